Background: an optimization exercise with open tools, aiming at a short achievable clock period and few clock cycles. Do not read the settings as production practice.
At most, simulation tests tie the RTL to the original design; equivalence was not proved.
Order is by start time. A run may have started before the one above it ended, and the first run may already hold edits.
Some runs may be left out. An edit can pass the tests and still lose a function that they never use.
Function not checked in runs 7 to 19, 21 to 25, 28 to 30, 34 and 37 to 51: the RTL went through the layout flow alone.
Power and IR drop assume default switching activity.

`flow/run.sh`:
```
#!/bin/bash
# synth_recipe.tcl (not shown) runs the flow's synth.tcl, then flattens the netlist and writes it again
# the make line also repeats each setting of config.mk as NAME=value (left out here)
make -C /OpenROAD-flow-scripts/flow DESIGN_CONFIG=/design/flow/config.mk WORK_HOME=/design/flow/orfs CLKGATE_MAP_FILE= SYNTH_SCRIPT=/design/flow/synth_recipe.tcl finish
```
`flow/config.mk`:
```
export PLATFORM = sky130hd
export DESIGN_NAME = mips8_cpu
export DESIGN_NICKNAME = mips8_cpu
export VERILOG_FILES = /design/flow/design.v
export SDC_FILE = /design/flow/constraint.sdc
export NUM_CORES = 4
export LEC_CHECK = 0
export CAP_MARGIN = 20
export CORE_MARGIN = 2
export CORE_UTILIZATION = 40
export PLACE_DENSITY = 0.6
export SLEW_MARGIN = 20
```
`flow/constraint.sdc`:
```
create_clock -name core_clock -period 5.0 [get_ports {clk}]
set_input_delay 1.0000 -clock core_clock [delete_from_list [all_inputs] [get_ports {clk}]]
set_output_delay 1.0000 -clock core_clock [all_outputs]
set_load 0.01 [all_outputs]
```
`flow/design.v`:
```
module state_control(clk, rst, prog_len, program_counter, state);
   input clk;
   input rst;
   input [7:0] prog_len;
   input [7:0] program_counter;
   output reg [2:0] state;
   always @ (posedge clk) begin
      if (rst) begin
         state <= 0;
      end
      else if ((state == 5) && (program_counter < prog_len)) begin
         state <= 0;
      end
      else if (state != 6) begin
         state <= state + 1;
      end
   end
endmodule
module decode(clk, state, instruction, opcode, rs, rt, rd, imm, func, jump_target);
   input clk;
   input [2:0] state;
   input [31:0] instruction;
   output reg [5:0] opcode;
   output reg [4:0] rs;
   output reg [4:0] rt;
   output reg [4:0] rd;
   output reg [15:0] imm;
   output reg [5:0] func;
   output reg [25:0] jump_target;
   always @ (posedge clk) begin
      if (state == 1) begin
         opcode <= instruction[31:26];
         rs <= instruction[25:21];
         imm <= instruction[15:0];
         func <= instruction[5:0];
         jump_target <= instruction[25:0];
         rd <= instruction[15:11];
         if (instruction[31:26] == 6'b000011) begin
            rt <= 31;
         end
         else begin
            rt <= instruction[20:16];
         end
      end
   end
endmodule
module execute(clk, rst, state, opcode, rsv, rtv, imm, func, jump_target, program_counter, data_addr, result, instruction_invalid);
   input clk;
   input rst;
   input [2:0] state;
   input [5:0] opcode;
   input [7:0] rsv;
   input [7:0] rtv;
   input [15:0] imm;
   input [5:0] func;
   input [25:0] jump_target;
   output reg [7:0] program_counter;
   output reg [7:0] data_addr;
   output reg [7:0] result;
   output reg instruction_invalid;
   always @ (posedge clk) begin
      if (rst) begin
         program_counter <= 0;
      end
      else if (state == 0) begin
         program_counter <= program_counter + 1;
      end
      else if (state == 3) begin
         if ((opcode == 6'b000000) && (func == 6'b001000)) begin
            program_counter <= rsv;
         end
         else if (opcode == 6'b000100) begin
            if (rsv == rtv) begin
               program_counter <= program_counter + imm[7:0] - 1;
            end
         end
         else if (opcode == 6'b000101) begin
            if (rsv != rtv) begin
               program_counter <= program_counter + imm[7:0] - 1;
            end
         end
         else if (opcode == 6'b000011) begin
            program_counter <= imm[7:0];
         end
      end
   end
   always @ (posedge clk) begin
      if (rst) begin
         instruction_invalid <= 1;
         data_addr <= 0;
      end
      else if (state == 3) begin
         if ((opcode == 6'b000000) && (func == 6'b100001)) begin
            result <= rsv + rtv;
            instruction_invalid <= 0;
         end
         else if ((opcode == 6'b000000) && (func == 6'b101010)) begin
            result <= {7'b0, $signed(rsv) < $signed(rtv)};
            instruction_invalid <= 0;
         end
         else if ((opcode == 6'b000000) && (func == 6'b001000)) begin
            instruction_invalid <= 1;
         end
         else if ((opcode == 6'b000100) || (opcode == 6'b000101)) begin
            instruction_invalid <= 0;
         end
         else if (opcode == 6'b000011) begin
            result <= program_counter;
            instruction_invalid <= 0;
         end
         else if (opcode == 6'b010111) begin
            data_addr <= rsv + imm[7:0];
            instruction_invalid <= 0;
         end
         else if (opcode == 6'b001001) begin
            result <= rsv + imm[7:0];
            instruction_invalid <= 0;
         end
         else begin
            instruction_invalid <= 1;
         end
      end
   end
endmodule
module register_file(clk, rst, state, rs, rt, rd, result, instruction_invalid, rsv, rtv, done, wb_en);
   input clk;
   input rst;
   input [2:0] state;
   input [4:0] rs;
   input [4:0] rt;
   input [4:0] rd;
   input [7:0] result;
   input instruction_invalid;
   output reg [7:0] rsv;
   output reg [7:0] rtv;
   output reg done;
   output wb_en;
   reg [7:0] regfile [0:31];
   integer i;
   assign wb_en = (state == 5) && (rd != 0) && (instruction_invalid == 0);
   always @ (posedge clk) begin
      if (rst) begin
         for (i = 0; i < 32; i = i + 1) begin
            regfile[i] <= 0;
         end
      end
      else if (wb_en) begin
         regfile[rd] <= result;
      end
   end
   always @ (posedge clk) begin
      if (rst) begin
         done <= 0;
      end
      else if (state == 2) begin
         rsv <= regfile[rs];
         rtv <= regfile[rt];
      end
      else if (state == 6) begin
         rsv <= regfile[2];
         done <= 1;
      end
   end
endmodule
module mips8_cpu(clk, rst, prog_len, imem_addr, imem_rdata, dmem_addr, dmem_rdata,
                 wb_en, wb_addr, wb_data, done, result);
   input clk;
   input rst;
   input [7:0] prog_len;
   output [7:0] imem_addr;
   input [31:0] imem_rdata;
   output [7:0] dmem_addr;
   input [7:0] dmem_rdata;
   output wb_en;
   output [4:0] wb_addr;
   output [7:0] wb_data;
   output done;
   output [7:0] result;
   wire [7:0] PC;
   wire [2:0] state;
   wire [5:0] opcode;
   wire [4:0] rs;
   wire [4:0] rt;
   wire [4:0] rd;
   wire [15:0] imm;
   wire [5:0] func;
   wire [25:0] jump_target;
   wire [7:0] alu_result;
   wire instruction_invalid;
   wire [7:0] rsv;
   wire [7:0] rtv;
   wire [7:0] data_addr;
   assign wb_addr = (opcode == 6'b000000) ? rd : (((opcode == 6'b000100) || (opcode == 6'b000101)) ? 5'b0 : rt);
   assign wb_data = (opcode == 6'b010111) ? dmem_rdata : alu_result;
   assign imem_addr = PC;
   assign dmem_addr = data_addr;
   assign result = rsv;
   state_control SC(clk, rst, prog_len, PC, state);
   decode ID(clk, state, imem_rdata, opcode, rs, rt, rd, imm, func, jump_target);
   register_file RF(clk, rst, state, rs, rt, wb_addr, wb_data, instruction_invalid, rsv, rtv, done, wb_en);
   execute EX(clk, rst, state, opcode, rsv, rtv, imm, func, jump_target, PC, data_addr, alu_result, instruction_invalid);
endmodule
```
==> results of run 1 <==
-- sequential cells by signal, indices dropped and copies added (netlist names), named ones only --
name / count
EX.data_addr: 8
EX.instruction_invalid: 1
EX.program_counter: 8
EX.result: 8
ID.func: 5
ID.imm: 3
ID.opcode: 6
ID.rd: 5
ID.rs: 5
ID.rt: 5
RF.done: 1
RF.regfile: 256
RF.rsv: 8
RF.rtv: 8
SC.state: 3
-- area by class of cell --
class,count,share of cell area (%)
clock inverters,24,1.20
flip-flops and latches,335,46.6
repair buffers,118,5.26
inverters,65,1.16
well taps,600,3.57
multi-input cells,907,37.4
clock buffers,44,4.73
-- worst max path at each step --
| stage | start | to | slack, ns |
|---|---|---|---|
| after floorplan | ID.opcode[3]$_DFFE_PP_ | RF.regfile[8][0]$_SDFFCE_PN0P_ | 2.03 |
| after global placement | ID.opcode[3]$_DFFE_PP_ | RF.regfile[24][1]$_SDFFCE_PN0P_ | 0.95 |
| after detailed placement | ID.opcode[3]$_DFFE_PP_ | RF.regfile[24][4]$_SDFFCE_PN0P_ | 0.83 |
| after CTS | ID.opcode[3]$_DFFE_PP_ | wb_en | 0.36 |
| after global routing | ID.opcode[3]$_DFFE_PP_ | wb_en | 0.15 |
| final | ID.opcode[3]$_DFFE_PP_ | wb_en | 0.39 |
-- cell usage after synthesis (3+ instances only) --
library cell / number
or3_1: 3
fa_1: 3
a211oi_1: 9
dfxtp_1: 26
ha_1: 48
nand3_1: 12
a221o_1: 4
nand2_1: 80
nand2b_1: 20
buf_1: 13
nor2_1: 279
o21ai_0: 27
clkbuf_1: 59
nor4_1: 6
mux4_2: 144
edfxtp_1: 309
mux2i_1: 16
nand3b_1: 4
o31ai_1: 5
nor3_1: 13
mux2_2: 13
and3_1: 5
nand4_1: 5
inv_1: 64
a21oi_1: 39
o22a_1: 4
or2_2: 8
xnor2_1: 18
buf_2: 6
buf_6: 4
nand2_4: 3
o22ai_1: 6
xor2_1: 5
a22oi_1: 35
and2_1: 3
a21o_1: 14
a31oi_1: 3
o21bai_1: 13
nand3_2: 6
nor2b_1: 7
o211ai_1: 3
-- layer usage --
layer | vias to the layer above | wire length (microns) | part of all wire, % | track usage (%)
met4 | 0 | 2250 | 4.0 | 9.38
li1 | 5405 | - | - | -
met3 | 108 | 5650 | 10 | 4.75
met2 | 671 | 27300 | 48 | 40.0
met5 | - | 0 | 0 | 0
met1 | 6330 | 21400 | 38 | 31.8
-- cells by family after synthesis --
group                      after synthesis
other                                    1
AOI/OAI and AO/OA                      184
DFF                                    335
buffers and inverters                  148
adders and majority gates               51
muxes                                  173
and+or+nand+nor                        468
xor gates and xnor gates                23
-- cell usage in the layout (no fill, tap or decap), types with 6 or more instances in the layout --
master / instances
a211oi_1: 9
a21o_1: 14
a21oi_1: 39
a22oi_1: 35
buf_4: 32
clkbuf_16: 39
clkdlybuf4s50_1: 84
clkinv_2: 10
conb_1: 8
dfxtp_1: 24
edfxtp_1: 309
ha_1: 48
inv_1: 64
mux2_2: 13
mux2i_1: 8
mux2i_2: 8
mux4_2: 144
nand2_1: 80
nand2b_1: 20
nand3_1: 12
nand3_2: 6
nor2_1: 279
nor3_1: 12
nor4_1: 6
o21ai_0: 27
o21bai_1: 13
o22ai_1: 6
or2_2: 8
xnor2_1: 18
-- stage by stage --
step / hold slack, ns / util (%) / setup slack, ns / instances / total power, mW
2_1_floorplan: 0.450 / - / 2.03 / 1390 / 4.43
3_3_place_gp: 0.444 / 43.8 / 0.948 / 2025 / 4.99
3_5_place_dp: 0.449 / 43.8 / 0.831 / 2025 / 5.02
4_1_cts: 0.458 / 46.5 / 0.356 / 2093 / 7.83
5_1_grt: 0.476 / 46.5 / 0.146 / 2093 / 8.07
6_report: 0.456 / 46.5 / 0.391 / 2093 / 7.81
-- critical path, delay by kind of cell, from the launching register on --
family,cells,cell delay [ns]
AO/OA/AOI/OAI,2,0.64
buffers and inverters,2,0.81
flip-flops,1,0.51
AND/OR/NAND/NOR,2,1.11
-- power groups by stage --
stage | Sequential, mW | Clock [mW] | Combinational (mW)
2_1_floorplan | 3.34 | 0 | 1.09
3_3_place_gp | 3.45 | 0 | 1.54
3_5_place_dp | 3.46 | 0 | 1.56
4_1_cts | 3.40 | 2.86 | 1.56
5_1_grt | 3.42 | 2.98 | 1.67
6_report | 3.40 | 2.83 | 1.58
==> results by group, run 1 <==
STA
  – Setup_tns: 0 ns
  – Max-slew headroom: 29.5%
  – Period utilization: between 90% and 100%
  – Final Hold Vio Count: 0
  – Worst-margin pin slew: 1.06 ns
  – Final Max Tran Viols: 0
  – Max frequency: approximately 220 MHz
  – Unrepaired setup endpoints after global routing: no
  – Fin crit period: roughly 4.6 ns
  – Clk_skew: approximately 0.024 ns
  – # setup viols final: 0

Finish
  – Area growth syn-to-layout: 15.5%
  – Fill cells: 4,023
  – N_diodes: 0
  – Final net count: around 1,600
  – Multi-input combinational cell area: just under 0.008 sq mm
  – Final instance area: roughly 0.021 sq mm
  – Storage element area: around 0.0098 sq mm
  – Share of layout cells above drive strength 1: between 15 and 20%

Min path
  – WHS Path Cells: 2
  – Hold Path Class: reg2reg
  – Worst Hold End: EX.data_addr[0]$_SDFFE_PP0P_
  – Min-delay src: EX.data_addr[0]$_SDFFE_PP0P_

Clock tree
  – Clock transition at the registers of the reported paths: around 0.06 ns
  – Clock Root Buffer: clkbuf_16
  – Clock Latency Late Sink: between 0.5 and 0.6 ns
  – CTS max path bufs: 3
  – Cts repair resizes: 0
  – CTS tree: built
  – CTS Buf Count: 37
  – CTS Sinks: between 300 and 400
  – Max H-tree Level: 2
  – # hold bufs at CTS: 0
  – Post-CTS setup repair buffer count: 0

Placement
  – Buffers on Ports: 85
  – Post-placement cell area: 0.0198 sq mm
  – Final HPWL DP: between 40,000 and 50,000 microns
  – Final GP Congestion: 0.969

Routing
  – DRT Pass-1 Iters: 7
  – Vias after detailed routing: 12,500
  – Total Routed Length: roughly 57,000 microns
  – Antenna viol nets, final: 0
  – Initial DRC count: ~1,700
  – Drt via density: 5.98
  – Drc violations: 0
  – WL per Instance: ~27 microns

Global routing
  – Largest net degree at the start of global routing: between 60 and 70
  – Global-route wire length before repair: 82,800 microns
  – Vias in the first global route: around 12,000
  – Total congestion overflow: 0
  – Gr usage total: between 20% and 30%
  – Initial antenna violation count: 0

Setup path
  – Flop2flop setup slack: a little over 0.8 ns
  – Critical-path cell list: nor4_4, buf_4, and2_0, a22oi_4, a211oi_1, clkdlybuf4s50_1
  – Worst r2r src: ID.opcode[3]$_DFFE_PP_
  – Worst EP required: roughly 4 ns
  – Worst Path Class, Setup: reg2out
  – Crit path largest cell delay: approximately 0.8 ns
  – Slowest CP cell: and2_0
  – Startpoint types: register
  – R2R depth: 7
  – RR Endpoint: RF.regfile[26][3]$_SDFFCE_PN0P_
  – Critical Path AT: 3.61 ns
  – Worst Path Max Fanout: 15
  – Crit end category: output port

Run status
  – Status: no timing/DRC/antenna violations

Synthesis
  – Most used DFF post-synth: edfxtp_1
  – Simple-Gate Fraction of Synth Area: a little under an eighth
  – Asr flop ratio synth: 0%
  – Ys Warns: 4
  – Adder-Cell Fraction of Synth Area: around 3.6%
  – Avg Inst Size Synth: between 10 and 15 sq um
  – Post-synth EDFFs: just over 300
  – Post-synthesis cell area: approximately 0.018 sq mm
  – Seq/Total Area, Yosys: ~54%
  – Complex-gate fraction of the synthesized area: slightly above 7%
  – Post-synthesis cell type count: between 70 and 80
  – Xor and xnor fraction of the mapped netlist area: between 1 and 1.5%
  – Mux contribution to synthesized area: about a fifth
  – Synth Instances: around 1,400
  – Synth area leader: edfxtp_1
  – Synth area leaders: edfxtp_1 51%, mux4_2 18%, nor2_1 5.8%, ha_1 3.3%, dfxtp_1 2.9%
  – Combinational family with the most area after synthesis: multiplexers
  – Post-synth top area share: between 50% and 60%
  – Flops & latches, synth: ~340

Power and ir drop
  – Clock share of power: 36.2%
  – Sw Pwr: ~2.2 mW
  – Logic gate share of total power: 20.2%
  – Sw Share: between 20% and 30%
  – Leak: ~7.5 nW
  – Internal power: 5.60 mW
  – Maximum vdd drop: approximately 0.00022 V
  – Sequential power share: between 40% and 50%
  – Cell area power density: between 300 and 400 mW/mm^2

Die
  – Die width: between 200 and 250 microns
  – Core Area: 0.0452 sq mm
  – Placement Rows: 78
  – Die ar.: around 0.047 sq mm
  – Initial core utilization: about two fifths
  – # IOs: 89
  – Die H: 217 microns

Job
  – Max-cap viol count: 0
Testbench counts, summed over its fixed seeds: cycles 146,610.
--- run 2: outline of the changes from run 1 ---
flow/design.v: 202 -> 210 lines; modules unchanged: 0
  mips8_cpu: edited, 38 -> 210 lines, shown in part
  removed: state_control, decode, execute, register_file
==> module mips8_cpu, changes in run 2, first 30 of 223 lines <==
@@ -12,27 +12,199 @@
    output [7:0] wb_data;
    output done;
    output [7:0] result;
-   wire [7:0] PC;
-   wire [2:0] state;
-   wire [5:0] opcode;
-   wire [4:0] rs;
-   wire [4:0] rt;
-   wire [4:0] rd;
-   wire [15:0] imm;
-   wire [5:0] func;
-   wire [25:0] jump_target;
-   wire [7:0] alu_result;
-   wire instruction_invalid;
-   wire [7:0] rsv;
-   wire [7:0] rtv;
-   wire [7:0] data_addr;
-   assign wb_addr = (opcode == 6'b000000) ? rd : (((opcode == 6'b000100) || (opcode == 6'b000101)) ? 5'b0 : rt);
-   assign wb_data = (opcode == 6'b010111) ? dmem_rdata : alu_result;
-   assign imem_addr = PC;
-   assign dmem_addr = data_addr;
-   assign result = rsv;
-   state_control SC(clk, rst, prog_len, PC, state);
-   decode ID(clk, state, imem_rdata, opcode, rs, rt, rd, imm, func, jump_target);
-   register_file RF(clk, rst, state, rs, rt, wb_addr, wb_data, instruction_invalid, rsv, rtv, done, wb_en);
-   execute EX(clk, rst, state, opcode, rsv, rtv, imm, func, jump_target, PC, data_addr, alu_result, instruction_invalid);
+   localparam NB = 8;
+   integer i;
+   reg [7:0] len_r;
==> run 2 against run 1 <==
  * Still clean
  * Non-clock buffer count is 40 higher
  * Largest cell class unchanged
  * Register-to-register slack better by 0.31 ns
  * Maximum frequency is 19% higher
  * Combinational power is 15% lower
  * Sequential power is 75% higher
  * Wire length is 39% higher
  * Final cell count is 48% higher
  * Clock skew hardly changed
  * Total power is 56% higher
  * Critical path depth is 4 higher
  * Worst setup slack better by 0.75 ns
  * Largest power group unchanged
  * Highest routed layer unchanged
==> results by group, run 2 <==
Synthesis
  – Asr flop ratio synth: 0%
  – Post-synthesis cell type count: between 70 and 80
  – Synth area leader: edfxtp_1
  – Top-count cell post-synth: edfxtp_1
  – Post-synth EDFFs: about 550
  – Most used DFF post-synth: edfxtp_1
  – Avg Inst Size Synth: roughly 15 sq um
  – Synth Instances: a little under 2,000
  – Seq/Total Area, Yosys: approximately 60%
  – Post-synthesis cell area: ~0.029 sq mm
  – Flops & latches, synth: 590
  – Ys Warns: 1
  – Commonest cells post-synth: 552 x edfxtp_1, 258 x and2_1, 157 x mux4_2
  – Post-synth top area share: a little under three fifths
  – Synth area leaders: edfxtp_1 57%, mux4_2 12%, and2_1 5.6%, dfxtp_1 2.6%, ha_1 2.2%

Die
  – Placement Rows: approximately 100
  – Core Area: between 0.07 and 0.08 sq mm
  – Initial core utilization: 40.4%
  – # IOs: slightly below 90
  – Die ar.: 0.0744 sq mm
  – Die width: around 270 microns
  – Die H: approximately 270 microns

Clock tree
  – Cts repair resizes: 0
  – Clock Root Buffer: clkbuf_16
  – CTS Buf Count: 66
  – Max H-tree Level: 3
  – CTS Sinks: 590
  – Clock transition at the registers of the reported paths: about 0.06 ns
  – CTS tree: built
  – CTS max path bufs: 3
  – Post-CTS setup repair buffer count: 0
  – # hold bufs at CTS: 0
  – Clock Latency Late Sink: 0.61 ns

Run status
  – Status: no timing/DRC/antenna violations

Finish
  – Largest registers: rf: 256 flops, btag: 64 flops, btgt: 64 flops
  – Reg with most FFs: rf
  – Max reg flops: around 260
  – Most frequent cells in the layout: 552 x edfxtp_1, 257 x and2_1, 157 x mux4_2, 109 x nor2_1, 85 x clkdlybuf4s50_1
  – Multi-input combinational cell area: approximately 0.011 sq mm
  – Most common cell after layout, fill and taps aside: edfxtp_1
  – Final net count: roughly 2,200
  – Final instance area: between 0.03 and 0.04 sq mm
  – Layout Utilization: 46.4%
  – Area growth syn-to-layout: 14.6%
  – Storage element area: 0.0173 sq mm
  – N_diodes: 0
  – Fill cells: just over 6,000
  – Share of layout cells above drive strength 1: 17.1%

Setup path
  – Crit end category: register
  – Worst Path Class, Setup: reg2reg
  – Critical Path Sink: A[5]$_SDFF_PP0_
  – Startpoint types: register
  – Worst Path Max Fanout: 8
  – RR Endpoint: A[5]$_SDFF_PP0_
  – Worst EP required: ~5.6 ns
  – R2R depth: 10
  – Worst r2r src: opA[6]$_DFFE_PN_
  – Flop2flop setup slack: between 1 and 1.5 ns
  – Crit path from: opA[6]$_DFFE_PN_
  – Critical Path AT: about 4.4 ns

Routing
  – WL per Instance: about 25 microns
  – Initial DRC count: ~1,700
  – Vias after detailed routing: about 18,000
  – Total Routed Length: 78,500 microns
  – Antenna viol nets, final: 0
  – Drc violations: 0
  – Drt via density: about 5.7
  – DRT Pass-1 Iters: 5

Global routing
  – Initial antenna violation count: 1
  – Global-route wire length before repair: roughly 120,000 microns
  – Largest net degree at the start of global routing: 65
  – Total congestion overflow: 0
  – Gr usage total: between 20% and 30%
  – Vias in the first global route: ~18,000

Power and ir drop
  – Logic gate share of total power: 11.1%
  – Leak: about 12 nW
  – Internal power: 9.10 mW
  – Sw Pwr: ~3.0 mW
  – Clock share of power: between 30% and 40%
  – Design Power: ~12 mW
  – Maximum vdd drop: 0.000260 V
  – Sequential power share: 49.0%
  – Sw Share: roughly 25%
  – Cell area power density: between 300 and 400 mW/mm^2

STA
  – Period utilization: around 77%
  – Final Max Tran Viols: 0
  – Fin crit period: 3.86 ns
  – Unrepaired setup endpoints after global routing: no
  – Final Hold Vio Count: 0
  – # setup viols final: 0
  – Setup_tns: 0 ns
  – Worst-margin pin slew: roughly 1.1 ns
  – Max frequency: 259 MHz
  – Clk_skew: 0.0239 ns
  – Max-slew headroom: between 20% and 30%

Placement
  – Buffers on Ports: 85
  – Final HPWL DP: 54,800 microns
  – Final GP Congestion: between 0.9 and 1
  – Post-placement cell area: roughly 0.031 sq mm

Job
  – Max-cap viol count: 0

Min path
  – Hold Path Class: reg2reg
==> run 2: how the worst min path moves through the flow <==
| stage | startpoint | end | slack, ns | cells past startpoint |
|---|---|---|---|---|
| final | idxI[2]$_SDFFCE_PP1N_ | idxD[2]$_DFFE_PP_ | 0.41 | 0 |
| after global routing | idxI[2]$_SDFFCE_PP1N_ | idxD[2]$_DFFE_PP_ | 0.42 | 0 |
| after CTS | idxI[2]$_SDFFCE_PP1N_ | idxD[2]$_DFFE_PP_ | 0.41 | 0 |
| after detailed placement | idxD[1]$_DFFE_PP_ | idxE[1]$_DFFE_PN_ | 0.41 | 0 |
| after global placement | predD$_DFFE_PP_ | predE$_DFFE_PN_ | 0.41 | 0 |
| after floorplan | idxI[0]$_SDFFCE_PP1N_ | idxD[0]$_DFFE_PP_ | 0.40 | 0 |
==> run 2: layout make-up <==
type / instances / area share [%]
inverter: 43 / 0.502
tap: 950 / 3.59
clock inverter: 34 / 1.10
multi-input combinational: 1232 / 32.8
clock buffer: 82 / 5.35
timing repair buffer: 158 / 4.33
sequential: 590 / 52.4
==> run 2: kinds of logic after synthesis <==
| logic type | after synthesis | synth area share [%] |
|---|---|---|
| compound gates | 236 | 5.60 |
| flops | 590 | 60.0 |
| xor+xnor | 131 | 3.99 |
| buf+inv | 165 | 2.47 |
| fa+ha+maj | 53 | 2.35 |
| simple gates | 607 | 11.6 |
| mux | 205 | 14.0 |
==> run 2: metrics by stage <==
step                cells  hold slack, ns  worst slack [ns]
finish               3089           0.412              1.14
global route         3089           0.416             0.948
CTS                  3089           0.412              1.21
detailed placement   2973           0.408              1.19
global placement     2973           0.407              1.28
floorplan            1987           0.400             0.692
==> run 2: worst max-delay path, stage by stage, from the launching register on <==
cell and delay [ns]:
edfxtp_1 0.54, ha_1 0.51, and3_1 0.35, nand3_1 0.14, o31a_1 0.31, ha_1 0.30, nand2b_1 0.09, o311ai_1 0.49
and2_1 0.35, nor3b_1 0.49, a221o_1 0.24
==> run 2: power by group through the flow <==
stage	Combinational (mW)	Clock, mW	Sequential, mW
2_1_floorplan	0.904	0	5.89
3_3_place_gp	1.32	0	6.05
3_5_place_dp	1.34	0	6.06
4_1_cts	1.35	4.92	5.96
5_1_grt	1.45	5.13	5.99
6_report	1.35	4.84	5.96
==> run 2: layer usage <==
| metal | share of wire (%) | GRT usage, % |
|---|---|---|
| met4 | 3.1 | 7.20 |
| met2 | 47 | 33.8 |
| met1 | 42 | 28.4 |
| met3 | 8.0 | 4.75 |
| met5 | 0 | 0 |
Testbench counts for the RTL of run 2, summed over its fixed seeds: cycles 29,368.
==> run 3, diff against run 2 <==
--- a/flow/config.mk
+++ b/flow/config.mk
@@ -5,8 +5,10 @@
 export SDC_FILE = /design/flow/constraint.sdc
 export NUM_CORES = 4
 export LEC_CHECK = 0
+export ABC_CLOCK_PERIOD_IN_PS = 2000
 export CAP_MARGIN = 20
 export CORE_MARGIN = 2
 export CORE_UTILIZATION = 40
 export PLACE_DENSITY = 0.6
+export SETUP_SLACK_MARGIN = 2
 export SLEW_MARGIN = 20
==> run 3 against run 2 <==
  * Still clean on timing, DRC and antenna
  * Clock skew grew 0.0085 ns
  * Register-to-register slack improved by 0.77 ns
  * Total power is 1.8% higher
  * Sequential share of layout area fell by 2.1 points
  * Critical path type unchanged
  * Highest routed layer is now met5
==> results by group, run 3 <==
Placement
  – Setup Slack @ Placement: between 1 and 1.5 ns
  – Final GP Congestion: roughly 0.91
  – Final HPWL DP: about 55,000 microns
  – Buffers on Ports: 85
  – Post-placement cell area: between 0.03 and 0.04 sq mm
  – Post-placement cell count: approximately 3,000

Finish
  – Layout Utilization: between 40% and 50%
  – Share of layout cells above drive strength 1: between 20% and 30%
  – Max reg flops: between 200 and 300
  – Fin cells: 3,169
  – Final instance area: 0.0346 sq mm
  – Reg with most FFs: rf
  – Most frequent cells in the layout: 552 x edfxtp_1, 255 x and2_1, 157 x mux4_2, 102 x buf_4, 92 x nor2_1
  – Most common cell after layout, fill and taps aside: edfxtp_1
  – Final net count: approximately 2,300
  – Largest registers: rf: 256 flops, btag: 64 flops, btgt: 64 flops
  – Fill cells: 6,065
  – Area growth syn-to-layout: 19.5%

Synthesis
  – Avg Inst Size Synth: 14.5 sq um
  – Commonest cells post-synth: 552 x edfxtp_1, 258 x and2_1, 157 x mux4_2
  – Post-synthesis cell area: about 0.029 sq mm
  – Synth Instances: about 2,000
  – Synth area leader: edfxtp_1
  – Synth area leaders: edfxtp_1 57%, mux4_2 12%, and2_1 5.6%, dfxtp_1 2.6%, ha_1 2.2%
  – Seq/Total Area, Yosys: 60.0%
  – Flops & latches, synth: just under 600
  – Ys Warns: 1
  – Post-synth EDFFs: approximately 550
  – Most used DFF post-synth: edfxtp_1
  – Top-count cell post-synth: edfxtp_1
  – Post-synthesis cell type count: 76
  – Post-synth top area share: 57.3%
  – Asr flop ratio synth: 0%

Die
  – Placement Rows: 98
  – Die ar.: between 0.07 and 0.08 sq mm
  – Core Area: between 0.07 and 0.08 sq mm
  – Die H: between 200 and 300 microns
  – Die width: between 200 and 300 microns
  – # IOs: between 80 and 90
  – Initial core utilization: 40.4%

Power and ir drop
  – Internal power: between 9 and 10 mW
  – Clock share of power: 39.5%
  – Sequential power share: between 40% and 50%
  – Leak: around 12 nW
  – Sw Share: 25.8%
  – Design Power: approximately 12 mW
  – Sw Pwr: ~3.2 mW
  – Logic gate share of total power: 12.6%
  – Cell area power density: roughly 360 mW/mm^2
  – Maximum vdd drop: 0.000310 V

STA
  – Period utilization: between 60 and 70%
  – Setup_tns: 0 ns
  – Max-slew headroom: about 28%
  – Worst-margin pin slew: 1.08 ns
  – Final Max Tran Viols: 0
  – Max frequency: 324 MHz
  – Clk_skew: approximately 0.032 ns
  – Unrepaired setup endpoints after global routing: yes
  – Setup ws final: between 1.5 and 2 ns
  – Hold slack: a little under 0.4 ns
  – Fin crit period: 3.09 ns
  – Final Hold Vio Count: 0
  – # setup viols final: 0

Setup path
  – Crit-path leading delay family: simple AND/OR/NAND/NOR gates
  – Worst Path Max Fanout: 8
  – Slowest CP cell: or4_4
  – Most frequent CP cell: ha_4
  – Buffering stage count on the worst path with inverters included: 2
  – Critical Path AT: around 3.4 ns
  – Crit path largest cell delay: between 0.4 and 0.5 ns
  – Worst EP required: roughly 5.3 ns
  – Worst Path Class, Setup: reg2reg
  – Critical-path cell list: ha_4, and4_4, a311o_1, o31a_1, ha_4, nand4bb_4, or4_4, buf_6, nor2_4, buf_16
  – Startpoint types: register
  – Crit end category: register

Routing
  – Total Routed Length: 81,700 microns
  – DRT Pass-1 Iters: 5
  – Drt via density: 5.70
  – Antenna viol nets, final: 0
  – WL per Instance: approximately 26 microns
  – Initial DRC count: 1,809
  – Drc violations: 0
  – Vias after detailed routing: 18,100

Clock tree
  – Max H-tree Level: 3
  – CTS max path bufs: 3
  – Clock Root Buffer: clkbuf_16
  – CTS Buf Count: slightly below 70
  – CTS tree: built
  – Clock Latency Late Sink: 0.62 ns
  – # hold bufs at CTS: 0
  – CTS Sinks: around 600
  – Clock transition at the registers of the reported paths: about 0.06 ns

Global routing
  – Vias in the first global route: ~18,000
  – Global-route wire length before repair: about 120,000 microns
  – Initial antenna violation count: 2
  – Gr usage total: 22.0%
  – Total congestion overflow: 0
  – Largest net degree at the start of global routing: 66

Min path
  – Hold Path Class: reg2reg

Run status
  – Status: no timing/DRC/antenna violations

Job
  – Max-cap viol count: 0
[run 3: timing repair]
action / 4_1_cts / 5_1_grt
setup buffers: 67 / 9
resized for setup: 68 / 51
pin swaps: 26 / 11
setup endpoints to repair: 331 / 395
cloned: 3 / 0
[run 3: cells by family (layout without fill, tap and decap cells)]
| kind of cell | Yosys count | in the layout | share of synthesized area [%] |
|---|---|---|---|
| adders and majority gates | 53 | 53 | 2.35 |
| and+or+nand+nor | 607 | 608 | 11.6 |
| xor gates and xnor gates | 131 | 131 | 3.99 |
| muxes | 205 | 205 | 14.0 |
| AOI/OAI and AO/OA | 236 | 236 | 5.60 |
| DFF | 590 | 590 | 60.0 |
| buffers and inverters | 165 | 395 | 2.47 |
| other | 0 | 1 | 0 |
[run 3: power by group through the flow]
| stage | clock, mW | combinational, mW | sequential, mW |
|---|---|---|---|
| 3_3_place_gp | 0 | 1.34 | 6.05 |
| 6_report | 4.89 | 1.55 | 5.92 |
| 3_5_place_dp | 0 | 1.35 | 6.06 |
| 5_1_grt | 5.15 | 1.65 | 5.95 |
| 2_1_floorplan | 0 | 0.917 | 5.89 |
| 4_1_cts | 4.96 | 1.51 | 5.92 |
[run 3: per-layer routing]
metal	part of all wire, %	vias to the layer above	wire length (microns)	GRT usage [%]
met5	0.026	-	21	0
met2	48	722	39600	36.7
li1	-	7967	-	-
met3	6.8	121	5530	3.81
met1	42	9238	34500	29.6
met4	2.5	4	2060	6.26
[run 3: path summary, 6_finish.rpt]
| path | start | to | slack (ns) | depth (start not counted) |
|---|---|---|---|---|
| max | opA[2]$_DFFE_PN_ | btgt[0][1]$_DFFE_PP_ | 1.91 | 10 |
| min | idxD[0]$_DFFE_PP_ | idxE[0]$_DFFE_PN_ | 0.39 | 0 |
| max reg2reg | opA[2]$_DFFE_PN_ | btgt[0][1]$_DFFE_PP_ | 1.91 | 10 |
| min reg2reg | idxD[0]$_DFFE_PP_ | idxE[0]$_DFFE_PN_ | 0.39 | 0 |
[run 3: cell type report]
class | count | area, sq um | area share (%)
diodes | 1 | 2.50 | 0.00724
multi-input cells | 1233 | 11300 | 32.8
inverters | 43 | 174 | 0.503
clock inverters | 40 | 413 | 1.19
well taps | 950 | 1190 | 3.44
repair buffers | 228 | 2310 | 6.70
flip-flops and latches | 590 | 17400 | 50.2
clock buffers | 84 | 1770 | 5.13
==> run 4, diff against run 3 <==
--- a/flow/config.mk
+++ b/flow/config.mk
@@ -10,5 +10,5 @@
 export CORE_MARGIN = 2
 export CORE_UTILIZATION = 40
 export PLACE_DENSITY = 0.6
-export SETUP_SLACK_MARGIN = 2
+export SETUP_SLACK_MARGIN = 3
 export SLEW_MARGIN = 20
==> run 4 against run 3 <==
  * Count of clock-buffer cells in the layout is 2 higher
  * Total power is 6.4% higher
  * Register-to-register slack better by 0.05 ns
  * Critical path depth is 3 higher
  * Hold slack better by 0.026 ns
  * Clock skew is 0.012 ns higher
  * Die area stayed put
  * Critical endpoint is now A[5]$_SDFF_PP0_
  * Largest cell class unchanged
  * Largest power group unchanged
==> results by group, run 4 <==
Run status
  – Status: no timing/DRC/antenna violations

Synthesis
  – Post-synthesis cell area: 0.0289 sq mm
  – Post-synthesis cell type count: 76
  – Synth area leader: edfxtp_1
  – Ys Warns: 1
  – Synth area leaders: edfxtp_1 57%, mux4_2 12%, and2_1 5.6%, dfxtp_1 2.6%, ha_1 2.2%
  – Top-count cell post-synth: edfxtp_1
  – Seq/Total Area, Yosys: approximately 60%
  – Post-synth top area share: a little under three fifths
  – Post-synth EDFFs: ~550
  – Avg Inst Size Synth: 14.5 sq um
  – Synth Instances: a little under 2,000
  – Commonest cells post-synth: 552 x edfxtp_1, 258 x and2_1, 157 x mux4_2
  – Most used DFF post-synth: edfxtp_1
  – Asr flop ratio synth: 0%
  – Flops & latches, synth: 590

STA
  – Setup ws final: 1.96 ns
  – Clk_skew: roughly 0.044 ns
  – Max frequency: 329 MHz
  – Fin crit period: about 3 ns
  – Final Max Tran Viols: 0
  – Unrepaired setup endpoints after global routing: yes
  – Max-slew headroom: between 20% and 30%
  – Hold slack: 0.420 ns
  – Setup_tns: 0 ns
  – Period utilization: between 60% and 70%
  – # setup viols final: 0
  – Final Hold Vio Count: 0
  – Worst-margin pin slew: about 1.2 ns

Setup path
  – WP depth: 13
  – Crit path from: opA[5]$_DFFE_PN_
  – Critical Path AT: between 3 and 4 ns
  – Crit-path leading delay family: compound AO/OA/AOI/OAI gates
  – R2R depth: 13
  – RR Endpoint: A[5]$_SDFF_PP0_
  – Worst Path Class, Setup: reg2reg
  – Worst EP required: 5.56 ns
  – Critical Path Sink: A[5]$_SDFF_PP0_
  – Buffering stage count on the worst path with inverters included: 1
  – Startpoint types: register
  – Critical-path cell list: ha_4, and3_4, a311o_1, o31a_1, buf_8, ha_4, nand2b_4, nor2_4, o311ai_4, o311ai_4, and2_4, nor3b_4, a221o_1
  – Slowest CP cell: edfxtp_1
  – Worst r2r src: opA[5]$_DFFE_PN_
  – Crit path largest cell delay: ~0.47 ns
  – Crit end category: register
  – Flop2flop setup slack: approximately 2.0 ns
  – Worst Path Max Fanout: 4

Finish
  – Max reg flops: around 260
  – Area growth syn-to-layout: 31.7%
  – Most common cell after layout, fill and taps aside: edfxtp_1
  – Final net count: 2,442
  – Largest registers: rf: 256 flops, btag: 64 flops, btgt: 64 flops
  – Fin cells: ~3,300
  – Share of layout cells above drive strength 1: a little under two fifths
  – Reg with most FFs: rf
  – Final instance area: approximately 0.038 sq mm
  – N_diodes: 0
  – Most frequent cells in the layout: 552 x edfxtp_1, 253 x and2_1, 193 x buf_4, 157 x mux4_2, 75 x buf_6
  – Layout Utilization: 53.3%

Die
  – Die H: 273 microns
  – Core Area: roughly 0.071 sq mm
  – Die ar.: 0.0744 sq mm
  – # IOs: 89
  – Die width: between 200 and 300 microns
  – Initial core utilization: 40.4%
  – Placement Rows: 98

Clock tree
  – CTS Sinks: 590
  – CTS Buf Count: 66
  – Clock Latency Late Sink: 0.63 ns
  – Clock Root Buffer: clkbuf_16
  – # hold bufs at CTS: 0
  – CTS max path bufs: 3
  – Max H-tree Level: 3
  – Clock transition at the registers of the reported paths: ~0.06 ns
  – CTS tree: built

Global routing
  – Total congestion overflow: 0
  – Initial antenna violation count: 3
  – Gr usage total: between 20% and 30%
  – Largest net degree at the start of global routing: 109
  – Global-route wire length before repair: 132,000 microns
  – Vias in the first global route: about 19,000

Routing
  – Drc violations: 0
  – DRT Pass-1 Iters: 7
  – Initial DRC count: around 2,300
  – Antenna viol nets, final: 0
  – WL per Instance: around 28 microns
  – Vias after detailed routing: between 15,000 and 20,000
  – Total Routed Length: a little over 90,000 microns
  – Drt via density: a little under 6

Power and ir drop
  – Sequential power share: 45.0%
  – Logic gate share of total power: between 10% and 20%
  – Sw Pwr: 3.40 mW
  – Clock share of power: 39.6%
  – Sw Share: between 20% and 30%
  – Maximum vdd drop: slightly above 0.0003 V
  – Design Power: ~13 mW
  – Internal power: 9.75 mW
  – Leak: 13.9 nW
  – Cell area power density: ~350 mW/mm^2

Min path
  – Hold Path Class: reg2reg
  – WHS Path Cells: 0

Placement
  – Final HPWL DP: 55,000 microns
  – Final GP Congestion: approximately 0.85
  – Post-placement cell area: roughly 0.031 sq mm
  – Setup Slack @ Placement: between 0.9 and 1 ns
  – Post-placement cell count: slightly below 3,000
  – Buffers on Ports: 85

Job
  – Max-cap viol count: 0
run 4: changes by cell type in the layout (fill, tap and decap cells not counted), sizes merged:
cell | before | now
clkbuf | 84 | 91
diode | 1 | 0
dlymetal6s2s | 1 | 0
clkinvlp | 4 | 0
and2 | 262 | 263
clkinv | 29 | 24
nand3 | 28 | 29
bufinv | 4 | 7
dlygate4sd2 | 0 | 1
clkdlybuf4s50 | 84 | 49
bufbuf | 0 | 8
buf | 143 | 338
run 4: area by class of cell:
class / count / area [sq um]
Multi-Input combinational cell: 1235 / 12600
Sequential cell: 590 / 17400
Timing Repair Buffer: 401 / 4410
Clock inverter: 32 / 457
Tap cell: 950 / 1190
Timing Repair inverter: 2 / 17.5
Inverter: 43 / 178
Fill cell: 5676 / 33400
Clock buffer: 86 / 1890
run 4: logic make-up (layout without fill, tap and decap cells):
group                    after synthesis  in the layout  share of synthesized area [%]
AND/OR/NAND/NOR                      607            610                           11.6
XOR/XNOR                             131            131                           3.99
adder cells (fa/ha/maj)               53             53                           2.35
AO/OA/AOI/OAI                        236            236                           5.60
multiplexers                         205            205                           14.0
flip-flops                           590            590                           60.0
buffers and inverters                165            564                           2.47
run 4: worst min path at each step:
stage / start / slack [ns] / to
after detailed placement: predD$_DFFE_PP_ / 0.40 / predE$_DFFE_PN_
final: predD$_DFFE_PP_ / 0.42 / predE$_DFFE_PN_
after CTS: predD$_DFFE_PP_ / 0.42 / predE$_DFFE_PN_
after global placement: predD$_DFFE_PP_ / 0.41 / predE$_DFFE_PN_
after floorplan: idxI[0]$_SDFFCE_PP1N_ / 0.40 / idxD[0]$_DFFE_PP_
after global routing: idxI[0]$_SDFFCE_PP1N_ / 0.44 / idxD[0]$_DFFE_PP_
run 4: routing by layer:
metal  wire length [microns]  track usage, %  vias to the layer above  part of all wire, %
met5                      26               0                        -                0.028
met4                    3120            7.82                        4                  3.4
met3                    9450            6.18                      194                   10
met2                   43400            39.1                     1077                   47
met1                   36600            32.8                    10000                   40
li1                        -               -                     8354                    -
run 4: repair_timing:
item                                    4_1_cts  5_1_grt
endpoints found under the setup margin      874      551
setup buffers                               197       65
gates cloned                                 20        4
pin swaps                                    98       64
gates resized for setup                     447      100
run 4: power by group through the flow:
| stage | clock network (mW) | registers [mW] | logic, mW |
|---|---|---|---|
| after detailed placement | 0 | 6.06 | 1.38 |
| after global placement | 0 | 6.05 | 1.36 |
| final | 5.20 | 5.92 | 2.03 |
| after global routing | 5.44 | 5.94 | 2.12 |
| after CTS | 5.25 | 5.91 | 1.88 |
| after floorplan | 0 | 5.89 | 0.961 |
--- run 5: outline of the changes from run 4 ---
flow/design.v: 210 -> 262 lines; modules unchanged: 0
  mips8_cpu: edited, 210 -> 262 lines, shown in part
==> module mips8_cpu, changes in run 5, first 25 of 329 lines <==
@@ -18,21 +18,24 @@
    always @(posedge clk) len_r <= prog_len;
    reg [7:0] rf [1:31];
    reg [7:0] A;
-   reg       fv;
    reg       halted;
+   reg       jrchk;
    reg [7:0] pcI;
    reg       vI;
    reg       predI;
    reg [2:0] idxI;
-   reg [31:0] IR;
-   reg [7:0] pcD;
    reg       vD;
+   reg [4:0] rsD, rtD, destD;
+   reg [31:1] rsohD, rtohD;
+   reg [7:0] immD, pcD, pc1D, tgtD;
+   reg       adduD, sltD, jrD, beqD, bneD, jalD, lwD, addiuD, wenD, useRsD, useRtD;
+   reg       pc1_geD;
    reg       predD;
    reg [2:0] idxD;
    reg       vE;
-   reg [7:0] opA, opB, pcE, pc1E, tgtE;
-   reg       tgt_geE, pc1_geE;
-   reg       sltE, jrE, beqE, bneE, jalE, lwE, wenE;
==> flow/config.mk (replaced) <==
export PLATFORM = sky130hd
export DESIGN_NAME = mips8_cpu
export DESIGN_NICKNAME = mips8_cpu
export VERILOG_FILES = /design/flow/design.v
export SDC_FILE = /design/flow/constraint.sdc
export NUM_CORES = 4
export LEC_CHECK = 0
export ABC_CLOCK_PERIOD_IN_PS = 1500
export CAP_MARGIN = 20
export CORE_MARGIN = 2
export CORE_UTILIZATION = 30
export PLACE_DENSITY = 0.5
export SETUP_SLACK_MARGIN = 3.5
export SLEW_MARGIN = 20
==> run 5 against run 4 <==
  * Die area increased by 37%
  * Clock skew decreased by 0.016 ns
  * Global-route usage rose by 2.1 points
  * Final cell count is 26% higher
  * Register-to-register slack better by 0.46 ns
  * Maximum frequency increased by 18%
  * First-iteration DRC count up 31%
  * Design area increased by 12%
  * Synthesized area grew 3.6%
  * Non-clock buffer count rose by 162
  * Critical endpoint is now opA[5]$_DFF_P_
  * Largest cell class unchanged
  * Highest routed layer unchanged
==> results by group, run 5 <==
Run status
  – Status: no timing/DRC/antenna violations

Clock tree
  – Max H-tree Level: 3
  – Clock Latency Late Sink: 0.68 ns
  – CTS Sinks: between 600 and 700
  – CTS tree: built
  – Clock transition at the registers of the reported paths: approximately 0.06 ns
  – CTS max path bufs: 3
  – CTS Buf Count: roughly 80
  – Clock Root Buffer: clkbuf_16

STA
  – Final Max Tran Viols: 0
  – Max-slew headroom: between 30 and 40%
  – # setup viols final: 0
  – Period utilization: around half
  – Setup ws final: approximately 2.4 ns
  – Max frequency: approximately 390 MHz
  – Fin crit period: 2.58 ns
  – Worst-margin pin slew: about 0.93 ns
  – Clk_skew: ~0.028 ns
  – Unrepaired setup endpoints after global routing: yes
  – Setup_tns: 0 ns
  – Final Hold Vio Count: 0

Synthesis
  – Most used DFF post-synth: edfxtp_1
  – Commonest cells post-synth: 508 x edfxtp_1, 251 x and2_1, 178 x dfxtp_1
  – Synth Instances: 2,357
  – Post-synth EDFFs: 508
  – Synth area leaders: edfxtp_1 51%, dfxtp_1 12%, and2_1 5.2%, a22oi_1 3.0%, xnor2_1 2.6%
  – Post-synth top area share: between 50% and 60%
  – Post-synthesis cell type count: 77
  – Flops & latches, synth: 686
  – Ys Warns: 1
  – Asr flop ratio synth: 0%
  – Post-synthesis cell area: between 0.02 and 0.03 sq mm
  – Seq/Total Area, Yosys: a little over three fifths
  – Top-count cell post-synth: edfxtp_1
  – Avg Inst Size Synth: 12.7 sq um
  – Synth area leader: edfxtp_1

Power and ir drop
  – Combinational Power: around 2.4 mW
  – Clock share of power: about two fifths
  – Sw Pwr: about 4.4 mW
  – Sw Share: 28.8%
  – Biggest consumer: registers
  – Maximum vdd drop: approximately 0.00025 V
  – Sequential power share: 46.0%
  – Logic gate share of total power: 15.4%
  – Cell area power density: 360 mW/mm^2
  – Leak: roughly 16 nW
  – Seq. pwr: between 7 and 8 mW
  – P_clk: ~6.0 mW
  – Internal power: about 11 mW

Placement
  – Post-placement cell area: approximately 0.033 sq mm
  – Final GP Congestion: between 1 and 1.5
  – Buffers on Ports: between 80 and 90
  – Setup Slack @ Placement: approximately 1.6 ns
  – Final HPWL DP: 91,200 microns

Finish
  – Final net count: about 3,000
  – Max reg flops: ~250
  – Most frequent cells in the layout: 508 x edfxtp_1, 271 x buf_4, 180 x buf_6, 144 x and2_1, 123 x dfxtp_1
  – Largest registers: rf: 248 flops, btag: 64 flops, btgt: 64 flops
  – Most common cell after layout, fill and taps aside: edfxtp_1
  – Share of layout cells above drive strength 1: 44.7%
  – N_diodes: 0
  – Area growth syn-to-layout: 42.9%
  – Reg with most FFs: rf
  – Final instance area: about 0.043 sq mm

Routing
  – Drt via density: around 5.6
  – Wire length on met1: approximately 59,000 microns
  – WL per Instance: 33.1 microns
  – Antenna viol nets, final: 0
  – Vias after detailed routing: approximately 23,000
  – DRT Pass-1 Iters: 8
  – DR WL met2: between 60,000 and 70,000 microns
  – Metal3 WL: 10,600 microns
  – Drc violations: 0
  – DR top layer: met5
  – Total Routed Length: between 100,000 and 150,000 microns
  – Initial DRC count: ~3,000

Global routing
  – Largest net degree at the start of global routing: 34
  – Vias in the first global route: 22,600
  – Initial antenna violation count: 6
  – Global-route wire length before repair: 188,000 microns
  – M2 GR Usage: between 30% and 40%
  – Total congestion overflow: 0
  – GRT busiest layer: met2
  – Grt met1 use: a little over a third
  – Met3 Usage GRT: ~5.3%
  – Gr usage total: a little over a quarter

Die
  – Core Area: ~0.099 sq mm
  – Die width: 320 microns
  – # IOs: 89
  – Die H: roughly 320 microns
  – Die ar.: 0.102 sq mm
  – Initial core utilization: a little under a third
  – Placement Rows: about 120

Min path
  – Hold Path Class: reg2reg

Setup path
  – Worst Path Max Fanout: 3
  – Critical Path Sink: opA[5]$_DFF_P_
  – R2R depth: 6
  – Worst EP required: 5.56 ns
  – Crit end category: register
  – Flop2flop setup slack: around 2.4 ns
  – Crit path from: rsohD[8]$_DFFE_PN_
  – Worst Path Class, Setup: reg2reg
  – RR Endpoint: opA[5]$_DFF_P_
  – Critical Path AT: 3.14 ns
  – Startpoint types: register
  – Worst r2r src: rsohD[8]$_DFFE_PN_

Job
  – Max-cap viol count: 0
run 5: changes by cell type after synthesis, sizes merged, moves of 40 or more:
cell	delta
mux4	-157
dfxtp	+140
a22oi	+101
a22o	+73
nor2	+69
a221oi	+65
clkbuf	+48
edfxtp	-44
o21ai	-40
run 5: kinds of logic (layout without fill, tap and decap cells):
| family | after synthesis | after routing | share of synthesized area [%] |
|---|---|---|---|
| xor gates and xnor gates | 131 | 131 | 4.02 |
| and+or+nand+nor | 790 | 804 | 14.4 |
| muxes | 45 | 45 | 1.63 |
| AOI/OAI and AO/OA | 463 | 464 | 12.1 |
| DFF | 686 | 686 | 62.8 |
| adders and majority gates | 51 | 51 | 2.18 |
| buffers and inverters | 191 | 747 | 2.81 |
run 5: repair_timing:
item,CTS,global route
pin swaps,227,130
setup endpoints to repair,963,826
resized for setup,755,265
hold buffers,0,0
buffers inserted,375,66
gates cloned,10,8
run 5: final cells by class:
type                       count  area (sq um)
timing repair buffer         563          5760
clock buffer                 104          2230
inverter                      39           158
fill                        8889         55900
tap                         1287          1610
multi-input combinational   1495         13600
clock inverter                41           458
sequential                   686         19000
run 5: through the flow:
step / hold slack (ns) / utilization (%) / instances / total power, mW
6_report: 0.325 / 43.4 / 4215 / 15.4
5_1_grt: 0.334 / 43.4 / 4215 / 15.8
4_1_cts: 0.326 / 41.7 / 4141 / 15.3
3_5_place_dp: 0.312 / 33.4 / 3611 / 8.85
3_3_place_gp: 0.312 / 33.4 / 3611 / 8.83
2_1_floorplan: 0.310 / - / 2357 / 7.76
run 5: worst min path at each step:
| stage | startpoint | end | slack (ns) | cells past startpoint |
|---|---|---|---|---|
| after CTS | pcE[3]$_DFF_P_ | uPc[3]$_DFF_P_ | 0.33 | 0 |
| after detailed placement | pcE[3]$_DFF_P_ | uPc[3]$_DFF_P_ | 0.31 | 0 |
| final | idxE[0]$_DFF_P_ | uIdx[0]$_DFF_P_ | 0.32 | 0 |
| after global routing | pcE[4]$_DFF_P_ | uPc[4]$_DFF_P_ | 0.33 | 0 |
| after floorplan | idxE[0]$_DFF_P_ | uIdx[0]$_DFF_P_ | 0.31 | 0 |
| after global placement | pcE[2]$_DFF_P_ | uPc[2]$_DFF_P_ | 0.31 | 0 |
run 5: worst max-delay path: stages (launching register included):
cell and delay [ns]:
edfxtp_1 0.54, a222oi_1 0.72, nand4_1 0.26, nor3_4 0.23, o22ai_1 0.13, a221o_1 0.30
mux2_2 0.27
Testbench counts for the RTL of run 5, summed over its fixed seeds: cycles 29,391.
==> run 6, diff against run 5 <==
==> flow/config.mk (replaced) <==
export PLATFORM = sky130hd
export DESIGN_NAME = mips8_cpu
export DESIGN_NICKNAME = mips8_cpu
export VERILOG_FILES = /design/flow/design.v
export SDC_FILE = /design/flow/constraint.sdc
export NUM_CORES = 4
export LEC_CHECK = 0
export ABC_CLOCK_PERIOD_IN_PS = 2000
export CAP_MARGIN = 20
export CORE_MARGIN = 2
export CORE_UTILIZATION = 40
export PLACE_DENSITY = 0.6
export SETUP_SLACK_MARGIN = 3
export SLEW_MARGIN = 20
==> run 6 against run 5 <==
  * Sequential power fell by 0.7%
  * Clock power decreased by 3%
  * Clock skew increased by 0.0051 ns
  * Wire length decreased by 6.2%
  * Combinational power is 11% lower
  * Design area decreased by 5.5%
  * Still clean
  * Critical path type unchanged
  * Largest power group unchanged
  * Sequential cell count unchanged
  * Utilization rose by 11 points
  * Critical path depth grew 3
==> results by group, run 6 <==
Global routing
  – Gr usage total: about a third
  – Total congestion overflow: 0
  – Vias in the first global route: ~22,000
  – Largest net degree at the start of global routing: 40
  – Global-route wire length before repair: ~180,000 microns
  – Initial antenna violation count: 4

Die
  – Core Area: 0.0743 sq mm
  – Initial core utilization: 40.3%
  – Die H: approximately 280 microns
  – Die ar.: approximately 0.077 sq mm
  – # IOs: 89
  – Die width: 278 microns
  – Placement Rows: 100

Placement
  – Final GP Congestion: 1.03
  – Post-placement cell area: ~0.032 sq mm
  – Final HPWL DP: between 80,000 and 90,000 microns
  – Buffers on Ports: 85

Power and ir drop
  – P_clk: approximately 5.8 mW
  – Seq. pwr: between 7 and 8 mW
  – Sequential power share: between 40% and 50%
  – Internal power: around 11 mW
  – Cell area power density: approximately 370 mW/mm^2
  – Leak: ~15 nW
  – Sw Share: 28.0%
  – Biggest consumer: registers
  – Logic gate share of total power: approximately 14%
  – Sw Pwr: roughly 4.2 mW
  – Maximum vdd drop: approximately 0.00025 V
  – Combinational Power: approximately 2.1 mW
  – Clock share of power: slightly below 40%

STA
  – Unrepaired setup endpoints after global routing: yes
  – Fin crit period: between 2 and 3 ns
  – Setup_tns: 0 ns
  – Period utilization: approximately half
  – Final Hold Vio Count: 0
  – # setup viols final: 0
  – Worst-margin pin slew: 1.01 ns
  – Max frequency: between 300 and 400 MHz
  – Max-slew headroom: 32.4%
  – Clk_skew: 0.0335 ns
  – Final Max Tran Viols: 0

Routing
  – Total Routed Length: between 100,000 and 150,000 microns
  – Vias after detailed routing: about 24,000
  – Antenna viol nets, final: 0
  – Drt via density: a little over 6
  – DRT Pass-1 Iters: 6
  – WL per Instance: between 30 and 40 microns
  – Drc violations: 0
  – Initial DRC count: 3,182

Clock tree
  – Clock Root Buffer: clkbuf_16
  – CTS max path bufs: 3
  – # hold bufs at CTS: 0
  – CTS Sinks: ~690
  – Max H-tree Level: 3
  – Clock transition at the registers of the reported paths: roughly 0.06 ns
  – CTS tree: built
  – CTS Buf Count: 74
  – Clock Latency Late Sink: 0.64 ns

Setup path
  – Worst EP required: roughly 5.5 ns
  – Crit end category: register
  – Startpoint types: register
  – Critical Path AT: 3.04 ns
  – Worst Path Max Fanout: 2
  – Worst Path Class, Setup: reg2reg
  – Flop2flop setup slack: 2.49 ns

Synthesis
  – Ys Warns: 1
  – Post-synthesis cell type count: 77
  – Post-synth top area share: about half
  – Commonest cells post-synth: 508 x edfxtp_1, 251 x and2_1, 178 x dfxtp_1
  – Synth area leaders: edfxtp_1 51%, dfxtp_1 12%, and2_1 5.2%, a22oi_1 3.0%, xnor2_1 2.6%
  – Seq/Total Area, Yosys: between 60% and 70%
  – Most used DFF post-synth: edfxtp_1
  – Synth Instances: 2,357
  – Top-count cell post-synth: edfxtp_1
  – Avg Inst Size Synth: ~13 sq um
  – Synth area leader: edfxtp_1
  – Post-synth EDFFs: 508
  – Post-synthesis cell area: 0.0299 sq mm
  – Asr flop ratio synth: 0%
  – Flops & latches, synth: between 600 and 700

Finish
  – Area growth syn-to-layout: 35.0%
  – Layout Utilization: 54.4%
  – Most common cell after layout, fill and taps aside: edfxtp_1
  – Share of layout cells above drive strength 1: ~36%
  – Final net count: roughly 2,900
  – Most frequent cells in the layout: 508 x edfxtp_1, 299 x buf_4, 251 x and2_1, 133 x dfxtp_1, 129 x nor2_1
  – Largest registers: rf: 248 flops, btag: 64 flops, btgt: 64 flops
  – Max reg flops: 248
  – Final instance area: approximately 0.04 sq mm
  – Reg with most FFs: rf

Job
  – Max-cap viol count: 0

Run status
  – Status: no timing/DRC/antenna violations

Min path
  – Hold Path Class: reg2reg
run 6: cell counts after synthesis:
No cell type changed its count.
run 6: layout make-up:
cell class / instances / area, sq um
Multi-Input combinational cell: 1502 / 12800
Clock inverter: 48 / 644
Sequential cell: 686 / 18900
Clock buffer: 87 / 1920
Tap cell: 969 / 1210
Inverter: 39 / 148
Timing Repair Buffer: 497 / 4730
Fill cell: 6038 / 33900
Antenna cell: 1 / 2.50
run 6: layer usage:
| layer | track usage [%] | part of all wire, % |
|---|---|---|
| met5 | 0 | 0.0069 |
| met4 | 21.0 | 7.6 |
| met3 | 6.97 | 10 |
| met2 | 49.3 | 43 |
| met1 | 43.8 | 39 |
run 6: final timing paths:
| path | startpoint | end | cells after the start |
|---|---|---|---|
| max | rtohD[14]$_DFFE_PN_ | opB[6]$_DFF_P_ | 9 |
| max reg2reg | rtohD[14]$_DFFE_PN_ | opB[6]$_DFF_P_ | 9 |
| min reg2reg | tgtE[6]$_DFF_P_ | uTgt[6]$_DFF_P_ | 0 |
| min | tgtE[6]$_DFF_P_ | uTgt[6]$_DFF_P_ | 0 |
run 6: critical path, stage by stage, from the launching register on:
cell      delay, ns
edfxtp_1       0.39
buf_4          0.17
a22o_1         0.22
a221oi_1       0.25
nand4_1        0.20
nor3_4         0.42
a211oi_2       0.14
a211oi_2       0.26
nor3_1         0.07
a221o_1        0.25
run 6: cell families (layout without fill, tap and decap cells):
group / Yosys count / count (layout) / share of synthesized area (%)
adder cells (fa/ha/maj): 51 / 51 / 2.18
multiplexers: 45 / 45 / 1.63
other: 0 / 1 / 0
buffers and inverters: 191 / 671 / 2.81
AND/OR/NAND/NOR: 790 / 808 / 14.4
flip-flops: 686 / 686 / 62.8
XOR/XNOR: 131 / 131 / 4.02
AO/OA/AOI/OAI: 463 / 467 / 12.1
run 6: what timing repair did:
item,in CTS,in global routing
setup buffers,301,78
pin swaps,160,111
cloned,16,6
endpoints found under the setup margin,685,345
resized for setup,544,149
run 6: through the flow:
| step | instances | total power, mW | hold slack, ns | setup slack [ns] |
|---|---|---|---|---|
| after floorplan | 2357 | 7.71 | 0.310 | 2.39 |
| after global placement | 3292 | 8.69 | 0.310 | 1.54 |
| after detailed placement | 3292 | 8.71 | 0.312 | 1.52 |
| after CTS | 3744 | 14.7 | 0.314 | 2.55 |
| after global routing | 3828 | 15.3 | 0.328 | 2.38 |
| final | 3829 | 14.9 | 0.322 | 2.49 |
==> run 7, diff against run 6 <==
--- a/flow/design.v
+++ b/flow/design.v
@@ -30,6 +30,8 @@
    reg [7:0] immD, pcD, pc1D, tgtD;
    reg       adduD, sltD, jrD, beqD, bneD, jalD, lwD, addiuD, wenD, useRsD, useRtD;
    reg       pc1_geD;
+   reg       sEs, sMs, sWs, sOs, sRs, sEt, sMt, sWt, sOt, sRt;
+   reg       hzE, hzM;
    reg       predD;
    reg [2:0] idxD;
    reg       vE;
@@ -74,27 +76,11 @@
             rdrf = rdrf | (oh[k] ? rf[k] : 8'd0);
       end
    endfunction
-   function [7:0] fwd;
-      input [4:0] r;
-      input [7:0] rfv;
-      reg mE, mM, mW, mO;
-      begin
-         mE = vE & wenE & (destE == r);
-         mM = mV & (mDest == r);
-         mW = wV & (wDest == r);
-         mO = oV & (oDest == r);
-         fwd = (mE ? resE : 8'd0)
-             | ((~mE & mM) ? mRes : 8'd0)
-             | ((~mE & ~mM & mW) ? wdata : 8'd0)
-             | ((~mE & ~mM & ~mW & mO) ? oData : 8'd0)
-             | ((~mE & ~mM & ~mW & ~mO) ? rfv : 8'd0);
-      end
-   endfunction
-   wire [7:0] rsv = fwd(rsD, rdrf(rsohD));
-   wire [7:0] rtv = fwd(rtD, rdrf(rtohD));
-   wire hazE = vE & wenE & lwE & ((useRsD & (destE == rsD)) | (useRtD & (destE == rtD)));
-   wire hazM = mV & mLoad & ((useRsD & (mDest == rsD)) | (useRtD & (mDest == rtD)));
-   wire stallD = vD & (hazE | hazM);
+   wire [7:0] rsv = ({8{sEs}} & resE) | ({8{sMs}} & mRes) | ({8{sWs}} & wdata)
+                  | ({8{sOs}} & oData) | ({8{sRs}} & rdrf(rsohD));
+   wire [7:0] rtv = ({8{sEt}} & resE) | ({8{sMt}} & mRes) | ({8{sWt}} & wdata)
+                  | ({8{sOt}} & oData) | ({8{sRt}} & rdrf(rtohD));
+   wire stallD = vD & (hzE | hzM);
    wire replayD = stallD & vI;
    wire tgt_geD = (tgtD >= len_r);
    wire tk_eqD = jalD | beqD;
@@ -121,6 +107,18 @@
    wire wenI = (adduI | sltI | jalI | lwI | addiuI) & (destI != 5'd0);
    wire [7:0] pc1I = pcI + 8'd1;
    wire [7:0] tgtI = jalI ? ins[7:0] : (pcI + ins[7:0]);
+   wire useRsI = adduI | sltI | jrI | beqI | bneI | lwI | addiuI;
+   wire useRtI = adduI | sltI | beqI | bneI;
+   wire fEs = vD & wenD & (destD == rsI);
+   wire fMs = vE & wenE & (destE == rsI);
+   wire fWs = mV & (mDest == rsI);
+   wire fOs = wV & (wDest == rsI);
+   wire fEt = vD & wenD & (destD == rtI);
+   wire fMt = vE & wenE & (destE == rtI);
+   wire fWt = mV & (mDest == rtI);
+   wire fOt = wV & (wDest == rtI);
+   wire hzEI = vD & wenD & lwD & ((useRsI & (destD == rsI)) | (useRtI & (destD == rtI)));
+   wire hzMI = vE & wenE & lwE & ((useRsI & (destE == rsI)) | (useRtI & (destE == rtI)));
    reg [31:1] rsohI, rtohI;
    always @(*) begin
       for (i = 1; i < 32; i = i + 1) begin
@@ -173,10 +171,27 @@
          lwD <= lwI;
          addiuD <= addiuI;
          wenD <= wenI;
-         useRsD <= adduI | sltI | jrI | beqI | bneI | lwI | addiuI;
-         useRtD <= adduI | sltI | beqI | bneI;
          predD <= predI;
          idxD <= idxI;
+         useRsD <= useRsI;
+         useRtD <= useRtI;
+         sEs <= fEs;
+         sMs <= ~fEs & fMs;
+         sWs <= ~fEs & ~fMs & fWs;
+         sOs <= ~fEs & ~fMs & ~fWs & fOs;
+         sRs <= ~fEs & ~fMs & ~fWs & ~fOs;
+         sEt <= fEt;
+         sMt <= ~fEt & fMt;
+         sWt <= ~fEt & ~fMt & fWt;
+         sOt <= ~fEt & ~fMt & ~fWt & fOt;
+         sRt <= ~fEt & ~fMt & ~fWt & ~fOt;
+         hzE <= hzEI;
+         hzM <= hzMI;
+      end else begin
+         sEs <= 1'b0; sMs <= sEs; sWs <= sMs; sOs <= sWs; sRs <= sRs | sOs;
+         sEt <= 1'b0; sMt <= sEt; sWt <= sMt; sOt <= sWt; sRt <= sRt | sOt;
+         hzE <= 1'b0;
+         hzM <= hzE;
       end
       opA <= jalD ? pc1D : rsv;
       opB <= (addiuD | lwD) ? immD : (jalD ? 8'd0 : rtv);
==> run 7 against run 6 <==
  * Synthesized cell count is 1.1% higher
  * First-iteration DRC count is 2.0% higher
  * Wire length is 5.3% higher
  * Clock skew is 0.00077 ns higher
  * Critical path depth is 4 higher
  * Hold slack better by 0.0016 ns
  * Via count is 0.30% lower
  * Highest routed layer unchanged
  * Worst setup slack better by 0.15 ns
  * Non-clock buffer count is 56 lower
  * Global-route usage is 2.2 points higher
==> results by group, run 7 <==
Run status
  – Status: no timing/DRC/antenna violations

Synthesis
  – Simple-Gate Fraction of Synth Area: between 10% and 20%
  – Avg Inst Size Synth: about 12 sq um
  – Mux contribution to synthesized area: 0.809%
  – Post-synth EDFFs: 496
  – Post-synthesis cell area: 0.0297 sq mm
  – Synth area leaders: edfxtp_1 50%, dfxtp_1 13%, and2_1 5.5%, a221oi_1 3.7%, a22o_1 3.6%
  – Post-synth top area share: between 50 and 60%
  – Synth Instances: ~2,400
  – Flops & latches, synth: approximately 690
  – Combinational family with the most area after synthesis: simple AND/OR/NAND/NOR gates
  – Xor and xnor fraction of the mapped netlist area: 3.86%
  – Synth area leader: edfxtp_1
  – Ys Warns: 1
  – Adder-Cell Fraction of Synth Area: roughly 2.2%
  – Top-count cell post-synth: edfxtp_1
  – Complex-gate fraction of the synthesized area: roughly 13%
  – Commonest cells post-synth: 496 x edfxtp_1, 259 x and2_1, 190 x dfxtp_1
  – Post-synthesis cell type count: between 60 and 70
  – Most used DFF post-synth: edfxtp_1
  – Asr flop ratio synth: 0%
  – Seq/Total Area, Yosys: a little over three fifths

Global routing
  – Global-route wire length before repair: around 180,000 microns
  – Initial antenna violation count: 12
  – Total congestion overflow: 0
  – Largest net degree at the start of global routing: 48
  – Gr usage total: between 30% and 40%
  – Vias in the first global route: between 20,000 and 25,000

Die
  – Initial core utilization: 40.6%
  – Placement Rows: 99
  – # IOs: 89
  – Die H: around 280 microns
  – Die ar.: roughly 0.076 sq mm
  – Core Area: between 0.07 and 0.08 sq mm
  – Die width: ~280 microns

Min path
  – Worst Hold End: uTgt[6]$_DFF_P_
  – WHS Path Cells: 0
  – Hold Path Class: reg2reg
  – Min-delay src: tgtE[6]$_DFF_P_

STA
  – # setup viols final: 0
  – Clk_skew: 0.0342 ns
  – Worst-margin pin slew: ~1.5 ns
  – Period utilization: 47.3%
  – Max-slew headroom: under 10%
  – Final Max Tran Viols: 0
  – Unrepaired setup endpoints after global routing: yes
  – Setup_tns: 0 ns
  – Fin crit period: approximately 2.4 ns
  – Max frequency: approximately 420 MHz
  – Final Hold Vio Count: 0

Setup path
  – Crit end category: register
  – Flop2flop setup slack: between 2 and 3 ns
  – Buffering stage count on the worst path with inverters included: 5
  – Worst EP required: 5.53 ns
  – R2R depth: 13
  – Most frequent CP cell: buf_6
  – Worst Path Max Fanout: 6
  – Worst r2r src: A[1]$_SDFF_PP0_
  – Critical Path AT: approximately 2.9 ns
  – Worst Path Class, Setup: reg2reg
  – RR Endpoint: A[2]$_SDFF_PP0_
  – Crit path largest cell delay: 0.40 ns
  – Critical-path cell list: buf_8, buf_4, xnor2_2, nand2_2, nor3_4, buf_6, nor4_4, and2_4, inv_6, buf_6, nand4b_1, o211ai_1, o21ai_1
  – Crit-path leading delay family: simple AND/OR/NAND/NOR gates
  – Slowest CP cell: dfxtp_4
  – Startpoint types: register

Finish
  – Area growth syn-to-layout: 32.7%
  – Fin cells: approximately 3,800
  – Final instance area: slightly below 0.04 sq mm
  – Layout Utilization: 53.8%
  – Final net count: ~2,800
  – Largest registers: rf: 248 flops, btag: 64 flops, btgt: 64 flops
  – Max reg flops: 248
  – Fill cells: 6,032
  – Most frequent cells in the layout: 496 x edfxtp_1, 255 x and2_1, 239 x buf_4, 143 x dfxtp_1, 130 x nor2_1
  – Share of layout cells above drive strength 1: a little under a third
  – Most common cell after layout, fill and taps aside: edfxtp_1
  – Reg with most FFs: rf

Routing
  – Total Routed Length: between 100,000 and 150,000 microns
  – WL per Instance: between 30 and 40 microns
  – Drt via density: 6.25
  – Initial DRC count: approximately 3,200
  – Vias after detailed routing: around 24,000
  – Antenna viol nets, final: 0
  – DRT Pass-1 Iters: 8
  – Drc violations: 0

Placement
  – Post-placement cell area: roughly 0.032 sq mm
  – Post-placement cell count: between 3,000 and 4,000
  – Final HPWL DP: ~85,000 microns
  – Final GP Congestion: roughly 1
  – Buffers on Ports: between 80 and 90

Clock tree
  – Clock transition at the registers of the reported paths: 0.06 ns
  – # hold bufs at CTS: 0
  – CTS Sinks: 686
  – Clock Root Buffer: clkbuf_16
  – Max H-tree Level: 3
  – CTS tree: built
  – Clock Latency Late Sink: 0.65 ns
  – CTS Buf Count: 76
  – CTS max path bufs: 3

Job
  – Max-cap viol count: 0

Power and ir drop
  – Cell area power density: between 300 and 400 mW/mm^2
  – Design Power: 15.3 mW
  – Maximum vdd drop: approximately 0.00030 V
  – Leak: 14.9 nW
[run 7: cell types whose count changed in the layout (fill, tap and decap cells not counted), sizes merged, moves of 10 or more]
cell	before	now
nand2	78	89
mux2	31	16
edfxtp	508	496
clkbuf	89	99
a221oi	76	127
nor3	58	45
and3	17	7
buf	459	395
a22o	84	121
dfxtp	178	190
a22oi	121	24
o21ai	17	54
[run 7: cell type report]
cell class	count	area, sq um	share of cell area, %
Clock inverter	45	609	1.55
Antenna cell	6	15.0	0.0381
Inverter	49	193	0.489
Sequential cell	686	18800	47.8
Tap cell	959	1200	3.05
Multi-Input combinational cell	1490	12100	30.8
Timing Repair inverter	1	7.51	0.0191
Timing Repair Buffer	441	4410	11.2
Clock buffer	95	2010	5.11
[run 7: logic make-up after synthesis]
logic type / Yosys count
xor+xnor: 131
mux: 22
flops: 686
buf+inv: 207
fa+ha+maj: 51
compound gates: 483
simple gates: 802
[run 7: layer usage]
metal	GRT usage, %	vias to the layer above	routed length, microns	share of wire [%]
li1	-	9714	-	-
met1	47.8	11900	55200	40
met2	50.8	1550	57600	42
met3	10.0	427	15600	11
met4	19.2	6	9220	6.7
met5	0	-	94	0.068
[run 7: worst max-delay path by stage]
stage / end / depth (start not counted) / startpoint / slack [ns]
2_1_floorplan: hzM$_DFF_P_ / 5 / hzE$_SDFF_PP0_ / 2.19
3_3_place_gp: tgtD[7]$_DFFE_PN_ / 10 / imem_rdata[1] / 1.53
3_5_place_dp: tgtD[7]$_DFFE_PN_ / 10 / imem_rdata[1] / 1.55
4_1_cts: A[1]$_SDFF_PP0_ / 11 / A[6]$_SDFF_PP0_ / 2.65
5_1_grt: A[2]$_SDFF_PP0_ / 13 / A[1]$_SDFF_PP0_ / 2.55
6_report: A[2]$_SDFF_PP0_ / 13 / A[1]$_SDFF_PP0_ / 2.64
[run 7: power breakdown]
part,internal (mW),leakage (nW),switching [mW]
registers,6.51,6.73,0.391
clock network,3.38,1.27,2.49
logic,1.14,6.93,1.42
[run 7: repair_timing]
item,CTS,global route
pin swaps,139,133
gates resized for setup,504,183
setup buffers,203,64
gates cloned,8,0
endpoints found under the setup margin,687,216
endpoints found under the hold margin,0,0
[run 7: per-stage QoR]
step	hold WS (ns)	setup slack (ns)
2_1_floorplan	0.310	2.19
3_3_place_gp	0.310	1.53
3_5_place_dp	0.312	1.55
4_1_cts	0.323	2.65
5_1_grt	0.329	2.55
6_report	0.324	2.64
==> run 8, diff against run 7 <==
--- a/flow/design.v
+++ b/flow/design.v
@@ -22,7 +22,7 @@
    reg       jrchk;
    reg [7:0] pcI;
    reg       vI;
-   reg       predI;
+   reg       predI;    
    reg [2:0] idxI;
    reg       vD;
    reg [4:0] rsD, rtD, destD;
@@ -32,7 +32,8 @@
    reg       pc1_geD;
    reg       sEs, sMs, sWs, sOs, sRs, sEt, sMt, sWt, sOt, sRt;
    reg       hzE, hzM;
-   reg       predD;
+   reg       predD;    
+   reg       btbD;     
    reg [2:0] idxD;
    reg       vE;
    reg [7:0] opA, opB, pcE, tgtE, next_eqE, next_neE;
@@ -40,6 +41,7 @@
    reg       sltE, jrE, brE, lwE, wenE;
    reg [4:0] destE;
    reg       predE;
+   reg       btbE;
    reg [2:0] idxE;
    reg       mV, mLoad;
    reg [4:0] mDest;
@@ -142,7 +144,8 @@
       end
    end
    wire haltF = jrchk & (A >= len_r);
-   wire [7:0] Apred = replayD ? pcI : (hitF ? btF : A + 8'd1);
+   wire spI = vI & ~predI & ~stallD & (jalI | ((beqI | bneI) & ins[7]));
+   wire [7:0] Apred = replayD ? pcI : (spI ? tgtI : (hitF ? btF : A + 8'd1));
    wire [7:0] Xeq = (vE & redir_eqE) ? (jrE ? opA : next_eqE) : Apred;
    wire [7:0] Xne = (vE & redir_neE) ? (jrE ? opA : next_neE) : Apred;
    wire [7:0] Anext = eq ? Xeq : Xne;
@@ -171,7 +174,8 @@
          lwD <= lwI;
          addiuD <= addiuI;
          wenD <= wenI;
-         predD <= predI;
+         predD <= predI | spI;
+         btbD <= predI;
          idxD <= idxI;
          useRsD <= useRsI;
          useRtD <= useRtI;
@@ -212,6 +216,7 @@
       wenE <= wenD;
       destE <= destD;
       predE <= predD;
+      btbE <= btbD;
       idxE <= idxD;
       mLoad <= lwE;
       mDest <= destE;
@@ -248,7 +253,7 @@
       end else begin
          halted <= halted | haltE | haltF;
          jrchk <= vE & jrE;
-         vI <= ~halted & ~haltE & ~haltF & ~redirE & ~replayD;
+         vI <= ~halted & ~haltE & ~haltF & ~redirE & ~replayD & ~spI;
          if (redirE) vD <= 1'b0;
          else if (~stallD) vD <= vI;
          vE <= vD & ~stallD & ~redirE;
@@ -257,8 +262,8 @@
          oV <= wV;
          if (oV) rf[oDest] <= oData;
          done_r <= (halted | haltE | haltF) & ~(vE & wenE) & ~mV & ~wV;
-         uAlloc <= vE & brE & takenE & ~predE;
-         uInval <= vE & brE & ~takenE & predE;
+         uAlloc <= vE & brE & takenE & ~btbE;
+         uInval <= vE & brE & ~takenE & btbE;
          if (uAlloc) begin
             bv[brr] <= 1'b1;
             brr <= brr + 3'd1;
==> run 8 against run 7 <==
  * Combinational power decreased by 11%
  * Largest cell class unchanged
  * Wire length decreased by 8.3%
  * Sequential power increased by 2%
  * Critical path type unchanged
  * Utilization decreased by 1.1 points
  * Final cell count decreased by 0.40%
==> results by group, run 8 <==
Power and ir drop
  – Design Power: 15.0 mW
  – Maximum vdd drop: ~0.00026 V
  – Leak: between 10 and 15 nW
  – Cell area power density: between 300 and 400 mW/mm^2

STA
  – Setup_tns: 0 ns
  – # setup viols final: 0
  – Final Hold Vio Count: 0
  – Unrepaired setup endpoints after global routing: yes
  – Max-slew headroom: about 15%
  – Max frequency: approximately 410 MHz
  – Fin crit period: 2.41 ns
  – Clk_skew: 0.0313 ns
  – Worst-margin pin slew: 1.28 ns
  – Period utilization: approximately half
  – Final Max Tran Viols: 0

Setup path
  – Worst Path Max Fanout: 4
  – Critical-path cell list: ha_4, inv_2, fa_2, nor2b_1, o21ai_1, nor3b_2, o31ai_2, buf_4, o22a_1, o21ai_2, a221oi_2, or2_1
  – Critical Path AT: ~3 ns
  – Worst EP required: ~5.6 ns
  – Crit path largest cell delay: 0.42 ns
  – Startpoint types: register
  – Slowest CP cell: dfxtp_4
  – Crit path from: pcI[0]$_DFF_P_
  – Crit end category: register
  – Worst r2r src: pcI[0]$_DFF_P_
  – Worst Path Class, Setup: reg2reg

Clock tree
  – Max H-tree Level: 3
  – CTS Buf Count: 74
  – CTS tree: built
  – CTS Sinks: between 600 and 700
  – CTS max path bufs: 3
  – Clock Latency Late Sink: 0.65 ns
  – Clock Root Buffer: clkbuf_16
  – # hold bufs at CTS: 0
  – Clock transition at the registers of the reported paths: 0.06 ns

Synthesis
  – Synth Instances: roughly 2,400
  – Commonest cells post-synth: 497 x edfxtp_1, 258 x and2_1, 190 x dfxtp_1
  – Most used DFF post-synth: edfxtp_1
  – Post-synthesis cell area: about 0.03 sq mm
  – Flops & latches, synth: between 600 and 700
  – Synth area leaders: edfxtp_1 50%, dfxtp_1 13%, and2_1 5.4%, a221oi_1 3.8%, a22o_1 3.7%
  – Post-synth top area share: ~50%
  – Ys Warns: 1
  – Synth area leader: edfxtp_1
  – Seq/Total Area, Yosys: between 60% and 70%
  – Top-count cell post-synth: edfxtp_1
  – Post-synthesis cell type count: just under 70
  – Post-synth EDFFs: roughly 500
  – Asr flop ratio synth: 0%
  – Avg Inst Size Synth: about 12 sq um

Placement
  – Final GP Congestion: between 1 and 1.5
  – Final HPWL DP: between 80,000 and 90,000 microns
  – Post-placement cell area: roughly 0.032 sq mm
  – Buffers on Ports: 85
  – Post-placement cell count: between 3,000 and 4,000

Die
  – Initial core utilization: around two fifths
  – Die H: around 280 microns
  – Core Area: 0.0732 sq mm
  – Die width: 276 microns
  – Placement Rows: 99
  – # IOs: a little under 90
  – Die ar.: 0.0764 sq mm

Routing
  – Initial DRC count: 3,096
  – DR WL met2: around 54,000 microns
  – Drt via density: between 6 and 7
  – Drc violations: 0
  – Metal3 WL: roughly 13,000 microns
  – WL per Instance: 33.7 microns
  – Antenna viol nets, final: 0
  – Vias after detailed routing: around 23,000
  – Wire length on met1: 52,600 microns
  – DRT Pass-1 Iters: 8
  – DR top layer: met4
  – Total Routed Length: ~130,000 microns

Global routing
  – Gr usage total: around 33%
  – Total congestion overflow: 0
  – Largest net degree at the start of global routing: approximately 70
  – Initial antenna violation count: 5
  – Global-route wire length before repair: about 170,000 microns
  – Vias in the first global route: about 22,000

Min path
  – Min-delay src: idxE[1]$_DFF_P_
  – Hold Path Class: reg2reg

Finish
  – Storage element area: between 0.015 and 0.02 sq mm
  – Reg with most FFs: rf
  – Final net count: between 2,000 and 3,000
  – Area growth syn-to-layout: 30.0%
  – Largest registers: rf: 248 flops, btag: 64 flops, btgt: 64 flops
  – Share of layout cells above drive strength 1: between 30% and 40%
  – Most frequent cells in the layout: 497 x edfxtp_1, 257 x and2_1, 249 x buf_4, 143 x dfxtp_1, 122 x a22o_1
  – Most common cell after layout, fill and taps aside: edfxtp_1
  – Multi-input combinational cell area: 0.0120 sq mm
  – Final instance area: between 0.03 and 0.04 sq mm
  – Max reg flops: between 200 and 250
  – Fill cells: a little over 6,000
  – Fin cells: about 3,800

Job
  – Max-cap viol count: 0

Run status
  – Status: no timing/DRC/antenna violations
[run 8: per-stage QoR]
step	hold slack (ns)	setup WS (ns)	util (%)
after CTS	0.323	2.63	51.6
after global routing	0.322	2.47	52.7
after global placement	0.310	1.13	43.7
final	0.322	2.59	52.7
after floorplan	0.310	2.26	-
after detailed placement	0.312	1.14	43.7
[run 8: critical path: cells and delay by family (launching register included)]
kind                     cells  cell delay, ns
buffers and inverters        2            0.20
AND/OR/NAND/NOR              3            0.40
adder cells (fa/ha/maj)      2            0.49
flip-flops                   1            0.42
AO/OA/AOI/OAI                5            0.83
[run 8: repair_timing]
item	CTS	global route
hold endpoints to repair	0	0
pin swaps	111	82
resized for setup	563	125
buffers inserted	243	43
cloned	3	0
setup endpoints to repair	540	185
[run 8: area by class of cell]
type	instances	share of cell area, %
multi-input cells	1503	31.0
repair inverters	1	0.0227
diodes	2	0.0130
clock buffers	95	5.16
flip-flops and latches	687	48.8
well taps	959	3.11
inverters	56	0.632
repair buffers	414	9.91
clock inverters	40	1.33
[run 8: logic make-up (layout without fill, tap and decap cells)]
logic type / count (synthesis) / count (layout) / synth area share (%)
compound gates: 503 / 504 / 13.1
xor+xnor: 128 / 128 / 3.77
fa+ha+maj: 51 / 51 / 2.20
buf+inv: 206 / 606 / 2.76
flops: 687 / 687 / 63.1
mux: 23 / 23 / 0.826
other cells: 0 / 2 / 0
simple gates: 797 / 797 / 14.3
[run 8: path summary, 6_finish.rpt]
kind                     endpoint  slack [ns]  cells past startpoint
setup reg to reg  A[4]$_SDFF_PP0_        2.59                     12
hold reg to reg   uIdx[1]$_DFF_P_        0.32                      0
hold / removal    uIdx[1]$_DFF_P_        0.32                      0
setup / recovery  A[4]$_SDFF_PP0_        2.59                     12
[run 8: power breakdown]
part           switching [mW]  total (mW)  internal (mW)  leakage, nW
clock network            2.42        5.65           3.23         1.21
logic                    1.34        2.28          0.941         6.61
registers               0.506        7.08           6.57         6.74
total                    4.26        15.0           10.7         14.6
[run 8: metal layers]
layer | vias to the layer above | GRT usage, %
li1 | 9669 | -
met3 | 292 | 6.90
met4 | 0 | 15.5
met2 | 1381 | 48.0
met5 | - | 0
met1 | 11700 | 45.7
==> run 9, diff against run 8 <==
--- a/flow/design.v
+++ b/flow/design.v
@@ -128,24 +128,29 @@
          rtohI[i] = (rtI == i);
       end
    end
-   reg       hitF;
+   wire [7:0] Aseq = A + 8'd1;
+   reg       hitN;
+   reg [2:0] idxN;
+   reg [7:0] btN;
+   always @(*) begin
+      hitN = 1'b0;
+      idxN = 3'd0;
+      btN  = 8'd0;
+      for (i = 0; i < NB; i = i + 1) begin
+         if (bv[i] && (btag[i] == Aseq)) begin
+            hitN = 1'b1;
+            idxN = i;
+            btN  = btN | btgt[i];
+         end
+      end
+   end
+   reg       hitS, seqS;
    reg [2:0] idxF;
    reg [7:0] btF;
-   always @(*) begin
-      hitF = 1'b0;
-      idxF = 3'd0;
-      btF  = 8'd0;
-      for (i = 0; i < NB; i = i + 1) begin
-         if (bv[i] && (btag[i] == A)) begin
-            hitF = 1'b1;
-            idxF = i;
-            btF  = btF | btgt[i];
-         end
-      end
-   end
+   wire      hitF = hitS & seqS;
    wire haltF = jrchk & (A >= len_r);
    wire spI = vI & ~predI & ~stallD & (jalI | ((beqI | bneI) & ins[7]));
-   wire [7:0] Apred = replayD ? pcI : (spI ? tgtI : (hitF ? btF : A + 8'd1));
+   wire [7:0] Apred = replayD ? pcI : (spI ? tgtI : (hitF ? btF : Aseq));
    wire [7:0] Xeq = (vE & redir_eqE) ? (jrE ? opA : next_eqE) : Apred;
    wire [7:0] Xne = (vE & redir_neE) ? (jrE ? opA : next_neE) : Apred;
    wire [7:0] Anext = eq ? Xeq : Xne;
@@ -154,6 +159,9 @@
       pcI <= A;
       predI <= hitF;
       idxI <= idxF;
+      hitS <= hitN;
+      idxF <= idxN;
+      btF <= btN;
       if (~stallD) begin
          rsD <= rsI;
          rtD <= rtI;
@@ -248,10 +256,12 @@
          uAlloc <= 1'b0;
          uInval <= 1'b0;
          A <= 8'd0;
+         seqS <= 1'b0;
          for (i = 0; i < NB; i = i + 1) bv[i] <= 1'b0;
          for (i = 1; i < 32; i = i + 1) rf[i] <= 8'd0;
       end else begin
          halted <= halted | haltE | haltF;
+         seqS <= ~redirE & ~replayD & ~spI & ~hitF;
          jrchk <= vE & jrE;
          vI <= ~halted & ~haltE & ~haltF & ~redirE & ~replayD & ~spI;
          if (redirE) vD <= 1'b0;
--- a/flow/config.mk
+++ b/flow/config.mk
@@ -9,6 +9,8 @@
 export CAP_MARGIN = 20
 export CORE_MARGIN = 2
 export CORE_UTILIZATION = 40
+export CTS_CLUSTER_DIAMETER = 80
+export CTS_CLUSTER_SIZE = 20
 export PLACE_DENSITY = 0.6
 export SETUP_SLACK_MARGIN = 3
 export SLEW_MARGIN = 20
==> run 9 against run 8 <==
  * Critical path depth did not move
  * Sequential power barely moved
  * Still clean on timing, DRC and antenna
  * Combinational power rose by 14%
  * Clock power shrank about 30%
  * Worst setup slack got worse by 0.15 ns
  * Hold slack better by 0.0068 ns
  * Sequential cell count increased by 13
  * Synthesized area up 2.3%
  * Final cell count increased by 1.0%
  * Global-route usage is 1.3 points higher
  * Design area up 0.85%
==> results by group, run 9 <==
Placement
  – Final HPWL DP: 89,200 microns
  – Buffers on Ports: between 80 and 90
  – Post-placement cell count: ~3,400
  – Final GP Congestion: slightly above 1

Clock tree
  – Clock Latency Late Sink: approximately 0.64 ns
  – CTS tree: built
  – Max H-tree Level: 2
  – Clock transition at the registers of the reported paths: ~0.080 ns
  – CTS max path bufs: 3
  – Clock Root Buffer: clkbuf_16
  – CTS Sinks: 700
  – # hold bufs at CTS: 0
  – CTS Buf Count: 46

Setup path
  – Most frequent CP cell: buf_6
  – Slowest CP cell: or4_4
  – Startpoint types: register
  – Crit-path leading delay family: simple AND/OR/NAND/NOR gates
  – Worst Path Class, Setup: reg2reg
  – Crit end category: register
  – Critical Path AT: roughly 3 ns
  – Crit path largest cell delay: 0.55 ns
  – Critical-path cell list: ha_4, nand3_4, xnor2_4, buf_6, buf_6, xnor2_1, or4_4, nor4_4, buf_6, buf_4, a21oi_2, o31ai_1
  – Worst EP required: ~5.5 ns
  – Worst Path Max Fanout: 8
  – Flop2flop setup slack: between 2 and 2.5 ns
  – Buffering stage count on the worst path with inverters included: 4

Synthesis
  – Synth area leaders: edfxtp_1 49%, dfxtp_1 13%, and2_1 5.2%, a221oi_1 3.7%, a22o_1 3.4%
  – Commonest cells post-synth: 497 x edfxtp_1, 254 x and2_1, 203 x dfxtp_1
  – Post-synthesis cell type count: 83
  – Post-synth top area share: 49.1%
  – Most used DFF post-synth: edfxtp_1
  – Post-synthesis cell area: 0.0304 sq mm
  – Seq/Total Area, Yosys: between 60% and 70%
  – Top-count cell post-synth: edfxtp_1
  – Synth Instances: between 2,000 and 2,500
  – Asr flop ratio synth: 0%
  – Post-synth EDFFs: slightly below 500
  – Synth area leader: edfxtp_1
  – Flops & latches, synth: 700
  – Avg Inst Size Synth: between 10 and 15 sq um
  – Ys Warns: 1

Routing
  – Drc violations: 0
  – DRT Pass-1 Iters: 7
  – Antenna viol nets, final: 0
  – Vias after detailed routing: ~23,000
  – WL per Instance: between 30 and 40 microns
  – Initial DRC count: ~2,700
  – Drt via density: approximately 6.1
  – Total Routed Length: ~130,000 microns

STA
  – Final Hold Vio Count: 0
  – Max frequency: approximately 390 MHz
  – Period utilization: 51.2%
  – Worst-margin pin slew: 1.18 ns
  – Final Max Tran Viols: 0
  – Setup_tns: 0 ns
  – Hold slack: about 0.33 ns
  – Fin crit period: about 2.6 ns
  – Clk_skew: between 0.03 and 0.04 ns
  – Unrepaired setup endpoints after global routing: yes
  – Max-slew headroom: 21.3%
  – # setup viols final: 0

Power and ir drop
  – Clock share of power: 29.1%
  – Sequential power share: 51.9%
  – Maximum vdd drop: 0.000264 V
  – Cell area power density: roughly 350 mW/mm^2
  – Internal power: 9.59 mW
  – Leak: between 10 and 15 nW
  – Design Power: between 10 and 15 mW
  – Sw Pwr: slightly above 4 mW
  – Logic gate share of total power: 19.0%
  – Sw Share: approximately 30%

Global routing
  – Largest net degree at the start of global routing: 64
  – Total congestion overflow: 0
  – Initial antenna violation count: 9
  – M2 GR Usage: approximately half
  – Global-route wire length before repair: roughly 180,000 microns
  – Gr usage total: ~34%
  – GRT busiest layer: met2
  – Met3 Usage GRT: 8.32%
  – Grt met1 use: between 40% and 50%
  – Vias in the first global route: 22,200

Job
  – Max-cap viol count: 0

Die
  – Die width: 280 microns
  – Die H: roughly 280 microns
  – # IOs: between 80 and 90
  – Core Area: about 0.076 sq mm
  – Die ar.: 0.0782 sq mm
  – Placement Rows: 101
  – Initial core utilization: 40.2%

Finish
  – Most frequent cells in the layout: 497 x edfxtp_1, 254 x and2_1, 253 x buf_4, 152 x dfxtp_1, 120 x nor2_1
  – Multi-input combinational cell area: around 0.013 sq mm
  – Max reg flops: between 200 and 250
  – Share of layout cells above drive strength 1: between 30% and 40%
  – Fill cells: roughly 6,500
  – Layout Utilization: approximately half
  – Reg with most FFs: rf
  – Fin cells: ~3,800
  – Largest registers: rf: 248 flops, btag: 64 flops, btgt: 64 flops
  – Storage element area: ~0.019 sq mm
  – Most common cell after layout, fill and taps aside: edfxtp_1
  – Area growth syn-to-layout: 28.1%
  – Final net count: 2,880

Run status
  – Status: no timing/DRC/antenna violations

Min path
  – Hold Path Class: reg2reg
==> run 9: cell families after synthesis <==
kind of cell	count (synthesis)	share of synthesized area, %
fa+ha+maj	53	2.22
buf+inv	201	2.60
xor+xnor	124	3.85
mux	30	1.05
simple gates	798	14.4
flops	700	62.5
compound gates	528	13.4
==> run 9: per-layer routing <==
metal	vias to the layer above	part of all wire (%)
met5	-	0.0097
met4	2	6.2
met3	318	9.8
met2	1307	44
met1	11800	40
li1	9859	-
==> run 9: cell type report <==
cell class,count,share of cell area [%]
Tap cell,978,3.14
Timing Repair Buffer,444,11.0
Clock buffer,67,3.16
Multi-Input combinational cell,1534,32.4
Inverter,52,0.601
Clock inverter,18,0.517
Antenna cell,1,0.00643
Timing Repair inverter,1,0.0418
Sequential cell,700,49.1
==> run 9: power groups by stage <==
stage	registers (mW)	logic (mW)	clock network (mW)
2_1_floorplan	6.95	0.845	0
3_3_place_gp	7.20	1.58	0
3_5_place_dp	7.20	1.60	0
4_1_cts	7.05	2.41	4.01
5_1_grt	7.10	2.69	4.20
6_report	7.08	2.60	3.97
==> run 9: worst register-to-register path: stages (launching register included) <==
cell     delay (ns)
dfxtp_4        0.41
ha_4           0.23
nand3_4        0.14
xnor2_4        0.19
buf_6          0.13
buf_6          0.10
xnor2_1        0.12
or4_4          0.55
nor4_4         0.21
buf_6          0.18
buf_4          0.12
a21oi_2        0.03
o31ai_1        0.06
==> run 9: repair_timing <==
| action | 4_1_cts | 5_1_grt |
|---|---|---|
| gates resized for setup | 620 | 150 |
| pin swaps | 132 | 94 |
| setup buffers | 256 | 46 |
| gates cloned | 9 | 0 |
| setup endpoints to repair | 753 | 243 |
==> run 9: metrics by stage <==
stage,cell area [sq um],setup slack [ns]
after global placement,32800,1.16
final,38900,2.44
after floorplan,31100,2.09
after detailed placement,32800,1.15
after CTS,38000,2.49
after global routing,38900,2.40
==> run 9: final timing paths <==
check	startpoint	end	cells after the start
worst min register to register	tgtE[1]$_DFF_P_	uTgt[1]$_DFF_P_	0
worst max-delay path	A[0]$_SDFF_PP0_	idxF[0]$_SDFF_PP1_	12
worst min-delay path	tgtE[1]$_DFF_P_	uTgt[1]$_DFF_P_	0
worst max register to register	A[0]$_SDFF_PP0_	idxF[0]$_SDFF_PP1_	12
==> run 10, diff against run 9 <==
--- a/flow/config.mk
+++ b/flow/config.mk
@@ -9,8 +9,6 @@
 export CAP_MARGIN = 20
 export CORE_MARGIN = 2
 export CORE_UTILIZATION = 40
-export CTS_CLUSTER_DIAMETER = 80
-export CTS_CLUSTER_SIZE = 20
 export PLACE_DENSITY = 0.6
 export SETUP_SLACK_MARGIN = 3
 export SLEW_MARGIN = 20
==> run 10 against run 9 <==
  * Still clean
  * Final cell count increased by 1.2%
  * Total power increased by 13%
  * Design area rose by 2.3%
  * Register-to-register slack better by 0.04 ns
  * Hold slack worse by 0.0080 ns
  * Sequential cell count unchanged
  * Critical path depth fell by 1
  * Via count rose by 1.7%
  * Clock power increased by 46%
  * Global-route usage grew 0.28 points
  * Sequential share of layout area shrank 1.1 points
  * Critical endpoint unchanged
  * Highest routed layer is now met4
==> results by group, run 10 <==
Run status
  – Status: no timing/DRC/antenna violations

STA
  – Max frequency: roughly 400 MHz
  – Final Hold Vio Count: 0
  – Worst-margin pin slew: approximately 1.2 ns
  – Clk_skew: ~0.023 ns
  – Setup ws final: between 2 and 2.5 ns
  – Max-slew headroom: a little over a fifth
  – Final Max Tran Viols: 0
  – Setup_tns: 0 ns
  – Fin crit period: 2.52 ns
  – # setup viols final: 0
  – Unrepaired setup endpoints after global routing: yes
  – Period utilization: between 50% and 60%

Setup path
  – Critical Path AT: slightly above 3 ns
  – Startpoint types: register
  – Worst Path Class, Setup: reg2reg
  – Worst EP required: ~5.5 ns
  – Crit path largest cell delay: about 0.55 ns
  – Slowest CP cell: or4_4
  – Buffering stage count on the worst path with inverters included: 3
  – Crit-path leading delay family: simple AND/OR/NAND/NOR gates
  – Critical-path cell list: ha_4, nand3_4, xnor2_4, buf_6, xnor2_2, or4_4, nor4_4, buf_6, buf_4, a21oi_2, o31ai_1
  – Crit end category: register
  – Most frequent CP cell: buf_6
  – Worst Path Max Fanout: 9

Finish
  – Reg with most FFs: rf
  – Fill cells: around 6,400
  – Final net count: 2,902
  – Largest registers: rf: 248 flops, btag: 64 flops, btgt: 64 flops
  – Share of layout cells above drive strength 1: roughly 32%
  – Max reg flops: ~250
  – Most frequent cells in the layout: 497 x edfxtp_1, 256 x buf_4, 253 x and2_1, 154 x dfxtp_1, 120 x nor2_1
  – Fin cells: 3,841
  – Area growth syn-to-layout: 31.1%
  – Layout Utilization: ~53%
  – Most common cell after layout, fill and taps aside: edfxtp_1

Routing
  – Vias after detailed routing: 23,700
  – WL per Instance: between 30 and 40 microns
  – Antenna viol nets, final: 0
  – Total Routed Length: roughly 140,000 microns
  – DRT Pass-1 Iters: 6
  – Drt via density: about 6
  – Initial DRC count: about 3,000
  – Drc violations: 0

Global routing
  – Global-route wire length before repair: between 150,000 and 200,000 microns
  – Total congestion overflow: 0
  – Largest net degree at the start of global routing: 64
  – Vias in the first global route: about 23,000
  – Initial antenna violation count: 8
  – Gr usage total: around 34%

Clock tree
  – CTS Buf Count: between 70 and 80
  – CTS tree: built
  – Clock Root Buffer: clkbuf_16
  – CTS max path bufs: 3
  – Max H-tree Level: 3
  – Clock transition at the registers of the reported paths: approximately 0.060 ns
  – Clock Latency Late Sink: 0.64 ns
  – CTS Sinks: 700

Synthesis
  – Commonest cells post-synth: 497 x edfxtp_1, 254 x and2_1, 203 x dfxtp_1
  – Flops & latches, synth: 700
  – Asr flop ratio synth: 0%
  – Post-synthesis cell type count: 83
  – Ys Warns: 1
  – Synth area leader: edfxtp_1
  – Seq/Total Area, Yosys: 62.5%
  – Avg Inst Size Synth: approximately 12 sq um
  – Synth area leaders: edfxtp_1 49%, dfxtp_1 13%, and2_1 5.2%, a221oi_1 3.7%, a22o_1 3.4%
  – Synth Instances: 2,434
  – Post-synthesis cell area: a little over 0.03 sq mm
  – Most used DFF post-synth: edfxtp_1
  – Post-synth EDFFs: 497
  – Post-synth top area share: roughly half
  – Top-count cell post-synth: edfxtp_1

Die
  – Die width: around 280 microns
  – Die ar.: between 0.07 and 0.08 sq mm
  – Placement Rows: 101
  – Initial core utilization: between 40% and 50%
  – Core Area: roughly 0.076 sq mm
  – # IOs: 89
  – Die H: 280 microns

Job
  – Max-cap viol count: 0

Min path
  – Hold Path Class: reg2reg

Power and ir drop
  – Design Power: between 15 and 20 mW
  – Cell area power density: ~390 mW/mm^2
  – Maximum vdd drop: 0.000269 V
  – Leak: between 15 and 20 nW

Placement
  – Post-placement cell count: roughly 3,400
  – Final HPWL DP: ~89,000 microns
  – Final GP Congestion: 1.01
  – Buffers on Ports: 85
  – Setup Slack @ Placement: between 1 and 1.5 ns
run 10: worst paths after layout:
path	start	end	slack [ns]	cells after the start
worst max-delay path	A[0]$_SDFF_PP0_	idxF[0]$_SDFF_PP1_	2.48	11
worst min-delay path	pcE[2]$_DFF_P_	uPc[2]$_DFF_P_	0.32	0
worst max register to register	A[0]$_SDFF_PP0_	idxF[0]$_SDFF_PP1_	2.48	11
worst min register to register	pcE[2]$_DFF_P_	uPc[2]$_DFF_P_	0.32	0
run 10: cells by family after synthesis:
logic type	after synthesis	synth area share, %
AOI/OAI and AO/OA	528	13.4
buffers and inverters	201	2.60
xor gates and xnor gates	124	3.85
muxes	30	1.05
and+or+nand+nor	798	14.4
DFF	700	62.5
adders and majority gates	53	2.22
run 10: report_power, final:
group / switching [mW] / total [mW] / internal [mW]
clock network: 2.40 / 5.80 / 3.39
logic: 1.47 / 2.57 / 1.10
registers: 0.446 / 7.09 / 6.64
run 10: metrics by stage:
step | cell area (sq um) | hold WS, ns
final | 39800 | 0.320
after global routing | 39800 | 0.326
after CTS | 39000 | 0.323
after detailed placement | 32800 | 0.312
after global placement | 32800 | 0.310
after floorplan | 31100 | 0.310
run 10: timing repair:
| action | in CTS | in global routing |
|---|---|---|
| pin swaps | 129 | 86 |
| cloned | 9 | 0 |
| setup buffers | 246 | 48 |
| hold buffers | 0 | 0 |
| gates resized for setup | 608 | 130 |
| endpoints found under the setup margin | 752 | 216 |
run 10: cell type report:
type	instances	area (sq um)	share of cell area [%]
Clock inverter	41	440	1.11
Timing Repair Buffer	436	4160	10.5
Multi-Input combinational cell	1534	12500	31.4
Inverter	52	235	0.590
Tap cell	978	1220	3.07
Timing Repair inverter	1	16.3	0.0408
Clock buffer	98	2100	5.27
Sequential cell	700	19100	48.0
Antenna cell	1	2.50	0.00628
run 10: per-layer routing:
layer | up-vias | routed length, microns | GRT usage (%)
met1 | 12000 | 54500 | 45.4
met2 | 1441 | 59600 | 51.6
met3 | 338 | 13500 | 9.11
li1 | 9924 | - | -
met4 | 0 | 7740 | 16.6
met5 | - | 0 | 0.188
==> run 11, diff against run 10 <==
--- a/flow/design.v
+++ b/flow/design.v
@@ -13,7 +13,7 @@
    output done;
    output [7:0] result;
    localparam NB = 8;
-   integer i;
+   integer i, ia, ib;
    reg [7:0] len_r;
    always @(posedge clk) len_r <= prog_len;
    reg [7:0] rf [1:31];
@@ -23,7 +23,7 @@
    reg [7:0] pcI;
    reg       vI;
    reg       predI;    
-   reg [2:0] idxI;
+   reg [NB-1:0] idxI;
    reg       vD;
    reg [4:0] rsD, rtD, destD;
    reg [31:1] rsohD, rtohD;
@@ -34,7 +34,7 @@
    reg       hzE, hzM;
    reg       predD;    
    reg       btbD;     
-   reg [2:0] idxD;
+   reg [NB-1:0] idxD;
    reg       vE;
    reg [7:0] opA, opB, pcE, tgtE, next_eqE, next_neE;
    reg       redir_eqE, redir_neE, halt_eqE, halt_neE, tk_eqE, tk_neE;
@@ -42,7 +42,7 @@
    reg [4:0] destE;
    reg       predE;
    reg       btbE;
-   reg [2:0] idxE;
+   reg [NB-1:0] idxE;
    reg       mV, mLoad;
    reg [4:0] mDest;
    reg [7:0] mRes;
@@ -60,7 +60,7 @@
    reg [2:0] brr;
    reg       uAlloc, uInval;
    reg [7:0] uPc, uTgt;
-   reg [2:0] uIdx;
+   reg [NB-1:0] uIdx;
    wire [7:0] sum = opA + opB;
    wire       lt  = $signed(opA) < $signed(opB);
    wire [7:0] resE = sltE ? {7'b0, lt} : sum;
@@ -123,33 +123,28 @@
    wire hzMI = vE & wenE & lwE & ((useRsI & (destE == rsI)) | (useRtI & (destE == rtI)));
    reg [31:1] rsohI, rtohI;
    always @(*) begin
-      for (i = 1; i < 32; i = i + 1) begin
-         rsohI[i] = (rsI == i);
-         rtohI[i] = (rtI == i);
+      for (ia = 1; ia < 32; ia = ia + 1) begin
+         rsohI[ia] = (rsI == ia);
+         rtohI[ia] = (rtI == ia);
       end
    end
    wire [7:0] Aseq = A + 8'd1;
-   reg       hitN;
-   reg [2:0] idxN;
+   reg [NB-1:0] ohN;
    reg [7:0] btN;
    always @(*) begin
-      hitN = 1'b0;
-      idxN = 3'd0;
       btN  = 8'd0;
-      for (i = 0; i < NB; i = i + 1) begin
-         if (bv[i] && (btag[i] == Aseq)) begin
-            hitN = 1'b1;
-            idxN = i;
-            btN  = btN | btgt[i];
-         end
+      for (ib = 0; ib < NB; ib = ib + 1) begin
+         ohN[ib] = bv[ib] && (btag[ib] == A);
+         btN  = btN | (ohN[ib] ? btgt[ib] : 8'd0);
       end
    end
    reg       hitS, seqS;
-   reg [2:0] idxF;
+   reg [NB-1:0] idxF;
    reg [7:0] btF;
    wire      hitF = hitS & seqS;
-   wire haltF = jrchk & (A >= len_r);
-   wire spI = vI & ~predI & ~stallD & (jalI | ((beqI | bneI) & ins[7]));
+   wire haltF = jrchk;    
+   localparam SP = 0;
+   wire spI = (SP != 0) & vI & ~predI & ~stallD & (jalI | ((beqI | bneI) & ins[7]));
    wire [7:0] Apred = replayD ? pcI : (spI ? tgtI : (hitF ? btF : Aseq));
    wire [7:0] Xeq = (vE & redir_eqE) ? (jrE ? opA : next_eqE) : Apred;
    wire [7:0] Xne = (vE & redir_neE) ? (jrE ? opA : next_neE) : Apred;
@@ -159,8 +154,8 @@
       pcI <= A;
       predI <= hitF;
       idxI <= idxF;
-      hitS <= hitN;
-      idxF <= idxN;
+      hitS <= |ohN;
+      idxF <= ohN;
       btF <= btN;
       if (~stallD) begin
          rsD <= rsI;
@@ -239,7 +234,7 @@
       uTgt <= tgtE;
       uIdx <= idxE;
       if (uAlloc) begin
-         btag[brr] <= uPc;
+         btag[brr] <= uPc - 8'd1;
          btgt[brr] <= uTgt;
       end
       if (rst) begin
@@ -262,7 +257,7 @@
       end else begin
          halted <= halted | haltE | haltF;
          seqS <= ~redirE & ~replayD & ~spI & ~hitF;
-         jrchk <= vE & jrE;
+         jrchk <= vE & jrE & (opA >= len_r);
          vI <= ~halted & ~haltE & ~haltF & ~redirE & ~replayD & ~spI;
          if (redirE) vD <= 1'b0;
          else if (~stallD) vD <= vI;
@@ -278,7 +273,8 @@
             bv[brr] <= 1'b1;
             brr <= brr + 3'd1;
          end else if (uInval) begin
-            bv[uIdx] <= 1'b0;
+            for (i = 0; i < NB; i = i + 1)
+               if (uIdx[i]) bv[i] <= 1'b0;
          end
       end
    end
==> run 11 against run 10 <==
  * Critical endpoint is now result[1]
  * Maximum frequency grew 6.5%
  * Utilization fell by 0.31 points
  * Design area shrank 1.7%
  * Critical path type is now reg2out
  * Still clean on timing, DRC and antenna
  * Final cell count down 2.0%
  * Sequential power rose by 0.8%
==> results by group, run 11 <==
Setup path
  – Critical Path AT: 1.37 ns
  – Crit-path leading delay family: flip-flops
  – Flop2flop setup slack: around 2.8 ns
  – Crit end category: output port
  – Worst EP required: about 4.0 ns
  – Crit path largest cell delay: around 0.42 ns
  – Buffering stage count on the worst path with inverters included: 2
  – Worst Path Max Fanout: 2
  – Slowest CP cell: edfxtp_1
  – Startpoint types: register
  – Worst Path Class, Setup: reg2out
  – Critical-path cell list: buf_12, buf_6

Run status
  – Status: no timing/DRC/antenna violations

Power and ir drop
  – Sequential power share: a little under half
  – Logic gate share of total power: between 10% and 20%
  – Internal power: 11.5 mW
  – Cell area power density: about 400 mW/mm^2
  – Maximum vdd drop: approximately 0.00027 V
  – Clock share of power: approximately 40%
  – Leak: 14.7 nW
  – Sw Share: around 27%
  – Sw Pwr: between 4 and 5 mW

STA
  – Fin crit period: about 2.4 ns
  – Final Max Tran Viols: 0
  – Worst-margin pin slew: 1.17 ns
  – # setup viols final: 0
  – Unrepaired setup endpoints after global routing: yes
  – Clk_skew: roughly 0.040 ns
  – Period utilization: a little under half
  – Final Hold Vio Count: 0
  – Setup_tns: 0 ns
  – Max-slew headroom: between 20% and 30%
  – Max frequency: between 400 and 500 MHz

Synthesis
  – Synth area leader: edfxtp_1
  – Seq/Total Area, Yosys: 64.1%
  – Xor and xnor fraction of the mapped netlist area: under 10%
  – Ys Warns: 1
  – Synth Instances: 2,415
  – Mux contribution to synthesized area: approximately 1.2%
  – Post-synth top area share: between 40% and 50%
  – Commonest cells post-synth: 493 x edfxtp_1, 259 x and2_1, 231 x dfxtp_1
  – Asr flop ratio synth: 0%
  – Top-count cell post-synth: edfxtp_1
  – Flops & latches, synth: around 720
  – Post-synth EDFFs: around 490
  – Post-synthesis cell area: 0.0303 sq mm
  – Complex-gate fraction of the synthesized area: between 10% and 20%
  – Synth area leaders: edfxtp_1 49%, dfxtp_1 15%, and2_1 5.3%, a22oi_1 3.4%, xnor2_1 2.2%
  – Most used DFF post-synth: edfxtp_1
  – Combinational family with the most area after synthesis: simple AND/OR/NAND/NOR gates
  – Avg Inst Size Synth: 12.5 sq um
  – Adder-Cell Fraction of Synth Area: around 2.2%
  – Post-synthesis cell type count: 64
  – Simple-Gate Fraction of Synth Area: 14.1%

Clock tree
  – Clock Latency Late Sink: around 0.65 ns
  – CTS max path bufs: 3
  – Clock transition at the registers of the reported paths: roughly 0.070 ns
  – CTS Sinks: ~720
  – CTS tree: built
  – CTS Buf Count: 78
  – # hold bufs at CTS: 0
  – Max H-tree Level: 3
  – Clock Root Buffer: clkbuf_16

Global routing
  – Vias in the first global route: roughly 22,000
  – Largest net degree at the start of global routing: 89
  – Total congestion overflow: 0
  – Global-route wire length before repair: around 170,000 microns
  – Initial antenna violation count: 2
  – Gr usage total: about 31%

Placement
  – Final HPWL DP: between 80,000 and 90,000 microns
  – Final GP Congestion: around 1
  – Buffers on Ports: between 80 and 90

Routing
  – Total Routed Length: roughly 120,000 microns
  – WL per Instance: approximately 32 microns
  – Initial DRC count: between 3,000 and 4,000
  – Drc violations: 0
  – Antenna viol nets, final: 0
  – DRT Pass-1 Iters: 6
  – Drt via density: between 6 and 7
  – Vias after detailed routing: 23,000

Die
  – Die ar.: between 0.07 and 0.08 sq mm
  – Initial core utilization: roughly 40%
  – Core Area: 0.0747 sq mm
  – Die H: about 280 microns
  – Die width: about 280 microns
  – Placement Rows: 100
  – # IOs: 89

Finish
  – Layout Utilization: about 52%
  – Fill cells: roughly 6,200
  – Most frequent cells in the layout: 493 x edfxtp_1, 258 x and2_1, 237 x buf_4, 178 x dfxtp_1, 123 x nor2_1
  – Largest registers: rf: 248 flops, btag: 64 flops, btgt: 64 flops
  – Reg with most FFs: rf
  – Final net count: approximately 2,800
  – Share of layout cells above drive strength 1: 29.2%
  – Max reg flops: 248
  – Area growth syn-to-layout: 29.2%
  – Most common cell after layout, fill and taps aside: edfxtp_1

Min path
  – Hold Path Class: reg2reg

Job
  – Max-cap viol count: 0
[run 11: final cells by class]
cell class,count,area (sq um),share of cell area [%]
antenna,2,5.00,0.0128
clock buffer,114,2290,5.85
clock inverter,32,539,1.38
inverter,46,179,0.457
multi-input combinational,1497,11800,30.1
sequential,724,19600,50.0
tap,969,1210,3.10
timing repair buffer,380,3550,9.08
[run 11: power by group through the flow]
stage | clock [mW] | combinational, mW | sequential, mW
floorplan | 0 | 0.767 | 7.10
global placement | 0 | 1.48 | 7.27
detailed placement | 0 | 1.49 | 7.28
CTS | 6.38 | 2.04 | 7.14
global route | 6.62 | 2.31 | 7.17
finish | 6.30 | 2.21 | 7.15
[run 11: worst paths after layout]
path / start / endpoint / cells past startpoint
hold reg to reg: idxE[6]$_DFF_P_ / uIdx[6]$_DFF_P_ / 0
setup reg to reg: rtohD[21]$_DFFE_PN_ / opB[1]$_DFF_P_ / 6
hold / removal: idxE[6]$_DFF_P_ / uIdx[6]$_DFF_P_ / 0
setup / recovery: rf[2][1]$_SDFFCE_PN0P_ / result[1] / 2
[run 11: cell families (layout without fill, tap and decap cells)]
family,after synthesis,after routing
and+or+nand+nor,793,796
DFF,724,724
AOI/OAI and AO/OA,483,483
buffers and inverters,197,572
xor gates and xnor gates,133,133
adders and majority gates,52,52
muxes,33,33
other,0,2
[run 11: routing by layer]
| layer | GRT usage [%] | routed length [microns] |
|---|---|---|
| met4 | 14.2 | 6770 |
| met3 | 6.66 | 11400 |
| met1 | 43.2 | 51400 |
| met5 | 0 | 0 |
| met2 | 45.5 | 52700 |
[run 11: timing repair]
action / in CTS / in global routing
pin swaps: 92 / 99
setup endpoints to repair: 608 / 295
setup buffers: 203 / 45
cloned: 6 / 2
resized for setup: 510 / 137
[run 11: through the flow]
stage	setup slack, ns	area [sq um]	std cells	hold WS, ns	total power, mW
finish	2.63	39100	3764	0.315	15.7
global route	2.60	39100	3762	0.318	16.1
CTS	2.62	38200	3715	0.310	15.6
detailed placement	1.64	32600	3360	0.312	8.77
global placement	1.67	32600	3360	0.311	8.75
floorplan	2.28	30900	2415	0.310	7.86
--- run 12: outline of the changes from run 11 ---
flow/design.v: 288 -> 219 lines; modules unchanged: 0
  mips8_cpu: edited, 288 -> 219 lines, shown in part
==> module mips8_cpu, changes in run 12, first 39 of 301 lines <==
@@ -13,6 +13,7 @@
    output done;
    output [7:0] result;
    localparam NB = 8;
+   localparam SP = 1;    
    integer i, ia, ib;
    reg [7:0] len_r;
    always @(posedge clk) len_r <= prog_len;
@@ -20,28 +21,21 @@
    reg [7:0] A;
    reg       halted;
    reg       jrchk;
-   reg [7:0] pcI;
-   reg       vI;
-   reg       predI;    
-   reg [NB-1:0] idxI;
+   reg       hitS, seqS;
+   reg [NB-1:0] idxF;
+   reg [7:0] btF;
+   reg [7:0] pcD;
    reg       vD;
-   reg [4:0] rsD, rtD, destD;
-   reg [31:1] rsohD, rtohD;
-   reg [7:0] immD, pcD, pc1D, tgtD;
-   reg       adduD, sltD, jrD, beqD, bneD, jalD, lwD, addiuD, wenD, useRsD, useRtD;
-   reg       pc1_geD;
-   reg       sEs, sMs, sWs, sOs, sRs, sEt, sMt, sWt, sOt, sRt;
-   reg       hzE, hzM;
    reg       predD;    
-   reg       btbD;     
    reg [NB-1:0] idxD;
    reg       vE;
-   reg [7:0] opA, opB, pcE, tgtE, next_eqE, next_neE;
-   reg       redir_eqE, redir_neE, halt_eqE, halt_neE, tk_eqE, tk_neE;
+   reg [7:0] opA, opB, pcE, pc1E, tgtE;
+   reg       pc1_geE;
+   reg       tk_eqE, tk_neE;
    reg       sltE, jrE, brE, lwE, wenE;
    reg [4:0] destE;
==> run 12 against run 11 <==
  * Still clean
  * Non-clock buffer count increased by 93
  * Critical path depth increased by 7
  * Maximum frequency decreased by 11%
  * Combinational power grew 8%
  * Wire length is 9.1% higher
  * First-iteration DRC count down 21%
  * Critical path type is now in2reg
  * Largest cell class unchanged
  * Largest power group unchanged
==> results by group, run 12 <==
Run status
  – Status: no timing/DRC/antenna violations

Clock tree
  – Clock Root Buffer: clkbuf_16
  – CTS Buf Count: 60
  – Clock Latency Late Sink: approximately 0.67 ns
  – CTS tree: built
  – Clock transition at the registers of the reported paths: approximately 0.060 ns
  – Max H-tree Level: 2
  – # hold bufs at CTS: 0
  – CTS max path bufs: 3
  – CTS Sinks: roughly 600

STA
  – Clk_skew: 0.0613 ns
  – Unrepaired setup endpoints after global routing: yes
  – Fin crit period: 2.67 ns
  – Max-slew headroom: 33.9%
  – Setup ws final: 2.33 ns
  – Final Hold Vio Count: 0
  – # setup viols final: 0
  – Setup_tns: 0 ns
  – Period utilization: between 50% and 60%
  – Worst-margin pin slew: approximately 0.99 ns
  – Final Max Tran Viols: 0
  – Max frequency: 374 MHz

Placement
  – Setup Slack @ Placement: just over 0.5 ns
  – Final GP Congestion: slightly above 1
  – Buffers on Ports: between 80 and 90
  – Final HPWL DP: between 90,000 and 100,000 microns

Synthesis
  – Post-synth top area share: 43.3%
  – Flops & latches, synth: about 580
  – Synth Instances: between 2,000 and 2,500
  – Xor and xnor fraction of the mapped netlist area: 4.46%
  – Complex-gate fraction of the synthesized area: roughly an eighth
  – Combinational family with the most area after synthesis: simple AND/OR/NAND/NOR gates
  – Ys Warns: 1
  – Top-count cell post-synth: edfxtp_1
  – Avg Inst Size Synth: about 12 sq um
  – Synth area leaders: edfxtp_1 43%, dfxtp_1 16%, a22oi_1 6.7%, and2_1 6.1%, nor2_1 3.0%
  – Adder-Cell Fraction of Synth Area: 2.55%
  – Mux contribution to synthesized area: under 10%
  – Most used DFF post-synth: edfxtp_1
  – Seq/Total Area, Yosys: about three fifths
  – Synth area leader: edfxtp_1
  – Asr flop ratio synth: 0%
  – Post-synthesis cell type count: 79
  – Post-synthesis cell area: between 0.02 and 0.03 sq mm
  – Simple-Gate Fraction of Synth Area: approximately 18%
  – Post-synth EDFFs: 376
  – Commonest cells post-synth: 376 x edfxtp_1, 255 x and2_1, 232 x a22oi_1

Setup path
  – Startpoint types: primary input
  – Crit path from: imem_rdata[7]
  – Crit path largest cell delay: about 0.43 ns
  – Worst Path Class, Setup: in2reg
  – Slowest CP cell: dlygate4sd2_1
  – R2R depth: 11
  – Worst r2r src: tgtE[0]$_DFF_P_
  – Critical Path Sink: A[5]$_SDFF_PP0_
  – Crit end category: register
  – Worst Path Max Fanout: 6
  – Critical Path AT: roughly 3.2 ns
  – Worst EP required: about 5.5 ns
  – RR Endpoint: A[4]$_SDFF_PP0_
  – Critical-path cell list: dlygate4sd2_1, nand3_1, a211o_4, a221o_1, o22ai_4, buf_12, mux2_4, mux2i_1, o22ai_1
  – Flop2flop setup slack: around 2.5 ns

Routing
  – Drc violations: 0
  – Wire length on met1: between 40,000 and 50,000 microns
  – Antenna viol nets, final: 0
  – DR WL met2: 62,600 microns
  – DR top layer: met5
  – DRT Pass-1 Iters: 8
  – Initial DRC count: about 2,400
  – Drt via density: ~6.1
  – Metal3 WL: roughly 9500 microns
  – Vias after detailed routing: 21,900
  – WL per Instance: around 37 microns
  – Total Routed Length: approximately 130,000 microns

Power and ir drop
  – Leak: 13.7 nW
  – Cell area power density: about 350 mW/mm^2
  – Sw Pwr: roughly 3.9 mW
  – Internal power: around 8.9 mW
  – Design Power: between 10 and 15 mW
  – Clock share of power: 35.1%
  – Logic gate share of total power: between 10% and 20%
  – Sequential power share: around 46%
  – Sw Share: about 30%
  – Maximum vdd drop: 0.000361 V

Die
  – Die width: between 200 and 300 microns
  – Core Area: 0.0645 sq mm
  – Placement Rows: 93
  – # IOs: 89
  – Die ar.: slightly below 0.07 sq mm
  – Die H: 259 microns
  – Initial core utilization: between 40% and 50%

Global routing
  – Largest net degree at the start of global routing: 34
  – Initial antenna violation count: 8
  – Vias in the first global route: 21,300
  – Global-route wire length before repair: 178,000 microns
  – Total congestion overflow: 0
  – Gr usage total: approximately two fifths

Min path
  – Hold Path Class: reg2reg

Finish
  – Final net count: 2,806
  – Largest registers: rf: 248 flops, btag: 64 flops, btgt: 64 flops
  – Layout Utilization: 56.5%
  – Most frequent cells in the layout: 376 x edfxtp_1, 262 x buf_4, 252 x and2_1, 190 x a22oi_1, 156 x dfxtp_1
  – Reg with most FFs: rf
  – Share of layout cells above drive strength 1: 37.2%
  – Most common cell after layout, fill and taps aside: edfxtp_1
  – Area growth syn-to-layout: 39.6%
  – Fill cells: 5,270
  – Max reg flops: between 200 and 250

Job
  – Max-cap viol count: 0
## run 12: power groups by stage
stage	Clock, mW	Combinational, mW	Sequential, mW
final	4.48	2.38	5.90
after global routing	4.71	2.48	5.90
after detailed placement	0	1.78	5.95
after global placement	0	1.77	5.94
after CTS	4.51	2.24	5.88
after floorplan	0	0.824	5.75
## run 12: critical path, delay by kind of cell
kind / cells / cell delay (ns)
AOI/OAI and AO/OA: 4 / 0.93
buffers and inverters: 2 / 0.58
muxes: 2 / 0.47
and+or+nand+nor: 1 / 0.22
## run 12: metrics by stage
stage / instance area [sq um] / instances / hold WS [ns]
after floorplan: 27200 / 2255 / 0.310
after global routing: 36400 / 3609 / 0.326
after global placement: 29400 / 3219 / 0.310
after CTS: 35300 / 3541 / 0.325
final: 36400 / 3611 / 0.323
after detailed placement: 29400 / 3219 / 0.312
## run 12: worst min path at each step
stage,start,endpoint,slack [ns],cells after the start
final,idxF[3]$_DFF_P_,idxD[3]$_DFF_P_,0.32,0
after global routing,idxF[0]$_DFF_P_,idxD[0]$_DFF_P_,0.33,0
after CTS,idxF[3]$_DFF_P_,idxD[3]$_DFF_P_,0.33,0
after detailed placement,pcE[2]$_DFF_P_,uPc[2]$_DFF_P_,0.31,0
after global placement,idxD[6]$_DFF_P_,idxE[6]$_DFF_P_,0.31,0
after floorplan,idxF[0]$_DFF_P_,idxD[0]$_DFF_P_,0.31,0
## run 12: cell type report
type                       instances  area [sq um]  area share, %
antenna                            2          5.00         0.0137
tap                              855          1070           2.94
clock buffer                      86          1700           4.66
clock inverter                    26           267          0.732
inverter                          48           186          0.512
multi-input combinational       1537         12700           34.9
sequential                       584         15600           42.8
timing repair buffer             473          4890           13.4
## run 12: repair_timing
| item | in CTS | in global routing |
|---|---|---|
| gates resized for setup | 772 | 132 |
| pin swaps | 179 | 114 |
| endpoints found under the setup margin | 619 | 183 |
| setup buffers | 202 | 65 |
| cloned | 8 | 3 |
## run 12: per-layer routing
layer,vias to the layer above,track usage [%]
met5,-,0
met4,6,27.8
met3,396,7.21
met2,1186,64.6
met1,11100,46.1
li1,9264,-
## run 12: logic make-up (layout without fill, tap and decap cells)
group | count (synthesis) | after routing
muxes | 28 | 28
other | 0 | 2
xor gates and xnor gates | 133 | 133
and+or+nand+nor | 856 | 858
AOI/OAI and AO/OA | 465 | 466
DFF | 584 | 584
adders and majority gates | 52 | 52
buffers and inverters | 137 | 633
==> run 13, diff against run 12 <==
--- a/flow/design.v
+++ b/flow/design.v
@@ -48,6 +48,7 @@
    reg [4:0] oDest;
    reg [7:0] oData;
    reg       done_r;
+   reg [7:0] res_r;    
    reg       bv [0:NB-1];
    reg [7:0] btag [0:NB-1];    
    reg [7:0] btgt [0:NB-1];
@@ -86,6 +87,8 @@
    wire [7:0] pc1D = pcD + 8'd1;
    wire [7:0] tgtD = jalD ? immD : (pcD + immD);
    wire [7:0] wdata = wLoad ? dmem_rdata : wRes;
+   wire skipM = mV & ~mLoad & ~wV;
+   wire skipE = vE & wenE & ~lwE & ~mV & ~wV;
    function [7:0] rdrf;
       input [4:0] r;
       integer k;
@@ -162,8 +165,8 @@
       wLoad <= mLoad;
       wDest <= mDest;
       wRes <= mRes;
-      oDest <= wDest;
-      oData <= wdata;
+      oDest <= wV ? wDest : (mV ? mDest : destE);
+      oData <= wV ? wdata : (mV ? mRes : resE);
       uPc <= pcE;
       uTgt <= tgtE;
       uIdx <= idxE;
@@ -187,16 +190,18 @@
          A <= 8'd0;
          for (i = 0; i < NB; i = i + 1) bv[i] <= 1'b0;
          for (i = 1; i < 32; i = i + 1) rf[i] <= 8'd0;
+         res_r <= 8'd0;
       end else begin
          halted <= halted | haltE | haltF;
          jrchk <= vE & jrE & (opA >= len_r);
          seqS <= ~redirE & ~stallD & ~spD & ~hitF;
          vD <= ~halted & ~haltE & ~haltF & ~redirE & ~stallD & ~spD;
          vE <= vD & ~stallD & ~redirE;
-         mV <= vE & wenE;
-         wV <= mV;
-         oV <= wV;
+         mV <= vE & wenE & ~skipE;
+         wV <= mV & ~skipM;
+         oV <= wV | skipM | skipE;
          if (oV) rf[oDest] <= oData;
+         res_r <= (oV & (oDest == 5'd2)) ? oData : rf[2];
          done_r <= (halted | haltE | haltF) & ~(vE & wenE) & ~mV & ~wV;
          uAlloc <= vE & brE & takenE & ~btbE;
          uInval <= vE & brE & ~takenE & btbE;
@@ -215,5 +220,5 @@
    assign wb_addr = oDest;
    assign wb_data = oData;
    assign done = done_r;
-   assign result = rf[2];
+   assign result = res_r;
 endmodule
==> run 13 against run 12 <==
  * Still clean
  * Sequential share of layout area decreased by 0.96 points
  * First-iteration DRC count decreased by 1.4%
  * Wire length decreased by 0.65%
  * Via count increased by 2.6%
  * Design area increased by 3.3%
  * Utilization increased by 0.80 points
  * Die area increased by 1.4%
  * Clock power increased by 15%
  * Synthesized area increased by 1.4%
  * Register-to-register slack got worse by 0.25 ns
  * Largest cell class unchanged
  * Largest power group unchanged
  * Highest routed layer unchanged
==> results by group, run 13 <==
Run status
  – Status: no timing/DRC/antenna violations

Setup path
  – RR Endpoint: A[5]$_SDFF_PP0_
  – Critical-path cell list: inv_2, ha_4, nand4_1, nor3_4, mux2i_1, buf_6, a311o_1, mux2_4, o21a_4, or3_4, o32ai_2
  – Buffering stage count on the worst path with inverters included: 2
  – Startpoint types: register
  – R2R depth: 11
  – Worst Path Max Fanout: 5
  – Worst EP required: ~5.5 ns
  – Crit end category: register
  – Critical Path AT: between 3 and 4 ns
  – Crit-path leading delay family: compound AO/OA/AOI/OAI gates
  – Worst r2r src: opA[0]$_DFF_P_
  – Flop2flop setup slack: roughly 2.2 ns
  – Worst Path Class, Setup: reg2reg
  – Slowest CP cell: dfxtp_2
  – Crit path largest cell delay: about 0.36 ns

Power and ir drop
  – Internal power: 9.74 mW
  – Design Power: about 14 mW
  – Sequential power share: between 40% and 50%
  – Cell area power density: 369 mW/mm^2
  – Sw Share: ~30%
  – Clock share of power: a little under two fifths
  – Logic gate share of total power: 20.7%
  – Sw Pwr: 4.14 mW
  – Leak: around 14 nW
  – Maximum vdd drop: ~0.00026 V

Clock tree
  – Max H-tree Level: 3
  – Clock transition at the registers of the reported paths: around 0.060 ns
  – CTS tree: built
  – Clock Latency Late Sink: 0.64 ns
  – Clock Root Buffer: clkbuf_16
  – # hold bufs at CTS: 0
  – CTS max path bufs: 3
  – CTS Buf Count: 67
  – CTS Sinks: ~590

Finish
  – Most common cell after layout, fill and taps aside: edfxtp_1
  – Share of layout cells above drive strength 1: 37.1%
  – Final net count: 2,868
  – Largest registers: rf: 248 flops, btag: 64 flops, btgt: 64 flops
  – Reg with most FFs: rf
  – Most frequent cells in the layout: 376 x edfxtp_1, 250 x and2_1, 230 x buf_4, 188 x a22oi_1, 166 x dfxtp_1
  – Fill cells: about 5,300
  – Max reg flops: roughly 250
  – Area growth syn-to-layout: 42.1%

Routing
  – WL per Instance: ~36 microns
  – DRT Pass-1 Iters: 8
  – Total Routed Length: between 100,000 and 150,000 microns
  – Vias after detailed routing: between 20,000 and 25,000
  – Drc violations: 0
  – Drt via density: about 6.1
  – Antenna viol nets, final: 0
  – Initial DRC count: 2,404

Min path
  – Hold Path Class: reg2reg
  – Min-delay src: idxE[3]$_DFF_P_
  – WHS Path Cells: 0
  – Worst Hold End: uIdx[3]$_DFF_P_

STA
  – Setup_tns: 0 ns
  – Worst-margin pin slew: slightly below 1 ns
  – Period utilization: between 50% and 60%
  – Max frequency: 359 MHz
  – Final Max Tran Viols: 0
  – Final Hold Vio Count: 0
  – Max-slew headroom: 34.7%
  – Clk_skew: about 0.022 ns
  – Unrepaired setup endpoints after global routing: yes
  – # setup viols final: 0
  – Fin crit period: 2.79 ns
  – Hold slack: approximately 0.32 ns

Synthesis
  – Post-synth EDFFs: between 300 and 400
  – Seq/Total Area, Yosys: 59.0%
  – Synth area leader: edfxtp_1
  – Asr flop ratio synth: 0%
  – Post-synthesis cell area: 0.0265 sq mm
  – Synth Instances: ~2,300
  – Avg Inst Size Synth: 11.5 sq um
  – Ys Warns: 1
  – Post-synthesis cell type count: between 60 and 70
  – Commonest cells post-synth: 376 x edfxtp_1, 254 x and2_1, 235 x a22oi_1
  – Most used DFF post-synth: edfxtp_1
  – Top-count cell post-synth: edfxtp_1
  – Post-synth top area share: between 40% and 50%
  – Flops & latches, synth: ~590
  – Synth area leaders: edfxtp_1 43%, dfxtp_1 16%, a22oi_1 6.7%, and2_1 6.0%, nor2_1 2.7%

Die
  – Initial core utilization: about two fifths
  – Core Area: 0.0656 sq mm
  – Die H: about 260 microns
  – Die ar.: 0.0683 sq mm
  – Placement Rows: 94
  – # IOs: between 80 and 90
  – Die width: about 260 microns

Placement
  – Final GP Congestion: 1.04
  – Final HPWL DP: 89,000 microns
  – Buffers on Ports: 85

Global routing
  – Vias in the first global route: roughly 22,000
  – Gr usage total: a little under two fifths
  – Largest net degree at the start of global routing: 33
  – Global-route wire length before repair: between 150,000 and 200,000 microns
  – Total congestion overflow: 0
  – Initial antenna violation count: 10

Job
  – Max-cap viol count: 0
==> run 13: cell types whose count changed in the layout (fill, tap and decap cells not counted), moves of 9 or more <==
cell / delta
dfxtp_1: +10
buf_4: -32
buf_6: +26
nand4_1: -13
buf_12: +9
xnor2_1: +12
xor2_1: -14
nor3_2: +18
nand2_1: +27
o21ai_0: +12
clkbuf_16: +10
==> run 13: stage by stage <==
stage,setup slack (ns),utilization [%],instances,cell area (sq um)
finish,2.21,57.3,3690,37600
detailed placement,0.621,45.2,3263,29700
CTS,2.22,54.8,3598,35900
global route,2.13,57.3,3686,37600
global placement,0.660,45.2,3262,29600
floorplan,2.08,-,2311,27600
==> run 13: kinds of logic after synthesis <==
group,share of synthesized area (%)
flip-flops,59.0
adder cells (fa/ha/maj),2.51
multiplexers,1.52
AO/OA/AOI/OAI,13.3
XOR/XNOR,4.40
AND/OR/NAND/NOR,17.3
buffers and inverters,2.05
==> run 13: layout make-up <==
cell class	count	area, sq um	area share [%]
diodes	5	12.5	0.0333
flip-flops and latches	592	15700	41.8
multi-input cells	1584	13100	34.8
clock buffers	96	2000	5.32
inverters	44	165	0.439
well taps	864	1080	2.87
repair buffers	477	5180	13.8
clock inverters	28	327	0.868
==> run 13: power by group through the flow <==
stage | sequential [mW] | combinational, mW | clock [mW]
floorplan | 5.81 | 0.844 | 0
detailed placement | 5.90 | 1.74 | 0
global placement | 5.89 | 1.73 | 0
CTS | 5.84 | 2.61 | 5.17
finish | 5.87 | 2.88 | 5.14
global route | 5.88 | 2.97 | 5.36
==> run 13: timing repair <==
action	CTS	global route
setup endpoints to repair	538	245
setup buffers	198	83
pin swaps	171	161
gates cloned	13	4
gates resized for setup	742	208
==> run 13: layer usage <==
metal,up-vias,track usage (%),part of all wire [%]
met5,-,0,0.026
met4,6,24.9,8.1
met3,382,7.19,7.3
met2,1190,63.2,47
met1,11400,45.5,37
li1,9533,-,-
==> run 13: worst max-delay path by stage <==
| stage | from | end | slack (ns) | cells past startpoint |
|---|---|---|---|---|
| global placement | imem_rdata[18] | opB[2]$_DFF_P_ | 0.66 | 10 |
| detailed placement | imem_rdata[16] | opB[6]$_DFF_P_ | 0.62 | 12 |
| floorplan | imem_rdata[27] | A[5]$_SDFF_PP0_ | 2.08 | 8 |
| CTS | opA[0]$_DFF_P_ | A[5]$_SDFF_PP0_ | 2.22 | 11 |
| global route | opA[0]$_DFF_P_ | A[5]$_SDFF_PP0_ | 2.13 | 11 |
| finish | opA[0]$_DFF_P_ | A[5]$_SDFF_PP0_ | 2.21 | 11 |
--- run 14: outline of the changes from run 13 ---
flow/design.v: 224 -> 303 lines; modules unchanged: 0
  mips8_cpu: edited, 224 -> 303 lines, shown in part
==> module mips8_cpu, changes in run 14, first 39 of 314 lines <==
@@ -13,7 +13,6 @@
    output done;
    output [7:0] result;
    localparam NB = 8;
-   localparam SP = 1;    
    integer i, ia, ib;
    reg [7:0] len_r;
    always @(posedge clk) len_r <= prog_len;
@@ -21,21 +20,28 @@
    reg [7:0] A;
    reg       halted;
    reg       jrchk;
-   reg       hitS, seqS;
-   reg [NB-1:0] idxF;
-   reg [7:0] btF;
-   reg [7:0] pcD;
+   reg [7:0] pcI;
+   reg       vI;
+   reg       predI;    
+   reg [NB-1:0] idxI;
    reg       vD;
+   reg [4:0] rsD, rtD, destD;
+   reg [31:1] rsohD, rtohD;
+   reg [7:0] immD, pcD, pc1D, tgtD;
+   reg       adduD, sltD, jrD, beqD, bneD, jalD, lwD, addiuD, wenD, useRsD, useRtD;
+   reg       pc1_geD;
+   reg       sEs, sMs, sWs, sOs, sRs, sEt, sMt, sWt, sOt, sRt;
+   reg       hzE, hzM;
    reg       predD;    
+   reg       btbD;     
    reg [NB-1:0] idxD;
    reg       vE;
-   reg [7:0] opA, opB, pcE, pc1E, tgtE;
-   reg       pc1_geE;
-   reg       tk_eqE, tk_neE;
+   reg [7:0] opA, opB, pcE, tgtE, next_eqE, next_neE;
+   reg       redir_eqE, redir_neE, halt_eqE, halt_neE, tk_eqE, tk_neE;
    reg       sltE, jrE, brE, lwE, wenE;
    reg [4:0] destE;
==> run 14 against run 13 <==
  * Total power increased by 15%
  * Largest power group unchanged
  * Critical path depth decreased by 3
  * Synthesized cell count increased by 8.2%
  * Clock skew increased by 0.037 ns
  * Via count increased by 6.6%
  * Combinational power decreased by 14%
  * Die area increased by 17%
  * Sequential share of layout area increased by 6.7 points
==> results by group, run 14 <==
Run status
  – Status: no timing/DRC/antenna violations

Die
  – Placement Rows: approximately 100
  – Die width: around 280 microns
  – Initial core utilization: approximately two fifths
  – Core Area: a little under 0.08 sq mm
  – Die H: 282 microns
  – # IOs: 89
  – Die ar.: around 0.08 sq mm
  – Tap Count: 1,040

Finish
  – Most frequent cells in the layout: 494 x edfxtp_1, 253 x and2_1, 240 x buf_4, 184 x dfxtp_1, 131 x nor2_1
  – FF+latch count: approximately 730
  – Non-CTS inverters: 53
  – Most common cell after layout, fill and taps aside: edfxtp_1
  – Fraction of area in registers: approximately 49%
  – Clock buffers: 101
  – Fill cells: ~6,600
  – Area growth syn-to-layout: 31.3%
  – Dominant class by area: sequential cells
  – Max reg flops: 248
  – Final instance area: between 0.04 and 0.05 sq mm
  – Count of multi-input gates: between 1,500 and 2,000
  – Multi-input gate share of the layout cell area: a little under a third
  – Clock tree cell share of total cell area: 6.77%
  – Largest registers: rf: 248 flops, btag: 64 flops, btgt: 64 flops
  – Reg with most FFs: rf
  – Storage element area: 0.0198 sq mm
  – Non-clock buffers: 413
  – Share of layout cells above drive strength 1: 31.9%
  – Final net count: just under 3,000
  – Multi-input combinational cell area: ~0.013 sq mm
  – N_diodes: 1
  – Layout non-clock buf frac: between 9 and 10%

STA
  – Setup_tns: 0 ns
  – Unrepaired setup endpoints after global routing: yes
  – # setup viols final: 0
  – Final Max Tran Viols: 0
  – Clk_skew: 0.0591 ns
  – Fin crit period: approximately 2.6 ns
  – Final Hold Vio Count: 0
  – Worst-margin pin slew: about 1.1 ns
  – Max-slew headroom: 27.5%
  – Max frequency: 379 MHz
  – Period utilization: 52.7%

Setup path
  – Crit end category: register
  – Critical Path AT: ~3.2 ns
  – Worst EP required: 5.53 ns
  – Worst Path Max Fanout: 6
  – Startpoint types: primary input
  – Worst Path Class, Setup: in2reg

Global routing
  – Initial antenna violation count: 5
  – Total congestion overflow: 0
  – Gr usage total: between 30% and 40%
  – Largest net degree at the start of global routing: 72
  – Vias in the first global route: roughly 23,000
  – Global-route wire length before repair: around 180,000 microns

Routing
  – Antenna viol nets, final: 0
  – Initial DRC count: 3,004
  – DRT Pass-1 Iters: 7
  – Drc violations: 0
  – Total Routed Length: 130,000 microns
  – Drt via density: ~6.1
  – DR WL met2: around 57,000 microns
  – WL per Instance: around 33 microns
  – Wire length on met1: around 53,000 microns
  – DR top layer: met5
  – Vias after detailed routing: approximately 24,000
  – Metal3 WL: ~13,000 microns

Synthesis
  – Top-count cell post-synth: edfxtp_1
  – Synth Instances: 2,500
  – Avg Inst Size Synth: about 12 sq um
  – Synth area leader: edfxtp_1
  – Ys Warns: 1
  – Synth area leaders: edfxtp_1 48%, dfxtp_1 15%, and2_1 5.1%, a221oi_1 3.7%, a22o_1 3.5%
  – Post-synth EDFFs: around 490
  – Asr flop ratio synth: 0%
  – Post-synthesis cell type count: 70
  – Post-synth top area share: between 40% and 50%
  – Post-synthesis cell area: ~0.031 sq mm
  – Commonest cells post-synth: 494 x edfxtp_1, 254 x and2_1, 239 x dfxtp_1
  – Most used DFF post-synth: edfxtp_1
  – Seq/Total Area, Yosys: a little over three fifths
  – Flops & latches, synth: between 700 and 800

Clock tree
  – Clock Latency Late Sink: 0.66 ns
  – CTS Sinks: 733
  – CTS max path bufs: 3
  – CTS Buf Count: between 70 and 80
  – # hold bufs at CTS: 0
  – CTS tree: built
  – Max H-tree Level: 3
  – Clock transition at the registers of the reported paths: ~0.060 ns
  – Clock Root Buffer: clkbuf_16

Placement
  – Post-placement cell area: 0.0333 sq mm
  – Final HPWL DP: approximately 85,000 microns
  – Final GP Congestion: roughly 1.0
  – Buffers on Ports: 85

Power and ir drop
  – Maximum vdd drop: approximately 0.00026 V
  – Cell area power density: 391 mW/mm^2
  – Leak: approximately 15 nW

Min path
  – Hold Path Class: reg2reg

Job
  – Max-cap viol count: 0
[run 14: cell count changes after synthesis, moves of 23 or more]
cell      delta
a22oi_1    -217
edfxtp_1   +118
o21ai_0     +24
nand2_1     -32
clkbuf_1    +66
a22o_1     +110
dfxtp_1     +23
a221oi_1   +110
[run 14: what timing repair did]
item / in CTS / in global routing
setup endpoints to repair: 789 / 197
pin swaps: 108 / 122
resized for setup: 628 / 179
setup buffers: 225 / 55
cloned: 4 / 2
[run 14: cells by family (layout without fill, tap and decap cells)]
family          count (synthesis)  count (layout)  share of synthesized area, %
buf+inv                       210             613                          2.58
other cells                     0               1                             0
fa+ha+maj                      52              52                          2.15
compound gates                512             512                          12.6
simple gates                  815             816                          14.1
xor+xnor                      134             134                          3.79
mux                            44              44                          1.49
flops                         733             733                          63.3
[run 14: critical path: stages]
cell	delay, ns
buf_6	0.10
or4_4	0.53
or2_4	0.31
a211o_4	0.39
mux2_4	0.32
mux2i_2	0.18
nand2_1	0.08
a32o_1	0.26
[run 14: layer usage]
metal  vias up  global-route usage (%)
met5         -                       0
met4         2                    16.9
met3       388                    8.46
met2      1470                    48.2
met1     12100                    42.6
li1      10100                       -
[run 14: final timing paths]
check / startpoint / end / slack, ns / cells past startpoint
setup / recovery: imem_rdata[31] / A[0]$_SDFF_PP0_ / 2.36 / 8
hold / removal: idxD[0]$_DFFE_PN_ / idxE[0]$_DFF_P_ / 0.31 / 0
setup reg to reg: rf[6][5]$_SDFFCE_PN0P_ / opA[5]$_DFF_P_ / 2.72 / 7
hold reg to reg: idxD[0]$_DFFE_PN_ / idxE[0]$_DFF_P_ / 0.31 / 0
[run 14: report_power, final]
group | switching (mW) | total, mW | internal [mW] | leakage [nW]
Clock | 2.59 | 6.16 | 3.57 | 1.34
Sequential | 0.370 | 7.28 | 6.91 | 7.10
Combinational | 1.49 | 2.48 | 0.990 | 7.05
Total | 4.44 | 15.9 | 11.5 | 15.5
[run 14: stage by stage]
step	power (mW)	std cells	utilization [%]	hold WS, ns	setup WS (ns)
3_5_place_dp	9.10	3511	43.2	0.312	1.02
3_3_place_gp	9.07	3511	43.2	0.311	1.04
6_report	15.9	3945	52.8	0.313	2.36
4_1_cts	15.7	3887	51.2	0.308	2.40
2_1_floorplan	8.11	2500	-	0.310	1.93
5_1_grt	16.3	3944	52.8	0.327	2.36
==> run 15, diff against run 14 <==
--- a/flow/design.v
+++ b/flow/design.v
@@ -26,7 +26,7 @@
    reg [NB-1:0] idxI;
    reg       vD;
    reg [4:0] rsD, rtD, destD;
-   reg [31:1] rsohD, rtohD;
+   reg [7:0] prsD, prtD;
    reg [7:0] immD, pcD, pc1D, tgtD;
    reg       adduD, sltD, jrD, beqD, bneD, jalD, lwD, addiuD, wenD, useRsD, useRtD;
    reg       pc1_geD;
@@ -66,8 +66,12 @@
    wire       lt  = $signed(opA) < $signed(opB);
    wire [7:0] resE = sltE ? {7'b0, lt} : sum;
    wire       eq  = (opA == opB);
-   wire       redirE = vE & (eq ? redir_eqE : redir_neE);
-   wire       haltE  = vE & (eq ? halt_eqE : halt_neE);
+   wire       rEq = vE & redir_eqE;
+   wire       rNe = vE & redir_neE;
+   wire       hEq = vE & halt_eqE;
+   wire       hNe = vE & halt_neE;
+   wire       redirE = eq ? rEq : rNe;
+   wire       haltE  = eq ? hEq : hNe;
    wire       takenE = eq ? tk_eqE : tk_neE;
    wire [7:0] wdata = wLoad ? dmem_rdata : wRes;
    wire skipM = mV & ~mLoad & ~wV;
@@ -82,9 +86,9 @@
       end
    endfunction
    wire [7:0] rsv = ({8{sEs}} & resE) | ({8{sMs}} & mRes) | ({8{sWs}} & wdata)
-                  | ({8{sOs}} & oData) | ({8{sRs}} & rdrf(rsohD));
+                  | ({8{sOs}} & oData) | ({8{sRs}} & prsD);
    wire [7:0] rtv = ({8{sEt}} & resE) | ({8{sMt}} & mRes) | ({8{sWt}} & wdata)
-                  | ({8{sOt}} & oData) | ({8{sRt}} & rdrf(rtohD));
+                  | ({8{sOt}} & oData) | ({8{sRt}} & prtD);
    wire stallD = vD & (hzE | hzM);
    wire replayD = stallD & vI;
    wire tgt_geD = (tgtD >= len_r);
@@ -172,8 +176,8 @@
          rsD <= rsI;
          rtD <= rtI;
          destD <= destI;
-         rsohD <= rsohI;
-         rtohD <= rtohI;
+         prsD <= (oV & (oDest == rsI)) ? oData : rdrf(rsohI);
+         prtD <= (oV & (oDest == rtI)) ? oData : rdrf(rtohI);
          immD <= ins[7:0];
          pcD <= pcI;
          pc1D <= pc1I;
@@ -212,6 +216,8 @@
          sOt <= (sEt & skipE) | (sMt & skipM) | sWt; sRt <= sRt | sOt;
          hzE <= 1'b0;
          hzM <= hzE;
+         if (oV & (oDest == rsD)) prsD <= oData;
+         if (oV & (oDest == rtD)) prtD <= oData;
       end
       opA <= jalD ? pc1D : rsv;
       opB <= (addiuD | lwD) ? immD : (jalD ? 8'd0 : rtv);
@@ -269,21 +275,22 @@
          for (i = 1; i < 32; i = i + 1) rf[i] <= 8'd0;
          res_r <= 8'd0;
       end else begin
-         halted <= halted | haltE | haltF;
-         seqS <= ~redirE & ~replayD & ~spI & ~hitF;
+         halted <= eq ? (halted | hEq | haltF) : (halted | hNe | haltF);
+         seqS <= eq ? (~rEq & ~replayD & ~spI & ~hitF) : (~rNe & ~replayD & ~spI & ~hitF);
          jrchk <= vE & jrE & (opA >= len_r);
-         vI <= ~halted & ~haltE & ~haltF & ~redirE & ~replayD & ~spI;
-         if (redirE) vD <= 1'b0;
-         else if (~stallD) vD <= vI;
-         vE <= vD & ~stallD & ~redirE;
+         vI <= eq ? (~halted & ~haltF & ~rEq & ~replayD & ~spI)
+                  : (~halted & ~haltF & ~rNe & ~replayD & ~spI);
+         vD <= eq ? (~rEq & (stallD ? vD : vI)) : (~rNe & (stallD ? vD : vI));
+         vE <= eq ? (vD & ~stallD & ~rEq) : (vD & ~stallD & ~rNe);
          mV <= vE & wenE & ~skipE;
          wV <= mV & ~skipM;
          oV <= wV | skipM | skipE;
          if (oV) rf[oDest] <= oData;
          res_r <= (oV & (oDest == 5'd2)) ? oData : rf[2];
-         done_r <= (halted | haltE | haltF) & ~(vE & wenE) & ~mV & ~wV;
-         uAlloc <= vE & brE & takenE & ~btbE;
-         uInval <= vE & brE & ~takenE & btbE;
+         done_r <= eq ? ((halted | hEq | haltF) & ~(vE & wenE) & ~mV & ~wV)
+                      : ((halted | hNe | haltF) & ~(vE & wenE) & ~mV & ~wV);
+         uAlloc <= vE & brE & ~btbE & (eq ? tk_eqE : tk_neE);
+         uInval <= vE & brE & btbE & ~(eq ? tk_eqE : tk_neE);
          if (uAlloc) begin
             bv[brr] <= 1'b1;
             brr <= brr + 3'd1;
==> run 15 against run 14 <==
  * Still clean
  * Wire length up 17%
  * Die area is 0.54% lower
  * Final cell count grew 7.2%
  * Global-route usage rose by 6.0 points
  * Count of clock-buffer cells in the layout increased by 4
  * Clock skew is 0.036 ns lower
  * Critical path depth increased by 1
  * Highest routed layer unchanged
==> results by group, run 15 <==
Run status
  – Status: no timing/DRC/antenna violations

Finish
  – Max reg flops: between 200 and 250
  – Fin cells: around 4,200
  – Fill cells: 6,343
  – Most common cell after layout, fill and taps aside: edfxtp_1
  – Area growth syn-to-layout: 39.4%
  – Share of layout cells above drive strength 1: between 30 and 40%
  – Reg with most FFs: rf
  – Most frequent cells in the layout: 458 x edfxtp_1, 285 x buf_4, 251 x and2_1, 190 x dfxtp_1, 162 x a22oi_1
  – Largest registers: rf: 248 flops, btag: 64 flops, btgt: 64 flops
  – Final net count: 3,237

Placement
  – Final GP Congestion: between 1 and 1.5
  – Buffers on Ports: 85
  – Post-placement cell count: approximately 3,800
  – Final HPWL DP: 103,000 microns

Die
  – # IOs: just under 90
  – Placement Rows: 101
  – Die ar.: about 0.079 sq mm
  – Die H: 282 microns
  – Core Area: 0.0761 sq mm
  – Initial core utilization: 40.5%
  – Die width: between 200 and 300 microns

Global routing
  – Largest net degree at the start of global routing: 33
  – Gr usage total: between 30% and 40%
  – Global-route wire length before repair: between 200,000 and 250,000 microns
  – Initial antenna violation count: 11
  – Total congestion overflow: 0
  – Vias in the first global route: ~25,000

Job
  – Max-cap viol count: 0

Setup path
  – Worst Path Max Fanout: 7
  – Crit path from: imem_rdata[20]
  – Worst Path Class, Setup: in2reg
  – Critical Path AT: 3.02 ns
  – Crit end category: register
  – R2R depth: 6
  – Critical Path Sink: prtD[7]$_DFFE_PP_
  – Startpoint types: primary input
  – Flop2flop setup slack: around 2.5 ns
  – Worst EP required: 5.35 ns
  – Worst r2r src: rf[2][3]$_SDFFCE_PN0P_
  – RR Endpoint: prsD[3]$_DFFE_PP_

Routing
  – Antenna viol nets, final: 0
  – Drc violations: 0
  – WL per Instance: 36.1 microns
  – Initial DRC count: roughly 3,000
  – DRT Pass-1 Iters: 8
  – Total Routed Length: ~150,000 microns
  – Drt via density: a little over 6
  – Vias after detailed routing: 25,700

Synthesis
  – Post-synthesis cell area: about 0.03 sq mm
  – Post-synth top area share: roughly 45%
  – Most used DFF post-synth: edfxtp_1
  – Asr flop ratio synth: 0%
  – Avg Inst Size Synth: around 12 sq um
  – Ys Warns: 1
  – Post-synth EDFFs: ~460
  – Synth Instances: 2,653
  – Top-count cell post-synth: edfxtp_1
  – Seq/Total Area, Yosys: about three fifths
  – Post-synthesis cell type count: a little under 80
  – Synth area leader: edfxtp_1
  – Flops & latches, synth: 697
  – Synth area leaders: edfxtp_1 45%, dfxtp_1 16%, and2_1 5.2%, a22oi_1 4.9%, nor2_1 2.4%
  – Commonest cells post-synth: 458 x edfxtp_1, 255 x and2_1, 239 x dfxtp_1

Power and ir drop
  – Clock share of power: between 30 and 40%
  – Maximum vdd drop: 0.000281 V
  – Sw Share: 30.4%
  – Sw Pwr: 4.88 mW
  – Leak: 16.1 nW
  – Logic gate share of total power: roughly 22%
  – Cell area power density: ~370 mW/mm^2
  – Sequential power share: between 40 and 50%
  – Internal power: between 10 and 15 mW

STA
  – Setup_tns: 0 ns
  – Final Hold Vio Count: 0
  – Hold slack: 0.318 ns
  – Max-slew headroom: between 30% and 40%
  – Max frequency: ~370 MHz
  – Fin crit period: 2.67 ns
  – Worst-margin pin slew: approximately 0.9 ns
  – # setup viols final: 0
  – Period utilization: between 50% and 60%
  – Final Max Tran Viols: 0
  – Unrepaired setup endpoints after global routing: yes
  – Clk_skew: between 0.02 and 0.025 ns

Clock tree
  – Clock Latency Late Sink: between 0.6 and 0.7 ns
  – # hold bufs at CTS: 0
  – CTS max path bufs: 3
  – CTS Sinks: approximately 700
  – Max H-tree Level: 3
  – CTS tree: built
  – Clock transition at the registers of the reported paths: ~0.070 ns
  – Clock Root Buffer: clkbuf_16
  – CTS Buf Count: between 70 and 80

Min path
  – Worst Hold End: uIdx[5]$_DFF_P_
  – WHS Path Cells: 0
  – Hold Path Class: reg2reg
  – Min-delay src: idxE[5]$_DFF_P_
[run 15: repair_timing]
action / CTS / global route
setup buffers: 252 / 64
endpoints found under the setup margin: 735 / 294
pin swaps: 221 / 174
gates resized for setup: 844 / 217
gates cloned: 19 / 2
[run 15: layout make-up]
type                            count  area [sq um]  share of cell area [%]
Antenna cell                        5          12.5                  0.0291
Clock buffer                      105          2190                    5.09
Clock inverter                     34           288                   0.670
Inverter                           62           272                   0.632
Multi-Input combinational cell   1764         14600                    34.0
Sequential cell                   697         18700                    43.4
Tap cell                         1030          1290                    3.00
Timing Repair Buffer              531          5620                    13.1
Timing Repair inverter              3          18.8                  0.0437
[run 15: routing by layer]
| metal | vias to the layer above | GRT usage (%) | routed length, microns |
|---|---|---|---|
| li1 | 10800 | - | - |
| met2 | 1449 | 62.8 | 71800 |
| met1 | 13000 | 46.3 | 58200 |
| met4 | 4 | 24.6 | 12200 |
| met3 | 428 | 6.50 | 10600 |
| met5 | - | 0 | 27 |
[run 15: per-stage QoR]
stage,worst slack [ns],cell area [sq um],utilization (%),power (mW)
global route,2.34,43000,56.5,16.5
floorplan,2.22,32000,-,7.95
CTS,2.44,41500,54.5,15.8
global placement,0.568,34200,44.9,9.19
detailed placement,0.626,34200,44.9,9.22
finish,2.33,43000,56.5,16.1
[run 15: logic make-up after synthesis]
logic type | after synthesis | synth area share [%]
adder cells (fa/ha/maj) | 52 | 2.16
flip-flops | 697 | 60.1
multiplexers | 62 | 2.10
XOR/XNOR | 157 | 4.46
AO/OA/AOI/OAI | 569 | 12.6
buffers and inverters | 195 | 2.69
AND/OR/NAND/NOR | 921 | 15.8
[run 15: power by group through the flow]
stage               combinational, mW  clock, mW  sequential, mW
global placement                 2.01          0            7.18
floorplan                        1.02          0            6.92
CTS                              3.19       5.63            7.01
finish                           3.47       5.55            7.04
detailed placement               2.03          0            7.19
global route                     3.56       5.84            7.05
[run 15: worst max-delay path, cell delays in order]
cell      delay (ns)
buf_12          0.11
buf_12          0.13
nand3b_1        0.12
buf_6           0.14
nor2_4          0.04
a222oi_1        0.68
and3_4          0.33
nand4_1         0.11
o31a_1          0.35
--- run 16: outline of the changes from run 15 ---
flow/design.v: 310 -> 353 lines; modules unchanged: 0
  mips8_cpu: edited, 310 -> 353 lines, shown in part
==> module mips8_cpu, changes in run 16, first 37 of 193 lines <==
@@ -26,7 +26,7 @@
    reg [NB-1:0] idxI;
    reg       vD;
    reg [4:0] rsD, rtD, destD;
-   reg [7:0] prsD, prtD;
+   reg [31:1] rsohD, rtohD;
    reg [7:0] immD, pcD, pc1D, tgtD;
    reg       adduD, sltD, jrD, beqD, bneD, jalD, lwD, addiuD, wenD, useRsD, useRtD;
    reg       pc1_geD;
@@ -62,16 +62,53 @@
    reg       uAlloc, uInval;
    reg [7:0] uPc, uTgt;
    reg [NB-1:0] uIdx;
-   wire [7:0] sum = opA + opB;
-   wire       lt  = $signed(opA) < $signed(opB);
-   wire [7:0] resE = sltE ? {7'b0, lt} : sum;
+   function [8:0] add8;    
+      input [7:0] a;
+      input [7:0] b;
+      input       cin;
+      reg [7:0] g, p, g1, p1, g2, p2, g3;
+      reg [8:0] c;
+      integer n;
+      begin
+         g = a & b;
+         p = a ^ b;
+         g[0] = g[0] | (p[0] & cin);
+         g1 = g; p1 = p;
+         for (n = 1; n < 8; n = n + 1) begin
+            g1[n] = g[n] | (p[n] & g[n-1]);
+            p1[n] = p[n] & p[n-1];
+         end
+         g2 = g1; p2 = p1;
+         for (n = 2; n < 8; n = n + 1) begin
+            g2[n] = g1[n] | (p1[n] & g1[n-2]);
+            p2[n] = p1[n] & p1[n-2];
+         end
==> run 16 against run 15 <==
  * Hold slack gained 0.0019 ns
  * Critical path depth grew 4
  * Clock skew grew 0.017 ns
  * Largest power group unchanged
  * Clock power grew 15%
  * Synthesized area grew 0.65%
  * Still clean
  * Largest cell class unchanged
  * Count of clock-buffer cells in the layout grew 9
==> results by group, run 16 <==
Global routing
  – Gr usage total: about a third
  – Largest net degree at the start of global routing: 80
  – Initial antenna violation count: 12
  – Met3 Usage GRT: a little over a tenth
  – Total congestion overflow: 0
  – Global-route wire length before repair: 182,000 microns
  – Grt met1 use: approximately 44%
  – Vias in the first global route: between 20,000 and 25,000
  – M2 GR Usage: 47.7%
  – GRT busiest layer: met2

Finish
  – Most frequent cells in the layout: 494 x edfxtp_1, 252 x and2_1, 249 x buf_4, 187 x dfxtp_1, 146 x a22oi_1
  – Final net count: 2,941
  – Storage element area: between 0.015 and 0.02 sq mm
  – Largest registers: rf: 248 flops, btag: 64 flops, btgt: 64 flops
  – Area growth syn-to-layout: 30.0%
  – Layout Utilization: between 50% and 60%
  – Fill cells: between 6,000 and 7,000
  – Final instance area: a little over 0.04 sq mm
  – Reg with most FFs: rf
  – Most common cell after layout, fill and taps aside: edfxtp_1
  – Fin cells: between 3,000 and 4,000
  – Share of layout cells above drive strength 1: ~30%
  – Max reg flops: approximately 250
  – Multi-input combinational cell area: 0.0123 sq mm

Setup path
  – Worst Path Class, Setup: reg2reg
  – Crit path from: opA[0]$_DFF_P_
  – Most frequent CP cell: o21a_1
  – Worst r2r src: opA[0]$_DFF_P_
  – Worst Path Max Fanout: 3
  – Buffering stage count on the worst path with inverters included: 1
  – Startpoint types: register
  – Crit-path leading delay family: compound AO/OA/AOI/OAI gates
  – Critical Path AT: between 3 and 4 ns
  – Crit end category: register
  – Slowest CP cell: dfxtp_4
  – Critical-path cell list: inv_1, ha_2, nor2b_4, o21a_1, o21a_1, o21ai_2, a21oi_2, a211oi_2, fa_2, mux2_4, a222oi_1, nand3_1, a22o_1
  – Crit path largest cell delay: ~0.37 ns
  – Worst EP required: 5.55 ns

Synthesis
  – Post-synthesis cell type count: 81
  – Commonest cells post-synth: 494 x edfxtp_1, 252 x and2_1, 239 x dfxtp_1
  – Asr flop ratio synth: 0%
  – Seq/Total Area, Yosys: between 60% and 70%
  – Avg Inst Size Synth: between 10 and 15 sq um
  – Post-synth EDFFs: around 490
  – Flops & latches, synth: between 700 and 800
  – Synth Instances: 2,510
  – Synth area leaders: edfxtp_1 48%, dfxtp_1 15%, and2_1 5.1%, a22oi_1 3.8%, xnor2_1 2.3%
  – Ys Warns: 1
  – Most used DFF post-synth: edfxtp_1
  – Synth area leader: edfxtp_1
  – Post-synthesis cell area: a little over 0.03 sq mm
  – Top-count cell post-synth: edfxtp_1
  – Post-synth top area share: roughly 48%

STA
  – Unrepaired setup endpoints after global routing: yes
  – Max-slew headroom: 17.6%
  – Final Hold Vio Count: 0
  – Max frequency: 345 MHz
  – Period utilization: roughly 58%
  – Fin crit period: approximately 2.9 ns
  – Setup_tns: 0 ns
  – Final Max Tran Viols: 0
  – # setup viols final: 0
  – Hold slack: between 0.3 and 0.4 ns
  – Setup ws final: approximately 2.1 ns
  – Clk_skew: between 0.03 and 0.04 ns
  – Worst-margin pin slew: around 1.2 ns

Routing
  – Drc violations: 0
  – Total Routed Length: roughly 140,000 microns
  – DRT Pass-1 Iters: 7
  – Wire length on met1: between 50,000 and 60,000 microns
  – Metal3 WL: about 15,000 microns
  – Drt via density: a little over 6
  – DR WL met2: about 57,000 microns
  – Antenna viol nets, final: 0
  – Vias after detailed routing: ~24,000
  – DR top layer: met5
  – Initial DRC count: between 3,000 and 4,000
  – WL per Instance: ~34 microns

Die
  – # IOs: between 80 and 90
  – Placement Rows: 102
  – Die ar.: 0.0798 sq mm
  – Core Area: roughly 0.077 sq mm
  – Initial core utilization: about two fifths
  – Die H: ~280 microns
  – Die width: between 200 and 300 microns

Clock tree
  – Clock Root Buffer: clkbuf_16
  – CTS Sinks: 733
  – Clock transition at the registers of the reported paths: about 0.06 ns
  – CTS Buf Count: between 80 and 90
  – CTS max path bufs: 3
  – Max H-tree Level: 3
  – CTS tree: built
  – Clock Latency Late Sink: about 0.66 ns

Placement
  – Buffers on Ports: 85
  – Post-placement cell area: 0.0336 sq mm
  – Post-placement cell count: roughly 3,500
  – Final GP Congestion: between 1 and 1.5
  – Final HPWL DP: around 88,000 microns
  – Setup Slack @ Placement: 1.56 ns

Min path
  – Hold Path Class: reg2reg
  – Min-delay src: idxF[5]$_DFF_P_

Power and ir drop
  – Leak: between 15 and 20 nW
  – Maximum vdd drop: approximately 0.00029 V
  – Design Power: about 16 mW
  – Cell area power density: 397 mW/mm^2

Run status
  – Status: no timing/DRC/antenna violations

Job
  – Max-cap viol count: 0
-- run 16: cell count changes after synthesis, moves of 17 or more --
cell	delta
a21oi_1	-44
a221oi_1	+36
a22o_1	+39
a22oi_1	-47
clkbuf_1	+39
edfxtp_1	+36
inv_1	-17
mux2i_1	-19
nand2_1	-49
nor2_1	-21
nor4_1	-21
o21ai_0	-66
or2_2	+35
xor2_1	-26
-- run 16: where the power goes --
part           internal (mW)  leakage, nW  switching, mW
logic                  0.988         6.63           1.49
clock network           3.74         1.41           2.63
registers               6.83         7.11          0.349
total                   11.6         15.1           4.46
-- run 16: worst paths after layout --
kind	slack, ns	cells past startpoint	to
worst max-delay path	2.10	13	opB[0]$_DFF_P_
worst min-delay path	0.32	0	idxI[5]$_DFF_P_
worst max register to register	2.10	13	opB[0]$_DFF_P_
worst min register to register	0.32	0	idxI[5]$_DFF_P_
-- run 16: cell families (layout without fill, tap and decap cells) --
group | count (synthesis) | after routing | share of synthesized area [%]
XOR/XNOR | 130 | 130 | 3.67
buffers and inverters | 205 | 602 | 2.63
AND/OR/NAND/NOR | 850 | 850 | 14.8
flip-flops | 733 | 733 | 63.2
adder cells (fa/ha/maj) | 50 | 50 | 2.09
multiplexers | 40 | 40 | 1.38
AO/OA/AOI/OAI | 502 | 502 | 12.2
other | 0 | 5 | 0
-- run 16: layout make-up --
| class | instances | share of cell area, % |
|---|---|---|
| antenna | 5 | 0.0310 |
| clock buffer | 114 | 6.00 |
| clock inverter | 35 | 1.11 |
| inverter | 47 | 0.515 |
| multi-input combinational | 1572 | 30.6 |
| sequential | 733 | 49.0 |
| tap | 1040 | 3.23 |
| timing repair buffer | 405 | 9.49 |
| timing repair inverter | 1 | 0.0217 |
-- run 16: what timing repair did --
action | CTS | global route
endpoints found under the hold margin | 0 | 0
endpoints found under the setup margin | 746 | 198
cloned | 4 | 2
resized for setup | 548 | 178
pin swaps | 98 | 114
hold buffers | 0 | 0
setup buffers | 178 | 65
-- run 16: worst register-to-register path, cell delays in order (launching register included) --
cell and delay, ns:
dfxtp_4 0.37, inv_1 0.08, ha_2 0.22, nor2b_4 0.11, o21a_1 0.13, o21a_1 0.15
o21ai_2 0.08, a21oi_2 0.15, a211oi_2 0.06, fa_2 0.33, mux2_4 0.30, a222oi_1 0.36
nand3_1 0.20, a22o_1 0.27
==> run 17, diff against run 16 <==
--- a/flow/config.mk
+++ b/flow/config.mk
@@ -8,7 +8,7 @@
 export ABC_CLOCK_PERIOD_IN_PS = 2000
 export CAP_MARGIN = 20
 export CORE_MARGIN = 2
-export CORE_UTILIZATION = 40
-export PLACE_DENSITY = 0.6
+export CORE_UTILIZATION = 50
+export PLACE_DENSITY = 0.7
 export SETUP_SLACK_MARGIN = 3
 export SLEW_MARGIN = 20
==> run 17 against run 16 <==
  * Non-clock buffer count is 22 lower
  * Total power shrank 3.9%
  * Synthesized area unchanged
  * Critical path type unchanged
==> results by group, run 17 <==
Synthesis
  – Post-synthesis cell type count: 81
  – Flops & latches, synth: ~730
  – Asr flop ratio synth: 0%
  – Post-synth top area share: between 40 and 50%
  – Ys Warns: 1
  – Synth Instances: around 2,500
  – Most used DFF post-synth: edfxtp_1
  – Top-count cell post-synth: edfxtp_1
  – Synth area leaders: edfxtp_1 48%, dfxtp_1 15%, and2_1 5.1%, a22oi_1 3.8%, xnor2_1 2.3%
  – Synth area leader: edfxtp_1
  – Seq/Total Area, Yosys: between 60% and 70%
  – Post-synthesis cell area: ~0.031 sq mm
  – Post-synth EDFFs: 494
  – Commonest cells post-synth: 494 x edfxtp_1, 252 x and2_1, 239 x dfxtp_1
  – Avg Inst Size Synth: between 10 and 15 sq um

Min path
  – Min-delay src: tgtE[2]$_DFF_P_
  – WHS Path Cells: 0
  – Worst Hold End: uTgt[2]$_DFF_P_
  – Hold Path Class: reg2reg

Power and ir drop
  – Design Power: between 15 and 20 mW
  – Cell area power density: between 300 and 400 mW/mm^2
  – Maximum vdd drop: 0.000254 V
  – Leak: between 10 and 15 nW

Finish
  – Area growth syn-to-layout: 27.6%
  – Most common cell after layout, fill and taps aside: edfxtp_1
  – Final net count: 2,915
  – Multi-input combinational cell area: 0.0126 sq mm
  – Reg with most FFs: rf
  – Storage element area: 0.0197 sq mm
  – Largest registers: rf: 248 flops, btag: 64 flops, btgt: 64 flops
  – Max reg flops: about 250
  – Most frequent cells in the layout: 494 x edfxtp_1, 252 x and2_1, 233 x buf_4, 190 x dfxtp_1, 136 x a22oi_1
  – Share of layout cells above drive strength 1: between 30% and 40%
  – Fill cells: ~4,500

Clock tree
  – CTS tree: built
  – Max H-tree Level: 3
  – # hold bufs at CTS: 0
  – Clock Latency Late Sink: approximately 0.65 ns
  – CTS Sinks: roughly 730
  – Clock Root Buffer: clkbuf_16
  – Clock transition at the registers of the reported paths: 0.06 ns
  – CTS Buf Count: 77
  – CTS max path bufs: 3

Die
  – Initial core utilization: around half
  – Core Area: 0.0615 sq mm
  – # IOs: 89
  – Die width: roughly 250 microns
  – Placement Rows: 91
  – Die H: roughly 250 microns
  – Die ar.: roughly 0.064 sq mm

Setup path
  – Crit path largest cell delay: 0.39 ns
  – Most frequent CP cell: o21a_1
  – R2R depth: 13
  – Worst Path Class, Setup: reg2reg
  – RR Endpoint: opB[0]$_DFF_P_
  – Critical Path AT: between 3 and 4 ns
  – Worst r2r src: opA[0]$_DFF_P_
  – Startpoint types: register
  – Worst EP required: ~5.5 ns
  – Slowest CP cell: dfxtp_4
  – Worst Path Max Fanout: 2
  – Flop2flop setup slack: approximately 2.1 ns
  – Crit end category: register
  – Critical-path cell list: inv_2, ha_2, nor2b_4, o21a_1, o21a_1, o21ai_2, a21oi_2, a211oi_2, fa_2, mux2_4, a222oi_1, nand3_1, a22o_1

Run status
  – Status: no timing/DRC/antenna violations

Placement
  – Final HPWL DP: between 80,000 and 90,000 microns
  – Final GP Congestion: ~1.1
  – Buffers on Ports: 85

Global routing
  – Global-route wire length before repair: about 180,000 microns
  – Total congestion overflow: 0
  – Gr usage total: between 40% and 50%
  – Vias in the first global route: between 20,000 and 25,000
  – Initial antenna violation count: 6
  – Largest net degree at the start of global routing: 61

STA
  – # setup viols final: 0
  – Period utilization: a little under three fifths
  – Final Hold Vio Count: 0
  – Fin crit period: 2.88 ns
  – Final Max Tran Viols: 0
  – Max-slew headroom: a little over an eighth
  – Worst-margin pin slew: approximately 1.3 ns
  – Clk_skew: between 0.03 and 0.04 ns
  – Max frequency: 348 MHz
  – Unrepaired setup endpoints after global routing: yes
  – Setup_tns: 0 ns

Routing
  – Drt via density: between 6 and 7
  – Drc violations: 0
  – Antenna viol nets, final: 0
  – Total Routed Length: ~130,000 microns
  – Initial DRC count: about 4,000
  – DRT Pass-1 Iters: 9
  – WL per Instance: ~36 microns
  – Vias after detailed routing: approximately 25,000

Job
  – Max-cap viol count: 0
run 17: cell counts after synthesis:
No cell type changed its count.
run 17: timing repair:
action	4_1_cts	5_1_grt
setup buffers	211	41
gates cloned	2	1
pin swaps	115	88
resized for setup	608	137
setup endpoints to repair	730	218
run 17: stage by stage:
step                      setup WS (ns)  std cells  area [sq um]  util, %  hold WS (ns)
after CTS                          2.21       3627         38700     62.9         0.324
after global routing               1.99       3669         39600     64.4         0.329
after global placement             1.52       3271         33000     53.8         0.311
final                              2.12       3672         39600     64.4         0.322
after floorplan                    2.48       2510         31600        -         0.310
after detailed placement           1.48       3271         33100     53.8         0.312
run 17: logic make-up after synthesis:
family | share of synthesized area [%]
muxes | 1.38
adders and majority gates | 2.09
xor gates and xnor gates | 3.67
and+or+nand+nor | 14.8
AOI/OAI and AO/OA | 12.2
buffers and inverters | 2.63
DFF | 63.2
run 17: layout make-up:
cell class	instances	area share, %
diodes	3	0.0190
clock buffers	110	5.52
clock inverters	33	0.825
inverters	47	0.493
multi-input cells	1573	31.9
flip-flops and latches	733	49.9
well taps	790	2.50
repair buffers	383	8.91
run 17: worst max-delay path, delay by kind of cell, from the launching register on:
kind	cells	cell delay (ns)
and+or+nand+nor	2	0.31
muxes	1	0.31
buffers and inverters	1	0.08
adders and majority gates	2	0.56
DFF	1	0.39
AOI/OAI and AO/OA	7	1.13
run 17: layer usage:
layer  routed length, microns  share of wire, %  track usage (%)
met3                    19900                15             18.0
met5                       65             0.049            0.309
met2                    53300                40             55.9
met1                    51200                39             55.0
met4                     7760               5.9             19.3
run 17: worst max-delay path by stage:
stage | startpoint | endpoint | slack [ns]
CTS | A[0]$_SDFF_PP0_ | imem_addr[0] | 2.21
detailed placement | imem_rdata[30] | A[6]$_SDFF_PP0_ | 1.48
global route | opA[0]$_DFF_P_ | opB[0]$_DFF_P_ | 1.99
floorplan | opB[1]$_DFF_P_ | opB[0]$_DFF_P_ | 2.48
global placement | imem_rdata[30] | A[6]$_SDFF_PP0_ | 1.52
finish | opA[0]$_DFF_P_ | opB[0]$_DFF_P_ | 2.12
run 17: power breakdown:
part / internal [mW] / switching [mW]
registers: 6.83 / 0.346
clock network: 3.28 / 2.47
logic: 0.953 / 1.51
==> run 18, diff against run 17 <==
--- a/flow/design.v
+++ b/flow/design.v
@@ -103,8 +103,7 @@
    endfunction
    wire [8:0] sumc = add8(opA, opB, 1'b0);
    wire [7:0] sum = sumc[7:0];
-   wire [8:0] difc = add8(opA, ~opB, 1'b1);
-   wire       lt  = (opA[7] & ~opB[7]) | (~(opA[7] ^ opB[7]) & difc[7]);
+   wire       lt  = ~ge8({~opA[7], opA[6:0]}, {~opB[7], opB[6:0]});
    wire [7:0] resE = {sum[7:1] & {7{~sltE}}, sltE ? lt : sum[0]};
    wire       eq  = (opA == opB);
    wire       redirE = vE & (eq ? redir_eqE : redir_neE);
--- a/flow/config.mk
+++ b/flow/config.mk
@@ -8,7 +8,7 @@
 export ABC_CLOCK_PERIOD_IN_PS = 2000
 export CAP_MARGIN = 20
 export CORE_MARGIN = 2
-export CORE_UTILIZATION = 50
-export PLACE_DENSITY = 0.7
+export CORE_UTILIZATION = 40
+export PLACE_DENSITY = 0.6
 export SETUP_SLACK_MARGIN = 3
 export SLEW_MARGIN = 20
==> run 18 against run 17 <==
  * Count of clock-buffer cells in the layout decreased by 11
  * Critical path depth down 4
  * Die area is 24% higher
  * Utilization down 11 points
  * Synthesized cell count down 0.84%
  * Clock power grew 9.2%
  * Global-route usage fell by 7.2 points
  * Maximum frequency rose by 15%
  * Combinational power shrank 6%
  * Wire length up 2.4%
  * Sequential cell count did not move
  * Critical path type unchanged
==> results by group, run 18 <==
Finish
  – Largest registers: rf: 248 flops, btag: 64 flops, btgt: 64 flops
  – Layout Utilization: a little over half
  – Storage element area: 0.0197 sq mm
  – Fill cells: approximately 6,400
  – Area growth syn-to-layout: 30.8%
  – Share of layout cells above drive strength 1: roughly 30%
  – Final instance area: roughly 0.040 sq mm
  – Multi-input combinational cell area: 0.0123 sq mm
  – Final net count: just under 3,000
  – Most common cell after layout, fill and taps aside: edfxtp_1
  – Fin cells: ~4,000
  – Max reg flops: 248
  – Most frequent cells in the layout: 494 x edfxtp_1, 257 x buf_4, 254 x and2_1, 185 x dfxtp_1, 135 x nor2_1
  – Reg with most FFs: rf

Power and ir drop
  – Maximum vdd drop: about 0.00030 V
  – Design Power: 15.8 mW
  – Cell area power density: 390 mW/mm^2
  – Leak: 15.2 nW

Setup path
  – Worst EP required: about 5.6 ns
  – Startpoint types: register
  – Slowest CP cell: or3b_4
  – Buffering stage count on the worst path with inverters included: 0
  – Crit end category: register
  – Crit-path leading delay family: simple AND/OR/NAND/NOR gates
  – Critical Path AT: 3.06 ns
  – Worst Path Class, Setup: reg2reg
  – Critical-path cell list: ha_4, fa_2, nor2b_4, or3_4, a21oi_4, o21bai_4, xor2_4, or3b_4, a32oi_2
  – Worst Path Max Fanout: 4
  – Crit path largest cell delay: around 0.4 ns

Synthesis
  – Ys Warns: 1
  – Post-synthesis cell area: between 0.03 and 0.04 sq mm
  – Post-synthesis cell type count: 72
  – Synth area leader: edfxtp_1
  – Seq/Total Area, Yosys: between 60% and 70%
  – Commonest cells post-synth: 494 x edfxtp_1, 254 x and2_1, 239 x dfxtp_1
  – Synth Instances: about 2,500
  – Post-synth top area share: approximately 48%
  – Synth area leaders: edfxtp_1 48%, dfxtp_1 15%, and2_1 5.1%, a22oi_1 3.3%, nor2_1 2.1%
  – Asr flop ratio synth: 0%
  – Post-synth EDFFs: approximately 490
  – Avg Inst Size Synth: 12.4 sq um
  – Most used DFF post-synth: edfxtp_1
  – Flops & latches, synth: about 730
  – Top-count cell post-synth: edfxtp_1

Clock tree
  – CTS Buf Count: 80
  – Clock Root Buffer: clkbuf_16
  – CTS tree: built
  – Max H-tree Level: 3
  – CTS max path bufs: 3
  – Clock transition at the registers of the reported paths: roughly 0.06 ns
  – CTS Sinks: 733
  – Clock Latency Late Sink: approximately 0.66 ns

Die
  – Core Area: between 0.07 and 0.08 sq mm
  – # IOs: 89
  – Die ar.: roughly 0.080 sq mm
  – Die H: between 200 and 300 microns
  – Placement Rows: 101
  – Initial core utilization: roughly 41%
  – Die width: roughly 280 microns

STA
  – Setup ws final: about 2.5 ns
  – Final Hold Vio Count: 0
  – Final Max Tran Viols: 0
  – Setup_tns: 0 ns
  – Period utilization: 50.2%
  – Clk_skew: approximately 0.027 ns
  – Fin crit period: around 2.5 ns
  – Unrepaired setup endpoints after global routing: yes
  – Max frequency: between 300 and 400 MHz
  – Worst-margin pin slew: ~1.2 ns
  – Max-slew headroom: between 20 and 25%
  – Hold slack: about 0.32 ns
  – # setup viols final: 0

Global routing
  – Largest net degree at the start of global routing: 80
  – Total congestion overflow: 0
  – Gr usage total: between 30% and 40%
  – Vias in the first global route: 23,200
  – Global-route wire length before repair: roughly 180,000 microns
  – Initial antenna violation count: 8

Routing
  – WL per Instance: 34.5 microns
  – Initial DRC count: 3,366
  – Vias after detailed routing: ~24,000
  – Drc violations: 0
  – Total Routed Length: between 100,000 and 150,000 microns
  – Drt via density: roughly 6
  – Antenna viol nets, final: 0
  – DRT Pass-1 Iters: 7

Job
  – Max-cap viol count: 0

Placement
  – Post-placement cell count: approximately 3,500
  – Setup Slack @ Placement: 1.41 ns
  – Post-placement cell area: approximately 0.033 sq mm
  – Final HPWL DP: about 86,000 microns
  – Buffers on Ports: 85
  – Final GP Congestion: roughly 1

Run status
  – Status: no timing/DRC/antenna violations

Min path
  – Hold Path Class: reg2reg
run 18: layer usage:
layer | global-route usage (%) | up-vias | routed length, microns
met4 | 18.6 | 4 | 9040
met1 | 44.2 | 12200 | 53400
met3 | 10.5 | 403 | 15800
met2 | 48.9 | 1555 | 57100
li1 | - | 9990 | -
met5 | 0 | - | 20
run 18: final cells by class:
cell class	instances	share of cell area, %
antenna	4	0.0248
clock buffer	99	5.41
clock inverter	49	1.56
inverter	43	0.483
multi-input combinational	1553	30.4
sequential	733	48.9
tap	1030	3.19
timing repair buffer	415	10.1
run 18: worst register-to-register path, stage by stage (launching register included):
cell      delay (ns)
dfxtp_4         0.36
ha_4            0.17
fa_2            0.35
nor2b_4         0.14
or3_4           0.34
a21oi_4         0.19
o21bai_4        0.09
xor2_4          0.18
or3b_4          0.40
a32oi_2         0.21
run 18: timing repair:
item | CTS | global route
endpoints found under the setup margin | 676 | 218
pin swaps | 100 | 98
setup buffers | 207 | 61
gates cloned | 4 | 4
gates resized for setup | 563 | 136
hold buffers | 0 | 0
run 18: power by group:
group / switching [mW] / leakage, nW / internal [mW] / total [mW]
logic: 1.40 / 6.77 / 0.905 / 2.31
registers: 0.326 / 7.10 / 6.83 / 7.15
clock network: 2.65 / 1.36 / 3.64 / 6.29
run 18: worst paths after layout:
kind | from | end | slack (ns) | cells past startpoint
max | opA[0]$_DFF_P_ | opA[6]$_DFF_P_ | 2.49 | 9
max reg2reg | opA[0]$_DFF_P_ | opA[6]$_DFF_P_ | 2.49 | 9
min | idxE[0]$_DFF_P_ | uIdx[0]$_DFF_P_ | 0.32 | 0
min reg2reg | idxE[0]$_DFF_P_ | uIdx[0]$_DFF_P_ | 0.32 | 0
run 18: cells by family after synthesis:
group	Yosys count	synth area share [%]
buf+inv	205	2.87
fa+ha+maj	49	2.03
xor+xnor	134	3.80
simple gates	821	14.3
mux	38	1.29
flops	733	63.5
compound gates	509	12.2
==> run 19, diff against run 18 <==
--- a/flow/config.mk
+++ b/flow/config.mk
@@ -5,7 +5,7 @@
 export SDC_FILE = /design/flow/constraint.sdc
 export NUM_CORES = 4
 export LEC_CHECK = 0
-export ABC_CLOCK_PERIOD_IN_PS = 2000
+export ABC_CLOCK_PERIOD_IN_PS = 1200
 export CAP_MARGIN = 20
 export CORE_MARGIN = 2
 export CORE_UTILIZATION = 40
==> run 19 against run 18 <==
  * Worst setup slack did not move
  * Utilization did not move
  * Combinational power barely moved
  * Critical endpoint unchanged
  * Largest cell class unchanged
==> results by group, run 19 <==
Routing
  – Drc violations: 0
  – DRT Pass-1 Iters: 7
  – Total Routed Length: ~140,000 microns
  – DR WL met2: around 57,000 microns
  – Drt via density: between 6 and 7
  – Wire length on met1: 53,400 microns
  – Metal3 WL: between 15,000 and 20,000 microns
  – Antenna viol nets, final: 0
  – Vias after detailed routing: ~24,000
  – Initial DRC count: between 3,000 and 4,000
  – WL per Instance: 34.5 microns
  – DR top layer: met5

Finish
  – Reg with most FFs: rf
  – Layout Utilization: around 53%
  – Most frequent cells in the layout: 494 x edfxtp_1, 257 x buf_4, 254 x and2_1, 185 x dfxtp_1, 135 x nor2_1
  – Largest registers: rf: 248 flops, btag: 64 flops, btgt: 64 flops
  – Area growth syn-to-layout: 30.8%
  – Fin cells: between 3,000 and 4,000
  – Final net count: 2,925
  – Max reg flops: ~250
  – Share of layout cells above drive strength 1: ~30%
  – Most common cell after layout, fill and taps aside: edfxtp_1

STA
  – Worst-margin pin slew: between 1 and 1.5 ns
  – Unrepaired setup endpoints after global routing: yes
  – Final Max Tran Viols: 0
  – Fin crit period: about 2.5 ns
  – Setup ws final: between 2 and 2.5 ns
  – Clk_skew: 0.0271 ns
  – Setup_tns: 0 ns
  – Max-slew headroom: between 20% and 30%
  – Period utilization: between 50% and 60%
  – # setup viols final: 0
  – Max frequency: approximately 400 MHz
  – Final Hold Vio Count: 0

Min path
  – Worst Hold End: uIdx[0]$_DFF_P_
  – Hold Path Class: reg2reg
  – Min-delay src: idxE[0]$_DFF_P_
  – WHS Path Cells: 0

Global routing
  – Grt met1 use: about 44%
  – Gr usage total: around 34%
  – GRT busiest layer: met2
  – Global-route wire length before repair: roughly 180,000 microns
  – M2 GR Usage: between 40% and 50%
  – Largest net degree at the start of global routing: 80
  – Initial antenna violation count: 8
  – Vias in the first global route: roughly 23,000
  – Met3 Usage GRT: between 10% and 20%
  – Total congestion overflow: 0

Clock tree
  – # hold bufs at CTS: 0
  – CTS tree: built
  – Clock Root Buffer: clkbuf_16
  – CTS Sinks: approximately 730
  – Max H-tree Level: 3
  – CTS max path bufs: 3
  – Clock Latency Late Sink: 0.66 ns
  – CTS Buf Count: 80
  – Clock transition at the registers of the reported paths: ~0.06 ns

Synthesis
  – Seq/Total Area, Yosys: 63.5%
  – Flops & latches, synth: approximately 730
  – Most used DFF post-synth: edfxtp_1
  – Commonest cells post-synth: 494 x edfxtp_1, 254 x and2_1, 239 x dfxtp_1
  – Avg Inst Size Synth: 12.4 sq um
  – Post-synth EDFFs: about 490
  – Top-count cell post-synth: edfxtp_1
  – Post-synthesis cell type count: 72
  – Post-synthesis cell area: 0.0309 sq mm
  – Asr flop ratio synth: 0%
  – Ys Warns: 1
  – Synth Instances: 2,489
  – Synth area leader: edfxtp_1
  – Synth area leaders: edfxtp_1 48%, dfxtp_1 15%, and2_1 5.1%, a22oi_1 3.3%, nor2_1 2.1%
  – Post-synth top area share: a little under half

Setup path
  – RR Endpoint: opA[6]$_DFF_P_
  – Crit end category: register
  – Worst r2r src: opA[0]$_DFF_P_
  – Startpoint types: register
  – Worst Path Max Fanout: 4
  – Flop2flop setup slack: between 2 and 2.5 ns
  – Worst Path Class, Setup: reg2reg
  – R2R depth: 9
  – Critical Path AT: 3.06 ns
  – Worst EP required: about 5.6 ns

Die
  – Die H: between 200 and 300 microns
  – Die width: between 200 and 300 microns
  – Core Area: ~0.076 sq mm
  – Placement Rows: between 100 and 150
  – Initial core utilization: 40.6%
  – # IOs: between 80 and 90
  – Die ar.: just under 0.08 sq mm

Placement
  – Post-placement cell count: between 3,000 and 4,000
  – Final GP Congestion: a little over 1
  – Buffers on Ports: 85
  – Final HPWL DP: between 80,000 and 90,000 microns
  – Setup Slack @ Placement: 1.41 ns

Power and ir drop
  – Leak: between 15 and 20 nW
  – Maximum vdd drop: ~0.00030 V
  – Cell area power density: roughly 390 mW/mm^2

Job
  – Max-cap viol count: 0

Run status
  – Status: no timing/DRC/antenna violations
==> run 19: cell counts in the layout (fill, tap and decap cells not counted) <==
Identical to the previous run, type by type.
==> run 19: worst max-delay path by stage <==
stage / from / endpoint / slack (ns) / cells after the start
2_1_floorplan: imem_rdata[1] / A[7]$_SDFF_PP0_ / 2.38 / 8
3_3_place_gp: imem_rdata[1] / A[7]$_SDFF_PP0_ / 1.44 / 9
3_5_place_dp: imem_rdata[1] / A[7]$_SDFF_PP0_ / 1.41 / 9
4_1_cts: opA[0]$_DFF_P_ / opA[6]$_DFF_P_ / 2.52 / 9
5_1_grt: opA[0]$_DFF_P_ / opA[6]$_DFF_P_ / 2.43 / 9
6_report: opA[0]$_DFF_P_ / opA[6]$_DFF_P_ / 2.49 / 9
==> run 19: layout make-up <==
cell class                 count  area (sq um)
fill                        6448         35800
sequential                   733         19700
multi-input combinational   1553         12300
timing repair buffer         415          4080
clock buffer                  99          2190
tap                         1030          1290
clock inverter                49           629
inverter                      43           195
antenna                        4          10.0
==> run 19: logic make-up (layout without fill, tap and decap cells) <==
logic type | after synthesis | after routing | share of synthesized area (%)
fa+ha+maj | 49 | 49 | 2.03
flops | 733 | 733 | 63.5
buf+inv | 205 | 606 | 2.87
compound gates | 509 | 509 | 12.2
mux | 38 | 38 | 1.29
simple gates | 821 | 823 | 14.3
other cells | 0 | 4 | 0
xor+xnor | 134 | 134 | 3.80
==> run 19: power by group <==
group / leakage [nW] / switching [mW] / internal (mW)
Clock: 1.36 / 2.65 / 3.64
Sequential: 7.10 / 0.326 / 6.83
Combinational: 6.77 / 1.40 / 0.905
==> run 19: repair_timing <==
| action | CTS | global route |
|---|---|---|
| resized for setup | 563 | 136 |
| setup endpoints to repair | 676 | 218 |
| pin swaps | 100 | 98 |
| setup buffers | 207 | 61 |
| cloned | 4 | 4 |
==> run 19: stage by stage <==
stage	total power [mW]	instance area, sq um	hold slack [ns]
2_1_floorplan	7.89	31500	0.310
5_1_grt	16.1	40400	0.323
6_report	15.8	40400	0.316
3_5_place_dp	8.82	33300	0.312
3_3_place_gp	8.79	33300	0.311
4_1_cts	15.6	39200	0.309
==> run 19: critical path, stage by stage, from the launching register on <==
cell and delay, ns:
dfxtp_4 0.36, ha_4 0.17, fa_2 0.35, nor2b_4 0.14, or3_4 0.34, a21oi_4 0.19, o21bai_4 0.09, xor2_4 0.18
or3b_4 0.40, a32oi_2 0.21
--- run 20: outline of the changes from run 19 ---
flow/design.v: 352 -> 288 lines; modules unchanged: 0
  mips8_cpu: edited, 352 -> 288 lines, shown in part
==> module mips8_cpu as of run 20, first 30 of 288 lines <==
module mips8_cpu(clk, rst, prog_len, imem_addr, imem_rdata, dmem_addr, dmem_rdata,
                 wb_en, wb_addr, wb_data, done, result);
   input clk;
   input rst;
   input [7:0] prog_len;
   output [7:0] imem_addr;
   input [31:0] imem_rdata;
   output [7:0] dmem_addr;
   input [7:0] dmem_rdata;
   output wb_en;
   output [4:0] wb_addr;
   output [7:0] wb_data;
   output done;
   output [7:0] result;
   localparam NB = 8;
   integer i, ia, ib;
   reg [7:0] len_r;
   always @(posedge clk) len_r <= prog_len;
   reg [7:0] rf [1:31];
   reg [7:0] A;
   reg       halted;
   reg       jrchk;
   reg [7:0] pcI;
   reg       vI;
   reg       predI;    
   reg [NB-1:0] idxI;
   reg       vD;
   reg [4:0] rsD, rtD, destD;
   reg [31:1] rsohD, rtohD;
   reg [7:0] immD, pcD, pc1D, tgtD;
--- a/flow/config.mk
+++ b/flow/config.mk
@@ -5,7 +5,7 @@
 export SDC_FILE = /design/flow/constraint.sdc
 export NUM_CORES = 4
 export LEC_CHECK = 0
-export ABC_CLOCK_PERIOD_IN_PS = 1200
+export ABC_CLOCK_PERIOD_IN_PS = 2000
 export CAP_MARGIN = 20
 export CORE_MARGIN = 2
 export CORE_UTILIZATION = 40
==> run 20 against run 19 <==
  * Still clean on timing, DRC and antenna
  * Synthesized cell count down 1.0%
  * Design area down 0.81%
  * Final cell count down 1.4%
  * Maximum frequency up 5.7%
  * Hold slack better by 0.0097 ns
  * Global-route usage down 1.9 points
  * Die area down 0.41%
  * Non-clock buffer count down 41
  * Sequential share of layout area about the same
  * First-iteration DRC count down 8.6%
  * Critical path type is now reg2out
  * Largest cell class unchanged
  * Largest power group unchanged
==> results by group, run 20 <==
Run status
  – Status: no timing/DRC/antenna violations

Finish
  – Storage element area: 0.0196 sq mm
  – Largest registers: rf: 248 flops, btag: 64 flops, btgt: 64 flops
  – Most common cell after layout, fill and taps aside: edfxtp_1
  – Area growth syn-to-layout: 30.3%
  – Final net count: around 2,900
  – Fill cells: 6,501
  – Most frequent cells in the layout: 494 x edfxtp_1, 258 x and2_1, 209 x buf_4, 179 x dfxtp_1, 157 x a22oi_1
  – Layout Utilization: between 50% and 60%
  – Multi-input combinational cell area: between 0.01 and 0.015 sq mm
  – Max reg flops: around 250
  – Reg with most FFs: rf
  – Share of layout cells above drive strength 1: a little under a third

STA
  – Clk_skew: around 0.018 ns
  – Setup_tns: 0 ns
  – # setup viols final: 0
  – Worst-margin pin slew: ~1.3 ns
  – Final Max Tran Viols: 0
  – Max-slew headroom: 11.9%
  – Final Hold Vio Count: 0
  – Fin crit period: around 2.4 ns
  – Unrepaired setup endpoints after global routing: yes
  – Hold slack: about 0.33 ns
  – Period utilization: approximately 47%
  – Max frequency: about 420 MHz

Min path
  – Hold Path Class: reg2reg
  – WHS Path Cells: 0

Synthesis
  – Asr flop ratio synth: 0%
  – Post-synthesis cell type count: 85
  – Commonest cells post-synth: 494 x edfxtp_1, 260 x and2_1, 231 x dfxtp_1
  – Xor and xnor fraction of the mapped netlist area: approximately 3.8%
  – Post-synth top area share: ~48%
  – Complex-gate fraction of the synthesized area: 12.1%
  – Post-synth EDFFs: ~490
  – Ys Warns: 1
  – Adder-Cell Fraction of Synth Area: around 2.2%
  – Combinational family with the most area after synthesis: simple AND/OR/NAND/NOR gates
  – Seq/Total Area, Yosys: 63.2%
  – Simple-Gate Fraction of Synth Area: 14.8%
  – Most used DFF post-synth: edfxtp_1
  – Avg Inst Size Synth: around 12 sq um
  – Post-synthesis cell area: 0.0308 sq mm
  – Synth area leaders: edfxtp_1 48%, dfxtp_1 15%, and2_1 5.3%, a22oi_1 4.3%, xnor2_1 2.6%
  – Mux contribution to synthesized area: under 10%
  – Synth Instances: about 2,500
  – Flops & latches, synth: about 730
  – Synth area leader: edfxtp_1
  – Top-count cell post-synth: edfxtp_1

Setup path
  – Startpoint types: register
  – Crit path largest cell delay: between 0.5 and 0.6 ns
  – Worst EP required: ~4 ns
  – Slowest CP cell: edfxtp_1
  – Worst Path Class, Setup: reg2out
  – Critical-path cell list: buf_6
  – Crit end category: output port
  – Critical Path AT: between 1 and 1.5 ns
  – Buffering stage count on the worst path with inverters included: 1
  – R2R depth: 7
  – Worst Path Max Fanout: 3
  – Crit-path leading delay family: flip-flops
  – WP depth: 1

Die
  – Die width: 281 microns
  – Die H: 281 microns
  – Core Area: around 0.076 sq mm
  – Die ar.: about 0.079 sq mm
  – Placement Rows: roughly 100
  – Initial core utilization: 40.5%
  – # IOs: 89

Clock tree
  – CTS Buf Count: 81
  – Clock Root Buffer: clkbuf_16
  – Clock transition at the registers of the reported paths: approximately 0.06 ns
  – CTS Sinks: roughly 730
  – Clock Latency Late Sink: 0.65 ns
  – CTS max path bufs: 3
  – # hold bufs at CTS: 0
  – Max H-tree Level: 3
  – CTS tree: built

Global routing
  – Gr usage total: 31.6%
  – Initial antenna violation count: 5
  – Vias in the first global route: around 23,000
  – Global-route wire length before repair: between 150,000 and 200,000 microns
  – Largest net degree at the start of global routing: 67
  – Total congestion overflow: 0

Power and ir drop
  – Design Power: about 16 mW
  – Cell area power density: ~400 mW/mm^2
  – Leak: between 15 and 20 nW
  – Maximum vdd drop: approximately 0.00026 V

Routing
  – Initial DRC count: roughly 3,100
  – DRT Pass-1 Iters: 6
  – Total Routed Length: 126,000 microns
  – Drt via density: slightly above 6
  – WL per Instance: 32.6 microns
  – Drc violations: 0
  – Antenna viol nets, final: 0
  – Vias after detailed routing: about 23,000

Placement
  – Final GP Congestion: roughly 1.0
  – Final HPWL DP: approximately 85,000 microns
  – Buffers on Ports: between 80 and 90

Job
  – Max-cap viol count: 0
==> run 20: logic make-up after synthesis <==
group           after synthesis
simple gates                828
flops                       725
compound gates              488
buf+inv                     199
xor+xnor                    132
fa+ha+maj                    52
mux                          40
==> run 20: area by class of cell <==
type                            count  share of cell area (%)
Antenna cell                        2                  0.0125
Clock buffer                      113                    5.87
Clock inverter                     38                    1.18
Inverter                           48                   0.502
Multi-Input combinational cell   1542                    31.3
Sequential cell                   725                    48.9
Tap cell                         1030                    3.21
Timing Repair Buffer              374                    9.04
==> run 20: worst paths after layout <==
check                    startpoint              end  slack (ns)
min reg2reg         idxF[0]$_DFF_P_  idxI[0]$_DFF_P_        0.33
min                 idxF[0]$_DFF_P_  idxI[0]$_DFF_P_        0.33
max          rf[2][7]$_SDFFCE_PN0P_        result[7]        2.63
max reg2reg     rsohD[11]$_DFFE_PN_   opA[7]$_DFF_P_        2.70
==> run 20: stage by stage <==
step	setup slack [ns]	instance area, sq um	instances
4_1_cts	2.59	39100	3838
5_1_grt	2.59	40100	3870
2_1_floorplan	2.25	31400	2464
3_5_place_dp	1.44	33200	3482
3_3_place_gp	1.44	33200	3482
6_report	2.63	40100	3872
==> run 20: report_power, final <==
group          leakage, nW  switching, mW  internal, mW
Clock                 1.38           2.59          3.61
Combinational         6.59           1.45          1.12
Sequential            7.04          0.342          6.86
==> run 20: metal layers <==
| metal | part of all wire, % | wire length [microns] | global-route usage [%] |
|---|---|---|---|
| met3 | 8.9 | 11200 | 6.61 |
| met5 | 0.010 | 13 | 0 |
| met2 | 44 | 55000 | 46.9 |
| met1 | 42 | 53600 | 44.6 |
| met4 | 5.1 | 6440 | 13.9 |
==> run 20: what timing repair did <==
action	CTS	global route
endpoints found under the setup margin	530	242
pin swaps	148	127
buffers inserted	199	31
gates resized for setup	591	151
cloned	6	1
Testbench counts for the RTL of run 20, summed over its fixed seeds: cycles 29,120.
==> run 21, diff against run 20 <==
--- a/flow/design.v
+++ b/flow/design.v
@@ -54,6 +54,7 @@
    reg [4:0] oDest;
    reg [7:0] oData;
    reg       done_r;
+   reg [7:0] res_r;    
    reg       bv [0:NB-1];
    reg [7:0] btag [0:NB-1];
    reg [7:0] btgt [0:NB-1];
@@ -69,6 +70,8 @@
    wire       haltE  = vE & (eq ? halt_eqE : halt_neE);
    wire       takenE = eq ? tk_eqE : tk_neE;
    wire [7:0] wdata = wLoad ? dmem_rdata : wRes;
+   wire skipM = mV & ~mLoad & ~wV;
+   wire skipE = vE & wenE & ~lwE & ~mV & ~wV;
    function [7:0] rdrf;
       input [31:1] oh;
       integer k;
@@ -106,19 +109,27 @@
    wire [4:0] rsI = ins[25:21];
    wire [4:0] rtI = ins[20:16];
    wire [4:0] destI = (adduI | sltI) ? ins[15:11] : (jalI ? 5'd31 : rtI);
-   wire wenI = (adduI | sltI | jalI | lwI | addiuI) & (destI != 5'd0);
+   wire wenI = ((adduI | sltI) & (ins[15:11] != 5'd0)) | jalI | ((lwI | addiuI) & (rtI != 5'd0));
    wire [7:0] pc1I = pcI + 8'd1;
    wire [7:0] tgtI = jalI ? ins[7:0] : (pcI + ins[7:0]);
    wire useRsI = adduI | sltI | jrI | beqI | bneI | lwI | addiuI;
    wire useRtI = adduI | sltI | beqI | bneI;
-   wire fEs = vD & wenD & (destD == rsI);
-   wire fMs = vE & wenE & (destE == rsI);
-   wire fWs = mV & (mDest == rsI);
-   wire fOs = wV & (wDest == rsI);
-   wire fEt = vD & wenD & (destD == rtI);
-   wire fMt = vE & wenE & (destE == rtI);
-   wire fWt = mV & (mDest == rtI);
-   wire fOt = wV & (wDest == rtI);
+   wire mDs = vD & wenD & (destD == rsI);
+   wire mEs = vE & wenE & (destE == rsI);
+   wire mMs = mV & (mDest == rsI);
+   wire mWs = wV & (wDest == rsI);
+   wire mDt = vD & wenD & (destD == rtI);
+   wire mEt = vE & wenE & (destE == rtI);
+   wire mMt = mV & (mDest == rtI);
+   wire mWt = wV & (wDest == rtI);
+   wire fEs = mDs;
+   wire fMs = ~mDs & mEs & ~skipE;
+   wire fWs = ~mDs & ~mEs & mMs & ~skipM;
+   wire fOs = ~mDs & ((mEs & skipE) | (~mEs & mMs & skipM) | (~mEs & ~mMs & mWs));
+   wire fEt = mDt;
+   wire fMt = ~mDt & mEt & ~skipE;
+   wire fWt = ~mDt & ~mEt & mMt & ~skipM;
+   wire fOt = ~mDt & ((mEt & skipE) | (~mEt & mMt & skipM) | (~mEt & ~mMt & mWt));
    wire hzEI = vD & wenD & lwD & ((useRsI & (destD == rsI)) | (useRtI & (destD == rtI)));
    wire hzMI = vE & wenE & lwE & ((useRsI & (destE == rsI)) | (useRtI & (destE == rtI)));
    reg [31:1] rsohI, rtohI;
@@ -143,7 +154,7 @@
    reg [7:0] btF;
    wire      hitF = hitS & seqS;
    wire haltF = jrchk;    
-   localparam SP = 1;
+   localparam SP = 0;
    wire spI = (SP != 0) & vI & ~predI & ~stallD & (jalI | ((beqI | bneI) & ins[7]));
    wire [7:0] Apred = replayD ? pcI : (spI ? tgtI : (hitF ? btF : Aseq));
    wire [7:0] Xeq = (vE & redir_eqE) ? (jrE ? opA : next_eqE) : Apred;
@@ -183,20 +194,22 @@
          useRsD <= useRsI;
          useRtD <= useRtI;
          sEs <= fEs;
-         sMs <= ~fEs & fMs;
-         sWs <= ~fEs & ~fMs & fWs;
-         sOs <= ~fEs & ~fMs & ~fWs & fOs;
+         sMs <= fMs;
+         sWs <= fWs;
+         sOs <= fOs;
          sRs <= ~fEs & ~fMs & ~fWs & ~fOs;
          sEt <= fEt;
-         sMt <= ~fEt & fMt;
-         sWt <= ~fEt & ~fMt & fWt;
-         sOt <= ~fEt & ~fMt & ~fWt & fOt;
+         sMt <= fMt;
+         sWt <= fWt;
+         sOt <= fOt;
          sRt <= ~fEt & ~fMt & ~fWt & ~fOt;
          hzE <= hzEI;
          hzM <= hzMI;
       end else begin
-         sEs <= 1'b0; sMs <= sEs; sWs <= sMs; sOs <= sWs; sRs <= sRs | sOs;
-         sEt <= 1'b0; sMt <= sEt; sWt <= sMt; sOt <= sWt; sRt <= sRt | sOt;
+         sEs <= 1'b0; sMs <= sEs & ~skipE; sWs <= sMs & ~skipM;
+         sOs <= (sEs & skipE) | (sMs & skipM) | sWs; sRs <= sRs | sOs;
+         sEt <= 1'b0; sMt <= sEt & ~skipE; sWt <= sMt & ~skipM;
+         sOt <= (sEt & skipE) | (sMt & skipM) | sWt; sRt <= sRt | sOt;
          hzE <= 1'b0;
          hzM <= hzE;
       end
@@ -228,8 +241,8 @@
       wLoad <= mLoad;
       wDest <= mDest;
       wRes <= mRes;
-      oDest <= wDest;
-      oData <= wdata;
+      oDest <= wV ? wDest : (mV ? mDest : destE);
+      oData <= wV ? wdata : (mV ? mRes : resE);
       uPc <= pcE;
       uTgt <= tgtE;
       uIdx <= idxE;
@@ -254,6 +267,7 @@
          seqS <= 1'b0;
          for (i = 0; i < NB; i = i + 1) bv[i] <= 1'b0;
          for (i = 1; i < 32; i = i + 1) rf[i] <= 8'd0;
+         res_r <= 8'd0;
       end else begin
          halted <= halted | haltE | haltF;
          seqS <= ~redirE & ~replayD & ~spI & ~hitF;
@@ -262,10 +276,11 @@
          if (redirE) vD <= 1'b0;
          else if (~stallD) vD <= vI;
          vE <= vD & ~stallD & ~redirE;
-         mV <= vE & wenE;
-         wV <= mV;
-         oV <= wV;
+         mV <= vE & wenE & ~skipE;
+         wV <= mV & ~skipM;
+         oV <= wV | skipM | skipE;
          if (oV) rf[oDest] <= oData;
+         res_r <= (oV & (oDest == 5'd2)) ? oData : rf[2];
          done_r <= (halted | haltE | haltF) & ~(vE & wenE) & ~mV & ~wV;
          uAlloc <= vE & brE & takenE & ~btbE;
          uInval <= vE & brE & ~takenE & btbE;
@@ -284,5 +299,5 @@
    assign wb_addr = oDest;
    assign wb_data = oData;
    assign done = done_r;
-   assign result = rf[2];
+   assign result = res_r;
 endmodule
--- a/flow/config.mk
+++ b/flow/config.mk
@@ -5,7 +5,6 @@
 export SDC_FILE = /design/flow/constraint.sdc
 export NUM_CORES = 4
 export LEC_CHECK = 0
-export ABC_CLOCK_PERIOD_IN_PS = 2000
 export CAP_MARGIN = 20
 export CORE_MARGIN = 2
 export CORE_UTILIZATION = 40
==> run 21 against run 20 <==
  * Critical path depth increased by 5
  * Non-clock buffer count up 59
  * Maximum frequency down 9.7%
  * Still clean on timing, DRC and antenna
  * First-iteration DRC count is 5.6% higher
  * Sequential share of layout area fell by 0.77 points
  * Clock power grew 4.3%
  * Sequential power about the same
  * Register-to-register slack worse by 0.33 ns
  * Hold slack got worse by 0.0021 ns
==> results by group, run 21 <==
STA
  – Period utilization: 52.5%
  – Final Hold Vio Count: 0
  – # setup viols final: 0
  – Clk_skew: between 0.03 and 0.04 ns
  – Max frequency: approximately 380 MHz
  – Final Max Tran Viols: 0
  – Fin crit period: about 2.6 ns
  – Max-slew headroom: 14.8%
  – Setup_tns: 0 ns
  – Worst-margin pin slew: approximately 1.3 ns
  – Unrepaired setup endpoints after global routing: yes

Synthesis
  – Seq/Total Area, Yosys: a little over three fifths
  – Post-synth EDFFs: just under 500
  – Post-synth top area share: roughly 48%
  – Commonest cells post-synth: 493 x edfxtp_1, 260 x and2_1, 239 x dfxtp_1
  – Most used DFF post-synth: edfxtp_1
  – Asr flop ratio synth: 0%
  – Avg Inst Size Synth: about 12 sq um
  – Synth Instances: between 2,000 and 3,000
  – Synth area leader: edfxtp_1
  – Flops & latches, synth: ~730
  – Post-synthesis cell area: roughly 0.031 sq mm
  – Synth area leaders: edfxtp_1 48%, dfxtp_1 15%, and2_1 5.3%, a22oi_1 4.3%, xnor2_1 2.5%
  – Top-count cell post-synth: edfxtp_1
  – Post-synthesis cell type count: 69
  – Ys Warns: 1

Clock tree
  – Clock Latency Late Sink: 0.66 ns
  – CTS Sinks: roughly 730
  – Max H-tree Level: 3
  – # hold bufs at CTS: 0
  – Cts repair resizes: ~540
  – Clock transition at the registers of the reported paths: approximately 0.06 ns
  – Clock Root Buffer: clkbuf_16
  – CTS Buf Count: 81
  – Post-CTS setup repair buffer count: approximately 230
  – CTS max path bufs: 3
  – CTS tree: built

Setup path
  – Startpoint types: register
  – Crit path largest cell delay: 0.91 ns
  – Buffering stage count on the worst path with inverters included: 1
  – Crit-path leading delay family: compound AO/OA/AOI/OAI gates
  – Worst Path Class, Setup: reg2reg
  – Critical Path AT: between 3 and 4 ns
  – Slowest CP cell: a222oi_1
  – Critical-path cell list: buf_6, a222oi_1, nand3_1, o41ai_2, nand3_1, a22o_1
  – Worst Path Max Fanout: 3
  – R2R depth: 6
  – Most frequent CP cell: nand3_1
  – Worst EP required: roughly 5.5 ns
  – Flop2flop setup slack: 2.37 ns
  – RR Endpoint: opB[1]$_DFF_P_
  – Crit end category: register
  – Worst r2r src: rtohD[14]$_DFFE_PN_

Power and ir drop
  – Cell area power density: between 300 and 400 mW/mm^2
  – Maximum vdd drop: 0.000251 V
  – Logic gate share of total power: 16.0%
  – Design Power: around 16 mW
  – Leak: approximately 16 nW
  – Sequential power share: 44.2%
  – Sw Share: ~28%
  – Clock share of power: between 30% and 40%
  – Sw Pwr: around 4.5 mW
  – Internal power: roughly 12 mW

Run status
  – Status: no timing/DRC/antenna violations

Finish
  – Final instance area: just over 0.04 sq mm
  – Layout Utilization: roughly 53%
  – Reg with most FFs: rf
  – Share of layout cells above drive strength 1: between 30% and 40%
  – Most frequent cells in the layout: 493 x edfxtp_1, 260 x and2_1, 255 x buf_4, 184 x dfxtp_1, 152 x a22oi_1
  – Largest registers: rf: 248 flops, btag: 64 flops, btgt: 64 flops
  – Max reg flops: between 200 and 250
  – Most common cell after layout, fill and taps aside: edfxtp_1
  – Fin cells: between 4,000 and 5,000
  – Final net count: 2,991
  – Area growth syn-to-layout: 32.4%

Routing
  – Antenna viol nets, final: 0
  – Initial DRC count: around 3,300
  – DRT Pass-1 Iters: 7
  – Drc violations: 0
  – Total Routed Length: about 140,000 microns
  – WL per Instance: about 34 microns
  – Vias after detailed routing: 24,400
  – Drt via density: 6.09

Min path
  – Min-delay src: pcE[3]$_DFF_P_
  – Hold Path Class: reg2reg
  – WHS Path Cells: 0
  – Worst Hold End: uPc[3]$_DFF_P_

Placement
  – Buffers on Ports: 85
  – Final GP Congestion: around 1
  – Post-placement cell count: between 3,000 and 4,000
  – Post-placement cell area: 0.0333 sq mm
  – Final HPWL DP: roughly 89,000 microns

Die
  – Initial core utilization: between 40% and 50%
  – Die width: about 280 microns
  – Die H: 282 microns
  – # IOs: 89
  – Placement Rows: ~100
  – Core Area: a little under 0.08 sq mm
  – Die ar.: 0.0797 sq mm

Global routing
  – Vias in the first global route: 23,200
  – Largest net degree at the start of global routing: roughly 120
  – Initial antenna violation count: 12
  – Global-route wire length before repair: 185,000 microns
  – Total congestion overflow: 0
  – Gr usage total: 34.2%

Job
  – Max-cap viol count: 0
-- run 21: changes by cell type in the layout (fill, tap and decap cells not counted), moves of 9 or more --
cell | before | now
nand2_1 | 86 | 105
xnor2_2 | 12 | 21
buf_12 | 25 | 36
nand3_1 | 58 | 67
a21oi_1 | 39 | 61
a31oi_1 | 5 | 16
clkbuf_1 | 17 | 6
nor2_1 | 120 | 137
clkinvlp_4 | 3 | 12
o21ai_0 | 18 | 40
buf_4 | 209 | 255
-- run 21: logic make-up (layout without fill, tap and decap cells) --
logic type	after synthesis	in the layout	share of synthesized area [%]
AO/OA/AOI/OAI	526	526	12.5
XOR/XNOR	132	132	3.73
AND/OR/NAND/NOR	840	841	14.5
multiplexers	35	35	1.21
adder cells (fa/ha/maj)	52	52	2.15
buffers and inverters	212	639	2.73
flip-flops	732	732	63.2
other	0	7	0
-- run 21: routing by layer --
layer	track usage, %	vias to the layer above	routed length, microns
met3	10.5	350	17000
met5	0	-	22
met4	15.8	4	7540
met2	49.7	1650	57800
li1	-	10200	-
met1	46.6	12200	55400
-- run 21: per-stage QoR --
step	setup WS (ns)	hold slack [ns]
detailed placement	1.45	0.312
CTS	2.53	0.326
global placement	1.51	0.310
global route	2.24	0.329
finish	2.37	0.323
floorplan	2.14	0.310
-- run 21: how the worst max path moves through the flow --
stage          cells past startpoint                 endpoint           startpoint  slack (ns)
2_1_floorplan                      5              sOs$_DFF_P_       hzE$_SDFF_PP0_        2.14
3_3_place_gp                       5  rf[16][7]$_SDFFCE_PN0P_                  rst        1.51
3_5_place_dp                       5  rf[16][7]$_SDFFCE_PN0P_                  rst        1.45
4_1_cts                            6           opB[1]$_DFF_P_  rtohD[14]$_DFFE_PN_        2.53
5_1_grt                            6           opB[1]$_DFF_P_  rtohD[25]$_DFFE_PN_        2.24
6_report                           6           opB[1]$_DFF_P_  rtohD[14]$_DFFE_PN_        2.37
-- run 21: power by group through the flow --
stage	registers (mW)	logic [mW]	clock network [mW]
3_5_place_dp	7.38	1.59	0
6_report	7.20	2.61	6.48
4_1_cts	7.18	2.37	6.55
2_1_floorplan	7.17	0.830	0
5_1_grt	7.22	2.70	6.79
3_3_place_gp	7.38	1.57	0
-- run 21: area by class of cell --
cell class / count / area (sq um)
Tap cell: 1040 / 1300
Timing Repair Buffer: 433 / 4330
Clock inverter: 50 / 618
Clock buffer: 101 / 2310
Multi-Input combinational cell: 1586 / 12500
Antenna cell: 7 / 17.5
Inverter: 55 / 228
Fill cell: 6531 / 36100
Sequential cell: 732 / 19700
==> run 22, diff against run 21 <==
--- a/flow/design.v
+++ b/flow/design.v
@@ -109,7 +109,7 @@
    wire [4:0] rsI = ins[25:21];
    wire [4:0] rtI = ins[20:16];
    wire [4:0] destI = (adduI | sltI) ? ins[15:11] : (jalI ? 5'd31 : rtI);
-   wire wenI = ((adduI | sltI) & (ins[15:11] != 5'd0)) | jalI | ((lwI | addiuI) & (rtI != 5'd0));
+   wire wenI = (adduI | sltI | jalI | lwI | addiuI) & (destI != 5'd0);
    wire [7:0] pc1I = pcI + 8'd1;
    wire [7:0] tgtI = jalI ? ins[7:0] : (pcI + ins[7:0]);
    wire useRsI = adduI | sltI | jrI | beqI | bneI | lwI | addiuI;
@@ -154,7 +154,7 @@
    reg [7:0] btF;
    wire      hitF = hitS & seqS;
    wire haltF = jrchk;    
-   localparam SP = 0;
+   localparam SP = 1;
    wire spI = (SP != 0) & vI & ~predI & ~stallD & (jalI | ((beqI | bneI) & ins[7]));
    wire [7:0] Apred = replayD ? pcI : (spI ? tgtI : (hitF ? btF : Aseq));
    wire [7:0] Xeq = (vE & redir_eqE) ? (jrE ? opA : next_eqE) : Apred;
--- a/flow/config.mk
+++ b/flow/config.mk
@@ -7,7 +7,7 @@
 export LEC_CHECK = 0
 export CAP_MARGIN = 20
 export CORE_MARGIN = 2
-export CORE_UTILIZATION = 40
-export PLACE_DENSITY = 0.6
+export CORE_UTILIZATION = 50
+export PLACE_DENSITY = 0.7
 export SETUP_SLACK_MARGIN = 3
 export SLEW_MARGIN = 20
==> run 22 against run 21 <==
  * Combinational power is 8.8% lower
  * Total power is 4.8% lower
  * Final cell count is 7.1% lower
  * Via count is 0.98% higher
  * Critical endpoint is now A[0]$_SDFF_PP0_
  * Count of clock-buffer cells in the layout is 5 higher
==> results by group, run 22 <==
Power and ir drop
  – Maximum vdd drop: roughly 0.00033 V
  – Cell area power density: between 300 and 400 mW/mm^2
  – Sequential power share: roughly 47%
  – Internal power: 11.2 mW
  – Sw Pwr: 4.34 mW
  – Logic gate share of total power: about 15%
  – Sw Share: between 20% and 30%
  – Leak: 15.4 nW
  – Design Power: approximately 16 mW
  – Clock share of power: about 38%

Synthesis
  – Synth Instances: 2,500
  – Most used DFF post-synth: edfxtp_1
  – Ys Warns: 1
  – Post-synthesis cell area: 0.0310 sq mm
  – Top-count cell post-synth: edfxtp_1
  – Avg Inst Size Synth: between 10 and 15 sq um
  – Synth area leader: edfxtp_1
  – Post-synthesis cell type count: 70
  – Asr flop ratio synth: 0%
  – Flops & latches, synth: ~730
  – Post-synth EDFFs: 494
  – Seq/Total Area, Yosys: a little over three fifths
  – Post-synth top area share: a little under half
  – Commonest cells post-synth: 494 x edfxtp_1, 254 x and2_1, 239 x dfxtp_1
  – Synth area leaders: edfxtp_1 48%, dfxtp_1 15%, and2_1 5.1%, a221oi_1 3.7%, a22o_1 3.5%

Global routing
  – Largest net degree at the start of global routing: 57
  – Vias in the first global route: 23,000
  – Initial antenna violation count: 10
  – Total congestion overflow: 0
  – Global-route wire length before repair: between 150,000 and 200,000 microns
  – Gr usage total: between 30% and 40%

Min path
  – Min-delay src: pcE[0]$_DFF_P_
  – Hold Path Class: reg2reg
  – WHS Path Cells: 0
  – Worst Hold End: uPc[0]$_DFF_P_

Clock tree
  – Clock transition at the registers of the reported paths: ~0.06 ns
  – CTS Sinks: between 700 and 800
  – Max H-tree Level: 3
  – # hold bufs at CTS: 0
  – Clock Latency Late Sink: 0.64 ns
  – Clock Root Buffer: clkbuf_16
  – CTS tree: built
  – CTS max path bufs: 3
  – CTS Buf Count: 77

Finish
  – Reg with most FFs: rf
  – Storage element area: between 0.015 and 0.02 sq mm
  – Max reg flops: approximately 250
  – Largest registers: rf: 248 flops, btag: 64 flops, btgt: 64 flops
  – Final net count: between 2,000 and 3,000
  – Multi-input combinational cell area: between 0.01 and 0.015 sq mm
  – Fill cells: approximately 4,400
  – Area growth syn-to-layout: 29.2%
  – Share of layout cells above drive strength 1: between 30 and 40%
  – Layout Utilization: about two thirds
  – Most common cell after layout, fill and taps aside: edfxtp_1
  – Final instance area: approximately 0.040 sq mm
  – Fin cells: 3,719
  – Most frequent cells in the layout: 494 x edfxtp_1, 264 x buf_4, 253 x and2_1, 190 x dfxtp_1, 132 x nor2_1

STA
  – Hold slack: about 0.32 ns
  – Final Hold Vio Count: 0
  – Max-slew headroom: 10.5%
  – Clk_skew: ~0.020 ns
  – Final Max Tran Viols: 0
  – Period utilization: between 50% and 60%
  – Setup ws final: 2.35 ns
  – Max frequency: ~380 MHz
  – # setup viols final: 0
  – Worst-margin pin slew: 1.34 ns
  – Setup_tns: 0 ns
  – Unrepaired setup endpoints after global routing: yes
  – Fin crit period: roughly 2.7 ns

Placement
  – Final GP Congestion: roughly 1.0
  – Buffers on Ports: 85
  – Post-placement cell count: around 3,300
  – Post-placement cell area: about 0.033 sq mm
  – Final HPWL DP: 83,900 microns
  – Setup Slack @ Placement: between 1 and 1.5 ns

Die
  – Placement Rows: 91
  – Core Area: around 0.061 sq mm
  – Die H: roughly 250 microns
  – # IOs: 89
  – Initial core utilization: approximately 50%
  – Die width: between 200 and 300 microns
  – Die ar.: around 0.064 sq mm

Setup path
  – Critical Path AT: approximately 3.2 ns
  – Buffering stage count on the worst path with inverters included: 1
  – Worst EP required: ~5.5 ns
  – Critical-path cell list: buf_8, or4_4, or2_4, a211o_4, mux2_4, mux2i_2, nand2_1, a32o_1
  – Crit-path leading delay family: simple AND/OR/NAND/NOR gates
  – Worst Path Class, Setup: in2reg
  – WP depth: 8
  – Crit path largest cell delay: between 0.5 and 0.6 ns
  – Slowest CP cell: or4_4
  – Crit end category: register
  – R2R depth: 7
  – Startpoint types: primary input
  – Flop2flop setup slack: between 2 and 2.5 ns
  – RR Endpoint: opA[3]$_DFF_P_
  – Worst Path Max Fanout: 5
  – Worst r2r src: rsohD[19]$_DFFE_PN_

Routing
  – Drc violations: 0
  – Drt via density: approximately 6.6
  – Total Routed Length: around 130,000 microns
  – DRT Pass-1 Iters: 8
  – WL per Instance: roughly 35 microns
  – Vias after detailed routing: approximately 25,000
  – Antenna viol nets, final: 0
  – Initial DRC count: about 3,700

Run status
  – Status: no timing/DRC/antenna violations

Job
  – Max-cap viol count: 0
[run 22: changes by cell type in the layout (fill, tap and decap cells not counted), sizes merged, moves of 10 or more]
cell,delta
a22oi,-160
a22o,+83
a221oi,+82
xor2,+36
nand3,-34
xnor2,-34
o41ai,-12
a21o,-11
buf,+11
o21ai,+11
clkinvlp,-10
[run 22: how the worst max path moves through the flow]
stage | from | to
floorplan | imem_rdata[29] | A[0]$_SDFF_PP0_
global placement | imem_rdata[29] | A[0]$_SDFF_PP0_
detailed placement | imem_rdata[28] | A[0]$_SDFF_PP0_
CTS | imem_rdata[31] | A[0]$_SDFF_PP0_
global route | imem_rdata[28] | A[0]$_SDFF_PP0_
finish | imem_rdata[28] | A[0]$_SDFF_PP0_
[run 22: layout make-up]
cell class                      instances  area share, %
Tap cell                              790           2.47
Clock inverter                         36          0.960
Multi-Input combinational cell       1558           31.2
Clock buffer                          106           5.45
Inverter                               53          0.560
Timing Repair Buffer                  434           9.93
Timing Repair inverter                  1         0.0219
Antenna cell                            8         0.0500
Sequential cell                       733           49.3
[run 22: layer usage]
layer  vias up  routed length (microns)  global-route usage, %
met5         -                      412                   3.32
met4         8                     7330                   17.8
met3       425                    17600                   14.2
met2      1805                    54500                   57.4
met1     12300                    49800                   54.0
li1      10100                        -                      -
[run 22: what timing repair did]
item                                    4_1_cts  5_1_grt
cloned                                        3        1
pin swaps                                   121      108
gates resized for setup                     606      154
buffers inserted                            241       65
endpoints found under the setup margin      752      259
[run 22: power by group through the flow]
| stage | Sequential, mW | Clock [mW] | Combinational [mW] |
|---|---|---|---|
| 2_1_floorplan | 7.24 | 0 | 0.870 |
| 3_3_place_gp | 7.39 | 0 | 1.70 |
| 3_5_place_dp | 7.40 | 0 | 1.73 |
| 4_1_cts | 7.27 | 5.84 | 2.14 |
| 5_1_grt | 7.31 | 6.07 | 2.45 |
| 6_report | 7.30 | 5.84 | 2.38 |
[run 22: kinds of logic (layout without fill, tap and decap cells)]
group	Yosys count	in the layout	share of synthesized area, %
compound gates	512	512	12.6
fa+ha+maj	52	52	2.15
mux	44	44	1.49
other cells	0	8	0
simple gates	815	816	14.1
xor+xnor	134	134	3.79
flops	733	733	63.3
buf+inv	210	630	2.58
==> run 23, diff against run 22 <==
--- a/flow/config.mk
+++ b/flow/config.mk
@@ -7,7 +7,7 @@
 export LEC_CHECK = 0
 export CAP_MARGIN = 20
 export CORE_MARGIN = 2
-export CORE_UTILIZATION = 50
-export PLACE_DENSITY = 0.7
-export SETUP_SLACK_MARGIN = 3
+export CORE_UTILIZATION = 40
+export PLACE_DENSITY = 0.6
+export SETUP_SLACK_MARGIN = 2.8
 export SLEW_MARGIN = 20
==> run 23 against run 22 <==
  * Critical path depth did not move
  * Sequential power barely moved
  * Maximum frequency up 1.4%
  * Total power is 0.11% higher
  * Critical endpoint unchanged
  * Largest power group unchanged
==> results by group, run 23 <==
Run status
  – Status: no timing/DRC/antenna violations

Die
  – Die H: between 200 and 300 microns
  – Placement Rows: 102
  – Die ar.: ~0.08 sq mm
  – Core Area: roughly 0.077 sq mm
  – Die width: ~280 microns
  – # IOs: approximately 90
  – Initial core utilization: between 40% and 50%

STA
  – Hold slack: a little over 0.3 ns
  – Final Hold Vio Count: 0
  – Final Max Tran Viols: 0
  – Max-slew headroom: ~27%
  – Max frequency: ~380 MHz
  – Clk_skew: 0.0319 ns
  – Setup ws final: roughly 2.4 ns
  – Period utilization: between 50% and 60%
  – Setup_tns: 0 ns
  – Unrepaired setup endpoints after global routing: yes
  – Fin crit period: 2.62 ns
  – Worst-margin pin slew: between 1 and 1.5 ns
  – # setup viols final: 0

Synthesis
  – Post-synthesis cell type count: 70
  – Synth area leaders: edfxtp_1 48%, dfxtp_1 15%, and2_1 5.1%, a221oi_1 3.7%, a22o_1 3.5%
  – Commonest cells post-synth: 494 x edfxtp_1, 254 x and2_1, 239 x dfxtp_1
  – Flops & latches, synth: ~730
  – Top-count cell post-synth: edfxtp_1
  – Most used DFF post-synth: edfxtp_1
  – Synth area leader: edfxtp_1
  – Avg Inst Size Synth: 12.4 sq um
  – Synth Instances: approximately 2,500
  – Asr flop ratio synth: 0%
  – Post-synth top area share: 47.9%
  – Ys Warns: 1
  – Post-synthesis cell area: between 0.03 and 0.04 sq mm
  – Seq/Total Area, Yosys: roughly 63%
  – Post-synth EDFFs: between 400 and 500

Global routing
  – Vias in the first global route: 22,200
  – Total congestion overflow: 0
  – Gr usage total: 30.8%
  – Global-route wire length before repair: ~170,000 microns
  – Largest net degree at the start of global routing: a little over 70
  – Initial antenna violation count: 11

Setup path
  – RR Endpoint: opA[3]$_DFF_P_
  – Startpoint types: primary input
  – Worst EP required: about 5.5 ns
  – Worst Path Max Fanout: 6
  – Worst r2r src: rsohD[24]$_DFFE_PN_
  – Crit path from: imem_rdata[31]
  – Worst Path Class, Setup: in2reg
  – Flop2flop setup slack: about 2.7 ns
  – Critical Path AT: 3.15 ns
  – R2R depth: 7
  – Crit end category: register

Finish
  – Layout Utilization: between 50% and 60%
  – Max reg flops: between 200 and 250
  – Area growth syn-to-layout: 24.7%
  – Most common cell after layout, fill and taps aside: edfxtp_1
  – Final net count: between 2,000 and 3,000
  – Share of layout cells above drive strength 1: between 20% and 30%
  – Reg with most FFs: rf
  – Largest registers: rf: 248 flops, btag: 64 flops, btgt: 64 flops
  – Most frequent cells in the layout: 494 x edfxtp_1, 253 x and2_1, 204 x dfxtp_1, 196 x buf_4, 143 x nor2_1

Clock tree
  – Clock Latency Late Sink: ~0.66 ns
  – Clock transition at the registers of the reported paths: about 0.060 ns
  – CTS Sinks: roughly 730
  – # hold bufs at CTS: 0
  – CTS tree: built
  – Clock Root Buffer: clkbuf_16
  – Max H-tree Level: 3
  – CTS max path bufs: 3
  – CTS Buf Count: 79

Min path
  – Hold Path Class: reg2reg
  – Min-delay src: tgtE[0]$_DFF_P_
  – WHS Path Cells: 0
  – Worst Hold End: uTgt[0]$_DFF_P_

Routing
  – Antenna viol nets, final: 0
  – Drc violations: 0
  – Vias after detailed routing: about 23,000
  – Initial DRC count: between 3,000 and 4,000
  – Total Routed Length: between 100,000 and 150,000 microns
  – DRT Pass-1 Iters: 10
  – Drt via density: between 6 and 7
  – WL per Instance: around 32 microns

Power and ir drop
  – Leak: around 15 nW
  – Design Power: about 16 mW
  – Cell area power density: roughly 400 mW/mm^2
  – Maximum vdd drop: around 0.00028 V

Job
  – Max-cap viol count: 0

Placement
  – Buffers on Ports: 85
  – Setup Slack @ Placement: 1.03 ns
  – Final GP Congestion: roughly 1.1
  – Final HPWL DP: ~86,000 microns
-- run 23: layout make-up --
| cell class | instances | area (sq um) |
|---|---|---|
| fillers | 6732 | 38400 |
| flip-flops and latches | 733 | 19700 |
| multi-input cells | 1557 | 11800 |
| repair buffers | 324 | 2820 |
| clock buffers | 106 | 2240 |
| well taps | 1040 | 1300 |
| clock inverters | 41 | 527 |
| inverters | 53 | 214 |
| diodes | 2 | 5.00 |
-- run 23: cells by family after synthesis --
kind of cell             Yosys count  synth area share, %
flip-flops                       733                 63.3
AND/OR/NAND/NOR                  815                 14.1
multiplexers                      44                 1.49
XOR/XNOR                         134                 3.79
buffers and inverters            210                 2.58
AO/OA/AOI/OAI                    512                 12.6
adder cells (fa/ha/maj)           52                 2.15
-- run 23: how the worst max path moves through the flow --
stage | cells after the start | end | slack [ns]
finish | 8 | A[0]$_SDFF_PP0_ | 2.38
global route | 8 | A[0]$_SDFF_PP0_ | 2.34
CTS | 8 | A[0]$_SDFF_PP0_ | 2.39
detailed placement | 8 | A[0]$_SDFF_PP0_ | 1.03
global placement | 8 | A[0]$_SDFF_PP0_ | 1.05
floorplan | 9 | A[0]$_SDFF_PP0_ | 1.93
-- run 23: power by group --
group / total, mW / leakage [nW] / internal, mW / switching (mW)
logic: 2.09 / 6.17 / 0.700 / 1.39
registers: 7.31 / 7.10 / 6.91 / 0.396
clock network: 6.13 / 1.33 / 3.57 / 2.56
-- run 23: critical path: stages --
cell,delay (ns)
buf_6,0.09
or4_4,0.52
or2_4,0.30
a211o_4,0.39
mux2_4,0.32
mux2i_2,0.17
nand2_1,0.08
a32o_1,0.26
-- run 23: stage by stage --
stage | cells | area [sq um]
after CTS | 3814 | 37900
after detailed placement | 3516 | 33200
final | 3856 | 38600
after global routing | 3854 | 38600
after global placement | 3516 | 33200
after floorplan | 2500 | 31400
-- run 23: layer usage --
layer | wire, microns | vias up | global-route usage, %
li1 | - | 9867 | -
met1 | 50400 | 11800 | 41.6
met4 | 7570 | 6 | 15.7
met3 | 12900 | 345 | 8.07
met5 | 85 | - | 0
met2 | 53100 | 1429 | 45.5
-- run 23: repair_timing --
| item | 4_1_cts | 5_1_grt |
|---|---|---|
| pin swaps | 39 | 59 |
| setup endpoints to repair | 600 | 207 |
| buffers inserted | 151 | 40 |
| hold endpoints to repair | 0 | 0 |
| resized for setup | 427 | 146 |
==> run 24, diff against run 23 <==
--- a/flow/config.mk
+++ b/flow/config.mk
@@ -5,9 +5,10 @@
 export SDC_FILE = /design/flow/constraint.sdc
 export NUM_CORES = 4
 export LEC_CHECK = 0
+export ABC_CLOCK_PERIOD_IN_PS = 10
 export CAP_MARGIN = 20
 export CORE_MARGIN = 2
 export CORE_UTILIZATION = 40
 export PLACE_DENSITY = 0.6
-export SETUP_SLACK_MARGIN = 2.8
+export SETUP_SLACK_MARGIN = 3
 export SLEW_MARGIN = 20
==> run 24 against run 23 <==
  * Still clean on timing, DRC and antenna
  * Wire length increased by 5.1%
  * Critical path depth did not move
  * Final cell count is 2.3% higher
  * Sequential power hardly changed
  * Die area unchanged
  * Utilization is 2.7 points higher
  * Total power grew 2.5%
  * Sequential cell count unchanged
  * Design area grew 5.3%
  * Synthesized area stayed put
  * Critical endpoint unchanged
  * Largest power group unchanged
==> results by group, run 24 <==
Run status
  – Status: no timing/DRC/antenna violations

STA
  – # setup viols final: 0
  – Setup_tns: 0 ns
  – Max frequency: between 300 and 400 MHz
  – Setup ws final: 2.36 ns
  – Final Hold Vio Count: 0
  – Unrepaired setup endpoints after global routing: yes
  – Final Max Tran Viols: 0
  – Worst-margin pin slew: 1.09 ns
  – Fin crit period: between 2 and 3 ns
  – Period utilization: 52.7%
  – Clk_skew: 0.0591 ns
  – Max-slew headroom: 27.5%

Finish
  – Most frequent cells in the layout: 494 x edfxtp_1, 253 x and2_1, 240 x buf_4, 184 x dfxtp_1, 131 x nor2_1
  – Area growth syn-to-layout: 31.3%
  – Most common cell after layout, fill and taps aside: edfxtp_1
  – Share of layout cells above drive strength 1: approximately a third
  – Final instance area: slightly above 0.04 sq mm
  – Largest registers: rf: 248 flops, btag: 64 flops, btgt: 64 flops
  – Reg with most FFs: rf
  – Final net count: between 2,000 and 3,000
  – Max reg flops: about 250

Die
  – # IOs: a little under 90
  – Die width: ~280 microns
  – Die H: roughly 280 microns
  – Core Area: ~0.077 sq mm
  – Placement Rows: 102
  – Initial core utilization: 40.2%
  – Die ar.: about 0.080 sq mm

Synthesis
  – Seq/Total Area, Yosys: between 60 and 70%
  – Synth Instances: 2,500
  – Avg Inst Size Synth: ~12 sq um
  – Asr flop ratio synth: 0%
  – Post-synthesis cell type count: 70
  – Flops & latches, synth: ~730
  – Synth area leaders: edfxtp_1 48%, dfxtp_1 15%, and2_1 5.1%, a221oi_1 3.7%, a22o_1 3.5%
  – Post-synthesis cell area: between 0.03 and 0.04 sq mm
  – Most used DFF post-synth: edfxtp_1
  – Post-synth top area share: between 40% and 50%
  – Post-synth EDFFs: between 400 and 500
  – Top-count cell post-synth: edfxtp_1
  – Ys Warns: 1
  – Synth area leader: edfxtp_1
  – Commonest cells post-synth: 494 x edfxtp_1, 254 x and2_1, 239 x dfxtp_1

Clock tree
  – Max H-tree Level: 3
  – Clock Root Buffer: clkbuf_16
  – # hold bufs at CTS: 0
  – Post-CTS setup repair buffer count: 225
  – Clock transition at the registers of the reported paths: 0.06 ns
  – CTS Buf Count: 79
  – Clock Latency Late Sink: 0.66 ns
  – Cts repair resizes: about 630
  – CTS tree: built
  – CTS Sinks: 733
  – CTS max path bufs: 3

Power and ir drop
  – Sw Share: 27.9%
  – Sw Pwr: between 4 and 5 mW
  – Maximum vdd drop: approximately 0.00026 V
  – Leak: around 15 nW
  – Logic gate share of total power: about 16%
  – Clock share of power: around two fifths
  – Internal power: ~11 mW
  – Sequential power share: about 46%
  – Combinational Power: 2.48 mW
  – Cell area power density: 391 mW/mm^2
  – Biggest consumer: registers
  – Design Power: 15.9 mW
  – P_clk: slightly above 6 mW
  – Seq. pwr: around 7.3 mW

Global routing
  – Largest net degree at the start of global routing: between 70 and 80
  – Vias in the first global route: 23,300
  – Initial antenna violation count: 5
  – Total congestion overflow: 0
  – Global-route wire length before repair: 177,000 microns
  – Gr usage total: about a third

Placement
  – Final GP Congestion: between 1 and 1.5
  – Setup Slack @ Placement: roughly 1 ns
  – Post-placement cell area: approximately 0.033 sq mm
  – Final HPWL DP: between 80,000 and 90,000 microns
  – Buffers on Ports: between 80 and 90

Setup path
  – R2R depth: 7
  – Worst Path Class, Setup: in2reg
  – Worst Path Max Fanout: 6
  – RR Endpoint: opA[5]$_DFF_P_
  – Worst EP required: ~5.5 ns
  – Crit end category: register
  – Critical Path Sink: A[0]$_SDFF_PP0_
  – Crit path from: imem_rdata[31]
  – Flop2flop setup slack: ~2.7 ns
  – Critical Path AT: roughly 3.2 ns
  – Startpoint types: primary input
  – Worst r2r src: rf[6][5]$_SDFFCE_PN0P_

Min path
  – Hold Path Class: reg2reg

Routing
  – Drt via density: 6.08
  – Vias after detailed routing: roughly 24,000
  – Initial DRC count: around 3,000
  – DRT Pass-1 Iters: 7
  – Drc violations: 0
  – WL per Instance: 33.0 microns
  – Antenna viol nets, final: 0
  – Total Routed Length: about 130,000 microns

Job
  – Max-cap viol count: 0
## run 24: cell count changes in the layout (fill, tap and decap cells not counted), moves of 10 or more
cell | before | now
buf_12 | 17 | 33
buf_2 | 32 | 19
buf_4 | 196 | 240
buf_6 | 40 | 84
or2_2 | 15 | 4
a221oi_1 | 90 | 64
or2_4 | 22 | 33
dfxtp_1 | 204 | 184
nor2_1 | 143 | 131
dfxtp_4 | 13 | 26
xnor2_1 | 53 | 43
nor2_4 | 22 | 34
a221oi_2 | 34 | 61
xnor2_2 | 3 | 13
## run 24: layout make-up
type	count	area, sq um
tap	1040	1300
antenna	1	2.50
multi-input combinational	1558	12600
inverter	53	216
timing repair buffer	413	4010
clock buffer	101	2230
clock inverter	46	522
sequential	733	19800
fill	6553	36400
## run 24: stage by stage
step / util (%) / std cells / hold slack [ns]
global placement: 43.2 / 3511 / 0.311
floorplan: - / 2500 / 0.310
CTS: 51.2 / 3887 / 0.308
detailed placement: 43.2 / 3511 / 0.312
finish: 52.8 / 3945 / 0.313
global route: 52.8 / 3944 / 0.327
## run 24: how the worst min path moves through the flow
stage	startpoint	end	slack [ns]	cells past startpoint
after floorplan	idxF[0]$_DFF_P_	idxI[0]$_DFF_P_	0.31	0
after global routing	idxF[6]$_DFF_P_	idxI[6]$_DFF_P_	0.33	0
final	idxD[0]$_DFFE_PN_	idxE[0]$_DFF_P_	0.31	0
after CTS	idxD[0]$_DFFE_PN_	idxE[0]$_DFF_P_	0.31	0
after global placement	idxF[2]$_DFF_P_	idxI[2]$_DFF_P_	0.31	0
after detailed placement	idxE[3]$_DFF_P_	uIdx[3]$_DFF_P_	0.31	0
## run 24: cell families after synthesis
group                      count (synthesis)  synth area share [%]
AOI/OAI and AO/OA                        512                  12.6
xor gates and xnor gates                 134                  3.79
adders and majority gates                 52                  2.15
buffers and inverters                    210                  2.58
DFF                                      733                  63.3
muxes                                     44                  1.49
and+or+nand+nor                          815                  14.1
## run 24: metal layers
| metal | up-vias | global-route usage (%) | share of wire (%) |
|---|---|---|---|
| met5 | - | 0 | 0.011 |
| met4 | 2 | 16.9 | 5.8 |
| met3 | 388 | 8.46 | 10 |
| met2 | 1470 | 48.2 | 44 |
| met1 | 12100 | 42.6 | 40 |
| li1 | 10100 | - | - |
## run 24: critical path: stages
cell and delay, ns:
buf_6 0.10, or4_4 0.53, or2_4 0.31, a211o_4 0.39
mux2_4 0.32, mux2i_2 0.18, nand2_1 0.08, a32o_1 0.26
==> run 25, diff against run 24 <==
--- a/flow/config.mk
+++ b/flow/config.mk
@@ -5,7 +5,7 @@
 export SDC_FILE = /design/flow/constraint.sdc
 export NUM_CORES = 4
 export LEC_CHECK = 0
-export ABC_CLOCK_PERIOD_IN_PS = 10
+export ABC_CLOCK_PERIOD_IN_PS = 600
 export CAP_MARGIN = 20
 export CORE_MARGIN = 2
 export CORE_UTILIZATION = 40
==> run 25 against run 24 <==
  * Count of clock-buffer cells in the layout did not move
  * Total power did not move
  * Design area did not move
  * Sequential power barely moved
  * Clock skew did not move
  * Non-clock buffer count did not move
  * Register-to-register slack barely moved
  * Sequential cell count did not move
  * Synthesized area did not move
  * Combinational power barely moved
  * Still clean on timing, DRC and antenna
  * Critical endpoint unchanged
==> results by group, run 25 <==
STA
  – Final Max Tran Viols: 0
  – Max-slew headroom: between 20% and 30%
  – Setup_tns: 0 ns
  – # setup viols final: 0
  – Setup ws final: about 2.4 ns
  – Worst-margin pin slew: between 1 and 1.5 ns
  – Clk_skew: 0.0591 ns
  – Final Hold Vio Count: 0
  – Unrepaired setup endpoints after global routing: yes
  – Max frequency: 379 MHz
  – Fin crit period: 2.64 ns
  – Period utilization: a little over half

Synthesis
  – Commonest cells post-synth: 494 x edfxtp_1, 254 x and2_1, 239 x dfxtp_1
  – Post-synthesis cell type count: 70
  – Synth Instances: approximately 2,500
  – Top-count cell post-synth: edfxtp_1
  – Post-synthesis cell area: roughly 0.031 sq mm
  – Asr flop ratio synth: 0%
  – Synth area leaders: edfxtp_1 48%, dfxtp_1 15%, and2_1 5.1%, a221oi_1 3.7%, a22o_1 3.5%
  – Seq/Total Area, Yosys: 63.3%
  – Flops & latches, synth: 733
  – Synth area leader: edfxtp_1
  – Post-synth EDFFs: approximately 500
  – Post-synth top area share: a little under half
  – Most used DFF post-synth: edfxtp_1
  – Avg Inst Size Synth: roughly 12 sq um
  – Ys Warns: 1

Run status
  – Status: no timing/DRC/antenna violations

Finish
  – Largest registers: rf: 248 flops, btag: 64 flops, btgt: 64 flops
  – Final net count: between 2,000 and 3,000
  – Area growth syn-to-layout: 31.3%
  – Most frequent cells in the layout: 494 x edfxtp_1, 253 x and2_1, 240 x buf_4, 184 x dfxtp_1, 131 x nor2_1
  – Most common cell after layout, fill and taps aside: edfxtp_1
  – Max reg flops: ~250
  – Share of layout cells above drive strength 1: 31.9%
  – Fill cells: approximately 6,600
  – Reg with most FFs: rf

Global routing
  – Gr usage total: ~32%
  – Total congestion overflow: 0
  – Vias in the first global route: roughly 23,000
  – Largest net degree at the start of global routing: just over 70
  – Global-route wire length before repair: between 150,000 and 200,000 microns
  – Initial antenna violation count: 5

Die
  – Placement Rows: between 100 and 150
  – Core Area: 0.0771 sq mm
  – Die ar.: 0.0797 sq mm
  – Die H: between 200 and 300 microns
  – # IOs: 89
  – Die width: 282 microns
  – Initial core utilization: between 40% and 50%

Routing
  – Initial DRC count: between 3,000 and 4,000
  – DRT Pass-1 Iters: 7
  – Drt via density: a little over 6
  – WL per Instance: around 33 microns
  – Vias after detailed routing: ~24,000
  – Antenna viol nets, final: 0
  – Total Routed Length: ~130,000 microns
  – Drc violations: 0

Clock tree
  – CTS tree: built
  – Clock Root Buffer: clkbuf_16
  – CTS Sinks: approximately 730
  – CTS max path bufs: 3
  – Max H-tree Level: 3
  – Clock Latency Late Sink: 0.66 ns
  – CTS Buf Count: 79
  – Clock transition at the registers of the reported paths: about 0.06 ns

Power and ir drop
  – Maximum vdd drop: 0.000259 V
  – Design Power: roughly 16 mW
  – Cell area power density: roughly 400 mW/mm^2
  – Leak: 15.5 nW

Placement
  – Final HPWL DP: roughly 85,000 microns
  – Final GP Congestion: between 1 and 1.5
  – Setup Slack @ Placement: roughly 1.0 ns
  – Buffers on Ports: 85

Setup path
  – Critical-path cell list: buf_6, or4_4, or2_4, a211o_4, mux2_4, mux2i_2, nand2_1, a32o_1
  – Crit end category: register
  – Worst EP required: 5.53 ns
  – Buffering stage count on the worst path with inverters included: 1
  – Worst Path Class, Setup: in2reg
  – Worst Path Max Fanout: 6
  – Startpoint types: primary input
  – Crit-path leading delay family: simple AND/OR/NAND/NOR gates
  – Critical Path AT: around 3.2 ns
  – Crit path largest cell delay: between 0.5 and 0.6 ns
  – Slowest CP cell: or4_4

Job
  – Max-cap viol count: 0

Min path
  – Hold Path Class: reg2reg
-- run 25: cell counts in the layout (fill, tap and decap cells not counted) --
Identical to the previous run, type by type.
-- run 25: area by class of cell --
type / count / area, sq um / area share (%)
antenna: 1 / 2.50 / 0.00615
inverter: 53 / 216 / 0.532
clock inverter: 46 / 522 / 1.28
multi-input combinational: 1558 / 12600 / 31.1
tap: 1040 / 1300 / 3.20
sequential: 733 / 19800 / 48.5
timing repair buffer: 413 / 4010 / 9.86
clock buffer: 101 / 2230 / 5.49
-- run 25: power breakdown --
group,switching (mW),internal [mW],leakage (nW)
Sequential,0.370,6.91,7.10
Combinational,1.49,0.990,7.05
Clock,2.59,3.57,1.34
-- run 25: cells by family after synthesis --
logic type | synth area share [%]
simple gates | 14.1
flops | 63.3
compound gates | 12.6
buf+inv | 2.58
xor+xnor | 3.79
fa+ha+maj | 2.15
mux | 1.49
-- run 25: metrics by stage --
| stage | cell area, sq um | utilization [%] | std cells | hold slack, ns |
|---|---|---|---|---|
| after global placement | 33300 | 43.2 | 3511 | 0.311 |
| after detailed placement | 33300 | 43.2 | 3511 | 0.312 |
| after global routing | 40700 | 52.8 | 3944 | 0.327 |
| final | 40700 | 52.8 | 3945 | 0.313 |
| after CTS | 39500 | 51.2 | 3887 | 0.308 |
| after floorplan | 31600 | - | 2500 | 0.310 |
-- run 25: worst paths after layout --
path | cells after the start | slack (ns) | start | endpoint
max reg2reg | 7 | 2.72 | rf[6][5]$_SDFFCE_PN0P_ | opA[5]$_DFF_P_
min | 0 | 0.31 | idxD[0]$_DFFE_PN_ | idxE[0]$_DFF_P_
min reg2reg | 0 | 0.31 | idxD[0]$_DFFE_PN_ | idxE[0]$_DFF_P_
max | 8 | 2.36 | imem_rdata[31] | A[0]$_SDFF_PP0_
-- run 25: worst reg2reg max path: cells and delay by family, from the launching register on --
kind | cells | cell delay, ns
DFF | 1 | 0.50
and+or+nand+nor | 2 | 0.52
AOI/OAI and AO/OA | 5 | 1.16
-- run 25: layer usage --
layer  up-vias  part of all wire [%]  track usage, %
met5         -                 0.011               0
met4         2                   5.8            16.9
met3       388                    10            8.46
met2      1470                    44            48.2
met1     12100                    40            42.6
li1      10100                     -               -
-- run 25: repair_timing --
item,4_1_cts,5_1_grt
hold buffers,0,0
pin swaps,108,122
gates cloned,4,2
gates resized for setup,628,179
setup buffers,225,55
setup endpoints to repair,789,197
==> run 26, diff against run 25 <==
--- a/flow/design.v
+++ b/flow/design.v
@@ -109,11 +109,11 @@
    wire [4:0] rsI = ins[25:21];
    wire [4:0] rtI = ins[20:16];
    wire [4:0] destI = (adduI | sltI) ? ins[15:11] : (jalI ? 5'd31 : rtI);
-   wire wenI = (adduI | sltI | jalI | lwI | addiuI) & (destI != 5'd0);
+   wire wenI = ((adduI | sltI) & (ins[15:11] != 5'd0)) | jalI | ((lwI | addiuI) & (rtI != 5'd0));
    wire [7:0] pc1I = pcI + 8'd1;
    wire [7:0] tgtI = jalI ? ins[7:0] : (pcI + ins[7:0]);
-   wire useRsI = adduI | sltI | jrI | beqI | bneI | lwI | addiuI;
-   wire useRtI = adduI | sltI | beqI | bneI;
+   wire useRsI = 1'b1;
+   wire useRtI = ~opI[5] & ~opI[4] & ~opI[3] & ~opI[1];
    wire mDs = vD & wenD & (destD == rsI);
    wire mEs = vE & wenE & (destE == rsI);
    wire mMs = mV & (mDest == rsI);
@@ -155,11 +155,18 @@
    wire      hitF = hitS & seqS;
    wire haltF = jrchk;    
    localparam SP = 1;
-   wire spI = (SP != 0) & vI & ~predI & ~stallD & (jalI | ((beqI | bneI) & ins[7]));
-   wire [7:0] Apred = replayD ? pcI : (spI ? tgtI : (hitF ? btF : Aseq));
-   wire [7:0] Xeq = (vE & redir_eqE) ? (jrE ? opA : next_eqE) : Apred;
-   wire [7:0] Xne = (vE & redir_neE) ? (jrE ? opA : next_neE) : Apred;
-   wire [7:0] Anext = eq ? Xeq : Xne;
+   wire spOp = (opI == 6'b000011) | ((opI[5:1] == 5'b00010) & ins[7]);
+   wire spI = (SP != 0) & vI & ~predI & ~stallD & spOp;
+   wire [7:0] Abase = replayD ? pcI : (hitF ? btF : Aseq);
+   wire       spSel = spI & ~replayD;
+   wire [7:0] Apred = spSel ? tgtI : Abase;
+   wire [7:0] Ceq = jrE ? opA : next_eqE;
+   wire [7:0] Cne = jrE ? opA : next_neE;
+   wire       rEqA = vE & redir_eqE;
+   wire       rNeA = vE & redir_neE;
+   wire       rA = eq ? rEqA : rNeA;
+   wire [7:0] Cr = eq ? Ceq : Cne;
+   wire [7:0] Anext = rA ? Cr : Apred;
    always @(posedge clk) begin
       A <= Anext;
       pcI <= A;
--- a/flow/config.mk
+++ b/flow/config.mk
@@ -5,10 +5,9 @@
 export SDC_FILE = /design/flow/constraint.sdc
 export NUM_CORES = 4
 export LEC_CHECK = 0
-export ABC_CLOCK_PERIOD_IN_PS = 600
 export CAP_MARGIN = 20
 export CORE_MARGIN = 2
 export CORE_UTILIZATION = 40
 export PLACE_DENSITY = 0.6
-export SETUP_SLACK_MARGIN = 3
+export SETUP_SLACK_MARGIN = 2.8
 export SLEW_MARGIN = 20
==> run 26 against run 25 <==
  * Total power down 3.2%
  * Synthesized area is 0.47% higher
  * Count of clock-buffer cells in the layout is 6 higher
  * Critical path type is now reg2reg
  * Largest power group unchanged
==> results by group, run 26 <==
Power and ir drop
  – Sw Pwr: 4.29 mW
  – Biggest consumer: registers
  – Internal power: about 11 mW
  – P_clk: around 6.0 mW
  – Leak: 14.6 nW
  – Logic gate share of total power: approximately 14%
  – Sw Share: between 20% and 30%
  – Combinational Power: 2.24 mW
  – Clock share of power: around two fifths
  – Seq. pwr: just over 7 mW
  – Sequential power share: between 40% and 50%
  – Cell area power density: around 390 mW/mm^2
  – Maximum vdd drop: 0.000242 V

Global routing
  – Global-route wire length before repair: between 150,000 and 200,000 microns
  – Vias in the first global route: roughly 23,000
  – Total congestion overflow: 0
  – Largest net degree at the start of global routing: 80
  – Gr usage total: between 30% and 40%
  – Initial antenna violation count: 7

STA
  – Final Max Tran Viols: 0
  – Fin crit period: ~2.3 ns
  – Setup_tns: 0 ns
  – Unrepaired setup endpoints after global routing: yes
  – Worst-margin pin slew: 1.22 ns
  – Final Hold Vio Count: 0
  – Max-slew headroom: between 10% and 20%
  – Max frequency: 437 MHz
  – Clk_skew: between 0.05 and 0.06 ns
  – Period utilization: a little under half
  – # setup viols final: 0

Clock tree
  – # hold bufs at CTS: 0
  – Clock transition at the registers of the reported paths: 0.06 ns
  – Max H-tree Level: 3
  – CTS Buf Count: 80
  – CTS Sinks: approximately 730
  – Clock Latency Late Sink: about 0.66 ns
  – CTS tree: built
  – Clock Root Buffer: clkbuf_16
  – CTS max path bufs: 3

Finish
  – Largest registers: rf: 248 flops, btag: 64 flops, btgt: 64 flops
  – Fill cells: 6,663
  – Most frequent cells in the layout: 494 x edfxtp_1, 251 x and2_1, 219 x buf_4, 199 x dfxtp_1, 161 x nor2_1
  – Final net count: 2,919
  – Final instance area: approximately 0.039 sq mm
  – Most common cell after layout, fill and taps aside: edfxtp_1
  – Max reg flops: approximately 250
  – Reg with most FFs: rf
  – Share of layout cells above drive strength 1: 24.2%
  – Fin cells: slightly below 4,000
  – Area growth syn-to-layout: 26.1%

Die
  – Die ar.: between 0.08 and 0.09 sq mm
  – Core Area: between 0.07 and 0.08 sq mm
  – Die width: 283 microns
  – Placement Rows: ~100
  – Initial core utilization: about two fifths
  – Die H: between 200 and 300 microns
  – # IOs: between 80 and 90

Setup path
  – Startpoint types: register
  – Worst Path Class, Setup: reg2reg
  – Crit end category: register
  – Worst EP required: between 5 and 6 ns
  – Critical Path AT: 2.79 ns
  – Worst Path Max Fanout: 8

Routing
  – DRT Pass-1 Iters: 6
  – WL per Instance: 33.7 microns
  – Initial DRC count: 2,630
  – Total Routed Length: between 100,000 and 150,000 microns
  – Antenna viol nets, final: 0
  – Vias after detailed routing: 23,800
  – Drt via density: 6.06
  – Drc violations: 0

Synthesis
  – Synth area leaders: edfxtp_1 48%, dfxtp_1 15%, and2_1 5.1%, a22oi_1 3.8%, xnor2_1 2.5%
  – Ys Warns: 1
  – Synth area leader: edfxtp_1
  – Most used DFF post-synth: edfxtp_1
  – Seq/Total Area, Yosys: between 60% and 70%
  – Post-synthesis cell area: about 0.031 sq mm
  – Avg Inst Size Synth: around 12 sq um
  – Asr flop ratio synth: 0%
  – Post-synthesis cell type count: 82
  – Flops & latches, synth: around 730
  – Commonest cells post-synth: 494 x edfxtp_1, 253 x and2_1, 239 x dfxtp_1
  – Post-synth EDFFs: 494
  – Synth Instances: roughly 2,500
  – Top-count cell post-synth: edfxtp_1
  – Post-synth top area share: 47.6%

Placement
  – Final HPWL DP: 89,700 microns
  – Buffers on Ports: 85
  – Post-placement cell area: ~0.034 sq mm
  – Final GP Congestion: 0.986
  – Post-placement cell count: ~3,600

Run status
  – Status: no timing/DRC/antenna violations

Min path
  – Hold Path Class: reg2reg

Job
  – Max-cap viol count: 0
## run 26: cell types whose count changed in the layout (fill, tap and decap cells not counted), moves of 19 or more
cell,delta
nor2_4,-22
or2_4,-33
xnor2_1,+44
a22o_1,-70
nand3_1,+21
buf_6,-62
a21oi_1,+19
xor2_1,-31
nor2_1,+30
a22oi_1,+143
a221oi_2,-53
buf_4,-21
## run 26: repair_timing
item / 4_1_cts / 5_1_grt
setup buffers: 156 / 34
resized for setup: 455 / 97
pin swaps: 44 / 56
setup endpoints to repair: 716 / 160
gates cloned: 4 / 0
## run 26: per-layer routing
metal	global-route usage (%)	vias up	part of all wire, %
met3	6.57	369	8.3
met1	41.2	12000	39
li1	-	10100	-
met4	16.3	8	6.2
met5	0.357	-	0.067
met2	52.6	1316	47
## run 26: stage by stage
stage | worst slack, ns | power [mW] | hold slack (ns) | utilization (%)
2_1_floorplan | 2.49 | 7.94 | 0.310 | -
3_3_place_gp | 1.07 | 8.89 | 0.310 | 43.5
3_5_place_dp | 1.01 | 8.90 | 0.312 | 43.5
4_1_cts | 2.68 | 15.4 | 0.323 | 50.1
5_1_grt | 2.62 | 15.8 | 0.321 | 50.8
6_report | 2.71 | 15.4 | 0.322 | 50.9
## run 26: final timing paths
path | to | start | slack [ns] | depth (start not counted)
worst max-delay path | opB[3]$_DFF_P_ | rtohD[23]$_DFFE_PN_ | 2.71 | 4
worst min-delay path | uIdx[5]$_DFF_P_ | idxE[5]$_DFF_P_ | 0.32 | 0
worst max register to register | opB[3]$_DFF_P_ | rtohD[23]$_DFFE_PN_ | 2.71 | 4
worst min register to register | uIdx[5]$_DFF_P_ | idxE[5]$_DFF_P_ | 0.32 | 0
## run 26: layout make-up
class,count,area [sq um],share of cell area [%]
flip-flops and latches,733,19700,50.2
multi-input cells,1593,12000,30.6
repair buffers,353,3270,8.32
clock buffers,107,2260,5.75
well taps,1040,1300,3.31
clock inverters,42,459,1.17
inverters,56,244,0.621
diodes,1,2.50,0.00637
## run 26: cell families (layout without fill, tap and decap cells)
kind of cell             after synthesis  after routing  synth area share, %
other                                  0              1                    0
buffers and inverters                220            558                 2.84
adder cells (fa/ha/maj)               52             52                 2.14
AND/OR/NAND/NOR                      823            823                 14.1
flip-flops                           733            733                 63.0
AO/OA/AOI/OAI                        552            552                 13.0
XOR/XNOR                             131            131                 3.71
multiplexers                          35             35                 1.18
## run 26: worst max-delay path, cell delays in order (launching register included)
cell and delay (ns):
edfxtp_1 0.65, a22oi_1 0.37, nand4_1 0.21, o41ai_4 0.76, a21oi_1 0.15
Testbench counts for the RTL of run 26, summed over its fixed seeds: cycles 28,874.
==> run 27, diff against run 26 <==
--- a/flow/config.mk
+++ b/flow/config.mk
@@ -9,5 +9,5 @@
 export CORE_MARGIN = 2
 export CORE_UTILIZATION = 40
 export PLACE_DENSITY = 0.6
-export SETUP_SLACK_MARGIN = 2.8
+export SETUP_SLACK_MARGIN = 3
 export SLEW_MARGIN = 20
==> run 27 against run 26 <==
  * First-iteration DRC count up 4.9%
  * Worst setup slack barely moved
  * Final cell count is 3.1% higher
  * Synthesized cell count unchanged
  * Combinational power grew 14%
  * Sequential share of layout area decreased by 2.8 points
  * Global-route usage rose by 1.1 points
  * Highest routed layer unchanged
==> results by group, run 27 <==
Job
  – Max-cap viol count: 0

Finish
  – Reg with most FFs: rf
  – Layout Utilization: a little over half
  – Final net count: between 3,000 and 4,000
  – Fill cells: roughly 6,400
  – Largest registers: rf: 248 flops, btag: 64 flops, btgt: 64 flops
  – Most frequent cells in the layout: 494 x edfxtp_1, 283 x buf_4, 251 x and2_1, 181 x dfxtp_1, 151 x nor2_1
  – Max reg flops: roughly 250
  – Most common cell after layout, fill and taps aside: edfxtp_1
  – Share of layout cells above drive strength 1: about a third
  – Area growth syn-to-layout: 33.7%

Synthesis
  – Commonest cells post-synth: 494 x edfxtp_1, 253 x and2_1, 239 x dfxtp_1
  – Asr flop ratio synth: 0%
  – Post-synthesis cell type count: 82
  – Post-synth EDFFs: slightly below 500
  – Most used DFF post-synth: edfxtp_1
  – Synth area leader: edfxtp_1
  – Seq/Total Area, Yosys: a little over three fifths
  – Synth area leaders: edfxtp_1 48%, dfxtp_1 15%, and2_1 5.1%, a22oi_1 3.8%, xnor2_1 2.5%
  – Post-synthesis cell area: a little over 0.03 sq mm
  – Post-synth top area share: between 40% and 50%
  – Top-count cell post-synth: edfxtp_1
  – Synth Instances: roughly 2,500
  – Ys Warns: 1
  – Avg Inst Size Synth: 12.2 sq um
  – Flops & latches, synth: ~730

STA
  – Period utilization: a little under half
  – Unrepaired setup endpoints after global routing: yes
  – # setup viols final: 0
  – Max-slew headroom: roughly 13%
  – Final Max Tran Viols: 0
  – Max frequency: approximately 440 MHz
  – Final Hold Vio Count: 0
  – Clk_skew: ~0.042 ns
  – Fin crit period: roughly 2.3 ns
  – Setup_tns: 0 ns
  – Setup ws final: 2.71 ns
  – Worst-margin pin slew: ~1.3 ns

Routing
  – Total Routed Length: ~140,000 microns
  – Vias after detailed routing: approximately 24,000
  – Antenna viol nets, final: 0
  – Drc violations: 0
  – Initial DRC count: between 2,000 and 3,000
  – WL per Instance: between 30 and 40 microns
  – DRT Pass-1 Iters: 9
  – Drt via density: roughly 6.0

Setup path
  – Worst Path Class, Setup: reg2reg
  – RR Endpoint: opB[2]$_DFF_P_
  – R2R depth: 6
  – Crit end category: register
  – Worst EP required: between 5 and 6 ns
  – Critical Path AT: between 2 and 3 ns
  – Startpoint types: register
  – Worst Path Max Fanout: 2
  – Crit path from: rtohD[27]$_DFFE_PN_
  – Flop2flop setup slack: between 2 and 3 ns
  – Worst r2r src: rtohD[27]$_DFFE_PN_
  – Critical Path Sink: opB[2]$_DFF_P_

Placement
  – Final HPWL DP: 89,700 microns
  – Buffers on Ports: 85
  – Final GP Congestion: around 1.0
  – Setup Slack @ Placement: ~1.4 ns

Global routing
  – Global-route wire length before repair: between 150,000 and 200,000 microns
  – Vias in the first global route: between 20,000 and 25,000
  – Largest net degree at the start of global routing: 80
  – Gr usage total: 33.5%
  – Initial antenna violation count: 10
  – Total congestion overflow: 0

Clock tree
  – Clock transition at the registers of the reported paths: 0.06 ns
  – Clock Root Buffer: clkbuf_16
  – Max H-tree Level: 3
  – CTS max path bufs: 3
  – # hold bufs at CTS: 0
  – Clock Latency Late Sink: around 0.67 ns
  – CTS Sinks: 733
  – CTS tree: built
  – CTS Buf Count: around 80

Min path
  – Hold Path Class: reg2reg
  – Min-delay src: idxE[0]$_DFF_P_

Die
  – # IOs: 89
  – Die width: roughly 280 microns
  – Initial core utilization: between 40% and 50%
  – Die ar.: 0.0801 sq mm
  – Die H: between 200 and 300 microns
  – Core Area: 0.0772 sq mm
  – Placement Rows: 102

Power and ir drop
  – Leak: between 15 and 20 nW
  – Maximum vdd drop: 0.000245 V
  – Cell area power density: 387 mW/mm^2

Run status
  – Status: no timing/DRC/antenna violations
run 27: cell counts after synthesis:
Identical to the previous run, type by type.
run 27: worst min path at each step:
stage                      end  cells past startpoint
6_report       uIdx[0]$_DFF_P_                      0
5_1_grt        uIdx[0]$_DFF_P_                      0
4_1_cts        uIdx[0]$_DFF_P_                      0
3_5_place_dp   uIdx[4]$_DFF_P_                      0
3_3_place_gp   uIdx[0]$_DFF_P_                      0
2_1_floorplan  idxI[0]$_DFF_P_                      0
run 27: where the power goes:
group	leakage (nW)	switching (mW)	internal, mW
sequential	7.11	0.310	6.83
combinational	7.14	1.51	1.04
clock	1.41	2.63	3.80
run 27: metal layers:
layer	up-vias	track usage [%]	wire, microns
met5	-	0	12
li1	10300	-	-
met3	400	6.88	12500
met2	1429	53.4	62500
met4	2	19.8	9760
met1	12200	42.3	52500
run 27: timing repair:
item / CTS / global route
buffers inserted: 297 / 34
endpoints found under the hold margin: 0 / 0
gates cloned: 6 / 0
pin swaps: 148 / 107
resized for setup: 656 / 137
setup endpoints to repair: 776 / 179
run 27: kinds of logic (layout without fill, tap and decap cells):
kind of cell / after synthesis / after routing / share of synthesized area [%]
AND/OR/NAND/NOR: 823 / 823 / 14.1
flip-flops: 733 / 733 / 63.0
AO/OA/AOI/OAI: 552 / 552 / 13.0
buffers and inverters: 220 / 677 / 2.84
XOR/XNOR: 131 / 131 / 3.71
adder cells (fa/ha/maj): 52 / 52 / 2.14
multiplexers: 35 / 35 / 1.18
other: 0 / 2 / 0
run 27: cell type report:
class / count / area [sq um] / area share (%)
clock buffer: 111 / 2310 / 5.56
clock inverter: 39 / 569 / 1.37
inverter: 56 / 249 / 0.598
antenna: 2 / 5.00 / 0.0120
sequential: 733 / 19800 / 47.5
tap: 1040 / 1300 / 3.13
timing repair buffer: 469 / 4700 / 11.3
multi-input combinational: 1593 / 12700 / 30.6
timing repair inverter: 2 / 17.5 / 0.0421
run 27: through the flow:
stage | std cells | cell area [sq um] | power [mW] | hold WS, ns
6_report | 4045 | 41600 | 16.1 | 0.309
5_1_grt | 4043 | 41600 | 16.5 | 0.320
4_1_cts | 4009 | 40700 | 15.9 | 0.320
3_5_place_dp | 3556 | 33600 | 8.92 | 0.312
3_3_place_gp | 3556 | 33600 | 8.90 | 0.311
2_1_floorplan | 2546 | 31900 | 7.95 | 0.310
run 27: critical path, cell delays in order, from the launching register on:
cell,delay [ns]
edfxtp_1,0.45
buf_6,0.17
a222oi_1,0.27
nand3_1,0.21
o41ai_4,0.68
nand3_2,0.19
a22o_1,0.21
==> run 28, diff against run 27 <==
--- a/flow/design.v
+++ b/flow/design.v
@@ -18,6 +18,7 @@
    always @(posedge clk) len_r <= prog_len;
    reg [7:0] rf [1:31];
    reg [7:0] A;
+   reg [7:0] An;    
    reg       halted;
    reg       jrchk;
    reg [7:0] pcI;
@@ -26,7 +27,8 @@
    reg [NB-1:0] idxI;
    reg       vD;
    reg [4:0] rsD, rtD, destD;
-   reg [31:1] rsohD, rtohD;
+   reg [7:0] rsloD, rtloD;
+   reg [63:0] csD, ctD;
    reg [7:0] immD, pcD, pc1D, tgtD;
    reg       adduD, sltD, jrD, beqD, bneD, jalD, lwD, addiuD, wenD, useRsD, useRtD;
    reg       pc1_geD;
@@ -54,6 +56,8 @@
    reg [4:0] oDest;
    reg [7:0] oData;
    reg       done_r;
+   reg [4:0] wbA;    
+   reg [7:0] wbD;
    reg [7:0] res_r;    
    reg       bv [0:NB-1];
    reg [7:0] btag [0:NB-1];
@@ -73,18 +77,44 @@
    wire skipM = mV & ~mLoad & ~wV;
    wire skipE = vE & wenE & ~lwE & ~mV & ~wV;
    function [7:0] rdrf;
-      input [31:1] oh;
+      input [7:0] oh;
+      input [63:0] c;
       integer k;
       begin
          rdrf = 8'd0;
-         for (k = 1; k < 32; k = k + 1)
-            rdrf = rdrf | (oh[k] ? rf[k] : 8'd0);
+         for (k = 0; k < 8; k = k + 1)
+            rdrf = rdrf | (oh[k] ? c[8*k +: 8] : 8'd0);
+      end
+   endfunction
+   function [63:0] cands;
+      input [1:0] g;
+      integer k;
+      reg [4:0] r;
+      begin
+         for (k = 0; k < 8; k = k + 1) begin
+            r = {g, k[2:0]};
+            if (oV & (oDest == r))
+               cands[8*k +: 8] = oData;
+            else if (r == 5'd0)
+               cands[8*k +: 8] = 8'd0;
+            else
+               cands[8*k +: 8] = rf[r];
+         end
+      end
+   endfunction
+   function [63:0] snoop;
+      input [1:0] g;
+      input [63:0] c;
+      integer k;
+      begin
+         for (k = 0; k < 8; k = k + 1)
+            snoop[8*k +: 8] = (oV & (oDest == {g, k[2:0]})) ? oData : c[8*k +: 8];
       end
    endfunction
    wire [7:0] rsv = ({8{sEs}} & resE) | ({8{sMs}} & mRes) | ({8{sWs}} & wdata)
-                  | ({8{sOs}} & oData) | ({8{sRs}} & rdrf(rsohD));
+                  | ({8{sOs}} & oData) | ({8{sRs}} & rdrf(rsloD, csD));
    wire [7:0] rtv = ({8{sEt}} & resE) | ({8{sMt}} & mRes) | ({8{sWt}} & wdata)
-                  | ({8{sOt}} & oData) | ({8{sRt}} & rdrf(rtohD));
+                  | ({8{sOt}} & oData) | ({8{sRt}} & rdrf(rtloD, ctD));
    wire stallD = vD & (hzE | hzM);
    wire replayD = stallD & vI;
    wire tgt_geD = (tgtD >= len_r);
@@ -132,20 +162,21 @@
    wire fOt = ~mDt & ((mEt & skipE) | (~mEt & mMt & skipM) | (~mEt & ~mMt & mWt));
    wire hzEI = vD & wenD & lwD & ((useRsI & (destD == rsI)) | (useRtI & (destD == rtI)));
    wire hzMI = vE & wenE & lwE & ((useRsI & (destE == rsI)) | (useRtI & (destE == rtI)));
-   reg [31:1] rsohI, rtohI;
+   reg [7:0] rsloI, rtloI;
    always @(*) begin
-      for (ia = 1; ia < 32; ia = ia + 1) begin
-         rsohI[ia] = (rsI == ia);
-         rtohI[ia] = (rtI == ia);
+      for (ia = 0; ia < 8; ia = ia + 1) begin
+         rsloI[ia] = (rsI[2:0] == ia);
+         rtloI[ia] = (rtI[2:0] == ia);
       end
    end
-   wire [7:0] Aseq = A + 8'd1;
+   wire [7:0] Ai = ~An;
+   wire [7:0] Aseq = Ai + 8'd1;
    reg [NB-1:0] ohN;
    reg [7:0] btN;
    always @(*) begin
       btN  = 8'd0;
       for (ib = 0; ib < NB; ib = ib + 1) begin
-         ohN[ib] = bv[ib] && (btag[ib] == A);
+         ohN[ib] = bv[ib] && (btag[ib] == Ai);
          btN  = btN | (ohN[ib] ? btgt[ib] : 8'd0);
       end
    end
@@ -169,7 +200,8 @@
    wire [7:0] Anext = rA ? Cr : Apred;
    always @(posedge clk) begin
       A <= Anext;
-      pcI <= A;
+      An <= ~Anext;
+      pcI <= Ai;
       predI <= hitF;
       idxI <= idxF;
       hitS <= |ohN;
@@ -179,8 +211,10 @@
          rsD <= rsI;
          rtD <= rtI;
          destD <= destI;
-         rsohD <= rsohI;
-         rtohD <= rtohI;
+         rsloD <= rsloI;
+         rtloD <= rtloI;
+         csD <= cands(rsI[4:3]);
+         ctD <= cands(rtI[4:3]);
          immD <= ins[7:0];
          pcD <= pcI;
          pc1D <= pc1I;
@@ -219,6 +253,8 @@
          sOt <= (sEt & skipE) | (sMt & skipM) | sWt; sRt <= sRt | sOt;
          hzE <= 1'b0;
          hzM <= hzE;
+         csD <= snoop(rsD[4:3], csD);
+         ctD <= snoop(rtD[4:3], ctD);
       end
       opA <= jalD ? pc1D : rsv;
       opB <= (addiuD | lwD) ? immD : (jalD ? 8'd0 : rtv);
@@ -250,6 +286,8 @@
       wRes <= mRes;
       oDest <= wV ? wDest : (mV ? mDest : destE);
       oData <= wV ? wdata : (mV ? mRes : resE);
+      wbA <= (wV | skipM | skipE) ? (wV ? wDest : (mV ? mDest : destE)) : 5'd0;
+      wbD <= (wV | skipM | skipE) ? (wV ? wdata : (mV ? mRes : resE)) : 8'd0;
       uPc <= pcE;
       uTgt <= tgtE;
       uIdx <= idxE;
@@ -271,6 +309,7 @@
          uAlloc <= 1'b0;
          uInval <= 1'b0;
          A <= 8'd0;
+         An <= 8'hff;
          seqS <= 1'b0;
          for (i = 0; i < NB; i = i + 1) bv[i] <= 1'b0;
          for (i = 1; i < 32; i = i + 1) rf[i] <= 8'd0;
@@ -303,8 +342,8 @@
    assign imem_addr = A;
    assign dmem_addr = dA;
    assign wb_en = oV;
-   assign wb_addr = oDest;
-   assign wb_data = oData;
+   assign wb_addr = wbA;
+   assign wb_data = wbD;
    assign done = done_r;
    assign result = res_r;
 endmodule
--- a/flow/config.mk
+++ b/flow/config.mk
@@ -9,5 +9,5 @@
 export CORE_MARGIN = 2
 export CORE_UTILIZATION = 40
 export PLACE_DENSITY = 0.6
-export SETUP_SLACK_MARGIN = 3
+export SETUP_SLACK_MARGIN = 2.8
 export SLEW_MARGIN = 20
==> run 28 against run 27 <==
  * Design area increased by 5.4%
  * First-iteration DRC count down 18%
  * Final cell count increased by 0.44%
  * Non-clock buffer count shrank 280
  * Clock skew decreased by 0.015 ns
  * Critical path type is now in2reg
  * Sequential cell count rose by 107
==> results by group, run 28 <==
Placement
  – Setup Slack @ Placement: about 1.3 ns
  – Post-placement cell count: between 3,000 and 4,000
  – Final HPWL DP: roughly 71,000 microns
  – Final GP Congestion: roughly 0.9
  – Post-placement cell area: between 0.03 and 0.04 sq mm
  – Buffers on Ports: 85

Die
  – Die ar.: 0.0944 sq mm
  – Die H: approximately 310 microns
  – Die width: a little over 300 microns
  – # IOs: just under 90
  – Core Area: roughly 0.091 sq mm
  – Placement Rows: between 100 and 150
  – Initial core utilization: between 40% and 50%

Global routing
  – M2 GR Usage: around 36%
  – GRT busiest layer: met2
  – Grt met1 use: between 30% and 40%
  – Global-route wire length before repair: roughly 160,000 microns
  – Largest net degree at the start of global routing: between 70 and 80
  – Vias in the first global route: ~24,000
  – Initial antenna violation count: 1
  – Met3 Usage GRT: under 10%
  – Total congestion overflow: 0
  – Gr usage total: ~23%

Synthesis
  – Post-synthesis cell area: about 0.037 sq mm
  – Post-synth top area share: 47.4%
  – Post-synth EDFFs: 580
  – Synth area leader: edfxtp_1
  – Seq/Total Area, Yosys: roughly 62%
  – Ys Warns: 1
  – Most used DFF post-synth: edfxtp_1
  – Synth Instances: 2,695
  – Top-count cell post-synth: edfxtp_1
  – Avg Inst Size Synth: roughly 14 sq um
  – Post-synthesis cell type count: 76
  – Flops & latches, synth: 840
  – Synth area leaders: edfxtp_1 47%, dfxtp_1 14%, mux4_2 6.9%, mux2_2 4.6%, and2_1 4.5%
  – Asr flop ratio synth: 0%
  – Commonest cells post-synth: 580 x edfxtp_1, 262 x and2_1, 260 x dfxtp_1

Setup path
  – Worst EP required: between 5 and 6 ns
  – Worst Path Class, Setup: in2reg
  – Startpoint types: primary input
  – RR Endpoint: A[6]$_SDFF_PP0_
  – Worst r2r src: pcI[0]$_DFF_P_
  – Flop2flop setup slack: between 2 and 3 ns
  – R2R depth: 8
  – Worst Path Max Fanout: 3
  – Crit end category: register
  – Critical Path AT: roughly 2.9 ns

Finish
  – Reg with most FFs: rf
  – Area growth syn-to-layout: 19.3%
  – Max reg flops: approximately 250
  – Fin cells: between 4,000 and 5,000
  – Share of layout cells above drive strength 1: 29.7%
  – Most frequent cells in the layout: 580 x edfxtp_1, 260 x and2_1, 207 x dfxtp_1, 120 x nand2_1, 112 x mux4_2
  – Most common cell after layout, fill and taps aside: edfxtp_1
  – Final instance area: 0.0439 sq mm
  – N_diodes: 0
  – Final net count: about 2,900
  – Layout Utilization: between 40 and 50%

Routing
  – Antenna viol nets, final: 0
  – DRT Pass-1 Iters: 6
  – Initial DRC count: between 2,000 and 2,500
  – Drc violations: 0
  – WL per Instance: between 20 and 30 microns
  – Total Routed Length: around 110,000 microns
  – Drt via density: 5.74
  – Vias after detailed routing: 23,300

STA
  – Setup_tns: 0 ns
  – Setup ws final: 2.57 ns
  – Hold slack: 0.311 ns
  – # setup viols final: 0
  – Final Hold Vio Count: 0
  – Max frequency: between 400 and 500 MHz
  – Fin crit period: ~2.4 ns
  – Max-slew headroom: between 20% and 30%
  – Final Max Tran Viols: 0
  – Unrepaired setup endpoints after global routing: yes
  – Period utilization: around half
  – Clk_skew: 0.0272 ns
  – Worst-margin pin slew: 1.14 ns

Min path
  – Min-delay src: idxF[5]$_DFF_P_
  – Hold Path Class: reg2reg
  – WHS Path Cells: 0
  – Worst Hold End: idxI[5]$_DFF_P_

Run status
  – Status: no timing/DRC/antenna violations

Job
  – Max-cap viol count: 0

Clock tree
  – Clock Root Buffer: clkbuf_16
  – CTS max path bufs: 3
  – CTS Sinks: 840
  – CTS Buf Count: 85
  – Max H-tree Level: 3
  – # hold bufs at CTS: 0
  – Clock transition at the registers of the reported paths: ~0.06 ns
  – Clock Latency Late Sink: around 0.65 ns
  – CTS tree: built

Power and ir drop
  – Maximum vdd drop: between 0.0002 and 0.00025 V
  – Leak: 16.1 nW
  – Cell area power density: roughly 380 mW/mm^2
  – Design Power: roughly 17 mW
-- run 28: cell count changes after synthesis, sizes merged, moves of 39 or more --
cell and delta:
xnor2 -40, mux4 +112, edfxtp +86, a221oi -44
a22o -39, nor2 -65, xor2 +52, a22oi -58
mux2 +135
-- run 28: cells by family (layout without fill, tap and decap cells) --
kind of cell | Yosys count | after routing | synth area share [%]
buffers and inverters | 222 | 403 | 2.41
AND/OR/NAND/NOR | 765 | 766 | 11.5
AO/OA/AOI/OAI | 394 | 394 | 7.48
flip-flops | 840 | 840 | 61.5
XOR/XNOR | 143 | 143 | 3.41
multiplexers | 279 | 279 | 11.9
adder cells (fa/ha/maj) | 52 | 52 | 1.81
-- run 28: timing repair --
item / in CTS / in global routing
pin swaps: 40 / 56
gates resized for setup: 419 / 123
endpoints found under the setup margin: 967 / 325
gates cloned: 3 / 3
setup buffers: 51 / 24
-- run 28: final cells by class --
cell class / count / area, sq um
clock buffers: 122 / 2480
clock inverters: 34 / 298
fillers: 7794 / 47500
inverters: 58 / 239
multi-input cells: 1634 / 14800
flip-flops and latches: 840 / 22700
well taps: 1186 / 1480
repair buffers: 189 / 1830
-- run 28: critical path, stage by stage --
cell and delay [ns]:
buf_12 0.11, ha_4 0.16, fa_2 0.37, a211oi_2 0.21
o21bai_1 0.13, and4_1 0.16, or3_4 0.42, a221oi_2 0.30
nor3_1 0.07
-- run 28: power breakdown --
part / total [mW] / internal (mW) / switching [mW]
combinational: 1.99 / 0.793 / 1.20
sequential: 8.45 / 7.88 / 0.565
clock: 6.40 / 3.71 / 2.69
-- run 28: how the worst max path moves through the flow --
stage	cells past startpoint	slack, ns	endpoint	startpoint
after global routing	9	2.55	An[6]$_SDFF_PP1_	imem_rdata[0]
after CTS	9	2.65	A[6]$_SDFF_PP0_	imem_rdata[0]
after floorplan	8	2.19	A[6]$_SDFF_PP0_	imem_rdata[0]
after detailed placement	9	1.32	A[6]$_SDFF_PP0_	imem_rdata[0]
after global placement	9	1.36	A[6]$_SDFF_PP0_	imem_rdata[0]
final	9	2.57	A[6]$_SDFF_PP0_	imem_rdata[0]
-- run 28: routing by layer --
layer	vias up	part of all wire, %
li1	10300	-
met1	11900	42
met2	956	47
met3	178	7.9
met4	2	3.0
met5	-	0.0073
==> run 29, diff against run 28 <==
--- a/flow/config.mk
+++ b/flow/config.mk
@@ -9,5 +9,5 @@
 export CORE_MARGIN = 2
 export CORE_UTILIZATION = 40
 export PLACE_DENSITY = 0.6
-export SETUP_SLACK_MARGIN = 2.8
+export SETUP_SLACK_MARGIN = 3
 export SLEW_MARGIN = 20
==> run 29 against run 28 <==
  * Critical path depth increased by 1
  * Global-route usage increased by 0.66 points
  * Non-clock buffer count increased by 104
  * Worst setup slack improved by 0.0098 ns
  * Clock skew increased by 0.0020 ns
  * Design area increased by 4.6%
  * Utilization increased by 2.2 points
  * Critical path type unchanged
==> results by group, run 29 <==
Setup path
  – Worst Path Max Fanout: 2
  – Worst EP required: 5.53 ns
  – Startpoint types: primary input
  – Crit end category: register
  – Worst Path Class, Setup: in2reg
  – Critical Path AT: a little under 3 ns

Finish
  – Area growth syn-to-layout: 24.8%
  – Final net count: approximately 3,000
  – Max reg flops: between 200 and 250
  – Final instance area: 0.0459 sq mm
  – Most frequent cells in the layout: 580 x edfxtp_1, 259 x and2_1, 185 x dfxtp_1, 141 x buf_4
  – Share of layout cells above drive strength 1: 35.8%
  – Storage element area: ~0.023 sq mm
  – Fill cells: between 7,000 and 8,000
  – Multi-input combinational cell area: between 0.015 and 0.02 sq mm
  – Reg with most FFs: rf
  – Most common cell after layout, fill and taps aside: edfxtp_1

Synthesis
  – Asr flop ratio synth: 0%
  – Top-count cell post-synth: edfxtp_1
  – Commonest cells post-synth: 580 x edfxtp_1, 262 x and2_1, 260 x dfxtp_1
  – Synth area leader: edfxtp_1
  – Post-synth EDFFs: 580
  – Avg Inst Size Synth: ~14 sq um
  – Flops & latches, synth: between 800 and 900
  – Synth area leaders: edfxtp_1 47%, dfxtp_1 14%, mux4_2 6.9%, mux2_2 4.6%, and2_1 4.5%
  – Post-synth top area share: a little under half
  – Post-synthesis cell area: 0.0368 sq mm
  – Synth Instances: about 2,700
  – Most used DFF post-synth: edfxtp_1
  – Seq/Total Area, Yosys: roughly 60%
  – Post-synthesis cell type count: 76
  – Ys Warns: 1

Min path
  – Hold Path Class: reg2reg

Die
  – Die H: between 300 and 400 microns
  – Die ar.: 0.0944 sq mm
  – Placement Rows: 111
  – Core Area: between 0.09 and 0.1 sq mm
  – # IOs: a little under 90
  – Initial core utilization: roughly two fifths
  – Die width: about 310 microns

Global routing
  – Gr usage total: between 20% and 30%
  – Initial antenna violation count: 5
  – Global-route wire length before repair: 162,000 microns
  – Vias in the first global route: approximately 24,000
  – Largest net degree at the start of global routing: between 50 and 60
  – Total congestion overflow: 0

STA
  – Max-slew headroom: between 20% and 30%
  – Hold slack: roughly 0.33 ns
  – Max frequency: 413 MHz
  – Setup_tns: 0 ns
  – Setup ws final: around 2.6 ns
  – Final Hold Vio Count: 0
  – Unrepaired setup endpoints after global routing: yes
  – Period utilization: 48.5%
  – Fin crit period: ~2.4 ns
  – Final Max Tran Viols: 0
  – # setup viols final: 0
  – Worst-margin pin slew: ~1.2 ns
  – Clk_skew: 0.0292 ns

Power and ir drop
  – Cell area power density: 370 mW/mm^2
  – Maximum vdd drop: between 0.0002 and 0.0003 V
  – Leak: between 15 and 20 nW

Clock tree
  – CTS Buf Count: 86
  – CTS Sinks: 840
  – # hold bufs at CTS: 0
  – Max H-tree Level: 3
  – Clock Root Buffer: clkbuf_16
  – CTS max path bufs: 3
  – Clock Latency Late Sink: about 0.65 ns
  – CTS tree: built
  – Clock transition at the registers of the reported paths: 0.06 ns

Routing
  – Drt via density: 5.75
  – Initial DRC count: 2,475
  – WL per Instance: between 20 and 30 microns
  – Antenna viol nets, final: 0
  – DRT Pass-1 Iters: 6
  – Vias after detailed routing: about 24,000
  – Total Routed Length: approximately 110,000 microns
  – Drc violations: 0

Run status
  – Status: no timing/DRC/antenna violations

Placement
  – Buffers on Ports: 85
  – Post-placement cell area: about 0.04 sq mm
  – Final HPWL DP: ~71,000 microns
  – Setup Slack @ Placement: 1.31 ns
  – Final GP Congestion: around 0.96

Job
  – Max-cap viol count: 0
run 29: cell types whose count changed in the layout (fill, tap and decap cells not counted), moves of 12 or more:
cell / change
buf_6: +36
mux2_2: -21
a21oi_1: -12
or2_4: +14
mux2_4: +21
dfxtp_1: -22
or2_2: -14
buf_2: -12
buf_4: +68
dfxtp_2: +17
buf_12: +13
run 29: metal layers:
metal  wire (microns)  up-vias  share of wire (%)  GRT usage, %
met3             8250      167                7.4          3.88
met2            52900      986                 47          37.3
met4             2980        2                2.7          7.54
met1            47600    12300                 43          32.3
met5               13        -              0.012             0
li1                 -    10500                  -             -
run 29: power by group:
part	internal (mW)	total, mW	switching, mW
logic	0.972	2.38	1.41
clock network	3.54	6.25	2.71
registers	7.88	8.34	0.461
total	12.4	17.0	4.58
run 29: what timing repair did:
action                                  4_1_cts  5_1_grt
pin swaps                                    90       89
endpoints found under the setup margin      994      456
gates cloned                                  9        3
buffers inserted                            110       63
gates resized for setup                     581      158
run 29: path summary, 6_finish.rpt:
kind | start | endpoint | slack, ns | cells past startpoint
min reg2reg | idxE[6]$_DFF_P_ | uIdx[6]$_DFF_P_ | 0.33 | 0
min | idxE[6]$_DFF_P_ | uIdx[6]$_DFF_P_ | 0.33 | 0
max reg2reg | pcI[0]$_DFF_P_ | An[6]$_SDFF_PP1_ | 2.63 | 9
max | imem_rdata[0] | An[6]$_SDFF_PP1_ | 2.58 | 10
run 29: cell families after synthesis:
logic type      synth area share [%]
compound gates                  7.48
xor+xnor                        3.41
fa+ha+maj                       1.81
buf+inv                         2.41
flops                           61.5
mux                             11.9
simple gates                    11.5
run 29: final cells by class:
type	instances	area share [%]
clock inverters	32	0.482
repair buffers	293	6.82
clock buffers	125	5.46
multi-input cells	1634	33.9
well taps	1186	3.23
flip-flops and latches	840	49.6
inverters	58	0.534
diodes	1	0.00545
run 29: stage by stage:
step / total power, mW / std cells / util (%)
finish: 17.0 / 4169 / 50.2
global route: 17.5 / 4168 / 50.2
CTS: 16.8 / 4102 / 48.8
detailed placement: 10.3 / 3826 / 43.2
global placement: 10.3 / 3826 / 43.2
floorplan: 9.39 / 2695 / -
run 29: critical path, stage by stage:
cell and delay, ns:
buf_12 0.10, ha_4 0.16, fa_2 0.36, a211oi_2 0.25, o21bai_2 0.10, buf_4 0.15, nor4_2 0.21, or3_4 0.23
a221oi_4 0.07, or3_1 0.32
==> run 30, diff against run 29 <==
--- a/flow/design.v
+++ b/flow/design.v
@@ -141,7 +141,10 @@
    wire [4:0] destI = (adduI | sltI) ? ins[15:11] : (jalI ? 5'd31 : rtI);
    wire wenI = ((adduI | sltI) & (ins[15:11] != 5'd0)) | jalI | ((lwI | addiuI) & (rtI != 5'd0));
    wire [7:0] pc1I = pcI + 8'd1;
-   wire [7:0] tgtI = jalI ? ins[7:0] : (pcI + ins[7:0]);
+   wire [4:0] tLo  = {1'b0, pcI[3:0]} + {1'b0, ins[3:0]};
+   wire [3:0] tHi0 = pcI[7:4] + ins[7:4];
+   wire [3:0] tHi1 = pcI[7:4] + ins[7:4] + 4'd1;
+   wire [7:0] tgtI = jalI ? ins[7:0] : {tLo[4] ? tHi1 : tHi0, tLo[3:0]};
    wire useRsI = 1'b1;
    wire useRtI = ~opI[5] & ~opI[4] & ~opI[3] & ~opI[1];
    wire mDs = vD & wenD & (destD == rsI);
==> run 30 against run 29 <==
  * Sequential share of layout area down 0.46 points
  * Total power grew 3.6%
  * Global-route usage is 0.57 points lower
  * Register-to-register slack better by 0.05 ns
  * Wire length down 1.7%
  * Critical path type unchanged
==> results by group, run 30 <==
Run status
  – Status: no timing/DRC/antenna violations

Setup path
  – Crit end category: register
  – Crit path largest cell delay: 0.57 ns
  – RR Endpoint: An[6]$_SDFF_PP1_
  – Crit path from: imem_rdata[4]
  – Slowest CP cell: fa_2
  – Startpoint types: primary input
  – Critical-path cell list: buf_12, ha_4, inv_2, fa_2, inv_2, ha_4, a21boi_1, xor2_1, o21ai_2, mux2i_2, a211o_1
  – Flop2flop setup slack: roughly 2.7 ns
  – Worst Path Class, Setup: in2reg
  – Crit-path leading delay family: adder cells
  – Worst EP required: around 5.5 ns
  – R2R depth: 9
  – WP depth: 11
  – Worst Path Max Fanout: 2
  – Critical Path Sink: An[6]$_SDFF_PP1_
  – Critical Path AT: 2.91 ns
  – Worst r2r src: pcI[5]$_DFF_P_
  – Buffering stage count on the worst path with inverters included: 3

Routing
  – DRT Pass-1 Iters: 6
  – Total Routed Length: between 100,000 and 150,000 microns
  – Antenna viol nets, final: 0
  – Initial DRC count: about 2,500
  – WL per Instance: 26.3 microns
  – Drc violations: 0
  – Drt via density: roughly 5.7
  – Vias after detailed routing: approximately 24,000

STA
  – Unrepaired setup endpoints after global routing: yes
  – Period utilization: a little under half
  – Clk_skew: about 0.043 ns
  – Setup ws final: 2.63 ns
  – Final Hold Vio Count: 0
  – # setup viols final: 0
  – Fin crit period: about 2.4 ns
  – Setup_tns: 0 ns
  – Worst-margin pin slew: 0.912 ns
  – Max-slew headroom: between 30% and 40%
  – Final Max Tran Viols: 0
  – Max frequency: approximately 420 MHz

Synthesis
  – Synth Instances: between 2,000 and 3,000
  – Flops & latches, synth: 840
  – Asr flop ratio synth: 0%
  – Synth area leaders: edfxtp_1 47%, dfxtp_1 14%, mux4_2 6.8%, and2_1 4.4%, mux2_2 4.4%
  – Post-synth EDFFs: 580
  – Ys Warns: 1
  – Seq/Total Area, Yosys: 61.4%
  – Post-synthesis cell area: 0.0369 sq mm
  – Post-synthesis cell type count: 81
  – Most used DFF post-synth: edfxtp_1
  – Commonest cells post-synth: 580 x edfxtp_1, 260 x and2_1, 260 x dfxtp_1
  – Top-count cell post-synth: edfxtp_1
  – Post-synth top area share: roughly 47%
  – Avg Inst Size Synth: around 14 sq um
  – Synth area leader: edfxtp_1

Placement
  – Final HPWL DP: just over 70,000 microns
  – Post-placement cell area: between 0.03 and 0.04 sq mm
  – Setup Slack @ Placement: around 1.2 ns
  – Buffers on Ports: 85
  – Final GP Congestion: ~0.96

Die
  – Placement Rows: approximately 110
  – Initial core utilization: just over 40%
  – Die ar.: 0.0946 sq mm
  – Die H: between 300 and 400 microns
  – Die width: slightly above 300 microns
  – # IOs: 89
  – Core Area: between 0.09 and 0.1 sq mm

Finish
  – Fill cells: 7,553
  – Area growth syn-to-layout: 25.8%
  – Reg with most FFs: rf
  – Max reg flops: 248
  – Final instance area: roughly 0.046 sq mm
  – Final net count: roughly 3,000
  – Most frequent cells in the layout: 580 x edfxtp_1, 258 x and2_1, 187 x dfxtp_1, 162 x buf_4, 112 x mux4_2
  – Share of layout cells above drive strength 1: roughly 37%
  – Most common cell after layout, fill and taps aside: edfxtp_1

Clock tree
  – CTS tree: built
  – Clock Latency Late Sink: approximately 0.66 ns
  – Max H-tree Level: 3
  – Clock Root Buffer: clkbuf_16
  – CTS Buf Count: 86
  – CTS max path bufs: 3
  – Clock transition at the registers of the reported paths: ~0.06 ns
  – CTS Sinks: 840

Global routing
  – Vias in the first global route: 23,900
  – Initial antenna violation count: 7
  – Largest net degree at the start of global routing: ~70
  – Total congestion overflow: 0
  – Global-route wire length before repair: around 160,000 microns
  – Gr usage total: 22.7%

Power and ir drop
  – Design Power: ~18 mW
  – Leak: 17.1 nW
  – Cell area power density: 379 mW/mm^2
  – Maximum vdd drop: around 0.00029 V

Min path
  – Hold Path Class: reg2reg

Job
  – Max-cap viol count: 0
## run 30: changes by cell type after synthesis, moves of 9 or more
cell,change
mux2i_1,+12
nor2_1,-14
xnor2_1,-14
xor2_1,+9
nand2_1,-9
## run 30: final cells by class
cell class,instances,area (sq um),share of cell area [%]
Clock inverter,43,462,0.996
Antenna cell,1,2.50,0.00540
Multi-Input combinational cell,1623,15700,33.8
Timing Repair Buffer,306,3150,6.79
Clock buffer,117,2580,5.56
Sequential cell,840,22800,49.1
Inverter,59,243,0.524
Tap cell,1186,1480,3.20
## run 30: report_power, final
| part | leakage [nW] | switching [mW] | internal (mW) |
|---|---|---|---|
| Clock | 1.49 | 2.78 | 4.04 |
| Combinational | 7.43 | 1.51 | 0.980 |
| Sequential | 8.20 | 0.368 | 7.88 |
## run 30: per-layer routing
layer | GRT usage (%) | up-vias | part of all wire, %
li1 | - | 10500 | -
met1 | 30.1 | 12200 | 41
met2 | 36.9 | 994 | 48
met3 | 4.90 | 250 | 7.8
met4 | 7.96 | 4 | 3.5
met5 | 0 | - | 0.018
## run 30: stage by stage
stage / utilization, % / std cells / hold WS (ns)
3_3_place_gp: 43.2 / 3821 / 0.312
4_1_cts: 49.0 / 4095 / 0.298
6_report: 50.6 / 4175 / 0.289
5_1_grt: 50.6 / 4174 / 0.302
2_1_floorplan: - / 2686 / 0.310
3_5_place_dp: 43.2 / 3822 / 0.312
## run 30: timing repair
item,CTS,global route
pin swaps,86,86
gates resized for setup,573,188
hold buffers,0,0
cloned,5,4
setup endpoints to repair,1010,596
setup buffers,108,75
## run 30: kinds of logic (layout without fill, tap and decap cells)
family          Yosys count  after routing  share of synthesized area (%)
fa+ha+maj                54             54                           1.89
xor+xnor                138            138                           3.28
buf+inv                 225            525                           2.42
flops                   840            840                           61.4
other cells               0              1                              0
mux                     286            286                           12.1
simple gates            739            741                           11.2
compound gates          404            404                           7.74
## run 30: worst min-delay path by stage
stage	cells past startpoint	start	endpoint	slack [ns]
final	0	idxE[5]$_DFF_P_	uIdx[5]$_DFF_P_	0.29
after global placement	0	idxE[4]$_DFF_P_	uIdx[4]$_DFF_P_	0.31
after global routing	0	idxE[5]$_DFF_P_	uIdx[5]$_DFF_P_	0.30
after CTS	0	idxE[5]$_DFF_P_	uIdx[5]$_DFF_P_	0.30
after detailed placement	0	pcE[6]$_DFF_P_	uPc[6]$_DFF_P_	0.31
after floorplan	0	idxF[0]$_DFF_P_	idxI[0]$_DFF_P_	0.31
==> run 31, diff against run 30 <==
--- a/flow/design.v
+++ b/flow/design.v
@@ -141,10 +141,7 @@
    wire [4:0] destI = (adduI | sltI) ? ins[15:11] : (jalI ? 5'd31 : rtI);
    wire wenI = ((adduI | sltI) & (ins[15:11] != 5'd0)) | jalI | ((lwI | addiuI) & (rtI != 5'd0));
    wire [7:0] pc1I = pcI + 8'd1;
-   wire [4:0] tLo  = {1'b0, pcI[3:0]} + {1'b0, ins[3:0]};
-   wire [3:0] tHi0 = pcI[7:4] + ins[7:4];
-   wire [3:0] tHi1 = pcI[7:4] + ins[7:4] + 4'd1;
-   wire [7:0] tgtI = jalI ? ins[7:0] : {tLo[4] ? tHi1 : tHi0, tLo[3:0]};
+   wire [7:0] tgtI = jalI ? ins[7:0] : (pcI + ins[7:0]);
    wire useRsI = 1'b1;
    wire useRtI = ~opI[5] & ~opI[4] & ~opI[3] & ~opI[1];
    wire mDs = vD & wenD & (destD == rsI);
@@ -188,7 +185,7 @@
    reg [7:0] btF;
    wire      hitF = hitS & seqS;
    wire haltF = jrchk;    
-   localparam SP = 1;
+   localparam SP = 0;
    wire spOp = (opI == 6'b000011) | ((opI[5:1] == 5'b00010) & ins[7]);
    wire spI = (SP != 0) & vI & ~predI & ~stallD & spOp;
    wire [7:0] Abase = replayD ? pcI : (hitF ? btF : Aseq);
==> run 31 against run 30 <==
  * Total power is 2.5% lower
  * Utilization fell by 0.63 points
  * Synthesized cell count down 0.41%
  * Critical path depth down 1
  * Combinational power shrank 5%
  * Largest power group unchanged
  * Non-clock buffer count is 7 lower
  * Die area down 0.15%
  * Still clean on timing, DRC and antenna
  * Critical endpoint is now An[0]$_SDFF_PP1_
==> results by group, run 31 <==
Min path
  – Min-delay src: idxF[4]$_DFF_P_
  – Hold Path Class: reg2reg

Global routing
  – Gr usage total: between 20% and 30%
  – Grt met1 use: between 30% and 40%
  – Met3 Usage GRT: ~3.5%
  – Initial antenna violation count: 1
  – GRT busiest layer: met2
  – Global-route wire length before repair: about 160,000 microns
  – Vias in the first global route: 23,500
  – M2 GR Usage: 35.4%
  – Total congestion overflow: 0
  – Largest net degree at the start of global routing: 56

Routing
  – Drc violations: 0
  – DRT Pass-1 Iters: 9
  – WL per Instance: between 20 and 30 microns
  – Initial DRC count: roughly 2,600
  – Antenna viol nets, final: 0
  – Total Routed Length: ~110,000 microns
  – Vias after detailed routing: between 20,000 and 25,000
  – Drt via density: approximately 5.7

Run status
  – Status: no timing/DRC/antenna violations

STA
  – Final Max Tran Viols: 0
  – Fin crit period: 2.21 ns
  – Clk_skew: 0.0357 ns
  – Period utilization: about 44%
  – Hold slack: between 0.3 and 0.4 ns
  – Setup_tns: 0 ns
  – # setup viols final: 0
  – Max-slew headroom: 41.3%
  – Final Hold Vio Count: 0
  – Max frequency: 453 MHz
  – Unrepaired setup endpoints after global routing: yes
  – Worst-margin pin slew: about 0.87 ns

Power and ir drop
  – Design Power: 17.1 mW
  – Maximum vdd drop: around 0.00023 V
  – Cell area power density: 375 mW/mm^2
  – Leak: about 17 nW

Synthesis
  – Flops & latches, synth: between 800 and 900
  – Commonest cells post-synth: 579 x edfxtp_1, 262 x and2_1, 260 x dfxtp_1
  – Synth area leaders: edfxtp_1 47%, dfxtp_1 14%, mux4_2 6.9%, and2_1 4.5%, mux2_2 4.4%
  – Post-synth top area share: 47.2%
  – Post-synth EDFFs: between 500 and 600
  – Post-synthesis cell area: 0.0368 sq mm
  – Top-count cell post-synth: edfxtp_1
  – Avg Inst Size Synth: ~14 sq um
  – Post-synthesis cell type count: 84
  – Most used DFF post-synth: edfxtp_1
  – Asr flop ratio synth: 0%
  – Synth area leader: edfxtp_1
  – Synth Instances: 2,675
  – Ys Warns: 1
  – Seq/Total Area, Yosys: approximately three fifths

Finish
  – Max reg flops: approximately 250
  – Fill cells: around 7,600
  – Area growth syn-to-layout: 24.2%
  – Fin cells: about 4,200
  – Most frequent cells in the layout: 579 x edfxtp_1, 260 x and2_1, 188 x dfxtp_1, 169 x buf_4, 116 x nand2_1
  – Final net count: 3,004
  – Share of layout cells above drive strength 1: between 30% and 40%
  – N_diodes: 0
  – Most common cell after layout, fill and taps aside: edfxtp_1
  – Reg with most FFs: rf

Setup path
  – Crit end category: register
  – Crit-path leading delay family: simple AND/OR/NAND/NOR gates
  – Worst EP required: 5.52 ns
  – Crit path largest cell delay: roughly 0.34 ns
  – Worst Path Class, Setup: reg2reg
  – Crit path from: opB[5]$_DFF_P_
  – Slowest CP cell: dfxtp_2
  – Worst Path Max Fanout: 7
  – Worst r2r src: opB[5]$_DFF_P_
  – Buffering stage count on the worst path with inverters included: 3
  – Most frequent CP cell: mux2i_4
  – Critical Path AT: roughly 2.7 ns
  – Critical-path cell list: inv_2, ha_4, nand4_1, nor2_2, buf_6, mux2i_4, nor2b_4, buf_12, mux2i_4, or2_1
  – Startpoint types: register

Placement
  – Final HPWL DP: between 60,000 and 70,000 microns
  – Buffers on Ports: 85
  – Final GP Congestion: about 0.90
  – Post-placement cell count: around 3,800

Clock tree
  – Clock Root Buffer: clkbuf_16
  – CTS Buf Count: 89
  – CTS Sinks: 839
  – Max H-tree Level: 3
  – Clock Latency Late Sink: 0.64 ns
  – # hold bufs at CTS: 0
  – CTS tree: built
  – CTS max path bufs: 3
  – Clock transition at the registers of the reported paths: 0.06 ns

Job
  – Max-cap viol count: 0

Die
  – Initial core utilization: between 40% and 50%
  – Die H: 307 microns
  – Die width: 307 microns
  – Placement Rows: approximately 110
  – # IOs: 89
  – Die ar.: 0.0944 sq mm
  – Core Area: 0.0914 sq mm
run 31: cell families (layout without fill, tap and decap cells):
| logic type | count (synthesis) | in the layout | share of synthesized area [%] |
|---|---|---|---|
| AO/OA/AOI/OAI | 393 | 396 | 7.65 |
| XOR/XNOR | 142 | 142 | 3.38 |
| adder cells (fa/ha/maj) | 52 | 52 | 1.81 |
| buffers and inverters | 224 | 522 | 2.56 |
| flip-flops | 839 | 839 | 61.4 |
| multiplexers | 281 | 281 | 11.9 |
| AND/OR/NAND/NOR | 744 | 745 | 11.3 |
run 31: area by class of cell:
class | instances | area [sq um] | share of cell area (%)
clock buffers | 122 | 2590 | 5.68
multi-input cells | 1616 | 15300 | 33.5
clock inverters | 44 | 343 | 0.750
well taps | 1186 | 1480 | 3.25
inverters | 57 | 241 | 0.528
flip-flops and latches | 839 | 22800 | 49.8
repair buffers | 299 | 2960 | 6.47
run 31: layer usage:
metal	share of wire, %	vias to the layer above
met5	0	-
met4	3.1	0
met1	43	12100
met3	7.5	199
met2	47	1021
li1	-	10500
run 31: worst reg2reg max path, cell delays in order, from the launching register on:
cell and delay (ns):
dfxtp_2 0.34, inv_2 0.05, ha_4 0.27, nand4_1 0.14, nor2_2 0.14, buf_6 0.15
mux2i_4 0.29, nor2b_4 0.13, buf_12 0.15, mux2i_4 0.18, or2_1 0.25
run 31: worst paths after layout:
check,to,slack (ns),cells past startpoint
worst max-delay path,An[0]$_SDFF_PP1_,2.79,10
worst min-delay path,idxI[4]$_DFF_P_,0.31,0
worst max register to register,An[0]$_SDFF_PP1_,2.79,10
worst min register to register,idxI[4]$_DFF_P_,0.31,0
run 31: repair_timing:
action | CTS | global route
resized for setup | 537 | 171
pin swaps | 77 | 102
gates cloned | 3 | 9
setup buffers | 82 | 97
endpoints found under the hold margin | 0 | 0
endpoints found under the setup margin | 975 | 513
run 31: stage by stage:
step                setup WS [ns]  util [%]  cell area [sq um]
floorplan                    2.35         -              37700
global placement             1.70      42.9              39200
detailed placement           1.59      42.9              39200
CTS                          2.78      48.1              44000
global route                 2.73      50.0              45700
finish                       2.79      50.0              45700
run 31: power breakdown:
group	internal (mW)	leakage, nW	switching (mW)	total, mW
registers	7.84	8.19	0.323	8.16
logic	0.920	7.31	1.44	2.36
clock network	3.81	1.45	2.80	6.61
Testbench counts for the RTL of run 31, summed over its fixed seeds: cycles 29,145.
==> run 32, diff against run 31 <==
--- a/flow/config.mk
+++ b/flow/config.mk
@@ -9,5 +9,5 @@
 export CORE_MARGIN = 2
 export CORE_UTILIZATION = 40
 export PLACE_DENSITY = 0.6
-export SETUP_SLACK_MARGIN = 3
+export SETUP_SLACK_MARGIN = 3.3
 export SLEW_MARGIN = 20
==> run 32 against run 31 <==
  * Maximum frequency fell by 2.2%
  * Sequential power increased by 1%
  * Final cell count rose by 4.6%
  * Largest power group unchanged
  * First-iteration DRC count increased by 15%
  * Clock skew increased by 0.021 ns
  * Clock power grew 3.3%
  * Hold slack got worse by 0.011 ns
  * Count of clock-buffer cells in the layout is 1 lower
==> results by group, run 32 <==
Routing
  – WL per Instance: approximately 27 microns
  – Vias after detailed routing: about 25,000
  – Antenna viol nets, final: 0
  – Drc violations: 0
  – DRT Pass-1 Iters: 8
  – Drt via density: 5.82
  – Initial DRC count: 2,945
  – Total Routed Length: 119,000 microns

Finish
  – Reg with most FFs: rf
  – Final instance area: approximately 0.05 sq mm
  – Fin cells: between 4,000 and 5,000
  – Share of layout cells above drive strength 1: approximately 47%
  – Most common cell after layout, fill and taps aside: edfxtp_1
  – Layout Utilization: between 50% and 60%
  – Area growth syn-to-layout: 35.8%
  – Fill cells: approximately 7,100
  – Final net count: around 3,200
  – Max reg flops: 248
  – Most frequent cells in the layout: 579 x edfxtp_1, 183 x dfxtp_1, 176 x buf_4, 159 x buf_6, 156 x and2_1

Die
  – Die width: a little over 300 microns
  – Initial core utilization: between 40% and 50%
  – # IOs: 89
  – Die ar.: approximately 0.094 sq mm
  – Placement Rows: 111
  – Core Area: ~0.091 sq mm
  – Die H: ~310 microns

Power and ir drop
  – Maximum vdd drop: about 0.0003 V
  – Cell area power density: 355 mW/mm^2
  – Leak: roughly 19 nW
  – Design Power: approximately 18 mW

Setup path
  – Critical Path AT: 2.84 ns
  – Worst r2r src: opB[5]$_DFF_P_
  – Critical-path cell list: inv_2, ha_4, buf_4, buf_8, or3b_1, a2111o_1, o211ai_4, buf_12, nand2_1, nand3_1, a22o_1
  – Worst Path Max Fanout: 10
  – Flop2flop setup slack: roughly 2.7 ns
  – Critical Path Sink: opB[6]$_DFF_P_
  – Worst EP required: about 5.6 ns
  – Slowest CP cell: or3b_1
  – Worst Path Class, Setup: reg2reg
  – Crit end category: register
  – R2R depth: 11
  – Buffering stage count on the worst path with inverters included: 4
  – Crit path from: opB[5]$_DFF_P_
  – WP depth: 11
  – Crit path largest cell delay: ~0.4 ns
  – RR Endpoint: opB[6]$_DFF_P_
  – Startpoint types: register
  – Crit-path leading delay family: compound AO/OA/AOI/OAI gates

Placement
  – Final HPWL DP: ~70,000 microns
  – Buffers on Ports: between 80 and 90
  – Post-placement cell area: 0.0397 sq mm
  – Post-placement cell count: around 3,800
  – Setup Slack @ Placement: between 1.5 and 2 ns
  – Final GP Congestion: 0.941

Clock tree
  – Clock Latency Late Sink: around 0.67 ns
  – CTS tree: built
  – Clock transition at the registers of the reported paths: around 0.06 ns
  – CTS max path bufs: 3
  – Max H-tree Level: 3
  – # hold bufs at CTS: 0
  – CTS Sinks: between 800 and 900
  – CTS Buf Count: between 80 and 90
  – Clock Root Buffer: clkbuf_16

Synthesis
  – Avg Inst Size Synth: between 10 and 15 sq um
  – Post-synth top area share: 47.2%
  – Commonest cells post-synth: 579 x edfxtp_1, 262 x and2_1, 260 x dfxtp_1
  – Complex-gate fraction of the synthesized area: about 7.6%
  – Synth area leaders: edfxtp_1 47%, dfxtp_1 14%, mux4_2 6.9%, and2_1 4.5%, mux2_2 4.4%
  – Adder-Cell Fraction of Synth Area: between 1.5 and 2%
  – Synth area leader: edfxtp_1
  – Top-count cell post-synth: edfxtp_1
  – Seq/Total Area, Yosys: between 60 and 70%
  – Asr flop ratio synth: 0%
  – Post-synthesis cell area: between 0.03 and 0.04 sq mm
  – Most used DFF post-synth: edfxtp_1
  – Mux contribution to synthesized area: about an eighth
  – Xor and xnor fraction of the mapped netlist area: roughly 3.4%
  – Ys Warns: 1
  – Post-synthesis cell type count: 84
  – Flops & latches, synth: 839
  – Post-synth EDFFs: roughly 580
  – Synth Instances: 2,675
  – Simple-Gate Fraction of Synth Area: a little under an eighth
  – Combinational family with the most area after synthesis: multiplexers

Global routing
  – Global-route wire length before repair: around 170,000 microns
  – Initial antenna violation count: 2
  – Largest net degree at the start of global routing: 61
  – Gr usage total: 24.6%
  – Vias in the first global route: around 25,000
  – Total congestion overflow: 0

STA
  – Max frequency: between 400 and 500 MHz
  – Final Hold Vio Count: 0
  – Final Max Tran Viols: 0
  – Hold slack: ~0.29 ns
  – # setup viols final: 0
  – Unrepaired setup endpoints after global routing: yes
  – Clk_skew: approximately 0.057 ns
  – Fin crit period: 2.25 ns
  – Setup_tns: 0 ns
  – Period utilization: between 40% and 50%
  – Max-slew headroom: 42.4%
  – Worst-margin pin slew: between 0.8 and 0.9 ns
  – Setup ws final: 2.75 ns

Job
  – Max-cap viol count: 0

Run status
  – Status: no timing/DRC/antenna violations

Min path
  – Hold Path Class: reg2reg
==> run 32: layer usage <==
metal	vias to the layer above	GRT usage (%)	wire length, microns
li1	10900	-	-
met2	1280	39.8	56000
met5	-	0	11
met3	309	5.20	10700
met1	12900	32.5	47100
met4	2	9.77	5030
==> run 32: worst min path at each step <==
stage / startpoint / to / slack, ns / depth (start not counted)
3_3_place_gp: idxE[1]$_DFF_P_ / uIdx[1]$_DFF_P_ / 0.31 / 0
5_1_grt: idxE[4]$_DFF_P_ / uIdx[4]$_DFF_P_ / 0.30 / 0
2_1_floorplan: idxF[0]$_DFF_P_ / idxI[0]$_DFF_P_ / 0.31 / 0
3_5_place_dp: idxE[1]$_DFF_P_ / uIdx[1]$_DFF_P_ / 0.31 / 0
4_1_cts: idxE[7]$_DFF_P_ / uIdx[7]$_DFF_P_ / 0.29 / 0
6_report: idxE[4]$_DFF_P_ / uIdx[4]$_DFF_P_ / 0.29 / 0
==> run 32: cell type report <==
type	count	area (sq um)	share of cell area (%)
antenna	1	2.50	0.00501
clock buffer	121	2580	5.16
clock inverter	44	495	0.991
inverter	57	253	0.506
multi-input combinational	1621	16700	33.4
sequential	839	22800	45.6
tap	1186	1480	2.97
timing repair buffer	485	5700	11.4
==> run 32: kinds of logic after synthesis <==
group / after synthesis
adder cells (fa/ha/maj): 52
AND/OR/NAND/NOR: 744
multiplexers: 281
flip-flops: 839
XOR/XNOR: 142
AO/OA/AOI/OAI: 393
buffers and inverters: 224
==> run 32: report_power, final <==
part           leakage (nW)  internal (mW)  switching, mW
clock network          1.50           3.96           2.87
registers              8.19           7.84          0.414
logic                  9.17           1.10           1.59
total                  18.9           12.9           4.87
==> run 32: repair_timing <==
item	CTS	global route
buffers inserted	275	75
endpoints found under the setup margin	1077	996
gates cloned	28	2
resized for setup	854	288
pin swaps	269	183
==> run 33, diff against run 32 <==
--- a/flow/design.v
+++ b/flow/design.v
@@ -68,7 +68,7 @@
    reg [NB-1:0] uIdx;
    wire [7:0] sum = opA + opB;
    wire       lt  = $signed(opA) < $signed(opB);
-   wire [7:0] resE = sltE ? {7'b0, lt} : sum;
+   wire [7:0] resE = {sum[7:1] & {7{~sltE}}, sltE ? lt : sum[0]};
    wire       eq  = (opA == opB);
    wire       redirE = vE & (eq ? redir_eqE : redir_neE);
    wire       haltE  = vE & (eq ? halt_eqE : halt_neE);
@@ -191,13 +191,9 @@
    wire [7:0] Abase = replayD ? pcI : (hitF ? btF : Aseq);
    wire       spSel = spI & ~replayD;
    wire [7:0] Apred = spSel ? tgtI : Abase;
-   wire [7:0] Ceq = jrE ? opA : next_eqE;
-   wire [7:0] Cne = jrE ? opA : next_neE;
-   wire       rEqA = vE & redir_eqE;
-   wire       rNeA = vE & redir_neE;
-   wire       rA = eq ? rEqA : rNeA;
-   wire [7:0] Cr = eq ? Ceq : Cne;
-   wire [7:0] Anext = rA ? Cr : Apred;
+   wire [7:0] Xeq = (vE & redir_eqE) ? (jrE ? opA : next_eqE) : Apred;
+   wire [7:0] Xne = (vE & redir_neE) ? (jrE ? opA : next_neE) : Apred;
+   wire [7:0] Anext = eq ? Xeq : Xne;
    always @(posedge clk) begin
       A <= Anext;
       An <= ~Anext;
@@ -285,9 +281,9 @@
       wDest <= mDest;
       wRes <= mRes;
       oDest <= wV ? wDest : (mV ? mDest : destE);
-      oData <= wV ? wdata : (mV ? mRes : resE);
-      wbA <= (wV | skipM | skipE) ? (wV ? wDest : (mV ? mDest : destE)) : 5'd0;
-      wbD <= (wV | skipM | skipE) ? (wV ? wdata : (mV ? mRes : resE)) : 8'd0;
+      oData <= (wV | mV) ? (wV ? wdata : mRes) : resE;
+      wbA <= skipE ? destE : (wV ? wDest : (skipM ? mDest : 5'd0));
+      wbD <= skipE ? resE : (wV ? wdata : (skipM ? mRes : 8'd0));
       uPc <= pcE;
       uTgt <= tgtE;
       uIdx <= idxE;
--- a/flow/config.mk
+++ b/flow/config.mk
@@ -9,5 +9,5 @@
 export CORE_MARGIN = 2
 export CORE_UTILIZATION = 40
 export PLACE_DENSITY = 0.6
-export SETUP_SLACK_MARGIN = 3.3
+export SETUP_SLACK_MARGIN = 3
 export SLEW_MARGIN = 20
==> run 33 against run 32 <==
  * Critical path depth down 10
  * Critical endpoint is now imem_addr[2]
  * Wire length down 4.0%
  * Via count decreased by 3.7%
  * Total power decreased by 2.4%
  * Largest cell class unchanged
  * Still clean on timing, DRC and antenna
==> results by group, run 33 <==
Finish
  – Max reg flops: between 200 and 250
  – Area growth syn-to-layout: 22.9%
  – Fill cells: slightly below 8,000
  – Reg with most FFs: rf
  – N_diodes: 0
  – Most frequent cells in the layout: 579 x edfxtp_1, 256 x and2_1, 178 x dfxtp_1, 121 x buf_4, 112 x mux4_2
  – Most common cell after layout, fill and taps aside: edfxtp_1
  – Share of layout cells above drive strength 1: 33.4%
  – Final net count: a little over 3,000

Synthesis
  – Mux contribution to synthesized area: a little under an eighth
  – Most used DFF post-synth: edfxtp_1
  – Combinational family with the most area after synthesis: multiplexers
  – Avg Inst Size Synth: 13.5 sq um
  – Synth area leaders: edfxtp_1 46%, dfxtp_1 14%, mux4_2 6.7%, mux2_2 4.4%, and2_1 4.3%
  – Synth Instances: approximately 2,800
  – Synth area leader: edfxtp_1
  – Flops & latches, synth: roughly 840
  – Top-count cell post-synth: edfxtp_1
  – Ys Warns: 1
  – Xor and xnor fraction of the mapped netlist area: under 10%
  – Post-synthesis cell area: 0.0374 sq mm
  – Asr flop ratio synth: 0%
  – Complex-gate fraction of the synthesized area: roughly 8.2%
  – Seq/Total Area, Yosys: 60.4%
  – Post-synth top area share: 46.5%
  – Post-synth EDFFs: 579
  – Simple-Gate Fraction of Synth Area: roughly an eighth
  – Post-synthesis cell type count: 91
  – Adder-Cell Fraction of Synth Area: around 1.8%
  – Commonest cells post-synth: 579 x edfxtp_1, 260 x dfxtp_1, 258 x and2_1

Routing
  – Drc violations: 0
  – DRT Pass-1 Iters: 7
  – Vias after detailed routing: approximately 24,000
  – Initial DRC count: roughly 2,800
  – Drt via density: 5.70
  – Total Routed Length: 114,000 microns
  – WL per Instance: 26.7 microns
  – Antenna viol nets, final: 0

Clock tree
  – CTS Sinks: between 800 and 900
  – Max H-tree Level: 3
  – CTS Buf Count: about 90
  – Clock Latency Late Sink: between 0.6 and 0.7 ns
  – CTS max path bufs: 3
  – Clock transition at the registers of the reported paths: roughly 0.060 ns
  – Clock Root Buffer: clkbuf_16
  – CTS tree: built

Global routing
  – Initial antenna violation count: 6
  – Gr usage total: a little under a quarter
  – Vias in the first global route: roughly 24,000
  – Total congestion overflow: 0
  – Global-route wire length before repair: ~160,000 microns
  – Largest net degree at the start of global routing: between 50 and 60

Setup path
  – Critical-path cell list: buf_6
  – Crit-path leading delay family: flip-flops
  – Buffering stage count on the worst path with inverters included: 1
  – Worst Path Max Fanout: 1
  – Worst r2r src: opB[4]$_DFF_P_
  – Worst EP required: approximately 4 ns
  – Slowest CP cell: dfxtp_4
  – Startpoint types: register
  – Crit end category: output port
  – Crit path from: A[2]$_SDFF_PP0_
  – Crit path largest cell delay: roughly 0.36 ns
  – Critical Path AT: around 1.2 ns
  – Worst Path Class, Setup: reg2out

STA
  – Max-slew headroom: between 20% and 30%
  – Fin crit period: 2.16 ns
  – Unrepaired setup endpoints after global routing: yes
  – Max frequency: 464 MHz
  – Final Hold Vio Count: 0
  – Final Max Tran Viols: 0
  – Period utilization: a little over two fifths
  – Hold slack: between 0.3 and 0.4 ns
  – Clk_skew: roughly 0.037 ns
  – # setup viols final: 0
  – Worst-margin pin slew: between 1 and 1.5 ns
  – Setup_tns: 0 ns

Power and ir drop
  – Leak: ~17 nW
  – Cell area power density: 377 mW/mm^2
  – Maximum vdd drop: 0.000263 V

Die
  – Initial core utilization: between 40% and 50%
  – Die H: 310 microns
  – Core Area: around 0.093 sq mm
  – # IOs: between 80 and 90
  – Placement Rows: 112
  – Die width: approximately 310 microns
  – Die ar.: 0.0960 sq mm

Run status
  – Status: no timing/DRC/antenna violations

Min path
  – Min-delay src: tgtE[1]$_DFF_P_
  – Hold Path Class: reg2reg

Placement
  – Final GP Congestion: between 0.9 and 1
  – Final HPWL DP: 74,200 microns
  – Buffers on Ports: 85

Job
  – Max-cap viol count: 0
## run 33: changes by cell type after synthesis, sizes merged, moves of 8 or more
| cell | previous run | this run |
|---|---|---|
| o211ai | 6 | 16 |
| nor3 | 29 | 50 |
| nand2 | 121 | 95 |
| o21ai | 94 | 75 |
| inv | 55 | 76 |
| a22o | 15 | 4 |
| buf | 56 | 64 |
| nand4 | 30 | 41 |
| a21oi | 68 | 80 |
## run 33: power breakdown
part | switching (mW) | internal [mW] | leakage (nW)
clock | 2.84 | 3.80 | 1.45
sequential | 0.365 | 7.89 | 8.19
combinational | 1.49 | 0.956 | 7.32
total | 4.69 | 12.7 | 17.0
## run 33: cell families (layout without fill, tap and decap cells)
family	Yosys count	count (layout)
adder cells (fa/ha/maj)	52	52
AND/OR/NAND/NOR	777	777
multiplexers	284	284
XOR/XNOR	135	135
AO/OA/AOI/OAI	423	424
flip-flops	839	839
buffers and inverters	258	512
## run 33: cell type report
type	instances	area [sq um]	share of cell area [%]
clock buffers	119	2490	5.42
clock inverters	51	454	0.987
inverters	78	309	0.672
multi-input cells	1672	15600	33.9
flip-flops and latches	839	22800	49.5
well taps	1254	1570	3.41
repair buffers	263	2780	6.04
repair inverters	1	8.76	0.0190
## run 33: worst paths after layout
kind,end,slack (ns),depth (start not counted)
setup / recovery,imem_addr[2],2.84,1
hold / removal,uTgt[1]$_DFF_P_,0.30,0
setup reg to reg,An[6]$_SDFF_PP1_,2.88,8
hold reg to reg,uTgt[1]$_DFF_P_,0.30,0
## run 33: what timing repair did
action | in CTS | in global routing
hold buffers | 0 | 0
endpoints found under the setup margin | 1007 | 457
setup buffers | 97 | 39
cloned | 3 | 8
pin swaps | 80 | 90
resized for setup | 521 | 170
## run 33: per-layer routing
metal,wire length (microns),GRT usage [%]
met5,36,0
met4,4190,8.26
met3,8160,4.00
met2,55800,38.4
met1,45800,30.1
## run 33: stage by stage
step	area [sq um]	cells	util [%]	worst slack, ns	total power, mW
after floorplan	38300	2768	-	2.54	9.41
after global placement	39900	3960	42.9	1.58	10.3
after detailed placement	39900	3960	42.9	1.56	10.4
after CTS	44700	4230	48.1	2.80	17.3
after global routing	46000	4277	49.4	2.81	17.9
final	46000	4277	49.4	2.84	17.3
Testbench counts for the RTL of run 33, summed over its fixed seeds: cycles 29,145.
==> run 34, diff against run 33 <==
--- a/flow/design.v
+++ b/flow/design.v
@@ -185,15 +185,14 @@
    reg [7:0] btF;
    wire      hitF = hitS & seqS;
    wire haltF = jrchk;    
-   localparam SP = 0;
+   localparam SP = 1;
    wire spOp = (opI == 6'b000011) | ((opI[5:1] == 5'b00010) & ins[7]);
    wire spI = (SP != 0) & vI & ~predI & ~stallD & spOp;
    wire [7:0] Abase = replayD ? pcI : (hitF ? btF : Aseq);
-   wire       spSel = spI & ~replayD;
-   wire [7:0] Apred = spSel ? tgtI : Abase;
-   wire [7:0] Xeq = (vE & redir_eqE) ? (jrE ? opA : next_eqE) : Apred;
-   wire [7:0] Xne = (vE & redir_neE) ? (jrE ? opA : next_neE) : Apred;
-   wire [7:0] Anext = eq ? Xeq : Xne;
+   wire [7:0] Xeq = (vE & redir_eqE) ? (jrE ? opA : next_eqE) : Abase;
+   wire [7:0] Xne = (vE & redir_neE) ? (jrE ? opA : next_neE) : Abase;
+   wire       selT = spI & ~(eq ? (vE & redir_eqE) : (vE & redir_neE));
+   wire [7:0] Anext = selT ? tgtI : (eq ? Xeq : Xne);
    always @(posedge clk) begin
       A <= Anext;
       An <= ~Anext;
==> run 34 against run 33 <==
  * Still clean on timing, DRC and antenna
  * Utilization up 0.37 points
  * Non-clock buffer count down 4
  * First-iteration DRC count down 16%
  * Clock power up 2%
  * Worst setup slack worse by 0.24 ns
  * Register-to-register slack worse by 0.24 ns
  * Maximum frequency down 9.8%
  * Design area down 0.90%
  * Via count down 0.48%
  * Wire length down 1.4%
  * Largest power group unchanged
==> results by group, run 34 <==
Run status
  – Status: no timing/DRC/antenna violations

Setup path
  – Worst Path Class, Setup: in2reg
  – R2R depth: 7
  – Crit end category: register
  – Critical Path AT: between 2 and 3 ns
  – Startpoint types: primary input
  – RR Endpoint: An[6]$_SDFF_PP1_
  – Flop2flop setup slack: ~2.6 ns
  – Worst r2r src: vD$_SDFFE_PP0N_
  – Worst Path Max Fanout: 3
  – Worst EP required: between 5 and 6 ns

Routing
  – WL per Instance: ~27 microns
  – Drt via density: about 5.8
  – Antenna viol nets, final: 0
  – DRT Pass-1 Iters: 7
  – Vias after detailed routing: between 20,000 and 25,000
  – Drc violations: 0
  – Initial DRC count: between 2,000 and 2,500
  – Total Routed Length: ~110,000 microns

Power and ir drop
  – Logic gate share of total power: about an eighth
  – Design Power: between 15 and 20 mW
  – Sw Pwr: roughly 4.7 mW
  – Sequential power share: roughly 48%
  – Internal power: roughly 13 mW
  – Leak: between 15 and 20 nW
  – Maximum vdd drop: ~0.00023 V
  – Cell area power density: between 300 and 400 mW/mm^2
  – Clock share of power: 38.8%
  – Sw Share: about a quarter

Synthesis
  – Most used DFF post-synth: edfxtp_1
  – Simple-Gate Fraction of Synth Area: between 10% and 20%
  – Asr flop ratio synth: 0%
  – Synth area leaders: edfxtp_1 47%, dfxtp_1 14%, mux4_2 6.8%, mux2_2 4.6%, and2_1 4.3%
  – Post-synthesis cell area: approximately 0.037 sq mm
  – Post-synth EDFFs: 580
  – Ys Warns: 1
  – Seq/Total Area, Yosys: between 60% and 70%
  – Xor and xnor fraction of the mapped netlist area: between 3 and 4%
  – Complex-gate fraction of the synthesized area: between 8 and 9%
  – Mux contribution to synthesized area: 12.0%
  – Synth Instances: roughly 2,700
  – Synth area leader: edfxtp_1
  – Avg Inst Size Synth: 13.6 sq um
  – Combinational family with the most area after synthesis: multiplexers
  – Commonest cells post-synth: 580 x edfxtp_1, 260 x dfxtp_1, 251 x and2_1
  – Post-synthesis cell type count: 89
  – Flops & latches, synth: between 800 and 900
  – Adder-Cell Fraction of Synth Area: under 10%
  – Post-synth top area share: between 40% and 50%
  – Top-count cell post-synth: edfxtp_1

Finish
  – Share of layout cells above drive strength 1: 33.1%
  – Max reg flops: about 250
  – Storage element area: roughly 0.023 sq mm
  – Reg with most FFs: rf
  – Area growth syn-to-layout: 23.5%
  – Final net count: approximately 3,000
  – Fill cells: around 7,600
  – Most frequent cells in the layout: 580 x edfxtp_1, 251 x and2_1, 200 x dfxtp_1, 115 x buf_4
  – Most common cell after layout, fill and taps aside: edfxtp_1
  – Multi-input combinational cell area: approximately 0.015 sq mm
  – N_diodes: 0

Global routing
  – Vias in the first global route: between 20,000 and 25,000
  – GRT busiest layer: met2
  – Total congestion overflow: 0
  – Initial antenna violation count: 1
  – Global-route wire length before repair: 160,000 microns
  – Gr usage total: between 20% and 30%
  – Largest net degree at the start of global routing: between 50 and 60
  – Grt met1 use: a little under a third
  – Met3 Usage GRT: 3.54%
  – M2 GR Usage: between 30% and 40%

Die
  – Initial core utilization: roughly two fifths
  – Die width: slightly above 300 microns
  – Die ar.: 0.0947 sq mm
  – # IOs: between 80 and 90
  – Placement Rows: 111
  – Core Area: around 0.092 sq mm
  – Die H: roughly 310 microns

STA
  – Final Hold Vio Count: 0
  – Fin crit period: about 2.4 ns
  – Worst-margin pin slew: approximately 0.97 ns
  – Unrepaired setup endpoints after global routing: yes
  – Max frequency: around 420 MHz
  – Final Max Tran Viols: 0
  – Period utilization: between 40% and 50%
  – Clk_skew: 0.0327 ns
  – Max-slew headroom: between 30% and 40%
  – Setup_tns: 0 ns
  – # setup viols final: 0

Min path
  – Hold Path Class: reg2reg
  – Worst Hold End: uTgt[3]$_DFF_P_
  – WHS Path Cells: 0
  – Min-delay src: tgtE[3]$_DFF_P_

Clock tree
  – CTS Sinks: 840
  – # hold bufs at CTS: 0
  – Clock transition at the registers of the reported paths: roughly 0.07 ns
  – CTS max path bufs: 3
  – CTS Buf Count: 90
  – Clock Root Buffer: clkbuf_16
  – CTS tree: built
  – Max H-tree Level: 3
  – Clock Latency Late Sink: a little under 0.7 ns

Placement
  – Final GP Congestion: 0.945
  – Final HPWL DP: 73,100 microns
  – Buffers on Ports: 85

Job
  – Max-cap viol count: 0
==> run 34: cell types whose count changed after synthesis, moves of 12 or more <==
| cell | previous run | this run |
|---|---|---|
| nand2_1 | 94 | 127 |
| inv_1 | 75 | 59 |
| nor3_1 | 44 | 27 |
| o21ai_0 | 67 | 104 |
| buf_2 | 41 | 29 |
| or2_2 | 32 | 3 |
==> run 34: area by class of cell <==
class,instances,area share [%]
Clock buffer,123,5.58
Clock inverter,43,0.974
Inverter,64,0.598
Multi-Input combinational cell,1638,33.9
Sequential cell,840,49.9
Tap cell,1186,3.26
Timing Repair Buffer,259,5.78
Timing Repair inverter,1,0.0137
==> run 34: per-layer routing <==
layer,share of wire (%),wire (microns)
met1,42,47300
met2,47,53400
met3,7.4,8350
met4,3.0,3320
met5,0,0
==> run 34: metrics by stage <==
stage	hold slack (ns)	instance area (sq um)	cells	util, %	setup slack, ns
floorplan	0.310	37900	2713	-	2.31
global placement	0.310	39500	3847	43.1	1.35
detailed placement	0.312	39500	3848	43.2	1.35
CTS	0.312	44600	4108	48.7	2.67
global route	0.326	45600	4154	49.8	2.58
finish	0.314	45600	4154	49.8	2.61
==> run 34: timing repair <==
| item | CTS | global route |
|---|---|---|
| gates resized for setup | 552 | 124 |
| pin swaps | 66 | 72 |
| gates cloned | 2 | 3 |
| setup buffers | 92 | 43 |
| endpoints found under the setup margin | 979 | 399 |
| hold endpoints to repair | 0 | 0 |
==> run 34: critical path, cell delays in order <==
cell and delay (ns):
buf_6 0.09, buf_6 0.12, ha_4 0.16, fa_2 0.39
a211oi_2 0.23, buf_4 0.14, o21bai_1 0.07, a21oi_2 0.16
xnor2_1 0.15, nand2_2 0.15, a311o_1 0.29
==> run 34: how the worst max path moves through the flow <==
stage,startpoint,end,slack [ns],cells past startpoint
finish,imem_rdata[0],An[6]$_SDFF_PP1_,2.61,11
CTS,imem_rdata[0],An[4]$_SDFF_PP1_,2.67,10
floorplan,imem_rdata[25],csD[24]$_DFFE_PP_,2.31,6
global placement,imem_rdata[0],An[4]$_SDFF_PP1_,1.35,10
detailed placement,imem_rdata[0],An[4]$_SDFF_PP1_,1.35,10
global route,imem_rdata[0],An[6]$_SDFF_PP1_,2.58,11
==> run 34: power groups by stage <==
stage	combinational [mW]	clock (mW)	sequential, mW
2_1_floorplan	1.18	0	8.19
3_3_place_gp	1.77	0	8.48
3_5_place_dp	1.84	0	8.46
4_1_cts	2.10	6.84	8.32
5_1_grt	2.45	7.11	8.37
6_report	2.32	6.76	8.34
==> run 35, diff against run 34 <==
--- a/flow/design.v
+++ b/flow/design.v
@@ -185,14 +185,15 @@
    reg [7:0] btF;
    wire      hitF = hitS & seqS;
    wire haltF = jrchk;    
-   localparam SP = 1;
+   localparam SP = 0;
    wire spOp = (opI == 6'b000011) | ((opI[5:1] == 5'b00010) & ins[7]);
    wire spI = (SP != 0) & vI & ~predI & ~stallD & spOp;
    wire [7:0] Abase = replayD ? pcI : (hitF ? btF : Aseq);
-   wire [7:0] Xeq = (vE & redir_eqE) ? (jrE ? opA : next_eqE) : Abase;
-   wire [7:0] Xne = (vE & redir_neE) ? (jrE ? opA : next_neE) : Abase;
-   wire       selT = spI & ~(eq ? (vE & redir_eqE) : (vE & redir_neE));
-   wire [7:0] Anext = selT ? tgtI : (eq ? Xeq : Xne);
+   wire       spSel = spI & ~replayD;
+   wire [7:0] Apred = spSel ? tgtI : Abase;
+   wire [7:0] Xeq = (vE & redir_eqE) ? (jrE ? opA : next_eqE) : Apred;
+   wire [7:0] Xne = (vE & redir_neE) ? (jrE ? opA : next_neE) : Apred;
+   wire [7:0] Anext = eq ? Xeq : Xne;
    always @(posedge clk) begin
       A <= Anext;
       An <= ~Anext;
--- a/flow/config.mk
+++ b/flow/config.mk
@@ -8,6 +8,8 @@
 export CAP_MARGIN = 20
 export CORE_MARGIN = 2
 export CORE_UTILIZATION = 40
+export CTS_CLUSTER_DIAMETER = 60
+export CTS_CLUSTER_SIZE = 30
 export PLACE_DENSITY = 0.6
 export SETUP_SLACK_MARGIN = 3
 export SLEW_MARGIN = 20
==> run 35 against run 34 <==
  * Final cell count increased by 2.2%
  * Design area rose by 0.18%
  * Maximum frequency rose by 11%
  * Synthesized area is 1.4% higher
  * Sequential share of layout area barely moved
  * Clock power down 12%
  * Synthesized cell count increased by 2.0%
  * Register-to-register slack gained 0.24 ns
  * Via count increased by 0.19%
  * Critical path type is now reg2out
  * Largest cell class unchanged
  * Largest power group unchanged
==> results by group, run 35 <==
Run status
  – Status: no timing/DRC/antenna violations

Routing
  – Initial DRC count: about 2,500
  – Vias after detailed routing: between 20,000 and 25,000
  – Drc violations: 0
  – DRT Pass-1 Iters: 6
  – Drt via density: around 5.7
  – Total Routed Length: approximately 110,000 microns
  – WL per Instance: around 27 microns
  – Antenna viol nets, final: 0

Synthesis
  – Avg Inst Size Synth: ~14 sq um
  – Synth area leaders: edfxtp_1 46%, dfxtp_1 14%, mux4_2 6.7%, mux2_2 4.4%, and2_1 4.3%
  – Commonest cells post-synth: 579 x edfxtp_1, 260 x dfxtp_1, 258 x and2_1
  – Ys Warns: 1
  – Synth Instances: approximately 2,800
  – Most used DFF post-synth: edfxtp_1
  – Synth area leader: edfxtp_1
  – Post-synthesis cell type count: 91
  – Flops & latches, synth: about 840
  – Seq/Total Area, Yosys: 60.4%
  – Post-synth top area share: 46.5%
  – Asr flop ratio synth: 0%
  – Post-synth EDFFs: a little under 600
  – Top-count cell post-synth: edfxtp_1
  – Post-synthesis cell area: 0.0374 sq mm

Clock tree
  – CTS tree: built
  – CTS max path bufs: 3
  – CTS Buf Count: 72
  – CTS Sinks: between 800 and 900
  – Max H-tree Level: 3
  – Clock transition at the registers of the reported paths: roughly 0.090 ns
  – # hold bufs at CTS: 0
  – Clock Root Buffer: clkbuf_16
  – Clock Latency Late Sink: around 0.64 ns

Placement
  – Setup Slack @ Placement: 1.56 ns
  – Final HPWL DP: roughly 74,000 microns
  – Final GP Congestion: roughly 0.93
  – Buffers on Ports: between 80 and 90

Setup path
  – R2R depth: 7
  – Startpoint types: register
  – Worst EP required: approximately 4.0 ns
  – Worst r2r src: opB[4]$_DFF_P_
  – Critical Path AT: approximately 1.2 ns
  – Slowest CP cell: dfxtp_4
  – Crit-path leading delay family: flip-flops
  – Flop2flop setup slack: between 2 and 3 ns
  – Worst Path Max Fanout: 2
  – Crit end category: output port
  – Worst Path Class, Setup: reg2out
  – Critical-path cell list: buf_6
  – Crit path from: oV$_SDFF_PP0_
  – Crit path largest cell delay: roughly 0.40 ns
  – Buffering stage count on the worst path with inverters included: 1
  – RR Endpoint: vI$_SDFF_PP0_

Power and ir drop
  – Maximum vdd drop: approximately 0.00027 V
  – Leak: around 17 nW
  – Cell area power density: ~360 mW/mm^2

Global routing
  – Vias in the first global route: between 20,000 and 25,000
  – Gr usage total: 23.0%
  – Largest net degree at the start of global routing: 52
  – Global-route wire length before repair: 161,000 microns
  – Initial antenna violation count: 7
  – Total congestion overflow: 0

STA
  – Setup_tns: 0 ns
  – Fin crit period: 2.15 ns
  – Hold slack: around 0.32 ns
  – Max frequency: 464 MHz
  – Max-slew headroom: 24.7%
  – Final Max Tran Viols: 0
  – Worst-margin pin slew: 1.13 ns
  – # setup viols final: 0
  – Period utilization: between 40% and 50%
  – Unrepaired setup endpoints after global routing: yes
  – Final Hold Vio Count: 0
  – Setup ws final: around 2.8 ns
  – Clk_skew: between 0.02 and 0.025 ns

Finish
  – Reg with most FFs: rf
  – Most frequent cells in the layout: 579 x edfxtp_1, 256 x and2_1, 179 x dfxtp_1, 123 x buf_4, 112 x mux4_2
  – Max reg flops: 248
  – Most common cell after layout, fill and taps aside: edfxtp_1
  – N_diodes: 0
  – Share of layout cells above drive strength 1: between 30 and 40%
  – Fill cells: about 8,000
  – Final net count: a little over 3,000
  – Area growth syn-to-layout: 22.0%

Die
  – Die width: about 310 microns
  – Die ar.: slightly below 0.1 sq mm
  – Initial core utilization: 40.2%
  – # IOs: 89
  – Core Area: approximately 0.093 sq mm
  – Placement Rows: 112
  – Die H: 310 microns

Job
  – Max-cap viol count: 0

Min path
  – Worst Hold End: uTgt[1]$_DFF_P_
  – Min-delay src: tgtE[1]$_DFF_P_
  – WHS Path Cells: 0
  – Hold Path Class: reg2reg
## run 35: report_power, final
group          internal, mW  switching, mW
clock                  2.98           2.94
combinational         0.989           1.50
sequential             7.88          0.366
total                  11.9           4.81
## run 35: final cells by class
cell class / instances / area, sq um / area share (%)
clock buffers: 79 / 1860 / 4.07
clock inverters: 54 / 627 / 1.37
inverters: 78 / 304 / 0.666
multi-input cells: 1672 / 15700 / 34.3
flip-flops and latches: 839 / 22800 / 49.8
well taps: 1254 / 1570 / 3.44
repair buffers: 269 / 2870 / 6.29
## run 35: cells by family after synthesis
logic type      Yosys count  synth area share [%]
simple gates            777                  11.8
mux                     284                  11.8
flops                   839                  60.4
fa+ha+maj                52                  1.78
buf+inv                 258                  2.87
compound gates          423                  8.19
xor+xnor                135                  3.16
## run 35: how the worst max path moves through the flow
stage,to,cells past startpoint
floorplan,csD[48]$_DFFE_PP_,6
global placement,rf[5][5]$_SDFFCE_PN0P_,5
detailed placement,sWt$_DFF_P_,6
CTS,imem_addr[2],1
global route,vI$_SDFF_PP0_,7
finish,wb_en,1
## run 35: routing by layer
layer  vias up  share of wire [%]  GRT usage (%)
met5         -              0.049              0
met4        10                3.9           7.46
met3       241                6.9           4.11
met2       946                 49           38.8
met1     12400                 40           29.9
li1      10700                  -              -
## run 35: timing repair
action | 4_1_cts | 5_1_grt
pin swaps | 71 | 87
gates resized for setup | 531 | 173
endpoints found under the setup margin | 1013 | 430
buffers inserted | 94 | 46
cloned | 4 | 8
## run 35: through the flow
| stage | power (mW) | cell area, sq um | util (%) | instances |
|---|---|---|---|---|
| floorplan | 9.41 | 38300 | - | 2768 |
| global placement | 10.3 | 39900 | 42.9 | 3960 |
| detailed placement | 10.4 | 39900 | 42.9 | 3960 |
| CTS | 16.6 | 44300 | 47.6 | 4191 |
| global route | 17.2 | 45700 | 49.1 | 4245 |
| finish | 16.7 | 45700 | 49.1 | 4245 |
Testbench counts for the RTL of run 35, summed over its fixed seeds: cycles 29,145.
==> run 36, diff against run 35 <==
--- a/flow/config.mk
+++ b/flow/config.mk
@@ -7,9 +7,7 @@
 export LEC_CHECK = 0
 export CAP_MARGIN = 20
 export CORE_MARGIN = 2
-export CORE_UTILIZATION = 40
-export CTS_CLUSTER_DIAMETER = 60
-export CTS_CLUSTER_SIZE = 30
-export PLACE_DENSITY = 0.6
+export CORE_UTILIZATION = 60
+export PLACE_DENSITY = 0.75
 export SETUP_SLACK_MARGIN = 3
 export SLEW_MARGIN = 20
==> run 36 against run 35 <==
  * Global-route usage grew 9.4 points
  * Final cell count shrank 9.6%
  * Largest power group unchanged
  * Hold slack gained 0.0037 ns
  * Utilization grew 24 points
  * Highest routed layer unchanged
  * Total power grew 2.5%
  * Non-clock buffer count shrank 14
  * Synthesized cell count is the same
  * Sequential power grew 2%
  * Synthesized area is the same
  * Maximum frequency grew 0.53%
==> results by group, run 36 <==
Run status
  – Status: no timing/DRC/antenna violations

Power and ir drop
  – Sw Share: 26.9%
  – Sw Pwr: 4.60 mW
  – Sequential power share: 49.1%
  – Maximum vdd drop: approximately 0.00038 V
  – Clock share of power: 37.2%
  – Cell area power density: 380 mW/mm^2
  – Internal power: ~12 mW
  – Leak: 16.8 nW
  – Logic gate share of total power: 13.6%

Setup path
  – Worst r2r src: opB[5]$_DFF_P_
  – Critical-path cell list: buf_6
  – Worst Path Max Fanout: 2
  – Crit path largest cell delay: approximately 0.4 ns
  – Worst Path Class, Setup: reg2out
  – Crit end category: output port
  – Startpoint types: register
  – Critical Path AT: about 1.1 ns
  – Slowest CP cell: dfxtp_4
  – RR Endpoint: done_r$_SDFF_PP0_
  – Worst EP required: approximately 4 ns
  – Flop2flop setup slack: ~2.9 ns
  – Crit-path leading delay family: flip-flops
  – R2R depth: 9
  – Buffering stage count on the worst path with inverters included: 1

Routing
  – Initial DRC count: approximately 2,900
  – WL per Instance: about 28 microns
  – Antenna viol nets, final: 0
  – Drc violations: 0
  – DRT Pass-1 Iters: 9
  – Total Routed Length: 106,000 microns
  – Drt via density: approximately 6.5
  – Vias after detailed routing: around 25,000

Synthesis
  – Post-synthesis cell area: around 0.037 sq mm
  – Post-synth top area share: about 46%
  – Seq/Total Area, Yosys: 60.4%
  – Post-synthesis cell type count: 91
  – Synth area leaders: edfxtp_1 46%, dfxtp_1 14%, mux4_2 6.7%, mux2_2 4.4%, and2_1 4.3%
  – Top-count cell post-synth: edfxtp_1
  – Most used DFF post-synth: edfxtp_1
  – Synth area leader: edfxtp_1
  – Avg Inst Size Synth: roughly 14 sq um
  – Post-synth EDFFs: 579
  – Asr flop ratio synth: 0%
  – Commonest cells post-synth: 579 x edfxtp_1, 260 x dfxtp_1, 258 x and2_1
  – Flops & latches, synth: approximately 840
  – Ys Warns: 1
  – Synth Instances: approximately 2,800

Min path
  – WHS Path Cells: 0
  – Worst Hold End: uPc[7]$_DFF_P_
  – Hold Path Class: reg2reg
  – Min-delay src: pcE[7]$_DFF_P_

Finish
  – Fin cells: approximately 3,800
  – Reg with most FFs: rf
  – Max reg flops: roughly 250
  – N_diodes: 0
  – Area growth syn-to-layout: 20.3%
  – Share of layout cells above drive strength 1: around 32%
  – Layout Utilization: 73.0%
  – Final instance area: approximately 0.045 sq mm
  – Most frequent cells in the layout: 579 x edfxtp_1, 256 x and2_1, 194 x dfxtp_1, 120 x buf_4, 112 x mux4_2
  – Final net count: 3,033
  – Most common cell after layout, fill and taps aside: edfxtp_1

STA
  – Unrepaired setup endpoints after global routing: yes
  – # setup viols final: 0
  – Max frequency: between 400 and 500 MHz
  – Fin crit period: 2.14 ns
  – Final Max Tran Viols: 0
  – Period utilization: between 40% and 50%
  – Max-slew headroom: 21.9%
  – Final Hold Vio Count: 0
  – Setup_tns: 0 ns
  – Worst-margin pin slew: between 1 and 1.5 ns
  – Clk_skew: between 0.02 and 0.025 ns

Clock tree
  – CTS Sinks: 839
  – CTS max path bufs: 3
  – Clock Root Buffer: clkbuf_16
  – Clock Latency Late Sink: about 0.65 ns
  – Clock transition at the registers of the reported paths: 0.07 ns
  – CTS Buf Count: 84
  – # hold bufs at CTS: 0
  – Max H-tree Level: 3
  – CTS tree: built

Die
  – Initial core utilization: a little over 60%
  – Die width: roughly 250 microns
  – Core Area: 0.0617 sq mm
  – Die ar.: 0.0644 sq mm
  – # IOs: about 90
  – Placement Rows: 91
  – Die H: between 200 and 300 microns

Global routing
  – Total congestion overflow: 0
  – Initial antenna violation count: 3
  – Global-route wire length before repair: around 150,000 microns
  – Vias in the first global route: ~25,000
  – Largest net degree at the start of global routing: 65
  – Gr usage total: ~32%

Placement
  – Buffers on Ports: 85
  – Post-placement cell area: around 0.039 sq mm
  – Final HPWL DP: just under 70,000 microns
  – Post-placement cell count: ~3,500
  – Final GP Congestion: 0.960

Job
  – Max-cap viol count: 0
-- run 36: layout make-up --
type | instances | area [sq um]
sequential | 839 | 22700
fill | 3776 | 16700
multi-input combinational | 1673 | 15600
timing repair buffer | 255 | 2540
clock buffer | 128 | 2540
tap | 837 | 1050
inverter | 78 | 305
clock inverter | 28 | 273
-- run 36: kinds of logic (layout without fill, tap and decap cells) --
family	after synthesis	count (layout)	share of synthesized area (%)
buffers and inverters	258	489	2.87
adders and majority gates	52	52	1.78
muxes	284	284	11.8
DFF	839	839	60.4
AOI/OAI and AO/OA	423	425	8.19
and+or+nand+nor	777	777	11.8
xor gates and xnor gates	135	135	3.16
-- run 36: power by group through the flow --
stage	Sequential (mW)	Clock [mW]	Combinational, mW
after floorplan	8.20	0	1.21
after detailed placement	8.52	0	1.77
after CTS	8.37	6.39	2.07
final	8.40	6.37	2.32
after global placement	8.50	0	1.74
after global routing	8.42	6.68	2.43
-- run 36: per-layer routing --
metal | up-vias | global-route usage, % | part of all wire (%)
met4 | 6 | 17.1 | 5.6
met1 | 12500 | 41.3 | 37
li1 | 10700 | - | -
met5 | - | 0 | 0.034
met2 | 1398 | 53.0 | 49
met3 | 368 | 6.08 | 8.3
-- run 36: worst max-delay path by stage --
| stage | slack [ns] | to | depth (start not counted) | start |
|---|---|---|---|---|
| finish | 2.86 | wb_en | 1 | oV$_SDFF_PP0_ |
| global route | 2.78 | vI$_SDFF_PP0_ | 9 | opB[5]$_DFF_P_ |
| CTS | 2.84 | wb_en | 1 | oV$_SDFF_PP0_ |
| detailed placement | 1.68 | ctD[2]$_DFFE_PP_ | 5 | imem_rdata[19] |
| global placement | 1.74 | sOs$_DFF_P_ | 6 | imem_rdata[21] |
| floorplan | 2.54 | csD[48]$_DFFE_PP_ | 6 | imem_rdata[25] |
-- run 36: stage by stage --
stage                     hold WS, ns  setup slack [ns]  power, mW
after floorplan                 0.310              2.54       9.41
after global placement          0.310              1.74       10.2
after detailed placement        0.312              1.68       10.3
after CTS                       0.326              2.84       16.8
after global routing            0.330              2.78       17.5
final                           0.325              2.86       17.1
-- run 36: repair_timing --
action	4_1_cts	5_1_grt
setup endpoints to repair	998	423
gates cloned	6	2
pin swaps	70	78
resized for setup	448	173
setup buffers	100	37
==> run 37, diff against run 36 <==
--- a/flow/design.v
+++ b/flow/design.v
@@ -32,6 +32,7 @@
    reg [7:0] immD, pcD, pc1D, tgtD;
    reg       adduD, sltD, jrD, beqD, bneD, jalD, lwD, addiuD, wenD, useRsD, useRtD;
    reg       pc1_geD;
+   reg       rtZD;    
    reg       sEs, sMs, sWs, sOs, sRs, sEt, sMt, sWt, sOt, sRt;
    reg       hzE, hzM;
    reg       predD;    
@@ -124,6 +125,14 @@
    wire redir_neD = jrD | (tk_neD ? (~predD | tgt_geD) : (predD | pc1_geD));
    wire halt_eqD = ~jrD & (tk_eqD ? tgt_geD : pc1_geD);
    wire halt_neD = ~jrD & (tk_neD ? tgt_geD : pc1_geD);
+   wire [7:0] zc = {opA[6:0] | opB[6:0], 1'b0};
+   wire       zE = &(~(opA ^ opB ^ zc));
+   wire       erD = vD & ~stallD & (beqD | bneD) & rtZD & sEs & ~sltE;
+   wire       rdZ = erD & (beqD != predD) & (beqD ? ~tgt_geD : ~pc1_geD);
+   wire       rdN = erD & (bneD != predD) & (bneD ? ~tgt_geD : ~pc1_geD);
+   wire [7:0] dtZ = beqD ? tgtD : pc1D;
+   wire [7:0] dtN = bneD ? tgtD : pc1D;
+   wire       redirD = zE ? rdZ : rdN;
    wire [31:0] ins = imem_rdata;
    wire [5:0] opI = ins[31:26];
    wire [5:0] fnI = ins[5:0];
@@ -191,8 +200,11 @@
    wire [7:0] Abase = replayD ? pcI : (hitF ? btF : Aseq);
    wire       spSel = spI & ~replayD;
    wire [7:0] Apred = spSel ? tgtI : Abase;
-   wire [7:0] Xeq = (vE & redir_eqE) ? (jrE ? opA : next_eqE) : Apred;
-   wire [7:0] Xne = (vE & redir_neE) ? (jrE ? opA : next_neE) : Apred;
+   wire [7:0] Pz = rdZ ? dtZ : Apred;
+   wire [7:0] Pn = rdN ? dtN : Apred;
+   wire [7:0] P  = zE ? Pz : Pn;
+   wire [7:0] Xeq = (vE & redir_eqE) ? (jrE ? opA : next_eqE) : P;
+   wire [7:0] Xne = (vE & redir_neE) ? (jrE ? opA : next_neE) : P;
    wire [7:0] Anext = eq ? Xeq : Xne;
    always @(posedge clk) begin
       A <= Anext;
@@ -206,6 +218,7 @@
       if (~stallD) begin
          rsD <= rsI;
          rtD <= rtI;
+         rtZD <= (rtI == 5'd0);
          destD <= destI;
          rsloD <= rsloI;
          rtloD <= rtloI;
@@ -258,8 +271,8 @@
       tgtE <= tgtD;
       next_eqE <= tk_eqD ? tgtD : pc1D;
       next_neE <= tk_neD ? tgtD : pc1D;
-      redir_eqE <= redir_eqD;
-      redir_neE <= redir_neD;
+      redir_eqE <= erD ? halt_eqD : redir_eqD;
+      redir_neE <= erD ? halt_neD : redir_neD;
       halt_eqE <= halt_eqD;
       halt_neE <= halt_neD;
       tk_eqE <= tk_eqD;
@@ -312,11 +325,11 @@
          res_r <= 8'd0;
       end else begin
          halted <= halted | haltE | haltF;
-         seqS <= ~redirE & ~replayD & ~spI & ~hitF;
+         seqS <= ~redirE & ~redirD & ~replayD & ~spI & ~hitF;
          jrchk <= vE & jrE & (opA >= len_r);
-         vI <= ~halted & ~haltE & ~haltF & ~redirE & ~replayD & ~spI;
+         vI <= ~halted & ~haltE & ~haltF & ~redirE & ~redirD & ~replayD & ~spI;
          if (redirE) vD <= 1'b0;
-         else if (~stallD) vD <= vI;
+         else if (~stallD) vD <= vI & ~redirD;
          vE <= vD & ~stallD & ~redirE;
          mV <= vE & wenE & ~skipE;
          wV <= mV & ~skipM;
--- a/flow/config.mk
+++ b/flow/config.mk
@@ -7,7 +7,7 @@
 export LEC_CHECK = 0
 export CAP_MARGIN = 20
 export CORE_MARGIN = 2
-export CORE_UTILIZATION = 60
-export PLACE_DENSITY = 0.75
+export CORE_UTILIZATION = 40
+export PLACE_DENSITY = 0.6
 export SETUP_SLACK_MARGIN = 3
 export SLEW_MARGIN = 20
==> run 37 against run 36 <==
  * Maximum frequency shrank 24%
  * Via count shrank 3.9%
  * Combinational power grew 7%
  * Hold slack lost 0.0063 ns
  * Non-clock buffer count grew 19
  * Sequential cell count grew 1
  * First-iteration DRC count shrank 17%
  * Critical path depth grew 11
  * Worst setup slack lost 0.68 ns
  * Largest cell class unchanged
  * Highest routed layer is now met4
==> results by group, run 37 <==
Run status
  – Status: no timing/DRC/antenna violations

Synthesis
  – Commonest cells post-synth: 580 x edfxtp_1, 260 x dfxtp_1, 251 x and2_1
  – Synth Instances: between 2,000 and 3,000
  – Post-synthesis cell type count: 76
  – Most used DFF post-synth: edfxtp_1
  – Seq/Total Area, Yosys: about 60%
  – Post-synth top area share: 47.0%
  – Ys Warns: 1
  – Post-synth EDFFs: 580
  – Top-count cell post-synth: edfxtp_1
  – Synth area leaders: edfxtp_1 47%, dfxtp_1 14%, mux4_2 6.8%, mux2_2 4.3%, and2_1 4.2%
  – Flops & latches, synth: 840
  – Synth area leader: edfxtp_1
  – Post-synthesis cell area: about 0.037 sq mm
  – Avg Inst Size Synth: ~14 sq um
  – Asr flop ratio synth: 0%

Placement
  – Buffers on Ports: 85
  – Final HPWL DP: 73,500 microns
  – Post-placement cell area: roughly 0.040 sq mm
  – Final GP Congestion: 0.930
  – Post-placement cell count: between 3,000 and 4,000
  – Setup Slack @ Placement: between 1.5 and 2 ns

Routing
  – Initial DRC count: between 2,000 and 2,500
  – Antenna viol nets, final: 0
  – Vias after detailed routing: 24,000
  – DRT Pass-1 Iters: 6
  – Drc violations: 0
  – WL per Instance: between 20 and 30 microns
  – Total Routed Length: around 110,000 microns
  – Drt via density: 5.74

STA
  – Hold slack: about 0.32 ns
  – Max-slew headroom: approximately 30%
  – Final Max Tran Viols: 0
  – # setup viols final: 0
  – Final Hold Vio Count: 0
  – Fin crit period: 2.82 ns
  – Setup_tns: 0 ns
  – Unrepaired setup endpoints after global routing: yes
  – Max frequency: roughly 350 MHz
  – Clk_skew: between 0.02 and 0.03 ns
  – Period utilization: 56.4%
  – Setup ws final: 2.18 ns
  – Worst-margin pin slew: ~1.0 ns

Min path
  – Worst Hold End: uPc[3]$_DFF_P_
  – Hold Path Class: reg2reg
  – WHS Path Cells: 0
  – Min-delay src: pcE[3]$_DFF_P_

Finish
  – Final net count: 3,031
  – Reg with most FFs: rf
  – Final instance area: approximately 0.046 sq mm
  – Fin cells: between 4,000 and 5,000
  – Most common cell after layout, fill and taps aside: edfxtp_1
  – Most frequent cells in the layout: 580 x edfxtp_1, 251 x and2_1, 187 x dfxtp_1, 116 x buf_4, 112 x mux4_2
  – N_diodes: 0
  – Max reg flops: between 200 and 250
  – Layout Utilization: around half
  – Share of layout cells above drive strength 1: 34.1%
  – Area growth syn-to-layout: 24.0%

Die
  – Core Area: just over 0.09 sq mm
  – Placement Rows: ~110
  – Die H: between 300 and 400 microns
  – Die width: a little over 300 microns
  – Initial core utilization: between 40 and 50%
  – # IOs: just under 90
  – Die ar.: approximately 0.095 sq mm

Global routing
  – Gr usage total: a little under a quarter
  – Global-route wire length before repair: 161,000 microns
  – Total congestion overflow: 0
  – Largest net degree at the start of global routing: between 50 and 60
  – Initial antenna violation count: 3
  – Vias in the first global route: approximately 24,000

Power and ir drop
  – Sw Share: between 20% and 30%
  – Logic gate share of total power: 14.2%
  – Sequential power share: 48.4%
  – Cell area power density: ~380 mW/mm^2
  – Leak: 17.1 nW
  – Design Power: between 15 and 20 mW
  – Clock share of power: a little under two fifths
  – Sw Pwr: between 4 and 5 mW
  – Internal power: ~13 mW
  – Maximum vdd drop: around 0.00031 V

Clock tree
  – CTS max path bufs: 3
  – Clock Root Buffer: clkbuf_16
  – CTS Sinks: 840
  – CTS tree: built
  – Clock transition at the registers of the reported paths: around 0.06 ns
  – Max H-tree Level: 3
  – CTS Buf Count: slightly below 90
  – Clock Latency Late Sink: between 0.6 and 0.7 ns

Setup path
  – Crit end category: register
  – RR Endpoint: An[6]$_SDFF_PP1_
  – Worst r2r src: tgtD[0]$_DFFE_PN_
  – Startpoint types: register
  – R2R depth: 12
  – Flop2flop setup slack: between 2 and 2.5 ns
  – Critical Path AT: approximately 3.3 ns
  – Worst Path Max Fanout: 6
  – Worst Path Class, Setup: reg2reg
  – Worst EP required: 5.52 ns

Job
  – Max-cap viol count: 0
[run 37: worst max path at each step]
stage | from | end | slack [ns] | depth (start not counted)
after floorplan | imem_rdata[25] | csD[24]$_DFFE_PP_ | 2.32 | 6
after global placement | imem_rdata[1] | tgtD[7]$_DFFE_PN_ | 1.50 | 10
after detailed placement | imem_rdata[1] | tgtD[7]$_DFFE_PN_ | 1.52 | 10
after CTS | tgtD[0]$_DFFE_PN_ | A[0]$_SDFF_PP0_ | 2.20 | 12
after global routing | opA[6]$_DFF_P_ | A[1]$_SDFF_PP0_ | 2.18 | 13
final | tgtD[0]$_DFFE_PN_ | An[6]$_SDFF_PP1_ | 2.18 | 12
[run 37: timing repair]
| action | in CTS | in global routing |
|---|---|---|
| endpoints found under the setup margin | 969 | 414 |
| pin swaps | 84 | 74 |
| gates cloned | 7 | 4 |
| buffers inserted | 88 | 58 |
| resized for setup | 533 | 157 |
| hold buffers | 0 | 0 |
[run 37: area by class of cell]
class	count	area, sq um
well taps	1186	1480
clock inverters	44	358
clock buffers	122	2570
repair buffers	274	2980
multi-input cells	1647	15400
fillers	7634	45700
inverters	70	290
flip-flops and latches	840	22800
[run 37: cells by family (layout without fill, tap and decap cells)]
| group | count (synthesis) | in the layout | share of synthesized area [%] |
|---|---|---|---|
| adders and majority gates | 59 | 59 | 2.03 |
| and+or+nand+nor | 744 | 744 | 11.1 |
| DFF | 840 | 840 | 61.1 |
| muxes | 272 | 272 | 11.6 |
| xor gates and xnor gates | 154 | 154 | 3.64 |
| AOI/OAI and AO/OA | 417 | 418 | 7.87 |
| buffers and inverters | 242 | 510 | 2.60 |
[run 37: worst max-delay path, stage by stage (launching register included)]
cell,delay (ns)
edfxtp_1,0.50
inv_2,0.14
ha_4,0.20
nand2b_4,0.14
a2111oi_4,0.43
o31a_1,0.30
o211ai_4,0.11
buf_12,0.15
buf_4,0.13
buf_6,0.12
nand2_8,0.07
o21ai_2,0.07
a211o_1,0.32
[run 37: per-layer routing]
metal  wire length (microns)  GRT usage (%)  up-vias
met5                       0              0        -
met4                    4980           9.71        0
met3                    7060           3.43      248
met2                   54800           39.0     1006
met1                   44700           29.9    12200
li1                        -              -    10600
[run 37: power groups by stage]
| stage | Sequential [mW] | Clock [mW] | Combinational (mW) |
|---|---|---|---|
| CTS | 8.49 | 6.68 | 2.32 |
| floorplan | 8.28 | 0 | 1.32 |
| global placement | 8.60 | 0 | 1.95 |
| finish | 8.51 | 6.60 | 2.49 |
| detailed placement | 8.62 | 0 | 1.99 |
| global route | 8.54 | 6.97 | 2.64 |
==> run 38, diff against run 37 <==
--- a/flow/design.v
+++ b/flow/design.v
@@ -128,8 +128,8 @@
    wire [7:0] zc = {opA[6:0] | opB[6:0], 1'b0};
    wire       zE = &(~(opA ^ opB ^ zc));
    wire       erD = vD & ~stallD & (beqD | bneD) & rtZD & sEs & ~sltE;
-   wire       rdZ = erD & (beqD != predD) & (beqD ? ~tgt_geD : ~pc1_geD);
-   wire       rdN = erD & (bneD != predD) & (bneD ? ~tgt_geD : ~pc1_geD);
+   wire       rdZ = erD & (beqD != predD);
+   wire       rdN = erD & (bneD != predD);
    wire [7:0] dtZ = beqD ? tgtD : pc1D;
    wire [7:0] dtN = bneD ? tgtD : pc1D;
    wire       redirD = zE ? rdZ : rdN;
@@ -202,10 +202,15 @@
    wire [7:0] Apred = spSel ? tgtI : Abase;
    wire [7:0] Pz = rdZ ? dtZ : Apred;
    wire [7:0] Pn = rdN ? dtN : Apred;
-   wire [7:0] P  = zE ? Pz : Pn;
-   wire [7:0] Xeq = (vE & redir_eqE) ? (jrE ? opA : next_eqE) : P;
-   wire [7:0] Xne = (vE & redir_neE) ? (jrE ? opA : next_neE) : P;
-   wire [7:0] Anext = eq ? Xeq : Xne;
+   wire [7:0] Ceq = jrE ? opA : next_eqE;
+   wire [7:0] Cne = jrE ? opA : next_neE;
+   wire       rEqA = vE & redir_eqE;
+   wire       rNeA = vE & redir_neE;
+   wire [7:0] XeqZ = rEqA ? Ceq : Pz;
+   wire [7:0] XeqN = rEqA ? Ceq : Pn;
+   wire [7:0] XneZ = rNeA ? Cne : Pz;
+   wire [7:0] XneN = rNeA ? Cne : Pn;
+   wire [7:0] Anext = eq ? (zE ? XeqZ : XeqN) : (zE ? XneZ : XneN);
    always @(posedge clk) begin
       A <= Anext;
       An <= ~Anext;
==> run 38 against run 37 <==
  * Count of clock-buffer cells in the layout fell by 13
  * Largest power group unchanged
  * Maximum frequency increased by 6.9%
  * Non-clock buffer count increased by 28
  * Sequential power shrank 2%
==> results by group, run 38 <==
Power and ir drop
  – Maximum vdd drop: approximately 0.00031 V
  – Sequential power share: around 47%
  – Clock share of power: 39.2%
  – Internal power: about 13 mW
  – Leak: between 15 and 20 nW
  – Design Power: around 18 mW
  – Sw Pwr: 4.89 mW
  – Logic gate share of total power: around 14%
  – Cell area power density: between 300 and 400 mW/mm^2
  – Sw Share: a little over a quarter

Global routing
  – Vias in the first global route: roughly 25,000
  – Total congestion overflow: 0
  – Initial antenna violation count: 5
  – Gr usage total: roughly a quarter
  – Largest net degree at the start of global routing: 50
  – Global-route wire length before repair: about 170,000 microns

Placement
  – Post-placement cell count: 3,984
  – Setup Slack @ Placement: roughly 1.4 ns
  – Final HPWL DP: 75,900 microns
  – Buffers on Ports: 85
  – Final GP Congestion: ~0.96
  – Post-placement cell area: 0.0403 sq mm

Finish
  – Most common cell after layout, fill and taps aside: edfxtp_1
  – Layout Utilization: 51.1%
  – Fin cells: around 4,300
  – Fill cells: between 7,000 and 8,000
  – Max reg flops: 248
  – Final instance area: ~0.047 sq mm
  – Storage element area: 0.0228 sq mm
  – Final net count: 3,123
  – Area growth syn-to-layout: 26.3%
  – Reg with most FFs: rf
  – Share of layout cells above drive strength 1: roughly a third
  – Multi-input combinational cell area: ~0.016 sq mm
  – Most frequent cells in the layout: 580 x edfxtp_1, 253 x and2_1, 199 x dfxtp_1, 143 x buf_4, 114 x nand2_1

Routing
  – DR top layer: met5
  – DRT Pass-1 Iters: 6
  – Wire length on met1: about 48,000 microns
  – Initial DRC count: ~2,600
  – Total Routed Length: approximately 120,000 microns
  – Antenna viol nets, final: 0
  – Metal3 WL: approximately 9000 microns
  – Drc violations: 0
  – WL per Instance: 27.2 microns
  – Drt via density: between 5 and 6
  – DR WL met2: 55,600 microns
  – Vias after detailed routing: 25,000

Setup path
  – Worst Path Max Fanout: 4
  – Startpoint types: register
  – Most frequent CP cell: or4_4
  – Slowest CP cell: or4_4
  – Worst Path Class, Setup: reg2reg
  – Worst EP required: ~5.6 ns
  – Crit end category: register
  – Critical-path cell list: inv_2, ha_4, xnor2_2, or4_4, or4_4, a211oi_4, nand2_2, a311o_1
  – Critical Path AT: 3.19 ns
  – Crit path largest cell delay: 0.56 ns

Die
  – # IOs: 89
  – Placement Rows: between 100 and 150
  – Initial core utilization: about two fifths
  – Die ar.: approximately 0.096 sq mm
  – Die width: about 310 microns
  – Core Area: a little over 0.09 sq mm
  – Die H: 309 microns

Clock tree
  – CTS Buf Count: between 90 and 100
  – CTS max path bufs: 3
  – CTS Sinks: 840
  – Max H-tree Level: 3
  – Clock Root Buffer: clkbuf_16
  – Clock Latency Late Sink: between 0.6 and 0.7 ns
  – CTS tree: built
  – Clock transition at the registers of the reported paths: roughly 0.070 ns

STA
  – Max-slew headroom: between 30% and 40%
  – Unrepaired setup endpoints after global routing: yes
  – Final Max Tran Viols: 0
  – Period utilization: 52.8%
  – Fin crit period: about 2.6 ns
  – Setup_tns: 0 ns
  – Final Hold Vio Count: 0
  – Setup ws final: between 2 and 2.5 ns
  – Clk_skew: approximately 0.025 ns
  – Hold slack: between 0.3 and 0.4 ns
  – Max frequency: 379 MHz
  – # setup viols final: 0
  – Worst-margin pin slew: approximately 0.93 ns

Synthesis
  – Synth area leader: edfxtp_1
  – Synth area leaders: edfxtp_1 47%, dfxtp_1 14%, mux4_2 6.8%, and2_1 4.3%, mux2_2 4.3%
  – Commonest cells post-synth: 580 x edfxtp_1, 260 x dfxtp_1, 255 x and2_1
  – Post-synthesis cell area: between 0.03 and 0.04 sq mm
  – Avg Inst Size Synth: ~13 sq um
  – Synth Instances: around 2,800
  – Post-synthesis cell type count: between 70 and 80
  – Most used DFF post-synth: edfxtp_1
  – Seq/Total Area, Yosys: 60.8%
  – Ys Warns: 1
  – Post-synth top area share: a little under half
  – Top-count cell post-synth: edfxtp_1
  – Post-synth EDFFs: between 500 and 600
  – Flops & latches, synth: 840
  – Asr flop ratio synth: 0%

Job
  – Max-cap viol count: 0

Run status
  – Status: no timing/DRC/antenna violations

Min path
  – Hold Path Class: reg2reg
run 38: changes by cell type after synthesis, sizes merged, moves of 21 or more:
cell   change
o21ai     +43
xnor2     -37
xor2      +30
or2       -28
nor3      +21
run 38: path summary, 6_finish.rpt:
path / cells past startpoint / slack, ns / startpoint / endpoint
worst max-delay path: 8 / 2.36 / opB[4]$_DFF_P_ / An[6]$_SDFF_PP1_
worst min-delay path: 0 / 0.32 / tgtE[0]$_DFF_P_ / uTgt[0]$_DFF_P_
worst max register to register: 8 / 2.36 / opB[4]$_DFF_P_ / An[6]$_SDFF_PP1_
worst min register to register: 0 / 0.32 / tgtE[0]$_DFF_P_ / uTgt[0]$_DFF_P_
run 38: cell type report:
cell class | instances | area share [%]
Antenna cell | 4 | 0.0213
Tap cell | 1243 | 3.31
Clock inverter | 60 | 1.50
Sequential cell | 840 | 48.4
Inverter | 86 | 0.796
Multi-Input combinational cell | 1692 | 34.2
Timing Repair inverter | 1 | 0.0186
Timing Repair Buffer | 302 | 6.63
Clock buffer | 109 | 5.14
run 38: per-layer routing:
| metal | vias up | GRT usage [%] |
|---|---|---|
| li1 | 10900 | - |
| met3 | 290 | 4.55 |
| met5 | - | 0 |
| met4 | 2 | 9.90 |
| met1 | 12700 | 32.0 |
| met2 | 1080 | 39.4 |
run 38: logic make-up (layout without fill, tap and decap cells):
family	Yosys count	after routing	share of synthesized area, %
AO/OA/AOI/OAI	477	477	8.73
XOR/XNOR	147	147	3.46
adder cells (fa/ha/maj)	59	59	2.02
buffers and inverters	265	558	2.73
flip-flops	840	840	60.8
multiplexers	271	271	11.5
other	0	4	0
AND/OR/NAND/NOR	737	738	10.8
run 38: timing repair:
action | CTS | global route
endpoints found under the setup margin | 1013 | 537
cloned | 7 | 3
pin swaps | 86 | 79
hold buffers | 0 | 0
resized for setup | 562 | 155
buffers inserted | 103 | 67
run 38: power by group through the flow:
stage	Sequential [mW]	Clock, mW	Combinational [mW]
final	8.34	7.03	2.54
after global routing	8.37	7.41	2.68
after CTS	8.33	7.13	2.33
after detailed placement	8.49	0	1.98
after global placement	8.47	0	1.94
after floorplan	8.21	0	1.27
run 38: critical path, delay by kind of cell (launching register included):
kind,cells,cell delay [ns]
and+or+nand+nor,3,1.12
AOI/OAI and AO/OA,2,0.61
DFF,1,0.34
adders and majority gates,1,0.25
xor gates and xnor gates,1,0.14
buffers and inverters,1,0.05
==> run 39, diff against run 38 <==
--- a/flow/design.v
+++ b/flow/design.v
@@ -42,6 +42,8 @@
    reg [7:0] opA, opB, pcE, tgtE, next_eqE, next_neE;
    reg       redir_eqE, redir_neE, halt_eqE, halt_neE, tk_eqE, tk_neE;
    reg       sltE, jrE, brE, lwE, wenE;
+   reg       immE;     
+   reg [7:0] nimmE;    
    reg [4:0] destE;
    reg       predE;
    reg       btbE;
@@ -125,9 +127,8 @@
    wire redir_neD = jrD | (tk_neD ? (~predD | tgt_geD) : (predD | pc1_geD));
    wire halt_eqD = ~jrD & (tk_eqD ? tgt_geD : pc1_geD);
    wire halt_neD = ~jrD & (tk_neD ? tgt_geD : pc1_geD);
-   wire [7:0] zc = {opA[6:0] | opB[6:0], 1'b0};
-   wire       zE = &(~(opA ^ opB ^ zc));
-   wire       erD = vD & ~stallD & (beqD | bneD) & rtZD & sEs & ~sltE;
+   wire       zE = (opA == nimmE);
+   wire       erD = vD & ~stallD & (beqD | bneD) & rtZD & sEs & immE;
    wire       rdZ = erD & (beqD != predD);
    wire       rdN = erD & (bneD != predD);
    wire [7:0] dtZ = beqD ? tgtD : pc1D;
@@ -283,6 +284,8 @@
       tk_eqE <= tk_eqD;
       tk_neE <= tk_neD;
       sltE <= sltD;
+      immE <= addiuD | jalD;
+      nimmE <= jalD ? 8'd0 : (8'd0 - immD);
       jrE <= jrD;
       brE <= beqD | bneD | jalD;
       lwE <= lwD;
==> run 39 against run 38 <==
  * Sequential share of layout area increased by 0.83 points
  * Worst setup slack improved by 0.24 ns
  * Utilization decreased by 1.1 points
  * Via count about the same
  * Final cell count about the same
  * First-iteration DRC count increased by 3.1%
  * Maximum frequency increased by 10%
  * Critical endpoint is now opB[4]$_DFF_P_
  * Largest power group unchanged
  * Highest routed layer unchanged
==> results by group, run 39 <==
Clock tree
  – Clock Latency Late Sink: around 0.69 ns
  – Max H-tree Level: 3
  – CTS max path bufs: 3
  – # hold bufs at CTS: 0
  – CTS Sinks: approximately 850
  – Clock Root Buffer: clkbuf_16
  – Clock transition at the registers of the reported paths: 0.06 ns
  – CTS tree: built
  – CTS Buf Count: just over 90

Setup path
  – Worst r2r src: opA[0]$_DFF_P_
  – Crit path largest cell delay: 0.40 ns
  – Worst Path Class, Setup: reg2reg
  – Flop2flop setup slack: about 2.6 ns
  – Slowest CP cell: or3_4
  – Buffering stage count on the worst path with inverters included: 0
  – Crit-path leading delay family: compound AO/OA/AOI/OAI gates
  – Crit path from: opA[0]$_DFF_P_
  – Worst EP required: about 5.6 ns
  – Startpoint types: register
  – Crit end category: register
  – Critical-path cell list: ha_4, fa_2, nor2b_4, o21a_4, or3_4, a21oi_4, a221o_1, a22o_1
  – Worst Path Max Fanout: 3
  – Critical Path AT: about 3.0 ns

Routing
  – Drt via density: ~5.8
  – Vias after detailed routing: between 20,000 and 30,000
  – Initial DRC count: 2,665
  – Drc violations: 0
  – WL per Instance: between 20 and 30 microns
  – DRT Pass-1 Iters: 7
  – Antenna viol nets, final: 0
  – Total Routed Length: roughly 120,000 microns

Finish
  – Most frequent cells in the layout: 580 x edfxtp_1, 251 x and2_1, 199 x dfxtp_1, 123 x buf_4, 112 x mux4_2
  – Final instance area: 0.0466 sq mm
  – Reg with most FFs: rf
  – Final net count: 3,107
  – Area growth syn-to-layout: 24.1%
  – Most common cell after layout, fill and taps aside: edfxtp_1
  – Share of layout cells above drive strength 1: 32.8%
  – Max reg flops: approximately 250

Placement
  – Buffers on Ports: 85
  – Setup Slack @ Placement: approximately 1.4 ns
  – Final HPWL DP: 76,200 microns
  – Final GP Congestion: between 0.9 and 1
  – Post-placement cell area: ~0.04 sq mm

STA
  – Period utilization: 47.9%
  – Unrepaired setup endpoints after global routing: yes
  – Max frequency: ~420 MHz
  – Clk_skew: about 0.035 ns
  – Setup ws final: 2.61 ns
  – # setup viols final: 0
  – Final Hold Vio Count: 0
  – Setup_tns: 0 ns
  – Max-slew headroom: between 20% and 30%
  – Worst-margin pin slew: approximately 1.1 ns
  – Final Max Tran Viols: 0
  – Fin crit period: 2.39 ns

Synthesis
  – Post-synth EDFFs: between 500 and 600
  – Seq/Total Area, Yosys: around 61%
  – Asr flop ratio synth: 0%
  – Synth Instances: ~2,800
  – Synth area leader: edfxtp_1
  – Most used DFF post-synth: edfxtp_1
  – Post-synthesis cell area: approximately 0.038 sq mm
  – Commonest cells post-synth: 580 x edfxtp_1, 269 x dfxtp_1, 251 x and2_1
  – Top-count cell post-synth: edfxtp_1
  – Synth area leaders: edfxtp_1 46%, dfxtp_1 14%, mux4_2 6.7%, mux2_2 4.4%, and2_1 4.2%
  – Avg Inst Size Synth: 13.4 sq um
  – Ys Warns: 1
  – Post-synth top area share: a little under half
  – Post-synthesis cell type count: 89
  – Flops & latches, synth: ~850

Global routing
  – Largest net degree at the start of global routing: 64
  – Gr usage total: about a quarter
  – Global-route wire length before repair: about 170,000 microns
  – Initial antenna violation count: 7
  – Total congestion overflow: 0
  – Vias in the first global route: between 20,000 and 25,000

Die
  – Die H: a little over 300 microns
  – Die ar.: just under 0.1 sq mm
  – # IOs: 89
  – Die width: 310 microns
  – Initial core utilization: between 40% and 50%
  – Core Area: 0.0932 sq mm
  – Placement Rows: approximately 110

Power and ir drop
  – Maximum vdd drop: between 0.0002 and 0.0003 V
  – Cell area power density: 373 mW/mm^2
  – Leak: around 17 nW

Min path
  – Hold Path Class: reg2reg
  – Min-delay src: idxE[4]$_DFF_P_

Run status
  – Status: no timing/DRC/antenna violations

Job
  – Max-cap viol count: 0
-- run 39: cell types whose count changed in the layout (fill, tap and decap cells not counted), sizes merged, moves of 8 or more --
cell,before,now
nand2,128,119
nand4,27,35
xnor2,42,52
buf,260,240
clkinv,42,24
nor3,47,55
clkbuf,117,144
bufinv,12,3
dfxtp,260,269
inv,90,81
a211oi,15,3
-- run 39: logic make-up (layout without fill, tap and decap cells) --
family	after synthesis	in the layout	synth area share (%)
DFF	849	849	60.7
and+or+nand+nor	755	758	11.1
AOI/OAI and AO/OA	449	449	8.24
muxes	285	285	11.9
buffers and inverters	263	531	2.77
xor gates and xnor gates	152	152	3.54
adders and majority gates	53	53	1.81
other	0	2	0
-- run 39: report_power, final --
group / total (mW) / internal, mW / switching, mW
Clock: 6.59 / 3.74 / 2.85
Combinational: 2.46 / 0.976 / 1.48
Sequential: 8.32 / 7.95 / 0.374
Total: 17.4 / 12.7 / 4.70
-- run 39: through the flow --
step	total power, mW	utilization, %	hold WS (ns)	instances
global route	17.9	50.0	0.323	4331
floorplan	9.43	-	0.310	2806
finish	17.4	50.0	0.310	4333
CTS	17.2	48.6	0.310	4265
detailed placement	10.4	43.1	0.312	3996
global placement	10.3	43.1	0.310	3996
-- run 39: worst paths after layout --
path                           to  cells past startpoint
setup / recovery   opB[4]$_DFF_P_                      8
hold / removal    uIdx[4]$_DFF_P_                      0
setup reg to reg   opB[4]$_DFF_P_                      8
hold reg to reg   uIdx[4]$_DFF_P_                      0
-- run 39: area by class of cell --
class / instances / area, sq um
well taps: 1254 / 1570
flip-flops and latches: 849 / 22900
clock inverters: 32 / 312
clock buffers: 134 / 2570
fillers: 7813 / 46600
diodes: 2 / 5.00
multi-input cells: 1697 / 15800
repair buffers: 284 / 3070
inverters: 81 / 333
-- run 39: worst reg2reg max path, delay by kind of cell (launching register included) --
kind | cells | cell delay, ns
DFF | 1 | 0.36
AOI/OAI and AO/OA | 4 | 0.89
adders and majority gates | 2 | 0.52
and+or+nand+nor | 2 | 0.54
-- run 39: timing repair --
action	CTS	global route
endpoints found under the setup margin	990	587
pin swaps	63	71
setup buffers	97	60
gates cloned	6	6
resized for setup	547	174
-- run 39: metal layers --
metal | share of wire (%) | GRT usage (%) | vias up | wire length [microns]
li1 | - | - | 10900 | -
met1 | 40 | 30.6 | 12700 | 46800
met2 | 48 | 40.1 | 1149 | 56700
met3 | 7.1 | 4.29 | 300 | 8400
met4 | 4.9 | 9.49 | 8 | 5780
met5 | 0.040 | 0 | - | 47
==> run 40, diff against run 39 <==
--- a/flow/config.mk
+++ b/flow/config.mk
@@ -9,5 +9,5 @@
 export CORE_MARGIN = 2
 export CORE_UTILIZATION = 40
 export PLACE_DENSITY = 0.6
-export SETUP_SLACK_MARGIN = 3
+export SETUP_SLACK_MARGIN = 2.8
 export SLEW_MARGIN = 20
==> run 40 against run 39 <==
  * Design area down 4.7%
  * Count of clock-buffer cells in the layout down 5
  * Combinational power is 14% lower
  * Final cell count down 2.1%
  * First-iteration DRC count down 11%
  * Synthesized area is the same
  * Die area stayed put
  * Clock power is 2% higher
  * Utilization shrank 2.3 points
  * Still clean
==> results by group, run 40 <==
Finish
  – Fill cells: ~8,000
  – Most frequent cells in the layout: 580 x edfxtp_1, 251 x and2_1, 229 x dfxtp_1, 120 x mux2_2, 112 x mux4_2
  – Reg with most FFs: rf
  – Final net count: roughly 3,000
  – Max reg flops: 248
  – Area growth syn-to-layout: 18.3%
  – Share of layout cells above drive strength 1: 26.7%
  – Most common cell after layout, fill and taps aside: edfxtp_1

Synthesis
  – Synth Instances: ~2,800
  – Most used DFF post-synth: edfxtp_1
  – Post-synth EDFFs: 580
  – Flops & latches, synth: approximately 850
  – Commonest cells post-synth: 580 x edfxtp_1, 269 x dfxtp_1, 251 x and2_1
  – Seq/Total Area, Yosys: between 60% and 70%
  – Asr flop ratio synth: 0%
  – Post-synthesis cell area: around 0.038 sq mm
  – Avg Inst Size Synth: around 13 sq um
  – Ys Warns: 1
  – Top-count cell post-synth: edfxtp_1
  – Synth area leaders: edfxtp_1 46%, dfxtp_1 14%, mux4_2 6.7%, mux2_2 4.4%, and2_1 4.2%
  – Synth area leader: edfxtp_1
  – Post-synth top area share: a little under half
  – Post-synthesis cell type count: 89

STA
  – Unrepaired setup endpoints after global routing: yes
  – # setup viols final: 0
  – Setup_tns: 0 ns
  – Hold slack: ~0.32 ns
  – Clk_skew: ~0.032 ns
  – Max frequency: around 430 MHz
  – Fin crit period: ~2.3 ns
  – Worst-margin pin slew: 0.977 ns
  – Final Max Tran Viols: 0
  – Period utilization: 46.2%
  – Final Hold Vio Count: 0
  – Max-slew headroom: 34.6%

Clock tree
  – Max H-tree Level: 3
  – Clock Latency Late Sink: between 0.6 and 0.7 ns
  – CTS tree: built
  – # hold bufs at CTS: 0
  – CTS Buf Count: just over 90
  – CTS Sinks: ~850
  – CTS max path bufs: 3
  – Clock Root Buffer: clkbuf_16
  – Clock transition at the registers of the reported paths: approximately 0.06 ns

Routing
  – Drt via density: approximately 5.7
  – Total Routed Length: roughly 110,000 microns
  – Vias after detailed routing: between 20,000 and 25,000
  – DRT Pass-1 Iters: 8
  – Drc violations: 0
  – Initial DRC count: between 2,000 and 2,500
  – WL per Instance: between 20 and 30 microns
  – Antenna viol nets, final: 0

Setup path
  – Buffering stage count on the worst path with inverters included: 0
  – Worst Path Class, Setup: reg2reg
  – Startpoint types: register
  – RR Endpoint: opB[4]$_DFF_P_
  – Worst r2r src: opA[0]$_DFF_P_
  – Worst Path Max Fanout: 4
  – Critical-path cell list: ha_4, fa_2, nor2b_1, o21a_1, or3_4, a21oi_4, a221o_1, a22o_1
  – Crit-path leading delay family: compound AO/OA/AOI/OAI gates
  – Crit end category: register
  – Critical Path Sink: opB[4]$_DFF_P_
  – WP depth: 8
  – Critical Path AT: 2.91 ns
  – Crit path from: opA[0]$_DFF_P_
  – Crit path largest cell delay: around 0.36 ns
  – R2R depth: 8
  – Flop2flop setup slack: roughly 2.7 ns
  – Worst EP required: about 5.6 ns
  – Slowest CP cell: dfxtp_4

Placement
  – Final GP Congestion: just under 1
  – Buffers on Ports: 85
  – Final HPWL DP: ~76,000 microns

Die
  – Placement Rows: ~110
  – Core Area: 0.0932 sq mm
  – Die H: around 310 microns
  – # IOs: 89
  – Initial core utilization: 40.3%
  – Die width: about 310 microns
  – Die ar.: ~0.096 sq mm

Global routing
  – Gr usage total: between 20% and 30%
  – Total congestion overflow: 0
  – Global-route wire length before repair: approximately 160,000 microns
  – Initial antenna violation count: 6
  – Largest net degree at the start of global routing: 67
  – Vias in the first global route: about 24,000

Min path
  – Worst Hold End: uIdx[1]$_DFF_P_
  – Min-delay src: idxE[1]$_DFF_P_
  – Hold Path Class: reg2reg
  – WHS Path Cells: 0

Power and ir drop
  – Leak: 16.4 nW
  – Cell area power density: 385 mW/mm^2
  – Maximum vdd drop: around 0.00022 V

Job
  – Max-cap viol count: 0

Run status
  – Status: no timing/DRC/antenna violations
run 40: cell types whose count changed in the layout (fill, tap and decap cells not counted), moves of 11 or more:
cell	delta
mux2_2	+19
nor2_2	-11
dfxtp_2	-25
nor2_1	+22
buf_4	-49
buf_12	-12
o21ai_4	-20
mux2_4	-19
o21ai_2	+17
dfxtp_1	+30
buf_6	-46
buf_2	+20
nor2_4	-11
run 40: through the flow:
stage | area (sq um) | setup WS, ns | std cells | util [%] | power (mW)
global placement | 39900 | 1.16 | 3997 | 42.8 | 10.3
finish | 44400 | 2.69 | 4240 | 47.7 | 17.1
detailed placement | 39900 | 1.08 | 3997 | 42.8 | 10.3
floorplan | 38100 | 2.31 | 2806 | - | 9.39
CTS | 43800 | 2.73 | 4208 | 47.0 | 17.1
global route | 44400 | 2.65 | 4237 | 47.7 | 17.7
run 40: worst reg2reg max path, cell delays in order (launching register included):
cell     delay [ns]
dfxtp_4        0.36
ha_4           0.17
fa_2           0.36
nor2b_1        0.15
o21a_1         0.21
or3_4          0.35
a21oi_4        0.27
a221o_1        0.25
a22o_1         0.13
run 40: what timing repair did:
item                                    4_1_cts  5_1_grt
endpoints found under the setup margin      919      357
resized for setup                           407       84
gates cloned                                  1        2
buffers inserted                             41       27
endpoints found under the hold margin         0        0
pin swaps                                    32       25
run 40: routing by layer:
| layer | track usage (%) | up-vias | share of wire (%) |
|---|---|---|---|
| met4 | 9.08 | 6 | 4.0 |
| li1 | - | 10800 | - |
| met1 | 30.2 | 12300 | 40 |
| met5 | 0 | - | 0.029 |
| met3 | 3.71 | 231 | 6.7 |
| met2 | 38.5 | 991 | 49 |
run 40: area by class of cell:
cell class              instances  area [sq um]  area share [%]
multi-input cells            1695         14900            33.6
inverters                      81           343           0.772
diodes                          3          7.51          0.0169
repair buffers                189          1740            3.93
well taps                    1254          1570            3.53
flip-flops and latches        849         22900            51.5
clock buffers                 129          2590            5.82
clock inverters                40           368           0.828
run 40: report_power, final:
part           total, mW  switching [mW]  internal [mW]
logic               2.11            1.35          0.755
registers           8.30           0.362           7.94
clock network       6.69            2.82           3.87
total               17.1            4.53           12.6
run 40: cells by family (layout without fill, tap and decap cells):
logic type,after synthesis,after routing,synth area share [%]
other,0,3,0
adder cells (fa/ha/maj),53,53,1.81
buffers and inverters,263,439,2.77
flip-flops,849,849,60.7
AO/OA/AOI/OAI,449,450,8.24
XOR/XNOR,152,152,3.54
AND/OR/NAND/NOR,755,755,11.1
multiplexers,285,285,11.9
==> run 41, diff against run 40 <==
--- a/flow/config.mk
+++ b/flow/config.mk
@@ -7,7 +7,7 @@
 export LEC_CHECK = 0
 export CAP_MARGIN = 20
 export CORE_MARGIN = 2
-export CORE_UTILIZATION = 40
-export PLACE_DENSITY = 0.6
-export SETUP_SLACK_MARGIN = 2.8
+export CORE_UTILIZATION = 60
+export PLACE_DENSITY = 0.75
+export SETUP_SLACK_MARGIN = 3
 export SLEW_MARGIN = 20
==> run 41 against run 40 <==
  * Global-route usage increased by 10 points
  * Design area increased by 4.0%
  * Via count increased by 5.6%
  * Maximum frequency increased by 3.5%
  * Die area decreased by 33%
  * First-iteration DRC count increased by 48%
  * Synthesized cell count unchanged
==> results by group, run 41 <==
Power and ir drop
  – Logic gate share of total power: between 10% and 20%
  – Leak: approximately 17 nW
  – Sw Share: 26.1%
  – Sw Pwr: 4.60 mW
  – Cell area power density: between 300 and 400 mW/mm^2
  – Sequential power share: around 48%
  – Maximum vdd drop: about 0.00034 V
  – Internal power: 13.0 mW
  – Clock share of power: approximately 40%
  – Design Power: around 18 mW

Routing
  – Drt via density: around 6.6
  – WL per Instance: 28.3 microns
  – Metal3 WL: ~12,000 microns
  – DR WL met2: 52,100 microns
  – Antenna viol nets, final: 0
  – Initial DRC count: roughly 3,500
  – Vias after detailed routing: 25,600
  – Total Routed Length: between 100,000 and 150,000 microns
  – Drc violations: 0
  – DR top layer: met4
  – Wire length on met1: roughly 42,000 microns
  – DRT Pass-1 Iters: 6

Finish
  – Area growth syn-to-layout: 23.1%
  – Most common cell after layout, fill and taps aside: edfxtp_1
  – Multi-input combinational cell area: 0.0158 sq mm
  – Most frequent cells in the layout: 580 x edfxtp_1, 251 x and2_1, 205 x dfxtp_1, 136 x buf_4, 112 x mux4_2
  – Storage element area: 0.0230 sq mm
  – Max reg flops: between 200 and 250
  – Layout Utilization: around three quarters
  – Final net count: just over 3,000
  – Fill cells: about 3,600
  – Share of layout cells above drive strength 1: between 30% and 40%
  – Reg with most FFs: rf

Die
  – Die width: approximately 250 microns
  – # IOs: 89
  – Placement Rows: 91
  – Initial core utilization: 60.8%
  – Core Area: ~0.06 sq mm
  – Die ar.: 0.0646 sq mm
  – Die H: approximately 250 microns

Global routing
  – Total congestion overflow: 0
  – Vias in the first global route: about 25,000
  – Gr usage total: 33.6%
  – Global-route wire length before repair: about 160,000 microns
  – Initial antenna violation count: 1
  – Largest net degree at the start of global routing: 51

Setup path
  – Crit path largest cell delay: 0.37 ns
  – Startpoint types: register
  – Worst EP required: around 5.6 ns
  – Worst Path Class, Setup: reg2reg
  – Critical Path AT: ~2.8 ns
  – Crit-path leading delay family: compound AO/OA/AOI/OAI gates
  – Slowest CP cell: fa_2
  – Buffering stage count on the worst path with inverters included: 0
  – Critical-path cell list: ha_4, fa_2, nor2b_4, o21a_4, or3_4, a21oi_4, a221o_1, a22o_1
  – Crit end category: register
  – Worst Path Max Fanout: 4

STA
  – Max-slew headroom: 22.8%
  – Setup_tns: 0 ns
  – Unrepaired setup endpoints after global routing: yes
  – Setup ws final: roughly 2.8 ns
  – Worst-margin pin slew: about 1.2 ns
  – Period utilization: about 45%
  – Fin crit period: ~2.2 ns
  – Clk_skew: between 0.02 and 0.03 ns
  – Final Max Tran Viols: 0
  – # setup viols final: 0
  – Max frequency: ~450 MHz
  – Final Hold Vio Count: 0

Synthesis
  – Synth area leaders: edfxtp_1 46%, dfxtp_1 14%, mux4_2 6.7%, mux2_2 4.4%, and2_1 4.2%
  – Post-synthesis cell area: between 0.03 and 0.04 sq mm
  – Synth area leader: edfxtp_1
  – Post-synthesis cell type count: a little under 90
  – Post-synth EDFFs: 580
  – Top-count cell post-synth: edfxtp_1
  – Asr flop ratio synth: 0%
  – Flops & latches, synth: 849
  – Most used DFF post-synth: edfxtp_1
  – Synth Instances: between 2,000 and 3,000
  – Avg Inst Size Synth: between 10 and 15 sq um
  – Post-synth top area share: a little under half
  – Ys Warns: 1
  – Seq/Total Area, Yosys: around 61%
  – Commonest cells post-synth: 580 x edfxtp_1, 269 x dfxtp_1, 251 x and2_1

Clock tree
  – Clock transition at the registers of the reported paths: 0.06 ns
  – Clock Root Buffer: clkbuf_16
  – CTS max path bufs: 3
  – CTS Sinks: approximately 850
  – Clock Latency Late Sink: between 0.6 and 0.7 ns
  – Max H-tree Level: 3
  – CTS tree: built
  – CTS Buf Count: between 80 and 90

Min path
  – Hold Path Class: reg2reg

Placement
  – Final HPWL DP: about 69,000 microns
  – Final GP Congestion: approximately 0.94
  – Buffers on Ports: between 80 and 90
  – Setup Slack @ Placement: between 1.5 and 2 ns

Job
  – Max-cap viol count: 0

Run status
  – Status: no timing/DRC/antenna violations
## run 41: timing repair
| item | 4_1_cts | 5_1_grt |
|---|---|---|
| buffers inserted | 107 | 53 |
| pin swaps | 60 | 78 |
| gates cloned | 7 | 1 |
| hold buffers | 0 | 0 |
| resized for setup | 517 | 215 |
| endpoints found under the setup margin | 949 | 588 |
## run 41: layer usage
metal / GRT usage [%] / vias up
li1: - / 10900
met1: 45.5 / 12800
met2: 52.6 / 1577
met3: 8.04 / 269
met4: 13.7 / 0
met5: 0 / -
## run 41: area by class of cell
class | count | area share (%)
sequential | 849 | 49.7
multi-input combinational | 1696 | 34.2
timing repair buffer | 282 | 6.27
clock buffer | 124 | 5.51
tap | 837 | 2.27
clock inverter | 39 | 1.33
inverter | 81 | 0.766
timing repair inverter | 1 | 0.0189
antenna | 2 | 0.0108
## run 41: per-stage QoR
stage | area [sq um] | std cells | hold slack [ns]
3_3_place_gp | 39600 | 3578 | 0.310
3_5_place_dp | 39600 | 3578 | 0.312
4_1_cts | 44900 | 3855 | 0.314
5_1_grt | 46200 | 3909 | 0.320
6_report | 46200 | 3911 | 0.306
2_1_floorplan | 38500 | 2806 | 0.310
## run 41: cell families after synthesis
logic type      synth area share, %
compound gates                 8.24
fa+ha+maj                      1.81
simple gates                   11.1
buf+inv                        2.77
flops                          60.7
mux                            11.9
xor+xnor                       3.54
## run 41: power groups by stage
stage / clock network, mW / logic [mW] / registers, mW
after floorplan: 0 / 1.17 / 8.26
after global placement: 0 / 1.67 / 8.54
after detailed placement: 0 / 1.71 / 8.56
after CTS: 7.07 / 1.95 / 8.41
after global routing: 7.35 / 2.25 / 8.46
final: 7.04 / 2.16 / 8.44
## run 41: worst paths after layout
check | start | to | slack [ns] | cells after the start
worst max register to register | opA[0]$_DFF_P_ | opB[4]$_DFF_P_ | 2.77 | 8
worst min-delay path | idxE[7]$_DFF_P_ | uIdx[7]$_DFF_P_ | 0.31 | 0
worst max-delay path | opA[0]$_DFF_P_ | opB[4]$_DFF_P_ | 2.77 | 8
worst min register to register | idxE[7]$_DFF_P_ | uIdx[7]$_DFF_P_ | 0.31 | 0
==> run 42, diff against run 41 <==
--- a/flow/design.v
+++ b/flow/design.v
@@ -32,7 +32,6 @@
    reg [7:0] immD, pcD, pc1D, tgtD;
    reg       adduD, sltD, jrD, beqD, bneD, jalD, lwD, addiuD, wenD, useRsD, useRtD;
    reg       pc1_geD;
-   reg       rtZD;    
    reg       sEs, sMs, sWs, sOs, sRs, sEt, sMt, sWt, sOt, sRt;
    reg       hzE, hzM;
    reg       predD;    
@@ -42,8 +41,6 @@
    reg [7:0] opA, opB, pcE, tgtE, next_eqE, next_neE;
    reg       redir_eqE, redir_neE, halt_eqE, halt_neE, tk_eqE, tk_neE;
    reg       sltE, jrE, brE, lwE, wenE;
-   reg       immE;     
-   reg [7:0] nimmE;    
    reg [4:0] destE;
    reg       predE;
    reg       btbE;
@@ -69,7 +66,10 @@
    reg       uAlloc, uInval;
    reg [7:0] uPc, uTgt;
    reg [NB-1:0] uIdx;
-   wire [7:0] sum = opA + opB;
+   wire [4:0] sLo  = {1'b0, opA[3:0]} + {1'b0, opB[3:0]};
+   wire [3:0] sHi0 = opA[7:4] + opB[7:4];
+   wire [3:0] sHi1 = opA[7:4] + opB[7:4] + 4'd1;
+   wire [7:0] sum = {sLo[4] ? sHi1 : sHi0, sLo[3:0]};
    wire       lt  = $signed(opA) < $signed(opB);
    wire [7:0] resE = {sum[7:1] & {7{~sltE}}, sltE ? lt : sum[0]};
    wire       eq  = (opA == opB);
@@ -127,13 +127,6 @@
    wire redir_neD = jrD | (tk_neD ? (~predD | tgt_geD) : (predD | pc1_geD));
    wire halt_eqD = ~jrD & (tk_eqD ? tgt_geD : pc1_geD);
    wire halt_neD = ~jrD & (tk_neD ? tgt_geD : pc1_geD);
-   wire       zE = (opA == nimmE);
-   wire       erD = vD & ~stallD & (beqD | bneD) & rtZD & sEs & immE;
-   wire       rdZ = erD & (beqD != predD);
-   wire       rdN = erD & (bneD != predD);
-   wire [7:0] dtZ = beqD ? tgtD : pc1D;
-   wire [7:0] dtN = bneD ? tgtD : pc1D;
-   wire       redirD = zE ? rdZ : rdN;
    wire [31:0] ins = imem_rdata;
    wire [5:0] opI = ins[31:26];
    wire [5:0] fnI = ins[5:0];
@@ -201,17 +194,9 @@
    wire [7:0] Abase = replayD ? pcI : (hitF ? btF : Aseq);
    wire       spSel = spI & ~replayD;
    wire [7:0] Apred = spSel ? tgtI : Abase;
-   wire [7:0] Pz = rdZ ? dtZ : Apred;
-   wire [7:0] Pn = rdN ? dtN : Apred;
-   wire [7:0] Ceq = jrE ? opA : next_eqE;
-   wire [7:0] Cne = jrE ? opA : next_neE;
-   wire       rEqA = vE & redir_eqE;
-   wire       rNeA = vE & redir_neE;
-   wire [7:0] XeqZ = rEqA ? Ceq : Pz;
-   wire [7:0] XeqN = rEqA ? Ceq : Pn;
-   wire [7:0] XneZ = rNeA ? Cne : Pz;
-   wire [7:0] XneN = rNeA ? Cne : Pn;
-   wire [7:0] Anext = eq ? (zE ? XeqZ : XeqN) : (zE ? XneZ : XneN);
+   wire [7:0] Xeq = (vE & redir_eqE) ? (jrE ? opA : next_eqE) : Apred;
+   wire [7:0] Xne = (vE & redir_neE) ? (jrE ? opA : next_neE) : Apred;
+   wire [7:0] Anext = eq ? Xeq : Xne;
    always @(posedge clk) begin
       A <= Anext;
       An <= ~Anext;
@@ -224,7 +209,6 @@
       if (~stallD) begin
          rsD <= rsI;
          rtD <= rtI;
-         rtZD <= (rtI == 5'd0);
          destD <= destI;
          rsloD <= rsloI;
          rtloD <= rtloI;
@@ -277,15 +261,13 @@
       tgtE <= tgtD;
       next_eqE <= tk_eqD ? tgtD : pc1D;
       next_neE <= tk_neD ? tgtD : pc1D;
-      redir_eqE <= erD ? halt_eqD : redir_eqD;
-      redir_neE <= erD ? halt_neD : redir_neD;
+      redir_eqE <= redir_eqD;
+      redir_neE <= redir_neD;
       halt_eqE <= halt_eqD;
       halt_neE <= halt_neD;
       tk_eqE <= tk_eqD;
       tk_neE <= tk_neD;
       sltE <= sltD;
-      immE <= addiuD | jalD;
-      nimmE <= jalD ? 8'd0 : (8'd0 - immD);
       jrE <= jrD;
       brE <= beqD | bneD | jalD;
       lwE <= lwD;
@@ -333,11 +315,11 @@
          res_r <= 8'd0;
       end else begin
          halted <= halted | haltE | haltF;
-         seqS <= ~redirE & ~redirD & ~replayD & ~spI & ~hitF;
+         seqS <= ~redirE & ~replayD & ~spI & ~hitF;
          jrchk <= vE & jrE & (opA >= len_r);
-         vI <= ~halted & ~haltE & ~haltF & ~redirE & ~redirD & ~replayD & ~spI;
+         vI <= ~halted & ~haltE & ~haltF & ~redirE & ~replayD & ~spI;
          if (redirE) vD <= 1'b0;
-         else if (~stallD) vD <= vI & ~redirD;
+         else if (~stallD) vD <= vI;
          vE <= vD & ~stallD & ~redirE;
          mV <= vE & wenE & ~skipE;
          wV <= mV & ~skipM;
--- a/flow/config.mk
+++ b/flow/config.mk
@@ -7,7 +7,7 @@
 export LEC_CHECK = 0
 export CAP_MARGIN = 20
 export CORE_MARGIN = 2
-export CORE_UTILIZATION = 60
-export PLACE_DENSITY = 0.75
+export CORE_UTILIZATION = 40
+export PLACE_DENSITY = 0.6
 export SETUP_SLACK_MARGIN = 3
 export SLEW_MARGIN = 20
==> run 42 against run 41 <==
  * Sequential share of layout area up 0.22 points
  * Largest cell class unchanged
  * Sequential power down 0.8%
  * Still clean
  * Critical path depth unchanged
  * Worst setup slack worse by 0.076 ns
  * Critical endpoint is now wbD[7]$_DFF_P_
  * Count of clock-buffer cells in the layout down 10
==> results by group, run 42 <==
Die
  – Die H: 308 microns
  – Die width: 308 microns
  – Core Area: around 0.092 sq mm
  – Initial core utilization: 40.4%
  – Placement Rows: approximately 110
  – Die ar.: 0.0948 sq mm
  – # IOs: 89

Synthesis
  – Seq/Total Area, Yosys: 61.2%
  – Flops & latches, synth: 839
  – Ys Warns: 1
  – Asr flop ratio synth: 0%
  – Synth area leader: edfxtp_1
  – Post-synthesis cell area: 0.0369 sq mm
  – Synth area leaders: edfxtp_1 47%, dfxtp_1 14%, mux4_2 6.8%, mux2_2 4.4%, and2_1 4.3%
  – Most used DFF post-synth: edfxtp_1
  – Commonest cells post-synth: 579 x edfxtp_1, 260 x dfxtp_1, 251 x and2_1
  – Top-count cell post-synth: edfxtp_1
  – Post-synth top area share: between 40% and 50%
  – Synth Instances: 2,704
  – Post-synth EDFFs: 579
  – Avg Inst Size Synth: 13.7 sq um
  – Post-synthesis cell type count: between 80 and 90

Setup path
  – Startpoint types: register
  – Worst EP required: roughly 5.5 ns
  – Crit end category: register
  – Critical Path AT: between 2 and 3 ns
  – Worst Path Class, Setup: reg2reg
  – Worst Path Max Fanout: 4

Global routing
  – Total congestion overflow: 0
  – Global-route wire length before repair: 159,000 microns
  – Grt met1 use: approximately a third
  – Vias in the first global route: between 20,000 and 25,000
  – Gr usage total: a little under a quarter
  – M2 GR Usage: ~36%
  – GRT busiest layer: met2
  – Initial antenna violation count: 3
  – Met3 Usage GRT: 3.79%
  – Largest net degree at the start of global routing: 56

Clock tree
  – # hold bufs at CTS: 0
  – Max H-tree Level: 3
  – CTS tree: built
  – Clock Latency Late Sink: ~0.67 ns
  – CTS Sinks: approximately 840
  – CTS Buf Count: 89
  – CTS max path bufs: 3
  – Clock transition at the registers of the reported paths: roughly 0.06 ns
  – Clock Root Buffer: clkbuf_16

STA
  – Fin crit period: about 2.3 ns
  – # setup viols final: 0
  – Setup_tns: 0 ns
  – Worst-margin pin slew: ~0.86 ns
  – Final Hold Vio Count: 0
  – Max-slew headroom: a little over two fifths
  – Unrepaired setup endpoints after global routing: yes
  – Period utilization: between 40% and 50%
  – Max frequency: around 430 MHz
  – Clk_skew: about 0.037 ns
  – Setup ws final: about 2.7 ns
  – Hold slack: approximately 0.30 ns
  – Final Max Tran Viols: 0

Power and ir drop
  – Logic gate share of total power: a little over an eighth
  – Maximum vdd drop: approximately 0.00025 V
  – Internal power: 12.9 mW
  – Cell area power density: just under 400 mW/mm^2
  – Sw Share: between 20% and 30%
  – Leak: ~17 nW
  – Sequential power share: a little under half
  – Sw Pwr: 4.66 mW
  – Clock share of power: between 30% and 40%

Finish
  – Reg with most FFs: rf
  – N_diodes: 0
  – Max reg flops: roughly 250
  – Share of layout cells above drive strength 1: around a third
  – Area growth syn-to-layout: 23.3%
  – Final instance area: between 0.04 and 0.05 sq mm
  – Fin cells: ~4,200
  – Most frequent cells in the layout: 579 x edfxtp_1, 249 x and2_1, 192 x dfxtp_1, 149 x buf_4, 122 x nand2_1
  – Most common cell after layout, fill and taps aside: edfxtp_1
  – Final net count: 3,011

Routing
  – Antenna viol nets, final: 0
  – Vias after detailed routing: 23,800
  – DR WL met2: slightly above 50,000 microns
  – Drc violations: 0
  – Wire length on met1: 46,300 microns
  – Total Routed Length: around 110,000 microns
  – Drt via density: about 5.7
  – Initial DRC count: 2,275
  – DRT Pass-1 Iters: 6
  – Metal3 WL: just under 9000 microns
  – WL per Instance: between 20 and 30 microns
  – DR top layer: met5

Placement
  – Setup Slack @ Placement: roughly 1.5 ns
  – Buffers on Ports: 85
  – Post-placement cell count: approximately 3,800
  – Final GP Congestion: a little over 0.9
  – Post-placement cell area: about 0.039 sq mm
  – Final HPWL DP: between 70,000 and 80,000 microns

Min path
  – Hold Path Class: reg2reg

Run status
  – Status: no timing/DRC/antenna violations

Job
  – Max-cap viol count: 0
## run 42: cell count changes in the layout (fill, tap and decap cells not counted), moves of 10 or more
| cell | delta |
|---|---|
| clkinv_2 | +10 |
| clkbuf_1 | -10 |
| nand2_1 | +15 |
| nor2_2 | -14 |
| dfxtp_2 | +14 |
| buf_6 | -20 |
| o21ai_2 | -20 |
| dfxtp_4 | -10 |
| o21ai_1 | +14 |
| xnor2_1 | -17 |
| or2_4 | +30 |
| dfxtp_1 | -13 |
| buf_4 | +13 |
| o21ai_4 | -14 |
## run 42: logic make-up (layout without fill, tap and decap cells)
kind of cell             after synthesis  in the layout  share of synthesized area, %
XOR/XNOR                             142            142                          3.40
buffers and inverters                244            517                          2.75
AND/OR/NAND/NOR                      746            746                          11.2
flip-flops                           839            839                          61.2
adder cells (fa/ha/maj)               54             54                          1.89
AO/OA/AOI/OAI                        402            404                          7.79
multiplexers                         277            277                          11.8
## run 42: layout make-up
class                   instances  area, sq um
fillers                      7639        46000
repair buffers                284         2750
multi-input cells            1623        15300
clock buffers                 114         2570
well taps                    1186         1480
clock inverters                49          499
inverters                      70          275
flip-flops and latches        839        22700
## run 42: worst max-delay path: stages (launching register included)
cell and delay, ns:
dfxtp_4 0.36, ha_4 0.16, fa_2 0.37, xor2_2 0.18
a2111oi_2 0.31, xnor3_2 0.31, nor2_4 0.08, a222oi_1 0.30
inv_1 0.08
## run 42: timing repair
item,CTS,global route
gates resized for setup,536,124
endpoints found under the setup margin,995,442
pin swaps,65,70
cloned,1,2
setup buffers,92,75
## run 42: power groups by stage
stage / sequential (mW) / clock (mW) / combinational (mW)
5_1_grt: 8.41 / 7.27 / 2.41
3_5_place_dp: 8.52 / 0 / 1.82
3_3_place_gp: 8.54 / 0 / 1.75
2_1_floorplan: 8.21 / 0 / 1.17
4_1_cts: 8.37 / 6.99 / 2.11
6_report: 8.37 / 6.91 / 2.29
## run 42: final timing paths
path                        start         endpoint  slack (ns)  cells after the start
hold / removal    idxE[6]$_DFF_P_  uIdx[6]$_DFF_P_        0.30                      0
hold reg to reg   idxE[6]$_DFF_P_  uIdx[6]$_DFF_P_        0.30                      0
setup / recovery   opA[4]$_DFF_P_   wbD[7]$_DFF_P_        2.69                      8
setup reg to reg   opA[4]$_DFF_P_   wbD[7]$_DFF_P_        2.69                      8
## run 42: per-stage QoR
stage	total power, mW	util, %
2_1_floorplan	9.38	-
3_3_place_gp	10.3	43.0
3_5_place_dp	10.3	43.0
4_1_cts	17.5	48.6
5_1_grt	18.1	49.8
6_report	17.6	49.8
==> run 43, diff against run 42 <==
--- a/flow/design.v
+++ b/flow/design.v
@@ -32,6 +32,7 @@
    reg [7:0] immD, pcD, pc1D, tgtD;
    reg       adduD, sltD, jrD, beqD, bneD, jalD, lwD, addiuD, wenD, useRsD, useRtD;
    reg       pc1_geD;
+   reg       rtZD;    
    reg       sEs, sMs, sWs, sOs, sRs, sEt, sMt, sWt, sOt, sRt;
    reg       hzE, hzM;
    reg       predD;    
@@ -41,6 +42,8 @@
    reg [7:0] opA, opB, pcE, tgtE, next_eqE, next_neE;
    reg       redir_eqE, redir_neE, halt_eqE, halt_neE, tk_eqE, tk_neE;
    reg       sltE, jrE, brE, lwE, wenE;
+   reg       immE;     
+   reg [7:0] nimmE;    
    reg [4:0] destE;
    reg       predE;
    reg       btbE;
@@ -127,6 +130,13 @@
    wire redir_neD = jrD | (tk_neD ? (~predD | tgt_geD) : (predD | pc1_geD));
    wire halt_eqD = ~jrD & (tk_eqD ? tgt_geD : pc1_geD);
    wire halt_neD = ~jrD & (tk_neD ? tgt_geD : pc1_geD);
+   wire       zE = (opA == nimmE);
+   wire       erD = vD & ~stallD & (beqD | bneD) & rtZD & sEs & immE;
+   wire       rdZ = erD & (beqD != predD);
+   wire       rdN = erD & (bneD != predD);
+   wire [7:0] dtZ = beqD ? tgtD : pc1D;
+   wire [7:0] dtN = bneD ? tgtD : pc1D;
+   wire       redirD = zE ? rdZ : rdN;
    wire [31:0] ins = imem_rdata;
    wire [5:0] opI = ins[31:26];
    wire [5:0] fnI = ins[5:0];
@@ -194,9 +204,17 @@
    wire [7:0] Abase = replayD ? pcI : (hitF ? btF : Aseq);
    wire       spSel = spI & ~replayD;
    wire [7:0] Apred = spSel ? tgtI : Abase;
-   wire [7:0] Xeq = (vE & redir_eqE) ? (jrE ? opA : next_eqE) : Apred;
-   wire [7:0] Xne = (vE & redir_neE) ? (jrE ? opA : next_neE) : Apred;
-   wire [7:0] Anext = eq ? Xeq : Xne;
+   wire [7:0] Pz = rdZ ? dtZ : Apred;
+   wire [7:0] Pn = rdN ? dtN : Apred;
+   wire [7:0] Ceq = jrE ? opA : next_eqE;
+   wire [7:0] Cne = jrE ? opA : next_neE;
+   wire       rEqA = vE & redir_eqE;
+   wire       rNeA = vE & redir_neE;
+   wire [7:0] XeqZ = rEqA ? Ceq : Pz;
+   wire [7:0] XeqN = rEqA ? Ceq : Pn;
+   wire [7:0] XneZ = rNeA ? Cne : Pz;
+   wire [7:0] XneN = rNeA ? Cne : Pn;
+   wire [7:0] Anext = eq ? (zE ? XeqZ : XeqN) : (zE ? XneZ : XneN);
    always @(posedge clk) begin
       A <= Anext;
       An <= ~Anext;
@@ -209,6 +227,7 @@
       if (~stallD) begin
          rsD <= rsI;
          rtD <= rtI;
+         rtZD <= (rtI == 5'd0);
          destD <= destI;
          rsloD <= rsloI;
          rtloD <= rtloI;
@@ -261,13 +280,15 @@
       tgtE <= tgtD;
       next_eqE <= tk_eqD ? tgtD : pc1D;
       next_neE <= tk_neD ? tgtD : pc1D;
-      redir_eqE <= redir_eqD;
-      redir_neE <= redir_neD;
+      redir_eqE <= erD ? halt_eqD : redir_eqD;
+      redir_neE <= erD ? halt_neD : redir_neD;
       halt_eqE <= halt_eqD;
       halt_neE <= halt_neD;
       tk_eqE <= tk_eqD;
       tk_neE <= tk_neD;
       sltE <= sltD;
+      immE <= addiuD | jalD;
+      nimmE <= jalD ? 8'd0 : (8'd0 - immD);
       jrE <= jrD;
       brE <= beqD | bneD | jalD;
       lwE <= lwD;
@@ -315,11 +336,11 @@
          res_r <= 8'd0;
       end else begin
          halted <= halted | haltE | haltF;
-         seqS <= ~redirE & ~replayD & ~spI & ~hitF;
+         seqS <= ~redirE & ~redirD & ~replayD & ~spI & ~hitF;
          jrchk <= vE & jrE & (opA >= len_r);
-         vI <= ~halted & ~haltE & ~haltF & ~redirE & ~replayD & ~spI;
+         vI <= ~halted & ~haltE & ~haltF & ~redirE & ~redirD & ~replayD & ~spI;
          if (redirE) vD <= 1'b0;
-         else if (~stallD) vD <= vI;
+         else if (~stallD) vD <= vI & ~redirD;
          vE <= vD & ~stallD & ~redirE;
          mV <= vE & wenE & ~skipE;
          wV <= mV & ~skipM;
==> run 43 against run 42 <==
  * Sequential cell count is 10 higher
  * Critical path depth is 2 higher
  * Non-clock buffer count is 37 higher
  * Highest routed layer unchanged
==> results by group, run 43 <==
Synthesis
  – Ys Warns: 1
  – Avg Inst Size Synth: about 13 sq um
  – Asr flop ratio synth: 0%
  – Most used DFF post-synth: edfxtp_1
  – Seq/Total Area, Yosys: about three fifths
  – Top-count cell post-synth: edfxtp_1
  – Post-synth EDFFs: 580
  – Synth Instances: between 2,000 and 3,000
  – Post-synthesis cell area: ~0.038 sq mm
  – Post-synthesis cell type count: around 70
  – Flops & latches, synth: 849
  – Synth area leader: edfxtp_1
  – Post-synth top area share: between 40% and 50%
  – Commonest cells post-synth: 580 x edfxtp_1, 269 x dfxtp_1, 250 x and2_1
  – Synth area leaders: edfxtp_1 46%, dfxtp_1 14%, mux4_2 6.7%, mux2_2 4.4%, and2_1 4.2%

Die
  – Die H: 310 microns
  – Initial core utilization: approximately 40%
  – Die ar.: 0.0963 sq mm
  – # IOs: just under 90
  – Placement Rows: ~110
  – Core Area: 0.0932 sq mm
  – Die width: 310 microns

Setup path
  – Most frequent CP cell: a21oi_4
  – Critical Path AT: between 2 and 3 ns
  – Worst Path Class, Setup: reg2reg
  – Crit end category: register
  – Worst EP required: ~5.6 ns
  – Buffering stage count on the worst path with inverters included: 2
  – Startpoint types: register
  – Slowest CP cell: or3b_4
  – Crit-path leading delay family: adder cells
  – Critical-path cell list: ha_4, fa_2, nand2b_4, a21oi_4, buf_6, or3b_4, a21oi_4, buf_12, a21oi_2, a21oi_1
  – Flop2flop setup slack: ~2.7 ns
  – Crit path largest cell delay: 0.40 ns
  – Worst Path Max Fanout: 4

Routing
  – Total Routed Length: between 100,000 and 150,000 microns
  – Metal3 WL: 7140 microns
  – Drt via density: around 5.7
  – Drc violations: 0
  – Initial DRC count: roughly 2,800
  – DRT Pass-1 Iters: 7
  – DR WL met2: between 50,000 and 60,000 microns
  – DR top layer: met5
  – Antenna viol nets, final: 0
  – Wire length on met1: approximately 47,000 microns
  – WL per Instance: around 26 microns
  – Vias after detailed routing: 24,800

Global routing
  – Initial antenna violation count: 2
  – Global-route wire length before repair: around 170,000 microns
  – Gr usage total: between 20% and 30%
  – Total congestion overflow: 0
  – Vias in the first global route: 24,800
  – Largest net degree at the start of global routing: 64

Clock tree
  – CTS max path bufs: 3
  – Clock transition at the registers of the reported paths: ~0.060 ns
  – Max H-tree Level: 3
  – CTS Buf Count: between 80 and 90
  – CTS tree: built
  – CTS Sinks: about 850
  – Clock Root Buffer: clkbuf_16
  – Clock Latency Late Sink: 0.67 ns
  – # hold bufs at CTS: 0

Finish
  – Most common cell after layout, fill and taps aside: edfxtp_1
  – Fill cells: about 7,800
  – Reg with most FFs: rf
  – Storage element area: about 0.023 sq mm
  – Max reg flops: between 200 and 250
  – Multi-input combinational cell area: 0.0159 sq mm
  – Most frequent cells in the layout: 580 x edfxtp_1, 250 x and2_1, 188 x dfxtp_1, 166 x buf_4, 145 x nand2_1
  – Fin cells: 4,387
  – Area growth syn-to-layout: 25.2%
  – Share of layout cells above drive strength 1: between 30% and 40%
  – Final net count: between 3,000 and 4,000
  – Layout Utilization: roughly half

Power and ir drop
  – Leak: roughly 17 nW
  – Cell area power density: 367 mW/mm^2
  – Internal power: about 13 mW
  – Sw Pwr: around 4.7 mW
  – Sw Share: roughly 27%
  – Maximum vdd drop: 0.000271 V
  – Sequential power share: around half
  – Design Power: about 17 mW
  – Clock share of power: 37.8%
  – Logic gate share of total power: between 10% and 20%

Min path
  – Hold Path Class: reg2reg

STA
  – Worst-margin pin slew: 1.17 ns
  – Period utilization: between 40% and 50%
  – Final Hold Vio Count: 0
  – Final Max Tran Viols: 0
  – Setup_tns: 0 ns
  – Max-slew headroom: between 20% and 30%
  – Clk_skew: 0.0335 ns
  – Fin crit period: 2.31 ns
  – Max frequency: roughly 430 MHz
  – # setup viols final: 0
  – Unrepaired setup endpoints after global routing: yes

Placement
  – Buffers on Ports: between 80 and 90
  – Final HPWL DP: 74,000 microns
  – Post-placement cell count: 4,014
  – Final GP Congestion: just under 1

Job
  – Max-cap viol count: 0

Run status
  – Status: no timing/DRC/antenna violations
## run 43: cell families (layout without fill, tap and decap cells)
group | after synthesis | after routing | share of synthesized area, %
XOR/XNOR | 154 | 154 | 3.63
other | 0 | 1 | 0
buffers and inverters | 242 | 555 | 2.52
adder cells (fa/ha/maj) | 55 | 55 | 1.89
multiplexers | 284 | 284 | 11.8
AO/OA/AOI/OAI | 426 | 427 | 7.64
AND/OR/NAND/NOR | 807 | 808 | 11.7
flip-flops | 849 | 849 | 60.8
## run 43: path summary, 6_finish.rpt
check / from / end / cells after the start
worst min-delay path: tgtE[2]$_DFF_P_ / uTgt[2]$_DFF_P_ / 0
worst min register to register: tgtE[2]$_DFF_P_ / uTgt[2]$_DFF_P_ / 0
worst max-delay path: opA[0]$_DFF_P_ / opA[5]$_DFF_P_ / 10
worst max register to register: opA[0]$_DFF_P_ / opA[5]$_DFF_P_ / 10
## run 43: metrics by stage
step	instance area [sq um]	setup WS (ns)	hold slack [ns]
global route	47000	2.63	0.322
detailed placement	40200	1.56	0.312
finish	47000	2.69	0.320
CTS	45600	2.74	0.319
global placement	40200	1.59	0.311
floorplan	38400	2.32	0.310
## run 43: cell type report
class	instances	area share (%)
flip-flops and latches	849	48.9
multi-input cells	1728	33.9
repair buffers	321	7.04
clock buffers	109	5.19
well taps	1254	3.34
clock inverters	56	0.977
inverters	69	0.628
diodes	1	0.00533
## run 43: timing repair
action / in CTS / in global routing
endpoints found under the setup margin: 983 / 457
gates cloned: 5 / 2
gates resized for setup: 595 / 151
setup buffers: 121 / 79
pin swaps: 91 / 86
## run 43: metal layers
layer / GRT usage [%] / up-vias
li1: - / 11000
met1: 30.9 / 12600
met2: 38.4 / 956
met3: 3.87 / 233
met4: 8.97 / 2
met5: 0 / -
## run 43: power by group through the flow
stage,logic (mW),clock network (mW),registers (mW)
finish,2.09,6.51,8.63
global route,2.20,6.87,8.66
CTS,1.86,6.59,8.60
detailed placement,1.48,0,8.77
global placement,1.41,0,8.79
floorplan,1.13,0,8.25
==> run 44, diff against run 43 <==
--- a/flow/design.v
+++ b/flow/design.v
@@ -69,10 +69,7 @@
    reg       uAlloc, uInval;
    reg [7:0] uPc, uTgt;
    reg [NB-1:0] uIdx;
-   wire [4:0] sLo  = {1'b0, opA[3:0]} + {1'b0, opB[3:0]};
-   wire [3:0] sHi0 = opA[7:4] + opB[7:4];
-   wire [3:0] sHi1 = opA[7:4] + opB[7:4] + 4'd1;
-   wire [7:0] sum = {sLo[4] ? sHi1 : sHi0, sLo[3:0]};
+   wire [7:0] sum = opA + opB;
    wire       lt  = $signed(opA) < $signed(opB);
    wire [7:0] resE = {sum[7:1] & {7{~sltE}}, sltE ? lt : sum[0]};
    wire       eq  = (opA == opB);
--- a/flow/config.mk
+++ b/flow/config.mk
@@ -7,7 +7,7 @@
 export LEC_CHECK = 0
 export CAP_MARGIN = 20
 export CORE_MARGIN = 2
-export CORE_UTILIZATION = 40
-export PLACE_DENSITY = 0.6
+export CORE_UTILIZATION = 70
+export PLACE_DENSITY = 0.8
 export SETUP_SLACK_MARGIN = 3
 export SLEW_MARGIN = 20
==> run 44 against run 43 <==
  * First-iteration DRC count increased by 61%
  * Worst setup slack got worse by 0.17 ns
  * Global-route usage increased by 17 points
  * Combinational power increased by 2%
  * Sequential cell count unchanged
  * Hold slack improved by 0.00087 ns
  * Sequential power increased by 1%
  * Critical endpoint is now A[6]$_SDFF_PP0_
  * Largest cell class unchanged
  * Largest power group unchanged
==> results by group, run 44 <==
Run status
  – Status: no timing/DRC/antenna violations

Placement
  – Final GP Congestion: approximately 1
  – Buffers on Ports: 85
  – Setup Slack @ Placement: roughly 1.4 ns
  – Post-placement cell area: ~0.039 sq mm
  – Final HPWL DP: 67,200 microns

Global routing
  – Initial antenna violation count: 0
  – Vias in the first global route: 26,000
  – Total congestion overflow: 0
  – Gr usage total: around two fifths
  – Largest net degree at the start of global routing: a little over 50
  – Global-route wire length before repair: 166,000 microns

Synthesis
  – Synth area leader: edfxtp_1
  – Flops & latches, synth: 849
  – Synth Instances: between 2,000 and 3,000
  – Asr flop ratio synth: 0%
  – Post-synth EDFFs: 580
  – Most used DFF post-synth: edfxtp_1
  – Synth area leaders: edfxtp_1 46%, dfxtp_1 14%, mux4_2 6.7%, mux2_2 4.4%, and2_1 4.2%
  – Post-synthesis cell type count: 89
  – Ys Warns: 1
  – Post-synthesis cell area: roughly 0.038 sq mm
  – Top-count cell post-synth: edfxtp_1
  – Avg Inst Size Synth: ~13 sq um
  – Seq/Total Area, Yosys: 60.7%
  – Commonest cells post-synth: 580 x edfxtp_1, 269 x dfxtp_1, 251 x and2_1
  – Post-synth top area share: a little under half

Power and ir drop
  – P_clk: roughly 6.6 mW
  – Logic gate share of total power: between 10% and 20%
  – Sw Share: a little over a quarter
  – Seq. pwr: a little under 9 mW
  – Clock share of power: between 30 and 40%
  – Leak: roughly 18 nW
  – Sw Pwr: 4.77 mW
  – Maximum vdd drop: 0.000386 V
  – Internal power: ~13 mW
  – Cell area power density: 376 mW/mm^2
  – Sequential power share: between 40% and 50%
  – Biggest consumer: registers
  – Combinational Power: ~2.1 mW

STA
  – Clk_skew: between 0.02 and 0.025 ns
  – # setup viols final: 0
  – Final Max Tran Viols: 0
  – Max-slew headroom: 14.3%
  – Setup_tns: 0 ns
  – Worst-margin pin slew: 1.29 ns
  – Final Hold Vio Count: 0
  – Period utilization: about half
  – Setup ws final: approximately 2.5 ns
  – Max frequency: roughly 400 MHz
  – Hold slack: about 0.32 ns
  – Fin crit period: roughly 2.5 ns
  – Unrepaired setup endpoints after global routing: yes

Routing
  – Initial DRC count: 4,429
  – Drc violations: 0
  – Drt via density: between 7 and 8
  – Total Routed Length: between 100,000 and 150,000 microns
  – DRT Pass-1 Iters: 9
  – Vias after detailed routing: roughly 27,000
  – Antenna viol nets, final: 0
  – WL per Instance: 32.6 microns

Clock tree
  – CTS Sinks: about 850
  – Max H-tree Level: 3
  – CTS Buf Count: between 80 and 90
  – Clock Latency Late Sink: between 0.6 and 0.7 ns
  – # hold bufs at CTS: 0
  – Cts repair resizes: 540
  – Clock Root Buffer: clkbuf_16
  – Post-CTS setup repair buffer count: around 140
  – CTS max path bufs: 3
  – CTS tree: built
  – Clock transition at the registers of the reported paths: ~0.070 ns

Finish
  – Most common cell after layout, fill and taps aside: edfxtp_1
  – Layout Utilization: around 88%
  – N_diodes: 0
  – Reg with most FFs: rf
  – Final instance area: between 0.04 and 0.05 sq mm
  – Storage element area: ~0.023 sq mm
  – Most frequent cells in the layout: 580 x edfxtp_1, 251 x and2_1, 204 x dfxtp_1, 136 x buf_4, 112 x mux4_2
  – Area growth syn-to-layout: 24.2%
  – Share of layout cells above drive strength 1: between 30% and 40%
  – Fill cells: just over 2,000
  – Max reg flops: roughly 250
  – Final net count: between 3,000 and 4,000
  – Multi-input combinational cell area: between 0.015 and 0.02 sq mm

Setup path
  – Startpoint types: register
  – Crit end category: register
  – Worst r2r src: An[2]$_SDFF_PP1_
  – Critical Path AT: between 3 and 4 ns
  – RR Endpoint: A[6]$_SDFF_PP0_
  – Flop2flop setup slack: ~2.5 ns
  – Worst EP required: roughly 5.5 ns
  – R2R depth: 8
  – Worst Path Class, Setup: reg2reg
  – Worst Path Max Fanout: 6

Die
  – Die width: around 240 microns
  – Core Area: around 0.053 sq mm
  – # IOs: 89
  – Die ar.: approximately 0.056 sq mm
  – Die H: between 200 and 250 microns
  – Placement Rows: 84
  – Initial core utilization: between 70% and 80%

Min path
  – Min-delay src: tgtE[3]$_DFF_P_
  – Worst Hold End: uTgt[3]$_DFF_P_
  – WHS Path Cells: 0
  – Hold Path Class: reg2reg

Job
  – Max-cap viol count: 0
[run 44: cell types whose count changed in the layout (fill, tap and decap cells not counted), moves of 19 or more]
| cell | before | now |
|---|---|---|
| buf_2 | 10 | 31 |
| buf_4 | 166 | 136 |
| mux2_2 | 100 | 80 |
| mux2_4 | 49 | 68 |
| nand2_1 | 145 | 94 |
| nor2_4 | 38 | 16 |
| o21ai_0 | 54 | 35 |
| o21ai_2 | 16 | 38 |
| o21ai_4 | 14 | 37 |
| or2_4 | 34 | 3 |
[run 44: worst max-delay path: stages, from the launching register on]
cell and delay [ns]:
dfxtp_4 0.38, clkbuf_4 0.20, buf_4 0.17, nor4_2 0.32, nand3_1 0.13, nor3b_1 0.17, o22ai_1 0.56, o221ai_4 0.19
o21a_1 0.23
[run 44: logic make-up (layout without fill, tap and decap cells)]
| kind of cell | count (synthesis) | after routing | synth area share [%] |
|---|---|---|---|
| AOI/OAI and AO/OA | 449 | 449 | 8.24 |
| xor gates and xnor gates | 152 | 152 | 3.54 |
| adders and majority gates | 53 | 53 | 1.81 |
| buffers and inverters | 263 | 549 | 2.77 |
| DFF | 849 | 849 | 60.7 |
| muxes | 285 | 285 | 11.9 |
| and+or+nand+nor | 755 | 757 | 11.1 |
[run 44: metrics by stage]
stage / power [mW] / std cells
2_1_floorplan: 9.43 / 2806
3_3_place_gp: 10.2 / 3419
3_5_place_dp: 10.3 / 3419
4_1_cts: 17.0 / 3715
5_1_grt: 17.8 / 3782
6_report: 17.5 / 3782
[run 44: layer usage]
layer | share of wire (%) | global-route usage (%)
met2 | 48 | 65.8
met4 | 8.3 | 23.6
met1 | 32 | 50.5
met3 | 12 | 8.45
met5 | 0 | 0
[run 44: area by class of cell]
| class | instances | area share (%) |
|---|---|---|
| clock buffer | 119 | 5.23 |
| clock inverter | 34 | 0.877 |
| inverter | 81 | 0.759 |
| multi-input combinational | 1696 | 34.7 |
| sequential | 849 | 49.2 |
| tap | 688 | 1.85 |
| timing repair buffer | 314 | 7.33 |
| timing repair inverter | 1 | 0.0188 |
[run 44: worst max path at each step]
stage / from / end / cells past startpoint
global placement: imem_rdata[30] / wenD$_DFFE_PN_ / 7
detailed placement: imem_rdata[30] / wenD$_DFFE_PN_ / 7
floorplan: imem_rdata[20] / ctD[24]$_DFFE_PP_ / 6
CTS: opA[1]$_DFF_P_ / opB[4]$_DFF_P_ / 8
finish: An[2]$_SDFF_PP1_ / A[6]$_SDFF_PP0_ / 8
global route: An[2]$_SDFF_PP1_ / A[6]$_SDFF_PP0_ / 8
==> run 45, diff against run 44 <==
--- a/flow/config.mk
+++ b/flow/config.mk
@@ -7,7 +7,7 @@
 export LEC_CHECK = 0
 export CAP_MARGIN = 20
 export CORE_MARGIN = 2
-export CORE_UTILIZATION = 70
-export PLACE_DENSITY = 0.8
-export SETUP_SLACK_MARGIN = 3
+export CORE_UTILIZATION = 55
+export PLACE_DENSITY = 0.7
+export SETUP_SLACK_MARGIN = 3.1
 export SLEW_MARGIN = 20
==> run 45 against run 44 <==
  * Register-to-register slack improved by 0.21 ns
  * Worst setup slack improved by 0.21 ns
  * Utilization down 18 points
  * Critical path type unchanged
  * Still clean on timing, DRC and antenna
  * Hold slack improved by 0.0023 ns
  * Design area rose by 2.4%
  * Combinational power up 2%
  * Clock skew grew 0.013 ns
==> results by group, run 45 <==
Min path
  – Min-delay src: idxF[3]$_DFF_P_
  – Worst Hold End: idxI[3]$_DFF_P_
  – WHS Path Cells: 0
  – Hold Path Class: reg2reg

Synthesis
  – Ys Warns: 1
  – Synth Instances: roughly 2,800
  – Post-synthesis cell area: roughly 0.038 sq mm
  – Most used DFF post-synth: edfxtp_1
  – Top-count cell post-synth: edfxtp_1
  – Post-synth top area share: 46.4%
  – Asr flop ratio synth: 0%
  – Synth area leader: edfxtp_1
  – Synth area leaders: edfxtp_1 46%, dfxtp_1 14%, mux4_2 6.7%, mux2_2 4.4%, and2_1 4.2%
  – Post-synth EDFFs: 580
  – Post-synthesis cell type count: 89
  – Avg Inst Size Synth: around 13 sq um
  – Seq/Total Area, Yosys: 60.7%
  – Commonest cells post-synth: 580 x edfxtp_1, 269 x dfxtp_1, 251 x and2_1
  – Flops & latches, synth: ~850

Setup path
  – Crit-path leading delay family: compound AO/OA/AOI/OAI gates
  – RR Endpoint: wbD[7]$_DFF_P_
  – R2R depth: 8
  – Critical-path cell list: inv_2, ha_4, nand2b_4, a2111o_1, a2111o_1, and4_4, and2_4, a21o_1
  – Buffering stage count on the worst path with inverters included: 1
  – Crit path from: opB[1]$_DFF_P_
  – Worst Path Class, Setup: reg2reg
  – WP depth: 8
  – Worst Path Max Fanout: 3
  – Startpoint types: register
  – Worst EP required: around 5.5 ns
  – Most frequent CP cell: a2111o_1
  – Slowest CP cell: a2111o_1
  – Crit end category: register
  – Worst r2r src: opB[1]$_DFF_P_
  – Crit path largest cell delay: between 0.4 and 0.5 ns
  – Critical Path AT: 2.80 ns
  – Flop2flop setup slack: about 2.7 ns

Die
  – Die ar.: 0.0704 sq mm
  – Placement Rows: 95
  – Initial core utilization: 55.7%
  – Die width: 265 microns
  – # IOs: 89
  – Die H: about 270 microns
  – Core Area: between 0.06 and 0.07 sq mm

STA
  – Final Hold Vio Count: 0
  – Unrepaired setup endpoints after global routing: yes
  – Max-slew headroom: roughly 23%
  – Clk_skew: about 0.036 ns
  – Final Max Tran Viols: 0
  – Worst-margin pin slew: approximately 1.2 ns
  – Setup_tns: 0 ns
  – Period utilization: a little under half
  – Fin crit period: ~2.3 ns
  – # setup viols final: 0
  – Max frequency: roughly 440 MHz

Clock tree
  – Max H-tree Level: 3
  – CTS max path bufs: 3
  – CTS Sinks: about 850
  – Clock transition at the registers of the reported paths: ~0.060 ns
  – Clock Latency Late Sink: between 0.6 and 0.7 ns
  – CTS Buf Count: a little under 90
  – # hold bufs at CTS: 0
  – Clock Root Buffer: clkbuf_16
  – CTS tree: built

Placement
  – Final GP Congestion: between 1 and 1.5
  – Buffers on Ports: between 80 and 90
  – Final HPWL DP: around 70,000 microns

Power and ir drop
  – Clock share of power: 37.9%
  – Logic gate share of total power: between 10% and 20%
  – Sw Share: a little over a quarter
  – Sw Pwr: 4.63 mW
  – Cell area power density: 365 mW/mm^2
  – Leak: 18.0 nW
  – Sequential power share: 49.5%
  – Internal power: 12.8 mW
  – Maximum vdd drop: about 0.00032 V

Finish
  – Area growth syn-to-layout: 27.1%
  – Fill cells: between 4,000 and 5,000
  – Most common cell after layout, fill and taps aside: edfxtp_1
  – Layout Utilization: between 70% and 80%
  – Final net count: 3,172
  – Multi-input combinational cell area: 0.0165 sq mm
  – Share of layout cells above drive strength 1: between 30% and 40%
  – Reg with most FFs: rf
  – Storage element area: roughly 0.023 sq mm
  – Most frequent cells in the layout: 580 x edfxtp_1, 250 x and2_1, 202 x dfxtp_1, 156 x buf_4, 112 x mux4_2
  – Max reg flops: roughly 250

Routing
  – Initial DRC count: between 3,000 and 4,000
  – Antenna viol nets, final: 0
  – WL per Instance: between 20 and 30 microns
  – Drt via density: 6.38
  – Drc violations: 0
  – DRT Pass-1 Iters: 9
  – Vias after detailed routing: between 20,000 and 30,000
  – Total Routed Length: about 110,000 microns

Global routing
  – Vias in the first global route: 25,000
  – Global-route wire length before repair: between 150,000 and 200,000 microns
  – Initial antenna violation count: 1
  – Gr usage total: between 30% and 40%
  – Largest net degree at the start of global routing: 68
  – Total congestion overflow: 0

Run status
  – Status: no timing/DRC/antenna violations

Job
  – Max-cap viol count: 0
[run 45: repair_timing]
| action | CTS | global route |
|---|---|---|
| endpoints found under the hold margin | 0 | 0 |
| cloned | 11 | 7 |
| setup endpoints to repair | 1035 | 462 |
| pin swaps | 86 | 122 |
| buffers inserted | 115 | 105 |
| gates resized for setup | 580 | 230 |
[run 45: how the worst max path moves through the flow]
stage	end
after floorplan	ctD[24]$_DFFE_PP_
after global placement	rf[21][3]$_SDFFCE_PN0P_
after detailed placement	rf[21][3]$_SDFFCE_PN0P_
after CTS	opA[2]$_DFF_P_
after global routing	wbD[7]$_DFF_P_
final	wbD[7]$_DFF_P_
[run 45: per-layer routing]
metal,global-route usage (%),routed length (microns)
met5,0,13
met4,12.7,5370
met3,5.09,9780
met2,51.5,55800
met1,38.8,41400
[run 45: power groups by stage]
stage                     Clock [mW]  Sequential, mW  Combinational (mW)
after global placement             0            8.77                1.49
final                           6.60            8.63                2.18
after CTS                       6.64            8.63                1.79
after floorplan                    0            8.26                1.21
after detailed placement           0            8.79                1.52
after global routing            6.93            8.65                2.29
[run 45: cell families (layout without fill, tap and decap cells)]
logic type                 Yosys count  in the layout  synth area share, %
DFF                                849            849                 60.7
buffers and inverters              263            597                 2.77
xor gates and xnor gates           152            152                 3.54
and+or+nand+nor                    755            757                 11.1
muxes                              285            285                 11.9
AOI/OAI and AO/OA                  449            451                 8.24
adders and majority gates           53             53                 1.81
other                                0              1                    0
[run 45: area by class of cell]
| class | instances | share of cell area [%] |
|---|---|---|
| Tap cell | 873 | 2.29 |
| Inverter | 81 | 0.728 |
| Clock inverter | 51 | 0.948 |
| Timing Repair Buffer | 351 | 8.29 |
| Multi-Input combinational cell | 1698 | 34.5 |
| Antenna cell | 1 | 0.00524 |
| Sequential cell | 849 | 48.1 |
| Clock buffer | 114 | 5.16 |
[run 45: stage by stage]
step                worst slack, ns  cell area, sq um  hold WS, ns  std cells  total power, mW
finish                         2.74             47800        0.323       4018             17.4
global placement               1.51             40100        0.310       3613             10.3
global route                   2.69             47800        0.331       4017             17.9
floorplan                      2.31             39000        0.310       2806             9.47
CTS                            2.75             45600        0.316       3904             17.1
detailed placement             1.45             40100        0.312       3613             10.3
==> run 46, diff against run 45 <==
--- a/flow/design.v
+++ b/flow/design.v
@@ -32,7 +32,6 @@
    reg [7:0] immD, pcD, pc1D, tgtD;
    reg       adduD, sltD, jrD, beqD, bneD, jalD, lwD, addiuD, wenD, useRsD, useRtD;
    reg       pc1_geD;
-   reg       rtZD;    
    reg       sEs, sMs, sWs, sOs, sRs, sEt, sMt, sWt, sOt, sRt;
    reg       hzE, hzM;
    reg       predD;    
@@ -42,8 +41,6 @@
    reg [7:0] opA, opB, pcE, tgtE, next_eqE, next_neE;
    reg       redir_eqE, redir_neE, halt_eqE, halt_neE, tk_eqE, tk_neE;
    reg       sltE, jrE, brE, lwE, wenE;
-   reg       immE;     
-   reg [7:0] nimmE;    
    reg [4:0] destE;
    reg       predE;
    reg       btbE;
@@ -114,10 +111,16 @@
             snoop[8*k +: 8] = (oV & (oDest == {g, k[2:0]})) ? oData : c[8*k +: 8];
       end
    endfunction
-   wire [7:0] rsv = ({8{sEs}} & resE) | ({8{sMs}} & mRes) | ({8{sWs}} & wdata)
-                  | ({8{sOs}} & oData) | ({8{sRs}} & rdrf(rsloD, csD));
-   wire [7:0] rtv = ({8{sEt}} & resE) | ({8{sMt}} & mRes) | ({8{sWt}} & wdata)
-                  | ({8{sOt}} & oData) | ({8{sRt}} & rdrf(rtloD, ctD));
+   wire [7:0] preA = jalD ? pc1D
+                   : (({8{sMs}} & mRes) | ({8{sWs}} & wdata)
+                    | ({8{sOs}} & oData) | ({8{sRs}} & rdrf(rsloD, csD)));
+   wire [7:0] preB = (addiuD | lwD) ? immD : (jalD ? 8'd0
+                   : (({8{sMt}} & mRes) | ({8{sWt}} & wdata)
+                    | ({8{sOt}} & oData) | ({8{sRt}} & rdrf(rtloD, ctD))));
+   wire       gA = sEs & ~jalD;
+   wire       gB = sEt & ~(addiuD | lwD | jalD);
+   wire [7:0] nextA = {sum[7:1] & {7{gA & ~sltE}}, gA & (sltE ? lt : sum[0])} | preA;
+   wire [7:0] nextB = {sum[7:1] & {7{gB & ~sltE}}, gB & (sltE ? lt : sum[0])} | preB;
    wire stallD = vD & (hzE | hzM);
    wire replayD = stallD & vI;
    wire tgt_geD = (tgtD >= len_r);
@@ -127,13 +130,6 @@
    wire redir_neD = jrD | (tk_neD ? (~predD | tgt_geD) : (predD | pc1_geD));
    wire halt_eqD = ~jrD & (tk_eqD ? tgt_geD : pc1_geD);
    wire halt_neD = ~jrD & (tk_neD ? tgt_geD : pc1_geD);
-   wire       zE = (opA == nimmE);
-   wire       erD = vD & ~stallD & (beqD | bneD) & rtZD & sEs & immE;
-   wire       rdZ = erD & (beqD != predD);
-   wire       rdN = erD & (bneD != predD);
-   wire [7:0] dtZ = beqD ? tgtD : pc1D;
-   wire [7:0] dtN = bneD ? tgtD : pc1D;
-   wire       redirD = zE ? rdZ : rdN;
    wire [31:0] ins = imem_rdata;
    wire [5:0] opI = ins[31:26];
    wire [5:0] fnI = ins[5:0];
@@ -201,17 +197,9 @@
    wire [7:0] Abase = replayD ? pcI : (hitF ? btF : Aseq);
    wire       spSel = spI & ~replayD;
    wire [7:0] Apred = spSel ? tgtI : Abase;
-   wire [7:0] Pz = rdZ ? dtZ : Apred;
-   wire [7:0] Pn = rdN ? dtN : Apred;
-   wire [7:0] Ceq = jrE ? opA : next_eqE;
-   wire [7:0] Cne = jrE ? opA : next_neE;
-   wire       rEqA = vE & redir_eqE;
-   wire       rNeA = vE & redir_neE;
-   wire [7:0] XeqZ = rEqA ? Ceq : Pz;
-   wire [7:0] XeqN = rEqA ? Ceq : Pn;
-   wire [7:0] XneZ = rNeA ? Cne : Pz;
-   wire [7:0] XneN = rNeA ? Cne : Pn;
-   wire [7:0] Anext = eq ? (zE ? XeqZ : XeqN) : (zE ? XneZ : XneN);
+   wire [7:0] Xeq = (vE & redir_eqE) ? (jrE ? opA : next_eqE) : Apred;
+   wire [7:0] Xne = (vE & redir_neE) ? (jrE ? opA : next_neE) : Apred;
+   wire [7:0] Anext = eq ? Xeq : Xne;
    always @(posedge clk) begin
       A <= Anext;
       An <= ~Anext;
@@ -224,7 +212,6 @@
       if (~stallD) begin
          rsD <= rsI;
          rtD <= rtI;
-         rtZD <= (rtI == 5'd0);
          destD <= destI;
          rsloD <= rsloI;
          rtloD <= rtloI;
@@ -271,21 +258,19 @@
          csD <= snoop(rsD[4:3], csD);
          ctD <= snoop(rtD[4:3], ctD);
       end
-      opA <= jalD ? pc1D : rsv;
-      opB <= (addiuD | lwD) ? immD : (jalD ? 8'd0 : rtv);
+      opA <= nextA;
+      opB <= nextB;
       pcE <= pcD;
       tgtE <= tgtD;
       next_eqE <= tk_eqD ? tgtD : pc1D;
       next_neE <= tk_neD ? tgtD : pc1D;
-      redir_eqE <= erD ? halt_eqD : redir_eqD;
-      redir_neE <= erD ? halt_neD : redir_neD;
+      redir_eqE <= redir_eqD;
+      redir_neE <= redir_neD;
       halt_eqE <= halt_eqD;
       halt_neE <= halt_neD;
       tk_eqE <= tk_eqD;
       tk_neE <= tk_neD;
       sltE <= sltD;
-      immE <= addiuD | jalD;
-      nimmE <= jalD ? 8'd0 : (8'd0 - immD);
       jrE <= jrD;
       brE <= beqD | bneD | jalD;
       lwE <= lwD;
@@ -333,11 +318,11 @@
          res_r <= 8'd0;
       end else begin
          halted <= halted | haltE | haltF;
-         seqS <= ~redirE & ~redirD & ~replayD & ~spI & ~hitF;
+         seqS <= ~redirE & ~replayD & ~spI & ~hitF;
          jrchk <= vE & jrE & (opA >= len_r);
-         vI <= ~halted & ~haltE & ~haltF & ~redirE & ~redirD & ~replayD & ~spI;
+         vI <= ~halted & ~haltE & ~haltF & ~redirE & ~replayD & ~spI;
          if (redirE) vD <= 1'b0;
-         else if (~stallD) vD <= vI & ~redirD;
+         else if (~stallD) vD <= vI;
          vE <= vD & ~stallD & ~redirE;
          mV <= vE & wenE & ~skipE;
          wV <= mV & ~skipM;
--- a/flow/config.mk
+++ b/flow/config.mk
@@ -7,7 +7,7 @@
 export LEC_CHECK = 0
 export CAP_MARGIN = 20
 export CORE_MARGIN = 2
-export CORE_UTILIZATION = 55
-export PLACE_DENSITY = 0.7
-export SETUP_SLACK_MARGIN = 3.1
+export CORE_UTILIZATION = 40
+export PLACE_DENSITY = 0.6
+export SETUP_SLACK_MARGIN = 3
 export SLEW_MARGIN = 20
==> run 46 against run 45 <==
  * Sequential cell count shrank 10
  * Sequential share of layout area grew 1.5 points
  * Wire length grew 0.87%
==> results by group, run 46 <==
Die
  – Core Area: slightly above 0.09 sq mm
  – Initial core utilization: around two fifths
  – Die width: just over 300 microns
  – # IOs: 89
  – Die ar.: approximately 0.095 sq mm
  – Die H: roughly 310 microns
  – Placement Rows: between 100 and 150

Routing
  – Vias after detailed routing: between 20,000 and 25,000
  – Drt via density: between 5 and 6
  – Total Routed Length: between 100,000 and 150,000 microns
  – WL per Instance: roughly 27 microns
  – DRT Pass-1 Iters: 6
  – Antenna viol nets, final: 0
  – Drc violations: 0
  – Initial DRC count: approximately 2,900

Global routing
  – Gr usage total: a little under a quarter
  – Vias in the first global route: between 20,000 and 25,000
  – Initial antenna violation count: 0
  – Largest net degree at the start of global routing: 50
  – Total congestion overflow: 0
  – Global-route wire length before repair: ~160,000 microns

Job
  – Max-cap viol count: 0

Finish
  – Final instance area: 0.0459 sq mm
  – Multi-input combinational cell area: around 0.016 sq mm
  – Most common cell after layout, fill and taps aside: edfxtp_1
  – Storage element area: 0.0227 sq mm
  – Fin cells: ~4,200
  – Share of layout cells above drive strength 1: between 30% and 40%
  – Layout Utilization: about half
  – Reg with most FFs: rf
  – Fill cells: approximately 7,800
  – Most frequent cells in the layout: 579 x edfxtp_1, 256 x and2_1, 194 x dfxtp_1, 124 x buf_4, 112 x mux4_2
  – Final net count: between 3,000 and 4,000
  – Max reg flops: 248
  – Area growth syn-to-layout: 23.4%

Run status
  – Status: no timing/DRC/antenna violations

Clock tree
  – CTS tree: built
  – CTS Buf Count: ~90
  – CTS max path bufs: 3
  – Clock Root Buffer: clkbuf_16
  – CTS Sinks: between 800 and 900
  – Max H-tree Level: 3
  – Clock Latency Late Sink: 0.67 ns
  – Clock transition at the registers of the reported paths: approximately 0.060 ns

Setup path
  – Critical Path AT: between 1 and 1.5 ns
  – Slowest CP cell: dfxtp_4
  – Crit path largest cell delay: 0.42 ns
  – Worst Path Max Fanout: 5
  – Startpoint types: register
  – Worst EP required: about 4.0 ns
  – Critical-path cell list: buf_6
  – Worst Path Class, Setup: reg2out
  – Buffering stage count on the worst path with inverters included: 1
  – Crit-path leading delay family: flip-flops
  – Crit end category: output port

Synthesis
  – Post-synth EDFFs: ~580
  – Synth area leader: edfxtp_1
  – Synth area leaders: edfxtp_1 47%, dfxtp_1 14%, mux4_2 6.8%, mux2_2 4.7%, and2_1 4.3%
  – Ys Warns: 1
  – Seq/Total Area, Yosys: approximately three fifths
  – Post-synthesis cell area: 0.0372 sq mm
  – Post-synthesis cell type count: 93
  – Most used DFF post-synth: edfxtp_1
  – Avg Inst Size Synth: around 14 sq um
  – Commonest cells post-synth: 579 x edfxtp_1, 260 x dfxtp_1, 257 x and2_1
  – Post-synth top area share: around 47%
  – Synth Instances: around 2,800
  – Asr flop ratio synth: 0%
  – Top-count cell post-synth: edfxtp_1
  – Flops & latches, synth: 839

Placement
  – Post-placement cell area: around 0.040 sq mm
  – Final HPWL DP: 74,000 microns
  – Final GP Congestion: between 0.9 and 1
  – Setup Slack @ Placement: ~1.6 ns
  – Post-placement cell count: between 3,000 and 4,000
  – Buffers on Ports: 85

STA
  – # setup viols final: 0
  – Final Max Tran Viols: 0
  – Unrepaired setup endpoints after global routing: yes
  – Worst-margin pin slew: 0.776 ns
  – Period utilization: between 40 and 50%
  – Fin crit period: roughly 2.2 ns
  – Final Hold Vio Count: 0
  – Hold slack: just under 0.3 ns
  – Setup_tns: 0 ns
  – Clk_skew: between 0.05 and 0.06 ns
  – Max-slew headroom: a little under 50%
  – Setup ws final: 2.80 ns
  – Max frequency: between 400 and 500 MHz

Power and ir drop
  – Cell area power density: around 380 mW/mm^2
  – Maximum vdd drop: around 0.00027 V
  – Design Power: about 18 mW
  – Leak: approximately 17 nW

Min path
  – Hold Path Class: reg2reg
## run 46: cell count changes in the layout (fill, tap and decap cells not counted), sizes merged, moves of 10 or more
cell | previous run | this run
nor4 | 19 | 30
a22o | 13 | 3
xnor2 | 52 | 33
nand2 | 119 | 99
a2111oi | 0 | 12
inv | 82 | 92
a211oi | 3 | 14
buf | 313 | 214
a22oi | 97 | 109
a21oi | 79 | 67
o21ai | 122 | 109
## run 46: where the power goes
group	total, mW	internal, mW	switching (mW)
sequential	8.32	7.89	0.435
combinational	2.33	0.907	1.43
clock	6.86	4.00	2.86
total	17.5	12.8	4.72
## run 46: worst paths after layout
kind | startpoint | endpoint | slack [ns] | cells after the start
hold reg to reg | idxF[0]$_DFF_P_ | idxI[0]$_DFF_P_ | 0.29 | 0
setup reg to reg | opB[0]$_DFF_P_ | wbD[6]$_DFF_P_ | 2.84 | 8
setup / recovery | oV$_SDFF_PP0_ | wb_en | 2.80 | 1
hold / removal | idxF[0]$_DFF_P_ | idxI[0]$_DFF_P_ | 0.29 | 0
## run 46: cell type report
cell class | count | share of cell area [%]
Antenna cell | 1 | 0.00545
Clock buffer | 112 | 5.38
Clock inverter | 53 | 1.31
Inverter | 87 | 0.771
Multi-Input combinational cell | 1658 | 34.0
Sequential cell | 839 | 49.6
Tap cell | 1243 | 3.39
Timing Repair Buffer | 251 | 5.54
Timing Repair inverter | 1 | 0.0191
## run 46: what timing repair did
| item | CTS | global route |
|---|---|---|
| setup buffers | 77 | 49 |
| endpoints found under the setup margin | 937 | 458 |
| hold buffers | 0 | 0 |
| gates cloned | 6 | 4 |
| pin swaps | 51 | 78 |
| hold endpoints to repair | 0 | 0 |
| gates resized for setup | 464 | 156 |
## run 46: cell families (layout without fill, tap and decap cells)
family | after synthesis | after routing | share of synthesized area (%)
DFF | 839 | 839 | 60.7
adders and majority gates | 52 | 52 | 1.79
other | 0 | 1 | 0
AOI/OAI and AO/OA | 434 | 434 | 8.19
and+or+nand+nor | 746 | 748 | 11.3
muxes | 286 | 286 | 12.0
xor gates and xnor gates | 138 | 138 | 3.27
buffers and inverters | 258 | 504 | 2.77
## run 46: routing by layer
layer  wire, microns  GRT usage, %  part of all wire, %  up-vias
li1                -             -                    -    10700
met1           46900          32.0                   41    12400
met2           53400          38.0                   47     1152
met3            8950          3.41                  7.9      234
met4            4150          7.61                  3.7        0
met5               0             0                    0        -
==> run 47, diff against run 46 <==
--- a/flow/design.v
+++ b/flow/design.v
@@ -32,6 +32,7 @@
    reg [7:0] immD, pcD, pc1D, tgtD;
    reg       adduD, sltD, jrD, beqD, bneD, jalD, lwD, addiuD, wenD, useRsD, useRtD;
    reg       pc1_geD;
+   reg       rtZD;    
    reg       sEs, sMs, sWs, sOs, sRs, sEt, sMt, sWt, sOt, sRt;
    reg       hzE, hzM;
    reg       predD;    
@@ -41,6 +42,8 @@
    reg [7:0] opA, opB, pcE, tgtE, next_eqE, next_neE;
    reg       redir_eqE, redir_neE, halt_eqE, halt_neE, tk_eqE, tk_neE;
    reg       sltE, jrE, brE, lwE, wenE;
+   reg       immE;     
+   reg [7:0] nimmE;    
    reg [4:0] destE;
    reg       predE;
    reg       btbE;
@@ -130,6 +133,13 @@
    wire redir_neD = jrD | (tk_neD ? (~predD | tgt_geD) : (predD | pc1_geD));
    wire halt_eqD = ~jrD & (tk_eqD ? tgt_geD : pc1_geD);
    wire halt_neD = ~jrD & (tk_neD ? tgt_geD : pc1_geD);
+   wire       zE = (opA == nimmE);
+   wire       erD = vD & ~stallD & (beqD | bneD) & rtZD & sEs & immE;
+   wire       rdZ = erD & (beqD != predD);
+   wire       rdN = erD & (bneD != predD);
+   wire [7:0] dtZ = beqD ? tgtD : pc1D;
+   wire [7:0] dtN = bneD ? tgtD : pc1D;
+   wire       redirD = zE ? rdZ : rdN;
    wire [31:0] ins = imem_rdata;
    wire [5:0] opI = ins[31:26];
    wire [5:0] fnI = ins[5:0];
@@ -197,9 +207,17 @@
    wire [7:0] Abase = replayD ? pcI : (hitF ? btF : Aseq);
    wire       spSel = spI & ~replayD;
    wire [7:0] Apred = spSel ? tgtI : Abase;
-   wire [7:0] Xeq = (vE & redir_eqE) ? (jrE ? opA : next_eqE) : Apred;
-   wire [7:0] Xne = (vE & redir_neE) ? (jrE ? opA : next_neE) : Apred;
-   wire [7:0] Anext = eq ? Xeq : Xne;
+   wire [7:0] Pz = rdZ ? dtZ : Apred;
+   wire [7:0] Pn = rdN ? dtN : Apred;
+   wire [7:0] Ceq = jrE ? opA : next_eqE;
+   wire [7:0] Cne = jrE ? opA : next_neE;
+   wire       rEqA = vE & redir_eqE;
+   wire       rNeA = vE & redir_neE;
+   wire [7:0] XeqZ = rEqA ? Ceq : Pz;
+   wire [7:0] XeqN = rEqA ? Ceq : Pn;
+   wire [7:0] XneZ = rNeA ? Cne : Pz;
+   wire [7:0] XneN = rNeA ? Cne : Pn;
+   wire [7:0] Anext = eq ? (zE ? XeqZ : XeqN) : (zE ? XneZ : XneN);
    always @(posedge clk) begin
       A <= Anext;
       An <= ~Anext;
@@ -212,6 +230,7 @@
       if (~stallD) begin
          rsD <= rsI;
          rtD <= rtI;
+         rtZD <= (rtI == 5'd0);
          destD <= destI;
          rsloD <= rsloI;
          rtloD <= rtloI;
@@ -264,13 +283,15 @@
       tgtE <= tgtD;
       next_eqE <= tk_eqD ? tgtD : pc1D;
       next_neE <= tk_neD ? tgtD : pc1D;
-      redir_eqE <= redir_eqD;
-      redir_neE <= redir_neD;
+      redir_eqE <= erD ? halt_eqD : redir_eqD;
+      redir_neE <= erD ? halt_neD : redir_neD;
       halt_eqE <= halt_eqD;
       halt_neE <= halt_neD;
       tk_eqE <= tk_eqD;
       tk_neE <= tk_neD;
       sltE <= sltD;
+      immE <= addiuD | jalD;
+      nimmE <= jalD ? 8'd0 : (8'd0 - immD);
       jrE <= jrD;
       brE <= beqD | bneD | jalD;
       lwE <= lwD;
@@ -318,11 +339,11 @@
          res_r <= 8'd0;
       end else begin
          halted <= halted | haltE | haltF;
-         seqS <= ~redirE & ~replayD & ~spI & ~hitF;
+         seqS <= ~redirE & ~redirD & ~replayD & ~spI & ~hitF;
          jrchk <= vE & jrE & (opA >= len_r);
-         vI <= ~halted & ~haltE & ~haltF & ~redirE & ~replayD & ~spI;
+         vI <= ~halted & ~haltE & ~haltF & ~redirE & ~redirD & ~replayD & ~spI;
          if (redirE) vD <= 1'b0;
-         else if (~stallD) vD <= vI;
+         else if (~stallD) vD <= vI & ~redirD;
          vE <= vD & ~stallD & ~redirE;
          mV <= vE & wenE & ~skipE;
          wV <= mV & ~skipM;
==> run 47 against run 46 <==
  * Still clean on timing, DRC and antenna
  * Synthesized area up 0.87%
  * Count of clock-buffer cells in the layout up 17
  * Worst setup slack worse by 0.18 ns
  * Total power up 1.2%
  * Global-route usage up 0.46 points
  * Critical path type is now reg2reg
  * Sequential power up 1%
  * Synthesized cell count up 2.0%
  * Design area up 2.1%
  * Final cell count up 2.6%
  * Wire length up 3.0%
==> results by group, run 47 <==
Run status
  – Status: no timing/DRC/antenna violations

Synthesis
  – Post-synth top area share: 46.4%
  – Avg Inst Size Synth: around 13 sq um
  – Mux contribution to synthesized area: 11.6%
  – Commonest cells post-synth: 580 x edfxtp_1, 269 x dfxtp_1, 260 x and2_1
  – Xor and xnor fraction of the mapped netlist area: under 10%
  – Post-synth EDFFs: 580
  – Synth area leader: edfxtp_1
  – Flops & latches, synth: roughly 850
  – Asr flop ratio synth: 0%
  – Post-synthesis cell area: 0.0375 sq mm
  – Top-count cell post-synth: edfxtp_1
  – Ys Warns: 1
  – Adder-Cell Fraction of Synth Area: 1.81%
  – Simple-Gate Fraction of Synth Area: between 10% and 20%
  – Seq/Total Area, Yosys: between 60% and 70%
  – Synth area leaders: edfxtp_1 46%, dfxtp_1 14%, mux4_2 6.7%, mux2_2 4.5%, and2_1 4.3%
  – Most used DFF post-synth: edfxtp_1
  – Combinational family with the most area after synthesis: multiplexers
  – Complex-gate fraction of the synthesized area: approximately 8.4%
  – Synth Instances: between 2,000 and 3,000
  – Post-synthesis cell type count: a little over 80

STA
  – Unrepaired setup endpoints after global routing: yes
  – Worst-margin pin slew: 1.11 ns
  – Fin crit period: approximately 2.4 ns
  – Max frequency: between 400 and 500 MHz
  – Max-slew headroom: between 20% and 30%
  – Setup_tns: 0 ns
  – Final Hold Vio Count: 0
  – Clk_skew: 0.0171 ns
  – # setup viols final: 0
  – Period utilization: a little under half
  – Final Max Tran Viols: 0

Routing
  – WL per Instance: between 20 and 30 microns
  – Vias after detailed routing: 24,900
  – Drt via density: around 5.7
  – Wire length on met1: 46,200 microns
  – Metal3 WL: approximately 7300 microns
  – Total Routed Length: 117,000 microns
  – Antenna viol nets, final: 0
  – DR WL met2: ~56,000 microns
  – Initial DRC count: around 2,600
  – Drc violations: 0
  – DRT Pass-1 Iters: 8
  – DR top layer: met5

Setup path
  – Crit end category: register
  – Startpoint types: register
  – Critical-path cell list: inv_2, ha_4, nand4_1, nor2_4, buf_6, nor3b_2, a311oi_2, a211oi_4, buf_6, a221o_1
  – Worst EP required: approximately 5.6 ns
  – Critical Path AT: ~2.9 ns
  – WP depth: 10
  – Crit path largest cell delay: ~0.35 ns
  – R2R depth: 10
  – Worst Path Class, Setup: reg2reg
  – Most frequent CP cell: buf_6
  – Crit-path leading delay family: compound AO/OA/AOI/OAI gates
  – Slowest CP cell: dfxtp_2
  – Buffering stage count on the worst path with inverters included: 3
  – Worst Path Max Fanout: 6

Clock tree
  – Max H-tree Level: 3
  – Clock transition at the registers of the reported paths: about 0.06 ns
  – # hold bufs at CTS: 0
  – Clock Root Buffer: clkbuf_16
  – Clock Latency Late Sink: 0.67 ns
  – CTS Sinks: roughly 850
  – CTS tree: built
  – CTS max path bufs: 3
  – CTS Buf Count: 91

Placement
  – Final GP Congestion: between 0.9 and 1
  – Buffers on Ports: between 80 and 90
  – Post-placement cell area: 0.0400 sq mm
  – Final HPWL DP: 76,500 microns
  – Post-placement cell count: around 4,000

Power and ir drop
  – Logic gate share of total power: between 10 and 15%
  – Leak: about 17 nW
  – Sw Share: about a quarter
  – Design Power: between 15 and 20 mW
  – Sequential power share: about 48%
  – Clock share of power: just under 40%
  – Maximum vdd drop: about 0.00026 V
  – Sw Pwr: between 4 and 5 mW
  – Internal power: between 10 and 15 mW
  – Cell area power density: 378 mW/mm^2

Finish
  – Area growth syn-to-layout: 24.8%
  – Reg with most FFs: rf
  – Most frequent cells in the layout: 580 x edfxtp_1, 259 x and2_1, 193 x dfxtp_1, 146 x buf_4, 121 x nand2_1
  – Layout Utilization: roughly 50%
  – Max reg flops: between 200 and 250
  – Most common cell after layout, fill and taps aside: edfxtp_1
  – Final instance area: 0.0468 sq mm
  – Share of layout cells above drive strength 1: 33.3%
  – Fin cells: between 4,000 and 5,000
  – Final net count: 3,129

Global routing
  – Vias in the first global route: roughly 24,000
  – Gr usage total: between 20% and 30%
  – Global-route wire length before repair: 166,000 microns
  – Total congestion overflow: 0
  – Largest net degree at the start of global routing: between 60 and 70
  – Initial antenna violation count: 5

Die
  – Die H: a little over 300 microns
  – # IOs: 89
  – Die width: roughly 310 microns
  – Initial core utilization: 40.3%
  – Die ar.: a little under 0.1 sq mm
  – Core Area: between 0.09 and 0.1 sq mm
  – Placement Rows: roughly 110

Min path
  – Hold Path Class: reg2reg
  – WHS Path Cells: 0

Job
  – Max-cap viol count: 0
[run 47: kinds of logic (layout without fill, tap and decap cells)]
logic type / count (synthesis) / in the layout
buffers and inverters: 242 / 536
and+or+nand+nor: 776 / 776
muxes: 278 / 278
DFF: 849 / 849
adders and majority gates: 53 / 53
other: 0 / 1
xor gates and xnor gates: 154 / 154
AOI/OAI and AO/OA: 455 / 456
[run 47: what timing repair did]
item                       in CTS  in global routing
gates resized for setup       565                193
setup endpoints to repair     977                577
cloned                          7                  2
setup buffers                 107                 71
pin swaps                      79                 76
[run 47: power groups by stage]
| stage | sequential, mW | clock [mW] | combinational [mW] |
|---|---|---|---|
| floorplan | 8.26 | 0 | 1.14 |
| CTS | 8.41 | 7.15 | 2.05 |
| detailed placement | 8.55 | 0 | 1.79 |
| global route | 8.44 | 7.43 | 2.36 |
| global placement | 8.54 | 0 | 1.76 |
| finish | 8.41 | 7.06 | 2.25 |
[run 47: worst register-to-register path, stage by stage, from the launching register on]
cell,delay (ns)
dfxtp_2,0.35
inv_2,0.04
ha_4,0.27
nand4_1,0.24
nor2_4,0.28
buf_6,0.16
nor3b_2,0.05
a311oi_2,0.35
a211oi_4,0.06
buf_6,0.18
a221o_1,0.28
[run 47: final cells by class]
| type | count | area [sq um] |
|---|---|---|
| Antenna cell | 1 | 2.50 |
| Clock buffer | 129 | 2600 |
| Clock inverter | 40 | 532 |
| Fill cell | 7797 | 46300 |
| Inverter | 64 | 264 |
| Multi-Input combinational cell | 1717 | 15800 |
| Sequential cell | 849 | 23000 |
| Tap cell | 1254 | 1570 |
| Timing Repair Buffer | 303 | 3100 |
[run 47: through the flow]
| step | hold WS (ns) | setup slack [ns] |
|---|---|---|
| after detailed placement | 0.312 | 1.54 |
| after floorplan | 0.310 | 2.31 |
| final | 0.322 | 2.62 |
| after CTS | 0.323 | 2.63 |
| after global placement | 0.311 | 1.58 |
| after global routing | 0.328 | 2.57 |
[run 47: final timing paths]
kind                   from               to  slack (ns)
max          opB[4]$_DFF_P_  A[3]$_SDFF_PP0_        2.62
min          pcE[6]$_DFF_P_   uPc[6]$_DFF_P_        0.32
max reg2reg  opB[4]$_DFF_P_  A[3]$_SDFF_PP0_        2.62
min reg2reg  pcE[6]$_DFF_P_   uPc[6]$_DFF_P_        0.32
[run 47: routing by layer]
layer / global-route usage, % / vias up
li1: - / 11000
met1: 30.3 / 12500
met2: 39.1 / 1069
met3: 3.62 / 302
met4: 12.9 / 4
met5: 0 / -
==> run 48, diff against run 47 <==
--- a/flow/design.v
+++ b/flow/design.v
@@ -42,8 +42,8 @@
    reg [7:0] opA, opB, pcE, tgtE, next_eqE, next_neE;
    reg       redir_eqE, redir_neE, halt_eqE, halt_neE, tk_eqE, tk_neE;
    reg       sltE, jrE, brE, lwE, wenE;
-   reg       immE;     
-   reg [7:0] nimmE;    
+   reg       zvE;      
+   reg       zPreE;    
    reg [4:0] destE;
    reg       predE;
    reg       btbE;
@@ -133,8 +133,8 @@
    wire redir_neD = jrD | (tk_neD ? (~predD | tgt_geD) : (predD | pc1_geD));
    wire halt_eqD = ~jrD & (tk_eqD ? tgt_geD : pc1_geD);
    wire halt_neD = ~jrD & (tk_neD ? tgt_geD : pc1_geD);
-   wire       zE = (opA == nimmE);
-   wire       erD = vD & ~stallD & (beqD | bneD) & rtZD & sEs & immE;
+   wire       zE = zPreE;
+   wire       erD = vD & ~stallD & (beqD | bneD) & rtZD & sEs & zvE;
    wire       rdZ = erD & (beqD != predD);
    wire       rdN = erD & (bneD != predD);
    wire [7:0] dtZ = beqD ? tgtD : pc1D;
@@ -290,8 +290,8 @@
       tk_eqE <= tk_eqD;
       tk_neE <= tk_neD;
       sltE <= sltD;
-      immE <= addiuD | jalD;
-      nimmE <= jalD ? 8'd0 : (8'd0 - immD);
+      zvE <= addiuD & ~sEs;
+      zPreE <= (preA == (8'd0 - immD));
       jrE <= jrD;
       brE <= beqD | bneD | jalD;
       lwE <= lwD;
==> run 48 against run 47 <==
  * Critical path depth down 2
  * Via count fell by 1.9%
  * Non-clock buffer count is 2 higher
  * Hold slack lost 0.018 ns
  * Final cell count shrank 1.3%
  * Sequential cell count is 7 lower
  * Utilization shrank 0.089 points
  * Register-to-register slack lost 0.04 ns
  * Worst setup slack worse by 0.042 ns
  * Wire length is 4.0% lower
  * Die area fell by 0.54%
  * Total power grew 2.9%
  * Critical path type unchanged
  * Critical endpoint is now zPreE$_DFF_P_
  * Largest power group unchanged
==> results by group, run 48 <==
Run status
  – Status: no timing/DRC/antenna violations

Setup path
  – RR Endpoint: zPreE$_DFF_P_
  – Worst Path Max Fanout: 6
  – Critical Path AT: ~3.0 ns
  – R2R depth: 8
  – Worst r2r src: rsloD[6]$_DFFE_PN_
  – Worst Path Class, Setup: reg2reg
  – Crit end category: register
  – Startpoint types: register
  – Flop2flop setup slack: about 2.6 ns
  – Worst EP required: 5.60 ns

STA
  – Max frequency: 413 MHz
  – Final Hold Vio Count: 0
  – Fin crit period: roughly 2.4 ns
  – Setup ws final: between 2 and 3 ns
  – Clk_skew: about 0.048 ns
  – Setup_tns: 0 ns
  – Worst-margin pin slew: 0.818 ns
  – Period utilization: about 48%
  – # setup viols final: 0
  – Max-slew headroom: roughly 45%
  – Final Max Tran Viols: 0
  – Unrepaired setup endpoints after global routing: yes

Die
  – Placement Rows: ~110
  – Die ar.: 0.0958 sq mm
  – Die width: approximately 310 microns
  – Core Area: approximately 0.093 sq mm
  – Initial core utilization: 40.2%
  – # IOs: 89
  – Die H: between 300 and 400 microns

Power and ir drop
  – Maximum vdd drop: ~0.00028 V
  – Leak: about 17 nW
  – Cell area power density: between 300 and 400 mW/mm^2

Synthesis
  – Synth area leader: edfxtp_1
  – Post-synthesis cell area: 0.0373 sq mm
  – Flops & latches, synth: between 800 and 900
  – Post-synth top area share: ~47%
  – Most used DFF post-synth: edfxtp_1
  – Synth area leaders: edfxtp_1 47%, dfxtp_1 14%, mux4_2 6.8%, and2_1 4.2%, mux2_2 4.1%
  – Synth Instances: ~2,700
  – Post-synthesis cell type count: 85
  – Top-count cell post-synth: edfxtp_1
  – Commonest cells post-synth: 580 x edfxtp_1, 262 x dfxtp_1, 251 x and2_1
  – Ys Warns: 1
  – Asr flop ratio synth: 0%
  – Post-synth EDFFs: between 500 and 600
  – Seq/Total Area, Yosys: approximately 61%
  – Avg Inst Size Synth: about 14 sq um

Placement
  – Buffers on Ports: 85
  – Setup Slack @ Placement: between 1 and 1.5 ns
  – Final GP Congestion: a little over 0.9
  – Post-placement cell area: 0.0400 sq mm
  – Final HPWL DP: just over 70,000 microns

Routing
  – Initial DRC count: 2,492
  – DRT Pass-1 Iters: 5
  – WL per Instance: 26.0 microns
  – Total Routed Length: between 100,000 and 150,000 microns
  – Drt via density: around 5.7
  – Drc violations: 0
  – Vias after detailed routing: between 20,000 and 25,000
  – Antenna viol nets, final: 0

Clock tree
  – Clock Root Buffer: clkbuf_16
  – Clock transition at the registers of the reported paths: approximately 0.06 ns
  – Clock Latency Late Sink: approximately 0.68 ns
  – CTS tree: built
  – CTS Sinks: about 840
  – CTS Buf Count: between 90 and 100
  – Max H-tree Level: 3
  – # hold bufs at CTS: 0
  – CTS max path bufs: 3

Finish
  – Most common cell after layout, fill and taps aside: edfxtp_1
  – Storage element area: between 0.02 and 0.025 sq mm
  – Fill cells: a little under 8,000
  – Reg with most FFs: rf
  – Max reg flops: around 250
  – Multi-input combinational cell area: roughly 0.016 sq mm
  – Area growth syn-to-layout: 24.9%
  – Most frequent cells in the layout: 580 x edfxtp_1, 251 x and2_1, 200 x dfxtp_1, 153 x buf_4, 112 x mux4_2
  – Layout Utilization: approximately half
  – Final net count: just over 3,000
  – Share of layout cells above drive strength 1: between 30 and 40%
  – Final instance area: ~0.047 sq mm

Min path
  – Min-delay src: idxE[5]$_DFF_P_
  – Worst Hold End: uIdx[5]$_DFF_P_
  – WHS Path Cells: 0
  – Hold Path Class: reg2reg

Global routing
  – Vias in the first global route: 23,700
  – Initial antenna violation count: 0
  – Gr usage total: a little under a quarter
  – Global-route wire length before repair: between 150,000 and 200,000 microns
  – Total congestion overflow: 0
  – Largest net degree at the start of global routing: 66

Job
  – Max-cap viol count: 0
-- run 48: worst max-delay path: stages (launching register included) --
cell	delay [ns]
edfxtp_1	0.52
buf_4	0.20
a22oi_1	0.25
nand4_1	0.31
a221o_1	0.42
o21ai_0	0.17
xor2_1	0.19
nand4_1	0.13
nor3_2	0.18
-- run 48: how the worst max path moves through the flow --
stage,start,to,slack (ns),cells past startpoint
floorplan,imem_rdata[19],ctD[24]$_DFFE_PP_,2.31,6
global placement,imem_rdata[1],tgtD[7]$_DFFE_PN_,1.53,10
detailed placement,imem_rdata[1],tgtD[7]$_DFFE_PN_,1.49,10
CTS,opA[0]$_DFF_P_,wbD[4]$_DFF_P_,2.68,8
global route,rsloD[4]$_DFFE_PN_,zPreE$_DFF_P_,2.55,9
finish,rsloD[6]$_DFFE_PN_,zPreE$_DFF_P_,2.58,8
-- run 48: power by group --
part / internal, mW / switching (mW) / total, mW / leakage (nW)
combinational: 1.18 / 1.63 / 2.80 / 7.60
sequential: 8.08 / 0.561 / 8.64 / 8.22
clock: 3.92 / 2.86 / 6.78 / 1.47
-- run 48: final cells by class --
type | instances | area share, %
diodes | 1 | 0.00537
clock buffers | 121 | 5.39
clock inverters | 48 | 1.07
inverters | 81 | 0.727
multi-input cells | 1649 | 33.9
flip-flops and latches | 842 | 48.9
well taps | 1254 | 3.37
repair buffers | 305 | 6.63
-- run 48: routing by layer --
| metal | global-route usage (%) | part of all wire [%] |
|---|---|---|
| met1 | 31.2 | 43 |
| met2 | 36.2 | 47 |
| met3 | 4.33 | 7.6 |
| met4 | 7.12 | 2.9 |
| met5 | 0 | 0 |
-- run 48: cell families after synthesis --
group / Yosys count / share of synthesized area (%)
fa+ha+maj: 53 / 1.82
compound gates: 416 / 8.08
flops: 842 / 60.7
mux: 272 / 11.6
simple gates: 749 / 11.3
buf+inv: 255 / 2.80
xor+xnor: 157 / 3.68
-- run 48: repair_timing --
action	CTS	global route
setup endpoints to repair	990	512
gates cloned	4	6
pin swaps	81	115
resized for setup	480	204
buffers inserted	98	86
-- run 48: through the flow --
step | hold slack [ns] | instances | power (mW)
floorplan | 0.310 | 2744 | 9.90
detailed placement | 0.312 | 3937 | 11.0
global route | 0.315 | 4300 | 18.8
global placement | 0.310 | 3937 | 10.9
CTS | 0.310 | 4208 | 18.0
finish | 0.304 | 4301 | 18.2
==> run 49, diff against run 48 <==
--- a/flow/config.mk
+++ b/flow/config.mk
@@ -7,7 +7,7 @@
 export LEC_CHECK = 0
 export CAP_MARGIN = 20
 export CORE_MARGIN = 2
-export CORE_UTILIZATION = 40
-export PLACE_DENSITY = 0.6
+export CORE_UTILIZATION = 60
+export PLACE_DENSITY = 0.75
 export SETUP_SLACK_MARGIN = 3
 export SLEW_MARGIN = 20
==> run 49 against run 48 <==
  * Critical path depth is 1 higher
  * Clock power fell by 1%
  * Global-route usage rose by 11 points
  * Synthesized cell count did not move
  * Total power down 0.23%
  * Final cell count decreased by 9.9%
  * Sequential power is essentially flat
==> results by group, run 49 <==
Clock tree
  – CTS max path bufs: 3
  – CTS Buf Count: between 80 and 90
  – CTS Sinks: roughly 840
  – Clock transition at the registers of the reported paths: ~0.06 ns
  – Clock Latency Late Sink: 0.67 ns
  – Clock Root Buffer: clkbuf_16
  – CTS tree: built
  – Max H-tree Level: 3

Synthesis
  – Commonest cells post-synth: 580 x edfxtp_1, 262 x dfxtp_1, 251 x and2_1
  – Mux contribution to synthesized area: ~12%
  – Flops & latches, synth: between 800 and 900
  – Ys Warns: 1
  – Simple-Gate Fraction of Synth Area: around 11%
  – Top-count cell post-synth: edfxtp_1
  – Post-synth top area share: 46.7%
  – Synth Instances: between 2,000 and 3,000
  – Post-synthesis cell area: ~0.037 sq mm
  – Synth area leaders: edfxtp_1 47%, dfxtp_1 14%, mux4_2 6.8%, and2_1 4.2%, mux2_2 4.1%
  – Most used DFF post-synth: edfxtp_1
  – Adder-Cell Fraction of Synth Area: ~1.8%
  – Complex-gate fraction of the synthesized area: 8.08%
  – Post-synthesis cell type count: 85
  – Synth area leader: edfxtp_1
  – Combinational family with the most area after synthesis: multiplexers
  – Avg Inst Size Synth: 13.6 sq um
  – Asr flop ratio synth: 0%
  – Post-synth EDFFs: just under 600
  – Seq/Total Area, Yosys: between 60% and 70%
  – Xor and xnor fraction of the mapped netlist area: approximately 3.7%

Placement
  – Buffers on Ports: between 80 and 90
  – Post-placement cell count: approximately 3,500
  – Setup Slack @ Placement: 1.55 ns
  – Final GP Congestion: about 0.96
  – Final HPWL DP: between 60,000 and 70,000 microns

Global routing
  – Gr usage total: approximately 33%
  – Vias in the first global route: ~25,000
  – Initial antenna violation count: 6
  – Global-route wire length before repair: about 160,000 microns
  – Largest net degree at the start of global routing: 63
  – Total congestion overflow: 0

Routing
  – DRT Pass-1 Iters: 6
  – WL per Instance: 28.4 microns
  – Initial DRC count: between 2,000 and 3,000
  – Vias after detailed routing: around 25,000
  – Total Routed Length: 110,000 microns
  – Antenna viol nets, final: 0
  – Drt via density: around 6.5
  – Drc violations: 0

Finish
  – Most frequent cells in the layout: 580 x edfxtp_1, 251 x and2_1, 200 x dfxtp_1, 146 x buf_4, 112 x mux4_2
  – Most common cell after layout, fill and taps aside: edfxtp_1
  – Area growth syn-to-layout: 23.6%
  – Fill cells: roughly 3,600
  – Share of layout cells above drive strength 1: 35.3%
  – Max reg flops: ~250
  – Fin cells: slightly below 4,000
  – N_diodes: 0
  – Storage element area: around 0.023 sq mm
  – Final net count: 3,071
  – Reg with most FFs: rf
  – Multi-input combinational cell area: about 0.016 sq mm

Setup path
  – Crit end category: register
  – Worst EP required: ~5.6 ns
  – Worst Path Class, Setup: reg2reg
  – Critical Path AT: just under 3 ns
  – Startpoint types: register
  – Worst Path Max Fanout: 5

STA
  – Setup ws final: about 2.6 ns
  – Setup_tns: 0 ns
  – Max-slew headroom: 40.8%
  – Unrepaired setup endpoints after global routing: yes
  – Fin crit period: 2.40 ns
  – Final Max Tran Viols: 0
  – Max frequency: about 420 MHz
  – Hold slack: between 0.3 and 0.4 ns
  – Worst-margin pin slew: between 0.8 and 0.9 ns
  – Period utilization: about half
  – Final Hold Vio Count: 0
  – # setup viols final: 0
  – Clk_skew: just under 0.05 ns

Die
  – Placement Rows: between 90 and 100
  – Core Area: 0.0616 sq mm
  – # IOs: between 80 and 90
  – Initial core utilization: between 60% and 70%
  – Die H: roughly 250 microns
  – Die width: roughly 250 microns
  – Die ar.: ~0.064 sq mm

Job
  – Max-cap viol count: 0

Power and ir drop
  – Design Power: ~18 mW
  – Cell area power density: between 300 and 400 mW/mm^2
  – Maximum vdd drop: approximately 0.00033 V
  – Leak: 17.3 nW

Min path
  – Hold Path Class: reg2reg

Run status
  – Status: no timing/DRC/antenna violations
run 49: cell counts after synthesis:
Identical to the previous run, type by type.
run 49: timing repair:
action / 4_1_cts / 5_1_grt
hold buffers: 0 / 0
resized for setup: 508 / 158
gates cloned: 6 / 5
endpoints found under the setup margin: 1026 / 387
pin swaps: 85 / 105
hold endpoints to repair: 0 / 0
buffers inserted: 106 / 81
run 49: kinds of logic after synthesis:
group	count (synthesis)
AOI/OAI and AO/OA	416
and+or+nand+nor	749
adders and majority gates	53
DFF	842
muxes	272
xor gates and xnor gates	157
buffers and inverters	255
run 49: metal layers:
layer / GRT usage [%] / share of wire, %
met1: 43.6 / 38
met2: 54.8 / 48
met3: 5.51 / 8.4
met4: 16.9 / 5.7
met5: 0 / 0.067
run 49: worst paths after layout:
path                      start        endpoint  cells past startpoint  slack (ns)
max reg2reg  rsloD[0]$_DFFE_PN_   zPreE$_DFF_P_                      9        2.60
min reg2reg      pcE[7]$_DFF_P_  uPc[7]$_DFF_P_                      0        0.31
min              pcE[7]$_DFF_P_  uPc[7]$_DFF_P_                      0        0.31
max          rsloD[0]$_DFFE_PN_   zPreE$_DFF_P_                      9        2.60
run 49: report_power, final:
group | internal (mW) | switching (mW) | total [mW]
Sequential | 8.08 | 0.587 | 8.67
Clock | 3.86 | 2.85 | 6.71
Combinational | 1.17 | 1.63 | 2.80
Total | 13.1 | 5.07 | 18.2
run 49: area by class of cell:
class / instances / share of cell area [%]
repair buffers: 309 / 6.98
inverters: 81 / 0.730
clock inverters: 49 / 1.39
clock buffers: 110 / 5.12
well taps: 837 / 2.27
flip-flops and latches: 842 / 49.4
multi-input cells: 1649 / 34.1
run 49: stage by stage:
| step | utilization (%) | instance area (sq um) |
|---|---|---|
| 6_report | 74.9 | 46100 |
| 5_1_grt | 74.9 | 46100 |
| 4_1_cts | 72.5 | 44600 |
| 3_5_place_dp | 64.1 | 39500 |
| 3_3_place_gp | 64.1 | 39500 |
| 2_1_floorplan | - | 38400 |
run 49: worst max-delay path, cell delays in order, from the launching register on:
cell and delay, ns:
edfxtp_1 0.45, buf_6 0.17, a22oi_2 0.24, nand4_1 0.22
a221oi_2 0.36, a21oi_4 0.10, mux2_4 0.33, mux2i_1 0.14
mux2i_1 0.11, nor3_2 0.18
==> run 50, diff against run 49 <==
--- a/flow/design.v
+++ b/flow/design.v
@@ -33,6 +33,7 @@
    reg       adduD, sltD, jrD, beqD, bneD, jalD, lwD, addiuD, wenD, useRsD, useRtD;
    reg       pc1_geD;
    reg       rtZD;    
+   reg [7:0] nimmD;   
    reg       sEs, sMs, sWs, sOs, sRs, sEt, sMt, sWt, sOt, sRt;
    reg       hzE, hzM;
    reg       predD;    
@@ -231,6 +232,7 @@
          rsD <= rsI;
          rtD <= rtI;
          rtZD <= (rtI == 5'd0);
+         nimmD <= 8'd0 - ins[7:0];
          destD <= destI;
          rsloD <= rsloI;
          rtloD <= rtloI;
@@ -291,7 +293,7 @@
       tk_neE <= tk_neD;
       sltE <= sltD;
       zvE <= addiuD & ~sEs;
-      zPreE <= (preA == (8'd0 - immD));
+      zPreE <= (preA == nimmD);
       jrE <= jrD;
       brE <= beqD | bneD | jalD;
       lwE <= lwD;
==> run 50 against run 49 <==
  * Register-to-register slack got worse by 0.02 ns
  * Clock skew is 0.0091 ns lower
  * Largest power group unchanged
  * Synthesized area is essentially flat
  * Synthesized cell count increased by 0.80%
  * Highest routed layer unchanged
  * Combinational power decreased by 14%
==> results by group, run 50 <==
Finish
  – Max reg flops: ~250
  – Most frequent cells in the layout: 587 x edfxtp_1, 255 x and2_1, 205 x dfxtp_1, 132 x buf_4, 112 x mux4_2
  – N_diodes: 0
  – Share of layout cells above drive strength 1: roughly 34%
  – Most common cell after layout, fill and taps aside: edfxtp_1
  – Reg with most FFs: rf
  – Final instance area: about 0.046 sq mm
  – Area growth syn-to-layout: 23.3%
  – Layout Utilization: roughly 75%
  – Final net count: a little over 3,000

Setup path
  – Worst Path Max Fanout: 7
  – Critical Path AT: just under 3 ns
  – Crit end category: register
  – Worst Path Class, Setup: reg2reg
  – Crit path largest cell delay: about 0.4 ns
  – Startpoint types: register
  – Worst EP required: 5.49 ns
  – Crit-path leading delay family: compound AO/OA/AOI/OAI gates
  – Critical-path cell list: inv_2, ha_4, nand4_1, buf_6, or3_4, a21oi_4, buf_4, nand2_4, o221a_2, o311ai_0
  – Buffering stage count on the worst path with inverters included: 3
  – Slowest CP cell: or3_4

STA
  – Period utilization: between 40% and 50%
  – Hold slack: between 0.3 and 0.4 ns
  – Fin crit period: ~2.4 ns
  – Max frequency: a little over 400 MHz
  – Final Max Tran Viols: 0
  – Clk_skew: around 0.039 ns
  – Setup_tns: 0 ns
  – # setup viols final: 0
  – Max-slew headroom: 42.0%
  – Final Hold Vio Count: 0
  – Unrepaired setup endpoints after global routing: yes
  – Worst-margin pin slew: between 0.8 and 0.9 ns

Routing
  – Total Routed Length: about 110,000 microns
  – WL per Instance: roughly 28 microns
  – DRT Pass-1 Iters: 9
  – DR top layer: met5
  – DR WL met2: 51,400 microns
  – Initial DRC count: 3,424
  – Drt via density: around 6.5
  – Antenna viol nets, final: 0
  – Drc violations: 0
  – Metal3 WL: 10,600 microns
  – Vias after detailed routing: ~25,000
  – Wire length on met1: just over 40,000 microns

Global routing
  – Vias in the first global route: roughly 25,000
  – Gr usage total: around a third
  – Largest net degree at the start of global routing: 53
  – Total congestion overflow: 0
  – Global-route wire length before repair: between 150,000 and 200,000 microns
  – Initial antenna violation count: 3

Placement
  – Buffers on Ports: 85
  – Post-placement cell area: approximately 0.04 sq mm
  – Final HPWL DP: 67,100 microns
  – Final GP Congestion: around 0.98

Synthesis
  – Top-count cell post-synth: edfxtp_1
  – Synth area leader: edfxtp_1
  – Avg Inst Size Synth: ~14 sq um
  – Post-synth EDFFs: 587
  – Asr flop ratio synth: 0%
  – Seq/Total Area, Yosys: approximately 60%
  – Flops & latches, synth: ~850
  – Post-synthesis cell area: 0.0373 sq mm
  – Commonest cells post-synth: 587 x edfxtp_1, 262 x dfxtp_1, 256 x and2_1
  – Synth Instances: between 2,000 and 3,000
  – Post-synth top area share: 47.2%
  – Ys Warns: 1
  – Most used DFF post-synth: edfxtp_1
  – Post-synthesis cell type count: a little under 80
  – Synth area leaders: edfxtp_1 47%, dfxtp_1 14%, mux4_2 6.8%, mux2_2 4.5%, and2_1 4.3%

Clock tree
  – CTS max path bufs: 3
  – Max H-tree Level: 3
  – CTS Sinks: around 850
  – Clock Latency Late Sink: approximately 0.66 ns
  – CTS Buf Count: 85
  – CTS tree: built
  – Clock Root Buffer: clkbuf_16
  – Clock transition at the registers of the reported paths: 0.07 ns

Power and ir drop
  – Maximum vdd drop: 0.000306 V
  – Leak: ~17 nW
  – Cell area power density: approximately 380 mW/mm^2
  – Design Power: ~17 mW

Die
  – Core Area: 0.0616 sq mm
  – Placement Rows: a little over 90
  – Die width: between 200 and 300 microns
  – Die ar.: between 0.06 and 0.07 sq mm
  – Initial core utilization: around three fifths
  – # IOs: 89
  – Die H: between 200 and 300 microns

Job
  – Max-cap viol count: 0

Run status
  – Status: no timing/DRC/antenna violations

Min path
  – Hold Path Class: reg2reg
-- run 50: cell types whose count changed after synthesis, moves of 21 or more --
cell	change
xnor2_1	-29
a22o_1	+27
nor3_1	+21
o21ai_0	+35
a22oi_1	-23
or2_2	-29
clkbuf_1	+27
xor2_1	+26
-- run 50: timing repair --
| action | CTS | global route |
|---|---|---|
| hold buffers | 0 | 0 |
| pin swaps | 69 | 72 |
| gates cloned | 6 | 3 |
| setup buffers | 103 | 49 |
| endpoints found under the setup margin | 987 | 628 |
| resized for setup | 563 | 182 |
-- run 50: through the flow --
stage                     setup WS, ns  std cells
after global placement            1.49       3545
after global routing              2.56       3864
after detailed placement          1.45       3545
after CTS                         2.68       3812
after floorplan                   2.32       2766
final                             2.58       3864
-- run 50: final cells by class --
cell class / instances / area (sq um)
clock buffer: 115 / 2420
clock inverter: 43 / 492
inverter: 71 / 307
sequential: 849 / 23000
tap: 837 / 1050
fill: 3598 / 15600
multi-input combinational: 1673 / 16000
timing repair buffer: 274 / 2760
timing repair inverter: 2 / 17.5
-- run 50: power by group --
group	switching (mW)	total, mW	internal, mW
combinational	1.46	2.41	0.948
sequential	0.444	8.45	8.00
clock	2.79	6.59	3.81
total	4.69	17.4	12.8
-- run 50: path summary, 6_finish.rpt --
| path | startpoint | endpoint | slack (ns) | depth (start not counted) |
|---|---|---|---|---|
| max reg2reg | opB[2]$_DFF_P_ | An[3]$_SDFF_PP1_ | 2.58 | 10 |
| min reg2reg | idxF[3]$_DFF_P_ | idxI[3]$_DFF_P_ | 0.33 | 0 |
| max | opB[2]$_DFF_P_ | An[3]$_SDFF_PP1_ | 2.58 | 10 |
| min | idxF[3]$_DFF_P_ | idxI[3]$_DFF_P_ | 0.33 | 0 |
-- run 50: cells by family after synthesis --
group | after synthesis | synth area share (%)
muxes | 278 | 11.7
AOI/OAI and AO/OA | 460 | 8.51
DFF | 849 | 61.2
buffers and inverters | 245 | 2.52
xor gates and xnor gates | 154 | 3.61
and+or+nand+nor | 725 | 10.5
adders and majority gates | 55 | 1.88
-- run 50: worst register-to-register path: stages (launching register included) --
cell and delay, ns:
dfxtp_2 0.36, inv_2 0.06, ha_4 0.26, nand4_1 0.11, buf_6 0.16, or3_4 0.41
a21oi_4 0.24, buf_4 0.16, nand2_4 0.08, o221a_2 0.30, o311ai_0 0.12
-- run 50: routing by layer --
layer / GRT usage [%] / vias up
li1: - / 10800
met1: 44.4 / 12700
met2: 52.8 / 1470
met3: 6.67 / 359
met4: 17.8 / 4
met5: 0 / -
==> run 51, diff against run 50 <==
--- a/flow/config.mk
+++ b/flow/config.mk
@@ -7,7 +7,7 @@
 export LEC_CHECK = 0
 export CAP_MARGIN = 20
 export CORE_MARGIN = 2
-export CORE_UTILIZATION = 60
-export PLACE_DENSITY = 0.75
+export CORE_UTILIZATION = 40
+export PLACE_DENSITY = 0.6
 export SETUP_SLACK_MARGIN = 3
 export SLEW_MARGIN = 20
==> run 51 against run 50 <==
  * Still clean on timing, DRC and antenna
  * Combinational power increased by 5%
  * Total power is 3.4% higher
  * Die area increased by 49%
  * Via count is 1.9% lower
  * Worst setup slack improved by 0.10 ns
==> results by group, run 51 <==
Run status
  – Status: no timing/DRC/antenna violations

STA
  – Final Hold Vio Count: 0
  – Fin crit period: 2.32 ns
  – Setup_tns: 0 ns
  – Worst-margin pin slew: roughly 0.8 ns
  – Hold slack: ~0.3 ns
  – # setup viols final: 0
  – Period utilization: 46.4%
  – Unrepaired setup endpoints after global routing: yes
  – Clk_skew: ~0.043 ns
  – Final Max Tran Viols: 0
  – Max-slew headroom: ~47%
  – Max frequency: about 430 MHz

Finish
  – Share of layout cells above drive strength 1: about 34%
  – Fill cells: approximately 7,700
  – Reg with most FFs: rf
  – Max reg flops: 248
  – Multi-input combinational cell area: between 0.015 and 0.02 sq mm
  – Final net count: around 3,000
  – Storage element area: between 0.02 and 0.025 sq mm
  – Area growth syn-to-layout: 25.6%
  – Most frequent cells in the layout: 587 x edfxtp_1, 255 x and2_1, 192 x dfxtp_1, 133 x buf_4, 112 x mux4_2
  – Most common cell after layout, fill and taps aside: edfxtp_1
  – N_diodes: 0

Synthesis
  – Synth Instances: around 2,800
  – Seq/Total Area, Yosys: 61.2%
  – Complex-gate fraction of the synthesized area: between 8 and 9%
  – Ys Warns: 1
  – Post-synthesis cell type count: between 70 and 80
  – Top-count cell post-synth: edfxtp_1
  – Post-synthesis cell area: roughly 0.037 sq mm
  – Most used DFF post-synth: edfxtp_1
  – Post-synth top area share: a little under half
  – Mux contribution to synthesized area: between 10% and 20%
  – Adder-Cell Fraction of Synth Area: 1.88%
  – Post-synth EDFFs: roughly 590
  – Xor and xnor fraction of the mapped netlist area: around 3.6%
  – Synth area leaders: edfxtp_1 47%, dfxtp_1 14%, mux4_2 6.8%, mux2_2 4.5%, and2_1 4.3%
  – Simple-Gate Fraction of Synth Area: 10.5%
  – Combinational family with the most area after synthesis: multiplexers
  – Avg Inst Size Synth: 13.5 sq um
  – Flops & latches, synth: 849
  – Asr flop ratio synth: 0%
  – Synth area leader: edfxtp_1
  – Commonest cells post-synth: 587 x edfxtp_1, 262 x dfxtp_1, 256 x and2_1

Die
  – Core Area: 0.0929 sq mm
  – Placement Rows: about 110
  – Initial core utilization: between 40% and 50%
  – Die H: approximately 310 microns
  – # IOs: 89
  – Die ar.: approximately 0.096 sq mm
  – Die width: between 300 and 400 microns

Global routing
  – Vias in the first global route: approximately 25,000
  – Initial antenna violation count: 2
  – Largest net degree at the start of global routing: 57
  – Gr usage total: 23.3%
  – Global-route wire length before repair: 164,000 microns
  – Total congestion overflow: 0

Setup path
  – WP depth: 9
  – R2R depth: 9
  – Crit end category: register
  – Worst EP required: roughly 5.6 ns
  – Crit path from: opA[3]$_DFF_P_
  – Worst r2r src: opA[3]$_DFF_P_
  – Buffering stage count on the worst path with inverters included: 2
  – Worst Path Class, Setup: reg2reg
  – Startpoint types: register
  – RR Endpoint: A[3]$_SDFF_PP0_
  – Crit path largest cell delay: approximately 0.40 ns
  – Worst Path Max Fanout: 7
  – Critical Path AT: ~2.9 ns
  – Slowest CP cell: or3_4
  – Critical-path cell list: ha_4, nand4_1, buf_6, or3_4, a21oi_4, buf_4, nand2_4, o221a_4, o311a_1
  – Crit-path leading delay family: compound AO/OA/AOI/OAI gates
  – Critical Path Sink: A[3]$_SDFF_PP0_
  – Flop2flop setup slack: around 2.7 ns

Clock tree
  – # hold bufs at CTS: 0
  – Clock Root Buffer: clkbuf_16
  – CTS Buf Count: approximately 90
  – CTS max path bufs: 3
  – Clock transition at the registers of the reported paths: ~0.060 ns
  – Max H-tree Level: 3
  – CTS tree: built
  – Clock Latency Late Sink: 0.67 ns
  – CTS Sinks: 849

Routing
  – DR top layer: met5
  – Drc violations: 0
  – Antenna viol nets, final: 0
  – DRT Pass-1 Iters: 5
  – Metal3 WL: just under 9000 microns
  – Initial DRC count: 2,536
  – Vias after detailed routing: roughly 25,000
  – Total Routed Length: 115,000 microns
  – Drt via density: ~5.8
  – WL per Instance: roughly 27 microns
  – Wire length on met1: roughly 48,000 microns
  – DR WL met2: roughly 55,000 microns

Job
  – Max-cap viol count: 0

Power and ir drop
  – Cell area power density: roughly 380 mW/mm^2
  – Maximum vdd drop: 0.000285 V
  – Leak: about 17 nW

Min path
  – Hold Path Class: reg2reg

Placement
  – Final GP Congestion: between 0.9 and 1
  – Buffers on Ports: 85
  – Final HPWL DP: 73,700 microns
## run 51: cell counts after synthesis
Identical to the previous run, type by type.
## run 51: how the worst min path moves through the flow
stage | from | endpoint | slack, ns | cells past startpoint
after floorplan | idxF[0]$_DFF_P_ | idxI[0]$_DFF_P_ | 0.31 | 0
after global placement | idxE[4]$_DFF_P_ | uIdx[4]$_DFF_P_ | 0.31 | 0
after detailed placement | idxF[3]$_DFF_P_ | idxI[3]$_DFF_P_ | 0.31 | 0
after CTS | idxF[3]$_DFF_P_ | idxI[3]$_DFF_P_ | 0.30 | 0
after global routing | idxF[0]$_DFF_P_ | idxI[0]$_DFF_P_ | 0.30 | 0
final | idxF[3]$_DFF_P_ | idxI[3]$_DFF_P_ | 0.31 | 0
## run 51: power breakdown
part | switching, mW | leakage [nW] | internal (mW)
sequential | 0.403 | 8.29 | 8.00
clock | 2.91 | 1.58 | 4.19
combinational | 1.54 | 7.44 | 0.984
total | 4.85 | 17.3 | 13.2
## run 51: layout make-up
class,instances,area share (%)
Sequential cell,849,49.0
Clock inverter,51,1.36
Clock buffer,120,5.50
Timing Repair inverter,2,0.0373
Inverter,71,0.645
Tap cell,1254,3.34
Timing Repair Buffer,282,6.25
Multi-Input combinational cell,1673,33.8
## run 51: what timing repair did
action | in CTS | in global routing
endpoints found under the setup margin | 1006 | 645
gates resized for setup | 550 | 185
buffers inserted | 102 | 57
pin swaps | 83 | 84
gates cloned | 6 | 4
## run 51: metrics by stage
step | power [mW] | utilization [%] | cell area [sq um] | instances | worst slack (ns)
after detailed placement | 10.5 | 43.0 | 40000 | 3962 | 1.45
after CTS | 17.9 | 49.0 | 45500 | 4241 | 2.70
final | 18.0 | 50.5 | 46900 | 4302 | 2.68
after global placement | 10.5 | 43.0 | 40000 | 3962 | 1.45
after floorplan | 9.52 | - | 38200 | 2766 | 2.32
after global routing | 18.6 | 50.5 | 46900 | 4302 | 2.63
## run 51: cells by family (layout without fill, tap and decap cells)
family / count (synthesis) / count (layout)
AOI/OAI and AO/OA: 460 / 460
xor gates and xnor gates: 154 / 154
adders and majority gates: 55 / 55
buffers and inverters: 245 / 526
DFF: 849 / 849
muxes: 278 / 278
and+or+nand+nor: 725 / 726
## run 51: metal layers
layer | vias up | track usage, %
met1 | 12700 | 31.6
met3 | 245 | 3.85
met5 | - | 0
li1 | 10800 | -
met4 | 2 | 8.00
met2 | 1072 | 38.1

-- static timing again, ports no longer ideal --
No port has a modelled driver above. Below, the same layouts with a new extraction and two added sets of constraints.
Step 1 sets driving cells, clkbuf_16 on the clock port and buf_2 on the other inputs (assumed; they add their load-dependent delay and slew).
Step 2 adds t to the input delays and takes it off the output delays; t is the mean of the earliest and latest rising clock arrival at the registers after step 1. Input paths then give back, and output paths get back, about the clock's delay inside the block.
a / b / c = ideal ports / drivers / drivers and shift; a / b = the first two.
run	t (ns)	slack for setup (ns)	worst setup path after step 2	cell pins on the clock port's net
run 1	0.591	0.391 / 0.331 / 0.826	register to register	1
run 2	0.667	1.141 / 1.141 / 1.132	input to register	1
run 3	0.674	1.909 / 1.909 / 1.714	input to register	1
run 4	0.673	1.958 / 1.958 / 1.958	register to register	1
run 5	0.738	2.421 / 2.421 / 2.101	input to register	1
run 6	0.695	2.486 / 2.486 / 2.206	input to register	1
run 7	0.701	2.635 / 2.635 / 2.226	input to register	1
run 8	0.703	2.590 / 2.575 / 1.888	input to register	1
run 9	0.684	2.439 / 2.439 / 1.812	input to register	1
run 10	0.696	2.475 / 2.475 / 1.826	input to register	1
run 11	0.705	2.630 / 2.559 / 2.252	input to register	1
run 12	0.718	2.326 / 2.276 / 1.558	input to register	1
run 13	0.689	2.213 / 2.213 / 1.616	input to register	1
run 14	0.700	2.364 / 2.399 / 1.699	input to register	1
run 15	0.696	2.331 / 2.299 / 1.604	input to register	1
run 16	0.713	2.099 / 2.099 / 2.099	register to register	1
run 17	0.696	2.124 / 2.124 / 2.124	register to register	1
run 18	0.716	2.492 / 2.492 / 2.034	input to register	1
run 19	0.716	2.492 / 2.492 / 2.034	input to register	1
run 20	0.710	2.627 / 2.564 / 2.173	input to register	1
run 21	0.710	2.374 / 2.374 / 2.173	input to register	1
run 22	0.702	2.347 / 2.375 / 1.674	input to register	1
run 23	0.714	2.383 / 2.419 / 1.706	input to register	1
run 24	0.700	2.364 / 2.399 / 1.699	input to register	1
run 25	0.700	2.364 / 2.399 / 1.699	input to register	1
run 26	0.704	2.713 / 2.689 / 2.078	input to register	1
run 27	0.721	2.713 / 2.657 / 2.226	input to register	1
run 28	0.703	2.567 / 2.588 / 1.885	input to register	1
run 29	0.699	2.577 / 2.590 / 1.891	input to register	1
run 30	0.701	2.625 / 2.623 / 1.922	input to register	1
run 31	0.700	2.795 / 2.784 / 2.226	input to register	1
run 32	0.705	2.745 / 2.692 / 2.175	input to register	1
run 33	0.718	2.844 / 2.778 / 2.300	input to register	1
run 34	0.728	2.609 / 2.606 / 1.878	input to register	1
run 35	0.702	2.846 / 2.781 / 2.341	input to register	1
run 36	0.706	2.858 / 2.792 / 2.204	input to register	1
run 37	0.724	2.179 / 2.179 / 2.072	input to register	1
run 38	0.727	2.362 / 2.362 / 2.141	input to register	1
run 39	0.744	2.606 / 2.606 / 2.174	input to register	1
run 40	0.732	2.690 / 2.690 / 2.040	input to register	1
run 41	0.714	2.769 / 2.769 / 2.158	input to register	1
run 42	0.723	2.693 / 2.693 / 2.153	input to register	1
run 43	0.724	2.689 / 2.689 / 2.214	input to register	1
run 44	0.722	2.521 / 2.521 / 2.072	input to register	1
run 45	0.703	2.735 / 2.735 / 2.212	input to register	1
run 46	0.708	2.799 / 2.737 / 2.298	input to register	1
run 47	0.742	2.619 / 2.619 / 2.185	input to register	1
run 48	0.716	2.577 / 2.577 / 2.011	input to register	1
run 49	0.716	2.597 / 2.597 / 1.967	input to register	1
run 50	0.705	2.580 / 2.580 / 2.088	input to register	1
run 51	0.728	2.681 / 2.681 / 2.067	input to register	1
After both steps setup and hold are still met in every run listed. The setup slack of run 12, which loses most, moves by -0.050 ns with the drivers and by -0.768 ns with both steps.
